Context: an optimization exercise on an open-source flow, tuned for small area. The choices shown serve that exercise and are no tape-out recipe. RTL that was checked went through simulation tests only; none was proved equivalent to the original. Runs are listed by start time; runs that overlapped did not see each other's results, and the first one shown may already differ from the original design. Not every run is shown, and edits may drop behaviour that the tests do not exercise. For runs 4, 8, 11, 14, 15 and 22 to 24, only the layout was checked, not whether the RTL still works. Power and IR drop assume default switching activity.

File: design.v
module  multiply_cell#(
    parameter WIDTH_multiplicand = 16,
    parameter WIDTH_multiplier = 16
)
(
    input   clk,
    input   rst,
    input   valid,
    input   [WIDTH_multiplicand + WIDTH_multiplier-1:0]       multiplicand,
    input   [WIDTH_multiplier-1:0]                          multiplier,
    input   [WIDTH_multiplicand + WIDTH_multiplier-1:0]       product_in,
    output  reg ready,
    output  reg [WIDTH_multiplicand + WIDTH_multiplier-1:0]   multiplicand_shift,
    output  reg [WIDTH_multiplier-1:0]                      multiplier_shift,
    output  reg [WIDTH_multiplicand + WIDTH_multiplier-1:0]   product_out   
);
always @(posedge clk)begin
    if(!rst)begin
        ready <= 0;
        multiplicand_shift  <= {(WIDTH_multiplicand + WIDTH_multiplier){1'd0}};
        multiplier_shift <= {WIDTH_multiplier{1'd0}};
        product_out <=  {(WIDTH_multiplicand + WIDTH_multiplier){1'd0}};
    end
    else if(valid)begin
        ready <= 1;
        multiplicand_shift <= (multiplicand<<1);
        multiplier_shift <= (multiplier>>1);
        if(multiplier[0])begin
            product_out <= product_in  + multiplicand;
        end
        else begin
            product_out <= product_in;
        end
    end
    else begin
        ready <= 0;
        multiplicand_shift  <= {(WIDTH_multiplicand + WIDTH_multiplier){1'd0}};
        multiplier_shift <= {WIDTH_multiplier{1'd0}};
        product_out <=  {(WIDTH_multiplicand + WIDTH_multiplier){1'd0}};
    end
end
endmodule
module FIX_unsigned_pipline_MUL #(
    parameter WIDTH_multiplicand = 16,
    parameter WIDTH_multiplier = 16
)
(
    input   clk,
    input   rst,
    input   valid,
    input   [WIDTH_multiplicand-1:0]       multiplicand,
    input   [WIDTH_multiplier-1:0]         multiplier,
    output  wire ready,
    output  wire [WIDTH_multiplicand + WIDTH_multiplier-1:0] product                      
);
wire     [WIDTH_multiplicand + WIDTH_multiplier-1:0]     multiplicand_shift [WIDTH_multiplier-1:0];
wire     [WIDTH_multiplier-1:0]                          multiplier_shift   [WIDTH_multiplier-1:0];
wire     [WIDTH_multiplier-1:0]                          valid_array;
wire     [WIDTH_multiplicand + WIDTH_multiplier-1:0]     product_array[WIDTH_multiplier-1:0];
assign  ready = valid_array[WIDTH_multiplier-1];
assign  product = product_array[WIDTH_multiplier-1];
    multiply_cell # (
        .WIDTH_multiplicand         (WIDTH_multiplicand),
        .WIDTH_multiplier           (WIDTH_multiplier)
    ) multiply_cell0(
        .clk                        (clk),
        .rst                        (rst),
        .valid                      (valid),
        .multiplicand               ({{WIDTH_multiplier{1'd0}},multiplicand}),
        .multiplier                 (multiplier),
        .product_in                 ({(WIDTH_multiplicand + WIDTH_multiplier){1'd0}}),
        .ready                      (valid_array[0]),
        .multiplicand_shift         (multiplicand_shift[0]),
        .multiplier_shift           (multiplier_shift[0]),
        .product_out                (product_array[0])
    );
generate
    genvar i;
    for(i=1;i<WIDTH_multiplier;i=i+1)begin:multiply_cellx
        multiply_cell # (
            .WIDTH_multiplicand             (WIDTH_multiplicand),
            .WIDTH_multiplier               (WIDTH_multiplier)
        ) multiply_cellx(
            .clk                            (clk),
            .rst                            (rst),
            .valid                          (valid_array[i-1]),
            .multiplicand                   (multiplicand_shift[i-1]),
            .multiplier                     (multiplier_shift[i-1]),
            .product_in                     (product_array[i-1]),
            .ready                          (valid_array[i]),
            .multiplicand_shift             (multiplicand_shift[i]),
            .multiplier_shift               (multiplier_shift[i]),
            .product_out                    (product_array[i])
        );
    end
    endgenerate
endmodule
module shift_register  #(
    parameter   WIDTH_in  = 16,
    parameter   WIDTH_out  = 16,
    parameter   DEEP      =   128 ,
    parameter   PTR_SIZE  =   10
)(
    input   wire   clk,
    input   wire   rst,
    input   wire   shift_en,
    input   wire   [WIDTH_in-1:0]    shift_in,
    output  wire   [WIDTH_out-1:0]    shift_out
);
reg     [WIDTH_in-1:0] SHIFT_BUFF   [0:DEEP-1];  
reg     [PTR_SIZE-1:0]  cnt;       
integer  i;
assign shift_out = (cnt==DEEP)?{{(WIDTH_out-WIDTH_in){1'd0}},SHIFT_BUFF[DEEP-1]}:0;
always@(posedge  clk)begin
    if(!rst)begin
        cnt <= 0; 
    end
    else  begin
        for(i=0;i<DEEP-1;i=i+1)begin
            SHIFT_BUFF[i+1] <= SHIFT_BUFF[i];
        end
        if(cnt==DEEP)begin
            cnt <= cnt;
        end
        else begin
            cnt <= cnt + 1;
        end
        if(shift_en)
            SHIFT_BUFF[0] <= shift_in;
        else
            SHIFT_BUFF[0] <= 0;
    end
end
endmodule
module pulse_arrays_pe  #(
    parameter   WIDTH_left     =   8,
    parameter   WIDTH_up       =   8,
    parameter   WIDTH_out      =   8
)(
    input   wire    clk,
    input   wire    rst,
    input   wire    [1:0]mode,            
    input   wire    [WIDTH_out-1:0]  left,
    input   wire    [WIDTH_up-1:0]  up,
    output  reg     [WIDTH_out-1:0]  right,
    output  reg     [WIDTH_up-1:0]  down,
    output  reg     [WIDTH_out-1:0]  out_data
);
wire    [WIDTH_out-1:0]  temp_data;
always@(posedge  clk)begin
    if(!rst)begin
        right   <=  0;
        down   <=  0;
        out_data <=  0;
    end
    else begin
        if(mode==0)begin
            right<= left; 
            down     <=  up;
            out_data <=  temp_data+out_data;
        end
        else if(mode==2)begin                  
            right    <=  out_data;
            out_data <=  0;
        end
        else
            right    <=  left;
    end
end
    FIX_unsigned_pipline_MUL  #(.WIDTH_multiplicand(WIDTH_left), .WIDTH_multiplier(WIDTH_up))
    uut
    (
        .clk               (clk),
        .rst               (rst),
        .valid             (1'd1),
        .multiplicand      (left[WIDTH_left-1:0]),
        .multiplier        (up),
        .ready             (),
        .product           (temp_data)
    );
endmodule
module pulse_arrays  #(
    parameter   WIDTH_left     =   8,
    parameter   WIDTH_up       =   8,
    parameter   WIDTH_out      =   16,
    parameter   Mritx_M   =   4, 
    parameter   Mritx_N   =   4,
    parameter   Mritx_L   =   4, 
    parameter   Mritx_LOG2_size  =   10  
)(
    input   clk,
    input   rst,
    input   wire    valid_left,
    input   wire    valid_up,
    input   wire  [Mritx_M*WIDTH_left-1:0]   left,
    input   wire  [Mritx_L*WIDTH_up-1:0]     up,
    output  reg     ready,                           
    output  wire  [WIDTH_out*Mritx_M-1:0]    product 
);
    localparam  idl      = 4'd0;
    localparam  state_in = 4'd1;
    localparam  state_out= 4'd2;
    reg [3:0] state;
    wire    [WIDTH_out-1:0]          left_temp [Mritx_M*Mritx_L-1:0];    
    wire    [WIDTH_up-1:0]           up_temp   [Mritx_M*Mritx_L-1:0];    
    reg     star,export_f,finish; 
    reg     [Mritx_LOG2_size-1:0]      cnt_flow1;
    reg     [Mritx_LOG2_size-1:0]      cnt_flow2;
    reg     [2*Mritx_L-1:0]      mode_control;
    wire    [WIDTH_out-1:0] out_data[Mritx_M*Mritx_L-1:0];  
assign left_temp[0] = valid_left?{{(WIDTH_out-WIDTH_left){1'd0}},left[WIDTH_left-1:0]}:0;
assign up_temp[0]   = valid_up?up[WIDTH_up-1:0]:0;
always @(posedge clk ) begin
    if(!rst)begin
        state <= idl;
        star  <= 0;
        export_f<= 0;
        ready <= 0;
        finish<= 0;
        cnt_flow1 <= 0;
        cnt_flow2 <= 0;
        mode_control   <= 0;
    end
    else begin
        case (state)
        idl :begin
            ready     <= 1;
            star      <= 0;
            export_f  <= 0;
            finish    <= 0;
            cnt_flow1 <= 0;
            cnt_flow2 <= 0;
            mode_control <= 0;
            if(valid_left&valid_up)
                state <= state_in;
            else
                state <= idl;
        end 
        state_in :begin
            ready     <= 0;
            star      <= 1;
            export_f  <= 0;
            finish    <= 0;
            cnt_flow1 <= cnt_flow1 + 1;
            cnt_flow2 <= 0;
            if(cnt_flow1==Mritx_M+Mritx_N+Mritx_L-2+WIDTH_up-1)begin
                state <= state_out;
                mode_control <= {Mritx_L{2'd2}};
            end
            else
                state <= state_in;
        end 
        state_out:begin
            ready     <= 0;
            star      <= 0;
            cnt_flow1 <= 0;
            cnt_flow2 <= cnt_flow2 + 1;
            if(cnt_flow2==0)
                mode_control <= {Mritx_L{2'd1}}<<2;
            else
                mode_control <= mode_control<<2;
            if(cnt_flow2==Mritx_L) begin
                state <= idl;
                finish<= 1;
                export_f<= 0;
            end
            else begin
                state <= state_out;
                finish<= 0;
                export_f<= 1;
            end
        end 
        default: begin
            ready     <= 0;
            star      <= 0;
            export_f  <= 0;
            finish    <= 0;
            cnt_flow1 <= 0;
            cnt_flow2 <= 0;
            mode_control <= 0;
            state <= idl;
        end
        endcase
    end
end
generate 
    genvar  i,j;
    for(i=0;i<=Mritx_M-1;i=i+1)begin
        for(j=0;j<=Mritx_L-1;j=j+1)begin:pulse_arrays_pex
            if(i==0&&j==0)begin
                pulse_arrays_pe #(
                    .WIDTH_left (WIDTH_left),
                    .WIDTH_up   (WIDTH_up),
                    .WIDTH_out  (WIDTH_out)
                )pulse_arrays_pex(
                    .clk        (clk),
                    .rst        (rst),
                    .mode       (mode_control[(j+1)*2-1:j*2]),
                    .left       (left_temp[0]),
                    .up         (up_temp[0]),
                    .right      (left_temp[i*Mritx_L+j+1]),
                    .down       (up_temp[(i+1)*Mritx_L+j]),
                    .out_data   (out_data[i*Mritx_L+j])
                );
            end
            else if(i==Mritx_M-1&&j==Mritx_L-1)begin
                pulse_arrays_pe #(
                    .WIDTH_left (WIDTH_left),
                    .WIDTH_up   (WIDTH_up),
                    .WIDTH_out  (WIDTH_out)
                )pulse_arrays_pex(
                    .clk        (clk),
                    .rst        (rst),
                    .mode       (mode_control[(j+1)*2-1:j*2]),
                    .left       (left_temp[i*Mritx_L+j]),
                    .up         (up_temp[i*Mritx_L+j]),
                    .right      (product[WIDTH_out*(i+1)-1:WIDTH_out*i]),
                    .down       (),
                    .out_data   (out_data[i*Mritx_L+j])
                );
            end
            else if(i==Mritx_M-1)begin
                pulse_arrays_pe #(
                    .WIDTH_left (WIDTH_left),
                    .WIDTH_up   (WIDTH_up),
                    .WIDTH_out  (WIDTH_out)
                )pulse_arrays_pex(
                    .clk        (clk),
                    .rst        (rst),
                    .mode       (mode_control[(j+1)*2-1:j*2]),
                    .left       (left_temp[i*Mritx_L+j]),
                    .up         (up_temp[i*Mritx_L+j]),
                    .right      (left_temp[i*Mritx_L+j+1]),
                    .down       (),
                    .out_data   (out_data[i*Mritx_L+j])
                );
            end
            else if(j==Mritx_L-1)begin
                pulse_arrays_pe #(
                    .WIDTH_left (WIDTH_left),
                    .WIDTH_up   (WIDTH_up),
                    .WIDTH_out  (WIDTH_out)
                )pulse_arrays_pex(
                    .clk        (clk),
                    .rst        (rst),
                    .mode       (mode_control[(j+1)*2-1:j*2]),
                    .left       (left_temp[i*Mritx_L+j]),
                    .up         (up_temp[i*Mritx_L+j]),
                    .right      (product[WIDTH_out*(i+1)-1:WIDTH_out*i]),
                    .down       (up_temp[(i+1)*Mritx_L+j]),
                    .out_data   (out_data[i*Mritx_L+j])
                );
            end
            else begin
                pulse_arrays_pe #(
                    .WIDTH_left (WIDTH_left),
                    .WIDTH_up   (WIDTH_up),
                    .WIDTH_out  (WIDTH_out)
                )pulse_arrays_pex(
                    .clk        (clk),
                    .rst        (rst),
                    .mode       (mode_control[(j+1)*2-1:j*2]),
                    .left       (left_temp[i*Mritx_L+j]),
                    .up         (up_temp[i*Mritx_L+j]),
                    .right      (left_temp[i*Mritx_L+j+1]),
                    .down       (up_temp[(i+1)*Mritx_L+j]),
                    .out_data   (out_data[i*Mritx_L+j])
                );
            end
        end
    end
endgenerate
generate
    genvar m,n;
        for(m=1;m<Mritx_M;m=m+1)begin:shift_register_left
            shift_register #(
                .WIDTH_in(WIDTH_left),
                .WIDTH_out(WIDTH_out),
                .DEEP(m),
                .PTR_SIZE(Mritx_LOG2_size)
            )shift_register_left(
                .clk(clk),
                .rst(rst),
                .shift_en(valid_left),
                .shift_in(left[(m+1)*WIDTH_left-1:(m)*WIDTH_left]),
                .shift_out(left_temp[m*Mritx_L])
            );
        end
        for(n=1;n<Mritx_L;n=n+1)begin:shift_register_up
            shift_register #(
                .WIDTH_in(WIDTH_up),
                .WIDTH_out(WIDTH_up),
                .DEEP(n),
                .PTR_SIZE(Mritx_LOG2_size)
            )shift_register_up(
                .clk(clk),
                .rst(rst),
                .shift_en(valid_up),
                .shift_in(up[(n+1)*WIDTH_up-1:n*WIDTH_up]),
                .shift_out(up_temp[n])
            );
        end
endgenerate
endmodule
File: run.sh
#!/bin/bash
# synth_recipe.tcl (not shown) runs the flow's synth.tcl, then flattens the netlist and writes it again
# the make line also repeats each setting of config.mk as NAME=value (left out here)
make -C /OpenROAD-flow-scripts/flow DESIGN_CONFIG=/design/flow/config.mk WORK_HOME=/design/flow/orfs CLKGATE_MAP_FILE= SYNTH_SCRIPT=/design/flow/synth_recipe.tcl finish
File: config.mk
export PLATFORM = sky130hd
export DESIGN_NAME = pulse_arrays
export DESIGN_NICKNAME = pulse_arrays
export VERILOG_FILES = /design/flow/design.v
export SDC_FILE = /design/flow/constraint.sdc
export NUM_CORES = 4
export LEC_CHECK = 0
export CAP_MARGIN = 20
export CORE_MARGIN = 2
export CORE_UTILIZATION = 40
export PLACE_DENSITY = 0.6
export SLEW_MARGIN = 20
File: constraint.sdc
create_clock -name core_clock -period 5.0 [get_ports {clk}]
set_input_delay 1.0000 -clock core_clock [delete_from_list [all_inputs] [get_ports {clk}]]
set_output_delay 1.0000 -clock core_clock [all_outputs]
set_load 0.01 [all_outputs]
==> results of run 1 <==
-- cell families (layout without fill, tap and decap cells) --
group	Yosys count	after routing	synth area share
AO/OA/AOI/OAI	2512	2512	0.1064
flip-flops	3729	3729	0.4943
other	0	21	0
multiplexers	807	807	0.05297
AND/OR/NAND/NOR	4666	4666	0.1555
adder cells (fa/ha/maj)	1267	1267	0.1099
buffers and inverters	1217	1356	0.02987
XOR/XNOR	893	893	0.05112
-- power by group through the flow --
stage	combinational, W	sequential [W]	clock [W]
3_3_place_gp	0.00145	0.0312	0
5_1_grt	0.00160	0.0306	0.0314
6_report	0.00146	0.0306	0.0297
4_1_cts	0.00148	0.0306	0.0302
2_1_floorplan	0.000952	0.0309	0
3_5_place_dp	0.00147	0.0312	0
-- area by class of cell --
cell class | count | area, sq um | share of cell area
timing repair buffer | 230 | 2402 | 0.01396
clock buffer | 545 | 11150 | 0.06479
antenna | 21 | 52.55 | 0.0003054
clock inverter | 165 | 2058 | 0.01196
inverter | 416 | 1562 | 0.009073
tap | 5038 | 6304 | 0.03663
sequential | 3729 | 75650 | 0.4396
multi-input combinational | 10150 | 72920 | 0.4237
-- worst register-to-register path, cell delays in order, from the launching register on --
cell	delay (ns)
dfxtp_1	0.33
ha_1	0.36
a2111oi_0	0.52
o211ai_1	0.30
a31oi_1	0.23
o21ai_0	0.15
o21bai_1	0.21
mux2i_1	0.50
a31oi_1	0.15
o21ai_0	0.18
-- placed cells by master (no fill, tap or decap), types with 50 or more instances in the layout --
master           instances
nor3_1                  50
dfxtp_1               3622
buf_4                   71
clkinv_2                79
a21boi_0               250
nand2_1                899
nand3_1                 98
nor2b_1                121
clkdlybuf4s50_1        129
mux2i_1                786
xnor2_1                581
ha_1                  1139
a21o_1                 325
a211oi_1               120
a21oi_1                814
o21ai_0                323
fa_1                   128
clkbuf_1                81
nor2_1                1204
clkbuf_8                68
clkbuf_16              396
and3_1                1787
o21bai_1               356
xor2_1                 312
inv_1                  410
edfxtp_1                96
and2_1                 362
-- cells in the mapped netlist, types with 22 or more instances --
library cell  number
a211oi_1         120
nor2b_1          125
fa_1             128
and2_1           362
xor2_1           312
dfxtp_1         3633
o21bai_1         356
o22a_1            36
o31ai_1           32
edfxtp_1          96
a22o_1            31
xnor2_1          581
nand2b_1          25
nand2_1          906
o21ai_0          323
nand3_1           98
nor3b_1           26
buf_1             86
a22oi_1           42
a21oi_1          814
a21o_1           325
nor2_1          1207
and3_1          1787
a31oi_1           22
a21boi_0         250
inv_1            411
ha_1            1139
clkbuf_1         714
nor3_1            50
o21a_1            31
mux2i_1          786
-- stage by stage --
stage	cell area [sq um]	hold slack [ns]	instances	utilization	worst slack (ns)
4_1_cts	172100	0.4108	20270	0.4511	1.905
5_1_grt	172000	0.4153	20270	0.4510	1.728
3_5_place_dp	158800	0.4045	19560	0.4164	1.653
2_1_floorplan	153000	0.4003	15090	-	2.516
3_3_place_gp	158800	0.4014	19560	0.4164	1.636
6_report	172100	0.4165	20290	0.4512	1.960
-- worst min-delay path by stage --
| stage | to | slack [ns] | depth (start not counted) |
|---|---|---|---|
| 3_5_place_dp | flip-flop | 0.40 | 0 |
| 4_1_cts | flip-flop | 0.41 | 0 |
| 6_report | flip-flop | 0.42 | 0 |
| 2_1_floorplan | flip-flop | 0.40 | 0 |
| 5_1_grt | flip-flop | 0.42 | 0 |
| 3_3_place_gp | flip-flop | 0.40 | 0 |
-- per-layer routing --
metal | vias to the layer above | wire, microns
met3 | 530 | 16790
met1 | 48810 | 185200
met5 | - | 46
met4 | 6 | 10130
met2 | 1777 | 177300
li1 | 51690 | -
==> notes.md, run 1 <==
dpl hpwl=274.8 mm; initial drt markers=6377; asr flop ratio synth=0; layout cells sized above 1=0.05332; CP Data Required Time=4.00 ns; Tmin final=3.040 ns; CP Capture Type=primary output; clock share of power=0.481; Bufs and invs on worst path=1; synth warn=16; Max Slew Vio Count=0; Post-synth EDFFs=96; Setup Buffers After CTS=0; final setup fails=0; Remaining DRCs=0; Hold-fix buffers, CTS=0; Die Height=622.4 microns; Synth Register Bits=3729; crit-path max FO=1; outcome=finished clean; final wirelength=389.4 mm; Layout fillers=35740; Area growth syn-to-layout=12.49%; drt via density=5.067; via count=102800; flop2flop setup slack=1.99 ns; largest net degree at the start of global routing=270; GP Congestion=0.8709; gr usage total=0.1963; initial antenna violation count=43; die width=622.4 microns; sequential power share=0.495; switching power=0.01342 W; met1 Resource Use GR=0.2725; met3 usage=0.02030; worst min path class=reg2reg; RSZ-0062 raised after global routing=false; Tightest Pin Transition=1.107 ns; CP top delay family=buffers and inverters; R2R depth=9; Critical Path Start Type=flip-flop; critical path arrival=2.04 ns; # rows=227; max cap viols=0; Critical-path top delay cell=clkdlybuf4s50_1; Primary FF master, synth=dfxtp_1; Power Total=0.06172 W; Detail Route Antenna Nets=0; final hold violations=0; Initial Utilization=0.4011; CP Cell Sequence=clkdlybuf4s50_1; register area share after synthesis=0.4943; Cell Pwr Density=358.7 nW/um^2; Clock Latency Late Sink=0.94 ns; IO Pins=133; setup TNS=0 ns; CTS sink cnt=3729; kind of critical path=reg2out; first-pass GRT wire length=598.7 mm; grt peak-use layer=met2; CTS H-Tree Depth=5; Mapped Area=153000 sq um; clock slew at reported path FFs=0.06 ns; leakage power=77.03 nW; Final nets=16240; wire per inst=19.19 microns; CP endpoint=product[3]; Worst path max stage delay=0.67 ns; Port Buffer Count=132; Logic pwr share=0.024; CTS buffer count=387; met2 usage=0.3240; post-synth top area share=0.4754; Relative slew margins=0.2621; CTS tree=built; clk buf depth=4; CTS root buf=clkbuf_16; CP Depth=1; Core ar.=381400 sq um; Final period util=0.6080; Synth area leader=dfxtp_1; FMAX=0.3289 GHz; Worst IR Drop VDD=0.3016 mV; Setup Skew=0.04788 ns; First-pass DRT Iterations=6; Yosys cell types=76; Total Die Area=387400 sq um; largest cells by area after synthesis=dfxtp_1 48%, ha_1 9.3%, and3_1 7.3%; Cells after Synth=15090; Internal=0.04830 W; GRT overflow=0; sw frac=0.2174; Syn Area/Cell=10.14 sq um; CTS resizes=0; number of global-route vias before repair=101600
==> inputs of run 2 (changes only) <==
==> design.v (replaced) <==
module pulse_arrays_pe (
    input  wire        clk,
    input  wire        load,
    input  wire [7:0]  a_in,
    input  wire [7:0]  b,
    input  wire        first,
    input  wire        last,
    output wire [15:0] out_data
);
reg  [7:0]  a0, a1, a2, a3;
reg  [15:0] acc;
reg  [15:0] r0, r1, r2;
wire [15:0] sum = (first ? 16'd0 : acc) + a2 * b;
always @(posedge clk) begin
    a0  <= load ? a_in : a3;
    a1  <= a0;
    a2  <= a1;
    a3  <= a2;
    acc <= sum;
    r0  <= last ? sum : r2;
    r1  <= r0;
    r2  <= r1;
end
assign out_data = r0;
endmodule
module pulse_arrays #(
    parameter   WIDTH_left     =   8,
    parameter   WIDTH_up       =   8,
    parameter   WIDTH_out      =   16,
    parameter   Mritx_M   =   4,
    parameter   Mritx_N   =   4,
    parameter   Mritx_L   =   4,
    parameter   Mritx_LOG2_size  =   10
)(
    input   clk,
    input   rst,
    input   wire    valid_left,
    input   wire    valid_up,
    input   wire  [31:0]   left,
    input   wire  [31:0]   up,
    output  reg     ready,
    output  wire  [63:0]   product
);
reg  [4:0] cnt;      
always @(posedge clk) begin
    if (!rst) begin
        cnt   <= 5'd0;
        ready <= 1'b0;
    end else if (cnt == 5'd0) begin
        ready <= 1'b1;
        if (valid_left & valid_up)
            cnt <= 5'd1;
    end else begin
        ready <= (cnt == 5'd24);
        cnt   <= (cnt == 5'd24) ? 5'd0 : cnt + 5'd1;
    end
end
wire first = (cnt[1:0] == 2'd3);    
wire last  = (cnt[1:0] == 2'd2);    
reg  [7:0] b [0:15];
integer n;
always @(posedge clk) begin
    for (n = 1; n < 16; n = n + 1)
        if (n % 4 != 0) b[n] <= b[n-1];
    b[0]  <= valid_up ? up[7:0]   : b[15];
    b[4]  <= valid_up ? up[15:8]  : b[3];
    b[8]  <= valid_up ? up[23:16] : b[7];
    b[12] <= valid_up ? up[31:24] : b[11];
end
wire [7:0] b_tap = b[2];
genvar i;
generate
    for (i = 0; i < 4; i = i + 1) begin : row
        pulse_arrays_pe pe (
            .clk     (clk),
            .load    (valid_left),
            .a_in    (left[8*i +: 8]),
            .b       (b_tap),
            .first   (first),
            .last    (last),
            .out_data(product[16*i +: 16])
        );
    end
endgenerate
endmodule
==> notes.md, run 2 <==
number of global-route vias before repair=14560 (was 101600); asr flop ratio synth=0 (unchanged); R2R Path Start=cnt[1]$_SDFFE_PN0P_; Worst Setup SP=cnt[1]$_SDFFE_PN0P_; crit-path most repeated cell=fa_1; Total Die Area=58570 sq um (was 387400 sq um); Largest register FFs=128; Worst path max stage delay=0.54 ns (was 0.67 ns); Port Buffer Count=132 (unchanged); CP endpoint=row[2].pe.r0[15]$_DFF_P_ (was product[3]); Hold-fix buffers, CTS=0 (unchanged); Relative slew margins=0.3256 (was 0.2621); CP Depth=17 (was 1); IO Pins=133 (unchanged); commonest non-fill, non-tap cell in the layout=dfxtp_1 (unchanged); drt via density=4.560 (was 5.067); kind of critical path=reg2reg (was reg2out); most frequent cells in the layout=513 x dfxtp_1, 354 x inv_1, 200 x fa_1, 157 x and2_1, 141 x ha_1 (was 3622 x dfxtp_1, 1787 x and3_1, 1204 x nor2_1, 1139 x ha_1, 899 x nand2_1); flop2flop setup slack=0.23 ns (was 1.99 ns); Tmin final=4.771 ns (was 3.040 ns); Final period util=0.9541 (was 0.6080); synth warn=3 (was 16); Primary FF master, synth=dfxtp_1 (unchanged); Top reg by flops=b; gr usage total=0.1540 (was 0.1963); CP Data Required Time=5.47 ns (was 4.00 ns); Clock Latency Late Sink=0.60 ns (was 0.94 ns); Initial Utilization=0.4035 (was 0.4011); Mapped Area=22660 sq um (was 153000 sq um); CP Capture Type=flip-flop (was primary output); Bufs and invs on worst path=4 (was 1); max cap viols=0 (unchanged); CTS sink cnt=518 (was 3729); CTS buffer count=51 (was 387); # rows=87 (was 227); First-pass DRT Iterations=4 (was 6); GP Congestion=0.8394 (was 0.8709); Setup Skew=0.02687 ns (was 0.04788 ns); capturing point of the worst reg2reg path=row[2].pe.r0[15]$_DFF_P_; CTS root buf=clkbuf_16 (unchanged); final setup fails=0 (unchanged); initial drt markers=474 (was 6377); CTS tree=built (unchanged); FMAX=0.2096 GHz (was 0.3289 GHz); clock slew at reported path FFs=0.06 ns (about the same); hold wc startpoint=b[0][1]$_DFF_P_; Remaining DRCs=0 (unchanged); CTS H-Tree Depth=2 (was 5); setup TNS=0 ns (unchanged); dpl hpwl=31.01 mm (was 274.8 mm); final wirelength=43.42 mm (was 389.4 mm); Tightest Pin Transition=1.012 ns (was 1.107 ns); register area share after synthesis=0.4576 (was 0.4943); GRT overflow=0 (unchanged); largest net degree at the start of global routing=41 (was 270); first-pass GRT wire length=73.74 mm (was 598.7 mm); critical path arrival=5.24 ns (was 2.04 ns); CP Cell Sequence=ha_4 > buf_12 > nand2b_1 > fa_1 > inv_1 > fa_1 > inv_1 > fa_1 > fa_1 > inv_1 > ha_1 > o21a_1 > o31a_1 > o31ai_2 > a41oi_2 > xnor2_1 > mux2_2 (was clkdlybuf4s50_1); R2R depth=17 (was 9); wire per inst=14.77 microns (was 19.19 microns); outcome=finished clean (unchanged); final hold violations=0 (unchanged); Die Height=242.0 microns (was 622.4 microns); crit-path max FO=19 (was 1); Post-synth EDFFs=0 (was 96); via count=13400 (was 102800); top cells by count, synth=518 x dfxtp_1, 354 x inv_1, 200 x fa_1 (was 3633 x dfxtp_1, 1787 x and3_1, 1207 x nor2_1); Core ar.=56170 sq um (was 381400 sq um); Critical-path top delay cell=fa_1 (was clkdlybuf4s50_1); most frequent cell after synthesis=dfxtp_1 (unchanged); clk buf depth=3 (was 4); Yosys cell types=60 (was 76); worst min path class=reg2reg (unchanged); Synth area leader=dfxtp_1 (unchanged); Detail Route Antenna Nets=0 (unchanged); largest cells by area after synthesis=dfxtp_1 46%, fa_1 18%, ha_1 7.9% (was dfxtp_1 48%, ha_1 9.3%, and3_1 7.3%); die width=242.0 microns (was 622.4 microns); initial antenna violation count=5 (was 43); layout cells sized above 1=0.1183 (was 0.05332); Synth Register Bits=518 (was 3729); post-synth top area share=0.4576 (was 0.4754); Final nets=2554 (was 16240); RSZ-0062 raised after global routing=false (unchanged); Critical Path Start Type=flip-flop (unchanged); Max Slew Vio Count=0 (unchanged); Syn Area/Cell=11.39 sq um (was 10.14 sq um); CP top delay family=adder cells (was buffers and inverters); Area growth syn-to-layout=18.86% (was 12.49%); Cells after Synth=1990 (was 15090)
## run 2: changes by cell type in the layout (fill, tap and decap cells not counted), sizes merged, moves of 785 or more
cell   delta
and3   -1785
dfxtp  -3115
ha      -996
mux2i   -785
nand2   -785
nor2   -1176
## run 2: per-stage QoR
step | hold WS (ns) | utilization | instance area [sq um] | setup slack, ns | std cells
after floorplan | 0.3096 | - | 22660 | 0.2563 | 1990
after global placement | 0.3099 | 0.4445 | 24970 | 0.05132 | 2845
after detailed placement | 0.3121 | 0.4445 | 24970 | 0.01013 | 2845
final | 0.3191 | 0.4796 | 26940 | 0.2295 | 2939
after global routing | 0.3241 | 0.4795 | 26930 | 0.01562 | 2938
after CTS | 0.3229 | 0.4778 | 26840 | 0.008865 | 2936
## run 2: worst min-delay path by stage
stage                               to  slack, ns  cells past startpoint
3_5_place_dp   row[0].pe.a2[4]$_DFF_P_       0.31                      0
4_1_cts               b[14][7]$_DFF_P_       0.32                      0
3_3_place_gp           b[1][6]$_DFF_P_       0.31                      0
2_1_floorplan         b[10][0]$_DFF_P_       0.31                      0
6_report               b[1][1]$_DFF_P_       0.32                      0
5_1_grt        row[1].pe.r2[9]$_DFF_P_       0.32                      0
## run 2: cell families after synthesis
group           share of synthesized area
compound gates                    0.03953
xor+xnor                          0.01927
fa+ha+maj                          0.2556
buf+inv                           0.06719
flops                              0.4576
mux                               0.06173
simple gates                      0.09905
## run 2: final cells by class
type                    instances  area, sq um
clock inverters                28        478.0
flip-flops and latches        518        10380
repair buffers                151         1568
multi-input cells            1067        10840
clock buffers                  63         1393
fillers                      5154        29230
diodes                          2        5.005
well taps                     756        945.9
inverters                     354         1329
## run 2: routing by layer
metal | vias to the layer above | GRT usage | wire, microns
li1 | 6449 | - | -
met4 | 6 | 0.04448 | 937
met3 | 65 | 0.04398 | 2634
met1 | 6674 | 0.1968 | 19920
met5 | - | 0 | 36
met2 | 209 | 0.2540 | 19890
## run 2: what timing repair did
action,4_1_cts,5_1_grt
resized for setup,0,18
endpoints found under the hold margin,0,0
endpoints found under the setup margin,0,33
setup buffers,0,0
Power of run 2 is left out: the tool's default activity adds up to more than one toggle a clock period on the data nets, which glitch-free logic cannot reach.
==> inputs of run 3 (changes only) <==
==> design.v (replaced) <==
module pulse_arrays_fa (input wire a, input wire b, input wire c, output wire s, output wire co);
    assign {co, s} = a + b + c;
endmodule
module pulse_arrays_ha (input wire a, input wire b, output wire s, output wire co);
    assign {co, s} = a + b;
endmodule
module pulse_arrays_mac (
    input  wire [7:0]  a,
    input  wire [7:0]  b,
    input  wire [15:0] acc,
    output wire [15:0] y
);
    wire pp_0_0 = a[0] & b[0];
    wire pp_0_1 = a[0] & b[1];
    wire pp_0_2 = a[0] & b[2];
    wire pp_0_3 = a[0] & b[3];
    wire pp_0_4 = a[0] & b[4];
    wire pp_0_5 = a[0] & b[5];
    wire pp_0_6 = a[0] & b[6];
    wire pp_0_7 = a[0] & b[7];
    wire pp_1_0 = a[1] & b[0];
    wire pp_1_1 = a[1] & b[1];
    wire pp_1_2 = a[1] & b[2];
    wire pp_1_3 = a[1] & b[3];
    wire pp_1_4 = a[1] & b[4];
    wire pp_1_5 = a[1] & b[5];
    wire pp_1_6 = a[1] & b[6];
    wire pp_1_7 = a[1] & b[7];
    wire pp_2_0 = a[2] & b[0];
    wire pp_2_1 = a[2] & b[1];
    wire pp_2_2 = a[2] & b[2];
    wire pp_2_3 = a[2] & b[3];
    wire pp_2_4 = a[2] & b[4];
    wire pp_2_5 = a[2] & b[5];
    wire pp_2_6 = a[2] & b[6];
    wire pp_2_7 = a[2] & b[7];
    wire pp_3_0 = a[3] & b[0];
    wire pp_3_1 = a[3] & b[1];
    wire pp_3_2 = a[3] & b[2];
    wire pp_3_3 = a[3] & b[3];
    wire pp_3_4 = a[3] & b[4];
    wire pp_3_5 = a[3] & b[5];
    wire pp_3_6 = a[3] & b[6];
    wire pp_3_7 = a[3] & b[7];
    wire pp_4_0 = a[4] & b[0];
    wire pp_4_1 = a[4] & b[1];
    wire pp_4_2 = a[4] & b[2];
    wire pp_4_3 = a[4] & b[3];
    wire pp_4_4 = a[4] & b[4];
    wire pp_4_5 = a[4] & b[5];
    wire pp_4_6 = a[4] & b[6];
    wire pp_4_7 = a[4] & b[7];
    wire pp_5_0 = a[5] & b[0];
    wire pp_5_1 = a[5] & b[1];
    wire pp_5_2 = a[5] & b[2];
    wire pp_5_3 = a[5] & b[3];
    wire pp_5_4 = a[5] & b[4];
    wire pp_5_5 = a[5] & b[5];
    wire pp_5_6 = a[5] & b[6];
    wire pp_5_7 = a[5] & b[7];
    wire pp_6_0 = a[6] & b[0];
    wire pp_6_1 = a[6] & b[1];
    wire pp_6_2 = a[6] & b[2];
    wire pp_6_3 = a[6] & b[3];
    wire pp_6_4 = a[6] & b[4];
    wire pp_6_5 = a[6] & b[5];
    wire pp_6_6 = a[6] & b[6];
    wire pp_6_7 = a[6] & b[7];
    wire pp_7_0 = a[7] & b[0];
    wire pp_7_1 = a[7] & b[1];
    wire pp_7_2 = a[7] & b[2];
    wire pp_7_3 = a[7] & b[3];
    wire pp_7_4 = a[7] & b[4];
    wire pp_7_5 = a[7] & b[5];
    wire pp_7_6 = a[7] & b[6];
    wire pp_7_7 = a[7] & b[7];
    wire s0, c0;
    pulse_arrays_ha u1 (.a(acc[0]), .b(pp_0_0), .s(s0), .co(c0));
    wire s1, c1;
    pulse_arrays_fa u2 (.a(acc[1]), .b(pp_0_1), .c(pp_1_0), .s(s1), .co(c1));
    wire s2, c2;
    pulse_arrays_ha u3 (.a(c0), .b(s1), .s(s2), .co(c2));
    wire s3, c3;
    pulse_arrays_fa u4 (.a(acc[2]), .b(pp_0_2), .c(pp_1_1), .s(s3), .co(c3));
    wire s4, c4;
    pulse_arrays_fa u5 (.a(pp_2_0), .b(c1), .c(s3), .s(s4), .co(c4));
    wire s5, c5;
    pulse_arrays_ha u6 (.a(c2), .b(s4), .s(s5), .co(c5));
    wire s6, c6;
    pulse_arrays_fa u7 (.a(acc[3]), .b(pp_0_3), .c(pp_1_2), .s(s6), .co(c6));
    wire s7, c7;
    pulse_arrays_fa u8 (.a(pp_2_1), .b(pp_3_0), .c(c3), .s(s7), .co(c7));
    wire s8, c8;
    pulse_arrays_fa u9 (.a(s6), .b(c4), .c(s7), .s(s8), .co(c8));
    wire s9, c9;
    pulse_arrays_ha u10 (.a(c5), .b(s8), .s(s9), .co(c9));
    wire s10, c10;
    pulse_arrays_fa u11 (.a(acc[4]), .b(pp_0_4), .c(pp_1_3), .s(s10), .co(c10));
    wire s11, c11;
    pulse_arrays_fa u12 (.a(pp_2_2), .b(pp_3_1), .c(pp_4_0), .s(s11), .co(c11));
    wire s12, c12;
    pulse_arrays_fa u13 (.a(c6), .b(s10), .c(s11), .s(s12), .co(c12));
    wire s13, c13;
    pulse_arrays_fa u14 (.a(c7), .b(s12), .c(c8), .s(s13), .co(c13));
    wire s14, c14;
    pulse_arrays_ha u15 (.a(c9), .b(s13), .s(s14), .co(c14));
    wire s15, c15;
    pulse_arrays_fa u16 (.a(acc[5]), .b(pp_0_5), .c(pp_1_4), .s(s15), .co(c15));
    wire s16, c16;
    pulse_arrays_fa u17 (.a(pp_2_3), .b(pp_3_2), .c(pp_4_1), .s(s16), .co(c16));
    wire s17, c17;
    pulse_arrays_fa u18 (.a(pp_5_0), .b(c10), .c(c11), .s(s17), .co(c17));
    wire s18, c18;
    pulse_arrays_fa u19 (.a(s15), .b(s16), .c(c12), .s(s18), .co(c18));
    wire s19, c19;
    pulse_arrays_fa u20 (.a(s17), .b(s18), .c(c13), .s(s19), .co(c19));
    wire s20, c20;
    pulse_arrays_ha u21 (.a(c14), .b(s19), .s(s20), .co(c20));
    wire s21, c21;
    pulse_arrays_fa u22 (.a(acc[6]), .b(pp_0_6), .c(pp_1_5), .s(s21), .co(c21));
    wire s22, c22;
    pulse_arrays_fa u23 (.a(pp_2_4), .b(pp_3_3), .c(pp_4_2), .s(s22), .co(c22));
    wire s23, c23;
    pulse_arrays_fa u24 (.a(pp_5_1), .b(pp_6_0), .c(c15), .s(s23), .co(c23));
    wire s24, c24;
    pulse_arrays_fa u25 (.a(c16), .b(s21), .c(s22), .s(s24), .co(c24));
    wire s25, c25;
    pulse_arrays_fa u26 (.a(c17), .b(s23), .c(s24), .s(s25), .co(c25));
    wire s26, c26;
    pulse_arrays_fa u27 (.a(c18), .b(s25), .c(c19), .s(s26), .co(c26));
    wire s27, c27;
    pulse_arrays_ha u28 (.a(c20), .b(s26), .s(s27), .co(c27));
    wire s28, c28;
    pulse_arrays_fa u29 (.a(acc[7]), .b(pp_0_7), .c(pp_1_6), .s(s28), .co(c28));
    wire s29, c29;
    pulse_arrays_fa u30 (.a(pp_2_5), .b(pp_3_4), .c(pp_4_3), .s(s29), .co(c29));
    wire s30, c30;
    pulse_arrays_fa u31 (.a(pp_5_2), .b(pp_6_1), .c(pp_7_0), .s(s30), .co(c30));
    wire s31, c31;
    pulse_arrays_fa u32 (.a(c21), .b(c22), .c(s28), .s(s31), .co(c31));
    wire s32, c32;
    pulse_arrays_fa u33 (.a(s29), .b(s30), .c(c23), .s(s32), .co(c32));
    wire s33, c33;
    pulse_arrays_fa u34 (.a(c24), .b(s31), .c(s32), .s(s33), .co(c33));
    wire s34, c34;
    pulse_arrays_fa u35 (.a(c25), .b(s33), .c(c26), .s(s34), .co(c34));
    wire s35, c35;
    pulse_arrays_ha u36 (.a(c27), .b(s34), .s(s35), .co(c35));
    wire s36, c36;
    pulse_arrays_fa u37 (.a(acc[8]), .b(pp_1_7), .c(pp_2_6), .s(s36), .co(c36));
    wire s37, c37;
    pulse_arrays_fa u38 (.a(pp_3_5), .b(pp_4_4), .c(pp_5_3), .s(s37), .co(c37));
    wire s38, c38;
    pulse_arrays_fa u39 (.a(pp_6_2), .b(pp_7_1), .c(c28), .s(s38), .co(c38));
    wire s39, c39;
    pulse_arrays_fa u40 (.a(c29), .b(c30), .c(s36), .s(s39), .co(c39));
    wire s40, c40;
    pulse_arrays_fa u41 (.a(s37), .b(c31), .c(s38), .s(s40), .co(c40));
    wire s41, c41;
    pulse_arrays_fa u42 (.a(s39), .b(c32), .c(s40), .s(s41), .co(c41));
    wire s42, c42;
    pulse_arrays_fa u43 (.a(c33), .b(s41), .c(c34), .s(s42), .co(c42));
    wire s43, c43;
    pulse_arrays_ha u44 (.a(c35), .b(s42), .s(s43), .co(c43));
    wire s44, c44;
    pulse_arrays_fa u45 (.a(acc[9]), .b(pp_2_7), .c(pp_3_6), .s(s44), .co(c44));
    wire s45, c45;
    pulse_arrays_fa u46 (.a(pp_4_5), .b(pp_5_4), .c(pp_6_3), .s(s45), .co(c45));
    wire s46, c46;
    pulse_arrays_fa u47 (.a(pp_7_2), .b(c36), .c(c37), .s(s46), .co(c46));
    wire s47, c47;
    pulse_arrays_fa u48 (.a(s44), .b(s45), .c(c38), .s(s47), .co(c47));
    wire s48, c48;
    pulse_arrays_fa u49 (.a(c39), .b(s46), .c(c40), .s(s48), .co(c48));
    wire s49, c49;
    pulse_arrays_fa u50 (.a(s47), .b(c41), .c(s48), .s(s49), .co(c49));
    wire s50, c50;
    pulse_arrays_fa u51 (.a(s49), .b(c42), .c(c43), .s(s50), .co(c50));
    wire s51, c51;
    pulse_arrays_fa u52 (.a(acc[10]), .b(pp_3_7), .c(pp_4_6), .s(s51), .co(c51));
    wire s52, c52;
    pulse_arrays_fa u53 (.a(pp_5_5), .b(pp_6_4), .c(pp_7_3), .s(s52), .co(c52));
    wire s53, c53;
    pulse_arrays_fa u54 (.a(c44), .b(c45), .c(s51), .s(s53), .co(c53));
    wire s54, c54;
    pulse_arrays_fa u55 (.a(s52), .b(c46), .c(s53), .s(s54), .co(c54));
    wire s55, c55;
    pulse_arrays_fa u56 (.a(c47), .b(s54), .c(c48), .s(s55), .co(c55));
    wire s56, c56;
    pulse_arrays_fa u57 (.a(c49), .b(s55), .c(c50), .s(s56), .co(c56));
    wire s57, c57;
    pulse_arrays_fa u58 (.a(acc[11]), .b(pp_4_7), .c(pp_5_6), .s(s57), .co(c57));
    wire s58, c58;
    pulse_arrays_fa u59 (.a(pp_6_5), .b(pp_7_4), .c(c51), .s(s58), .co(c58));
    wire s59, c59;
    pulse_arrays_fa u60 (.a(c52), .b(s57), .c(c53), .s(s59), .co(c59));
    wire s60, c60;
    pulse_arrays_fa u61 (.a(s58), .b(c54), .c(s59), .s(s60), .co(c60));
    wire s61, c61;
    pulse_arrays_fa u62 (.a(s60), .b(c55), .c(c56), .s(s61), .co(c61));
    wire s62, c62;
    pulse_arrays_fa u63 (.a(acc[12]), .b(pp_5_7), .c(pp_6_6), .s(s62), .co(c62));
    wire s63, c63;
    pulse_arrays_fa u64 (.a(pp_7_5), .b(c57), .c(s62), .s(s63), .co(c63));
    wire s64, c64;
    pulse_arrays_fa u65 (.a(c58), .b(s63), .c(c59), .s(s64), .co(c64));
    wire s65, c65;
    pulse_arrays_fa u66 (.a(c60), .b(s64), .c(c61), .s(s65), .co(c65));
    wire s66, c66;
    pulse_arrays_fa u67 (.a(acc[13]), .b(pp_6_7), .c(pp_7_6), .s(s66), .co(c66));
    wire s67, c67;
    pulse_arrays_fa u68 (.a(c62), .b(s66), .c(c63), .s(s67), .co(c67));
    wire s68, c68;
    pulse_arrays_fa u69 (.a(s67), .b(c64), .c(c65), .s(s68), .co(c68));
    wire s69, c69;
    pulse_arrays_fa u70 (.a(acc[14]), .b(pp_7_7), .c(c66), .s(s69), .co(c69));
    wire s70, c70;
    pulse_arrays_fa u71 (.a(s69), .b(c67), .c(c68), .s(s70), .co(c70));
    wire s71 = acc[15] ^ c69 ^ c70;
    assign y = {s71, s70, s68, s65, s61, s56, s50, s43, s35, s27, s20, s14, s9, s5, s2, s0};
endmodule
module pulse_arrays #(
    parameter   WIDTH_left     =   8,
    parameter   WIDTH_up       =   8,
    parameter   WIDTH_out      =   16,
    parameter   Mritx_M   =   4,
    parameter   Mritx_N   =   4,
    parameter   Mritx_L   =   4,
    parameter   Mritx_LOG2_size  =   10
)(
    input   clk,
    input   rst,
    input   wire    valid_left,
    input   wire    valid_up,
    input   wire  [31:0]   left,
    input   wire  [31:0]   up,
    output  reg     ready,
    output  wire  [63:0]   product
);
reg  [4:0] cnt;      
always @(posedge clk) begin
    if (!rst) begin
        cnt   <= 5'd0;
        ready <= 1'b0;
    end else if (cnt == 5'd0) begin
        ready <= 1'b1;
        if (valid_left & valid_up)
            cnt <= 5'd1;
    end else begin
        ready <= (cnt == 5'd24);
        cnt   <= (cnt == 5'd24) ? 5'd0 : cnt + 5'd1;
    end
end
wire first = (cnt[1:0] == 2'd3);    
wire last  = (cnt[1:0] == 2'd2);    
reg  [7:0] b [0:15];
integer n;
always @(posedge clk) begin
    for (n = 1; n < 16; n = n + 1)
        if (n % 4 != 0) b[n] <= b[n-1];
    b[0]  <= valid_up ? up[7:0]   : b[15];
    b[4]  <= valid_up ? up[15:8]  : b[3];
    b[8]  <= valid_up ? up[23:16] : b[7];
    b[12] <= valid_up ? up[31:24] : b[11];
end
reg  [7:0]  a0 [0:3], a1 [0:3], a2 [0:3], a3 [0:3];
reg  [15:0] acc [0:3];
reg  [15:0] r0 [0:3], r1 [0:3], r2 [0:3];
wire [15:0] sum [0:3];
genvar i;
generate
    for (i = 0; i < 4; i = i + 1) begin : row
        pulse_arrays_mac mac (
            .a   (a2[i]),
            .b   (b[2]),
            .acc (first ? 16'd0 : acc[i]),
            .y   (sum[i])
        );
        always @(posedge clk) begin
            a0[i]  <= valid_left ? left[8*i +: 8] : a3[i];
            a1[i]  <= a0[i];
            a2[i]  <= a1[i];
            a3[i]  <= a2[i];
            acc[i] <= sum[i];
            r0[i]  <= last ? sum[i] : r2[i];
            r1[i]  <= r0[i];
            r2[i]  <= r1[i];
        end
        assign product[16*i +: 16] = r0[i];
    end
endgenerate
endmodule
--- a/config.mk
+++ b/config.mk
@@ -10,3 +10,4 @@
 export CORE_UTILIZATION = 40
 export PLACE_DENSITY = 0.6
 export SLEW_MARGIN = 20
+export SYNTH_HIERARCHICAL = 1
==> notes.md, run 3 <==
most frequent cell after synthesis=dfxtp_1 (unchanged); Relative slew margins=0.5734 (was 0.3256); wire per inst=16.87 microns (was 14.77 microns); clk buf depth=3 (unchanged); Area growth syn-to-layout=21.84% (was 18.86%); Critical-path top delay cell=fa_1 (unchanged); Post-synth EDFFs=0 (unchanged); Top reg by flops=b (unchanged); Total Die Area=52060 sq um (was 58570 sq um); final hold violations=0 (unchanged); Bufs and invs on worst path=1 (was 4); CP endpoint=r0[2][15]$_DFF_P_ (was row[2].pe.r0[15]$_DFF_P_); Critical Path Start Type=flip-flop (unchanged); initial antenna violation count=1 (was 5); Synth area leader=dfxtp_1 (unchanged); Tmin final=6.671 ns (was 4.771 ns); CP Cell Sequence=ha_4 > buf_12 > nor2b_4 > fa_2 > fa_1 > fa_2 > fa_2 > fa_2 > fa_2 > fa_2 > fa_1 > ha_2 > fa_2 > fa_2 > fa_2 > fa_2 > fa_2 > fa_2 > xor3_1 > mux2_4 (was ha_4 > buf_12 > nand2b_1 > fa_1 > inv_1 > fa_1 > inv_1 > fa_1 > fa_1 > inv_1 > ha_1 > o21a_1 > o31a_1 > o31ai_2 > a41oi_2 > xnor2_1 > mux2_2); post-route insts no fill=2269 (was 2939); CTS tree=built (unchanged); Final period util=1.334 (was 0.9541); RSZ-0062 raised after global routing=true (was false); crit-path most repeated cell=fa_2 (was fa_1); Layout fillers=4375 (was 5154); register area share after synthesis=0.5159 (was 0.4576); via count=9899 (was 13400); Largest register FFs=128 (unchanged); critical path arrival=7.16 ns (was 5.24 ns); most frequent cells in the layout=514 x dfxtp_1, 256 x and2_1, 197 x fa_1, 131 x clkdlybuf4s50_1, 105 x mux2_2 (was 513 x dfxtp_1, 354 x inv_1, 200 x fa_1, 157 x and2_1, 141 x ha_1); Remaining DRCs=0 (unchanged); dpl ws=-1.730 ns (was 0.01013 ns); flop2flop setup slack=-1.67 ns (was 0.23 ns); GP Congestion=0.7897 (was 0.8394); FMAX=0.1499 GHz (was 0.2096 GHz); largest net degree at the start of global routing=34 (was 41); kind of critical path=reg2reg (unchanged); Worst Setup SP=cnt[1]$_SDFFE_PN0P_ (unchanged); CP Depth=20 (was 17); SO Faults=negative setup slack; Core ar.=49860 sq um (was 56170 sq um); Syn Area/Cell=14.68 sq um (was 11.39 sq um); drt via density=4.363 (was 4.560); Synth Register Bits=518 (unchanged); largest cells by area after synthesis=dfxtp_1 52%, fa_1 25%, and2_1 8.0% (was dfxtp_1 46%, fa_1 18%, ha_1 7.9%); number of global-route vias before repair=11400 (was 14560); # rows=82 (was 87); clock slew at reported path FFs=0.06 ns (about the same); R2R Path Start=cnt[1]$_SDFFE_PN0P_ (unchanged); gr usage total=0.1550 (was 0.1540); CTS buffer count=53 (was 51); outcome=failed layout checks (was finished clean); CP Data Required Time=5.48 ns (was 5.47 ns); Port Buffer Count=132 (unchanged); Setup Skew=0.03051 ns (was 0.02687 ns); Primary FF master, synth=dfxtp_1 (unchanged); Yosys cell types=27 (was 60); GRT overflow=0 (unchanged); First-pass DRT Iterations=4 (unchanged); top cells by count, synth=518 x dfxtp_1, 256 x and2_1, 248 x fa_1 (was 518 x dfxtp_1, 354 x inv_1, 200 x fa_1); synth warn=25 (was 3); setup ws final=-1.671 ns (was 0.2295 ns); Mapped Area=20100 sq um (was 22660 sq um); CTS root buf=clkbuf_16 (unchanged); max cap viols=0 (unchanged); post-synth top area share=0.5159 (was 0.4576); CTS sink cnt=518 (unchanged); crit-path max FO=9 (was 19); die width=228.2 microns (was 242.0 microns); Tightest Pin Transition=0.6399 ns (was 1.012 ns); commonest non-fill, non-tap cell in the layout=dfxtp_1 (unchanged); Cells after Synth=1369 (was 1990); placed instance count=2172 (was 2845); Clock Latency Late Sink=0.61 ns (was 0.60 ns); worst min path class=reg2reg (unchanged); Hold-fix buffers, CTS=0 (unchanged); first-pass GRT wire length=63.08 mm (was 73.74 mm); R2R depth=20 (was 17); CP Capture Type=flip-flop (unchanged); dpl hpwl=27.24 mm (was 31.01 mm); Die Height=228.2 microns (was 242.0 microns); final setup fails=45 (was 0); Detail Route Antenna Nets=0 (unchanged); CP top delay family=adder cells (unchanged); IO Pins=133 (unchanged); capturing point of the worst reg2reg path=r0[2][15]$_DFF_P_ (was row[2].pe.r0[15]$_DFF_P_); CTS H-Tree Depth=2 (unchanged); layout cells sized above 1=0.2318 (was 0.1183); Worst path max stage delay=0.48 ns (was 0.54 ns); fin util=0.4911 (was 0.4796); Final nets=1913 (was 2554); initial drt markers=311 (was 474); Max Slew Vio Count=0 (unchanged); final wirelength=38.28 mm (was 43.42 mm); Initial Utilization=0.4031 (was 0.4035); asr flop ratio synth=0 (unchanged)
-- run 3: cell families after synthesis --
| family | Yosys count | share of synthesized area |
|---|---|---|
| AND/OR/NAND/NOR | 332 | 0.1028 |
| flip-flops | 518 | 0.5159 |
| adder cells (fa/ha/maj) | 287 | 0.2713 |
| XOR/XNOR | 6 | 0.005603 |
| AO/OA/AOI/OAI | 7 | 0.002615 |
| buffers and inverters | 90 | 0.02957 |
| multiplexers | 129 | 0.07221 |
-- run 3: Yosys stat by module (local to each module, per instance) --
module            cells  times used  flops+latches
pulse_arrays        761           1            518
pulse_arrays_fa       1         248              0
pulse_arrays_mac     81           4              0
pulse_arrays_ha       1          36              0
-- run 3: repair_timing --
| item | CTS | global route |
|---|---|---|
| resized for setup | 1 | 4 |
| pin swaps | 3 | 0 |
| setup buffers | 2 | 1 |
| gates cloned | 0 | 0 |
| endpoints found under the setup margin | 48 | 51 |
-- run 3: routing by layer --
metal,track usage,vias to the layer above,part of all wire
met1,0.2051,5018,0.46
met5,0,-,0.00029
met4,0.04820,2,0.024
li1,-,4657,-
met3,0.03013,65,0.038
met2,0.2577,157,0.48
-- run 3: area by class of cell --
class	count	area [sq um]	area share
Multi-Input combinational cell	761	9417	0.3845
Clock inverter	22	250.2	0.01022
Sequential cell	518	10380	0.4239
Clock buffer	71	1504	0.06141
Inverter	4	15.01	0.0006131
Tap cell	672	840.8	0.03433
Antenna cell	1	2.502	0.0001022
Timing Repair Buffer	220	2079	0.08492
-- run 3: through the flow --
stage	hold slack (ns)	instance area (sq um)	setup TNS (ns)
floorplan	0.3095	20490	-44.11
global placement	0.3097	22690	-42.29
detailed placement	0.3120	22690	-44.37
CTS	0.3060	24460	-43.90
global route	0.3243	24490	-48.33
finish	0.3138	24490	-42.13
-- run 3: how the worst min path moves through the flow --
stage / cells past startpoint / slack [ns] / end / from
finish: 0 / 0.31 / r2[0][14]$_DFF_P_ / r1[0][14]$_DFF_P_
detailed placement: 0 / 0.31 / b[2][2]$_DFF_P_ / b[1][2]$_DFF_P_
CTS: 0 / 0.31 / r2[0][14]$_DFF_P_ / r1[0][14]$_DFF_P_
floorplan: 0 / 0.31 / b[2][1]$_DFF_P_ / b[1][1]$_DFF_P_
global placement: 0 / 0.31 / r2[1][11]$_DFF_P_ / r1[1][11]$_DFF_P_
global route: 0 / 0.32 / r2[0][14]$_DFF_P_ / r1[0][14]$_DFF_P_
Power of run 3 is not shown: the default activity estimate is doubtful for this run.
==> inputs of run 4 (changes only) <==
==> design.v (replaced) <==
module pulse_arrays_fa (input wire a, input wire b, input wire c, output wire s, output wire co);
    assign {co, s} = a + b + c;
endmodule
module pulse_arrays_ha (input wire a, input wire b, output wire s, output wire co);
    assign {co, s} = a + b;
endmodule
module pulse_arrays_mac (
    input  wire [7:0]  a,
    input  wire [7:0]  b,
    input  wire [15:0] acc,
    output wire [15:0] y
);
    wire pp_0_0 = a[0] & b[0];
    wire pp_0_1 = a[0] & b[1];
    wire pp_0_2 = a[0] & b[2];
    wire pp_0_3 = a[0] & b[3];
    wire pp_0_4 = a[0] & b[4];
    wire pp_0_5 = a[0] & b[5];
    wire pp_0_6 = a[0] & b[6];
    wire pp_0_7 = a[0] & b[7];
    wire pp_1_0 = a[1] & b[0];
    wire pp_1_1 = a[1] & b[1];
    wire pp_1_2 = a[1] & b[2];
    wire pp_1_3 = a[1] & b[3];
    wire pp_1_4 = a[1] & b[4];
    wire pp_1_5 = a[1] & b[5];
    wire pp_1_6 = a[1] & b[6];
    wire pp_1_7 = a[1] & b[7];
    wire pp_2_0 = a[2] & b[0];
    wire pp_2_1 = a[2] & b[1];
    wire pp_2_2 = a[2] & b[2];
    wire pp_2_3 = a[2] & b[3];
    wire pp_2_4 = a[2] & b[4];
    wire pp_2_5 = a[2] & b[5];
    wire pp_2_6 = a[2] & b[6];
    wire pp_2_7 = a[2] & b[7];
    wire pp_3_0 = a[3] & b[0];
    wire pp_3_1 = a[3] & b[1];
    wire pp_3_2 = a[3] & b[2];
    wire pp_3_3 = a[3] & b[3];
    wire pp_3_4 = a[3] & b[4];
    wire pp_3_5 = a[3] & b[5];
    wire pp_3_6 = a[3] & b[6];
    wire pp_3_7 = a[3] & b[7];
    wire pp_4_0 = a[4] & b[0];
    wire pp_4_1 = a[4] & b[1];
    wire pp_4_2 = a[4] & b[2];
    wire pp_4_3 = a[4] & b[3];
    wire pp_4_4 = a[4] & b[4];
    wire pp_4_5 = a[4] & b[5];
    wire pp_4_6 = a[4] & b[6];
    wire pp_4_7 = a[4] & b[7];
    wire pp_5_0 = a[5] & b[0];
    wire pp_5_1 = a[5] & b[1];
    wire pp_5_2 = a[5] & b[2];
    wire pp_5_3 = a[5] & b[3];
    wire pp_5_4 = a[5] & b[4];
    wire pp_5_5 = a[5] & b[5];
    wire pp_5_6 = a[5] & b[6];
    wire pp_5_7 = a[5] & b[7];
    wire pp_6_0 = a[6] & b[0];
    wire pp_6_1 = a[6] & b[1];
    wire pp_6_2 = a[6] & b[2];
    wire pp_6_3 = a[6] & b[3];
    wire pp_6_4 = a[6] & b[4];
    wire pp_6_5 = a[6] & b[5];
    wire pp_6_6 = a[6] & b[6];
    wire pp_6_7 = a[6] & b[7];
    wire pp_7_0 = a[7] & b[0];
    wire pp_7_1 = a[7] & b[1];
    wire pp_7_2 = a[7] & b[2];
    wire pp_7_3 = a[7] & b[3];
    wire pp_7_4 = a[7] & b[4];
    wire pp_7_5 = a[7] & b[5];
    wire pp_7_6 = a[7] & b[6];
    wire pp_7_7 = a[7] & b[7];
    wire s0, c0;
    pulse_arrays_ha u1 (.a(acc[1]), .b(pp_0_1), .s(s0), .co(c0));
    wire s1, c1;
    pulse_arrays_fa u2 (.a(acc[2]), .b(pp_0_2), .c(pp_1_1), .s(s1), .co(c1));
    wire s2, c2;
    pulse_arrays_ha u3 (.a(pp_2_0), .b(c0), .s(s2), .co(c2));
    wire s3, c3;
    pulse_arrays_fa u4 (.a(acc[3]), .b(pp_0_3), .c(pp_1_2), .s(s3), .co(c3));
    wire s4, c4;
    pulse_arrays_fa u5 (.a(pp_2_1), .b(pp_3_0), .c(c1), .s(s4), .co(c4));
    wire s5, c5;
    pulse_arrays_ha u6 (.a(c2), .b(s3), .s(s5), .co(c5));
    wire s6, c6;
    pulse_arrays_fa u7 (.a(acc[4]), .b(pp_0_4), .c(pp_1_3), .s(s6), .co(c6));
    wire s7, c7;
    pulse_arrays_fa u8 (.a(pp_2_2), .b(pp_3_1), .c(pp_4_0), .s(s7), .co(c7));
    wire s8, c8;
    pulse_arrays_fa u9 (.a(c3), .b(s6), .c(s7), .s(s8), .co(c8));
    wire s9, c9;
    pulse_arrays_ha u10 (.a(c5), .b(c4), .s(s9), .co(c9));
    wire s10, c10;
    pulse_arrays_fa u11 (.a(acc[5]), .b(pp_0_5), .c(pp_1_4), .s(s10), .co(c10));
    wire s11, c11;
    pulse_arrays_fa u12 (.a(pp_2_3), .b(pp_3_2), .c(pp_4_1), .s(s11), .co(c11));
    wire s12, c12;
    pulse_arrays_fa u13 (.a(pp_5_0), .b(c6), .c(c7), .s(s12), .co(c12));
    wire s13, c13;
    pulse_arrays_fa u14 (.a(s10), .b(s11), .c(c8), .s(s13), .co(c13));
    wire s14, c14;
    pulse_arrays_ha u15 (.a(s12), .b(c9), .s(s14), .co(c14));
    wire s15, c15;
    pulse_arrays_fa u16 (.a(acc[6]), .b(pp_0_6), .c(pp_1_5), .s(s15), .co(c15));
    wire s16, c16;
    pulse_arrays_fa u17 (.a(pp_2_4), .b(pp_3_3), .c(pp_4_2), .s(s16), .co(c16));
    wire s17, c17;
    pulse_arrays_fa u18 (.a(pp_5_1), .b(pp_6_0), .c(c10), .s(s17), .co(c17));
    wire s18, c18;
    pulse_arrays_fa u19 (.a(c11), .b(s15), .c(s16), .s(s18), .co(c18));
    wire s19, c19;
    pulse_arrays_fa u20 (.a(c12), .b(s17), .c(s18), .s(s19), .co(c19));
    wire s20, c20;
    pulse_arrays_ha u21 (.a(c14), .b(c13), .s(s20), .co(c20));
    wire s21, c21;
    pulse_arrays_fa u22 (.a(acc[7]), .b(pp_0_7), .c(pp_1_6), .s(s21), .co(c21));
    wire s22, c22;
    pulse_arrays_fa u23 (.a(pp_2_5), .b(pp_3_4), .c(pp_4_3), .s(s22), .co(c22));
    wire s23, c23;
    pulse_arrays_fa u24 (.a(pp_5_2), .b(pp_6_1), .c(pp_7_0), .s(s23), .co(c23));
    wire s24, c24;
    pulse_arrays_fa u25 (.a(c15), .b(c16), .c(s21), .s(s24), .co(c24));
    wire s25, c25;
    pulse_arrays_fa u26 (.a(s22), .b(s23), .c(c17), .s(s25), .co(c25));
    wire s26, c26;
    pulse_arrays_fa u27 (.a(c18), .b(s24), .c(s25), .s(s26), .co(c26));
    wire s27, c27;
    pulse_arrays_ha u28 (.a(c19), .b(c20), .s(s27), .co(c27));
    wire s28, c28;
    pulse_arrays_fa u29 (.a(acc[8]), .b(pp_1_7), .c(pp_2_6), .s(s28), .co(c28));
    wire s29, c29;
    pulse_arrays_fa u30 (.a(pp_3_5), .b(pp_4_4), .c(pp_5_3), .s(s29), .co(c29));
    wire s30, c30;
    pulse_arrays_fa u31 (.a(pp_6_2), .b(pp_7_1), .c(c21), .s(s30), .co(c30));
    wire s31, c31;
    pulse_arrays_fa u32 (.a(c22), .b(c23), .c(s28), .s(s31), .co(c31));
    wire s32, c32;
    pulse_arrays_fa u33 (.a(s29), .b(c24), .c(s30), .s(s32), .co(c32));
    wire s33, c33;
    pulse_arrays_fa u34 (.a(s31), .b(c25), .c(s32), .s(s33), .co(c33));
    wire s34, c34;
    pulse_arrays_ha u35 (.a(c26), .b(c27), .s(s34), .co(c34));
    wire s35, c35;
    pulse_arrays_fa u36 (.a(acc[9]), .b(pp_2_7), .c(pp_3_6), .s(s35), .co(c35));
    wire s36, c36;
    pulse_arrays_fa u37 (.a(pp_4_5), .b(pp_5_4), .c(pp_6_3), .s(s36), .co(c36));
    wire s37, c37;
    pulse_arrays_fa u38 (.a(pp_7_2), .b(c28), .c(c29), .s(s37), .co(c37));
    wire s38, c38;
    pulse_arrays_fa u39 (.a(s35), .b(s36), .c(c30), .s(s38), .co(c38));
    wire s39, c39;
    pulse_arrays_fa u40 (.a(c31), .b(s37), .c(s38), .s(s39), .co(c39));
    wire s40, c40;
    pulse_arrays_fa u41 (.a(c32), .b(c33), .c(s39), .s(s40), .co(c40));
    wire s41, c41;
    pulse_arrays_fa u42 (.a(acc[10]), .b(pp_3_7), .c(pp_4_6), .s(s41), .co(c41));
    wire s42, c42;
    pulse_arrays_fa u43 (.a(pp_5_5), .b(pp_6_4), .c(pp_7_3), .s(s42), .co(c42));
    wire s43, c43;
    pulse_arrays_fa u44 (.a(c35), .b(c36), .c(s41), .s(s43), .co(c43));
    wire s44, c44;
    pulse_arrays_fa u45 (.a(s42), .b(c37), .c(s43), .s(s44), .co(c44));
    wire s45, c45;
    pulse_arrays_fa u46 (.a(c38), .b(s44), .c(c39), .s(s45), .co(c45));
    wire s46, c46;
    pulse_arrays_fa u47 (.a(acc[11]), .b(pp_4_7), .c(pp_5_6), .s(s46), .co(c46));
    wire s47, c47;
    pulse_arrays_fa u48 (.a(pp_6_5), .b(pp_7_4), .c(c41), .s(s47), .co(c47));
    wire s48, c48;
    pulse_arrays_fa u49 (.a(c42), .b(s46), .c(c43), .s(s48), .co(c48));
    wire s49, c49;
    pulse_arrays_fa u50 (.a(s47), .b(c44), .c(s48), .s(s49), .co(c49));
    wire s50, c50;
    pulse_arrays_fa u51 (.a(acc[12]), .b(pp_5_7), .c(pp_6_6), .s(s50), .co(c50));
    wire s51, c51;
    pulse_arrays_fa u52 (.a(pp_7_5), .b(c46), .c(s50), .s(s51), .co(c51));
    wire s52, c52;
    pulse_arrays_fa u53 (.a(c47), .b(s51), .c(c48), .s(s52), .co(c52));
    wire s53, c53;
    pulse_arrays_fa u54 (.a(acc[13]), .b(pp_6_7), .c(pp_7_6), .s(s53), .co(c53));
    wire s54, c54;
    pulse_arrays_fa u55 (.a(c50), .b(s53), .c(c51), .s(s54), .co(c54));
    wire s55, c55;
    pulse_arrays_fa u56 (.a(acc[14]), .b(pp_7_7), .c(c53), .s(s55), .co(c55));
    wire [15:0] hi0 = {acc[15], s55, s54, c49, s49, c40, c34, s33, s26, s19, s14, s8, s5, s1, pp_1_0, acc[0]};
    wire [15:0] hi1 = {c55, c54, c52, s52, c45, s45, s40, s34, s27, s20, s13, s9, s4, s2, s0, pp_0_0};
    assign y = hi0 + hi1;
endmodule
module pulse_arrays #(
    parameter   WIDTH_left     =   8,
    parameter   WIDTH_up       =   8,
    parameter   WIDTH_out      =   16,
    parameter   Mritx_M   =   4,
    parameter   Mritx_N   =   4,
    parameter   Mritx_L   =   4,
    parameter   Mritx_LOG2_size  =   10
)(
    input   clk,
    input   rst,
    input   wire    valid_left,
    input   wire    valid_up,
    input   wire  [31:0]   left,
    input   wire  [31:0]   up,
    output  reg     ready,
    output  wire  [63:0]   product
);
reg  [4:0] cnt;      
always @(posedge clk) begin
    if (!rst) begin
        cnt   <= 5'd0;
        ready <= 1'b0;
    end else if (cnt == 5'd0) begin
        ready <= 1'b1;
        if (valid_left & valid_up)
            cnt <= 5'd1;
    end else begin
        ready <= (cnt == 5'd24);
        cnt   <= (cnt == 5'd24) ? 5'd0 : cnt + 5'd1;
    end
end
wire first = (cnt[1:0] == 2'd3);    
wire last  = (cnt[1:0] == 2'd2);    
reg  [7:0] b [0:15];
integer n;
always @(posedge clk) begin
    for (n = 1; n < 16; n = n + 1)
        if (n % 4 != 0) b[n] <= b[n-1];
    b[0]  <= valid_up ? up[7:0]   : b[15];
    b[4]  <= valid_up ? up[15:8]  : b[3];
    b[8]  <= valid_up ? up[23:16] : b[7];
    b[12] <= valid_up ? up[31:24] : b[11];
end
reg  [7:0]  a0 [0:3], a1 [0:3], a2 [0:3], a3 [0:3];
reg  [15:0] acc [0:3];
reg  [15:0] r0 [0:3], r1 [0:3], r2 [0:3];
wire [15:0] sum [0:3];
genvar i;
generate
    for (i = 0; i < 4; i = i + 1) begin : row
        pulse_arrays_mac mac (
            .a   (a2[i]),
            .b   (b[2]),
            .acc (first ? 16'd0 : acc[i]),
            .y   (sum[i])
        );
        always @(posedge clk) begin
            a0[i]  <= valid_left ? left[8*i +: 8] : a3[i];
            a1[i]  <= a0[i];
            a2[i]  <= a1[i];
            a3[i]  <= a2[i];
            acc[i] <= sum[i];
            r0[i]  <= last ? sum[i] : r2[i];
            r1[i]  <= r0[i];
            r2[i]  <= r1[i];
        end
        assign product[16*i +: 16] = r0[i];
    end
endgenerate
endmodule
==> notes.md, run 4 <==
most frequent cells in the layout=517 x dfxtp_1, 256 x and2_1, 196 x fa_1, 131 x clkdlybuf4s50_1, 128 x mux2_2 (was 514 x dfxtp_1, 256 x and2_1, 197 x fa_1, 131 x clkdlybuf4s50_1, 105 x mux2_2); register area share after synthesis=0.4896 (was 0.5159); die width=234.1 microns (was 228.2 microns); initial drt markers=514 (was 311); CTS tree=built (unchanged); wire per inst=17.34 microns (was 16.87 microns); drt via density=4.814 (was 4.363); Max Slew Vio Count=0 (unchanged); final setup fails=0 (was 45); Critical Path Start Type=flip-flop (unchanged); Mapped Area=21180 sq um (was 20100 sq um); Port Buffer Count=132 (unchanged); First-pass DRT Iterations=5 (was 4); final hold slack=0.3136 ns (was 0.3138 ns); Setup Skew=0.01431 ns (was 0.03051 ns); gr usage total=0.1652 (was 0.1550); synth warn=25 (unchanged); Largest register FFs=128 (unchanged); Primary FF master, synth=dfxtp_1 (unchanged); Yosys cell types=39 (was 27); CP endpoint=r0[1][14]$_DFF_P_ (was r0[2][15]$_DFF_P_); crit-path max FO=8 (was 9); commonest non-fill, non-tap cell in the layout=dfxtp_1 (unchanged); CTS buffer count=53 (unchanged); final wirelength=44.05 mm (was 38.28 mm); ANT cells=0 (was 1); post-synth top area share=0.4896 (was 0.5159); Detail Route Antenna Nets=0 (unchanged); Hold-fix buffers, CTS=0 (unchanged); R2R depth=15 (was 20); number of global-route vias before repair=13450 (was 11400); Core ar.=52450 sq um (was 49860 sq um); Post-synth EDFFs=0 (unchanged); first-pass GRT wire length=70.82 mm (was 63.08 mm); clock slew at reported path FFs=0.07 ns (was 0.06 ns); top cells by count, synth=518 x dfxtp_1, 256 x and2_1, 196 x fa_1 (was 518 x dfxtp_1, 256 x and2_1, 248 x fa_1); CTS H-Tree Depth=2 (unchanged); Synth area leader=dfxtp_1 (unchanged); GRT overflow=0 (unchanged); Worst Setup SP=cnt[0]$_SDFFE_PN0P_ (was cnt[1]$_SDFFE_PN0P_); Top reg by flops=b (unchanged); max cap viols=0 (unchanged); Cells after Synth=1617 (was 1369); Clock Latency Late Sink=0.60 ns (was 0.61 ns); final hold violations=0 (unchanged); clk buf depth=3 (unchanged); outcome=finished clean (was failed layout checks); CP Capture Type=flip-flop (unchanged); CTS sink cnt=518 (unchanged); IO Pins=133 (unchanged); Initial Utilization=0.4039 (was 0.4031); Area growth syn-to-layout=20.26% (was 21.84%); largest cells by area after synthesis=dfxtp_1 49%, fa_1 19%, and2_1 7.6% (was dfxtp_1 52%, fa_1 25%, and2_1 8.0%); CP Data Required Time=5.49 ns (was 5.48 ns); Tmin final=4.855 ns (was 6.671 ns); largest net degree at the start of global routing=65 (was 34); initial antenna violation count=0 (was 1); Relative slew margins=0.3076 (was 0.5734); via count=12230 (was 9899); # rows=84 (was 82); Synth Register Bits=518 (unchanged); CTS root buf=clkbuf_16 (unchanged); Final nets=2172 (was 1913); capturing point of the worst reg2reg path=r0[1][14]$_DFF_P_ (was r0[2][15]$_DFF_P_); most frequent cell after synthesis=dfxtp_1 (unchanged); FMAX=0.2060 GHz (was 0.1499 GHz); Total Die Area=54810 sq um (was 52060 sq um); critical path arrival=5.34 ns (was 7.16 ns); R2R Path Start=cnt[0]$_SDFFE_PN0P_ (was cnt[1]$_SDFFE_PN0P_); GP Congestion=0.8421 (was 0.7897); dpl hpwl=30.84 mm (was 27.24 mm); worst min path class=reg2reg (unchanged); Tightest Pin Transition=1.039 ns (was 0.6399 ns); Die Height=234.1 microns (was 228.2 microns); asr flop ratio synth=0 (unchanged); Final period util=0.9709 (was 1.334); kind of critical path=reg2reg (unchanged); flop2flop setup slack=0.15 ns (was -1.67 ns); Remaining DRCs=0 (unchanged); Syn Area/Cell=13.10 sq um (was 14.68 sq um); layout cells sized above 1=0.1447 (was 0.2318)
-- run 4: worst min path at each step --
stage                           from  depth (start not counted)               end  slack [ns]
global placement     b[4][4]$_DFF_P_                          0   b[5][4]$_DFF_P_        0.31
CTS                 a0[1][1]$_DFF_P_                          0  a1[1][1]$_DFF_P_        0.31
detailed placement   b[0][4]$_DFF_P_                          0   b[1][4]$_DFF_P_        0.31
floorplan           a0[0][0]$_DFF_P_                          0  a1[0][0]$_DFF_P_        0.31
finish              a0[1][1]$_DFF_P_                          0  a1[1][1]$_DFF_P_        0.31
global route        a0[1][1]$_DFF_P_                          0  a1[1][1]$_DFF_P_        0.31
-- run 4: Yosys stat by module, one instance, submodules excluded --
module / cells inside / flip-flops and latches / cell area [sq um]
pulse_arrays: 761 / 518 / 12510
pulse_arrays_mac: 158 / 0 / 1107
pulse_arrays_fa: 1 / 0 / 20.02
pulse_arrays_ha: 1 / 0 / 12.51
-- run 4: per-layer routing --
layer,GRT usage,vias to the layer above,part of all wire
li1,-,5800,-
met1,0.2102,6133,0.44
met2,0.2800,212,0.49
met3,0.02833,82,0.037
met4,0.06408,0,0.032
met5,0,-,0
-- run 4: cell type report --
| cell class | count | area [sq um] |
|---|---|---|
| clock buffer | 65 | 1401 |
| clock inverter | 29 | 430.4 |
| fill | 4662 | 26970 |
| inverter | 4 | 15.01 |
| multi-input combinational | 1073 | 10730 |
| sequential | 518 | 10370 |
| tap | 688 | 860.8 |
| timing repair buffer | 163 | 1662 |
-- run 4: worst max-delay path, stage by stage (launching register included) --
cell and delay (ns):
dfxtp_2 0.39, ha_4 0.20, buf_12 0.14, nor2b_1 0.06, fa_1 0.46, fa_1 0.47, fa_1 0.49, fa_1 0.40
fa_1 0.47, ha_1 0.38, and4_2 0.23, o21a_1 0.10, a21oi_1 0.33, o211ai_1 0.17, xor2_1 0.18, mux2_2 0.28
-- run 4: repair_timing --
| item | 4_1_cts | 5_1_grt |
|---|---|---|
| endpoints found under the setup margin | 0 | 16 |
| buffers inserted | 0 | 0 |
| gates resized for setup | 0 | 5 |
-- run 4: kinds of logic after synthesis --
kind of cell | count (synthesis) | synth area share
xor+xnor | 54 | 0.02233
mux | 129 | 0.06853
fa+ha+maj | 291 | 0.2414
buf+inv | 26 | 0.005375
compound gates | 171 | 0.05328
simple gates | 428 | 0.1195
flops | 518 | 0.4896
-- run 4: metrics by stage --
stage | setup WS, ns | instance area (sq um) | TNS [ns] | instances | util
after global routing | -0.0007296 | 25470 | -0.0007296 | 2540 | 0.4857
after global placement | 0.1369 | 23620 | 0 | 2446 | 0.4504
final | 0.1455 | 25470 | 0 | 2540 | 0.4857
after CTS | 0.03527 | 25450 | 0 | 2540 | 0.4853
after floorplan | -0.005110 | 21180 | -0.01533 | 1617 | -
after detailed placement | 0.05214 | 23620 | 0 | 2446 | 0.4504
Power of run 4 is not shown: default switching activity piles up to over one toggle a cycle in this logic, so the estimate is an artifact.
==> inputs of run 5 (changes only) <==
==> design.v (replaced) <==
module pulse_arrays_fa (input wire a, input wire b, input wire c, output wire s, output wire co);
    assign {co, s} = a + b + c;
endmodule
module pulse_arrays_ha (input wire a, input wire b, output wire s, output wire co);
    assign {co, s} = a + b;
endmodule
module pulse_arrays_mac (
    input  wire [7:0]  a,
    input  wire [7:0]  b,
    input  wire [15:0] acc,
    output wire [15:0] y
);
    wire pp_0_0 = a[0] & b[0];
    wire pp_0_1 = a[0] & b[1];
    wire pp_0_2 = a[0] & b[2];
    wire pp_0_3 = a[0] & b[3];
    wire pp_0_4 = a[0] & b[4];
    wire pp_0_5 = a[0] & b[5];
    wire pp_0_6 = a[0] & b[6];
    wire pp_0_7 = a[0] & b[7];
    wire pp_1_0 = a[1] & b[0];
    wire pp_1_1 = a[1] & b[1];
    wire pp_1_2 = a[1] & b[2];
    wire pp_1_3 = a[1] & b[3];
    wire pp_1_4 = a[1] & b[4];
    wire pp_1_5 = a[1] & b[5];
    wire pp_1_6 = a[1] & b[6];
    wire pp_1_7 = a[1] & b[7];
    wire pp_2_0 = a[2] & b[0];
    wire pp_2_1 = a[2] & b[1];
    wire pp_2_2 = a[2] & b[2];
    wire pp_2_3 = a[2] & b[3];
    wire pp_2_4 = a[2] & b[4];
    wire pp_2_5 = a[2] & b[5];
    wire pp_2_6 = a[2] & b[6];
    wire pp_2_7 = a[2] & b[7];
    wire pp_3_0 = a[3] & b[0];
    wire pp_3_1 = a[3] & b[1];
    wire pp_3_2 = a[3] & b[2];
    wire pp_3_3 = a[3] & b[3];
    wire pp_3_4 = a[3] & b[4];
    wire pp_3_5 = a[3] & b[5];
    wire pp_3_6 = a[3] & b[6];
    wire pp_3_7 = a[3] & b[7];
    wire pp_4_0 = a[4] & b[0];
    wire pp_4_1 = a[4] & b[1];
    wire pp_4_2 = a[4] & b[2];
    wire pp_4_3 = a[4] & b[3];
    wire pp_4_4 = a[4] & b[4];
    wire pp_4_5 = a[4] & b[5];
    wire pp_4_6 = a[4] & b[6];
    wire pp_4_7 = a[4] & b[7];
    wire pp_5_0 = a[5] & b[0];
    wire pp_5_1 = a[5] & b[1];
    wire pp_5_2 = a[5] & b[2];
    wire pp_5_3 = a[5] & b[3];
    wire pp_5_4 = a[5] & b[4];
    wire pp_5_5 = a[5] & b[5];
    wire pp_5_6 = a[5] & b[6];
    wire pp_5_7 = a[5] & b[7];
    wire pp_6_0 = a[6] & b[0];
    wire pp_6_1 = a[6] & b[1];
    wire pp_6_2 = a[6] & b[2];
    wire pp_6_3 = a[6] & b[3];
    wire pp_6_4 = a[6] & b[4];
    wire pp_6_5 = a[6] & b[5];
    wire pp_6_6 = a[6] & b[6];
    wire pp_6_7 = a[6] & b[7];
    wire pp_7_0 = a[7] & b[0];
    wire pp_7_1 = a[7] & b[1];
    wire pp_7_2 = a[7] & b[2];
    wire pp_7_3 = a[7] & b[3];
    wire pp_7_4 = a[7] & b[4];
    wire pp_7_5 = a[7] & b[5];
    wire pp_7_6 = a[7] & b[6];
    wire pp_7_7 = a[7] & b[7];
    wire s0, c0;
    pulse_arrays_ha u1 (.a(acc[0]), .b(pp_0_0), .s(s0), .co(c0));
    wire s1, c1;
    pulse_arrays_fa u2 (.a(acc[1]), .b(pp_0_1), .c(pp_1_0), .s(s1), .co(c1));
    wire s2, c2;
    pulse_arrays_ha u3 (.a(c0), .b(s1), .s(s2), .co(c2));
    wire s3, c3;
    pulse_arrays_fa u4 (.a(acc[2]), .b(pp_0_2), .c(pp_1_1), .s(s3), .co(c3));
    wire s4, c4;
    pulse_arrays_fa u5 (.a(pp_2_0), .b(c1), .c(s3), .s(s4), .co(c4));
    wire s5, c5;
    pulse_arrays_ha u6 (.a(c2), .b(s4), .s(s5), .co(c5));
    wire s6, c6;
    pulse_arrays_fa u7 (.a(acc[3]), .b(pp_0_3), .c(pp_1_2), .s(s6), .co(c6));
    wire s7, c7;
    pulse_arrays_fa u8 (.a(pp_2_1), .b(pp_3_0), .c(c3), .s(s7), .co(c7));
    wire s8, c8;
    pulse_arrays_fa u9 (.a(s6), .b(c4), .c(s7), .s(s8), .co(c8));
    wire s9, c9;
    pulse_arrays_ha u10 (.a(c5), .b(s8), .s(s9), .co(c9));
    wire s10, c10;
    pulse_arrays_fa u11 (.a(acc[4]), .b(pp_0_4), .c(pp_1_3), .s(s10), .co(c10));
    wire s11, c11;
    pulse_arrays_fa u12 (.a(pp_2_2), .b(pp_3_1), .c(pp_4_0), .s(s11), .co(c11));
    wire s12, c12;
    pulse_arrays_fa u13 (.a(c6), .b(s10), .c(s11), .s(s12), .co(c12));
    wire s13, c13;
    pulse_arrays_fa u14 (.a(c7), .b(s12), .c(c8), .s(s13), .co(c13));
    wire s14, c14;
    pulse_arrays_fa u15 (.a(acc[5]), .b(pp_0_5), .c(pp_1_4), .s(s14), .co(c14));
    wire s15, c15;
    pulse_arrays_fa u16 (.a(pp_2_3), .b(pp_3_2), .c(pp_4_1), .s(s15), .co(c15));
    wire s16, c16;
    pulse_arrays_fa u17 (.a(pp_5_0), .b(c10), .c(c11), .s(s16), .co(c16));
    wire s17, c17;
    pulse_arrays_fa u18 (.a(s14), .b(s15), .c(c12), .s(s17), .co(c17));
    wire s18, c18;
    pulse_arrays_ha u19 (.a(s16), .b(s17), .s(s18), .co(c18));
    wire s19, c19;
    pulse_arrays_fa u20 (.a(acc[6]), .b(pp_0_6), .c(pp_1_5), .s(s19), .co(c19));
    wire s20, c20;
    pulse_arrays_fa u21 (.a(pp_2_4), .b(pp_3_3), .c(pp_4_2), .s(s20), .co(c20));
    wire s21, c21;
    pulse_arrays_fa u22 (.a(pp_5_1), .b(pp_6_0), .c(c14), .s(s21), .co(c21));
    wire s22, c22;
    pulse_arrays_fa u23 (.a(c15), .b(s19), .c(s20), .s(s22), .co(c22));
    wire s23, c23;
    pulse_arrays_fa u24 (.a(c16), .b(s21), .c(s22), .s(s23), .co(c23));
    wire s24, c24;
    pulse_arrays_ha u25 (.a(c17), .b(s23), .s(s24), .co(c24));
    wire s25, c25;
    pulse_arrays_fa u26 (.a(acc[7]), .b(pp_0_7), .c(pp_1_6), .s(s25), .co(c25));
    wire s26, c26;
    pulse_arrays_fa u27 (.a(pp_2_5), .b(pp_3_4), .c(pp_4_3), .s(s26), .co(c26));
    wire s27, c27;
    pulse_arrays_fa u28 (.a(pp_5_2), .b(pp_6_1), .c(pp_7_0), .s(s27), .co(c27));
    wire s28, c28;
    pulse_arrays_fa u29 (.a(c19), .b(c20), .c(s25), .s(s28), .co(c28));
    wire s29, c29;
    pulse_arrays_fa u30 (.a(s26), .b(s27), .c(c21), .s(s29), .co(c29));
    wire s30, c30;
    pulse_arrays_fa u31 (.a(c22), .b(s28), .c(s29), .s(s30), .co(c30));
    wire s31, c31;
    pulse_arrays_ha u32 (.a(c23), .b(c24), .s(s31), .co(c31));
    wire s32, c32;
    pulse_arrays_fa u33 (.a(acc[8]), .b(pp_1_7), .c(pp_2_6), .s(s32), .co(c32));
    wire s33, c33;
    pulse_arrays_fa u34 (.a(pp_3_5), .b(pp_4_4), .c(pp_5_3), .s(s33), .co(c33));
    wire s34, c34;
    pulse_arrays_fa u35 (.a(pp_6_2), .b(pp_7_1), .c(c25), .s(s34), .co(c34));
    wire s35, c35;
    pulse_arrays_fa u36 (.a(c26), .b(c27), .c(s32), .s(s35), .co(c35));
    wire s36, c36;
    pulse_arrays_fa u37 (.a(s33), .b(c28), .c(s34), .s(s36), .co(c36));
    wire s37, c37;
    pulse_arrays_fa u38 (.a(s35), .b(c29), .c(s36), .s(s37), .co(c37));
    wire s38, c38;
    pulse_arrays_ha u39 (.a(c30), .b(s37), .s(s38), .co(c38));
    wire s39, c39;
    pulse_arrays_fa u40 (.a(acc[9]), .b(pp_2_7), .c(pp_3_6), .s(s39), .co(c39));
    wire s40, c40;
    pulse_arrays_fa u41 (.a(pp_4_5), .b(pp_5_4), .c(pp_6_3), .s(s40), .co(c40));
    wire s41, c41;
    pulse_arrays_fa u42 (.a(pp_7_2), .b(c32), .c(c33), .s(s41), .co(c41));
    wire s42, c42;
    pulse_arrays_fa u43 (.a(s39), .b(s40), .c(c34), .s(s42), .co(c42));
    wire s43, c43;
    pulse_arrays_fa u44 (.a(c35), .b(s41), .c(s42), .s(s43), .co(c43));
    wire s44, c44;
    pulse_arrays_fa u45 (.a(c36), .b(c37), .c(s43), .s(s44), .co(c44));
    wire s45, c45;
    pulse_arrays_fa u46 (.a(acc[10]), .b(pp_3_7), .c(pp_4_6), .s(s45), .co(c45));
    wire s46, c46;
    pulse_arrays_fa u47 (.a(pp_5_5), .b(pp_6_4), .c(pp_7_3), .s(s46), .co(c46));
    wire s47, c47;
    pulse_arrays_fa u48 (.a(c39), .b(c40), .c(s45), .s(s47), .co(c47));
    wire s48, c48;
    pulse_arrays_fa u49 (.a(s46), .b(c41), .c(s47), .s(s48), .co(c48));
    wire s49, c49;
    pulse_arrays_fa u50 (.a(c42), .b(s48), .c(c43), .s(s49), .co(c49));
    wire s50, c50;
    pulse_arrays_fa u51 (.a(acc[11]), .b(pp_4_7), .c(pp_5_6), .s(s50), .co(c50));
    wire s51, c51;
    pulse_arrays_fa u52 (.a(pp_6_5), .b(pp_7_4), .c(c45), .s(s51), .co(c51));
    wire s52, c52;
    pulse_arrays_fa u53 (.a(c46), .b(s50), .c(c47), .s(s52), .co(c52));
    wire s53, c53;
    pulse_arrays_fa u54 (.a(s51), .b(c48), .c(s52), .s(s53), .co(c53));
    wire s54, c54;
    pulse_arrays_fa u55 (.a(acc[12]), .b(pp_5_7), .c(pp_6_6), .s(s54), .co(c54));
    wire s55, c55;
    pulse_arrays_fa u56 (.a(pp_7_5), .b(c50), .c(s54), .s(s55), .co(c55));
    wire s56, c56;
    pulse_arrays_fa u57 (.a(c51), .b(s55), .c(c52), .s(s56), .co(c56));
    wire s57, c57;
    pulse_arrays_fa u58 (.a(acc[13]), .b(pp_6_7), .c(pp_7_6), .s(s57), .co(c57));
    wire s58, c58;
    pulse_arrays_fa u59 (.a(c54), .b(s57), .c(c55), .s(s58), .co(c58));
    wire s59, c59;
    pulse_arrays_fa u60 (.a(acc[14]), .b(pp_7_7), .c(c57), .s(s59), .co(c59));
    wire [11:0] hi0 = {acc[15], s59, s58, c53, s53, c44, c38, c31, s30, c18, s18, c9};
    wire [11:0] hi1 = {c59, c58, c56, s56, c49, s49, s44, s38, s31, s24, c13, s13};
    assign y = {hi0 + hi1, s9, s5, s2, s0};
endmodule
module pulse_arrays #(
    parameter   WIDTH_left     =   8,
    parameter   WIDTH_up       =   8,
    parameter   WIDTH_out      =   16,
    parameter   Mritx_M   =   4,
    parameter   Mritx_N   =   4,
    parameter   Mritx_L   =   4,
    parameter   Mritx_LOG2_size  =   10
)(
    input   clk,
    input   rst,
    input   wire    valid_left,
    input   wire    valid_up,
    input   wire  [31:0]   left,
    input   wire  [31:0]   up,
    output  reg     ready,
    output  wire  [63:0]   product
);
reg  [4:0] cnt;      
always @(posedge clk) begin
    if (!rst) begin
        cnt   <= 5'd0;
        ready <= 1'b0;
    end else if (cnt == 5'd0) begin
        ready <= 1'b1;
        if (valid_left & valid_up)
            cnt <= 5'd1;
    end else begin
        ready <= (cnt == 5'd24);
        cnt   <= (cnt == 5'd24) ? 5'd0 : cnt + 5'd1;
    end
end
wire first = (cnt[1:0] == 2'd3);    
wire last  = (cnt[1:0] == 2'd2);    
reg  [7:0] b [0:15];
integer n;
always @(posedge clk) begin
    for (n = 1; n < 16; n = n + 1)
        if (n % 4 != 0) b[n] <= b[n-1];
    b[0]  <= valid_up ? up[7:0]   : b[15];
    b[4]  <= valid_up ? up[15:8]  : b[3];
    b[8]  <= valid_up ? up[23:16] : b[7];
    b[12] <= valid_up ? up[31:24] : b[11];
end
reg  [7:0]  a0 [0:3], a1 [0:3], a2 [0:3], a3 [0:3];
reg  [15:0] acc [0:3];
reg  [15:0] r0 [0:3], r1 [0:3], r2 [0:3];
wire [15:0] sum [0:3];
genvar i;
generate
    for (i = 0; i < 4; i = i + 1) begin : row
        pulse_arrays_mac mac (
            .a   (a2[i]),
            .b   (b[2]),
            .acc (first ? 16'd0 : acc[i]),
            .y   (sum[i])
        );
        always @(posedge clk) begin
            a0[i]  <= valid_left ? left[8*i +: 8] : a3[i];
            a1[i]  <= a0[i];
            a2[i]  <= a1[i];
            a3[i]  <= a2[i];
            acc[i] <= sum[i];
            r0[i]  <= last ? sum[i] : r2[i];
            r1[i]  <= r0[i];
            r2[i]  <= r1[i];
        end
        assign product[16*i +: 16] = r0[i];
    end
endgenerate
endmodule
==> notes.md, run 5 <==
setup ws final=0.2384 ns (was 0.1455 ns); dpl hpwl=27.73 mm (was 30.84 mm); max cap viols=0 (unchanged); IO Pins=133 (unchanged); layout cells sized above 1=0.1551 (was 0.1447); clk buf depth=3 (unchanged); Post-Synth Adder-Cell Area=0.2515 (was 0.2414); flop2flop setup slack=0.24 ns (was 0.15 ns); Worst path max stage delay=0.54 ns (was 0.49 ns); Detail Route Antenna Nets=0 (unchanged); critical path arrival=5.25 ns (was 5.34 ns); Hold Path Stages=0 (unchanged); Core ar.=51410 sq um (was 52450 sq um); initial antenna violation count=4 (was 0); wire per inst=17.00 microns (was 17.34 microns); clock slew at reported path FFs=0.06 ns (was 0.07 ns); Synth Area in Compound Gates=0.03404 (was 0.05328); Mapped Area=20800 sq um (was 21180 sq um); Hold-fix buffers, CTS=0 (unchanged); # rows=83 (was 84); crit-path max FO=16 (was 8); largest family of logic cells by synthesized area=adder cells (unchanged); Primary FF master, synth=dfxtp_1 (unchanged); number of global-route vias before repair=12330 (was 13450); Clock Latency Late Sink=0.61 ns (was 0.60 ns); R2R depth=15 (unchanged); Cells after Synth=1509 (was 1617); die width=232.1 microns (was 234.1 microns); CP Capture Type=flip-flop (unchanged); CP Depth=15 (unchanged); GP Congestion=0.7900 (was 0.8421); CP top delay family=adder cells (unchanged); Area growth syn-to-layout=19.74% (was 20.26%); Tightest Pin Transition=1.053 ns (was 1.039 ns); Critical Path Start Type=flip-flop (unchanged); post-synth top area share=0.4984 (was 0.4896); Largest register FFs=128 (unchanged); register area share after synthesis=0.4984 (was 0.4896); largest cells by area after synthesis=dfxtp_1 50%, fa_1 20%, and2_1 7.9% (was dfxtp_1 49%, fa_1 19%, and2_1 7.6%); final wirelength=40.83 mm (was 44.05 mm); CTS tree=built (unchanged); multiplexer share of the synthesized area=0.06976 (was 0.06853); Bufs and invs on worst path=1 (unchanged); post-route insts no fill=2401 (was 2540); Yosys cell types=38 (was 39); kind of critical path=reg2reg (unchanged); post-synthesis simple-gate area fraction=0.1149 (was 0.1195); Setup Skew=0.02128 ns (was 0.01431 ns); Critical-path top delay cell=fa_1 (unchanged); Remaining DRCs=0 (unchanged); CP Cell Sequence=ha_4 > buf_12 > nor2b_1 > fa_1 > fa_1 > fa_1 > fa_1 > ha_1 > ha_1 > and3_4 > a2111oi_4 > a21oi_2 > a41oi_2 > xnor2_1 > mux2_2 (was ha_4 > buf_12 > nor2b_1 > fa_1 > fa_1 > fa_1 > fa_1 > fa_1 > ha_1 > and4_2 > o21a_1 > a21oi_1 > o211ai_1 > xor2_1 > mux2_2); final hold violations=0 (unchanged); first-pass GRT wire length=66.86 mm (was 70.82 mm); FMAX=0.2100 GHz (was 0.2060 GHz); GRT overflow=0 (unchanged); Max Slew Vio Count=0 (unchanged); Die Height=232.1 microns (was 234.1 microns); Tmin final=4.762 ns (was 4.855 ns); ANT cells=0 (unchanged); crit-path most repeated cell=fa_1 (unchanged); drt via density=4.631 (was 4.814); CP Data Required Time=5.49 ns (about the same); most frequent cell after synthesis=dfxtp_1 (unchanged); CTS root buf=clkbuf_16 (unchanged); final setup fails=0 (unchanged); Total Die Area=53850 sq um (was 54810 sq um); Relative slew margins=0.2977 (was 0.3076); outcome=finished clean (unchanged); dpl ws=0.003059 ns (was 0.05214 ns); via count=11120 (was 12230); commonest non-fill, non-tap cell in the layout=dfxtp_1 (unchanged); placed instance count=2302 (was 2446); Top reg by flops=b (unchanged); Synth Register Bits=518 (unchanged); Final period util=0.9523 (was 0.9709); asr flop ratio synth=0 (unchanged); synth warn=25 (unchanged); most frequent cells in the layout=516 x dfxtp_1, 264 x and2_1, 212 x fa_1, 130 x clkdlybuf4s50_1, 128 x mux2_2 (was 517 x dfxtp_1, 256 x and2_1, 196 x fa_1, 131 x clkdlybuf4s50_1, 128 x mux2_2); worst min path class=reg2reg (unchanged); Syn Area/Cell=13.79 sq um (was 13.10 sq um); First-pass DRT Iterations=4 (was 5); CTS sink cnt=518 (unchanged); gr usage total=0.1581 (was 0.1652); Synth Area in XOR/XNOR=0.01936 (was 0.02233); largest net degree at the start of global routing=65 (unchanged); CTS H-Tree Depth=2 (unchanged); initial drt markers=335 (was 514); Final nets=2039 (was 2172); Port Buffer Count=132 (unchanged); Synth area leader=dfxtp_1 (unchanged); Post-synth EDFFs=0 (unchanged); top cells by count, synth=518 x dfxtp_1, 264 x and2_1, 212 x fa_1 (was 518 x dfxtp_1, 256 x and2_1, 196 x fa_1); Initial Utilization=0.4047 (was 0.4039); CTS buffer count=52 (was 53)
## run 5: cell count changes after synthesis, sizes merged, moves of 12 or more
cell / delta
nor3: -12
nor2: -16
buf: +16
nand2: -24
o21ai: -32
fa: +16
ha: -16
a21oi: -12
o21a: -12
xor2: -12
nand4: +12
## run 5: cells by family after synthesis
kind of cell	count (synthesis)
fa+ha+maj	291
compound gates	91
xor+xnor	46
flops	518
simple gates	388
buf+inv	46
mux	129
## run 5: worst paths after layout
check / from / endpoint
worst max-delay path: cnt[0]$_SDFFE_PN0P_ / r0[3][15]$_DFF_P_
worst min-delay path: b[14][7]$_DFF_P_ / b[15][7]$_DFF_P_
worst max register to register: cnt[0]$_SDFFE_PN0P_ / r0[3][15]$_DFF_P_
worst min register to register: b[14][7]$_DFF_P_ / b[15][7]$_DFF_P_
## run 5: cell type report
class | count | area [sq um]
inverters | 4 | 15.01
well taps | 680 | 850.8
fillers | 4561 | 26490
repair buffers | 159 | 1632
clock inverters | 22 | 326.6
clock buffers | 73 | 1470
flip-flops and latches | 518 | 10370
multi-input cells | 945 | 10240
## run 5: routing by layer
metal / vias to the layer above / track usage / wire (microns)
li1: 5292 / - / -
met1: 5591 / 0.2089 / 18400
met2: 169 / 0.2646 / 19810
met3: 66 / 0.02701 / 1644
met4: 0 / 0.04948 / 970
met5: - / 0 / 0
## run 5: per-module statistics from Yosys, one instance, submodules excluded
module,cell area (sq um),flip-flops and latches,times used,cells inside
pulse_arrays_ha,12.51,0,32,1
pulse_arrays_mac,933.4,0,4,127
pulse_arrays_fa,20.02,0,208,1
pulse_arrays,12510,518,1,761
## run 5: what timing repair did
action,CTS,global route
cloned,0,1
pin swaps,0,4
endpoints found under the setup margin,3,20
setup buffers,0,3
gates resized for setup,3,9
## run 5: through the flow
step           utilization  hold slack, ns  setup TNS (ns)  area, sq um
3_3_place_gp        0.4478          0.3095               0        23020
6_report            0.4846          0.3112               0        24910
5_1_grt             0.4846          0.3237      -0.0003797        24910
4_1_cts             0.4829          0.3072               0        24830
2_1_floorplan            -          0.3096               0        20810
3_5_place_dp        0.4478          0.3121               0        23020
Power of run 5 is left out for the same reason.
==> inputs of run 6 (changes only) <==
--- a/config.mk
+++ b/config.mk
@@ -8,6 +8,7 @@
 export CAP_MARGIN = 20
 export CORE_MARGIN = 2
 export CORE_UTILIZATION = 40
+export CTS_BUF_LIST = sky130_fd_sc_hd__clkbuf_4
 export PLACE_DENSITY = 0.6
 export SLEW_MARGIN = 20
 export SYNTH_HIERARCHICAL = 1
==> notes.md, run 6 <==
Synth Area in XOR/XNOR=0.01936 (unchanged); FMAX=0.2084 GHz (was 0.2100 GHz); CTS tree=built (unchanged); largest net degree at the start of global routing=65 (unchanged); commonest non-fill, non-tap cell in the layout=dfxtp_1 (unchanged); Mapped Area=20800 sq um (unchanged); asr flop ratio synth=0 (unchanged); Detail Route Antenna Nets=0 (unchanged); met3 routed WL=1.984 mm (was 1.644 mm); most frequent cells in the layout=516 x dfxtp_1, 264 x and2_1, 212 x fa_1, 193 x clkbuf_4, 130 x clkdlybuf4s50_1 (was 516 x dfxtp_1, 264 x and2_1, 212 x fa_1, 130 x clkdlybuf4s50_1, 128 x mux2_2); flop2flop setup slack=0.20 ns (was 0.24 ns); Max Slew Vio Count=0 (unchanged); CP Cell Sequence=ha_4 > buf_12 > nor2b_1 > fa_1 > fa_1 > fa_1 > fa_1 > ha_1 > ha_1 > and3_4 > a2111oi_4 > a21oi_2 > a41oi_2 > xnor2_1 > mux2_2 (unchanged); Worst Setup SP=cnt[0]$_SDFFE_PN0P_ (unchanged); Hold Path Stages=0 (unchanged); clock slew at reported path FFs=0.06 ns (about the same); Relative slew margins=0.2936 (was 0.2977); Multi-input gate area=10250 sq um (was 10240 sq um); First-pass DRT Iterations=4 (unchanged); hold endpoint=r2[2][5]$_DFF_P_ (was b[15][7]$_DFF_P_); Yosys cell types=38 (unchanged); Total Die Area=53850 sq um (unchanged); largest cells by area after synthesis=dfxtp_1 50%, fa_1 20%, and2_1 7.9% (unchanged); top cells by count, synth=518 x dfxtp_1, 264 x and2_1, 212 x fa_1 (unchanged); FF/Latch Area=10370 sq um (unchanged); CTS H-Tree Depth=4 (was 2); CTS root buf=clkbuf_4 (was clkbuf_16); layout cells sized above 1=0.2124 (was 0.1551); Final nets=2122 (was 2039); Hold-fix buffers, CTS=0 (unchanged); first-pass GRT wire length=68.61 mm (was 66.86 mm); final wirelength=41.93 mm (was 40.83 mm); drt via density=4.573 (was 4.631); RSZ-0062 raised after global routing=false; Top reg by flops=b (unchanged); CP Data Required Time=5.82 ns (was 5.49 ns); CTS sink cnt=518 (unchanged); Port Buffer Count=132 (unchanged); Post-Synth Adder-Cell Area=0.2515 (unchanged); initial drt markers=356 (was 335); met2 wire len=20.41 mm (was 19.81 mm); clk buf depth=3 (unchanged); CP Capture Type=flip-flop (unchanged); kind of critical path=reg2reg (unchanged); synth warn=25 (unchanged); Critical-path top delay cell=fa_1 (unchanged); CTS buffer count=135 (was 52); Synth Register Bits=518 (unchanged); Final period util=0.9596 (was 0.9523); Worst path max stage delay=0.53 ns (was 0.54 ns); IO Pins=133 (unchanged); worst min path class=reg2reg (unchanged); Area growth syn-to-layout=19.74% (unchanged); R2R depth=15 (unchanged); Remaining DRCs=0 (unchanged); Synth Area in Compound Gates=0.03404 (unchanged); dpl hpwl=27.73 mm (unchanged); outcome=finished clean (unchanged); initial antenna violation count=5 (was 4); register area share after synthesis=0.4984 (unchanged); wire per inst=16.46 microns (was 17.00 microns); Syn Area/Cell=13.79 sq um (unchanged); setup TNS=0 ns (unchanged); Synth area leader=dfxtp_1 (unchanged); Setup Skew=0.06750 ns (was 0.02128 ns); hold wc startpoint=r1[2][5]$_DFF_P_ (was b[14][7]$_DFF_P_); multiplexer share of the synthesized area=0.06976 (unchanged); die width=232.1 microns (unchanged); Critical Path Start Type=flip-flop (unchanged); max cap viols=0 (unchanged); CP top delay family=adder cells (unchanged); number of global-route vias before repair=13070 (was 12330); Tightest Pin Transition=1.060 ns (was 1.053 ns); Primary FF master, synth=dfxtp_1 (unchanged); crit-path most repeated cell=fa_1 (unchanged); post-synth top area share=0.4984 (unchanged); capturing point of the worst reg2reg path=r0[1][15]$_DFF_P_ (was r0[3][15]$_DFF_P_); # rows=83 (unchanged); Cells after Synth=1509 (unchanged); gr usage total=0.1652 (was 0.1581); final setup fails=0 (unchanged); final hold violations=0 (unchanged); largest family of logic cells by synthesized area=adder cells (unchanged); Clock Latency Late Sink=0.94 ns (was 0.61 ns); via count=11650 (was 11120); R2R Path Start=cnt[0]$_SDFFE_PN0P_ (unchanged); GRT overflow=0 (unchanged); Post-synth EDFFs=0 (unchanged); Core ar.=51410 sq um (unchanged); Top Metal Used=met4 (unchanged); post-synthesis simple-gate area fraction=0.1149 (unchanged); Layout fillers=4677 (was 4561); Largest register FFs=128 (unchanged); crit-path max FO=19 (was 16); wire length on met1=18.60 mm (was 18.40 mm); most frequent cell after synthesis=dfxtp_1 (unchanged); critical path arrival=5.62 ns (was 5.25 ns); Tmin final=4.798 ns (was 4.762 ns); Bufs and invs on worst path=1 (unchanged); Die Height=232.1 microns (unchanged); Initial Utilization=0.4047 (unchanged); GP Congestion=0.7900 (unchanged)
-- run 6: kinds of logic after synthesis --
logic type	Yosys count
mux	129
xor+xnor	46
buf+inv	46
fa+ha+maj	291
simple gates	388
compound gates	91
flops	518
-- run 6: metrics by stage --
step | cell area (sq um) | hold slack [ns] | std cells | util | setup WS [ns]
floorplan | 20810 | 0.3096 | 1509 | - | 0.02816
global placement | 23020 | 0.3095 | 2302 | 0.4478 | 0.1415
detailed placement | 23020 | 0.3121 | 2302 | 0.4478 | 0.003059
CTS | 24800 | 0.2772 | 2536 | 0.4825 | 0.03512
global route | 24910 | 0.2988 | 2546 | 0.4846 | 0.002015
finish | 24910 | 0.2882 | 2547 | 0.4846 | 0.2019
-- run 6: layer usage --
layer	global-route usage	up-vias
met5	0	-
li1	-	5558
met4	0.07051	0
met3	0.04789	71
met2	0.2673	222
met1	0.2059	5796
-- run 6: per-module statistics from Yosys, one instance, submodules excluded --
module / flip-flops and latches / cells
pulse_arrays_ha: 0 / 1
pulse_arrays_fa: 0 / 1
pulse_arrays_mac: 0 / 127
pulse_arrays: 518 / 761
-- run 6: cell type report --
type	instances	share of cell area
Clock buffer	193	0.05816
Antenna cell	7	0.0007032
Inverter	4	0.0006027
Tap cell	680	0.03415
Timing Repair Buffer	159	0.06549
Multi-Input combinational cell	945	0.4114
Clock inverter	41	0.01311
Sequential cell	518	0.4164
-- run 6: worst max-delay path by stage --
stage | end | cells past startpoint
floorplan | r0[1][15]$_DFF_P_ | 16
global placement | r0[2][12]$_DFF_P_ | 15
detailed placement | r0[2][12]$_DFF_P_ | 15
CTS | r0[1][12]$_DFF_P_ | 15
global route | r0[2][15]$_DFF_P_ | 15
finish | r0[1][15]$_DFF_P_ | 15
-- run 6: repair_timing --
action	4_1_cts	5_1_grt
setup buffers	0	3
gates resized for setup	2	11
endpoints found under the setup margin	2	16
gates cloned	0	1
pin swaps	0	3
Power of run 6 is left out for the same reason.
==> inputs of run 7 (changes only) <==
--- a/config.mk
+++ b/config.mk
@@ -8,7 +8,7 @@
 export CAP_MARGIN = 20
 export CORE_MARGIN = 2
 export CORE_UTILIZATION = 40
-export CTS_BUF_LIST = sky130_fd_sc_hd__clkbuf_4
+export CTS_BUF_LIST = sky130_fd_sc_hd__clkbuf_8
 export PLACE_DENSITY = 0.6
 export SLEW_MARGIN = 20
 export SYNTH_HIERARCHICAL = 1
==> notes.md, run 7 <==
outcome=finished clean (unchanged); R2R Path Start=cnt[1]$_SDFFE_PN0P_ (was cnt[0]$_SDFFE_PN0P_); commonest non-fill, non-tap cell in the layout=dfxtp_1 (unchanged); Tmin final=4.775 ns (was 4.798 ns); first-pass GRT wire length=67.54 mm (was 68.61 mm); worst min path class=reg2reg (unchanged); fin util=0.4867 (was 0.4846); Initial Utilization=0.4047 (unchanged); Synth area leader=dfxtp_1 (unchanged); via count=11280 (was 11650); max cap viols=0 (unchanged); wire per inst=16.90 microns (was 16.46 microns); hold endpoint=a2[3][6]$_DFF_P_ (was r2[2][5]$_DFF_P_); synth warn=25 (unchanged); largest net degree at the start of global routing=65 (unchanged); Post-synth EDFFs=0 (unchanged); clk buf depth=3 (unchanged); R2R depth=15 (unchanged); # rows=83 (unchanged); Hold Path Stages=0 (unchanged); initial drt markers=360 (was 356); drt via density=4.586 (was 4.573); critical path arrival=5.31 ns (was 5.62 ns); gr usage total=0.1606 (was 0.1652); FMAX=0.2094 GHz (was 0.2084 GHz); CP Capture Type=flip-flop (unchanged); flop2flop setup slack=0.22 ns (was 0.20 ns); Tightest Pin Transition=1.059 ns (was 1.060 ns); Mapped Area=20800 sq um (unchanged); final hold violations=0 (unchanged); CTS buffer count=86 (was 135); Die Height=232.1 microns (unchanged); dpl ws=0.003059 ns (unchanged); Remaining DRCs=0 (unchanged); asr flop ratio synth=0 (unchanged); hold wc startpoint=a1[3][6]$_DFF_P_ (was r1[2][5]$_DFF_P_); Detail Route Antenna Nets=0 (unchanged); Synth Register Bits=518 (unchanged); most frequent cell after synthesis=dfxtp_1 (unchanged); GRT overflow=0 (unchanged); ANT cells=0 (was 7); number of global-route vias before repair=12670 (was 13070); Max Slew Vio Count=0 (unchanged); Total Die Area=53850 sq um (unchanged); Clock Latency Late Sink=0.66 ns (was 0.94 ns); Cells after Synth=1509 (unchanged); Setup Skew=0.03159 ns (was 0.06750 ns); Critical-path top delay cell=fa_1 (unchanged); kind of critical path=reg2reg (unchanged); Port Buffer Count=132 (unchanged); capturing point of the worst reg2reg path=r0[3][12]$_DFF_P_ (was r0[1][15]$_DFF_P_); Final period util=0.9551 (was 0.9596); setup ws final=0.2247 ns (was 0.2019 ns); Critical Path Start Type=flip-flop (unchanged); Final nets=2073 (was 2122); Largest register FFs=128 (unchanged); CTS root buf=clkbuf_8 (was clkbuf_4); Relative slew margins=0.2942 (was 0.2936); most frequent cells in the layout=515 x dfxtp_1, 264 x and2_1, 212 x fa_1, 130 x clkdlybuf4s50_1, 128 x mux2_2 (was 516 x dfxtp_1, 264 x and2_1, 212 x fa_1, 193 x clkbuf_4, 130 x clkdlybuf4s50_1); Area growth syn-to-layout=20.26% (was 19.74%); Worst path max stage delay=0.49 ns (was 0.53 ns); crit-path most repeated cell=fa_1 (unchanged); post-synth top area share=0.4984 (unchanged); dpl hpwl=27.73 mm (unchanged); layout cells sized above 1=0.1782 (was 0.2124); Core ar.=51410 sq um (unchanged); CTS tree=built (unchanged); register area share after synthesis=0.4984 (unchanged); GP Congestion=0.7900 (unchanged); crit-path max FO=16 (was 19); First-pass DRT Iterations=4 (unchanged); CTS H-Tree Depth=3 (was 4); clock slew at reported path FFs=0.06 ns (about the same); IO Pins=133 (unchanged); Yosys cell types=38 (unchanged); Primary FF master, synth=dfxtp_1 (unchanged); Syn Area/Cell=13.79 sq um (unchanged); Layout fillers=4593 (was 4677); CP Data Required Time=5.53 ns (was 5.82 ns); CP Cell Sequence=ha_4 > buf_12 > nor2b_1 > fa_1 > fa_1 > fa_1 > fa_1 > ha_1 > fa_1 > a211oi_2 > o21bai_1 > a2111oi_1 > nor3_1 > xor2_1 > mux2_2 (was ha_4 > buf_12 > nor2b_1 > fa_1 > fa_1 > fa_1 > fa_1 > ha_1 > ha_1 > and3_4 > a2111oi_4 > a21oi_2 > a41oi_2 > xnor2_1 > mux2_2); initial antenna violation count=2 (was 5); die width=232.1 microns (unchanged); final setup fails=0 (unchanged); top cells by count, synth=518 x dfxtp_1, 264 x and2_1, 212 x fa_1 (unchanged); largest cells by area after synthesis=dfxtp_1 50%, fa_1 20%, and2_1 7.9% (unchanged); Top reg by flops=b (unchanged); CTS sink cnt=518 (unchanged); final wirelength=41.56 mm (was 41.93 mm)
## run 7: cell counts after synthesis
Identical to the previous run, type by type.
## run 7: metal layers
layer	vias up	GRT usage	routed length, microns	share of wire
li1	5378	-	-	-
met1	5651	0.2073	18880	0.45
met2	178	0.2633	20190	0.49
met3	69	0.03942	1557	0.037
met4	0	0.05429	936	0.023
met5	-	0	0	0
## run 7: final cells by class
type | count | area (sq um) | share of cell area
sequential | 518 | 10370 | 0.4146
multi-input combinational | 945 | 10240 | 0.4093
timing repair buffer | 159 | 1649 | 0.06591
clock buffer | 105 | 1445 | 0.05776
tap | 680 | 850.8 | 0.03401
clock inverter | 48 | 446.7 | 0.01785
inverter | 4 | 15.01 | 0.0006001
## run 7: cell families (layout without fill, tap and decap cells)
kind of cell | Yosys count | in the layout | share of synthesized area
AOI/OAI and AO/OA | 91 | 91 | 0.03404
xor gates and xnor gates | 46 | 46 | 0.01936
adders and majority gates | 291 | 291 | 0.2515
buffers and inverters | 46 | 316 | 0.01197
DFF | 518 | 518 | 0.4984
muxes | 129 | 129 | 0.06976
and+or+nand+nor | 388 | 388 | 0.1149
## run 7: worst max-delay path, delay by kind of cell (launching register included)
family,cells,cell delay (ns)
DFF,1,0.38
buffers and inverters,1,0.16
AOI/OAI and AO/OA,3,0.85
xor gates and xnor gates,1,0.17
muxes,1,0.28
and+or+nand+nor,2,0.22
adders and majority gates,7,2.59
## run 7: modules after synthesis, one instance, submodules excluded
module,cell area [sq um],flops+latches,cells inside
pulse_arrays_mac,933.4,0,127
pulse_arrays_fa,20.02,0,1
pulse_arrays,12510,518,761
pulse_arrays_ha,12.51,0,1
## run 7: per-stage QoR
step | hold WS (ns) | TNS, ns | cells | instance area [sq um]
6_report | 0.3066 | 0 | 2459 | 25020
5_1_grt | 0.3136 | -0.06303 | 2459 | 25020
4_1_cts | 0.3061 | 0 | 2455 | 24920
3_5_place_dp | 0.3121 | 0 | 2302 | 23020
3_3_place_gp | 0.3095 | 0 | 2302 | 23020
2_1_floorplan | 0.3096 | 0 | 1509 | 20810
## run 7: how the worst max path moves through the flow
stage / end / start / slack, ns
after floorplan: r0[1][15]$_DFF_P_ / cnt[1]$_SDFFE_PN0P_ / 0.03
after global placement: r0[2][12]$_DFF_P_ / cnt[0]$_SDFFE_PN0P_ / 0.14
after detailed placement: r0[2][12]$_DFF_P_ / cnt[0]$_SDFFE_PN0P_ / 0.003
after CTS: r0[1][12]$_DFF_P_ / cnt[0]$_SDFFE_PN0P_ / 0.006
after global routing: r0[3][12]$_DFF_P_ / cnt[1]$_SDFFE_PN0P_ / -0.06
final: r0[3][12]$_DFF_P_ / cnt[1]$_SDFFE_PN0P_ / 0.22
## run 7: what timing repair did
item                       4_1_cts  5_1_grt
resized for setup                1       11
setup buffers                    0        2
gates cloned                     0        2
setup endpoints to repair        1       18
hold buffers                     0        0
pin swaps                        0        4
Power of run 7 is left out for the same reason.
==> inputs of run 8 (changes only) <==
==> design.v (replaced) <==
module pulse_arrays_fa (input wire a, input wire b, input wire c, output wire s, output wire co);
    assign {co, s} = a + b + c;
endmodule
module pulse_arrays_hai (input wire a, input wire b, output wire s, output wire co);
    assign s  = ~(a ^ b);
    assign co = a | b;
endmodule
module pulse_arrays_mac (
    input  wire [7:0]  a,
    input  wire [7:0]  b,
    input  wire [15:0] acc,
    input  wire        first,
    output wire [15:0] y
);
    wire ppn_0_0 = ~(a[0] & b[0]);
    wire ppn_0_1 = ~(a[0] & b[1]);
    wire ppn_0_2 = ~(a[0] & b[2]);
    wire ppn_0_3 = ~(a[0] & b[3]);
    wire ppn_0_4 = ~(a[0] & b[4]);
    wire ppn_0_5 = ~(a[0] & b[5]);
    wire ppn_0_6 = ~(a[0] & b[6]);
    wire ppn_0_7 = ~(a[0] & b[7]);
    wire ppn_1_0 = ~(a[1] & b[0]);
    wire ppn_1_1 = ~(a[1] & b[1]);
    wire ppn_1_2 = ~(a[1] & b[2]);
    wire ppn_1_3 = ~(a[1] & b[3]);
    wire ppn_1_4 = ~(a[1] & b[4]);
    wire ppn_1_5 = ~(a[1] & b[5]);
    wire ppn_1_6 = ~(a[1] & b[6]);
    wire ppn_1_7 = ~(a[1] & b[7]);
    wire ppn_2_0 = ~(a[2] & b[0]);
    wire ppn_2_1 = ~(a[2] & b[1]);
    wire ppn_2_2 = ~(a[2] & b[2]);
    wire ppn_2_3 = ~(a[2] & b[3]);
    wire ppn_2_4 = ~(a[2] & b[4]);
    wire ppn_2_5 = ~(a[2] & b[5]);
    wire ppn_2_6 = ~(a[2] & b[6]);
    wire ppn_2_7 = ~(a[2] & b[7]);
    wire ppn_3_0 = ~(a[3] & b[0]);
    wire ppn_3_1 = ~(a[3] & b[1]);
    wire ppn_3_2 = ~(a[3] & b[2]);
    wire ppn_3_3 = ~(a[3] & b[3]);
    wire ppn_3_4 = ~(a[3] & b[4]);
    wire ppn_3_5 = ~(a[3] & b[5]);
    wire ppn_3_6 = ~(a[3] & b[6]);
    wire ppn_3_7 = ~(a[3] & b[7]);
    wire ppn_4_0 = ~(a[4] & b[0]);
    wire ppn_4_1 = ~(a[4] & b[1]);
    wire ppn_4_2 = ~(a[4] & b[2]);
    wire ppn_4_3 = ~(a[4] & b[3]);
    wire ppn_4_4 = ~(a[4] & b[4]);
    wire ppn_4_5 = ~(a[4] & b[5]);
    wire ppn_4_6 = ~(a[4] & b[6]);
    wire ppn_4_7 = ~(a[4] & b[7]);
    wire ppn_5_0 = ~(a[5] & b[0]);
    wire ppn_5_1 = ~(a[5] & b[1]);
    wire ppn_5_2 = ~(a[5] & b[2]);
    wire ppn_5_3 = ~(a[5] & b[3]);
    wire ppn_5_4 = ~(a[5] & b[4]);
    wire ppn_5_5 = ~(a[5] & b[5]);
    wire ppn_5_6 = ~(a[5] & b[6]);
    wire ppn_5_7 = ~(a[5] & b[7]);
    wire ppn_6_0 = ~(a[6] & b[0]);
    wire ppn_6_1 = ~(a[6] & b[1]);
    wire ppn_6_2 = ~(a[6] & b[2]);
    wire ppn_6_3 = ~(a[6] & b[3]);
    wire ppn_6_4 = ~(a[6] & b[4]);
    wire ppn_6_5 = ~(a[6] & b[5]);
    wire ppn_6_6 = ~(a[6] & b[6]);
    wire ppn_6_7 = ~(a[6] & b[7]);
    wire ppn_7_0 = ~(a[7] & b[0]);
    wire ppn_7_1 = ~(a[7] & b[1]);
    wire ppn_7_2 = ~(a[7] & b[2]);
    wire ppn_7_3 = ~(a[7] & b[3]);
    wire ppn_7_4 = ~(a[7] & b[4]);
    wire ppn_7_5 = ~(a[7] & b[5]);
    wire ppn_7_6 = ~(a[7] & b[6]);
    wire ppn_7_7 = ~(a[7] & b[7]);
    wire [15:0] accn = ~(acc & {16{~first}});
    wire s0, c0;
    pulse_arrays_hai u1 (.a(accn[0]), .b(ppn_0_0), .s(s0), .co(c0));
    wire s1, c1;
    pulse_arrays_fa u2 (.a(accn[1]), .b(ppn_0_1), .c(ppn_1_0), .s(s1), .co(c1));
    wire s2, c2;
    pulse_arrays_hai u3 (.a(c0), .b(s1), .s(s2), .co(c2));
    wire s3, c3;
    pulse_arrays_fa u4 (.a(accn[2]), .b(ppn_0_2), .c(ppn_1_1), .s(s3), .co(c3));
    wire s4, c4;
    pulse_arrays_fa u5 (.a(ppn_2_0), .b(c1), .c(s3), .s(s4), .co(c4));
    wire s5, c5;
    pulse_arrays_hai u6 (.a(c2), .b(s4), .s(s5), .co(c5));
    wire s6, c6;
    pulse_arrays_fa u7 (.a(accn[3]), .b(ppn_0_3), .c(ppn_1_2), .s(s6), .co(c6));
    wire s7, c7;
    pulse_arrays_fa u8 (.a(ppn_2_1), .b(ppn_3_0), .c(c3), .s(s7), .co(c7));
    wire s8, c8;
    pulse_arrays_fa u9 (.a(s6), .b(c4), .c(s7), .s(s8), .co(c8));
    wire s9, c9;
    pulse_arrays_hai u10 (.a(c5), .b(s8), .s(s9), .co(c9));
    wire s10, c10;
    pulse_arrays_fa u11 (.a(accn[4]), .b(ppn_0_4), .c(ppn_1_3), .s(s10), .co(c10));
    wire s11, c11;
    pulse_arrays_fa u12 (.a(ppn_2_2), .b(ppn_3_1), .c(ppn_4_0), .s(s11), .co(c11));
    wire s12, c12;
    pulse_arrays_fa u13 (.a(c6), .b(s10), .c(s11), .s(s12), .co(c12));
    wire s13, c13;
    pulse_arrays_fa u14 (.a(c7), .b(s12), .c(c8), .s(s13), .co(c13));
    wire s14, c14;
    pulse_arrays_fa u15 (.a(accn[5]), .b(ppn_0_5), .c(ppn_1_4), .s(s14), .co(c14));
    wire s15, c15;
    pulse_arrays_fa u16 (.a(ppn_2_3), .b(ppn_3_2), .c(ppn_4_1), .s(s15), .co(c15));
    wire s16, c16;
    pulse_arrays_fa u17 (.a(ppn_5_0), .b(c10), .c(c11), .s(s16), .co(c16));
    wire s17, c17;
    pulse_arrays_fa u18 (.a(s14), .b(s15), .c(c12), .s(s17), .co(c17));
    wire s18, c18;
    pulse_arrays_hai u19 (.a(s16), .b(s17), .s(s18), .co(c18));
    wire s19, c19;
    pulse_arrays_fa u20 (.a(accn[6]), .b(ppn_0_6), .c(ppn_1_5), .s(s19), .co(c19));
    wire s20, c20;
    pulse_arrays_fa u21 (.a(ppn_2_4), .b(ppn_3_3), .c(ppn_4_2), .s(s20), .co(c20));
    wire s21, c21;
    pulse_arrays_fa u22 (.a(ppn_5_1), .b(ppn_6_0), .c(c14), .s(s21), .co(c21));
    wire s22, c22;
    pulse_arrays_fa u23 (.a(c15), .b(s19), .c(s20), .s(s22), .co(c22));
    wire s23, c23;
    pulse_arrays_fa u24 (.a(c16), .b(s21), .c(s22), .s(s23), .co(c23));
    wire s24, c24;
    pulse_arrays_hai u25 (.a(c17), .b(s23), .s(s24), .co(c24));
    wire s25, c25;
    pulse_arrays_fa u26 (.a(accn[7]), .b(ppn_0_7), .c(ppn_1_6), .s(s25), .co(c25));
    wire s26, c26;
    pulse_arrays_fa u27 (.a(ppn_2_5), .b(ppn_3_4), .c(ppn_4_3), .s(s26), .co(c26));
    wire s27, c27;
    pulse_arrays_fa u28 (.a(ppn_5_2), .b(ppn_6_1), .c(ppn_7_0), .s(s27), .co(c27));
    wire s28, c28;
    pulse_arrays_fa u29 (.a(c19), .b(c20), .c(s25), .s(s28), .co(c28));
    wire s29, c29;
    pulse_arrays_fa u30 (.a(s26), .b(s27), .c(c21), .s(s29), .co(c29));
    wire s30, c30;
    pulse_arrays_fa u31 (.a(c22), .b(s28), .c(s29), .s(s30), .co(c30));
    wire s31, c31;
    pulse_arrays_hai u32 (.a(c23), .b(c24), .s(s31), .co(c31));
    wire s32, c32;
    pulse_arrays_fa u33 (.a(accn[8]), .b(ppn_1_7), .c(ppn_2_6), .s(s32), .co(c32));
    wire s33, c33;
    pulse_arrays_fa u34 (.a(ppn_3_5), .b(ppn_4_4), .c(ppn_5_3), .s(s33), .co(c33));
    wire s34, c34;
    pulse_arrays_fa u35 (.a(ppn_6_2), .b(ppn_7_1), .c(c25), .s(s34), .co(c34));
    wire s35, c35;
    pulse_arrays_fa u36 (.a(c26), .b(c27), .c(s32), .s(s35), .co(c35));
    wire s36, c36;
    pulse_arrays_fa u37 (.a(s33), .b(c28), .c(s34), .s(s36), .co(c36));
    wire s37, c37;
    pulse_arrays_fa u38 (.a(s35), .b(c29), .c(s36), .s(s37), .co(c37));
    wire s38, c38;
    pulse_arrays_hai u39 (.a(c30), .b(s37), .s(s38), .co(c38));
    wire s39, c39;
    pulse_arrays_fa u40 (.a(accn[9]), .b(ppn_2_7), .c(ppn_3_6), .s(s39), .co(c39));
    wire s40, c40;
    pulse_arrays_fa u41 (.a(ppn_4_5), .b(ppn_5_4), .c(ppn_6_3), .s(s40), .co(c40));
    wire s41, c41;
    pulse_arrays_fa u42 (.a(ppn_7_2), .b(c32), .c(c33), .s(s41), .co(c41));
    wire s42, c42;
    pulse_arrays_fa u43 (.a(s39), .b(s40), .c(c34), .s(s42), .co(c42));
    wire s43, c43;
    pulse_arrays_fa u44 (.a(c35), .b(s41), .c(s42), .s(s43), .co(c43));
    wire s44, c44;
    pulse_arrays_fa u45 (.a(c36), .b(c37), .c(s43), .s(s44), .co(c44));
    wire s45, c45;
    pulse_arrays_fa u46 (.a(accn[10]), .b(ppn_3_7), .c(ppn_4_6), .s(s45), .co(c45));
    wire s46, c46;
    pulse_arrays_fa u47 (.a(ppn_5_5), .b(ppn_6_4), .c(ppn_7_3), .s(s46), .co(c46));
    wire s47, c47;
    pulse_arrays_fa u48 (.a(c39), .b(c40), .c(s45), .s(s47), .co(c47));
    wire s48, c48;
    pulse_arrays_fa u49 (.a(s46), .b(c41), .c(s47), .s(s48), .co(c48));
    wire s49, c49;
    pulse_arrays_fa u50 (.a(c42), .b(s48), .c(c43), .s(s49), .co(c49));
    wire s50, c50;
    pulse_arrays_fa u51 (.a(accn[11]), .b(ppn_4_7), .c(ppn_5_6), .s(s50), .co(c50));
    wire s51, c51;
    pulse_arrays_fa u52 (.a(ppn_6_5), .b(ppn_7_4), .c(c45), .s(s51), .co(c51));
    wire s52, c52;
    pulse_arrays_fa u53 (.a(c46), .b(s50), .c(c47), .s(s52), .co(c52));
    wire s53, c53;
    pulse_arrays_fa u54 (.a(s51), .b(c48), .c(s52), .s(s53), .co(c53));
    wire s54, c54;
    pulse_arrays_fa u55 (.a(accn[12]), .b(ppn_5_7), .c(ppn_6_6), .s(s54), .co(c54));
    wire s55, c55;
    pulse_arrays_fa u56 (.a(ppn_7_5), .b(c50), .c(s54), .s(s55), .co(c55));
    wire s56, c56;
    pulse_arrays_fa u57 (.a(c51), .b(s55), .c(c52), .s(s56), .co(c56));
    wire s57, c57;
    pulse_arrays_fa u58 (.a(accn[13]), .b(ppn_6_7), .c(ppn_7_6), .s(s57), .co(c57));
    wire s58, c58;
    pulse_arrays_fa u59 (.a(c54), .b(s57), .c(c55), .s(s58), .co(c58));
    wire s59, c59;
    pulse_arrays_fa u60 (.a(accn[14]), .b(ppn_7_7), .c(c57), .s(s59), .co(c59));
    wire [15:0] r0n = {accn[15], s59, s58, c53, s53, c44, c38, c31, s30, c18, s18, c9, s9, s5, s2, s0};
    wire [15:0] r1n = {c59, c58, c56, s56, c49, s49, s44, s38, s31, s24, c13, s13, 1'b1, 1'b1, 1'b1, 1'b1};
    assign y = ~r0n + ~r1n;
endmodule
module pulse_arrays #(
    parameter   WIDTH_left     =   8,
    parameter   WIDTH_up       =   8,
    parameter   WIDTH_out      =   16,
    parameter   Mritx_M   =   4,
    parameter   Mritx_N   =   4,
    parameter   Mritx_L   =   4,
    parameter   Mritx_LOG2_size  =   10
)(
    input   clk,
    input   rst,
    input   wire    valid_left,
    input   wire    valid_up,
    input   wire  [31:0]   left,
    input   wire  [31:0]   up,
    output  reg     ready,
    output  wire  [63:0]   product
);
reg  [4:0] cnt;      
always @(posedge clk) begin
    if (!rst) begin
        cnt   <= 5'd0;
        ready <= 1'b0;
    end else if (cnt == 5'd0) begin
        ready <= 1'b1;
        if (valid_left & valid_up)
            cnt <= 5'd1;
    end else begin
        ready <= (cnt == 5'd24);
        cnt   <= (cnt == 5'd24) ? 5'd0 : cnt + 5'd1;
    end
end
wire first = (cnt[1:0] == 2'd3);    
wire last  = (cnt[1:0] == 2'd2);    
reg  [7:0] b [0:15];
integer n;
always @(posedge clk) begin
    for (n = 1; n < 16; n = n + 1)
        if (n % 4 != 0) b[n] <= b[n-1];
    b[0]  <= valid_up ? up[7:0]   : b[15];
    b[4]  <= valid_up ? up[15:8]  : b[3];
    b[8]  <= valid_up ? up[23:16] : b[7];
    b[12] <= valid_up ? up[31:24] : b[11];
end
reg  [7:0]  a0 [0:3], a1 [0:3], a2 [0:3], a3 [0:3];
reg  [15:0] acc [0:3];
reg  [15:0] r0 [0:3], r1 [0:3], r2 [0:3];
wire [15:0] sum [0:3];
genvar i;
generate
    for (i = 0; i < 4; i = i + 1) begin : row
        pulse_arrays_mac mac (
            .a   (a2[i]),
            .b   (b[2]),
            .acc (acc[i]),
            .first(first),
            .y   (sum[i])
        );
        always @(posedge clk) begin
            a0[i]  <= valid_left ? left[8*i +: 8] : a3[i];
            a1[i]  <= a0[i];
            a2[i]  <= a1[i];
            a3[i]  <= a2[i];
            acc[i] <= sum[i];
            r0[i]  <= last ? sum[i] : r2[i];
            r1[i]  <= r0[i];
            r2[i]  <= r1[i];
        end
        assign product[16*i +: 16] = r0[i];
    end
endgenerate
endmodule
--- a/config.mk
+++ b/config.mk
@@ -8,7 +8,6 @@
 export CAP_MARGIN = 20
 export CORE_MARGIN = 2
 export CORE_UTILIZATION = 40
-export CTS_BUF_LIST = sky130_fd_sc_hd__clkbuf_8
 export PLACE_DENSITY = 0.6
 export SLEW_MARGIN = 20
 export SYNTH_HIERARCHICAL = 1
==> notes.md, run 8 <==
crit-path max FO=18 (was 16); flop2flop setup slack=0.16 ns (was 0.22 ns); most frequent cell after synthesis=dfxtp_1 (unchanged); R2R depth=16 (was 15); Primary FF master, synth=dfxtp_1 (unchanged); FMAX=0.2064 GHz (was 0.2094 GHz); initial drt markers=452 (was 360); register area share after synthesis=0.4904 (was 0.4984); final hold slack=0.3197 ns (was 0.3066 ns); Hold Path Stages=0 (unchanged); CTS sink cnt=518 (unchanged); Clock Latency Late Sink=0.60 ns (was 0.66 ns); CTS buffer count=53 (was 86); Critical Path Start Type=flip-flop (unchanged); Post-synth EDFFs=0 (unchanged); layout cells sized above 1=0.1548 (was 0.1782); Initial Utilization=0.4032 (was 0.4047); largest net degree at the start of global routing=65 (unchanged); drt via density=4.546 (was 4.586); CP Data Required Time=5.48 ns (was 5.53 ns); setup ws final=0.1550 ns (was 0.2247 ns); number of global-route vias before repair=13260 (was 12670); dpl hpwl=28.69 mm (was 27.73 mm); Port Buffer Count=132 (unchanged); Tightest Pin Transition=0.5467 ns (was 1.059 ns); most frequent cells in the layout=518 x dfxtp_1, 264 x nand2_1, 236 x inv_1, 204 x fa_1, 131 x clkdlybuf4s50_1 (was 515 x dfxtp_1, 264 x and2_1, 212 x fa_1, 130 x clkdlybuf4s50_1, 128 x mux2_2); critical path arrival=5.32 ns (was 5.31 ns); Core ar.=52450 sq um (was 51410 sq um); CTS root buf=clkbuf_16 (was clkbuf_8); via count=12090 (was 11280); Setup Skew=0.01542 ns (was 0.03159 ns); max cap viols=0 (unchanged); capturing point of the worst reg2reg path=r0[2][12]$_DFF_P_ (was r0[3][12]$_DFF_P_); hold endpoint=b[2][0]$_DFF_P_ (was a2[3][6]$_DFF_P_); Yosys cell types=39 (was 38); Cells after Synth=1786 (was 1509); CTS tree=built (unchanged); R2R Path Start=cnt[0]$_SDFFE_PN0P_ (was cnt[1]$_SDFFE_PN0P_); Die Height=233.9 microns (was 232.1 microns); die width=233.9 microns (was 232.1 microns); first-pass GRT wire length=68.62 mm (was 67.54 mm); # rows=84 (was 83); largest cells by area after synthesis=dfxtp_1 49%, fa_1 20%, mux2_2 6.8% (was dfxtp_1 50%, fa_1 20%, and2_1 7.9%); Synth Register Bits=518 (unchanged); post-synth top area share=0.4904 (was 0.4984); clk buf depth=3 (unchanged); gr usage total=0.1607 (was 0.1606); Mapped Area=21140 sq um (was 20800 sq um); IO Pins=133 (unchanged); CP Capture Type=flip-flop (unchanged); synth warn=25 (unchanged); First-pass DRT Iterations=4 (unchanged); CTS H-Tree Depth=2 (was 3); asr flop ratio synth=0 (unchanged); outcome=finished clean (unchanged); commonest non-fill, non-tap cell in the layout=dfxtp_1 (unchanged); final setup fails=0 (unchanged); Relative slew margins=0.6355 (was 0.2942); setup TNS=0 ns (unchanged); Final nets=2285 (was 2073); Detail Route Antenna Nets=0 (unchanged); GP Congestion=0.7938 (was 0.7900); dpl ws=0.01818 ns (was 0.003059 ns); final wirelength=42.20 mm (was 41.56 mm); initial antenna violation count=2 (unchanged); hold wc startpoint=b[1][0]$_DFF_P_ (was a1[3][6]$_DFF_P_); GRT overflow=0 (unchanged); Total Die Area=54720 sq um (was 53850 sq um); final hold violations=0 (unchanged); top cells by count, synth=518 x dfxtp_1, 264 x nand2_1, 236 x inv_1 (was 518 x dfxtp_1, 264 x and2_1, 212 x fa_1); Max Slew Vio Count=0 (unchanged); worst min path class=reg2reg (unchanged); Syn Area/Cell=11.84 sq um (was 13.79 sq um); Largest register FFs=128 (unchanged); Hold-fix buffers, CTS=0 (unchanged); Remaining DRCs=0 (unchanged); Final period util=0.9690 (was 0.9551); clock slew at reported path FFs=0.06 ns (about the same); fin util=0.4836 (was 0.4867); kind of critical path=reg2reg (unchanged); wire per inst=15.86 microns (was 16.90 microns); Top reg by flops=b (unchanged); Area growth syn-to-layout=19.94% (was 20.26%); Tmin final=4.845 ns (was 4.775 ns); Synth area leader=dfxtp_1 (unchanged)
## run 8: cell count changes after synthesis, sizes merged, moves of 12 or more
cell	before	now
clkbuf	13	70
buf	29	17
and2	264	8
nand2b	0	60
inv	4	236
nand2	8	264
nor2b	65	5
## run 8: per-module statistics from Yosys (local to each module, per instance)
module            copies in the design  flops+latches
pulse_arrays                         1            518
pulse_arrays_fa                    208              0
pulse_arrays_hai                    32              0
pulse_arrays_mac                     4              0
## run 8: worst max-delay path, stage by stage (launching register included)
cell	delay [ns]
dfxtp_1	0.33
ha_4	0.21
buf_12	0.17
nand2b_1	0.18
fa_1	0.44
fa_1	0.46
fa_1	0.40
fa_1	0.51
inv_1	0.05
ha_1	0.21
fa_1	0.41
a211oi_2	0.28
o21bai_1	0.14
a2111oi_2	0.38
nor3_1	0.11
xor2_1	0.16
mux2_2	0.27
## run 8: per-stage QoR
stage | cell area [sq um] | cells
finish | 25360 | 2660
global route | 25360 | 2660
CTS | 25100 | 2651
detailed placement | 23330 | 2551
global placement | 23330 | 2551
floorplan | 21150 | 1786
## run 8: how the worst max path moves through the flow
stage | from | to | depth (start not counted)
after floorplan | cnt[1]$_SDFFE_PN0P_ | r0[0][15]$_DFF_P_ | 18
after detailed placement | cnt[0]$_SDFFE_PN0P_ | r0[1][15]$_DFF_P_ | 18
final | cnt[0]$_SDFFE_PN0P_ | r0[2][12]$_DFF_P_ | 16
after global placement | cnt[0]$_SDFFE_PN0P_ | r0[0][15]$_DFF_P_ | 18
after CTS | cnt[0]$_SDFFE_PN0P_ | r0[3][12]$_DFF_P_ | 16
after global routing | cnt[0]$_SDFFE_PN0P_ | r0[3][15]$_DFF_P_ | 18
## run 8: final cells by class
| type | instances | area, sq um |
|---|---|---|
| repair buffers | 172 | 1750 |
| diodes | 2 | 5.005 |
| clock inverters | 24 | 180.2 |
| multi-input cells | 945 | 9727 |
| clock buffers | 75 | 1582 |
| inverters | 236 | 885.9 |
| well taps | 688 | 860.8 |
| flip-flops and latches | 518 | 10370 |
| fillers | 4667 | 27080 |
## run 8: cell families after synthesis
| group | share of synthesized area |
|---|---|
| flip-flops | 0.4904 |
| AND/OR/NAND/NOR | 0.08279 |
| buffers and inverters | 0.05811 |
| adder cells (fa/ha/maj) | 0.2475 |
| multiplexers | 0.06864 |
| AO/OA/AOI/OAI | 0.03349 |
| XOR/XNOR | 0.01905 |
## run 8: metal layers
metal | wire length, microns | track usage | vias to the layer above
met1 | 18900 | 0.2068 | 5962
met4 | 1490 | 0.06388 | 0
met5 | 0 | 0 | -
li1 | - | - | 5784
met3 | 2144 | 0.03696 | 95
met2 | 19660 | 0.2626 | 252
## run 8: repair_timing
item,in CTS,in global routing
cloned,0,1
hold endpoints to repair,0,0
resized for setup,1,35
setup endpoints to repair,2,20
buffers inserted,1,5
pin swaps,1,16
Power of run 8 is left out for the same reason.
==> inputs of run 9 (changes only) <==
==> design.v: back to that of run 5 <==
--- a/config.mk
+++ b/config.mk
@@ -8,6 +8,9 @@
 export CAP_MARGIN = 20
 export CORE_MARGIN = 2
 export CORE_UTILIZATION = 40
+export CTS_BUF_LIST = sky130_fd_sc_hd__clkbuf_8
+export CTS_CLUSTER_DIAMETER = 60
+export CTS_CLUSTER_SIZE = 16
 export PLACE_DENSITY = 0.6
 export SLEW_MARGIN = 20
 export SYNTH_HIERARCHICAL = 1
==> notes.md, run 9 <==
kind of critical path=reg2reg (unchanged); GRT overflow=0 (unchanged); crit-path max FO=16 (was 18); Synth Area in Compound Gates=0.03404 (was 0.03349); CTS buffer count=44 (was 53); Initial Utilization=0.4047 (was 0.4032); gr usage total=0.1560 (was 0.1607); largest family of logic cells by synthesized area=adder cells (unchanged); FMAX=0.2097 GHz (was 0.2064 GHz); placed instance count=2302 (was 2551); post-route insts no fill=2369 (was 2660); CTS H-Tree Depth=2 (unchanged); GP Congestion=0.7900 (was 0.7938); Critical Path Start Type=flip-flop (unchanged); asr flop ratio synth=0 (unchanged); CP top delay family=adder cells (unchanged); Cells after Synth=1509 (was 1786); CP Data Required Time=5.52 ns (was 5.48 ns); Critical-path top delay cell=fa_1 (unchanged); Synth Area in XOR/XNOR=0.01936 (was 0.01905); worst min path class=reg2reg (unchanged); Hold-fix buffers, CTS=0 (unchanged); fin util=0.4664 (was 0.4836); most frequent cells in the layout=516 x dfxtp_1, 264 x and2_1, 212 x fa_1, 130 x clkdlybuf4s50_1, 128 x mux2_2 (was 518 x dfxtp_1, 264 x nand2_1, 236 x inv_1, 204 x fa_1, 131 x clkdlybuf4s50_1); Clock Latency Late Sink=0.63 ns (was 0.60 ns); ANT cells=0 (was 2); Max Slew Vio Count=0 (unchanged); Largest register FFs=128 (unchanged); top cells by count, synth=518 x dfxtp_1, 264 x and2_1, 212 x fa_1 (was 518 x dfxtp_1, 264 x nand2_1, 236 x inv_1); final hold violations=0 (unchanged); Syn Area/Cell=13.79 sq um (was 11.84 sq um); clock slew at reported path FFs=0.10 ns (was 0.06 ns); CP Capture Type=flip-flop (unchanged); Bufs and invs on worst path=1 (was 2); Post-Synth Adder-Cell Area=0.2515 (was 0.2475); First-pass DRT Iterations=4 (unchanged); max cap viols=0 (unchanged); Port Buffer Count=132 (unchanged); Die Height=232.1 microns (was 233.9 microns); largest net degree at the start of global routing=65 (unchanged); Core ar.=51410 sq um (was 52450 sq um); Yosys cell types=38 (was 39); first-pass GRT wire length=66.01 mm (was 68.62 mm); Detail Route Antenna Nets=0 (unchanged); Synth Register Bits=518 (unchanged); Worst path max stage delay=0.49 ns (was 0.51 ns); Setup Skew=0.02301 ns (was 0.01542 ns); via count=10990 (was 12090); outcome=finished clean (unchanged); post-route design area=23980 sq um (was 25360 sq um); die width=232.1 microns (was 233.9 microns); post-synth top area share=0.4984 (was 0.4904); drt via density=4.639 (was 4.546); largest cells by area after synthesis=dfxtp_1 50%, fa_1 20%, and2_1 7.9% (was dfxtp_1 49%, fa_1 20%, mux2_2 6.8%); Post-synth EDFFs=0 (unchanged); CTS sink cnt=518 (unchanged); register area share after synthesis=0.4984 (was 0.4904); Top reg by flops=b (unchanged); Remaining DRCs=0 (unchanged); dpl hpwl=27.73 mm (was 28.69 mm); Primary FF master, synth=dfxtp_1 (unchanged); commonest non-fill, non-tap cell in the layout=dfxtp_1 (unchanged); IO Pins=133 (unchanged); DP Area=23020 sq um (was 23330 sq um); multiplexer share of the synthesized area=0.06976 (was 0.06864); Total Die Area=53850 sq um (was 54720 sq um); synth warn=25 (unchanged); wire per inst=16.99 microns (was 15.86 microns); CTS tree=built (unchanged); most frequent cell after synthesis=dfxtp_1 (unchanged); Final nets=2032 (was 2285); Synth area leader=dfxtp_1 (unchanged); crit-path most repeated cell=fa_1 (unchanged); Area growth syn-to-layout=15.25% (was 19.94%); post-synthesis simple-gate area fraction=0.1149 (was 0.08279); # rows=83 (was 84); CP Cell Sequence=ha_4 > buf_12 > nor2b_1 > fa_1 > fa_1 > fa_1 > fa_1 > ha_1 > fa_1 > a211oi_2 > o21bai_1 > a2111oi_1 > nor3_1 > xor2_1 > mux2_2 (was ha_4 > buf_12 > nand2b_1 > fa_1 > fa_1 > fa_1 > fa_1 > inv_1 > ha_1 > fa_1 > a211oi_2 > o21bai_1 > a2111oi_2 > nor3_1 > xor2_1 > mux2_2); Tmin final=4.769 ns (was 4.845 ns); initial drt markers=347 (was 452); number of global-route vias before repair=12180 (was 13260); Relative slew margins=0.3662 (was 0.6355); critical path arrival=5.29 ns (was 5.32 ns); layout cells sized above 1=0.1445 (was 0.1548); Mapped Area=20800 sq um (was 21140 sq um); final wirelength=40.26 mm (was 42.20 mm); Final period util=0.9538 (was 0.9690); final setup fails=0 (unchanged); CTS root buf=clkbuf_8 (was clkbuf_16); Tightest Pin Transition=0.9507 ns (was 0.5467 ns); initial antenna violation count=3 (was 2); clk buf depth=3 (unchanged)
## run 9: kinds of logic after synthesis
kind of cell,after synthesis
xor+xnor,46
compound gates,91
mux,129
fa+ha+maj,291
simple gates,388
buf+inv,46
flops,518
## run 9: final timing paths
check                            from                 to  slack (ns)  cells after the start
setup / recovery  cnt[1]$_SDFFE_PN0P_  r0[3][12]$_DFF_P_        0.23                     15
hold / removal      r1[2][15]$_DFF_P_  r2[2][15]$_DFF_P_        0.32                      0
setup reg to reg  cnt[1]$_SDFFE_PN0P_  r0[3][12]$_DFF_P_        0.23                     15
hold reg to reg     r1[2][15]$_DFF_P_  r2[2][15]$_DFF_P_        0.32                      0
## run 9: routing by layer
metal | share of wire | vias to the layer above | GRT usage
met4 | 0.021 | 0 | 0.04447
met3 | 0.039 | 57 | 0.02665
met2 | 0.48 | 152 | 0.2604
met1 | 0.46 | 5529 | 0.2082
li1 | - | 5251 | -
met5 | 0 | - | 0
## run 9: cell type report
type	count	area (sq um)
Clock buffer	45	619.3
Multi-Input combinational cell	945	10240
Tap cell	680	850.8
Sequential cell	518	10370
Timing Repair Buffer	160	1659
Clock inverter	17	216.5
Inverter	4	15.01
Fill cell	4637	27430
## run 9: modules after synthesis (local to each module, per instance)
module | cells | cell area [sq um]
pulse_arrays_ha | 1 | 12.51
pulse_arrays_mac | 127 | 933.4
pulse_arrays | 761 | 12510
pulse_arrays_fa | 1 | 20.02
## run 9: what timing repair did
item	in CTS	in global routing
setup endpoints to repair	2	17
cloned	0	1
gates resized for setup	2	10
buffers inserted	0	3
pin swaps	0	4
## run 9: per-stage QoR
stage               setup WS (ns)  TNS (ns)  hold WS [ns]
finish                     0.2308         0        0.3240
CTS                      0.009969         0        0.3179
floorplan                 0.02816         0        0.3096
detailed placement       0.003059         0        0.3121
global placement           0.1415         0        0.3095
global route             -0.09559  -0.09559        0.3244
Power of run 9 is left out for the same reason.
==> inputs of run 10 (changes only) <==
==> flow/run.sh (new file) <==
#!/bin/bash
# The standard layout flow, with one change: the buffers that
# buffer_ports puts on every input and output port are the smallest buffer
# cell (buf_1) instead of the cell buffer_ports picks by default.
set -euo pipefail
export BUFFER_PORTS_ARGS="-buffer_cell sky130_fd_sc_hd__buf_1"
bash standard.sh finish > standard.log 2>&1
==> standard.sh (new file) <==
#!/bin/bash
# synth_recipe.tcl (not shown) runs the flow's synth.tcl, then flattens the netlist and writes it again
# the make line also repeats each setting of config.mk as NAME=value (left out here)
make -C /OpenROAD-flow-scripts/flow DESIGN_CONFIG=/design/flow/config.mk WORK_HOME=/design/flow/orfs CLKGATE_MAP_FILE= SYNTH_SCRIPT=/design/flow/synth_recipe.tcl "${@:-finish}"
removed: run.sh
==> notes.md, run 10 <==
outcome=finished clean (unchanged); gr usage total=0.1567 (was 0.1560); kind of critical path=reg2reg (unchanged); clock slew at reported path FFs=0.10 ns (about the same); Port Buffer Count=132 (unchanged); Layout fillers=4703 (was 4637); First-pass DRT Iterations=4 (unchanged); drt via density=4.664 (was 4.639); top cells by count, synth=518 x dfxtp_1, 264 x and2_1, 212 x fa_1 (unchanged); IO Pins=133 (unchanged); largest net degree at the start of global routing=65 (unchanged); Total Die Area=53850 sq um (unchanged); Die Height=232.1 microns (unchanged); Clock Latency Late Sink=0.64 ns (was 0.63 ns); dpl hpwl=27.98 mm (was 27.73 mm); Top reg by flops=b (unchanged); Largest register FFs=128 (unchanged); final wirelength=40.19 mm (was 40.26 mm); Max Slew Vio Count=0 (unchanged); Synth area leader=dfxtp_1 (unchanged); final hold violations=0 (unchanged); hold wc startpoint=r1[3][10]$_DFF_P_ (was r1[2][15]$_DFF_P_); final hold slack=0.3170 ns (was 0.3240 ns); asr flop ratio synth=0 (unchanged); Primary FF master, synth=dfxtp_1 (unchanged); # rows=83 (unchanged); Hold-fix buffers, CTS=0 (unchanged); worst min path class=reg2reg (unchanged); most frequent cells in the layout=515 x dfxtp_1, 264 x and2_1, 212 x fa_1, 130 x buf_1, 128 x mux2_2 (was 516 x dfxtp_1, 264 x and2_1, 212 x fa_1, 130 x clkdlybuf4s50_1, 128 x mux2_2); Worst Setup SP=cnt[0]$_SDFFE_PN0P_ (was cnt[1]$_SDFFE_PN0P_); largest cells by area after synthesis=dfxtp_1 50%, fa_1 20%, and2_1 7.9% (unchanged); Post-synth EDFFs=0 (unchanged); Mapped Area=20800 sq um (unchanged); critical path arrival=5.30 ns (was 5.29 ns); layout cells sized above 1=0.1420 (was 0.1445); Yosys cell types=38 (unchanged); commonest non-fill, non-tap cell in the layout=dfxtp_1 (unchanged); GRT overflow=0 (unchanged); via count=11020 (was 10990); ANT cells=0 (unchanged); CTS tree=built (unchanged); synth warn=25 (unchanged); initial drt markers=410 (was 347); max cap viols=0 (unchanged); CP Data Required Time=5.53 ns (was 5.52 ns); register area share after synthesis=0.4984 (unchanged); RSZ-0062 raised after global routing=true; die width=232.1 microns (unchanged); CTS sink cnt=518 (unchanged); crit-path max FO=26 (was 16); final setup fails=0 (unchanged); CTS H-Tree Depth=2 (unchanged); Final nets=2024 (was 2032); Remaining DRCs=0 (unchanged); post-synth top area share=0.4984 (unchanged); FMAX=0.2097 GHz (about the same); clk buf depth=3 (unchanged); CP Capture Type=flip-flop (unchanged); Initial Utilization=0.4047 (unchanged); Cells after Synth=1509 (unchanged); CTS buffer count=44 (unchanged); Tightest Pin Transition=1.063 ns (was 0.9507 ns); R2R Path Start=cnt[0]$_SDFFE_PN0P_ (was cnt[1]$_SDFFE_PN0P_); Final period util=0.9539 (was 0.9538); Hold Path Stages=0 (unchanged); post-route insts no fill=2363 (was 2369); Tmin final=4.770 ns (was 4.769 ns); first-pass GRT wire length=66.10 mm (was 66.01 mm); most frequent cell after synthesis=dfxtp_1 (unchanged); placed instance count=2296 (was 2302); wire per inst=17.01 microns (was 16.99 microns); FF/Latch Area=10370 sq um (about the same); Relative slew margins=0.2915 (was 0.3662); Multi-input gate area=10230 sq um (was 10240 sq um); CTS root buf=clkbuf_8 (unchanged); R2R depth=15 (unchanged); Setup Skew=0.01923 ns (was 0.02301 ns); Synth Register Bits=518 (unchanged); initial antenna violation count=3 (unchanged); Syn Area/Cell=13.79 sq um (unchanged); Critical Path Start Type=flip-flop (unchanged); GP Congestion=0.7975 (was 0.7900); Core ar.=51410 sq um (unchanged); Detail Route Antenna Nets=0 (unchanged); Area growth syn-to-layout=11.18% (was 15.25%); number of global-route vias before repair=12200 (was 12180)
==> run 10: cell counts after synthesis <==
No cell type changed its count.
==> run 10: logic make-up after synthesis <==
group	share of synthesized area
adders and majority gates	0.2515
muxes	0.06976
DFF	0.4984
and+or+nand+nor	0.1149
buffers and inverters	0.01197
xor gates and xnor gates	0.01936
AOI/OAI and AO/OA	0.03404
==> run 10: Yosys stat by module, one instance, submodules excluded <==
module / cell area [sq um] / cells / times used
pulse_arrays: 12510 / 761 / 1
pulse_arrays_ha: 12.51 / 1 / 32
pulse_arrays_mac: 933.4 / 127 / 4
pulse_arrays_fa: 20.02 / 1 / 208
==> run 10: area by class of cell <==
cell class,count,share of cell area
Tap cell,680,0.03678
Sequential cell,518,0.4485
Clock buffer,47,0.02797
Timing Repair Buffer,152,0.03359
Clock inverter,17,0.01006
Multi-Input combinational cell,945,0.4425
Inverter,4,0.0006491
==> run 10: through the flow <==
step	worst slack, ns	instance area, sq um	utilization	TNS (ns)
6_report	0.2303	23130	0.4500	0
5_1_grt	-0.01756	23130	0.4500	-0.02181
4_1_cts	0.03305	23070	0.4488	0
3_5_place_dp	0.03744	22190	0.4316	0
3_3_place_gp	0.06751	22190	0.4316	0
2_1_floorplan	0.02816	20810	-	0
==> run 10: timing repair <==
action / in CTS / in global routing
pin swaps: 0 / 3
buffers inserted: 0 / 3
setup endpoints to repair: 1 / 20
resized for setup: 1 / 10
==> run 10: worst max-delay path, cell delays in order, from the launching register on <==
cell and delay [ns]:
dfxtp_2 0.39, ha_4 0.20, buf_12 0.19, nor2b_1 0.09, fa_1 0.45, fa_1 0.45
fa_1 0.53, fa_1 0.41, ha_1 0.28, ha_1 0.34, and3_4 0.18, a2111oi_4 0.40
a21oi_2 0.13, a41oi_2 0.22, xnor2_1 0.10, mux2_2 0.28
==> run 10: per-layer routing <==
metal	part of all wire	track usage	vias to the layer above
met2	0.48	0.2637	177
met5	0	0	-
met3	0.043	0.02615	61
li1	-	-	5230
met4	0.023	0.04647	0
met1	0.45	0.2072	5553
==> run 10: final timing paths <==
kind                       end  slack, ns
max          r0[1][15]$_DFF_P_       0.23
min          r2[3][10]$_DFF_P_       0.32
max reg2reg  r0[1][15]$_DFF_P_       0.23
min reg2reg  r2[3][10]$_DFF_P_       0.32
Power of run 10 is left out for the same reason.
==> inputs of run 11 (changes only) <==
--- a/design.v
+++ b/design.v
@@ -103,100 +103,149 @@
     wire s13, c13;
     pulse_arrays_fa u14 (.a(c7), .b(s12), .c(c8), .s(s13), .co(c13));
     wire s14, c14;
-    pulse_arrays_fa u15 (.a(acc[5]), .b(pp_0_5), .c(pp_1_4), .s(s14), .co(c14));
+    pulse_arrays_ha u15 (.a(c9), .b(s13), .s(s14), .co(c14));
     wire s15, c15;
-    pulse_arrays_fa u16 (.a(pp_2_3), .b(pp_3_2), .c(pp_4_1), .s(s15), .co(c15));
+    pulse_arrays_fa u16 (.a(acc[5]), .b(pp_0_5), .c(pp_1_4), .s(s15), .co(c15));
     wire s16, c16;
-    pulse_arrays_fa u17 (.a(pp_5_0), .b(c10), .c(c11), .s(s16), .co(c16));
+    pulse_arrays_fa u17 (.a(pp_2_3), .b(pp_3_2), .c(pp_4_1), .s(s16), .co(c16));
     wire s17, c17;
-    pulse_arrays_fa u18 (.a(s14), .b(s15), .c(c12), .s(s17), .co(c17));
+    pulse_arrays_fa u18 (.a(pp_5_0), .b(c10), .c(c11), .s(s17), .co(c17));
     wire s18, c18;
-    pulse_arrays_ha u19 (.a(s16), .b(s17), .s(s18), .co(c18));
+    pulse_arrays_fa u19 (.a(s15), .b(s16), .c(c12), .s(s18), .co(c18));
     wire s19, c19;
-    pulse_arrays_fa u20 (.a(acc[6]), .b(pp_0_6), .c(pp_1_5), .s(s19), .co(c19));
+    pulse_arrays_fa u20 (.a(s17), .b(s18), .c(c13), .s(s19), .co(c19));
     wire s20, c20;
-    pulse_arrays_fa u21 (.a(pp_2_4), .b(pp_3_3), .c(pp_4_2), .s(s20), .co(c20));
+    pulse_arrays_ha u21 (.a(c14), .b(s19), .s(s20), .co(c20));
     wire s21, c21;
-    pulse_arrays_fa u22 (.a(pp_5_1), .b(pp_6_0), .c(c14), .s(s21), .co(c21));
+    pulse_arrays_fa u22 (.a(acc[6]), .b(pp_0_6), .c(pp_1_5), .s(s21), .co(c21));
     wire s22, c22;
-    pulse_arrays_fa u23 (.a(c15), .b(s19), .c(s20), .s(s22), .co(c22));
+    pulse_arrays_fa u23 (.a(pp_2_4), .b(pp_3_3), .c(pp_4_2), .s(s22), .co(c22));
     wire s23, c23;
-    pulse_arrays_fa u24 (.a(c16), .b(s21), .c(s22), .s(s23), .co(c23));
+    pulse_arrays_fa u24 (.a(pp_5_1), .b(pp_6_0), .c(c15), .s(s23), .co(c23));
     wire s24, c24;
-    pulse_arrays_ha u25 (.a(c17), .b(s23), .s(s24), .co(c24));
+    pulse_arrays_fa u25 (.a(c16), .b(s21), .c(s22), .s(s24), .co(c24));
     wire s25, c25;
-    pulse_arrays_fa u26 (.a(acc[7]), .b(pp_0_7), .c(pp_1_6), .s(s25), .co(c25));
+    pulse_arrays_fa u26 (.a(c17), .b(s23), .c(s24), .s(s25), .co(c25));
     wire s26, c26;
-    pulse_arrays_fa u27 (.a(pp_2_5), .b(pp_3_4), .c(pp_4_3), .s(s26), .co(c26));
+    pulse_arrays_fa u27 (.a(c18), .b(s25), .c(c19), .s(s26), .co(c26));
     wire s27, c27;
-    pulse_arrays_fa u28 (.a(pp_5_2), .b(pp_6_1), .c(pp_7_0), .s(s27), .co(c27));
+    pulse_arrays_fa u28 (.a(acc[7]), .b(pp_0_7), .c(pp_1_6), .s(s27), .co(c27));
     wire s28, c28;
-    pulse_arrays_fa u29 (.a(c19), .b(c20), .c(s25), .s(s28), .co(c28));
+    pulse_arrays_fa u29 (.a(pp_2_5), .b(pp_3_4), .c(pp_4_3), .s(s28), .co(c28));
     wire s29, c29;
-    pulse_arrays_fa u30 (.a(s26), .b(s27), .c(c21), .s(s29), .co(c29));
+    pulse_arrays_fa u30 (.a(pp_5_2), .b(pp_6_1), .c(pp_7_0), .s(s29), .co(c29));
     wire s30, c30;
-    pulse_arrays_fa u31 (.a(c22), .b(s28), .c(s29), .s(s30), .co(c30));
+    pulse_arrays_fa u31 (.a(c21), .b(c22), .c(s27), .s(s30), .co(c30));
     wire s31, c31;
-    pulse_arrays_ha u32 (.a(c23), .b(c24), .s(s31), .co(c31));
+    pulse_arrays_fa u32 (.a(s28), .b(s29), .c(c23), .s(s31), .co(c31));
     wire s32, c32;
-    pulse_arrays_fa u33 (.a(acc[8]), .b(pp_1_7), .c(pp_2_6), .s(s32), .co(c32));
+    pulse_arrays_fa u33 (.a(c24), .b(s30), .c(s31), .s(s32), .co(c32));
     wire s33, c33;
-    pulse_arrays_fa u34 (.a(pp_3_5), .b(pp_4_4), .c(pp_5_3), .s(s33), .co(c33));
+    pulse_arrays_ha u34 (.a(c25), .b(s32), .s(s33), .co(c33));
     wire s34, c34;
-    pulse_arrays_fa u35 (.a(pp_6_2), .b(pp_7_1), .c(c25), .s(s34), .co(c34));
+    pulse_arrays_fa u35 (.a(acc[8]), .b(pp_1_7), .c(pp_2_6), .s(s34), .co(c34));
     wire s35, c35;
-    pulse_arrays_fa u36 (.a(c26), .b(c27), .c(s32), .s(s35), .co(c35));
+    pulse_arrays_fa u36 (.a(pp_3_5), .b(pp_4_4), .c(pp_5_3), .s(s35), .co(c35));
     wire s36, c36;
-    pulse_arrays_fa u37 (.a(s33), .b(c28), .c(s34), .s(s36), .co(c36));
+    pulse_arrays_fa u37 (.a(pp_6_2), .b(pp_7_1), .c(c27), .s(s36), .co(c36));
     wire s37, c37;
-    pulse_arrays_fa u38 (.a(s35), .b(c29), .c(s36), .s(s37), .co(c37));
+    pulse_arrays_fa u38 (.a(c28), .b(c29), .c(s34), .s(s37), .co(c37));
     wire s38, c38;
-    pulse_arrays_ha u39 (.a(c30), .b(s37), .s(s38), .co(c38));
+    pulse_arrays_fa u39 (.a(s35), .b(c30), .c(s36), .s(s38), .co(c38));
     wire s39, c39;
-    pulse_arrays_fa u40 (.a(acc[9]), .b(pp_2_7), .c(pp_3_6), .s(s39), .co(c39));
+    pulse_arrays_fa u40 (.a(s37), .b(c31), .c(s38), .s(s39), .co(c39));
     wire s40, c40;
-    pulse_arrays_fa u41 (.a(pp_4_5), .b(pp_5_4), .c(pp_6_3), .s(s40), .co(c40));
+    pulse_arrays_ha u41 (.a(c32), .b(s39), .s(s40), .co(c40));
     wire s41, c41;
-    pulse_arrays_fa u42 (.a(pp_7_2), .b(c32), .c(c33), .s(s41), .co(c41));
+    pulse_arrays_fa u42 (.a(acc[9]), .b(pp_2_7), .c(pp_3_6), .s(s41), .co(c41));
     wire s42, c42;
-    pulse_arrays_fa u43 (.a(s39), .b(s40), .c(c34), .s(s42), .co(c42));
+    pulse_arrays_fa u43 (.a(pp_4_5), .b(pp_5_4), .c(pp_6_3), .s(s42), .co(c42));
     wire s43, c43;
-    pulse_arrays_fa u44 (.a(c35), .b(s41), .c(s42), .s(s43), .co(c43));
+    pulse_arrays_fa u44 (.a(pp_7_2), .b(c34), .c(c35), .s(s43), .co(c43));
     wire s44, c44;
-    pulse_arrays_fa u45 (.a(c36), .b(c37), .c(s43), .s(s44), .co(c44));
+    pulse_arrays_fa u45 (.a(s41), .b(s42), .c(c36), .s(s44), .co(c44));
     wire s45, c45;
-    pulse_arrays_fa u46 (.a(acc[10]), .b(pp_3_7), .c(pp_4_6), .s(s45), .co(c45));
+    pulse_arrays_fa u46 (.a(c37), .b(s43), .c(s44), .s(s45), .co(c45));
     wire s46, c46;
-    pulse_arrays_fa u47 (.a(pp_5_5), .b(pp_6_4), .c(pp_7_3), .s(s46), .co(c46));
+    pulse_arrays_fa u47 (.a(c38), .b(c39), .c(s45), .s(s46), .co(c46));
     wire s47, c47;
-    pulse_arrays_fa u48 (.a(c39), .b(c40), .c(s45), .s(s47), .co(c47));
+    pulse_arrays_fa u48 (.a(acc[10]), .b(pp_3_7), .c(pp_4_6), .s(s47), .co(c47));
     wire s48, c48;
-    pulse_arrays_fa u49 (.a(s46), .b(c41), .c(s47), .s(s48), .co(c48));
+    pulse_arrays_fa u49 (.a(pp_5_5), .b(pp_6_4), .c(pp_7_3), .s(s48), .co(c48));
     wire s49, c49;
-    pulse_arrays_fa u50 (.a(c42), .b(s48), .c(c43), .s(s49), .co(c49));
+    pulse_arrays_fa u50 (.a(c41), .b(c42), .c(s47), .s(s49), .co(c49));
     wire s50, c50;
-    pulse_arrays_fa u51 (.a(acc[11]), .b(pp_4_7), .c(pp_5_6), .s(s50), .co(c50));
+    pulse_arrays_fa u51 (.a(s48), .b(c43), .c(s49), .s(s50), .co(c50));
     wire s51, c51;
-    pulse_arrays_fa u52 (.a(pp_6_5), .b(pp_7_4), .c(c45), .s(s51), .co(c51));
+    pulse_arrays_fa u52 (.a(c44), .b(s50), .c(c45), .s(s51), .co(c51));
     wire s52, c52;
-    pulse_arrays_fa u53 (.a(c46), .b(s50), .c(c47), .s(s52), .co(c52));
+    pulse_arrays_fa u53 (.a(acc[11]), .b(pp_4_7), .c(pp_5_6), .s(s52), .co(c52));
     wire s53, c53;
-    pulse_arrays_fa u54 (.a(s51), .b(c48), .c(s52), .s(s53), .co(c53));
+    pulse_arrays_fa u54 (.a(pp_6_5), .b(pp_7_4), .c(c47), .s(s53), .co(c53));
     wire s54, c54;
-    pulse_arrays_fa u55 (.a(acc[12]), .b(pp_5_7), .c(pp_6_6), .s(s54), .co(c54));
+    pulse_arrays_fa u55 (.a(c48), .b(s52), .c(c49), .s(s54), .co(c54));
     wire s55, c55;
-    pulse_arrays_fa u56 (.a(pp_7_5), .b(c50), .c(s54), .s(s55), .co(c55));
+    pulse_arrays_fa u56 (.a(s53), .b(c50), .c(s54), .s(s55), .co(c55));
     wire s56, c56;
-    pulse_arrays_fa u57 (.a(c51), .b(s55), .c(c52), .s(s56), .co(c56));
+    pulse_arrays_fa u57 (.a(acc[12]), .b(pp_5_7), .c(pp_6_6), .s(s56), .co(c56));
     wire s57, c57;
-    pulse_arrays_fa u58 (.a(acc[13]), .b(pp_6_7), .c(pp_7_6), .s(s57), .co(c57));
+    pulse_arrays_fa u58 (.a(pp_7_5), .b(c52), .c(s56), .s(s57), .co(c57));
     wire s58, c58;
-    pulse_arrays_fa u59 (.a(c54), .b(s57), .c(c55), .s(s58), .co(c58));
+    pulse_arrays_fa u59 (.a(c53), .b(s57), .c(c54), .s(s58), .co(c58));
     wire s59, c59;
-    pulse_arrays_fa u60 (.a(acc[14]), .b(pp_7_7), .c(c57), .s(s59), .co(c59));
-    wire [11:0] hi0 = {acc[15], s59, s58, c53, s53, c44, c38, c31, s30, c18, s18, c9};
-    wire [11:0] hi1 = {c59, c58, c56, s56, c49, s49, s44, s38, s31, s24, c13, s13};
-    assign y = {hi0 + hi1, s9, s5, s2, s0};
+    pulse_arrays_fa u60 (.a(acc[13]), .b(pp_6_7), .c(pp_7_6), .s(s59), .co(c59));
+    wire s60, c60;
+    pulse_arrays_fa u61 (.a(c56), .b(s59), .c(c57), .s(s60), .co(c60));
+    wire s61, c61;
+    pulse_arrays_fa u62 (.a(acc[14]), .b(pp_7_7), .c(c59), .s(s61), .co(c61));
+    wire s62, c62;
+    pulse_arrays_ha u63 (.a(c20), .b(s26), .s(s62), .co(c62));
+    wire s63, c63;
+    pulse_arrays_ha u64 (.a(s33), .b(c26), .s(s63), .co(c63));
+    wire s64, c64;
+    pulse_arrays_ha u65 (.a(c33), .b(s40), .s(s64), .co(c64));
+    wire s65, c65;
+    pulse_arrays_ha u66 (.a(c40), .b(s46), .s(s65), .co(c65));
+    wire s66, c66;
+    pulse_arrays_ha u67 (.a(c46), .b(s51), .s(s66), .co(c66));
+    wire s67, c67;
+    pulse_arrays_ha u68 (.a(s55), .b(c51), .s(s67), .co(c67));
+    wire s68, c68;
+    pulse_arrays_ha u69 (.a(c55), .b(s58), .s(s68), .co(c68));
+    wire s69, c69;
+    pulse_arrays_ha u70 (.a(s60), .b(c58), .s(s69), .co(c69));
+    wire s70, c70;
+    pulse_arrays_ha u71 (.a(s61), .b(c60), .s(s70), .co(c70));
+    wire p9 = acc[15] ^ c61;
+    wire gg71 = c63 | (s63 & c62);
+    wire pp71 = s63 & s62;
+    wire gg72 = c65 | (s65 & c64);
+    wire pp72 = s65 & s64;
+    wire gg73 = c67 | (s67 & c66);
+    wire pp73 = s67 & s66;
+    wire gg74 = c69 | (s69 & c68);
+    wire pp74 = s69 & s68;
+    wire gg75 = 1'b0 | (p9 & c70);
+    wire pp75 = p9 & s70;
+    wire gg76 = gg72 | (pp72 & gg71);
+    wire pp76 = pp72 & pp71;
+    wire gg77 = gg74 | (pp74 & gg73);
+    wire pp77 = pp74 & pp73;
+    wire gg78 = gg77 | (pp77 & gg76);
+    wire pp78 = pp77 & pp76;
+    wire gg79 = gg73 | (pp73 & gg76);
+    wire pp79 = pp73 & pp76;
+    wire gg80 = gg75 | (pp75 & gg78);
+    wire pp80 = pp75 & pp78;
+    wire gg81 = c64 | (s64 & gg71);
+    wire pp81 = s64 & pp71;
+    wire gg82 = c66 | (s66 & gg76);
+    wire pp82 = s66 & pp76;
+    wire gg83 = c68 | (s68 & gg79);
+    wire pp83 = s68 & pp79;
+    wire gg84 = c70 | (s70 & gg78);
+    wire pp84 = s70 & pp78;
+    assign y = {(p9 ^ gg84), (s70 ^ gg78), (s69 ^ gg83), (s68 ^ gg79), (s67 ^ gg82), (s66 ^ gg76), (s65 ^ gg81), (s64 ^ gg71), (s63 ^ c62), s62, s20, s14, s9, s5, s2, s0};
 endmodule
 module pulse_arrays #(
     parameter   WIDTH_left     =   8,
@@ -217,21 +266,27 @@
     output  wire  [63:0]   product
 );
 reg  [4:0] cnt;      
+reg        first;    
+reg        last;     
 always @(posedge clk) begin
     if (!rst) begin
         cnt   <= 5'd0;
         ready <= 1'b0;
-    end else if (cnt == 5'd0) begin
-        ready <= 1'b1;
-        if (valid_left & valid_up)
-            cnt <= 5'd1;
+        first <= 1'b0;
+        last  <= 1'b0;
     end else begin
-        ready <= (cnt == 5'd24);
-        cnt   <= (cnt == 5'd24) ? 5'd0 : cnt + 5'd1;
+        first <= (cnt[1:0] == 2'd2);
+        last  <= (cnt[1:0] == 2'd1);
+        if (cnt == 5'd0) begin
+            ready <= 1'b1;
+            if (valid_left & valid_up)
+                cnt <= 5'd1;
+        end else begin
+            ready <= (cnt == 5'd24);
+            cnt   <= (cnt == 5'd24) ? 5'd0 : cnt + 5'd1;
+        end
     end
 end
-wire first = (cnt[1:0] == 2'd3);    
-wire last  = (cnt[1:0] == 2'd2);    
 reg  [7:0] b [0:15];
 integer n;
 always @(posedge clk) begin
==> notes.md, run 11 <==
fin util=0.4562 (was 0.4500); Clock Latency Late Sink=0.63 ns (was 0.64 ns); commonest non-fill, non-tap cell in the layout=dfxtp_1 (unchanged); CTS sink cnt=520 (was 518); placed instance count=2232 (was 2296); Tightest Pin Transition=1.007 ns (was 1.063 ns); post-route design area=22890 sq um (was 23130 sq um); outcome=finished clean (unchanged); GRT overflow=0 (unchanged); Critical Path Start Type=flip-flop (unchanged); setup ws final=0.1552 ns (was 0.2303 ns); Relative slew margins=0.3290 (was 0.2915); dpl ws=-0.2808 ns (was 0.03744 ns); Layout fillers=4587 (was 4703); initial antenna violation count=1 (was 3); Die Height=229.4 microns (was 232.1 microns); drt via density=4.516 (was 4.664); most frequent cell after synthesis=dfxtp_1 (unchanged); # rows=82 (was 83); IO Pins=133 (unchanged); CP Capture Type=flip-flop (unchanged); die width=229.4 microns (was 232.1 microns); Synth area leader=dfxtp_1 (unchanged); largest cells by area after synthesis=dfxtp_1 51%, fa_1 21%, and2_1 7.9% (was dfxtp_1 50%, fa_1 20%, and2_1 7.9%); Top reg by flops=b (unchanged); first-pass GRT wire length=64.56 mm (was 66.10 mm); FMAX=0.2064 GHz (was 0.2097 GHz); Port Buffer Count=132 (unchanged); Setup Skew=0.03889 ns (was 0.01923 ns); synth warn=25 (unchanged); Primary FF master, synth=dfxtp_1 (unchanged); CTS root buf=clkbuf_8 (unchanged); CTS buffer count=43 (was 44); Tmin final=4.845 ns (was 4.770 ns); First-pass DRT Iterations=4 (unchanged); post-synth top area share=0.5121 (was 0.4984); most frequent cells in the layout=516 x dfxtp_1, 257 x and2_1, 191 x fa_1, 130 x buf_1, 128 x mux2_2 (was 515 x dfxtp_1, 264 x and2_1, 212 x fa_1, 130 x buf_1, 128 x mux2_2); CTS H-Tree Depth=2 (unchanged); Detail Route Antenna Nets=0 (unchanged); layout cells sized above 1=0.1841 (was 0.1420); CTS tree=built (unchanged); clk buf depth=3 (unchanged); final setup fails=0 (unchanged); RSZ-0062 raised after global routing=true (unchanged); post-route insts no fill=2297 (was 2363); Max Slew Vio Count=0 (unchanged); max cap viols=0 (unchanged); gr usage total=0.1562 (was 0.1567); Cells after Synth=1434 (was 1509); GP Congestion=0.7827 (was 0.7975); kind of critical path=reg2reg (unchanged); Final nets=1984 (was 2024); final wirelength=39.28 mm (was 40.19 mm); largest net degree at the start of global routing=65 (unchanged); CP Data Required Time=5.53 ns (about the same); final hold violations=0 (unchanged); Hold-fix buffers, CTS=0 (unchanged); Syn Area/Cell=14.18 sq um (was 13.79 sq um); wire per inst=17.10 microns (was 17.01 microns); crit-path max FO=7 (was 26); Total Die Area=52640 sq um (was 53850 sq um); top cells by count, synth=520 x dfxtp_1, 258 x and2_1, 216 x fa_1 (was 518 x dfxtp_1, 264 x and2_1, 212 x fa_1); Post-synth EDFFs=0 (unchanged); Mapped Area=20330 sq um (was 20800 sq um); asr flop ratio synth=0 (unchanged); Remaining DRCs=0 (unchanged); number of global-route vias before repair=11840 (was 12200); register area share after synthesis=0.5121 (was 0.4984); Initial Utilization=0.4052 (was 0.4047); Final period util=0.9690 (was 0.9539); Core ar.=50170 sq um (was 51410 sq um); Yosys cell types=33 (was 38); clock slew at reported path FFs=0.10 ns (about the same); critical path arrival=5.38 ns (was 5.30 ns); Synth Register Bits=520 (was 518); DP Area=21810 sq um (was 22190 sq um); Largest register FFs=128 (unchanged); dpl hpwl=27.16 mm (was 27.98 mm); Area growth syn-to-layout=12.59% (was 11.18%); worst min path class=reg2reg (unchanged); initial drt markers=344 (was 410); via count=10370 (was 11020)
==> run 11: changes by cell type after synthesis, moves of 6 or more <==
| cell | delta |
|---|---|
| a21oi_1 | -24 |
| ha_1 | +13 |
| a21o_1 | -12 |
| buf_4 | +12 |
| nand4_1 | -12 |
| xnor2_1 | -12 |
| xor2_1 | -12 |
| nor2_1 | +8 |
| nor3_1 | -8 |
| o21ai_0 | -8 |
| and2_1 | -6 |
==> run 11: final timing paths <==
check / startpoint / end / slack, ns / cells past startpoint
max: b[2][1]$_DFF_P_ / r0[1][11]$_DFF_P_ / 0.16 / 17
min: a1[1][2]$_DFF_P_ / a2[1][2]$_DFF_P_ / 0.31 / 0
max reg2reg: b[2][1]$_DFF_P_ / r0[1][11]$_DFF_P_ / 0.16 / 17
min reg2reg: a1[1][2]$_DFF_P_ / a2[1][2]$_DFF_P_ / 0.31 / 0
==> run 11: cell families (layout without fill, tap and decap cells) <==
kind of cell	count (synthesis)	in the layout	share of synthesized area
adders and majority gates	308	308	0.2693
muxes	129	129	0.07139
and+or+nand+nor	362	362	0.1084
AOI/OAI and AO/OA	35	35	0.01268
xor gates and xnor gates	22	22	0.009478
buffers and inverters	58	248	0.01668
DFF	520	520	0.5121
other	0	1	0
==> run 11: timing repair <==
item,4_1_cts,5_1_grt
pin swaps,0,21
gates cloned,0,2
endpoints found under the setup margin,28,23
buffers inserted,0,1
resized for setup,9,50
==> run 11: stage by stage <==
step           hold WS, ns  setup TNS, ns
2_1_floorplan       0.3096        -0.7607
3_3_place_gp        0.3096         -1.587
3_5_place_dp        0.3121         -3.209
4_1_cts             0.3178              0
5_1_grt             0.3002       -0.09835
6_report            0.3115              0
==> run 11: worst max-delay path, stage by stage (launching register included) <==
cell and delay, ns:
dfxtp_4 0.39, buf_12 0.15, and2_4 0.16, fa_2 0.35
fa_1 0.49, fa_2 0.39, fa_2 0.38, fa_2 0.37
fa_2 0.48, ha_4 0.18, ha_2 0.17, or2_4 0.25
a31oi_4 0.24, inv_1 0.07, ha_1 0.19, nor2_1 0.12
xnor2_1 0.10, mux2_2 0.27
==> run 11: routing by layer <==
layer  global-route usage  vias to the layer above  wire length (microns)
li1                     -                     4907                      -
met1               0.2114                     5260                  18190
met2               0.2570                      149                  18710
met3              0.02839                       58                   1524
met4              0.04383                        0                    852
met5                    0                        -                      0
==> run 11: area by class of cell <==
| class | count | area, sq um | area share |
|---|---|---|---|
| multi-input cells | 856 | 9798 | 0.4281 |
| flip-flops and latches | 520 | 10420 | 0.4553 |
| clock inverters | 12 | 118.9 | 0.005193 |
| diodes | 1 | 2.502 | 0.0001093 |
| clock buffers | 49 | 674.4 | 0.02946 |
| well taps | 672 | 840.8 | 0.03673 |
| repair buffers | 179 | 1002 | 0.04378 |
| inverters | 8 | 30.03 | 0.001312 |
==> run 11: Yosys stat by module (local to each module, per instance) <==
module,cells,copies in the design
pulse_arrays,766,1
pulse_arrays_mac,96,4
pulse_arrays_fa,1,216
pulse_arrays_ha,1,68
Power of run 11 is left out for the same reason.
==> inputs of run 12 (changes only) <==
--- a/design.v
+++ b/design.v
@@ -103,149 +103,157 @@
     wire s13, c13;
     pulse_arrays_fa u14 (.a(c7), .b(s12), .c(c8), .s(s13), .co(c13));
     wire s14, c14;
-    pulse_arrays_ha u15 (.a(c9), .b(s13), .s(s14), .co(c14));
+    pulse_arrays_fa u15 (.a(acc[5]), .b(pp_0_5), .c(pp_1_4), .s(s14), .co(c14));
     wire s15, c15;
-    pulse_arrays_fa u16 (.a(acc[5]), .b(pp_0_5), .c(pp_1_4), .s(s15), .co(c15));
+    pulse_arrays_fa u16 (.a(pp_2_3), .b(pp_3_2), .c(pp_4_1), .s(s15), .co(c15));
     wire s16, c16;
-    pulse_arrays_fa u17 (.a(pp_2_3), .b(pp_3_2), .c(pp_4_1), .s(s16), .co(c16));
+    pulse_arrays_fa u17 (.a(pp_5_0), .b(c10), .c(c11), .s(s16), .co(c16));
     wire s17, c17;
-    pulse_arrays_fa u18 (.a(pp_5_0), .b(c10), .c(c11), .s(s17), .co(c17));
+    pulse_arrays_fa u18 (.a(s14), .b(s15), .c(c12), .s(s17), .co(c17));
     wire s18, c18;
-    pulse_arrays_fa u19 (.a(s15), .b(s16), .c(c12), .s(s18), .co(c18));
+    pulse_arrays_ha u19 (.a(s16), .b(s17), .s(s18), .co(c18));
     wire s19, c19;
-    pulse_arrays_fa u20 (.a(s17), .b(s18), .c(c13), .s(s19), .co(c19));
+    pulse_arrays_fa u20 (.a(acc[6]), .b(pp_0_6), .c(pp_1_5), .s(s19), .co(c19));
     wire s20, c20;
-    pulse_arrays_ha u21 (.a(c14), .b(s19), .s(s20), .co(c20));
+    pulse_arrays_fa u21 (.a(pp_2_4), .b(pp_3_3), .c(pp_4_2), .s(s20), .co(c20));
     wire s21, c21;
-    pulse_arrays_fa u22 (.a(acc[6]), .b(pp_0_6), .c(pp_1_5), .s(s21), .co(c21));
+    pulse_arrays_fa u22 (.a(pp_5_1), .b(pp_6_0), .c(c14), .s(s21), .co(c21));
     wire s22, c22;
-    pulse_arrays_fa u23 (.a(pp_2_4), .b(pp_3_3), .c(pp_4_2), .s(s22), .co(c22));
+    pulse_arrays_fa u23 (.a(c15), .b(s19), .c(s20), .s(s22), .co(c22));
     wire s23, c23;
-    pulse_arrays_fa u24 (.a(pp_5_1), .b(pp_6_0), .c(c15), .s(s23), .co(c23));
+    pulse_arrays_fa u24 (.a(c16), .b(s21), .c(s22), .s(s23), .co(c23));
     wire s24, c24;
-    pulse_arrays_fa u25 (.a(c16), .b(s21), .c(s22), .s(s24), .co(c24));
+    pulse_arrays_ha u25 (.a(c17), .b(s23), .s(s24), .co(c24));
     wire s25, c25;
-    pulse_arrays_fa u26 (.a(c17), .b(s23), .c(s24), .s(s25), .co(c25));
+    pulse_arrays_fa u26 (.a(acc[7]), .b(pp_0_7), .c(pp_1_6), .s(s25), .co(c25));
     wire s26, c26;
-    pulse_arrays_fa u27 (.a(c18), .b(s25), .c(c19), .s(s26), .co(c26));
+    pulse_arrays_fa u27 (.a(pp_2_5), .b(pp_3_4), .c(pp_4_3), .s(s26), .co(c26));
     wire s27, c27;
-    pulse_arrays_fa u28 (.a(acc[7]), .b(pp_0_7), .c(pp_1_6), .s(s27), .co(c27));
+    pulse_arrays_fa u28 (.a(pp_5_2), .b(pp_6_1), .c(pp_7_0), .s(s27), .co(c27));
     wire s28, c28;
-    pulse_arrays_fa u29 (.a(pp_2_5), .b(pp_3_4), .c(pp_4_3), .s(s28), .co(c28));
+    pulse_arrays_fa u29 (.a(c19), .b(c20), .c(s25), .s(s28), .co(c28));
     wire s29, c29;
-    pulse_arrays_fa u30 (.a(pp_5_2), .b(pp_6_1), .c(pp_7_0), .s(s29), .co(c29));
+    pulse_arrays_fa u30 (.a(s26), .b(s27), .c(c21), .s(s29), .co(c29));
     wire s30, c30;
-    pulse_arrays_fa u31 (.a(c21), .b(c22), .c(s27), .s(s30), .co(c30));
+    pulse_arrays_fa u31 (.a(c22), .b(s28), .c(s29), .s(s30), .co(c30));
     wire s31, c31;
-    pulse_arrays_fa u32 (.a(s28), .b(s29), .c(c23), .s(s31), .co(c31));
+    pulse_arrays_ha u32 (.a(c23), .b(c24), .s(s31), .co(c31));
     wire s32, c32;
-    pulse_arrays_fa u33 (.a(c24), .b(s30), .c(s31), .s(s32), .co(c32));
+    pulse_arrays_fa u33 (.a(acc[8]), .b(pp_1_7), .c(pp_2_6), .s(s32), .co(c32));
     wire s33, c33;
-    pulse_arrays_ha u34 (.a(c25), .b(s32), .s(s33), .co(c33));
+    pulse_arrays_fa u34 (.a(pp_3_5), .b(pp_4_4), .c(pp_5_3), .s(s33), .co(c33));
     wire s34, c34;
-    pulse_arrays_fa u35 (.a(acc[8]), .b(pp_1_7), .c(pp_2_6), .s(s34), .co(c34));
+    pulse_arrays_fa u35 (.a(pp_6_2), .b(pp_7_1), .c(c25), .s(s34), .co(c34));
     wire s35, c35;
-    pulse_arrays_fa u36 (.a(pp_3_5), .b(pp_4_4), .c(pp_5_3), .s(s35), .co(c35));
+    pulse_arrays_fa u36 (.a(c26), .b(c27), .c(s32), .s(s35), .co(c35));
     wire s36, c36;
-    pulse_arrays_fa u37 (.a(pp_6_2), .b(pp_7_1), .c(c27), .s(s36), .co(c36));
+    pulse_arrays_fa u37 (.a(s33), .b(c28), .c(s34), .s(s36), .co(c36));
     wire s37, c37;
-    pulse_arrays_fa u38 (.a(c28), .b(c29), .c(s34), .s(s37), .co(c37));
+    pulse_arrays_fa u38 (.a(s35), .b(c29), .c(s36), .s(s37), .co(c37));
     wire s38, c38;
-    pulse_arrays_fa u39 (.a(s35), .b(c30), .c(s36), .s(s38), .co(c38));
+    pulse_arrays_ha u39 (.a(c30), .b(s37), .s(s38), .co(c38));
     wire s39, c39;
-    pulse_arrays_fa u40 (.a(s37), .b(c31), .c(s38), .s(s39), .co(c39));
+    pulse_arrays_fa u40 (.a(acc[9]), .b(pp_2_7), .c(pp_3_6), .s(s39), .co(c39));
     wire s40, c40;
-    pulse_arrays_ha u41 (.a(c32), .b(s39), .s(s40), .co(c40));
+    pulse_arrays_fa u41 (.a(pp_4_5), .b(pp_5_4), .c(pp_6_3), .s(s40), .co(c40));
     wire s41, c41;
-    pulse_arrays_fa u42 (.a(acc[9]), .b(pp_2_7), .c(pp_3_6), .s(s41), .co(c41));
+    pulse_arrays_fa u42 (.a(pp_7_2), .b(c32), .c(c33), .s(s41), .co(c41));
     wire s42, c42;
-    pulse_arrays_fa u43 (.a(pp_4_5), .b(pp_5_4), .c(pp_6_3), .s(s42), .co(c42));
+    pulse_arrays_fa u43 (.a(s39), .b(s40), .c(c34), .s(s42), .co(c42));
     wire s43, c43;
-    pulse_arrays_fa u44 (.a(pp_7_2), .b(c34), .c(c35), .s(s43), .co(c43));
+    pulse_arrays_fa u44 (.a(c35), .b(s41), .c(s42), .s(s43), .co(c43));
     wire s44, c44;
-    pulse_arrays_fa u45 (.a(s41), .b(s42), .c(c36), .s(s44), .co(c44));
+    pulse_arrays_fa u45 (.a(c36), .b(c37), .c(s43), .s(s44), .co(c44));
     wire s45, c45;
-    pulse_arrays_fa u46 (.a(c37), .b(s43), .c(s44), .s(s45), .co(c45));
+    pulse_arrays_fa u46 (.a(acc[10]), .b(pp_3_7), .c(pp_4_6), .s(s45), .co(c45));
     wire s46, c46;
-    pulse_arrays_fa u47 (.a(c38), .b(c39), .c(s45), .s(s46), .co(c46));
+    pulse_arrays_fa u47 (.a(pp_5_5), .b(pp_6_4), .c(pp_7_3), .s(s46), .co(c46));
     wire s47, c47;
-    pulse_arrays_fa u48 (.a(acc[10]), .b(pp_3_7), .c(pp_4_6), .s(s47), .co(c47));
+    pulse_arrays_fa u48 (.a(c39), .b(c40), .c(s45), .s(s47), .co(c47));
     wire s48, c48;
-    pulse_arrays_fa u49 (.a(pp_5_5), .b(pp_6_4), .c(pp_7_3), .s(s48), .co(c48));
+    pulse_arrays_fa u49 (.a(s46), .b(c41), .c(s47), .s(s48), .co(c48));
     wire s49, c49;
-    pulse_arrays_fa u50 (.a(c41), .b(c42), .c(s47), .s(s49), .co(c49));
+    pulse_arrays_fa u50 (.a(c42), .b(s48), .c(c43), .s(s49), .co(c49));
     wire s50, c50;
-    pulse_arrays_fa u51 (.a(s48), .b(c43), .c(s49), .s(s50), .co(c50));
+    pulse_arrays_fa u51 (.a(acc[11]), .b(pp_4_7), .c(pp_5_6), .s(s50), .co(c50));
     wire s51, c51;
-    pulse_arrays_fa u52 (.a(c44), .b(s50), .c(c45), .s(s51), .co(c51));
+    pulse_arrays_fa u52 (.a(pp_6_5), .b(pp_7_4), .c(c45), .s(s51), .co(c51));
     wire s52, c52;
-    pulse_arrays_fa u53 (.a(acc[11]), .b(pp_4_7), .c(pp_5_6), .s(s52), .co(c52));
+    pulse_arrays_fa u53 (.a(c46), .b(s50), .c(c47), .s(s52), .co(c52));
     wire s53, c53;
-    pulse_arrays_fa u54 (.a(pp_6_5), .b(pp_7_4), .c(c47), .s(s53), .co(c53));
+    pulse_arrays_fa u54 (.a(s51), .b(c48), .c(s52), .s(s53), .co(c53));
     wire s54, c54;
-    pulse_arrays_fa u55 (.a(c48), .b(s52), .c(c49), .s(s54), .co(c54));
+    pulse_arrays_fa u55 (.a(acc[12]), .b(pp_5_7), .c(pp_6_6), .s(s54), .co(c54));
     wire s55, c55;
-    pulse_arrays_fa u56 (.a(s53), .b(c50), .c(s54), .s(s55), .co(c55));
+    pulse_arrays_fa u56 (.a(pp_7_5), .b(c50), .c(s54), .s(s55), .co(c55));
     wire s56, c56;
-    pulse_arrays_fa u57 (.a(acc[12]), .b(pp_5_7), .c(pp_6_6), .s(s56), .co(c56));
+    pulse_arrays_fa u57 (.a(c51), .b(s55), .c(c52), .s(s56), .co(c56));
     wire s57, c57;
-    pulse_arrays_fa u58 (.a(pp_7_5), .b(c52), .c(s56), .s(s57), .co(c57));
+    pulse_arrays_fa u58 (.a(acc[13]), .b(pp_6_7), .c(pp_7_6), .s(s57), .co(c57));
     wire s58, c58;
-    pulse_arrays_fa u59 (.a(c53), .b(s57), .c(c54), .s(s58), .co(c58));
+    pulse_arrays_fa u59 (.a(c54), .b(s57), .c(c55), .s(s58), .co(c58));
     wire s59, c59;
-    pulse_arrays_fa u60 (.a(acc[13]), .b(pp_6_7), .c(pp_7_6), .s(s59), .co(c59));
+    pulse_arrays_fa u60 (.a(acc[14]), .b(pp_7_7), .c(c57), .s(s59), .co(c59));
     wire s60, c60;
-    pulse_arrays_fa u61 (.a(c56), .b(s59), .c(c57), .s(s60), .co(c60));
+    pulse_arrays_ha u61 (.a(c9), .b(s13), .s(s60), .co(c60));
     wire s61, c61;
-    pulse_arrays_fa u62 (.a(acc[14]), .b(pp_7_7), .c(c59), .s(s61), .co(c61));
+    pulse_arrays_ha u62 (.a(s18), .b(c13), .s(s61), .co(c61));
     wire s62, c62;
-    pulse_arrays_ha u63 (.a(c20), .b(s26), .s(s62), .co(c62));
+    pulse_arrays_ha u63 (.a(c18), .b(s24), .s(s62), .co(c62));
     wire s63, c63;
-    pulse_arrays_ha u64 (.a(s33), .b(c26), .s(s63), .co(c63));
+    pulse_arrays_ha u64 (.a(s30), .b(s31), .s(s63), .co(c63));
     wire s64, c64;
-    pulse_arrays_ha u65 (.a(c33), .b(s40), .s(s64), .co(c64));
+    pulse_arrays_ha u65 (.a(c31), .b(s38), .s(s64), .co(c64));
     wire s65, c65;
-    pulse_arrays_ha u66 (.a(c40), .b(s46), .s(s65), .co(c65));
+    pulse_arrays_ha u66 (.a(c38), .b(s44), .s(s65), .co(c65));
     wire s66, c66;
-    pulse_arrays_ha u67 (.a(c46), .b(s51), .s(s66), .co(c66));
+    pulse_arrays_ha u67 (.a(c44), .b(s49), .s(s66), .co(c66));
     wire s67, c67;
-    pulse_arrays_ha u68 (.a(s55), .b(c51), .s(s67), .co(c67));
+    pulse_arrays_ha u68 (.a(s53), .b(c49), .s(s67), .co(c67));
     wire s68, c68;
-    pulse_arrays_ha u69 (.a(c55), .b(s58), .s(s68), .co(c68));
+    pulse_arrays_ha u69 (.a(c53), .b(s56), .s(s68), .co(c68));
     wire s69, c69;
-    pulse_arrays_ha u70 (.a(s60), .b(c58), .s(s69), .co(c69));
+    pulse_arrays_ha u70 (.a(s58), .b(c56), .s(s69), .co(c69));
     wire s70, c70;
-    pulse_arrays_ha u71 (.a(s61), .b(c60), .s(s70), .co(c70));
-    wire p9 = acc[15] ^ c61;
-    wire gg71 = c63 | (s63 & c62);
-    wire pp71 = s63 & s62;
-    wire gg72 = c65 | (s65 & c64);
-    wire pp72 = s65 & s64;
-    wire gg73 = c67 | (s67 & c66);
-    wire pp73 = s67 & s66;
-    wire gg74 = c69 | (s69 & c68);
-    wire pp74 = s69 & s68;
-    wire gg75 = 1'b0 | (p9 & c70);
-    wire pp75 = p9 & s70;
-    wire gg76 = gg72 | (pp72 & gg71);
-    wire pp76 = pp72 & pp71;
-    wire gg77 = gg74 | (pp74 & gg73);
-    wire pp77 = pp74 & pp73;
-    wire gg78 = gg77 | (pp77 & gg76);
-    wire pp78 = pp77 & pp76;
-    wire gg79 = gg73 | (pp73 & gg76);
-    wire pp79 = pp73 & pp76;
-    wire gg80 = gg75 | (pp75 & gg78);
-    wire pp80 = pp75 & pp78;
-    wire gg81 = c64 | (s64 & gg71);
-    wire pp81 = s64 & pp71;
-    wire gg82 = c66 | (s66 & gg76);
-    wire pp82 = s66 & pp76;
-    wire gg83 = c68 | (s68 & gg79);
-    wire pp83 = s68 & pp79;
-    wire gg84 = c70 | (s70 & gg78);
-    wire pp84 = s70 & pp78;
-    assign y = {(p9 ^ gg84), (s70 ^ gg78), (s69 ^ gg83), (s68 ^ gg79), (s67 ^ gg82), (s66 ^ gg76), (s65 ^ gg81), (s64 ^ gg71), (s63 ^ c62), s62, s20, s14, s9, s5, s2, s0};
+    pulse_arrays_ha u71 (.a(s59), .b(c58), .s(s70), .co(c70));
+    wire p11 = acc[15] ^ c59;
+    wire gg71 = c61 | (s61 & c60);
+    wire pp71 = s61 & s60;
+    wire gg72 = c63 | (s63 & c62);
+    wire pp72 = s63 & s62;
+    wire gg73 = c65 | (s65 & c64);
+    wire pp73 = s65 & s64;
+    wire gg74 = c67 | (s67 & c66);
+    wire pp74 = s67 & s66;
+    wire gg75 = c69 | (s69 & c68);
+    wire pp75 = s69 & s68;
+    wire gg76 = 1'b0 | (p11 & c70);
+    wire pp76 = p11 & s70;
+    wire gg77 = gg72 | (pp72 & gg71);
+    wire pp77 = pp72 & pp71;
+    wire gg78 = gg74 | (pp74 & gg73);
+    wire pp78 = pp74 & pp73;
+    wire gg79 = gg76 | (pp76 & gg75);
+    wire pp79 = pp76 & pp75;
+    wire gg80 = gg78 | (pp78 & gg77);
+    wire pp80 = pp78 & pp77;
+    wire gg81 = gg79 | (pp79 & gg80);
+    wire pp81 = pp79 & pp80;
+    wire gg82 = gg73 | (pp73 & gg77);
+    wire pp82 = pp73 & pp77;
+    wire gg83 = gg75 | (pp75 & gg80);
+    wire pp83 = pp75 & pp80;
+    wire gg84 = c62 | (s62 & gg71);
+    wire pp84 = s62 & pp71;
+    wire gg85 = c64 | (s64 & gg77);
+    wire pp85 = s64 & pp77;
+    wire gg86 = c66 | (s66 & gg82);
+    wire pp86 = s66 & pp82;
+    wire gg87 = c68 | (s68 & gg80);
+    wire pp87 = s68 & pp80;
+    wire gg88 = c70 | (s70 & gg83);
+    wire pp88 = s70 & pp83;
+    assign y = {(p11 ^ gg88), (s70 ^ gg83), (s69 ^ gg87), (s68 ^ gg80), (s67 ^ gg86), (s66 ^ gg82), (s65 ^ gg85), (s64 ^ gg77), (s63 ^ gg84), (s62 ^ gg71), (s61 ^ c60), s60, s9, s5, s2, s0};
 endmodule
 module pulse_arrays #(
     parameter   WIDTH_left     =   8,
==> notes.md, run 12 <==
outcome=finished clean (unchanged); Relative slew margins=0.4361 (was 0.3290); critical path arrival=5.28 ns (was 5.38 ns); synth warn=25 (unchanged); Die Height=229.9 microns (was 229.4 microns); max cap viols=0 (unchanged); most frequent cells in the layout=517 x dfxtp_1, 258 x and2_1, 208 x fa_1, 130 x buf_1, 128 x mux2_2 (was 516 x dfxtp_1, 257 x and2_1, 191 x fa_1, 130 x buf_1, 128 x mux2_2); Top reg by flops=b (unchanged); Setup Skew=0.02610 ns (was 0.03889 ns); Mapped Area=20410 sq um (was 20330 sq um); largest net degree at the start of global routing=38 (was 65); Largest register FFs=128 (unchanged); Core ar.=50270 sq um (was 50170 sq um); Cells after Synth=1454 (was 1434); CP Cell Sequence=buf_12 > and2_1 > fa_1 > fa_1 > fa_1 > fa_1 > fa_1 > ha_1 > a21oi_2 > o21ai_1 > a21o_1 > a31o_1 > ha_1 > nor2_1 > xnor2_1 > mux2_2 (was buf_12 > and2_4 > fa_2 > fa_1 > fa_2 > fa_2 > fa_2 > fa_2 > ha_4 > ha_2 > or2_4 > a31oi_4 > inv_1 > ha_1 > nor2_1 > xnor2_1 > mux2_2); worst min path class=reg2reg (unchanged); largest cells by area after synthesis=dfxtp_1 51%, fa_1 20%, and2_1 7.9% (was dfxtp_1 51%, fa_1 21%, and2_1 7.9%); setup TNS=0 ns (unchanged); die width=229.9 microns (was 229.4 microns); post-synth top area share=0.5101 (was 0.5121); Worst path max stage delay=0.49 ns (about the same); dpl hpwl=27.18 mm (was 27.16 mm); Setup Buffers After CTS=0 (unchanged); Remaining DRCs=0 (unchanged); number of global-route vias before repair=11670 (was 11840); Initial Utilization=0.4060 (was 0.4052); CP Capture Type=flip-flop (unchanged); Clock Latency Late Sink=0.64 ns (was 0.63 ns); Area growth syn-to-layout=11.13% (was 12.59%); Tmin final=4.756 ns (was 4.845 ns); RSZ-0062 raised after global routing=false (was true); Layout fillers=4617 (was 4587); clk buf depth=3 (unchanged); Max Slew Vio Count=0 (unchanged); most frequent cell after synthesis=dfxtp_1 (unchanged); Detail Route Antenna Nets=0 (unchanged); initial drt markers=337 (was 344); post-route design area=22680 sq um (was 22890 sq um); CTS H-Tree Depth=2 (unchanged); crit-path max FO=32 (was 7); register area share after synthesis=0.5101 (was 0.5121); ANT cells=0 (was 1); CTS resizes=0 (was 9); GP Congestion=0.7892 (was 0.7827); crit-path most repeated cell=fa_1 (was fa_2); FF/Latch Area=10410 sq um (was 10420 sq um); First-pass DRT Iterations=4 (unchanged); initial antenna violation count=1 (unchanged); FMAX=0.2103 GHz (was 0.2064 GHz); kind of critical path=reg2reg (unchanged); CTS buffer count=43 (unchanged); CTS tree=built (unchanged); Multi-input gate area=9751 sq um (was 9798 sq um); commonest non-fill, non-tap cell in the layout=dfxtp_1 (unchanged); Final period util=0.9512 (was 0.9690); wire per inst=16.61 microns (was 17.10 microns); final hold violations=0 (unchanged); Post-synth EDFFs=0 (unchanged); Final nets=2004 (was 1984); CTS sink cnt=520 (unchanged); Critical Path Start Type=flip-flop (unchanged); top cells by count, synth=520 x dfxtp_1, 258 x and2_1, 208 x fa_1 (was 520 x dfxtp_1, 258 x and2_1, 216 x fa_1); first-pass GRT wire length=63.66 mm (was 64.56 mm); final wirelength=38.40 mm (was 39.28 mm); clock slew at reported path FFs=0.10 ns (about the same); final setup fails=0 (unchanged); GRT overflow=0 (unchanged); IO Pins=133 (unchanged); gr usage total=0.1540 (was 0.1562); # rows=82 (unchanged); Primary FF master, synth=dfxtp_1 (unchanged); asr flop ratio synth=0 (unchanged); drt via density=4.508 (was 4.516); Total Die Area=52850 sq um (was 52640 sq um); Port Buffer Count=132 (unchanged); Synth area leader=dfxtp_1 (unchanged); Hold-fix buffers, CTS=0 (unchanged); via count=10420 (was 10370); Synth Register Bits=520 (unchanged); CTS root buf=clkbuf_8 (unchanged); CP Data Required Time=5.53 ns (about the same); Syn Area/Cell=14.04 sq um (was 14.18 sq um); Yosys cell types=33 (unchanged); layout cells sized above 1=0.1524 (was 0.1841); Tightest Pin Transition=0.8458 ns (was 1.007 ns); Critical-path top delay cell=fa_1 (unchanged); DP Area=21850 sq um (was 21810 sq um)
run 12: final timing paths:
| path | start | to | slack, ns | cells after the start |
|---|---|---|---|---|
| worst min-delay path | a1[3][4]$_DFF_P_ | a2[3][4]$_DFF_P_ | 0.31 | 0 |
| worst min register to register | a1[3][4]$_DFF_P_ | a2[3][4]$_DFF_P_ | 0.31 | 0 |
| worst max-delay path | b[2][4]$_DFF_P_ | r0[0][15]$_DFF_P_ | 0.24 | 16 |
| worst max register to register | b[2][4]$_DFF_P_ | r0[0][15]$_DFF_P_ | 0.24 | 16 |
run 12: layout make-up:
cell class / instances / share of cell area
Sequential cell: 520 / 0.4591
Multi-Input combinational cell: 888 / 0.4299
Timing Repair Buffer: 167 / 0.03757
Tap cell: 672 / 0.03707
Clock buffer: 45 / 0.02731
Clock inverter: 16 / 0.008330
Inverter: 4 / 0.0006620
run 12: critical path: cells and delay by family, from the launching register on:
family	cells	cell delay, ns
adder cells (fa/ha/maj)	7	2.78
AO/OA/AOI/OAI	4	0.68
flip-flops	1	0.35
AND/OR/NAND/NOR	2	0.30
multiplexers	1	0.27
buffers and inverters	1	0.17
XOR/XNOR	1	0.09
run 12: through the flow:
step	std cells	setup slack, ns	utilization	hold slack [ns]
global placement	2251	0.3020	0.4347	0.3096
CTS	2312	0.1883	0.4507	0.3167
floorplan	1454	0.1792	-	0.3096
detailed placement	2251	0.2154	0.4347	0.3121
global route	2312	0.001157	0.4511	0.3120
finish	2312	0.2441	0.4511	0.3147
run 12: logic make-up after synthesis:
kind of cell,count (synthesis),synth area share
multiplexers,129,0.07111
flip-flops,520,0.5101
XOR/XNOR,26,0.01116
AND/OR/NAND/NOR,382,0.1119
buffers and inverters,46,0.01293
adder cells (fa/ha/maj),312,0.2678
AO/OA/AOI/OAI,39,0.01508
run 12: layer usage:
layer  up-vias  part of all wire  track usage
met5         -           0.00026            0
met4         2             0.021      0.04456
met3        57             0.038      0.02790
met2       137              0.47       0.2485
met1      5221              0.47       0.2122
li1       5005                 -            -
run 12: Yosys stat by module (local to each module, per instance):
module,cells inside,flip-flops and latches
pulse_arrays,766,520
pulse_arrays_fa,1,0
pulse_arrays_ha,1,0
pulse_arrays_mac,101,0
Power of run 12 is left out for the same reason.
==> inputs of run 13 (changes only) <==
==> design.v: back to that of run 5 <==
==> flow/run.sh (replaced) <==
#!/bin/bash
# The standard layout flow, with two changes:
# - the buffers that buffer_ports puts on every input and output port are the
#   smallest buffer cell (buf_1) instead of the cell buffer_ports picks;
# - clock tree synthesis inserts no dummy loads (its other arguments are the
#   ones the standard flow derives from config.mk).
set -euo pipefail
export BUFFER_PORTS_ARGS="-buffer_cell sky130_fd_sc_hd__buf_1"
export CTS_ARGS="-sink_clustering_enable -repair_clock_nets -sink_clustering_size 16 -sink_clustering_max_diameter 60 -buf_list sky130_fd_sc_hd__clkbuf_8 -dont_use_dummy_load"
bash standard.sh finish > standard.log 2>&1
==> notes.md, run 13 <==
top cells by count, synth=518 x dfxtp_1, 264 x and2_1, 212 x fa_1 (was 520 x dfxtp_1, 258 x and2_1, 208 x fa_1); Initial Utilization=0.4047 (was 0.4060); Total Die Area=53850 sq um (was 52850 sq um); most frequent cells in the layout=516 x dfxtp_1, 264 x and2_1, 212 x fa_1, 130 x buf_1, 128 x mux2_2 (was 517 x dfxtp_1, 258 x and2_1, 208 x fa_1, 130 x buf_1, 128 x mux2_2); initial drt markers=363 (was 337); register area share after synthesis=0.4984 (was 0.5101); Relative slew margins=0.2864 (was 0.4361); DP Area=22190 sq um (was 21850 sq um); drt via density=4.674 (was 4.508); layout cells sized above 1=0.1312 (was 0.1524); Post-Synth Adder-Cell Area=0.2515 (was 0.2678); met3 routed WL=1.703 mm (was 1.461 mm); Hold Path Stages=0 (unchanged); Core ar.=51410 sq um (was 50270 sq um); post-synthesis simple-gate area fraction=0.1149 (was 0.1119); FMAX=0.2091 GHz (was 0.2103 GHz); CP Capture Type=flip-flop (unchanged); Syn Area/Cell=13.79 sq um (was 14.04 sq um); crit-path max FO=26 (was 32); asr flop ratio synth=0 (unchanged); Layout fillers=4724 (was 4617); initial antenna violation count=3 (was 1); Mapped Area=20800 sq um (was 20410 sq um); Port Buffer Count=132 (unchanged); Worst Setup SP=cnt[1]$_SDFFE_PN0P_ (was b[2][4]$_DFF_P_); wire per inst=17.12 microns (was 16.61 microns); via count=10950 (was 10420); Synth Area in XOR/XNOR=0.01936 (was 0.01116); multiplexer share of the synthesized area=0.06976 (was 0.07111); RSZ-0062 raised after global routing=true (was false); Multi-input gate area=10230 sq um (was 9751 sq um); final setup fails=0 (unchanged); First-pass DRT Iterations=4 (unchanged); Critical Path Start Type=flip-flop (unchanged); dpl hpwl=27.98 mm (was 27.18 mm); Synth Area in Compound Gates=0.03404 (was 0.01508); met2 wire len=19.31 mm (was 17.92 mm); flop2flop setup slack=0.22 ns (was 0.24 ns); Yosys cell types=38 (was 33); largest family of logic cells by synthesized area=adder cells (unchanged); Die Height=232.1 microns (was 229.9 microns); post-synth top area share=0.4984 (was 0.5101); R2R Path Start=cnt[1]$_SDFFE_PN0P_ (was b[2][4]$_DFF_P_); final wirelength=40.10 mm (was 38.40 mm); Setup Skew=0.07513 ns (was 0.02610 ns); Synth area leader=dfxtp_1 (unchanged); Tightest Pin Transition=1.070 ns (was 0.8458 ns); number of global-route vias before repair=12170 (was 11670); Top Metal Used=met4 (was met5); post-route design area=22840 sq um (was 22680 sq um); Post-synth EDFFs=0 (unchanged); GP Congestion=0.7975 (was 0.7892); R2R depth=15 (was 16); CTS tree=built (unchanged); final hold violations=0 (unchanged); capturing point of the worst reg2reg path=r0[0][15]$_DFF_P_ (unchanged); ANT cells=0 (unchanged); Tmin final=4.782 ns (was 4.756 ns); CTS sink cnt=518 (was 520); wire length on met1=18.13 mm (was 18.19 mm); first-pass GRT wire length=65.90 mm (was 63.66 mm); Remaining DRCs=0 (unchanged); gr usage total=0.1563 (was 0.1540); Synth Register Bits=518 (was 520); critical path arrival=5.28 ns (about the same); synth warn=25 (unchanged); largest net degree at the start of global routing=65 (was 38); FF/Latch Area=10370 sq um (was 10410 sq um); clk buf depth=3 (unchanged); outcome=finished clean (unchanged); IO Pins=133 (unchanged); Cells after Synth=1509 (was 1454); Top reg by flops=b (unchanged); CTS buffer count=44 (was 43); kind of critical path=reg2reg (unchanged); CP Data Required Time=5.50 ns (was 5.53 ns); worst min path class=reg2reg (unchanged); # rows=83 (was 82); Detail Route Antenna Nets=0 (unchanged); largest cells by area after synthesis=dfxtp_1 50%, fa_1 20%, and2_1 7.9% (was dfxtp_1 51%, fa_1 20%, and2_1 7.9%); GRT overflow=0 (unchanged); die width=232.1 microns (was 229.9 microns); most frequent cell after synthesis=dfxtp_1 (unchanged); commonest non-fill, non-tap cell in the layout=dfxtp_1 (unchanged); Max Slew Vio Count=0 (unchanged); clock slew at reported path FFs=0.09 ns (was 0.10 ns); CTS root buf=clkbuf_8 (unchanged); Largest register FFs=128 (unchanged); CP endpoint=r0[0][15]$_DFF_P_ (unchanged); Primary FF master, synth=dfxtp_1 (unchanged); Final nets=2023 (was 2004); CTS H-Tree Depth=2 (unchanged); Final period util=0.9565 (was 0.9512); max cap viols=0 (unchanged); Clock Latency Late Sink=0.63 ns (was 0.64 ns); Area growth syn-to-layout=9.791% (was 11.13%)
## run 13: cell count changes after synthesis, sizes merged, moves of 6 or more
cell / before / now
a2111oi: 1 / 9
a21oi: 12 / 36
and2: 258 / 264
and3: 2 / 10
ha: 104 / 79
nand2: 20 / 8
nand4: 1 / 13
nor2: 25 / 9
nor3: 0 / 8
xnor2: 21 / 29
xor2: 5 / 17
## run 13: stage by stage
step           instances  worst slack [ns]    util  setup TNS (ns)  hold slack (ns)
2_1_floorplan       1509           0.02816       -               0           0.3096
3_3_place_gp        2296           0.06751  0.4316               0           0.3096
3_5_place_dp        2296           0.03744  0.4316               0           0.3121
4_1_cts             2340          0.008084  0.4434               0           0.2874
5_1_grt             2342          -0.02115  0.4443        -0.02115           0.2912
6_report            2342            0.2175  0.4443               0           0.2858
## run 13: routing by layer
| layer | global-route usage | vias to the layer above |
|---|---|---|
| met5 | 0 | - |
| met4 | 0.04708 | 0 |
| met3 | 0.02579 | 63 |
| met2 | 0.2629 | 166 |
| met1 | 0.2069 | 5510 |
| li1 | - | 5207 |
## run 13: logic make-up (layout without fill, tap and decap cells)
group,count (synthesis),in the layout
flops,518,518
xor+xnor,46,46
mux,129,129
simple gates,388,388
fa+ha+maj,291,291
compound gates,91,91
buf+inv,46,199
## run 13: what timing repair did
item                                    CTS  global route
setup buffers                             0             2
resized for setup                         0             8
hold endpoints to repair                  0             0
hold buffers                              0             0
endpoints found under the setup margin    0            20
## run 13: how the worst min path moves through the flow
stage / to / from / slack (ns)
global placement: b[15][2]$_DFF_P_ / b[14][2]$_DFF_P_ / 0.31
global route: r2[3][10]$_DFF_P_ / r1[3][10]$_DFF_P_ / 0.29
finish: a1[1][5]$_DFF_P_ / a0[1][5]$_DFF_P_ / 0.29
floorplan: a1[0][0]$_DFF_P_ / a0[0][0]$_DFF_P_ / 0.31
detailed placement: a2[0][3]$_DFF_P_ / a1[0][3]$_DFF_P_ / 0.31
CTS: r2[3][10]$_DFF_P_ / r1[3][10]$_DFF_P_ / 0.29
## run 13: critical path, stage by stage (launching register included)
cell and delay [ns]:
dfxtp_1 0.39, ha_4 0.21, buf_12 0.19, nor2b_1 0.09, fa_1 0.51, fa_1 0.41, fa_1 0.53, fa_1 0.41
ha_1 0.29, ha_1 0.34, and3_4 0.18, a2111oi_4 0.39, a21oi_2 0.14, a41oi_2 0.23, xnor2_1 0.10, mux2_2 0.26
## run 13: modules after synthesis, one instance, submodules excluded
| module | times used | flip-flops and latches |
|---|---|---|
| pulse_arrays | 1 | 518 |
| pulse_arrays_fa | 208 | 0 |
| pulse_arrays_ha | 32 | 0 |
| pulse_arrays_mac | 4 | 0 |
## run 13: area by class of cell
class,instances,area share
multi-input cells,945,0.4480
inverters,4,0.0006573
repair buffers,151,0.03352
well taps,680,0.03725
flip-flops and latches,518,0.4541
clock buffers,44,0.02651
Power of run 13 is left out for the same reason.
==> inputs of run 14 (changes only) <==
==> design.v (replaced) <==
module pulse_arrays_fa (input wire a, input wire b, input wire c, output wire s, output wire co);
    assign {co, s} = a + b + c;
endmodule
module pulse_arrays_ha (input wire a, input wire b, output wire s, output wire co);
    assign {co, s} = a + b;
endmodule
module pulse_arrays_mac (
    input  wire [7:0]  a,
    input  wire [7:0]  b,
    input  wire [15:0] acc,
    output wire [15:0] y
);
    wire pp_0_0 = a[0] & b[0];
    wire pp_0_1 = a[0] & b[1];
    wire pp_0_2 = a[0] & b[2];
    wire pp_0_3 = a[0] & b[3];
    wire pp_0_4 = a[0] & b[4];
    wire pp_0_5 = a[0] & b[5];
    wire pp_0_6 = a[0] & b[6];
    wire pp_0_7 = a[0] & b[7];
    wire pp_1_0 = a[1] & b[0];
    wire pp_1_1 = a[1] & b[1];
    wire pp_1_2 = a[1] & b[2];
    wire pp_1_3 = a[1] & b[3];
    wire pp_1_4 = a[1] & b[4];
    wire pp_1_5 = a[1] & b[5];
    wire pp_1_6 = a[1] & b[6];
    wire pp_1_7 = a[1] & b[7];
    wire pp_2_0 = a[2] & b[0];
    wire pp_2_1 = a[2] & b[1];
    wire pp_2_2 = a[2] & b[2];
    wire pp_2_3 = a[2] & b[3];
    wire pp_2_4 = a[2] & b[4];
    wire pp_2_5 = a[2] & b[5];
    wire pp_2_6 = a[2] & b[6];
    wire pp_2_7 = a[2] & b[7];
    wire pp_3_0 = a[3] & b[0];
    wire pp_3_1 = a[3] & b[1];
    wire pp_3_2 = a[3] & b[2];
    wire pp_3_3 = a[3] & b[3];
    wire pp_3_4 = a[3] & b[4];
    wire pp_3_5 = a[3] & b[5];
    wire pp_3_6 = a[3] & b[6];
    wire pp_3_7 = a[3] & b[7];
    wire pp_4_0 = a[4] & b[0];
    wire pp_4_1 = a[4] & b[1];
    wire pp_4_2 = a[4] & b[2];
    wire pp_4_3 = a[4] & b[3];
    wire pp_4_4 = a[4] & b[4];
    wire pp_4_5 = a[4] & b[5];
    wire pp_4_6 = a[4] & b[6];
    wire pp_4_7 = a[4] & b[7];
    wire pp_5_0 = a[5] & b[0];
    wire pp_5_1 = a[5] & b[1];
    wire pp_5_2 = a[5] & b[2];
    wire pp_5_3 = a[5] & b[3];
    wire pp_5_4 = a[5] & b[4];
    wire pp_5_5 = a[5] & b[5];
    wire pp_5_6 = a[5] & b[6];
    wire pp_5_7 = a[5] & b[7];
    wire pp_6_0 = a[6] & b[0];
    wire pp_6_1 = a[6] & b[1];
    wire pp_6_2 = a[6] & b[2];
    wire pp_6_3 = a[6] & b[3];
    wire pp_6_4 = a[6] & b[4];
    wire pp_6_5 = a[6] & b[5];
    wire pp_6_6 = a[6] & b[6];
    wire pp_6_7 = a[6] & b[7];
    wire pp_7_0 = a[7] & b[0];
    wire pp_7_1 = a[7] & b[1];
    wire pp_7_2 = a[7] & b[2];
    wire pp_7_3 = a[7] & b[3];
    wire pp_7_4 = a[7] & b[4];
    wire pp_7_5 = a[7] & b[5];
    wire pp_7_6 = a[7] & b[6];
    wire pp_7_7 = a[7] & b[7];
    wire s0, c0;
    pulse_arrays_ha u1 (.a(acc[0]), .b(pp_0_0), .s(s0), .co(c0));
    wire s1, c1;
    pulse_arrays_fa u2 (.a(acc[1]), .b(pp_0_1), .c(pp_1_0), .s(s1), .co(c1));
    wire s2, c2;
    pulse_arrays_ha u3 (.a(c0), .b(s1), .s(s2), .co(c2));
    wire s3, c3;
    pulse_arrays_fa u4 (.a(acc[2]), .b(pp_0_2), .c(pp_1_1), .s(s3), .co(c3));
    wire s4, c4;
    pulse_arrays_fa u5 (.a(pp_2_0), .b(c1), .c(s3), .s(s4), .co(c4));
    wire s5, c5;
    pulse_arrays_fa u6 (.a(acc[3]), .b(pp_0_3), .c(pp_1_2), .s(s5), .co(c5));
    wire s6, c6;
    pulse_arrays_fa u7 (.a(pp_2_1), .b(pp_3_0), .c(c3), .s(s6), .co(c6));
    wire s7, c7;
    pulse_arrays_ha u8 (.a(s5), .b(c4), .s(s7), .co(c7));
    wire s8, c8;
    pulse_arrays_fa u9 (.a(acc[4]), .b(pp_0_4), .c(pp_1_3), .s(s8), .co(c8));
    wire s9, c9;
    pulse_arrays_fa u10 (.a(pp_2_2), .b(pp_3_1), .c(pp_4_0), .s(s9), .co(c9));
    wire s10, c10;
    pulse_arrays_fa u11 (.a(c5), .b(s8), .c(s9), .s(s10), .co(c10));
    wire s11, c11;
    pulse_arrays_ha u12 (.a(c6), .b(s10), .s(s11), .co(c11));
    wire s12, c12;
    pulse_arrays_fa u13 (.a(acc[5]), .b(pp_0_5), .c(pp_1_4), .s(s12), .co(c12));
    wire s13, c13;
    pulse_arrays_fa u14 (.a(pp_2_3), .b(pp_3_2), .c(pp_4_1), .s(s13), .co(c13));
    wire s14, c14;
    pulse_arrays_fa u15 (.a(pp_5_0), .b(c8), .c(c9), .s(s14), .co(c14));
    wire s15, c15;
    pulse_arrays_fa u16 (.a(s12), .b(s13), .c(c10), .s(s15), .co(c15));
    wire s16, c16;
    pulse_arrays_ha u17 (.a(s14), .b(c11), .s(s16), .co(c16));
    wire s17, c17;
    pulse_arrays_fa u18 (.a(acc[6]), .b(pp_0_6), .c(pp_1_5), .s(s17), .co(c17));
    wire s18, c18;
    pulse_arrays_fa u19 (.a(pp_2_4), .b(pp_3_3), .c(pp_4_2), .s(s18), .co(c18));
    wire s19, c19;
    pulse_arrays_fa u20 (.a(pp_5_1), .b(pp_6_0), .c(c12), .s(s19), .co(c19));
    wire s20, c20;
    pulse_arrays_fa u21 (.a(c13), .b(s17), .c(s18), .s(s20), .co(c20));
    wire s21, c21;
    pulse_arrays_fa u22 (.a(c14), .b(s19), .c(s20), .s(s21), .co(c21));
    wire s22, c22;
    pulse_arrays_ha u23 (.a(c15), .b(c16), .s(s22), .co(c22));
    wire s23, c23;
    pulse_arrays_fa u24 (.a(acc[7]), .b(pp_0_7), .c(pp_1_6), .s(s23), .co(c23));
    wire s24, c24;
    pulse_arrays_fa u25 (.a(pp_2_5), .b(pp_3_4), .c(pp_4_3), .s(s24), .co(c24));
    wire s25, c25;
    pulse_arrays_fa u26 (.a(pp_5_2), .b(pp_6_1), .c(pp_7_0), .s(s25), .co(c25));
    wire s26, c26;
    pulse_arrays_fa u27 (.a(c17), .b(c18), .c(s23), .s(s26), .co(c26));
    wire s27, c27;
    pulse_arrays_fa u28 (.a(s24), .b(s25), .c(c19), .s(s27), .co(c27));
    wire s28, c28;
    pulse_arrays_fa u29 (.a(c20), .b(s26), .c(s27), .s(s28), .co(c28));
    wire s29, c29;
    pulse_arrays_ha u30 (.a(c21), .b(c22), .s(s29), .co(c29));
    wire s30, c30;
    pulse_arrays_fa u31 (.a(acc[8]), .b(pp_1_7), .c(pp_2_6), .s(s30), .co(c30));
    wire s31, c31;
    pulse_arrays_fa u32 (.a(pp_3_5), .b(pp_4_4), .c(pp_5_3), .s(s31), .co(c31));
    wire s32, c32;
    pulse_arrays_fa u33 (.a(pp_6_2), .b(pp_7_1), .c(c23), .s(s32), .co(c32));
    wire s33, c33;
    pulse_arrays_fa u34 (.a(c24), .b(c25), .c(s30), .s(s33), .co(c33));
    wire s34, c34;
    pulse_arrays_fa u35 (.a(s31), .b(c26), .c(s32), .s(s34), .co(c34));
    wire s35, c35;
    pulse_arrays_fa u36 (.a(s33), .b(c27), .c(s34), .s(s35), .co(c35));
    wire s36, c36;
    pulse_arrays_ha u37 (.a(c28), .b(c29), .s(s36), .co(c36));
    wire s37, c37;
    pulse_arrays_fa u38 (.a(acc[9]), .b(pp_2_7), .c(pp_3_6), .s(s37), .co(c37));
    wire s38, c38;
    pulse_arrays_fa u39 (.a(pp_4_5), .b(pp_5_4), .c(pp_6_3), .s(s38), .co(c38));
    wire s39, c39;
    pulse_arrays_fa u40 (.a(pp_7_2), .b(c30), .c(c31), .s(s39), .co(c39));
    wire s40, c40;
    pulse_arrays_fa u41 (.a(s37), .b(s38), .c(c32), .s(s40), .co(c40));
    wire s41, c41;
    pulse_arrays_fa u42 (.a(c33), .b(s39), .c(s40), .s(s41), .co(c41));
    wire s42, c42;
    pulse_arrays_fa u43 (.a(c34), .b(c35), .c(s41), .s(s42), .co(c42));
    wire s43, c43;
    pulse_arrays_fa u44 (.a(acc[10]), .b(pp_3_7), .c(pp_4_6), .s(s43), .co(c43));
    wire s44, c44;
    pulse_arrays_fa u45 (.a(pp_5_5), .b(pp_6_4), .c(pp_7_3), .s(s44), .co(c44));
    wire s45, c45;
    pulse_arrays_fa u46 (.a(c37), .b(c38), .c(s43), .s(s45), .co(c45));
    wire s46, c46;
    pulse_arrays_fa u47 (.a(s44), .b(c39), .c(s45), .s(s46), .co(c46));
    wire s47, c47;
    pulse_arrays_fa u48 (.a(c40), .b(s46), .c(c41), .s(s47), .co(c47));
    wire s48, c48;
    pulse_arrays_fa u49 (.a(acc[11]), .b(pp_4_7), .c(pp_5_6), .s(s48), .co(c48));
    wire s49, c49;
    pulse_arrays_fa u50 (.a(pp_6_5), .b(pp_7_4), .c(c43), .s(s49), .co(c49));
    wire s50, c50;
    pulse_arrays_fa u51 (.a(c44), .b(s48), .c(c45), .s(s50), .co(c50));
    wire s51, c51;
    pulse_arrays_fa u52 (.a(s49), .b(c46), .c(s50), .s(s51), .co(c51));
    wire s52, c52;
    pulse_arrays_fa u53 (.a(acc[12]), .b(pp_5_7), .c(pp_6_6), .s(s52), .co(c52));
    wire s53, c53;
    pulse_arrays_fa u54 (.a(pp_7_5), .b(c48), .c(s52), .s(s53), .co(c53));
    wire s54, c54;
    pulse_arrays_fa u55 (.a(c49), .b(s53), .c(c50), .s(s54), .co(c54));
    wire s55, c55;
    pulse_arrays_fa u56 (.a(acc[13]), .b(pp_6_7), .c(pp_7_6), .s(s55), .co(c55));
    wire s56, c56;
    pulse_arrays_fa u57 (.a(c52), .b(s55), .c(c53), .s(s56), .co(c56));
    wire s57, c57;
    pulse_arrays_fa u58 (.a(acc[14]), .b(pp_7_7), .c(c55), .s(s57), .co(c57));
    wire s58, c58;
    pulse_arrays_ha u59 (.a(c2), .b(s4), .s(s58), .co(c58));
    wire s59, c59;
    pulse_arrays_ha u60 (.a(s6), .b(s7), .s(s59), .co(c59));
    wire s60, c60;
    pulse_arrays_ha u61 (.a(c7), .b(s11), .s(s60), .co(c60));
    wire s61, c61;
    pulse_arrays_ha u62 (.a(s15), .b(s16), .s(s61), .co(c61));
    wire s62, c62;
    pulse_arrays_ha u63 (.a(s21), .b(s22), .s(s62), .co(c62));
    wire s63, c63;
    pulse_arrays_ha u64 (.a(s28), .b(s29), .s(s63), .co(c63));
    wire s64, c64;
    pulse_arrays_ha u65 (.a(s35), .b(s36), .s(s64), .co(c64));
    wire s65, c65;
    pulse_arrays_ha u66 (.a(c36), .b(s42), .s(s65), .co(c65));
    wire s66, c66;
    pulse_arrays_ha u67 (.a(c42), .b(s47), .s(s66), .co(c66));
    wire s67, c67;
    pulse_arrays_ha u68 (.a(s51), .b(c47), .s(s67), .co(c67));
    wire s68, c68;
    pulse_arrays_ha u69 (.a(c51), .b(s54), .s(s68), .co(c68));
    wire s69, c69;
    pulse_arrays_ha u70 (.a(s56), .b(c54), .s(s69), .co(c69));
    wire s70, c70;
    pulse_arrays_ha u71 (.a(s57), .b(c56), .s(s70), .co(c70));
    wire p13 = acc[15] ^ c57;
    wire gg71 = c59 | (s59 & c58);
    wire pp71 = s59 & s58;
    wire gg72 = c61 | (s61 & c60);
    wire pp72 = s61 & s60;
    wire gg73 = c63 | (s63 & c62);
    wire pp73 = s63 & s62;
    wire gg74 = c65 | (s65 & c64);
    wire pp74 = s65 & s64;
    wire gg75 = c67 | (s67 & c66);
    wire pp75 = s67 & s66;
    wire gg76 = c69 | (s69 & c68);
    wire pp76 = s69 & s68;
    wire gg77 = 1'b0 | (p13 & c70);
    wire pp77 = p13 & s70;
    wire gg78 = gg72 | (pp72 & gg71);
    wire pp78 = pp72 & pp71;
    wire gg79 = gg74 | (pp74 & gg73);
    wire pp79 = pp74 & pp73;
    wire gg80 = gg76 | (pp76 & gg75);
    wire pp80 = pp76 & pp75;
    wire gg81 = gg79 | (pp79 & gg78);
    wire pp81 = pp79 & pp78;
    wire gg82 = gg80 | (pp80 & gg81);
    wire pp82 = pp80 & pp81;
    wire gg83 = gg73 | (pp73 & gg78);
    wire pp83 = pp73 & pp78;
    wire gg84 = gg75 | (pp75 & gg81);
    wire pp84 = pp75 & pp81;
    wire gg85 = gg77 | (pp77 & gg82);
    wire pp85 = pp77 & pp82;
    wire gg86 = c60 | (s60 & gg71);
    wire pp86 = s60 & pp71;
    wire gg87 = c62 | (s62 & gg78);
    wire pp87 = s62 & pp78;
    wire gg88 = c64 | (s64 & gg83);
    wire pp88 = s64 & pp83;
    wire gg89 = c66 | (s66 & gg81);
    wire pp89 = s66 & pp81;
    wire gg90 = c68 | (s68 & gg84);
    wire pp90 = s68 & pp84;
    wire gg91 = c70 | (s70 & gg82);
    wire pp91 = s70 & pp82;
    assign y = {(p13 ^ gg91), (s70 ^ gg82), (s69 ^ gg90), (s68 ^ gg84), (s67 ^ gg89), (s66 ^ gg81), (s65 ^ gg88), (s64 ^ gg83), (s63 ^ gg87), (s62 ^ gg78), (s61 ^ gg86), (s60 ^ gg71), (s59 ^ c58), s58, s2, s0};
endmodule
module pulse_arrays #(
    parameter   WIDTH_left     =   8,
    parameter   WIDTH_up       =   8,
    parameter   WIDTH_out      =   16,
    parameter   Mritx_M   =   4,
    parameter   Mritx_N   =   4,
    parameter   Mritx_L   =   4,
    parameter   Mritx_LOG2_size  =   10
)(
    input   clk,
    input   rst,
    input   wire    valid_left,
    input   wire    valid_up,
    input   wire  [31:0]   left,
    input   wire  [31:0]   up,
    output  reg     ready,
    output  wire  [63:0]   product
);
reg  [4:0] cnt;      
reg        first;    
reg        last;     
always @(posedge clk) begin
    if (!rst) begin
        cnt   <= 5'd0;
        ready <= 1'b0;
        first <= 1'b0;
        last  <= 1'b0;
    end else begin
        first <= (cnt[1:0] == 2'd2);
        last  <= (cnt[1:0] == 2'd1);
        if (cnt == 5'd0) begin
            ready <= 1'b1;
            if (valid_left & valid_up)
                cnt <= 5'd1;
        end else begin
            ready <= (cnt == 5'd24);
            cnt   <= (cnt == 5'd24) ? 5'd0 : cnt + 5'd1;
        end
    end
end
reg  [7:0] b [0:15];
integer n;
always @(posedge clk) begin
    for (n = 1; n < 16; n = n + 1)
        if (n % 4 != 0) b[n] <= b[n-1];
    b[0]  <= valid_up ? up[7:0]   : b[15];
    b[4]  <= valid_up ? up[15:8]  : b[3];
    b[8]  <= valid_up ? up[23:16] : b[7];
    b[12] <= valid_up ? up[31:24] : b[11];
end
reg  [7:0]  a0 [0:3], a1 [0:3], a2 [0:3], a3 [0:3];
reg  [15:0] acc [0:3];
reg  [15:0] r0 [0:3], r1 [0:3], r2 [0:3];
wire [15:0] sum [0:3];
genvar i;
generate
    for (i = 0; i < 4; i = i + 1) begin : row
        pulse_arrays_mac mac (
            .a   (a2[i]),
            .b   (b[2]),
            .acc (first ? 16'd0 : acc[i]),
            .y   (sum[i])
        );
        always @(posedge clk) begin
            a0[i]  <= valid_left ? left[8*i +: 8] : a3[i];
            a1[i]  <= a0[i];
            a2[i]  <= a1[i];
            a3[i]  <= a2[i];
            acc[i] <= sum[i];
            r0[i]  <= last ? sum[i] : r2[i];
            r1[i]  <= r0[i];
            r2[i]  <= r1[i];
        end
        assign product[16*i +: 16] = r0[i];
    end
endgenerate
endmodule
==> flow/run.sh (replaced) <==
#!/bin/bash
# The standard layout flow, with one change: the buffers that
# buffer_ports puts on every input and output port are the smallest buffer
# cell (buf_1) instead of the cell buffer_ports picks by default.
set -euo pipefail
export BUFFER_PORTS_ARGS="-buffer_cell sky130_fd_sc_hd__buf_1"
bash standard.sh finish > standard.log 2>&1
==> notes.md, run 14 <==
outcome=finished clean (unchanged); Hold-fix buffers, CTS=0 (unchanged); Cells after Synth=1482 (was 1509); GRT overflow=0 (unchanged); asr flop ratio synth=0 (unchanged); Mapped Area=20470 sq um (was 20800 sq um); synth warn=25 (unchanged); FF/Latch Area=10420 sq um (was 10370 sq um); First-pass DRT Iterations=6 (was 4); ANT cells=0 (unchanged); dpl hpwl=28.72 mm (was 27.98 mm); Tmin final=4.755 ns (was 4.782 ns); largest cells by area after synthesis=dfxtp_1 51%, fa_1 20%, and2_1 7.9% (was dfxtp_1 50%, fa_1 20%, and2_1 7.9%); Syn Area/Cell=13.82 sq um (was 13.79 sq um); first-pass GRT wire length=65.79 mm (was 65.90 mm); Critical Path Start Type=flip-flop (unchanged); Synth Register Bits=520 (was 518); gr usage total=0.1590 (was 0.1563); via count=10880 (was 10950); commonest non-fill, non-tap cell in the layout=dfxtp_1 (unchanged); Synth Area in Compound Gates=0.01528 (was 0.03404); most frequent cells in the layout=517 x dfxtp_1, 258 x and2_1, 200 x fa_1, 130 x buf_1, 128 x mux2_2 (was 516 x dfxtp_1, 264 x and2_1, 212 x fa_1, 130 x buf_1, 128 x mux2_2); Synth Area in XOR/XNOR=0.01283 (was 0.01936); Clock Latency Late Sink=0.67 ns (was 0.63 ns); GP Congestion=0.8333 (was 0.7975); Tightest Pin Transition=1.011 ns (was 1.070 ns); CTS root buf=clkbuf_8 (unchanged); CTS sink cnt=520 (was 518); # rows=82 (was 83); top cells by count, synth=520 x dfxtp_1, 258 x and2_1, 200 x fa_1 (was 518 x dfxtp_1, 264 x and2_1, 212 x fa_1); Remaining DRCs=0 (unchanged); largest net degree at the start of global routing=35 (was 65); most frequent cell after synthesis=dfxtp_1 (unchanged); Detail Route Antenna Nets=0 (unchanged); largest family of logic cells by synthesized area=adder cells (unchanged); initial antenna violation count=1 (was 3); Setup Skew=0.05345 ns (was 0.07513 ns); clk buf depth=3 (unchanged); IO Pins=133 (unchanged); CTS H-Tree Depth=2 (unchanged); crit-path max FO=13 (was 26); Setup Buffers After CTS=0 (unchanged); Port Buffer Count=132 (unchanged); Primary FF master, synth=dfxtp_1 (unchanged); Synth area leader=dfxtp_1 (unchanged); initial drt markers=339 (was 363); CTS buffer count=44 (unchanged); Yosys cell types=32 (was 38); Multi-input gate area=9882 sq um (was 10230 sq um); register area share after synthesis=0.5084 (was 0.4984); Relative slew margins=0.3260 (was 0.2864); post-synth top area share=0.5084 (was 0.4984); final hold violations=0 (unchanged); Largest register FFs=128 (unchanged); final wirelength=40.52 mm (was 40.10 mm); critical path arrival=5.29 ns (was 5.28 ns); max cap viols=0 (unchanged); Initial Utilization=0.4064 (was 0.4047); Die Height=230.2 microns (was 232.1 microns); post-route design area=22920 sq um (was 22840 sq um); Total Die Area=53010 sq um (was 53850 sq um); layout cells sized above 1=0.1469 (was 0.1312); number of global-route vias before repair=12210 (was 12170); Layout fillers=4572 (was 4724); post-synthesis simple-gate area fraction=0.1147 (was 0.1149); final setup fails=0 (unchanged); Top reg by flops=b (unchanged); clock slew at reported path FFs=0.09 ns (about the same); FMAX=0.2103 GHz (was 0.2091 GHz); multiplexer share of the synthesized area=0.07089 (was 0.06976); Core ar.=50380 sq um (was 51410 sq um); kind of critical path=reg2reg (unchanged); Max Slew Vio Count=0 (unchanged); Post-synth EDFFs=0 (unchanged); drt via density=4.623 (was 4.674); CP Data Required Time=5.53 ns (was 5.50 ns); CP Capture Type=flip-flop (unchanged); Final nets=2048 (was 2023); Final period util=0.9510 (was 0.9565); CTS tree=built (unchanged); Area growth syn-to-layout=11.93% (was 9.791%); Post-Synth Adder-Cell Area=0.2664 (was 0.2515); DP Area=21990 sq um (was 22190 sq um); die width=230.2 microns (was 232.1 microns); wire per inst=17.22 microns (was 17.12 microns); worst min path class=reg2reg (unchanged)
run 14: metal layers:
metal  global-route usage  part of all wire  vias to the layer above
li1                     -                 -                     5155
met1               0.2106              0.46                     5463
met2               0.2610              0.47                      191
met3              0.03646             0.046                       68
met4              0.04435             0.022                        2
met5                    0           0.00047                        -
run 14: timing repair:
item                                    CTS  global route
resized for setup                         1            13
cloned                                    0             1
endpoints found under the setup margin    2            15
run 14: cell families after synthesis:
family                   Yosys count
AO/OA/AOI/OAI                     51
XOR/XNOR                          30
adder cells (fa/ha/maj)          316
buffers and inverters             46
flip-flops                       520
multiplexers                     129
AND/OR/NAND/NOR                  390
run 14: through the flow:
stage | util | setup slack (ns) | hold slack, ns | cells | setup TNS, ns
CTS | 0.4532 | 0.01442 | 0.3144 | 2352 | 0
detailed placement | 0.4366 | 0.06803 | 0.3121 | 2289 | 0
floorplan | - | 0.2737 | 0.3096 | 1482 | 0
finish | 0.4549 | 0.2452 | 0.3133 | 2353 | 0
global route | 0.4549 | -0.002934 | 0.3027 | 2353 | -0.002934
global placement | 0.4366 | 0.1473 | 0.3095 | 2289 | 0
run 14: critical path, cell delays in order, from the launching register on:
cell	delay (ns)
dfxtp_4	0.41
buf_12	0.18
nor2b_1	0.09
fa_1	0.45
fa_1	0.45
fa_1	0.48
fa_1	0.41
fa_1	0.48
ha_1	0.37
a21oi_2	0.17
nand3_1	0.10
a21oi_2	0.19
o21ai_0	0.14
ha_1	0.19
nor2_1	0.13
xnor2_1	0.09
mux2_2	0.27
run 14: modules after synthesis (local to each module, per instance):
module	cells inside	flops+latches	copies in the design	cell area [sq um]
pulse_arrays_ha	1	0	84	12.51
pulse_arrays_mac	108	0	4	711.9
pulse_arrays_fa	1	0	200	20.02
pulse_arrays	766	520	1	12570
run 14: layout make-up:
cell class,instances,share of cell area
flip-flops and latches,520,0.4545
multi-input cells,916,0.4312
repair buffers,170,0.03909
well taps,672,0.03669
clock buffers,47,0.02823
clock inverters,16,0.008299
inverters,12,0.001965
run 14: final timing paths:
check,start,end,slack (ns),cells after the start
worst max-delay path,first$_SDFF_PN0_,r0[2][15]$_DFF_P_,0.25,16
worst min-delay path,r1[2][11]$_DFF_P_,r2[2][11]$_DFF_P_,0.31,0
worst max register to register,first$_SDFF_PN0_,r0[2][15]$_DFF_P_,0.25,16
worst min register to register,r1[2][11]$_DFF_P_,r2[2][11]$_DFF_P_,0.31,0
Power of run 14 is not shown: the default activity estimate is doubtful for this run.
==> inputs of run 15 (changes only) <==
==> design.v (replaced) <==
module pulse_arrays_fa (input wire a, input wire b, input wire c, output wire s, output wire co);
    assign {co, s} = a + b + c;
endmodule
module pulse_arrays_ha (input wire a, input wire b, output wire s, output wire co);
    assign {co, s} = a + b;
endmodule
module pulse_arrays_mac (
    input  wire [7:0]  a,
    input  wire [7:0]  b,
    input  wire [15:0] acc,
    output wire [15:0] y
);
    wire pp_0_0 = a[0] & b[0];
    wire pp_0_1 = a[0] & b[1];
    wire pp_0_2 = a[0] & b[2];
    wire pp_0_3 = a[0] & b[3];
    wire pp_0_4 = a[0] & b[4];
    wire pp_0_5 = a[0] & b[5];
    wire pp_0_6 = a[0] & b[6];
    wire pp_0_7 = a[0] & b[7];
    wire pp_1_0 = a[1] & b[0];
    wire pp_1_1 = a[1] & b[1];
    wire pp_1_2 = a[1] & b[2];
    wire pp_1_3 = a[1] & b[3];
    wire pp_1_4 = a[1] & b[4];
    wire pp_1_5 = a[1] & b[5];
    wire pp_1_6 = a[1] & b[6];
    wire pp_1_7 = a[1] & b[7];
    wire pp_2_0 = a[2] & b[0];
    wire pp_2_1 = a[2] & b[1];
    wire pp_2_2 = a[2] & b[2];
    wire pp_2_3 = a[2] & b[3];
    wire pp_2_4 = a[2] & b[4];
    wire pp_2_5 = a[2] & b[5];
    wire pp_2_6 = a[2] & b[6];
    wire pp_2_7 = a[2] & b[7];
    wire pp_3_0 = a[3] & b[0];
    wire pp_3_1 = a[3] & b[1];
    wire pp_3_2 = a[3] & b[2];
    wire pp_3_3 = a[3] & b[3];
    wire pp_3_4 = a[3] & b[4];
    wire pp_3_5 = a[3] & b[5];
    wire pp_3_6 = a[3] & b[6];
    wire pp_3_7 = a[3] & b[7];
    wire pp_4_0 = a[4] & b[0];
    wire pp_4_1 = a[4] & b[1];
    wire pp_4_2 = a[4] & b[2];
    wire pp_4_3 = a[4] & b[3];
    wire pp_4_4 = a[4] & b[4];
    wire pp_4_5 = a[4] & b[5];
    wire pp_4_6 = a[4] & b[6];
    wire pp_4_7 = a[4] & b[7];
    wire pp_5_0 = a[5] & b[0];
    wire pp_5_1 = a[5] & b[1];
    wire pp_5_2 = a[5] & b[2];
    wire pp_5_3 = a[5] & b[3];
    wire pp_5_4 = a[5] & b[4];
    wire pp_5_5 = a[5] & b[5];
    wire pp_5_6 = a[5] & b[6];
    wire pp_5_7 = a[5] & b[7];
    wire pp_6_0 = a[6] & b[0];
    wire pp_6_1 = a[6] & b[1];
    wire pp_6_2 = a[6] & b[2];
    wire pp_6_3 = a[6] & b[3];
    wire pp_6_4 = a[6] & b[4];
    wire pp_6_5 = a[6] & b[5];
    wire pp_6_6 = a[6] & b[6];
    wire pp_6_7 = a[6] & b[7];
    wire pp_7_0 = a[7] & b[0];
    wire pp_7_1 = a[7] & b[1];
    wire pp_7_2 = a[7] & b[2];
    wire pp_7_3 = a[7] & b[3];
    wire pp_7_4 = a[7] & b[4];
    wire pp_7_5 = a[7] & b[5];
    wire pp_7_6 = a[7] & b[6];
    wire pp_7_7 = a[7] & b[7];
    wire s0, c0;
    pulse_arrays_ha u1 (.a(acc[0]), .b(pp_0_0), .s(s0), .co(c0));
    wire s1, c1;
    pulse_arrays_fa u2 (.a(acc[1]), .b(pp_0_1), .c(pp_1_0), .s(s1), .co(c1));
    wire s2, c2;
    pulse_arrays_ha u3 (.a(c0), .b(s1), .s(s2), .co(c2));
    wire s3, c3;
    pulse_arrays_fa u4 (.a(acc[2]), .b(pp_0_2), .c(pp_1_1), .s(s3), .co(c3));
    wire s4, c4;
    pulse_arrays_fa u5 (.a(pp_2_0), .b(c1), .c(s3), .s(s4), .co(c4));
    wire s5, c5;
    pulse_arrays_ha u6 (.a(c2), .b(s4), .s(s5), .co(c5));
    wire s6, c6;
    pulse_arrays_fa u7 (.a(acc[3]), .b(pp_0_3), .c(pp_1_2), .s(s6), .co(c6));
    wire s7, c7;
    pulse_arrays_fa u8 (.a(pp_2_1), .b(pp_3_0), .c(c3), .s(s7), .co(c7));
    wire s8, c8;
    pulse_arrays_fa u9 (.a(s6), .b(c4), .c(s7), .s(s8), .co(c8));
    wire s9, c9;
    pulse_arrays_ha u10 (.a(c5), .b(s8), .s(s9), .co(c9));
    wire s10, c10;
    pulse_arrays_fa u11 (.a(acc[4]), .b(pp_0_4), .c(pp_1_3), .s(s10), .co(c10));
    wire s11, c11;
    pulse_arrays_fa u12 (.a(pp_2_2), .b(pp_3_1), .c(pp_4_0), .s(s11), .co(c11));
    wire s12, c12;
    pulse_arrays_fa u13 (.a(c6), .b(s10), .c(s11), .s(s12), .co(c12));
    wire s13, c13;
    pulse_arrays_fa u14 (.a(c7), .b(s12), .c(c8), .s(s13), .co(c13));
    wire s14, c14;
    pulse_arrays_fa u15 (.a(acc[5]), .b(pp_0_5), .c(pp_1_4), .s(s14), .co(c14));
    wire s15, c15;
    pulse_arrays_fa u16 (.a(pp_2_3), .b(pp_3_2), .c(pp_4_1), .s(s15), .co(c15));
    wire s16, c16;
    pulse_arrays_fa u17 (.a(pp_5_0), .b(c10), .c(c11), .s(s16), .co(c16));
    wire s17, c17;
    pulse_arrays_fa u18 (.a(s14), .b(s15), .c(c12), .s(s17), .co(c17));
    wire s18, c18;
    pulse_arrays_ha u19 (.a(s16), .b(s17), .s(s18), .co(c18));
    wire s19, c19;
    pulse_arrays_fa u20 (.a(acc[6]), .b(pp_0_6), .c(pp_1_5), .s(s19), .co(c19));
    wire s20, c20;
    pulse_arrays_fa u21 (.a(pp_2_4), .b(pp_3_3), .c(pp_4_2), .s(s20), .co(c20));
    wire s21, c21;
    pulse_arrays_fa u22 (.a(pp_5_1), .b(pp_6_0), .c(c14), .s(s21), .co(c21));
    wire s22, c22;
    pulse_arrays_fa u23 (.a(c15), .b(s19), .c(s20), .s(s22), .co(c22));
    wire s23, c23;
    pulse_arrays_fa u24 (.a(c16), .b(s21), .c(s22), .s(s23), .co(c23));
    wire s24, c24;
    pulse_arrays_ha u25 (.a(c17), .b(s23), .s(s24), .co(c24));
    wire s25, c25;
    pulse_arrays_fa u26 (.a(acc[7]), .b(pp_0_7), .c(pp_1_6), .s(s25), .co(c25));
    wire s26, c26;
    pulse_arrays_fa u27 (.a(pp_2_5), .b(pp_3_4), .c(pp_4_3), .s(s26), .co(c26));
    wire s27, c27;
    pulse_arrays_fa u28 (.a(pp_5_2), .b(pp_6_1), .c(pp_7_0), .s(s27), .co(c27));
    wire s28, c28;
    pulse_arrays_fa u29 (.a(c19), .b(c20), .c(s25), .s(s28), .co(c28));
    wire s29, c29;
    pulse_arrays_fa u30 (.a(s26), .b(s27), .c(c21), .s(s29), .co(c29));
    wire s30, c30;
    pulse_arrays_fa u31 (.a(c22), .b(s28), .c(s29), .s(s30), .co(c30));
    wire s31, c31;
    pulse_arrays_ha u32 (.a(c23), .b(c24), .s(s31), .co(c31));
    wire s32, c32;
    pulse_arrays_fa u33 (.a(acc[8]), .b(pp_1_7), .c(pp_2_6), .s(s32), .co(c32));
    wire s33, c33;
    pulse_arrays_fa u34 (.a(pp_3_5), .b(pp_4_4), .c(pp_5_3), .s(s33), .co(c33));
    wire s34, c34;
    pulse_arrays_fa u35 (.a(pp_6_2), .b(pp_7_1), .c(c25), .s(s34), .co(c34));
    wire s35, c35;
    pulse_arrays_fa u36 (.a(c26), .b(c27), .c(s32), .s(s35), .co(c35));
    wire s36, c36;
    pulse_arrays_fa u37 (.a(s33), .b(c28), .c(s34), .s(s36), .co(c36));
    wire s37, c37;
    pulse_arrays_fa u38 (.a(s35), .b(c29), .c(s36), .s(s37), .co(c37));
    wire s38, c38;
    pulse_arrays_ha u39 (.a(c30), .b(s37), .s(s38), .co(c38));
    wire s39, c39;
    pulse_arrays_fa u40 (.a(acc[9]), .b(pp_2_7), .c(pp_3_6), .s(s39), .co(c39));
    wire s40, c40;
    pulse_arrays_fa u41 (.a(pp_4_5), .b(pp_5_4), .c(pp_6_3), .s(s40), .co(c40));
    wire s41, c41;
    pulse_arrays_fa u42 (.a(pp_7_2), .b(c32), .c(c33), .s(s41), .co(c41));
    wire s42, c42;
    pulse_arrays_fa u43 (.a(s39), .b(s40), .c(c34), .s(s42), .co(c42));
    wire s43, c43;
    pulse_arrays_fa u44 (.a(c35), .b(s41), .c(s42), .s(s43), .co(c43));
    wire s44, c44;
    pulse_arrays_fa u45 (.a(c36), .b(c37), .c(s43), .s(s44), .co(c44));
    wire s45, c45;
    pulse_arrays_fa u46 (.a(acc[10]), .b(pp_3_7), .c(pp_4_6), .s(s45), .co(c45));
    wire s46, c46;
    pulse_arrays_fa u47 (.a(pp_5_5), .b(pp_6_4), .c(pp_7_3), .s(s46), .co(c46));
    wire s47, c47;
    pulse_arrays_fa u48 (.a(c39), .b(c40), .c(s45), .s(s47), .co(c47));
    wire s48, c48;
    pulse_arrays_fa u49 (.a(s46), .b(c41), .c(s47), .s(s48), .co(c48));
    wire s49, c49;
    pulse_arrays_fa u50 (.a(c42), .b(s48), .c(c43), .s(s49), .co(c49));
    wire s50, c50;
    pulse_arrays_fa u51 (.a(acc[11]), .b(pp_4_7), .c(pp_5_6), .s(s50), .co(c50));
    wire s51, c51;
    pulse_arrays_fa u52 (.a(pp_6_5), .b(pp_7_4), .c(c45), .s(s51), .co(c51));
    wire s52, c52;
    pulse_arrays_fa u53 (.a(c46), .b(s50), .c(c47), .s(s52), .co(c52));
    wire s53, c53;
    pulse_arrays_fa u54 (.a(s51), .b(c48), .c(s52), .s(s53), .co(c53));
    wire s54, c54;
    pulse_arrays_fa u55 (.a(acc[12]), .b(pp_5_7), .c(pp_6_6), .s(s54), .co(c54));
    wire s55, c55;
    pulse_arrays_fa u56 (.a(pp_7_5), .b(c50), .c(s54), .s(s55), .co(c55));
    wire s56, c56;
    pulse_arrays_fa u57 (.a(c51), .b(s55), .c(c52), .s(s56), .co(c56));
    wire s57, c57;
    pulse_arrays_fa u58 (.a(acc[13]), .b(pp_6_7), .c(pp_7_6), .s(s57), .co(c57));
    wire s58, c58;
    pulse_arrays_fa u59 (.a(c54), .b(s57), .c(c55), .s(s58), .co(c58));
    wire s59, c59;
    pulse_arrays_fa u60 (.a(acc[14]), .b(pp_7_7), .c(c57), .s(s59), .co(c59));
    wire s60, c60;
    pulse_arrays_ha u61 (.a(c9), .b(s13), .s(s60), .co(c60));
    wire s61, c61;
    pulse_arrays_ha u62 (.a(s18), .b(c13), .s(s61), .co(c61));
    wire s62, c62;
    pulse_arrays_ha u63 (.a(c18), .b(s24), .s(s62), .co(c62));
    wire s63, c63;
    pulse_arrays_ha u64 (.a(s30), .b(s31), .s(s63), .co(c63));
    wire s64, c64;
    pulse_arrays_ha u65 (.a(c31), .b(s38), .s(s64), .co(c64));
    wire s65, c65;
    pulse_arrays_ha u66 (.a(c38), .b(s44), .s(s65), .co(c65));
    wire s66, c66;
    pulse_arrays_ha u67 (.a(c44), .b(s49), .s(s66), .co(c66));
    wire s67, c67;
    pulse_arrays_ha u68 (.a(s53), .b(c49), .s(s67), .co(c67));
    wire s68, c68;
    pulse_arrays_ha u69 (.a(c53), .b(s56), .s(s68), .co(c68));
    wire s69, c69;
    pulse_arrays_ha u70 (.a(s58), .b(c56), .s(s69), .co(c69));
    wire s70, c70;
    pulse_arrays_ha u71 (.a(s59), .b(c58), .s(s70), .co(c70));
    wire p11 = acc[15] ^ c59;
    wire gg71 = c61 | (s61 & c60);
    wire gg72 = c62 | (s62 & gg71);
    wire gg73 = c63 | (s63 & gg72);
    wire gg74 = c64 | (s64 & gg73);
    wire gg75 = c65 | (s65 & gg74);
    wire gg76 = c66 | (s66 & gg75);
    wire gg77 = c67 | (s67 & gg76);
    wire gg78 = c68 | (s68 & gg77);
    wire gg79 = c69 | (s69 & gg78);
    wire gg80 = c70 | (s70 & gg79);
    wire gg81 = 1'b0 | (p11 & gg80);
    assign y = {(p11 ^ gg80), (s70 ^ gg79), (s69 ^ gg78), (s68 ^ gg77), (s67 ^ gg76), (s66 ^ gg75), (s65 ^ gg74), (s64 ^ gg73), (s63 ^ gg72), (s62 ^ gg71), (s61 ^ c60), s60, s9, s5, s2, s0};
endmodule
module pulse_arrays #(
    parameter   WIDTH_left     =   8,
    parameter   WIDTH_up       =   8,
    parameter   WIDTH_out      =   16,
    parameter   Mritx_M   =   4,
    parameter   Mritx_N   =   4,
    parameter   Mritx_L   =   4,
    parameter   Mritx_LOG2_size  =   10
)(
    input   clk,
    input   rst,
    input   wire    valid_left,
    input   wire    valid_up,
    input   wire  [31:0]   left,
    input   wire  [31:0]   up,
    output  reg     ready,
    output  wire  [63:0]   product
);
reg  [4:0] cnt;      
reg        first;    
reg        last;     
always @(posedge clk) begin
    if (!rst) begin
        cnt   <= 5'd0;
        ready <= 1'b0;
        first <= 1'b0;
        last  <= 1'b0;
    end else begin
        first <= (cnt[1:0] == 2'd2);
        last  <= (cnt[1:0] == 2'd1);
        if (cnt == 5'd0) begin
            ready <= 1'b1;
            if (valid_left & valid_up)
                cnt <= 5'd1;
        end else begin
            ready <= (cnt == 5'd24);
            cnt   <= (cnt == 5'd24) ? 5'd0 : cnt + 5'd1;
        end
    end
end
reg  [7:0] b [0:15];
integer n;
always @(posedge clk) begin
    for (n = 1; n < 16; n = n + 1)
        if (n % 4 != 0) b[n] <= b[n-1];
    b[0]  <= valid_up ? up[7:0]   : b[15];
    b[4]  <= valid_up ? up[15:8]  : b[3];
    b[8]  <= valid_up ? up[23:16] : b[7];
    b[12] <= valid_up ? up[31:24] : b[11];
end
reg  [7:0]  a0 [0:3], a1 [0:3], a2 [0:3], a3 [0:3];
reg  [15:0] acc [0:3];
reg  [15:0] r0 [0:3], r1 [0:3], r2 [0:3];
wire [15:0] sum [0:3];
genvar i;
generate
    for (i = 0; i < 4; i = i + 1) begin : row
        pulse_arrays_mac mac (
            .a   (a2[i]),
            .b   (b[2]),
            .acc (first ? 16'd0 : acc[i]),
            .y   (sum[i])
        );
        always @(posedge clk) begin
            a0[i]  <= valid_left ? left[8*i +: 8] : a3[i];
            a1[i]  <= a0[i];
            a2[i]  <= a1[i];
            a3[i]  <= a2[i];
            acc[i] <= sum[i];
            r0[i]  <= last ? sum[i] : r2[i];
            r1[i]  <= r0[i];
            r2[i]  <= r1[i];
        end
        assign product[16*i +: 16] = r0[i];
    end
endgenerate
endmodule
==> notes.md, run 15 <==
crit-path max FO=8 (was 13); layout cells sized above 1=0.2634 (was 0.1469); Synth Register Bits=520 (unchanged); setup ws final=-1.778 ns (was 0.2452 ns); RSZ-0062 raised after global routing=true; Yosys cell types=27 (was 32); final setup fails=44 (was 0); Post-synth EDFFs=0 (unchanged); Largest register FFs=128 (unchanged); Initial Utilization=0.4044 (was 0.4064); CP top delay family=adder cells (unchanged); Mapped Area=20250 sq um (was 20470 sq um); CP Data Required Time=5.54 ns (was 5.53 ns); multiplexer share of the synthesized area=0.07168 (was 0.07089); max cap viols=0 (unchanged); Synth Area in Compound Gates=0.002595 (was 0.01528); Die Height=229.0 microns (was 230.2 microns); Worst path max stage delay=0.46 ns (was 0.48 ns); final hold violations=0 (unchanged); Port Buffer Count=132 (unchanged); largest net degree at the start of global routing=65 (was 35); critical path arrival=7.31 ns (was 5.29 ns); largest family of logic cells by synthesized area=adder cells (unchanged); fin util=0.4803 (was 0.4549); placed instance count=2246 (was 2289); post-route insts no fill=2336 (was 2353); GP Congestion=0.8214 (was 0.8333); synth warn=25 (unchanged); Max Slew Vio Count=0 (unchanged); top cells by count, synth=520 x dfxtp_1, 258 x and2_1, 208 x fa_1 (was 520 x dfxtp_1, 258 x and2_1, 200 x fa_1); Area growth syn-to-layout=18.75% (was 11.93%); FMAX=0.1475 GHz (was 0.2103 GHz); most frequent cell after synthesis=dfxtp_1 (unchanged); CTS H-Tree Depth=2 (unchanged); GRT overflow=0 (unchanged); die width=229.0 microns (was 230.2 microns); CTS root buf=clkbuf_8 (unchanged); outcome=failed layout checks (was finished clean); R2R depth=29 (was 16); Final nets=2042 (was 2048); most frequent cells in the layout=511 x dfxtp_1, 248 x and2_1, 181 x fa_1, 130 x buf_1, 111 x mux2_2 (was 517 x dfxtp_1, 258 x and2_1, 200 x fa_1, 130 x buf_1, 128 x mux2_2); Total Die Area=52440 sq um (was 53010 sq um); first-pass GRT wire length=66.25 mm (was 65.79 mm); CTS tree=built (unchanged); CTS buffer count=45 (was 44); clock slew at reported path FFs=0.09 ns (about the same); Tmin final=6.778 ns (was 4.755 ns); Bufs and invs on worst path=1 (unchanged); initial drt markers=326 (was 339); Critical-path top delay cell=dfxtp_4 (was fa_1); Relative slew margins=0.3860 (was 0.3260); Syn Area/Cell=14.32 sq um (was 13.82 sq um); post-synth top area share=0.5141 (was 0.5084); Tightest Pin Transition=0.9209 ns (was 1.011 ns); First-pass DRT Iterations=4 (was 6); final wirelength=40.85 mm (was 40.52 mm); worst min path class=reg2reg (unchanged); SO Faults=negative setup slack; CTS sink cnt=520 (unchanged); Primary FF master, synth=dfxtp_1 (unchanged); Clock Latency Late Sink=0.65 ns (was 0.67 ns); largest cells by area after synthesis=dfxtp_1 51%, fa_1 21%, and2_1 8.0% (was dfxtp_1 51%, fa_1 20%, and2_1 7.9%); setup TNS=-43.30 ns (was 0 ns); clk buf depth=3 (unchanged); number of global-route vias before repair=11930 (was 12210); wire per inst=17.49 microns (was 17.22 microns); kind of critical path=reg2reg (unchanged); initial antenna violation count=0 (was 1); Hold Path Stages=0 (unchanged); post-synthesis simple-gate area fraction=0.1145 (was 0.1147); Setup Skew=0.04104 ns (was 0.05345 ns); Detail Route Antenna Nets=0 (unchanged); drt via density=4.498 (was 4.623); Remaining DRCs=0 (unchanged); CP Depth=29 (was 16); dpl hpwl=27.97 mm (was 28.72 mm); Top reg by flops=b (unchanged); asr flop ratio synth=0 (unchanged); # rows=82 (unchanged); Critical Path Start Type=flip-flop (unchanged); Synth Area in XOR/XNOR=0.004325 (was 0.01283); via count=10510 (was 10880); Core ar.=50070 sq um (was 50380 sq um); commonest non-fill, non-tap cell in the layout=dfxtp_1 (unchanged); Final period util=1.356 (was 0.9510); register area share after synthesis=0.5141 (was 0.5084); IO Pins=133 (unchanged); Post-Synth Adder-Cell Area=0.2798 (was 0.2664); CP Capture Type=flip-flop (unchanged); Cells after Synth=1414 (was 1482); gr usage total=0.1633 (was 0.1590); Synth area leader=dfxtp_1 (unchanged); dpl ws=-2.743 ns (was 0.06803 ns)
-- run 15: changes by cell type after synthesis, moves of 8 or more --
cell / before / now
a21o_1: 8 / 0
fa_1: 200 / 208
inv_1: 12 / 4
buf_4: 12 / 20
nand4_1: 9 / 1
or2_2: 4 / 36
a21oi_1: 20 / 0
xnor2_1: 25 / 5
nand2_1: 12 / 4
nor2_1: 25 / 5
nand3_1: 10 / 2
o21ai_0: 10 / 2
-- run 15: layout make-up --
type	count	area (sq um)
diodes	1	2.502
fillers	4487	26020
well taps	672	840.8
repair buffers	227	1363
multi-input cells	848	10530
inverters	4	15.01
clock inverters	19	235.2
clock buffers	45	619.3
flip-flops and latches	520	10440
-- run 15: worst register-to-register path, delay by kind of cell (launching register included) --
| kind | cells | cell delay, ns |
|---|---|---|
| and+or+nand+nor | 11 | 2.30 |
| xor gates and xnor gates | 1 | 0.07 |
| buffers and inverters | 1 | 0.17 |
| muxes | 1 | 0.26 |
| DFF | 1 | 0.46 |
| adders and majority gates | 15 | 3.40 |
-- run 15: final timing paths --
path,endpoint,startpoint,slack (ns)
max,r0[3][15]$_DFF_P_,b[2][2]$_DFF_P_,-1.78
min,a1[2][3]$_DFF_P_,a0[2][3]$_DFF_P_,0.32
max reg2reg,r0[3][15]$_DFF_P_,b[2][2]$_DFF_P_,-1.78
min reg2reg,a1[2][3]$_DFF_P_,a0[2][3]$_DFF_P_,0.32
-- run 15: metrics by stage --
step,hold WS [ns],instance area [sq um]
after CTS,0.3126,23950
final,0.3184,24050
after detailed placement,0.3121,22030
after global placement,0.3097,22030
after global routing,0.3114,24040
after floorplan,0.3095,20410
-- run 15: Yosys stat by module (local to each module, per instance) --
module            copies in the design  cell area, sq um
pulse_arrays                         1             12570
pulse_arrays_mac                     4             640.6
pulse_arrays_fa                    208             20.02
pulse_arrays_ha                     76             12.51
-- run 15: logic make-up after synthesis --
group	Yosys count
flip-flops	520
AND/OR/NAND/NOR	374
adder cells (fa/ha/maj)	328
multiplexers	129
buffers and inverters	46
XOR/XNOR	10
AO/OA/AOI/OAI	7
-- run 15: routing by layer --
layer	wire length (microns)	vias to the layer above	track usage
met5	0	-	0
met4	1088	0	0.05296
met3	1562	71	0.02714
met2	19500	185	0.2702
met1	18700	5274	0.2188
li1	-	4977	-
-- run 15: what timing repair did --
| item | CTS | global route |
|---|---|---|
| endpoints found under the setup margin | 56 | 46 |
| pin swaps | 99 | 37 |
| cloned | 1 | 0 |
| gates resized for setup | 180 | 23 |
| hold buffers | 0 | 0 |
| setup buffers | 24 | 2 |
Power of run 15 is left out: the tool's default activity adds up to more than one toggle a clock period on the data nets, which glitch-free logic cannot reach.
==> inputs of run 16 (changes only) <==
--- a/design.v
+++ b/design.v
@@ -218,17 +218,42 @@
     pulse_arrays_ha u71 (.a(s59), .b(c58), .s(s70), .co(c70));
     wire p11 = acc[15] ^ c59;
     wire gg71 = c61 | (s61 & c60);
-    wire gg72 = c62 | (s62 & gg71);
-    wire gg73 = c63 | (s63 & gg72);
-    wire gg74 = c64 | (s64 & gg73);
-    wire gg75 = c65 | (s65 & gg74);
-    wire gg76 = c66 | (s66 & gg75);
-    wire gg77 = c67 | (s67 & gg76);
-    wire gg78 = c68 | (s68 & gg77);
-    wire gg79 = c69 | (s69 & gg78);
-    wire gg80 = c70 | (s70 & gg79);
-    wire gg81 = 1'b0 | (p11 & gg80);
-    assign y = {(p11 ^ gg80), (s70 ^ gg79), (s69 ^ gg78), (s68 ^ gg77), (s67 ^ gg76), (s66 ^ gg75), (s65 ^ gg74), (s64 ^ gg73), (s63 ^ gg72), (s62 ^ gg71), (s61 ^ c60), s60, s9, s5, s2, s0};
+    wire pp71 = s61 & s60;
+    wire gg72 = c63 | (s63 & c62);
+    wire pp72 = s63 & s62;
+    wire gg73 = c65 | (s65 & c64);
+    wire pp73 = s65 & s64;
+    wire gg74 = c67 | (s67 & c66);
+    wire pp74 = s67 & s66;
+    wire gg75 = c69 | (s69 & c68);
+    wire pp75 = s69 & s68;
+    wire gg76 = 1'b0 | (p11 & c70);
+    wire pp76 = p11 & s70;
+    wire gg77 = gg72 | (pp72 & gg71);
+    wire pp77 = pp72 & pp71;
+    wire gg78 = gg74 | (pp74 & gg73);
+    wire pp78 = pp74 & pp73;
+    wire gg79 = gg76 | (pp76 & gg75);
+    wire pp79 = pp76 & pp75;
+    wire gg80 = gg78 | (pp78 & gg77);
+    wire pp80 = pp78 & pp77;
+    wire gg81 = gg79 | (pp79 & gg80);
+    wire pp81 = pp79 & pp80;
+    wire gg82 = gg73 | (pp73 & gg77);
+    wire pp82 = pp73 & pp77;
+    wire gg83 = gg75 | (pp75 & gg80);
+    wire pp83 = pp75 & pp80;
+    wire gg84 = c62 | (s62 & gg71);
+    wire pp84 = s62 & pp71;
+    wire gg85 = c64 | (s64 & gg77);
+    wire pp85 = s64 & pp77;
+    wire gg86 = c66 | (s66 & gg82);
+    wire pp86 = s66 & pp82;
+    wire gg87 = c68 | (s68 & gg80);
+    wire pp87 = s68 & pp80;
+    wire gg88 = c70 | (s70 & gg83);
+    wire pp88 = s70 & pp83;
+    assign y = {(p11 ^ gg88), (s70 ^ gg83), (s69 ^ gg87), (s68 ^ gg80), (s67 ^ gg86), (s66 ^ gg82), (s65 ^ gg85), (s64 ^ gg77), (s63 ^ gg84), (s62 ^ gg71), (s61 ^ c60), s60, s9, s5, s2, s0};
 endmodule
 module pulse_arrays #(
     parameter   WIDTH_left     =   8,
==> flow/run.sh (replaced) <==
#!/bin/bash
# The standard layout flow, with two changes:
# - the buffers that buffer_ports puts on every input and output port are the
#   smallest buffer cell (buf_1) instead of the cell buffer_ports picks;
# - clock tree synthesis inserts no dummy loads (its other arguments are the
#   ones the standard flow derives from config.mk).
set -euo pipefail
export BUFFER_PORTS_ARGS="-buffer_cell sky130_fd_sc_hd__buf_1"
export CTS_ARGS="-sink_clustering_enable -repair_clock_nets -sink_clustering_size 16 -sink_clustering_max_diameter 60 -buf_list sky130_fd_sc_hd__clkbuf_8 -dont_use_dummy_load"
bash standard.sh finish > standard.log 2>&1
==> notes.md, run 16 <==
outcome=finished clean (was failed layout checks); flop2flop setup slack=0.22 ns (was -1.78 ns); post-route insts no fill=2296 (was 2336); Cells after Synth=1454 (was 1414); FMAX=0.2091 GHz (was 0.1475 GHz); met1 Resource Use GR=0.2111 (was 0.2188); final wirelength=38.56 mm (was 40.85 mm); DP Area=21850 sq um (was 22030 sq um); met3 usage=0.02753 (was 0.02714); top cells by count, synth=520 x dfxtp_1, 258 x and2_1, 208 x fa_1 (unchanged); hold wc startpoint=a1[3][4]$_DFF_P_ (was a0[2][3]$_DFF_P_); post-route design area=22510 sq um (was 24050 sq um); met2 usage=0.2486 (was 0.2702); Die Height=229.9 microns (was 229.0 microns); initial antenna violation count=1 (was 0); max cap viols=0 (unchanged); Final period util=0.9566 (was 1.356); Port Buffer Count=132 (unchanged); Clock Latency Late Sink=0.63 ns (was 0.65 ns); Yosys cell types=33 (was 27); Setup Buffers After CTS=0 (was 24); CTS root buf=clkbuf_8 (unchanged); CTS buffer count=43 (was 45); Post-synth EDFFs=0 (unchanged); Core ar.=50270 sq um (was 50070 sq um); initial drt markers=304 (was 326); Detail Route Antenna Nets=0 (unchanged); clk buf depth=3 (unchanged); Final nets=2005 (was 2042); post-synth top area share=0.5101 (was 0.5141); setup TNS=0 ns (was -43.30 ns); drt via density=4.509 (was 4.498); largest net degree at the start of global routing=38 (was 65); dpl hpwl=27.18 mm (was 27.97 mm); worst min path class=reg2reg (unchanged); largest cells by area after synthesis=dfxtp_1 51%, fa_1 20%, and2_1 7.9% (was dfxtp_1 51%, fa_1 21%, and2_1 8.0%); wire per inst=16.79 microns (was 17.49 microns); asr flop ratio synth=0 (unchanged); CP endpoint=r0[3][15]$_DFF_P_ (unchanged); Max Slew Vio Count=0 (unchanged); Synth Register Bits=520 (unchanged); kind of critical path=reg2reg (unchanged); placed instance count=2251 (was 2246); CP Capture Type=flip-flop (unchanged); Syn Area/Cell=14.04 sq um (was 14.32 sq um); Largest register FFs=128 (unchanged); die width=229.9 microns (was 229.0 microns); grt peak-use layer=met2 (unchanged); CTS sink cnt=520 (unchanged); final hold violations=0 (unchanged); RSZ-0062 raised after global routing=false (was true); CTS H-Tree Depth=2 (unchanged); layout cells sized above 1=0.1460 (was 0.2634); Synth area leader=dfxtp_1 (unchanged); critical path arrival=5.28 ns (was 7.31 ns); Layout fillers=4625 (was 4487); CP Data Required Time=5.50 ns (was 5.54 ns); Top reg by flops=b (unchanged); # rows=82 (unchanged); R2R Path Start=b[2][7]$_DFF_P_ (was b[2][2]$_DFF_P_); GRT overflow=0 (unchanged); crit-path max FO=17 (was 8); Worst Setup SP=b[2][7]$_DFF_P_ (was b[2][2]$_DFF_P_); CTS tree=built (unchanged); R2R depth=16 (was 29); commonest non-fill, non-tap cell in the layout=dfxtp_1 (unchanged); final setup fails=0 (was 44); Hold Path Stages=0 (unchanged); register area share after synthesis=0.5101 (was 0.5141); Initial Utilization=0.4060 (was 0.4044); most frequent cells in the layout=517 x dfxtp_1, 258 x and2_1, 207 x fa_1, 130 x buf_1, 128 x mux2_2 (was 511 x dfxtp_1, 248 x and2_1, 181 x fa_1, 130 x buf_1, 111 x mux2_2); first-pass GRT wire length=63.49 mm (was 66.25 mm); Tmin final=4.783 ns (was 6.778 ns); Relative slew margins=0.4382 (was 0.3860); Area growth syn-to-layout=10.29% (was 18.75%); Tightest Pin Transition=0.8427 ns (was 0.9209 ns); clock slew at reported path FFs=0.09 ns (about the same); Remaining DRCs=0 (unchanged); Setup Skew=0.09708 ns (was 0.04104 ns); Total Die Area=52850 sq um (was 52440 sq um); gr usage total=0.1536 (was 0.1633); dpl ws=0.2154 ns (was -2.743 ns); number of global-route vias before repair=11610 (was 11930); Primary FF master, synth=dfxtp_1 (unchanged); setup ws final=0.2169 ns (was -1.778 ns); Critical Path Start Type=flip-flop (unchanged); synth warn=25 (unchanged); First-pass DRT Iterations=4 (unchanged); capturing point of the worst reg2reg path=r0[3][15]$_DFF_P_ (unchanged); IO Pins=133 (unchanged); most frequent cell after synthesis=dfxtp_1 (unchanged); Mapped Area=20410 sq um (was 20250 sq um); via count=10350 (was 10510); GP Congestion=0.7892 (was 0.8214)
-- run 16: timing repair --
action / in CTS / in global routing
hold buffers: 0 / 0
resized for setup: 0 / 7
endpoints found under the setup margin: 0 / 3
-- run 16: critical path, stage by stage (launching register included) --
cell and delay, ns:
dfxtp_4 0.39, buf_12 0.16, and2_1 0.18, fa_1 0.42, fa_1 0.51, fa_1 0.43
fa_1 0.41, fa_1 0.53, ha_2 0.30, a21oi_2 0.16, o21ai_1 0.08, a21o_1 0.18
a31o_1 0.22, ha_1 0.18, nor2_1 0.13, xnor2_1 0.09, mux2_2 0.26
-- run 16: layout make-up --
cell class	count	area (sq um)	share of cell area
well taps	672	840.8	0.03735
clock buffers	43	591.8	0.02629
diodes	1	2.502	0.0001112
repair buffers	168	877.1	0.03897
flip-flops and latches	520	10420	0.4628
multi-input cells	888	9766	0.4339
inverters	4	15.01	0.0006670
-- run 16: per-stage QoR --
step	hold WS, ns	utilization
3_3_place_gp	0.3096	0.4347
4_1_cts	0.2773	0.4464
3_5_place_dp	0.3121	0.4347
5_1_grt	0.2710	0.4477
2_1_floorplan	0.3096	-
6_report	0.2758	0.4477
-- run 16: worst min path at each step --
stage / to / slack (ns)
floorplan: a1[0][0]$_DFF_P_ / 0.31
global placement: r2[1][8]$_DFF_P_ / 0.31
detailed placement: r2[0][6]$_DFF_P_ / 0.31
CTS: a2[3][4]$_DFF_P_ / 0.28
global route: a2[3][4]$_DFF_P_ / 0.27
finish: a2[3][4]$_DFF_P_ / 0.28
-- run 16: cells by family (layout without fill, tap and decap cells) --
logic type | count (synthesis) | after routing | share of synthesized area
fa+ha+maj | 312 | 312 | 0.2678
flops | 520 | 520 | 0.5101
xor+xnor | 26 | 26 | 0.01116
other cells | 0 | 1 | 0
simple gates | 382 | 382 | 0.1119
mux | 129 | 129 | 0.07111
buf+inv | 46 | 215 | 0.01293
compound gates | 39 | 39 | 0.01508
-- run 16: modules after synthesis (local to each module, per instance) --
module,flip-flops and latches,cells
pulse_arrays,520,766
pulse_arrays_ha,0,1
pulse_arrays_fa,0,1
pulse_arrays_mac,0,101
-- run 16: routing by layer --
| layer | share of wire | routed length (microns) |
|---|---|---|
| met5 | 0.00034 | 13 |
| met4 | 0.022 | 829 |
| met3 | 0.039 | 1520 |
| met2 | 0.47 | 18010 |
| met1 | 0.47 | 18180 |
Power of run 16 is left out for the same reason.
==> inputs of run 17 (changes only) <==
--- a/flow/run.sh
+++ b/flow/run.sh
@@ -6,5 +6,5 @@
 #   ones the standard flow derives from config.mk).
 set -euo pipefail
 export BUFFER_PORTS_ARGS="-buffer_cell sky130_fd_sc_hd__buf_1"
-export CTS_ARGS="-sink_clustering_enable -repair_clock_nets -sink_clustering_size 16 -sink_clustering_max_diameter 60 -buf_list sky130_fd_sc_hd__clkbuf_8 -dont_use_dummy_load"
+export CTS_ARGS="-sink_clustering_enable -repair_clock_nets -sink_clustering_size 10 -sink_clustering_max_diameter 50 -buf_list sky130_fd_sc_hd__clkbuf_4 -dont_use_dummy_load"
 bash standard.sh finish > standard.log 2>&1
==> notes.md, run 17 <==
outcome=finished clean (unchanged); wire per inst=16.73 microns (was 16.79 microns); Port Buffer Count=132 (unchanged); post-route insts no fill=2318 (was 2296); Tightest Pin Transition=0.8534 ns (was 0.8427 ns); post-synth top area share=0.5101 (unchanged); setup ws final=0.2191 ns (was 0.2169 ns); Synth Register Bits=520 (unchanged); critical path arrival=5.49 ns (was 5.28 ns); Synth area leader=dfxtp_1 (unchanged); Detail Route Antenna Nets=0 (unchanged); Area growth syn-to-layout=9.766% (was 10.29%); worst min path class=reg2reg (unchanged); # rows=82 (unchanged); Remaining DRCs=0 (unchanged); final setup fails=0 (unchanged); clock slew at reported path FFs=0.10 ns (was 0.09 ns); Critical Path Start Type=flip-flop (unchanged); CTS buffer count=61 (was 43); Syn Area/Cell=14.04 sq um (unchanged); CTS tree=built (unchanged); IO Pins=133 (unchanged); top cells by count, synth=520 x dfxtp_1, 258 x and2_1, 208 x fa_1 (unchanged); Primary FF master, synth=dfxtp_1 (unchanged); number of global-route vias before repair=11870 (was 11610); Multi-input gate area=9778 sq um (was 9766 sq um); via count=10490 (was 10350); largest net degree at the start of global routing=38 (unchanged); dpl hpwl=27.18 mm (unchanged); Layout fillers=4644 (was 4625); FF/Latch Area=10420 sq um (unchanged); Clock Latency Late Sink=0.88 ns (was 0.63 ns); gr usage total=0.1554 (was 0.1536); final hold slack=0.2354 ns (was 0.2758 ns); most frequent cell after synthesis=dfxtp_1 (unchanged); Yosys cell types=33 (unchanged); register area share after synthesis=0.5101 (unchanged); kind of critical path=reg2reg (unchanged); Cells after Synth=1454 (unchanged); Total Die Area=52850 sq um (unchanged); Max Slew Vio Count=0 (unchanged); fin util=0.4456 (was 0.4477); CTS H-Tree Depth=2 (unchanged); Core ar.=50270 sq um (unchanged); Top reg by flops=b (unchanged); Initial Utilization=0.4060 (unchanged); initial antenna violation count=4 (was 1); CP Data Required Time=5.71 ns (was 5.50 ns); Mapped Area=20410 sq um (unchanged); commonest non-fill, non-tap cell in the layout=dfxtp_1 (unchanged); most frequent cells in the layout=517 x dfxtp_1, 258 x and2_1, 207 x fa_1, 130 x buf_1, 128 x mux2_2 (unchanged); CTS root buf=clkbuf_4 (was clkbuf_8); layout cells sized above 1=0.1590 (was 0.1460); placed instance count=2251 (unchanged); crit-path max FO=32 (was 17); GRT overflow=0 (unchanged); Setup Skew=0.1319 ns (was 0.09708 ns); first-pass GRT wire length=64.23 mm (was 63.49 mm); final hold violations=0 (unchanged); RSZ-0062 raised after global routing=true (was false); Post-synth EDFFs=0 (unchanged); GP Congestion=0.7892 (unchanged); Die Height=229.9 microns (unchanged); FMAX=0.2092 GHz (was 0.2091 GHz); Tmin final=4.781 ns (was 4.783 ns); initial drt markers=332 (was 304); final wirelength=38.79 mm (was 38.56 mm); clk buf depth=3 (unchanged); asr flop ratio synth=0 (unchanged); largest cells by area after synthesis=dfxtp_1 51%, fa_1 20%, and2_1 7.9% (unchanged); Final nets=2024 (was 2005); drt via density=4.527 (was 4.509); dpl ws=0.2154 ns (unchanged); Hold-fix buffers, CTS=0 (unchanged); Final period util=0.9562 (was 0.9566); synth warn=25 (unchanged); CP Capture Type=flip-flop (unchanged); max cap viols=0 (unchanged); die width=229.9 microns (unchanged); Relative slew margins=0.4310 (was 0.4382); CTS sink cnt=520 (unchanged); Largest register FFs=128 (unchanged); First-pass DRT Iterations=4 (unchanged)
==> run 17: cell types whose count changed in the layout (fill, tap and decap cells not counted) <==
| cell | change |
|---|---|
| diode_2 | +3 |
| nor2b_1 | -5 |
| clkbuf_8 | -43 |
| buf_4 | +1 |
| nor2b_2 | +5 |
| clkbuf_4 | +61 |
==> run 17: per-layer routing <==
metal,track usage,part of all wire
met1,0.2113,0.47
met2,0.2489,0.47
met3,0.03720,0.043
met4,0.04073,0.018
met5,0,0.00070
==> run 17: modules after synthesis, one instance, submodules excluded <==
module,copies in the design,flops+latches
pulse_arrays,1,520
pulse_arrays_mac,4,0
pulse_arrays_fa,208,0
pulse_arrays_ha,76,0
==> run 17: path summary, 6_finish.rpt <==
check | startpoint | endpoint | slack [ns] | cells past startpoint
worst min register to register | r0[0][13]$_DFF_P_ | r1[0][13]$_DFF_P_ | 0.24 | 0
worst max register to register | b[2][7]$_DFF_P_ | r0[3][15]$_DFF_P_ | 0.22 | 16
worst max-delay path | b[2][7]$_DFF_P_ | r0[3][15]$_DFF_P_ | 0.22 | 16
worst min-delay path | r0[0][13]$_DFF_P_ | r1[0][13]$_DFF_P_ | 0.24 | 0
==> run 17: cell families (layout without fill, tap and decap cells) <==
group | count (synthesis) | after routing | share of synthesized area
flip-flops | 520 | 520 | 0.5101
AND/OR/NAND/NOR | 382 | 382 | 0.1119
adder cells (fa/ha/maj) | 312 | 312 | 0.2678
multiplexers | 129 | 129 | 0.07111
buffers and inverters | 46 | 234 | 0.01293
AO/OA/AOI/OAI | 39 | 39 | 0.01508
XOR/XNOR | 26 | 26 | 0.01116
other | 0 | 4 | 0
==> run 17: stage by stage <==
step | TNS [ns] | instance area (sq um)
floorplan | 0 | 20410
global placement | 0 | 21850
detailed placement | 0 | 21850
CTS | 0 | 22310
global route | -0.01009 | 22400
finish | 0 | 22400
==> run 17: cell type report <==
| class | instances | area share |
|---|---|---|
| timing repair buffer | 169 | 0.03949 |
| antenna | 4 | 0.0004468 |
| sequential | 520 | 0.4650 |
| tap | 672 | 0.03753 |
| inverter | 4 | 0.0006702 |
| clock buffer | 61 | 0.02044 |
| multi-input combinational | 888 | 0.4365 |
==> run 17: what timing repair did <==
| item | 4_1_cts | 5_1_grt |
|---|---|---|
| endpoints found under the setup margin | 0 | 3 |
| setup buffers | 0 | 1 |
| gates resized for setup | 0 | 12 |
==> run 17: worst max-delay path: stages, from the launching register on <==
cell and delay (ns):
dfxtp_2 0.35, buf_12 0.16, and2_1 0.18, fa_1 0.42, fa_1 0.51, fa_1 0.43, fa_1 0.41, fa_1 0.53
ha_2 0.30, a21oi_2 0.16, o21ai_1 0.08, a21o_1 0.18, a31o_1 0.22, ha_1 0.18, nor2_1 0.13, xnor2_1 0.09
mux2_2 0.26
Power of run 17 is left out for the same reason.
==> inputs of run 18 (changes only) <==
--- a/flow/run.sh
+++ b/flow/run.sh
@@ -6,5 +6,5 @@
 #   ones the standard flow derives from config.mk).
 set -euo pipefail
 export BUFFER_PORTS_ARGS="-buffer_cell sky130_fd_sc_hd__buf_1"
-export CTS_ARGS="-sink_clustering_enable -repair_clock_nets -sink_clustering_size 10 -sink_clustering_max_diameter 50 -buf_list sky130_fd_sc_hd__clkbuf_4 -dont_use_dummy_load"
+export CTS_ARGS="-sink_clustering_enable -repair_clock_nets -sink_clustering_size 16 -sink_clustering_max_diameter 60 -buf_list sky130_fd_sc_hd__clkbuf_8 -dont_use_dummy_load"
 bash standard.sh finish > standard.log 2>&1
--- a/config.mk
+++ b/config.mk
@@ -7,10 +7,10 @@
 export LEC_CHECK = 0
 export CAP_MARGIN = 20
 export CORE_MARGIN = 2
-export CORE_UTILIZATION = 40
+export CORE_UTILIZATION = 60
 export CTS_BUF_LIST = sky130_fd_sc_hd__clkbuf_8
 export CTS_CLUSTER_DIAMETER = 60
 export CTS_CLUSTER_SIZE = 16
-export PLACE_DENSITY = 0.6
+export PLACE_DENSITY = 0.75
 export SLEW_MARGIN = 20
 export SYNTH_HIERARCHICAL = 1
==> notes.md, run 18 <==
Tmin final=4.775 ns (was 4.781 ns); final setup fails=0 (unchanged); wire per inst=17.78 microns (was 16.73 microns); layout cells sized above 1=0.1406 (was 0.1590); first-pass GRT wire length=60.13 mm (was 64.23 mm); CTS root buf=clkbuf_8 (was clkbuf_4); Total Die Area=35510 sq um (was 52850 sq um); synth warn=25 (unchanged); flop2flop setup slack=0.23 ns (was 0.22 ns); CP Capture Type=flip-flop (unchanged); Synth Register Bits=520 (unchanged); setup TNS=0 ns (unchanged); Yosys cell types=33 (unchanged); Synth Area in Compound Gates=0.01508 (unchanged); CTS buffer count=40 (was 61); Core ar.=33530 sq um (was 50270 sq um); Final nets=1996 (was 2024); Max Slew Vio Count=0 (unchanged); Setup Skew=0.08706 ns (was 0.1319 ns); Syn Area/Cell=14.04 sq um (unchanged); drt via density=5.084 (was 4.527); Mapped Area=20410 sq um (unchanged); Tightest Pin Transition=0.9277 ns (was 0.8534 ns); Critical Path Start Type=flip-flop (unchanged); commonest non-fill, non-tap cell in the layout=dfxtp_1 (unchanged); final wirelength=36.67 mm (was 38.79 mm); clock slew at reported path FFs=0.10 ns (about the same); Detail Route Antenna Nets=0 (unchanged); CTS H-Tree Depth=2 (unchanged); ANT cells=0 (was 4); Relative slew margins=0.3815 (was 0.4310); Synth Area in XOR/XNOR=0.01116 (unchanged); Remaining DRCs=0 (unchanged); critical path arrival=5.29 ns (was 5.49 ns); Initial Utilization=0.6087 (was 0.4060); Cells after Synth=1454 (unchanged); Top reg by flops=b (unchanged); CTS tree=built (unchanged); most frequent cell after synthesis=dfxtp_1 (unchanged); Die Height=188.4 microns (was 229.9 microns); post-synthesis simple-gate area fraction=0.1119 (unchanged); Post-Synth Adder-Cell Area=0.2678 (unchanged); CP Data Required Time=5.51 ns (was 5.71 ns); die width=188.4 microns (was 229.9 microns); FMAX=0.2094 GHz (was 0.2092 GHz); Area growth syn-to-layout=8.632% (was 9.766%); asr flop ratio synth=0 (unchanged); Synth area leader=dfxtp_1 (unchanged); outcome=finished clean (unchanged); multiplexer share of the synthesized area=0.07111 (unchanged); # rows=67 (was 82); GP Congestion=0.7978 (was 0.7892); final hold violations=0 (unchanged); gr usage total=0.2165 (was 0.1554); most frequent cells in the layout=516 x dfxtp_1, 258 x and2_1, 208 x fa_1, 130 x buf_1, 128 x mux2_2 (was 517 x dfxtp_1, 258 x and2_1, 207 x fa_1, 130 x buf_1, 128 x mux2_2); largest net degree at the start of global routing=35 (was 38); GRT overflow=0 (unchanged); kind of critical path=reg2reg (unchanged); number of global-route vias before repair=11670 (was 11870); First-pass DRT Iterations=4 (unchanged); largest cells by area after synthesis=dfxtp_1 51%, fa_1 20%, and2_1 7.9% (unchanged); Final period util=0.9550 (was 0.9562); crit-path max FO=30 (was 32); worst min path class=reg2reg (unchanged); clk buf depth=3 (unchanged); largest family of logic cells by synthesized area=adder cells (unchanged); Hold-fix buffers, CTS=0 (unchanged); Port Buffer Count=132 (unchanged); CTS sink cnt=520 (unchanged); Layout fillers=2542 (was 4644); top cells by count, synth=520 x dfxtp_1, 258 x and2_1, 208 x fa_1 (unchanged); initial antenna violation count=0 (was 4); RSZ-0062 raised after global routing=false (was true); post-synth top area share=0.5101 (unchanged); Largest register FFs=128 (unchanged); IO Pins=133 (unchanged); initial drt markers=317 (was 332); max cap viols=0 (unchanged); Clock Latency Late Sink=0.63 ns (was 0.88 ns); register area share after synthesis=0.5101 (unchanged); Post-synth EDFFs=0 (unchanged); dpl hpwl=25.14 mm (was 27.18 mm); via count=10480 (was 10490); Primary FF master, synth=dfxtp_1 (unchanged)
## run 18: changes by cell type in the layout (fill, tap and decap cells not counted), moves of 2 or more
| cell | previous run | this run |
|---|---|---|
| nor2b_2 | 5 | 0 |
| clkbuf_8 | 0 | 40 |
| diode_2 | 4 | 0 |
| buf_4 | 28 | 19 |
| clkbuf_4 | 61 | 0 |
| nor2b_1 | 60 | 65 |
| clkbuf_16 | 1 | 3 |
## run 18: path summary, 6_finish.rpt
| check | from | endpoint | depth (start not counted) |
|---|---|---|---|
| hold reg to reg | a1[1][4]$_DFF_P_ | a2[1][4]$_DFF_P_ | 0 |
| setup reg to reg | first$_SDFF_PN0_ | r0[2][15]$_DFF_P_ | 16 |
| hold / removal | a1[1][4]$_DFF_P_ | a2[1][4]$_DFF_P_ | 0 |
| setup / recovery | first$_SDFF_PN0_ | r0[2][15]$_DFF_P_ | 16 |
## run 18: through the flow
| stage | util | instance area (sq um) | cells | setup slack [ns] | hold WS, ns |
|---|---|---|---|---|---|
| 6_report | 0.6612 | 22170 | 2062 | 0.2252 | 0.2500 |
| 3_5_place_dp | 0.6415 | 21510 | 2019 | 0.2135 | 0.3121 |
| 4_1_cts | 0.6579 | 22060 | 2059 | 0.1454 | 0.2543 |
| 3_3_place_gp | 0.6415 | 21510 | 2019 | 0.3180 | 0.3096 |
| 5_1_grt | 0.6612 | 22170 | 2062 | 0.01911 | 0.2452 |
| 2_1_floorplan | - | 20410 | 1454 | 0.1792 | 0.3096 |
## run 18: cells by family (layout without fill, tap and decap cells)
kind of cell    count (synthesis)  count (layout)
flops                         520             520
simple gates                  382             382
fa+ha+maj                     312             312
mux                           129             129
buf+inv                        46             206
compound gates                 39              39
xor+xnor                       26              26
## run 18: modules after synthesis, one instance, submodules excluded
module	flip-flops and latches	area, sq um	times used	cells inside
pulse_arrays_ha	0	12.51	76	1
pulse_arrays_mac	0	680.7	4	101
pulse_arrays	520	12570	1	766
pulse_arrays_fa	0	20.02	208	1
## run 18: timing repair
action                                 4_1_cts  5_1_grt
setup endpoints to repair                    0        2
gates resized for setup                      0        6
endpoints found under the hold margin        0        0
buffers inserted                             0        0
## run 18: layout make-up
cell class,count,area [sq um],area share
clock buffer,40,550.5,0.02483
sequential,520,10420,0.4699
timing repair buffer,162,867.1,0.03911
tap,448,560.5,0.02528
inverter,4,15.01,0.0006772
multi-input combinational,888,9761,0.4402
## run 18: worst max-delay path: stages (launching register included)
cell and delay, ns:
dfxtp_4 0.42, buf_12 0.20, nor2b_1 0.09, fa_1 0.45
fa_1 0.47, fa_1 0.49, fa_1 0.41, fa_1 0.47
ha_1 0.35, a21oi_2 0.18, o21ai_1 0.08, a21o_1 0.19
a31o_1 0.22, ha_1 0.17, nor2_1 0.12, xnor2_1 0.09
mux2_2 0.26
## run 18: metal layers
metal	GRT usage	share of wire	vias to the layer above
li1	-	-	4964
met1	0.2821	0.43	5264
met2	0.3655	0.50	193
met3	0.03744	0.045	63
met4	0.08023	0.026	0
met5	0	0	-
Power of run 18 is left out for the same reason.
==> inputs of run 19 (changes only) <==
--- a/flow/run.sh
+++ b/flow/run.sh
@@ -6,5 +6,5 @@
 #   ones the standard flow derives from config.mk).
 set -euo pipefail
 export BUFFER_PORTS_ARGS="-buffer_cell sky130_fd_sc_hd__buf_1"
-export CTS_ARGS="-sink_clustering_enable -repair_clock_nets -sink_clustering_size 16 -sink_clustering_max_diameter 60 -buf_list sky130_fd_sc_hd__clkbuf_8 -dont_use_dummy_load"
+export CTS_ARGS="-sink_clustering_enable -repair_clock_nets -sink_clustering_size 10 -sink_clustering_max_diameter 50 -buf_list sky130_fd_sc_hd__clkbuf_4 -dont_use_dummy_load"
 bash standard.sh finish > standard.log 2>&1
--- a/config.mk
+++ b/config.mk
@@ -8,9 +8,6 @@
 export CAP_MARGIN = 20
 export CORE_MARGIN = 2
 export CORE_UTILIZATION = 60
-export CTS_BUF_LIST = sky130_fd_sc_hd__clkbuf_8
-export CTS_CLUSTER_DIAMETER = 60
-export CTS_CLUSTER_SIZE = 16
 export PLACE_DENSITY = 0.75
 export SLEW_MARGIN = 20
 export SYNTH_HIERARCHICAL = 1
==> notes.md, run 19 <==
synth warn=25 (unchanged); Remaining DRCs=0 (unchanged); GP Congestion=0.7978 (unchanged); IO Pins=133 (unchanged); post-synth top area share=0.5101 (unchanged); via count=10590 (was 10480); gr usage total=0.2172 (was 0.2165); CTS sink cnt=520 (unchanged); Layout fillers=2599 (was 2542); die width=188.4 microns (unchanged); wire per inst=17.32 microns (was 17.78 microns); placed instance count=2019 (unchanged); Top reg by flops=b (unchanged); Mapped Area=20410 sq um (unchanged); CP Cell Sequence=buf_4 > and2_1 > fa_1 > fa_1 > fa_1 > fa_1 > fa_1 > ha_4 > a21oi_2 > o21ai_1 > a21o_1 > a31o_1 > ha_1 > nor2_1 > xnor2_1 > mux2_2 (was buf_12 > nor2b_1 > fa_1 > fa_1 > fa_1 > fa_1 > fa_1 > ha_1 > a21oi_2 > o21ai_1 > a21o_1 > a31o_1 > ha_1 > nor2_1 > xnor2_1 > mux2_2); commonest non-fill, non-tap cell in the layout=dfxtp_1 (unchanged); initial antenna violation count=1 (was 0); Setup Skew=0.07195 ns (was 0.08706 ns); Max Slew Vio Count=0 (unchanged); CTS tree=built (unchanged); most frequent cells in the layout=518 x dfxtp_1, 258 x and2_1, 208 x fa_1, 130 x buf_1, 128 x mux2_2 (was 516 x dfxtp_1, 258 x and2_1, 208 x fa_1, 130 x buf_1, 128 x mux2_2); most frequent cell after synthesis=dfxtp_1 (unchanged); critical path arrival=5.42 ns (was 5.29 ns); largest net degree at the start of global routing=35 (unchanged); Largest register FFs=128 (unchanged); Core ar.=33530 sq um (unchanged); kind of critical path=reg2reg (unchanged); Synth Register Bits=520 (unchanged); max cap viols=0 (unchanged); DP Area=21510 sq um (unchanged); layout cells sized above 1=0.1483 (was 0.1406); Final period util=0.9574 (was 0.9550); Synth area leader=dfxtp_1 (unchanged); Tmin final=4.787 ns (was 4.775 ns); crit-path max FO=27 (was 30); Total Die Area=35510 sq um (unchanged); Relative slew margins=0.3886 (was 0.3815); GRT overflow=0 (unchanged); Port Buffer Count=132 (unchanged); post-route insts no fill=2081 (was 2062); Cells after Synth=1454 (unchanged); Primary FF master, synth=dfxtp_1 (unchanged); register area share after synthesis=0.5101 (unchanged); post-route design area=21980 sq um (was 22170 sq um); CP Capture Type=flip-flop (unchanged); worst min path class=reg2reg (unchanged); Critical-path top delay cell=fa_1 (unchanged); First-pass DRT Iterations=4 (unchanged); final hold violations=0 (unchanged); final setup fails=0 (unchanged); final wirelength=36.05 mm (was 36.67 mm); initial drt markers=312 (was 317); Syn Area/Cell=14.04 sq um (unchanged); largest cells by area after synthesis=dfxtp_1 51%, fa_1 20%, and2_1 7.9% (unchanged); number of global-route vias before repair=11880 (was 11670); CTS buffer count=61 (was 40); Yosys cell types=33 (unchanged); outcome=finished clean (unchanged); first-pass GRT wire length=60.49 mm (was 60.13 mm); CTS H-Tree Depth=2 (unchanged); Hold-fix buffers, CTS=0 (unchanged); Area growth syn-to-layout=7.718% (was 8.632%); Clock Latency Late Sink=0.81 ns (was 0.63 ns); Tightest Pin Transition=0.9171 ns (was 0.9277 ns); Post-synth EDFFs=0 (unchanged); CP Data Required Time=5.63 ns (was 5.51 ns); Final nets=2014 (was 1996); crit-path most repeated cell=fa_1 (unchanged); clk buf depth=3 (unchanged); setup TNS=0 ns (unchanged); Initial Utilization=0.6087 (unchanged); Detail Route Antenna Nets=0 (unchanged); drt via density=5.087 (was 5.084); Critical Path Start Type=flip-flop (unchanged); final hold slack=0.2608 ns (was 0.2500 ns); # rows=67 (unchanged); FMAX=0.2089 GHz (was 0.2094 GHz); CTS root buf=clkbuf_4 (was clkbuf_8); clock slew at reported path FFs=0.10 ns (about the same); Worst path max stage delay=0.57 ns (was 0.49 ns); top cells by count, synth=520 x dfxtp_1, 258 x and2_1, 208 x fa_1 (unchanged); Die Height=188.4 microns (unchanged); asr flop ratio synth=0 (unchanged); dpl hpwl=25.14 mm (unchanged)
-- run 19: cell counts after synthesis --
No cell type changed its count.
-- run 19: modules after synthesis, one instance, submodules excluded --
module | copies in the design | cell area [sq um]
pulse_arrays_mac | 4 | 680.7
pulse_arrays | 1 | 12570
pulse_arrays_ha | 76 | 12.51
pulse_arrays_fa | 208 | 20.02
-- run 19: per-layer routing --
metal	vias up	part of all wire	GRT usage
li1	5021	-	-
met1	5307	0.44	0.2810
met2	190	0.49	0.3659
met3	68	0.044	0.04098
met4	0	0.025	0.08113
met5	-	0	0
-- run 19: critical path, delay by kind of cell (launching register included) --
kind                       cells  cell delay (ns)
AOI/OAI and AO/OA              4             0.64
xor gates and xnor gates       1             0.09
adders and majority gates      7             2.73
buffers and inverters          1             0.23
DFF                            1             0.32
muxes                          1             0.26
and+or+nand+nor                2             0.32
-- run 19: cell families after synthesis --
family | share of synthesized area
DFF | 0.5101
and+or+nand+nor | 0.1119
adders and majority gates | 0.2678
muxes | 0.07111
buffers and inverters | 0.01293
AOI/OAI and AO/OA | 0.01508
xor gates and xnor gates | 0.01116
-- run 19: metrics by stage --
stage,setup slack [ns],utilization
after global placement,0.3180,0.6415
final,0.2132,0.6556
after detailed placement,0.2135,0.6415
after global routing,-0.002741,0.6556
after CTS,0.1217,0.6552
after floorplan,0.1792,-
-- run 19: path summary, 6_finish.rpt --
kind	endpoint	slack (ns)	cells after the start	startpoint
worst min register to register	a2[1][4]$_DFF_P_	0.26	0	a1[1][4]$_DFF_P_
worst max register to register	r0[3][15]$_DFF_P_	0.21	16	b[2][5]$_DFF_P_
worst min-delay path	a2[1][4]$_DFF_P_	0.26	0	a1[1][4]$_DFF_P_
worst max-delay path	r0[3][15]$_DFF_P_	0.21	16	b[2][5]$_DFF_P_
-- run 19: area by class of cell --
class | instances | area [sq um] | share of cell area
Inverter | 4 | 15.01 | 0.0006829
Timing Repair Buffer | 159 | 788.3 | 0.03585
Multi-Input combinational cell | 888 | 9748 | 0.4434
Clock buffer | 61 | 457.9 | 0.02083
Tap cell | 448 | 560.5 | 0.02550
Sequential cell | 520 | 10410 | 0.4736
Antenna cell | 1 | 2.502 | 0.0001138
-- run 19: repair_timing --
action | CTS | global route
endpoints found under the setup margin | 0 | 1
setup buffers | 0 | 0
resized for setup | 0 | 1
Power of run 19 is left out for the same reason.
==> inputs of run 20 (changes only) <==
==> design.v (replaced) <==
module pulse_arrays_fa (input wire a, input wire b, input wire c, output wire s, output wire co);
    assign {co, s} = a + b + c;
endmodule
module pulse_arrays_ha (input wire a, input wire b, output wire s, output wire co);
    assign {co, s} = a + b;
endmodule
module pulse_arrays_sel (input wire s1, input wire b1, input wire s2, input wire b2,
                         input wire s3, input wire b3, output wire yn);
    assign yn = ~((s1 & b1) | (s2 & b2) | (s3 & b3));
endmodule
module pulse_arrays_mac (
    input  wire [7:0]  a,
    input  wire [7:0]  b,
    input  wire [9:1]  t,
    input  wire [15:0] acc,
    input  wire        nfirst,
    output wire [15:0] y
);
    wire s1_0 = a[0] & ~a[1];
    wire s2_0 = ~a[0] & a[1];
    wire s3_0 = a[0] & a[1];
    wire s1_1 = a[2] & ~a[3];
    wire s2_1 = ~a[2] & a[3];
    wire s3_1 = a[2] & a[3];
    wire s1_2 = a[4] & ~a[5];
    wire s2_2 = ~a[4] & a[5];
    wire s3_2 = a[4] & a[5];
    wire s1_3 = a[6] & ~a[7];
    wire s2_3 = ~a[6] & a[7];
    wire s3_3 = a[6] & a[7];
    wire ppn_0_0 = ~((s1_0 & b[0]) | (s3_0 & b[0]));
    wire ppn_0_1;
    pulse_arrays_sel u_pp_0_1 (.s1(s1_0), .b1(b[1]), .s2(s2_0), .b2(b[0]), .s3(s3_0), .b3(t[1]), .yn(ppn_0_1));
    wire ppn_0_2;
    pulse_arrays_sel u_pp_0_2 (.s1(s1_0), .b1(b[2]), .s2(s2_0), .b2(b[1]), .s3(s3_0), .b3(t[2]), .yn(ppn_0_2));
    wire ppn_0_3;
    pulse_arrays_sel u_pp_0_3 (.s1(s1_0), .b1(b[3]), .s2(s2_0), .b2(b[2]), .s3(s3_0), .b3(t[3]), .yn(ppn_0_3));
    wire ppn_0_4;
    pulse_arrays_sel u_pp_0_4 (.s1(s1_0), .b1(b[4]), .s2(s2_0), .b2(b[3]), .s3(s3_0), .b3(t[4]), .yn(ppn_0_4));
    wire ppn_0_5;
    pulse_arrays_sel u_pp_0_5 (.s1(s1_0), .b1(b[5]), .s2(s2_0), .b2(b[4]), .s3(s3_0), .b3(t[5]), .yn(ppn_0_5));
    wire ppn_0_6;
    pulse_arrays_sel u_pp_0_6 (.s1(s1_0), .b1(b[6]), .s2(s2_0), .b2(b[5]), .s3(s3_0), .b3(t[6]), .yn(ppn_0_6));
    wire ppn_0_7;
    pulse_arrays_sel u_pp_0_7 (.s1(s1_0), .b1(b[7]), .s2(s2_0), .b2(b[6]), .s3(s3_0), .b3(t[7]), .yn(ppn_0_7));
    wire ppn_0_8 = ~((s2_0 & b[7]) | (s3_0 & t[8]));
    wire ppn_0_9 = ~((s3_0 & t[9]));
    wire ppn_1_0 = ~((s1_1 & b[0]) | (s3_1 & b[0]));
    wire ppn_1_1;
    pulse_arrays_sel u_pp_1_1 (.s1(s1_1), .b1(b[1]), .s2(s2_1), .b2(b[0]), .s3(s3_1), .b3(t[1]), .yn(ppn_1_1));
    wire ppn_1_2;
    pulse_arrays_sel u_pp_1_2 (.s1(s1_1), .b1(b[2]), .s2(s2_1), .b2(b[1]), .s3(s3_1), .b3(t[2]), .yn(ppn_1_2));
    wire ppn_1_3;
    pulse_arrays_sel u_pp_1_3 (.s1(s1_1), .b1(b[3]), .s2(s2_1), .b2(b[2]), .s3(s3_1), .b3(t[3]), .yn(ppn_1_3));
    wire ppn_1_4;
    pulse_arrays_sel u_pp_1_4 (.s1(s1_1), .b1(b[4]), .s2(s2_1), .b2(b[3]), .s3(s3_1), .b3(t[4]), .yn(ppn_1_4));
    wire ppn_1_5;
    pulse_arrays_sel u_pp_1_5 (.s1(s1_1), .b1(b[5]), .s2(s2_1), .b2(b[4]), .s3(s3_1), .b3(t[5]), .yn(ppn_1_5));
    wire ppn_1_6;
    pulse_arrays_sel u_pp_1_6 (.s1(s1_1), .b1(b[6]), .s2(s2_1), .b2(b[5]), .s3(s3_1), .b3(t[6]), .yn(ppn_1_6));
    wire ppn_1_7;
    pulse_arrays_sel u_pp_1_7 (.s1(s1_1), .b1(b[7]), .s2(s2_1), .b2(b[6]), .s3(s3_1), .b3(t[7]), .yn(ppn_1_7));
    wire ppn_1_8 = ~((s2_1 & b[7]) | (s3_1 & t[8]));
    wire ppn_1_9 = ~((s3_1 & t[9]));
    wire ppn_2_0 = ~((s1_2 & b[0]) | (s3_2 & b[0]));
    wire ppn_2_1;
    pulse_arrays_sel u_pp_2_1 (.s1(s1_2), .b1(b[1]), .s2(s2_2), .b2(b[0]), .s3(s3_2), .b3(t[1]), .yn(ppn_2_1));
    wire ppn_2_2;
    pulse_arrays_sel u_pp_2_2 (.s1(s1_2), .b1(b[2]), .s2(s2_2), .b2(b[1]), .s3(s3_2), .b3(t[2]), .yn(ppn_2_2));
    wire ppn_2_3;
    pulse_arrays_sel u_pp_2_3 (.s1(s1_2), .b1(b[3]), .s2(s2_2), .b2(b[2]), .s3(s3_2), .b3(t[3]), .yn(ppn_2_3));
    wire ppn_2_4;
    pulse_arrays_sel u_pp_2_4 (.s1(s1_2), .b1(b[4]), .s2(s2_2), .b2(b[3]), .s3(s3_2), .b3(t[4]), .yn(ppn_2_4));
    wire ppn_2_5;
    pulse_arrays_sel u_pp_2_5 (.s1(s1_2), .b1(b[5]), .s2(s2_2), .b2(b[4]), .s3(s3_2), .b3(t[5]), .yn(ppn_2_5));
    wire ppn_2_6;
    pulse_arrays_sel u_pp_2_6 (.s1(s1_2), .b1(b[6]), .s2(s2_2), .b2(b[5]), .s3(s3_2), .b3(t[6]), .yn(ppn_2_6));
    wire ppn_2_7;
    pulse_arrays_sel u_pp_2_7 (.s1(s1_2), .b1(b[7]), .s2(s2_2), .b2(b[6]), .s3(s3_2), .b3(t[7]), .yn(ppn_2_7));
    wire ppn_2_8 = ~((s2_2 & b[7]) | (s3_2 & t[8]));
    wire ppn_2_9 = ~((s3_2 & t[9]));
    wire ppn_3_0 = ~((s1_3 & b[0]) | (s3_3 & b[0]));
    wire ppn_3_1;
    pulse_arrays_sel u_pp_3_1 (.s1(s1_3), .b1(b[1]), .s2(s2_3), .b2(b[0]), .s3(s3_3), .b3(t[1]), .yn(ppn_3_1));
    wire ppn_3_2;
    pulse_arrays_sel u_pp_3_2 (.s1(s1_3), .b1(b[2]), .s2(s2_3), .b2(b[1]), .s3(s3_3), .b3(t[2]), .yn(ppn_3_2));
    wire ppn_3_3;
    pulse_arrays_sel u_pp_3_3 (.s1(s1_3), .b1(b[3]), .s2(s2_3), .b2(b[2]), .s3(s3_3), .b3(t[3]), .yn(ppn_3_3));
    wire ppn_3_4;
    pulse_arrays_sel u_pp_3_4 (.s1(s1_3), .b1(b[4]), .s2(s2_3), .b2(b[3]), .s3(s3_3), .b3(t[4]), .yn(ppn_3_4));
    wire ppn_3_5;
    pulse_arrays_sel u_pp_3_5 (.s1(s1_3), .b1(b[5]), .s2(s2_3), .b2(b[4]), .s3(s3_3), .b3(t[5]), .yn(ppn_3_5));
    wire ppn_3_6;
    pulse_arrays_sel u_pp_3_6 (.s1(s1_3), .b1(b[6]), .s2(s2_3), .b2(b[5]), .s3(s3_3), .b3(t[6]), .yn(ppn_3_6));
    wire ppn_3_7;
    pulse_arrays_sel u_pp_3_7 (.s1(s1_3), .b1(b[7]), .s2(s2_3), .b2(b[6]), .s3(s3_3), .b3(t[7]), .yn(ppn_3_7));
    wire ppn_3_8 = ~((s2_3 & b[7]) | (s3_3 & t[8]));
    wire ppn_3_9 = ~((s3_3 & t[9]));
    wire [15:0] accn = ~(acc & {16{nfirst}});
    wire s0, c0;
    pulse_arrays_fa u1 (.a(accn[0]), .b(ppn_0_0), .c(1'b1), .s(s0), .co(c0));
    wire s1, c1;
    pulse_arrays_fa u2 (.a(accn[1]), .b(ppn_0_1), .c(c0), .s(s1), .co(c1));
    wire s2, c2;
    pulse_arrays_fa u3 (.a(accn[2]), .b(ppn_0_2), .c(ppn_1_0), .s(s2), .co(c2));
    wire s3, c3;
    pulse_arrays_fa u4 (.a(s2), .b(c1), .c(1'b1), .s(s3), .co(c3));
    wire s4, c4;
    pulse_arrays_fa u5 (.a(accn[3]), .b(ppn_0_3), .c(ppn_1_1), .s(s4), .co(c4));
    wire s5, c5;
    pulse_arrays_fa u6 (.a(c2), .b(s4), .c(c3), .s(s5), .co(c5));
    wire s6, c6;
    pulse_arrays_fa u7 (.a(accn[4]), .b(ppn_0_4), .c(ppn_1_2), .s(s6), .co(c6));
    wire s7, c7;
    pulse_arrays_fa u8 (.a(ppn_2_0), .b(c4), .c(s6), .s(s7), .co(c7));
    wire s8, c8;
    pulse_arrays_fa u9 (.a(accn[5]), .b(ppn_0_5), .c(ppn_1_3), .s(s8), .co(c8));
    wire s9, c9;
    pulse_arrays_fa u10 (.a(ppn_2_1), .b(c6), .c(s8), .s(s9), .co(c9));
    wire s10, c10;
    pulse_arrays_fa u11 (.a(accn[6]), .b(ppn_0_6), .c(ppn_1_4), .s(s10), .co(c10));
    wire s11, c11;
    pulse_arrays_fa u12 (.a(ppn_2_2), .b(ppn_3_0), .c(c8), .s(s11), .co(c11));
    wire s12, c12;
    pulse_arrays_fa u13 (.a(s10), .b(c9), .c(1'b1), .s(s12), .co(c12));
    wire s13, c13;
    pulse_arrays_fa u14 (.a(accn[7]), .b(ppn_0_7), .c(ppn_1_5), .s(s13), .co(c13));
    wire s14, c14;
    pulse_arrays_fa u15 (.a(ppn_2_3), .b(ppn_3_1), .c(c10), .s(s14), .co(c14));
    wire s15, c15;
    pulse_arrays_fa u16 (.a(s13), .b(c11), .c(s14), .s(s15), .co(c15));
    wire s16, c16;
    pulse_arrays_fa u17 (.a(accn[8]), .b(ppn_0_8), .c(ppn_1_6), .s(s16), .co(c16));
    wire s17, c17;
    pulse_arrays_fa u18 (.a(ppn_2_4), .b(ppn_3_2), .c(c13), .s(s17), .co(c17));
    wire s18, c18;
    pulse_arrays_fa u19 (.a(s16), .b(c14), .c(s17), .s(s18), .co(c18));
    wire s19, c19;
    pulse_arrays_fa u20 (.a(accn[9]), .b(ppn_0_9), .c(ppn_1_7), .s(s19), .co(c19));
    wire s20, c20;
    pulse_arrays_fa u21 (.a(ppn_2_5), .b(ppn_3_3), .c(c16), .s(s20), .co(c20));
    wire s21, c21;
    pulse_arrays_fa u22 (.a(s19), .b(c17), .c(s20), .s(s21), .co(c21));
    wire s22, c22;
    pulse_arrays_fa u23 (.a(accn[10]), .b(ppn_1_8), .c(ppn_2_6), .s(s22), .co(c22));
    wire s23, c23;
    pulse_arrays_fa u24 (.a(ppn_3_4), .b(c19), .c(s22), .s(s23), .co(c23));
    wire s24, c24;
    pulse_arrays_fa u25 (.a(c20), .b(s23), .c(1'b1), .s(s24), .co(c24));
    wire s25, c25;
    pulse_arrays_fa u26 (.a(accn[11]), .b(ppn_1_9), .c(ppn_2_7), .s(s25), .co(c25));
    wire s26, c26;
    pulse_arrays_fa u27 (.a(ppn_3_5), .b(c22), .c(s25), .s(s26), .co(c26));
    wire s27, c27;
    pulse_arrays_fa u28 (.a(c23), .b(s26), .c(1'b1), .s(s27), .co(c27));
    wire s28, c28;
    pulse_arrays_fa u29 (.a(accn[12]), .b(ppn_2_8), .c(ppn_3_6), .s(s28), .co(c28));
    wire s29, c29;
    pulse_arrays_fa u30 (.a(c25), .b(s28), .c(c26), .s(s29), .co(c29));
    wire s30, c30;
    pulse_arrays_fa u31 (.a(accn[13]), .b(ppn_2_9), .c(ppn_3_7), .s(s30), .co(c30));
    wire s31, c31;
    pulse_arrays_fa u32 (.a(c28), .b(s30), .c(1'b1), .s(s31), .co(c31));
    wire s32, c32;
    pulse_arrays_fa u33 (.a(accn[14]), .b(ppn_3_8), .c(c30), .s(s32), .co(c32));
    wire s33 = accn[15] ^ ppn_3_9 ^ c32;
    wire s34, c34;
    pulse_arrays_ha u35 (.a(s7), .b(c5), .s(s34), .co(c34));
    wire s35, c35;
    pulse_arrays_ha u36 (.a(c7), .b(s9), .s(s35), .co(c35));
    wire s36, c36;
    pulse_arrays_ha u37 (.a(s11), .b(s12), .s(s36), .co(c36));
    wire s37, c37;
    pulse_arrays_ha u38 (.a(c12), .b(s15), .s(s37), .co(c37));
    wire s38, c38;
    pulse_arrays_ha u39 (.a(c15), .b(s18), .s(s38), .co(c38));
    wire s39, c39;
    pulse_arrays_ha u40 (.a(c18), .b(s21), .s(s39), .co(c39));
    wire s40, c40;
    pulse_arrays_ha u41 (.a(c21), .b(s24), .s(s40), .co(c40));
    wire s41, c41;
    pulse_arrays_ha u42 (.a(c24), .b(s27), .s(s41), .co(c41));
    wire s42, c42;
    pulse_arrays_ha u43 (.a(s29), .b(c27), .s(s42), .co(c42));
    wire s43, c43;
    pulse_arrays_ha u44 (.a(s31), .b(c29), .s(s43), .co(c43));
    wire s44, c44;
    pulse_arrays_ha u45 (.a(c31), .b(s32), .s(s44), .co(c44));
    wire p45 = ~s33;
    wire gg46 = c34 | s34;
    wire gg47 = c35 | (s35 & gg46);
    wire pq47 = s35 & 1'b0;
    wire gg48 = c37 | (s37 & c36);
    wire pq48 = s37 & s36;
    wire gg49 = c39 | (s39 & c38);
    wire pq49 = s39 & s38;
    wire gg50 = c41 | (s41 & c40);
    wire pq50 = s41 & s40;
    wire gg51 = c43 | (s43 & c42);
    wire pq51 = s43 & s42;
    wire gg52 = s33 | (p45 & c44);
    wire pq52 = p45 & s44;
    wire gg53 = gg48 | (pq48 & gg47);
    wire pq53 = pq48 & pq47;
    wire gg54 = gg50 | (pq50 & gg49);
    wire pq54 = pq50 & pq49;
    wire gg55 = gg52 | (pq52 & gg51);
    wire pq55 = pq52 & pq51;
    wire gg56 = gg54 | (pq54 & gg53);
    wire pq56 = pq54 & pq53;
    wire gg57 = gg55 | (pq55 & gg56);
    wire pq57 = pq55 & pq56;
    wire gg58 = gg49 | (pq49 & gg53);
    wire pq58 = pq49 & pq53;
    wire gg59 = gg51 | (pq51 & gg56);
    wire pq59 = pq51 & pq56;
    wire gg60 = c36 | (s36 & gg47);
    wire pq60 = s36 & pq47;
    wire gg61 = c38 | (s38 & gg53);
    wire pq61 = s38 & pq53;
    wire gg62 = c40 | (s40 & gg58);
    wire pq62 = s40 & pq58;
    wire gg63 = c42 | (s42 & gg56);
    wire pq63 = s42 & pq56;
    wire gg64 = c44 | (s44 & gg59);
    wire pq64 = s44 & pq59;
    assign y = {~(p45 ^ gg64), ~(s44 ^ gg59), ~(s43 ^ gg63), ~(s42 ^ gg56), ~(s41 ^ gg62), ~(s40 ^ gg58), ~(s39 ^ gg61), ~(s38 ^ gg53), ~(s37 ^ gg60), ~(s36 ^ gg47), ~(s35 ^ gg46), ~(s34 ^ 1'b1), ~s5, ~s3, ~s1, ~s0};
endmodule
module pulse_arrays #(
    parameter   WIDTH_left     =   8,
    parameter   WIDTH_up       =   8,
    parameter   WIDTH_out      =   16,
    parameter   Mritx_M   =   4,
    parameter   Mritx_N   =   4,
    parameter   Mritx_L   =   4,
    parameter   Mritx_LOG2_size  =   10
)(
    input   clk,
    input   rst,
    input   wire    valid_left,
    input   wire    valid_up,
    input   wire  [31:0]   left,
    input   wire  [31:0]   up,
    output  reg     ready,
    output  wire  [63:0]   product
);
reg  [4:0] cnt;      
reg        nfirst;   
reg        last;     
always @(posedge clk) begin
    if (!rst) begin
        cnt   <= 5'd0;
        ready <= 1'b0;
        nfirst <= 1'b1;
        last   <= 1'b0;
    end else begin
        nfirst <= (cnt[1:0] != 2'd2);
        last   <= (cnt[1:0] == 2'd1);
        if (cnt == 5'd0) begin
            ready <= 1'b1;
            if (valid_left & valid_up)
                cnt <= 5'd1;
        end else begin
            ready <= (cnt == 5'd24);
            cnt   <= (cnt == 5'd24) ? 5'd0 : cnt + 5'd1;
        end
    end
end
reg  [7:0] b [0:15];
integer n;
always @(posedge clk) begin
    for (n = 1; n < 16; n = n + 1)
        if (n % 4 != 0) b[n] <= b[n-1];
    b[0]  <= valid_up ? up[7:0]   : b[15];
    b[4]  <= valid_up ? up[15:8]  : b[3];
    b[8]  <= valid_up ? up[23:16] : b[7];
    b[12] <= valid_up ? up[31:24] : b[11];
end
reg  [9:1] t;
wire [9:1] t_next;
wire [8:1] tc;
pulse_arrays_ha t1 (.a(b[1][1]), .b(b[1][0]), .s(t_next[1]), .co(tc[1]));
genvar x;
generate
    for (x = 2; x < 8; x = x + 1) begin : t3
        pulse_arrays_fa f (.a(b[1][x]), .b(b[1][x-1]), .c(tc[x-1]), .s(t_next[x]), .co(tc[x]));
    end
endgenerate
pulse_arrays_ha t8 (.a(b[1][7]), .b(tc[7]), .s(t_next[8]), .co(t_next[9]));
always @(posedge clk)
    t <= t_next;
reg  [7:0]  a0 [0:3], a1 [0:3], a2 [0:3], a3 [0:3];
reg  [15:0] acc [0:3];
reg  [15:0] r0 [0:3], r1 [0:3], r2 [0:3];
wire [15:0] sum [0:3];
genvar i;
generate
    for (i = 0; i < 4; i = i + 1) begin : row
        pulse_arrays_mac mac (
            .a   (a2[i]),
            .b   (b[2]),
            .t   (t),
            .acc (acc[i]),
            .nfirst(nfirst),
            .y   (sum[i])
        );
        always @(posedge clk) begin
            a0[i]  <= valid_left ? left[8*i +: 8] : a3[i];
            a1[i]  <= a0[i];
            a2[i]  <= a1[i];
            a3[i]  <= a2[i];
            acc[i] <= sum[i];
            r0[i]  <= last ? sum[i] : r2[i];
            r1[i]  <= r0[i];
            r2[i]  <= r1[i];
        end
        assign product[16*i +: 16] = r0[i];
    end
endgenerate
endmodule
--- a/config.mk
+++ b/config.mk
@@ -7,7 +7,7 @@
 export LEC_CHECK = 0
 export CAP_MARGIN = 20
 export CORE_MARGIN = 2
-export CORE_UTILIZATION = 60
-export PLACE_DENSITY = 0.75
+export CORE_UTILIZATION = 45
+export PLACE_DENSITY = 0.65
 export SLEW_MARGIN = 20
 export SYNTH_HIERARCHICAL = 1
==> notes.md, run 20 <==
worst min path class=reg2reg (unchanged); Area growth syn-to-layout=10.34% (was 7.718%); CP Cell Sequence=nor2b_2 > a222oi_1 > fa_1 > fa_1 > fa_1 > ha_1 > or2_1 > ha_1 > o211ai_1 > nand2_1 > a21o_1 > a31o_1 > ha_1 > nor2_1 > xnor2_1 > xnor2_1 > mux2_2 (was buf_4 > and2_1 > fa_1 > fa_1 > fa_1 > fa_1 > fa_1 > ha_4 > a21oi_2 > o21ai_1 > a21o_1 > a31o_1 > ha_1 > nor2_1 > xnor2_1 > mux2_2); Mapped Area=18930 sq um (was 20410 sq um); gr usage total=0.1851 (was 0.2172); Post-Synth Adder-Cell Area=0.1949 (was 0.2678); DP Area=20370 sq um (was 21510 sq um); Primary FF master, synth=dfxtp_1 (unchanged); critical path arrival=5.43 ns (was 5.42 ns); synth warn=25 (unchanged); layout cells sized above 1=0.1696 (was 0.1483); First-pass DRT Iterations=14 (was 4); Setup Skew=0.09505 ns (was 0.07195 ns); Yosys cell types=35 (was 33); die width=209.1 microns (was 188.4 microns); Port Buffer Count=132 (unchanged); Layout fillers=3634 (was 2599); Top reg by flops=b (unchanged); GP Congestion=0.9057 (was 0.7978); dpl hpwl=27.87 mm (was 25.14 mm); fin util=0.5002 (was 0.6556); met2 wire len=17.33 mm (was 17.74 mm); CP Capture Type=flip-flop (unchanged); first-pass GRT wire length=63.25 mm (was 60.49 mm); Clock Latency Late Sink=0.84 ns (was 0.81 ns); GRT overflow=0 (unchanged); crit-path max FO=7 (was 27); Final period util=0.9501 (was 0.9574); Post-synth EDFFs=0 (unchanged); max cap viols=0 (unchanged); Remaining DRCs=0 (unchanged); final hold violations=0 (unchanged); final wirelength=39.36 mm (was 36.05 mm); Final nets=1880 (was 2014); IO Pins=133 (unchanged); Synth area leader=dfxtp_1 (unchanged); # rows=75 (was 67); wire per inst=18.39 microns (was 17.32 microns); post-route design area=20890 sq um (was 21980 sq um); register area share after synthesis=0.5595 (was 0.5101); largest cells by area after synthesis=dfxtp_1 56%, fa_1 15%, mux2_2 8.6% (was dfxtp_1 51%, fa_1 20%, and2_1 7.9%); clock slew at reported path FFs=0.10 ns (about the same); CTS sink cnt=529 (was 520); setup TNS=0 ns (unchanged); Initial Utilization=0.4533 (was 0.6087); number of global-route vias before repair=11920 (was 11880); multiplexer share of the synthesized area=0.08619 (was 0.07111); Synth Area in XOR/XNOR=0.01547 (was 0.01116); Detail Route Antenna Nets=0 (unchanged); Worst path max stage delay=0.51 ns (was 0.57 ns); Relative slew margins=0.3522 (was 0.3886); asr flop ratio synth=0 (unchanged); Max Slew Vio Count=0 (unchanged); Syn Area/Cell=13.84 sq um (was 14.04 sq um); initial antenna violation count=3 (was 1); largest family of logic cells by synthesized area=adder cells (unchanged); Synth Register Bits=529 (was 520); CTS H-Tree Depth=2 (unchanged); wire length on met1=17.48 mm (was 15.83 mm); Tightest Pin Transition=0.9716 ns (was 0.9171 ns); met3 routed WL=3.377 mm (was 1.570 mm); CTS tree=built (unchanged); drt via density=5.255 (was 5.087); post-synthesis simple-gate area fraction=0.05361 (was 0.1119); CP Data Required Time=5.68 ns (was 5.63 ns); final hold slack=0.2947 ns (was 0.2608 ns); Die Height=209.1 microns (was 188.4 microns); kind of critical path=reg2reg (unchanged); top cells by count, synth=529 x dfxtp_1, 144 x mux2_2, 138 x fa_1 (was 520 x dfxtp_1, 258 x and2_1, 208 x fa_1); outcome=finished clean (unchanged); Largest register FFs=128 (unchanged); most frequent cell after synthesis=dfxtp_1 (unchanged); Critical-path top delay cell=fa_1 (unchanged); Synth Area in Compound Gates=0.07363 (was 0.01508); post-synth top area share=0.5595 (was 0.5101); CTS buffer count=61 (unchanged); most frequent cells in the layout=524 x dfxtp_1, 144 x mux2_2, 137 x fa_1, 133 x nand2_1, 130 x buf_1 (was 518 x dfxtp_1, 258 x and2_1, 208 x fa_1, 130 x buf_1, 128 x mux2_2); Top Metal Used=met5 (was met4); Core ar.=41760 sq um (was 33530 sq um); initial drt markers=1534 (was 312); Critical Path Start Type=flip-flop (unchanged); Cells after Synth=1368 (was 1454); Total Die Area=43720 sq um (was 35510 sq um); clk buf depth=3 (unchanged); FMAX=0.2105 GHz (was 0.2089 GHz); largest net degree at the start of global routing=35 (unchanged); commonest non-fill, non-tap cell in the layout=dfxtp_1 (unchanged); CTS root buf=clkbuf_4 (unchanged); Tmin final=4.750 ns (was 4.787 ns); final setup fails=0 (unchanged); via count=11250 (was 10590)
==> run 20: changes by cell type in the layout (fill, tap and decap cells not counted), sizes merged, moves of 24 or more <==
cell    previous run  this run
nor2b             65        33
nand2             20       133
inv                4        44
and2             258        17
a222oi             0       112
fa               208       138
conb               0        24
ha               104        74
==> run 20: cell type report <==
type / instances / area (sq um) / area share
flip-flops and latches: 529 / 10600 / 0.5074
well taps: 539 / 674.4 / 0.03229
repair buffers: 176 / 858.3 / 0.04109
clock buffers: 61 / 457.9 / 0.02192
diodes: 3 / 7.507 / 0.0003594
inverters: 44 / 165.2 / 0.007907
multi-input cells: 788 / 8125 / 0.3890
==> run 20: per-stage QoR <==
| step | std cells | setup WS (ns) |
|---|---|---|
| global placement | 2074 | 0.3063 |
| CTS | 2135 | 0.1220 |
| floorplan | 1388 | 0.2731 |
| finish | 2140 | 0.2495 |
| detailed placement | 2074 | 0.1465 |
| global route | 2138 | -0.0008429 |
==> run 20: Yosys stat by module (local to each module, per instance) <==
module / copies in the design / cells
pulse_arrays_mac: 4 / 92
pulse_arrays_fa: 138 / 1
pulse_arrays_ha: 46 / 1
pulse_arrays: 1 / 704
pulse_arrays_sel: 112 / 1
==> run 20: cells by family (layout without fill, tap and decap cells) <==
kind of cell | Yosys count | count (layout)
xor gates and xnor gates | 30 | 30
buffers and inverters | 71 | 281
other | 4 | 27
AOI/OAI and AO/OA | 151 | 151
and+or+nand+nor | 226 | 226
muxes | 145 | 145
adders and majority gates | 212 | 212
DFF | 529 | 529
==> run 20: critical path, delay by kind of cell, from the launching register on <==
family,cells,cell delay [ns]
adders and majority gates,6,2.03
and+or+nand+nor,4,0.71
xor gates and xnor gates,2,0.24
DFF,1,0.37
muxes,1,0.26
AOI/OAI and AO/OA,4,1.03
==> run 20: worst paths after layout <==
path | from | to | slack (ns) | cells past startpoint
worst min-delay path | a1[1][3]$_DFF_P_ | a2[1][3]$_DFF_P_ | 0.29 | 0
worst min register to register | a1[1][3]$_DFF_P_ | a2[1][3]$_DFF_P_ | 0.29 | 0
worst max register to register | a2[2][0]$_DFF_P_ | r0[2][15]$_DFF_P_ | 0.25 | 17
worst max-delay path | a2[2][0]$_DFF_P_ | r0[2][15]$_DFF_P_ | 0.25 | 17
==> run 20: what timing repair did <==
item / CTS / global route
hold buffers: 0 / 0
endpoints found under the setup margin: 0 / 4
setup buffers: 0 / 1
gates resized for setup: 0 / 10
hold endpoints to repair: 0 / 0
==> run 20: routing by layer <==
layer	GRT usage	vias up
met5	0	-
met4	0.07808	2
met3	0.04989	88
met2	0.2818	472
met1	0.2501	5431
li1	-	5253
Power of run 20 is not shown: the default activity estimate is doubtful for this run.
==> inputs of run 21 (changes only) <==
--- a/config.mk
+++ b/config.mk
@@ -7,7 +7,7 @@
 export LEC_CHECK = 0
 export CAP_MARGIN = 20
 export CORE_MARGIN = 2
-export CORE_UTILIZATION = 45
-export PLACE_DENSITY = 0.65
+export CORE_UTILIZATION = 60
+export PLACE_DENSITY = 0.75
 export SLEW_MARGIN = 20
 export SYNTH_HIERARCHICAL = 1
==> notes.md, run 21 <==
outcome=finished clean (unchanged); worst min path class=reg2reg (unchanged); crit-path max FO=8 (was 7); initial drt markers=1432 (was 1534); Multi-input gate area=8129 sq um (was 8125 sq um); Worst path max stage delay=0.51 ns (about the same); Final period util=0.9543 (was 0.9501); Hold-fix buffers, CTS=0 (unchanged); Post-synth EDFFs=0 (unchanged); GRT overflow=0 (unchanged); number of global-route vias before repair=11660 (was 11920); hold endpoint=r2[1][5]$_DFF_P_ (was a2[1][3]$_DFF_P_); Relative slew margins=0.4194 (was 0.3522); CTS sink cnt=529 (unchanged); Largest register FFs=128 (unchanged); flop2flop setup slack=0.23 ns (was 0.25 ns); CP Capture Type=flip-flop (unchanged); R2R depth=17 (unchanged); Critical Path Start Type=flip-flop (unchanged); final hold violations=0 (unchanged); Max Slew Vio Count=0 (unchanged); Initial Utilization=0.6046 (was 0.4533); initial antenna violation count=3 (unchanged); hold wc startpoint=r1[1][5]$_DFF_P_ (was a1[1][3]$_DFF_P_); drt via density=5.653 (was 5.255); Core ar.=31310 sq um (was 41760 sq um); R2R Path Start=a2[2][1]$_DFF_P_ (was a2[2][0]$_DFF_P_); final setup fails=0 (unchanged); FMAX=0.2096 GHz (was 0.2105 GHz); Hold Path Stages=0 (unchanged); post-synth top area share=0.5595 (unchanged); final wirelength=37.62 mm (was 39.36 mm); wire per inst=18.89 microns (was 18.39 microns); asr flop ratio synth=0 (unchanged); Primary FF master, synth=dfxtp_1 (unchanged); top cells by count, synth=529 x dfxtp_1, 144 x mux2_2, 138 x fa_1 (unchanged); kind of critical path=reg2reg (unchanged); CTS tree=built (unchanged); Top reg by flops=b (unchanged); commonest non-fill, non-tap cell in the layout=dfxtp_1 (unchanged); max cap viols=0 (unchanged); Mapped Area=18930 sq um (unchanged); FF/Latch Area=10600 sq um (about the same); register area share after synthesis=0.5595 (unchanged); Critical-path top delay cell=fa_1 (unchanged); gr usage total=0.2348 (was 0.1851); most frequent cells in the layout=525 x dfxtp_1, 144 x mux2_2, 138 x fa_1, 133 x nand2_1, 130 x buf_1 (was 524 x dfxtp_1, 144 x mux2_2, 137 x fa_1, 133 x nand2_1, 130 x buf_1); clk buf depth=3 (unchanged); critical path arrival=5.35 ns (was 5.43 ns); most frequent cell after synthesis=dfxtp_1 (unchanged); dpl hpwl=26.12 mm (was 27.87 mm); Syn Area/Cell=13.84 sq um (unchanged); Tmin final=4.772 ns (was 4.750 ns); Yosys cell types=35 (unchanged); Synth Register Bits=529 (unchanged); CTS H-Tree Depth=2 (unchanged); Detail Route Antenna Nets=0 (unchanged); RSZ-0062 raised after global routing=true; Die Height=181.6 microns (was 209.1 microns); layout cells sized above 1=0.1655 (was 0.1696); synth warn=25 (unchanged); Layout fillers=2312 (was 3634); GP Congestion=0.8886 (was 0.9057); clock slew at reported path FFs=0.11 ns (was 0.10 ns); largest net degree at the start of global routing=37 (was 35); first-pass GRT wire length=61.23 mm (was 63.25 mm); Area growth syn-to-layout=9.280% (was 10.34%); Cells after Synth=1368 (unchanged); CTS buffer count=61 (unchanged); final hold slack=0.2391 ns (was 0.2947 ns); Final nets=1871 (was 1880); setup TNS=0 ns (unchanged); IO Pins=133 (unchanged); CTS root buf=clkbuf_4 (unchanged); capturing point of the worst reg2reg path=r0[2][15]$_DFF_P_ (unchanged); Total Die Area=32990 sq um (was 43720 sq um); CP Data Required Time=5.58 ns (was 5.68 ns); Clock Latency Late Sink=0.77 ns (was 0.84 ns); Tightest Pin Transition=0.8710 ns (was 0.9716 ns); # rows=65 (was 75); via count=11260 (was 11250); Port Buffer Count=132 (unchanged); Remaining DRCs=0 (unchanged); Synth area leader=dfxtp_1 (unchanged); First-pass DRT Iterations=13 (was 14); die width=181.6 microns (was 209.1 microns); largest cells by area after synthesis=dfxtp_1 56%, fa_1 15%, mux2_2 8.6% (unchanged); CP Cell Sequence=and2_2 > a222oi_1 > fa_1 > fa_1 > fa_1 > ha_1 > or2_1 > ha_1 > o211ai_1 > nand2_1 > a21o_1 > a31o_1 > ha_1 > nor2_1 > xnor2_1 > xnor2_1 > mux2_2 (was nor2b_2 > a222oi_1 > fa_1 > fa_1 > fa_1 > ha_1 > or2_1 > ha_1 > o211ai_1 > nand2_1 > a21o_1 > a31o_1 > ha_1 > nor2_1 > xnor2_1 > xnor2_1 > mux2_2); Setup Skew=0.1213 ns (was 0.09505 ns)
[run 21: layout make-up]
cell class | instances | area share
Clock buffer | 61 | 0.02214
Inverter | 44 | 0.007984
Multi-Input combinational cell | 788 | 0.3930
Sequential cell | 529 | 0.5123
Tap cell | 402 | 0.02431
Timing Repair Buffer | 167 | 0.04016
Antenna cell | 1 | 0.0001210
[run 21: metal layers]
metal | vias to the layer above | routed length [microns] | GRT usage
li1 | 5239 | - | -
met1 | 5360 | 16020 | 0.3150
met2 | 552 | 17360 | 0.3767
met3 | 108 | 3082 | 0.05616
met4 | 2 | 1149 | 0.08000
met5 | - | 13 | 0
[run 21: worst max-delay path by stage]
| stage | cells past startpoint | end | from |
|---|---|---|---|
| finish | 17 | r0[2][15]$_DFF_P_ | a2[2][1]$_DFF_P_ |
| global placement | 17 | r0[2][15]$_DFF_P_ | a2[2][0]$_DFF_P_ |
| detailed placement | 17 | r0[3][15]$_DFF_P_ | a2[3][0]$_DFF_P_ |
| global route | 17 | r0[2][15]$_DFF_P_ | a2[2][1]$_DFF_P_ |
| CTS | 17 | r0[2][15]$_DFF_P_ | a2[2][0]$_DFF_P_ |
| floorplan | 17 | r0[0][15]$_DFF_P_ | b[2][0]$_DFF_P_ |
[run 21: logic make-up (layout without fill, tap and decap cells)]
family          count (synthesis)  count (layout)  share of synthesized area
flops                         529             529                     0.5595
compound gates                151             151                    0.07363
simple gates                  226             226                    0.05361
xor+xnor                       30              30                    0.01547
other cells                     4              25                  0.0007929
buf+inv                        71             272                    0.01600
fa+ha+maj                     212             212                     0.1949
mux                           145             145                    0.08619
[run 21: Yosys stat by module, one instance, submodules excluded]
module / flip-flops and latches / cells / times used / cell area, sq um
pulse_arrays: 529 / 704 / 1 / 12320
pulse_arrays_ha: 0 / 1 / 46 / 12.51
pulse_arrays_mac: 0 / 92 / 4 / 536.8
pulse_arrays_sel: 0 / 1 / 112 / 10.01
pulse_arrays_fa: 0 / 1 / 138 / 20.02
[run 21: worst max-delay path: cells and delay by family (launching register included)]
kind	cells	cell delay, ns
flip-flops	1	0.36
adder cells (fa/ha/maj)	6	2.04
AO/OA/AOI/OAI	4	0.95
multiplexers	1	0.26
XOR/XNOR	2	0.25
AND/OR/NAND/NOR	4	0.76
[run 21: what timing repair did]
action                     CTS  global route
setup endpoints to repair    0             4
setup buffers                0             1
resized for setup            0            13
[run 21: metrics by stage]
step | util | setup slack (ns) | std cells | cell area (sq um)
finish | 0.6607 | 0.2283 | 1992 | 20690
floorplan | - | 0.2731 | 1388 | 19000
global route | 0.6607 | -0.02416 | 1992 | 20690
detailed placement | 0.6448 | 0.1686 | 1929 | 20190
CTS | 0.6594 | 0.08458 | 1990 | 20650
global placement | 0.6448 | 0.3201 | 1929 | 20190
Power of run 21 is left out: the tool's default activity adds up to more than one toggle a clock period on the data nets, which glitch-free logic cannot reach.
==> inputs of run 22 (changes only) <==
--- a/design.v
+++ b/design.v
@@ -114,117 +114,109 @@
     wire s7, c7;
     pulse_arrays_fa u8 (.a(ppn_2_0), .b(c4), .c(s6), .s(s7), .co(c7));
     wire s8, c8;
-    pulse_arrays_fa u9 (.a(accn[5]), .b(ppn_0_5), .c(ppn_1_3), .s(s8), .co(c8));
+    pulse_arrays_fa u9 (.a(s7), .b(c5), .c(1'b1), .s(s8), .co(c8));
     wire s9, c9;
-    pulse_arrays_fa u10 (.a(ppn_2_1), .b(c6), .c(s8), .s(s9), .co(c9));
+    pulse_arrays_fa u10 (.a(accn[5]), .b(ppn_0_5), .c(ppn_1_3), .s(s9), .co(c9));
     wire s10, c10;
-    pulse_arrays_fa u11 (.a(accn[6]), .b(ppn_0_6), .c(ppn_1_4), .s(s10), .co(c10));
+    pulse_arrays_fa u11 (.a(ppn_2_1), .b(c6), .c(s9), .s(s10), .co(c10));
     wire s11, c11;
-    pulse_arrays_fa u12 (.a(ppn_2_2), .b(ppn_3_0), .c(c8), .s(s11), .co(c11));
+    pulse_arrays_fa u12 (.a(c7), .b(s10), .c(c8), .s(s11), .co(c11));
     wire s12, c12;
-    pulse_arrays_fa u13 (.a(s10), .b(c9), .c(1'b1), .s(s12), .co(c12));
+    pulse_arrays_fa u13 (.a(accn[6]), .b(ppn_0_6), .c(ppn_1_4), .s(s12), .co(c12));
     wire s13, c13;
-    pulse_arrays_fa u14 (.a(accn[7]), .b(ppn_0_7), .c(ppn_1_5), .s(s13), .co(c13));
+    pulse_arrays_fa u14 (.a(ppn_2_2), .b(ppn_3_0), .c(c9), .s(s13), .co(c13));
     wire s14, c14;
-    pulse_arrays_fa u15 (.a(ppn_2_3), .b(ppn_3_1), .c(c10), .s(s14), .co(c14));
+    pulse_arrays_fa u15 (.a(s12), .b(c10), .c(s13), .s(s14), .co(c14));
     wire s15, c15;
-    pulse_arrays_fa u16 (.a(s13), .b(c11), .c(s14), .s(s15), .co(c15));
+    pulse_arrays_fa u16 (.a(accn[7]), .b(ppn_0_7), .c(ppn_1_5), .s(s15), .co(c15));
     wire s16, c16;
-    pulse_arrays_fa u17 (.a(accn[8]), .b(ppn_0_8), .c(ppn_1_6), .s(s16), .co(c16));
+    pulse_arrays_fa u17 (.a(ppn_2_3), .b(ppn_3_1), .c(c12), .s(s16), .co(c16));
     wire s17, c17;
-    pulse_arrays_fa u18 (.a(ppn_2_4), .b(ppn_3_2), .c(c13), .s(s17), .co(c17));
+    pulse_arrays_fa u18 (.a(s15), .b(c13), .c(s16), .s(s17), .co(c17));
     wire s18, c18;
-    pulse_arrays_fa u19 (.a(s16), .b(c14), .c(s17), .s(s18), .co(c18));
+    pulse_arrays_fa u19 (.a(accn[8]), .b(ppn_0_8), .c(ppn_1_6), .s(s18), .co(c18));
     wire s19, c19;
-    pulse_arrays_fa u20 (.a(accn[9]), .b(ppn_0_9), .c(ppn_1_7), .s(s19), .co(c19));
+    pulse_arrays_fa u20 (.a(ppn_2_4), .b(ppn_3_2), .c(c15), .s(s19), .co(c19));
     wire s20, c20;
-    pulse_arrays_fa u21 (.a(ppn_2_5), .b(ppn_3_3), .c(c16), .s(s20), .co(c20));
+    pulse_arrays_fa u21 (.a(s18), .b(c16), .c(s19), .s(s20), .co(c20));
     wire s21, c21;
-    pulse_arrays_fa u22 (.a(s19), .b(c17), .c(s20), .s(s21), .co(c21));
+    pulse_arrays_fa u22 (.a(accn[9]), .b(ppn_0_9), .c(ppn_1_7), .s(s21), .co(c21));
     wire s22, c22;
-    pulse_arrays_fa u23 (.a(accn[10]), .b(ppn_1_8), .c(ppn_2_6), .s(s22), .co(c22));
+    pulse_arrays_fa u23 (.a(ppn_2_5), .b(ppn_3_3), .c(c18), .s(s22), .co(c22));
     wire s23, c23;
-    pulse_arrays_fa u24 (.a(ppn_3_4), .b(c19), .c(s22), .s(s23), .co(c23));
+    pulse_arrays_fa u24 (.a(s21), .b(c19), .c(s22), .s(s23), .co(c23));
     wire s24, c24;
-    pulse_arrays_fa u25 (.a(c20), .b(s23), .c(1'b1), .s(s24), .co(c24));
+    pulse_arrays_fa u25 (.a(accn[10]), .b(ppn_1_8), .c(ppn_2_6), .s(s24), .co(c24));
     wire s25, c25;
-    pulse_arrays_fa u26 (.a(accn[11]), .b(ppn_1_9), .c(ppn_2_7), .s(s25), .co(c25));
+    pulse_arrays_fa u26 (.a(ppn_3_4), .b(c21), .c(s24), .s(s25), .co(c25));
     wire s26, c26;
-    pulse_arrays_fa u27 (.a(ppn_3_5), .b(c22), .c(s25), .s(s26), .co(c26));
+    pulse_arrays_fa u27 (.a(c22), .b(s25), .c(c23), .s(s26), .co(c26));
     wire s27, c27;
-    pulse_arrays_fa u28 (.a(c23), .b(s26), .c(1'b1), .s(s27), .co(c27));
+    pulse_arrays_fa u28 (.a(accn[11]), .b(ppn_1_9), .c(ppn_2_7), .s(s27), .co(c27));
     wire s28, c28;
-    pulse_arrays_fa u29 (.a(accn[12]), .b(ppn_2_8), .c(ppn_3_6), .s(s28), .co(c28));
+    pulse_arrays_fa u29 (.a(ppn_3_5), .b(c24), .c(s27), .s(s28), .co(c28));
     wire s29, c29;
     pulse_arrays_fa u30 (.a(c25), .b(s28), .c(c26), .s(s29), .co(c29));
     wire s30, c30;
-    pulse_arrays_fa u31 (.a(accn[13]), .b(ppn_2_9), .c(ppn_3_7), .s(s30), .co(c30));
+    pulse_arrays_fa u31 (.a(accn[12]), .b(ppn_2_8), .c(ppn_3_6), .s(s30), .co(c30));
     wire s31, c31;
-    pulse_arrays_fa u32 (.a(c28), .b(s30), .c(1'b1), .s(s31), .co(c31));
+    pulse_arrays_fa u32 (.a(c27), .b(s30), .c(c28), .s(s31), .co(c31));
     wire s32, c32;
-    pulse_arrays_fa u33 (.a(accn[14]), .b(ppn_3_8), .c(c30), .s(s32), .co(c32));
-    wire s33 = accn[15] ^ ppn_3_9 ^ c32;
+    pulse_arrays_fa u33 (.a(accn[13]), .b(ppn_2_9), .c(ppn_3_7), .s(s32), .co(c32));
+    wire s33, c33;
+    pulse_arrays_fa u34 (.a(c30), .b(s32), .c(c31), .s(s33), .co(c33));
     wire s34, c34;
-    pulse_arrays_ha u35 (.a(s7), .b(c5), .s(s34), .co(c34));
-    wire s35, c35;
-    pulse_arrays_ha u36 (.a(c7), .b(s9), .s(s35), .co(c35));
-    wire s36, c36;
-    pulse_arrays_ha u37 (.a(s11), .b(s12), .s(s36), .co(c36));
+    pulse_arrays_fa u35 (.a(accn[14]), .b(ppn_3_8), .c(c32), .s(s34), .co(c34));
+    wire s35 = accn[15] ^ ppn_3_9 ^ c34;
+    wire p36 = ~s11;
     wire s37, c37;
-    pulse_arrays_ha u38 (.a(c12), .b(s15), .s(s37), .co(c37));
+    pulse_arrays_ha u38 (.a(s14), .b(c11), .s(s37), .co(c37));
     wire s38, c38;
-    pulse_arrays_ha u39 (.a(c15), .b(s18), .s(s38), .co(c38));
+    pulse_arrays_ha u39 (.a(c14), .b(s17), .s(s38), .co(c38));
     wire s39, c39;
-    pulse_arrays_ha u40 (.a(c18), .b(s21), .s(s39), .co(c39));
+    pulse_arrays_ha u40 (.a(c17), .b(s20), .s(s39), .co(c39));
     wire s40, c40;
-    pulse_arrays_ha u41 (.a(c21), .b(s24), .s(s40), .co(c40));
-    wire s41, c41;
-    pulse_arrays_ha u42 (.a(c24), .b(s27), .s(s41), .co(c41));
-    wire s42, c42;
-    pulse_arrays_ha u43 (.a(s29), .b(c27), .s(s42), .co(c42));
+    pulse_arrays_ha u41 (.a(c20), .b(s23), .s(s40), .co(c40));
+    wire p41 = ~s26;
+    wire p42 = ~s29;
     wire s43, c43;
     pulse_arrays_ha u44 (.a(s31), .b(c29), .s(s43), .co(c43));
-    wire s44, c44;
-    pulse_arrays_ha u45 (.a(c31), .b(s32), .s(s44), .co(c44));
-    wire p45 = ~s33;
-    wire gg46 = c34 | s34;
-    wire gg47 = c35 | (s35 & gg46);
-    wire pq47 = s35 & 1'b0;
-    wire gg48 = c37 | (s37 & c36);
-    wire pq48 = s37 & s36;
+    wire p44 = ~s33;
+    wire s45, c45;
+    pulse_arrays_ha u46 (.a(s34), .b(c33), .s(s45), .co(c45));
+    wire p46 = ~s35;
+    wire gg47 = s11 | p36;
+    wire gg48 = c37 | (s37 & gg47);
+    wire pq48 = s37 & 1'b0;
     wire gg49 = c39 | (s39 & c38);
     wire pq49 = s39 & s38;
-    wire gg50 = c41 | (s41 & c40);
-    wire pq50 = s41 & s40;
-    wire gg51 = c43 | (s43 & c42);
-    wire pq51 = s43 & s42;
-    wire gg52 = s33 | (p45 & c44);
-    wire pq52 = p45 & s44;
-    wire gg53 = gg48 | (pq48 & gg47);
-    wire pq53 = pq48 & pq47;
-    wire gg54 = gg50 | (pq50 & gg49);
-    wire pq54 = pq50 & pq49;
-    wire gg55 = gg52 | (pq52 & gg51);
-    wire pq55 = pq52 & pq51;
-    wire gg56 = gg54 | (pq54 & gg53);
-    wire pq56 = pq54 & pq53;
-    wire gg57 = gg55 | (pq55 & gg56);
-    wire pq57 = pq55 & pq56;
-    wire gg58 = gg49 | (pq49 & gg53);
-    wire pq58 = pq49 & pq53;
-    wire gg59 = gg51 | (pq51 & gg56);
-    wire pq59 = pq51 & pq56;
-    wire gg60 = c36 | (s36 & gg47);
-    wire pq60 = s36 & pq47;
-    wire gg61 = c38 | (s38 & gg53);
-    wire pq61 = s38 & pq53;
-    wire gg62 = c40 | (s40 & gg58);
-    wire pq62 = s40 & pq58;
-    wire gg63 = c42 | (s42 & gg56);
-    wire pq63 = s42 & pq56;
-    wire gg64 = c44 | (s44 & gg59);
-    wire pq64 = s44 & pq59;
-    assign y = {~(p45 ^ gg64), ~(s44 ^ gg59), ~(s43 ^ gg63), ~(s42 ^ gg56), ~(s41 ^ gg62), ~(s40 ^ gg58), ~(s39 ^ gg61), ~(s38 ^ gg53), ~(s37 ^ gg60), ~(s36 ^ gg47), ~(s35 ^ gg46), ~(s34 ^ 1'b1), ~s5, ~s3, ~s1, ~s0};
+    wire gg50 = s26 | (p41 & c40);
+    wire pq50 = p41 & s40;
+    wire gg51 = c43 | (s43 & s29);
+    wire pq51 = s43 & p42;
+    wire gg52 = c45 | (s45 & s33);
+    wire pq52 = s45 & p44;
+    wire gg53 = gg49 | (pq49 & gg48);
+    wire pq53 = pq49 & pq48;
+    wire gg54 = gg51 | (pq51 & gg50);
+    wire pq54 = pq51 & pq50;
+    wire gg55 = gg54 | (pq54 & gg53);
+    wire pq55 = pq54 & pq53;
+    wire gg56 = gg50 | (pq50 & gg53);
+    wire pq56 = pq50 & pq53;
+    wire gg57 = gg52 | (pq52 & gg55);
+    wire pq57 = pq52 & pq55;
+    wire gg58 = c38 | (s38 & gg48);
+    wire pq58 = s38 & pq48;
+    wire gg59 = c40 | (s40 & gg53);
+    wire pq59 = s40 & pq53;
+    wire gg60 = s29 | (p42 & gg56);
+    wire pq60 = p42 & pq56;
+    wire gg61 = s33 | (p44 & gg55);
+    wire pq61 = p44 & pq55;
+    wire gg62 = s35 | (p46 & gg57);
+    wire pq62 = p46 & pq57;
+    assign y = {~(p46 ^ gg57), ~(s45 ^ gg61), ~(p44 ^ gg55), ~(s43 ^ gg60), ~(p42 ^ gg56), ~(p41 ^ gg59), ~(s40 ^ gg53), ~(s39 ^ gg58), ~(s38 ^ gg48), ~(s37 ^ gg47), ~(p36 ^ 1'b1), ~s8, ~s5, ~s3, ~s1, ~s0};
 endmodule
 module pulse_arrays #(
     parameter   WIDTH_left     =   8,
==> notes.md, run 22 <==
dpl hpwl=26.46 mm (was 26.12 mm); GRT overflow=0 (unchanged); via count=11180 (was 11260); fin util=0.6692 (was 0.6607); First-pass DRT Iterations=15 (was 13); worst min path class=reg2reg (unchanged); Synth Register Bits=529 (unchanged); capturing point of the worst reg2reg path=r0[2][13]$_DFF_P_ (was r0[2][15]$_DFF_P_); Final nets=1810 (was 1871); Critical-path top delay cell=fa_1 (unchanged); kind of critical path=reg2reg (unchanged); Syn Area/Cell=14.15 sq um (was 13.84 sq um); placed instance count=1882 (was 1929); initial antenna violation count=2 (was 3); Worst path max stage delay=0.54 ns (was 0.51 ns); largest cells by area after synthesis=dfxtp_1 57%, fa_1 16%, mux2_2 8.7% (was dfxtp_1 56%, fa_1 15%, mux2_2 8.6%); post-route insts no fill=1945 (was 1992); gr usage total=0.2339 (was 0.2348); Relative slew margins=0.4312 (was 0.4194); setup TNS=0 ns (unchanged); final hold violations=0 (unchanged); crit-path most repeated cell=fa_1; IO Pins=133 (unchanged); most frequent cells in the layout=523 x dfxtp_1, 144 x mux2_2, 142 x fa_1, 130 x buf_1, 121 x nand2_1 (was 525 x dfxtp_1, 144 x mux2_2, 138 x fa_1, 133 x nand2_1, 130 x buf_1); Die Height=180.7 microns (was 181.6 microns); Synth area leader=dfxtp_1 (unchanged); initial drt markers=1641 (was 1432); RSZ-0062 raised after global routing=false (was true); top cells by count, synth=529 x dfxtp_1, 146 x fa_1, 144 x mux2_2 (was 529 x dfxtp_1, 144 x mux2_2, 138 x fa_1); final wirelength=37.67 mm (was 37.62 mm); Port Buffer Count=132 (unchanged); Post-synth EDFFs=0 (unchanged); most frequent cell after synthesis=dfxtp_1 (unchanged); Tmin final=4.838 ns (was 4.772 ns); largest net degree at the start of global routing=35 (was 37); flop2flop setup slack=0.16 ns (was 0.23 ns); clk buf depth=3 (unchanged); CP Capture Type=flip-flop (unchanged); post-synth top area share=0.5651 (was 0.5595); clock slew at reported path FFs=0.10 ns (was 0.11 ns); critical path arrival=5.46 ns (was 5.35 ns); Core ar.=30670 sq um (was 31310 sq um); drt via density=5.747 (was 5.653); R2R Path Start=a2[2][0]$_DFF_P_ (was a2[2][1]$_DFF_P_); Mapped Area=18740 sq um (was 18930 sq um); CP Data Required Time=5.62 ns (was 5.58 ns); Hold-fix buffers, CTS=0 (unchanged); outcome=finished clean (unchanged); max cap viols=0 (unchanged); CTS H-Tree Depth=2 (unchanged); Cells after Synth=1324 (was 1368); wire per inst=19.37 microns (was 18.89 microns); register area share after synthesis=0.5651 (was 0.5595); first-pass GRT wire length=60.77 mm (was 61.23 mm); Total Die Area=32660 sq um (was 32990 sq um); Yosys cell types=41 (was 35); Final period util=0.9676 (was 0.9543); Initial Utilization=0.6110 (was 0.6046); Detail Route Antenna Nets=0 (unchanged); Max Slew Vio Count=0 (unchanged); Tightest Pin Transition=0.8531 ns (was 0.8710 ns); Setup Skew=0.06937 ns (was 0.1213 ns); CTS tree=built (unchanged); CTS root buf=clkbuf_4 (unchanged); # rows=64 (was 65); Top reg by flops=b (unchanged); GP Congestion=0.9273 (was 0.8886); crit-path max FO=7 (was 8); hold wc startpoint=b[6][5]$_DFF_P_ (was r1[1][5]$_DFF_P_); Critical Path Start Type=flip-flop (unchanged); R2R depth=14 (was 17); layout cells sized above 1=0.1970 (was 0.1655); Largest register FFs=128 (unchanged); CP Cell Sequence=nor2b_2 > a222oi_1 > fa_1 > fa_2 > fa_2 > fa_1 > fa_1 > ha_4 > o211ai_1 > a21boi_2 > nor3_2 > o2bb2ai_2 > ha_2 > mux2_2 (was and2_2 > a222oi_1 > fa_1 > fa_1 > fa_1 > ha_1 > or2_1 > ha_1 > o211ai_1 > nand2_1 > a21o_1 > a31o_1 > ha_1 > nor2_1 > xnor2_1 > xnor2_1 > mux2_2); Remaining DRCs=0 (unchanged); die width=180.7 microns (was 181.6 microns); Clock Latency Late Sink=0.75 ns (was 0.77 ns); CTS sink cnt=529 (unchanged); Area growth syn-to-layout=9.521% (was 9.280%); FMAX=0.2067 GHz (was 0.2096 GHz); Hold Path Stages=0 (unchanged); Primary FF master, synth=dfxtp_1 (unchanged); final setup fails=0 (unchanged); synth warn=25 (unchanged); commonest non-fill, non-tap cell in the layout=dfxtp_1 (unchanged); Worst Setup SP=a2[2][0]$_DFF_P_ (was a2[2][1]$_DFF_P_); number of global-route vias before repair=11510 (was 11660); CTS buffer count=61 (unchanged); asr flop ratio synth=0 (unchanged); hold endpoint=b[7][5]$_DFF_P_ (was r2[1][5]$_DFF_P_)
run 22: kinds of logic (layout without fill, tap and decap cells):
logic type,after synthesis,in the layout,synth area share
other cells,4,13,0.0008010
buf+inv,71,287,0.01749
xor+xnor,30,30,0.01562
compound gates,143,143,0.07278
simple gates,210,210,0.05442
mux,145,145,0.08707
flops,529,529,0.5651
fa+ha+maj,192,192,0.1867
run 22: worst max path at each step:
stage / endpoint / slack [ns] / cells after the start
after floorplan: r0[0][13]$_DFF_P_ / 0.18 / 14
after global placement: r0[1][13]$_DFF_P_ / 0.23 / 14
after detailed placement: r0[2][14]$_DFF_P_ / 0.01 / 15
after CTS: r0[2][14]$_DFF_P_ / 0.0004 / 15
after global routing: r0[0][14]$_DFF_P_ / 0.002 / 15
final: r0[2][13]$_DFF_P_ / 0.16 / 14
run 22: critical path: cells and delay by family (launching register included):
kind	cells	cell delay, ns
flops	1	0.36
mux	1	0.26
compound gates	4	0.97
fa+ha+maj	7	2.70
simple gates	2	0.45
run 22: layer usage:
layer | global-route usage | vias to the layer above | wire [microns]
li1 | - | 5109 | -
met1 | 0.3356 | 5354 | 16190
met2 | 0.3497 | 607 | 16560
met3 | 0.05805 | 106 | 3901
met4 | 0.07903 | 2 | 1009
met5 | 0 | - | 12
run 22: repair_timing:
item	in CTS	in global routing
buffers inserted	0	1
hold endpoints to repair	0	0
resized for setup	0	19
setup endpoints to repair	0	17
run 22: per-stage QoR:
step                instance area (sq um)  hold WS, ns  setup slack (ns)
floorplan                           18770       0.3096            0.1839
global placement                    20000       0.3097            0.2271
detailed placement                  20000       0.3121           0.01329
CTS                                 20450       0.2710         0.0003562
global route                        20520       0.2675          0.001751
finish                              20520       0.2757            0.1618
run 22: final cells by class:
type	count	area, sq um
diodes	1	2.502
repair buffers	182	898.4
clock buffers	61	457.9
well taps	396	495.5
flip-flops and latches	529	10600
fillers	2278	10150
inverters	44	165.2
multi-input cells	732	7906
run 22: modules after synthesis, one instance, submodules excluded:
module            flip-flops and latches  copies in the design  cells  cell area [sq um]
pulse_arrays                         529                     1    704              12320
pulse_arrays_fa                        0                   146      1              20.02
pulse_arrays_ha                        0                    26      1              12.51
pulse_arrays_mac                       0                     4     84              511.7
pulse_arrays_sel                       0                   112      1              10.01
Power of run 22 is left out for the same reason.
==> inputs of run 23 (changes only) <==
--- a/config.mk
+++ b/config.mk
@@ -5,6 +5,7 @@
 export SDC_FILE = /design/flow/constraint.sdc
 export NUM_CORES = 4
 export LEC_CHECK = 0
+export ABC_AREA = 1
 export CAP_MARGIN = 20
 export CORE_MARGIN = 2
 export CORE_UTILIZATION = 60
==> notes.md, run 23 <==
outcome=finished clean (unchanged); worst min path class=reg2reg (unchanged); Die Height=191.5 microns (was 180.7 microns); First-pass DRT Iterations=5 (was 15); die width=191.5 microns (was 180.7 microns); Post-synth EDFFs=0 (unchanged); IO Pins=133 (unchanged); FMAX=0.2131 GHz (was 0.2067 GHz); asr flop ratio synth=0 (unchanged); Detail Route Antenna Nets=0 (unchanged); via count=13290 (was 11180); final setup fails=0 (unchanged); Multi-input gate area=9214 sq um (was 7906 sq um); Largest register FFs=128 (unchanged); Hold-fix buffers, CTS=0 (unchanged); largest cells by area after synthesis=dfxtp_1 50%, fa_1 14%, nand2_1 11% (was dfxtp_1 57%, fa_1 16%, mux2_2 8.7%); Initial Utilization=0.6103 (was 0.6110); Synth area leader=dfxtp_1 (unchanged); final hold violations=0 (unchanged); clk buf depth=3 (unchanged); drt via density=4.864 (was 5.747); crit-path most repeated cell=fa_1 (unchanged); gr usage total=0.2450 (was 0.2339); Layout fillers=2792 (was 2278); RSZ-0062 raised after global routing=false (unchanged); initial drt markers=612 (was 1641); synth warn=25 (unchanged); GRT overflow=0 (unchanged); Remaining DRCs=0 (unchanged); largest family of logic cells by synthesized area=simple AND/OR/NAND/NOR gates (was adder cells); CP Cell Sequence=buf_12 > nand2_1 > fa_1 > fa_1 > fa_1 > fa_1 > fa_1 > fa_1 > ha_1 > inv_1 > nand2_2 > nand2_1 > nand2_2 > nand2_2 > and2_1 > ha_1 > xor2_1 > mux2_4 (was nor2b_2 > a222oi_1 > fa_1 > fa_2 > fa_2 > fa_1 > fa_1 > ha_4 > o211ai_1 > a21boi_2 > nor3_2 > o2bb2ai_2 > ha_2 > mux2_2); layout cells sized above 1=0.1771 (was 0.1970); final wirelength=42.10 mm (was 37.67 mm); max cap viols=0 (unchanged); most frequent cells in the layout=627 x nand2_1, 527 x dfxtp_1, 259 x inv_1, 146 x fa_1, 130 x buf_1 (was 523 x dfxtp_1, 144 x mux2_2, 142 x fa_1, 130 x buf_1, 121 x nand2_1); commonest non-fill, non-tap cell in the layout=nand2_1 (was dfxtp_1); Synth Area in XOR/XNOR=0.007062 (was 0.01562); Core ar.=34540 sq um (was 30670 sq um); setup ws final=0.3072 ns (was 0.1618 ns); Worst Setup SP=nfirst$_SDFF_PN1_ (was a2[2][0]$_DFF_P_); Max Slew Vio Count=0 (unchanged); dpl hpwl=30.13 mm (was 26.46 mm); FF/Latch Area=10600 sq um (about the same); largest net degree at the start of global routing=43 (was 35); CTS tree=built (unchanged); Mapped Area=21080 sq um (was 18740 sq um); register area share after synthesis=0.5023 (was 0.5651); Port Buffer Count=132 (unchanged); CP Data Required Time=5.61 ns (was 5.62 ns); Clock Latency Late Sink=0.76 ns (was 0.75 ns); crit-path max FO=42 (was 7); hold wc startpoint=r1[1][14]$_DFF_P_ (was b[6][5]$_DFF_P_); clock slew at reported path FFs=0.11 ns (was 0.10 ns); R2R Path Start=nfirst$_SDFF_PN1_ (was a2[2][0]$_DFF_P_); CTS root buf=clkbuf_4 (unchanged); Post-Synth Adder-Cell Area=0.1659 (was 0.1867); top cells by count, synth=627 x nand2_1, 529 x dfxtp_1, 259 x inv_1 (was 529 x dfxtp_1, 146 x fa_1, 144 x mux2_2); Tightest Pin Transition=0.8455 ns (was 0.8531 ns); Critical Path Start Type=flip-flop (unchanged); CTS H-Tree Depth=3 (was 2); CTS sink cnt=529 (unchanged); Worst path max stage delay=0.45 ns (was 0.54 ns); critical path arrival=5.30 ns (was 5.46 ns); Top reg by flops=b (unchanged); Cells after Synth=2055 (was 1324); wire per inst=15.40 microns (was 19.37 microns); Relative slew margins=0.4363 (was 0.4312); kind of critical path=reg2reg (unchanged); multiplexer share of the synthesized area=0.07976 (was 0.08707); most frequent cell after synthesis=nand2_1 (was dfxtp_1); Tmin final=4.693 ns (was 4.838 ns); CTS buffer count=66 (was 61); Primary FF master, synth=dfxtp_1 (unchanged); CP Capture Type=flip-flop (unchanged); Yosys cell types=29 (was 41); Syn Area/Cell=10.26 sq um (was 14.15 sq um); Final period util=0.9386 (was 0.9676); Setup Skew=0.1106 ns (was 0.06937 ns); GP Congestion=0.8931 (was 0.9273); first-pass GRT wire length=69.61 mm (was 60.77 mm); Area growth syn-to-layout=8.154% (was 9.521%); Critical-path top delay cell=fa_1 (unchanged); number of global-route vias before repair=13790 (was 11510); initial antenna violation count=2 (unchanged); setup TNS=0 ns (unchanged); Final nets=2538 (was 1810); Synth Register Bits=529 (unchanged); post-synth top area share=0.5023 (was 0.5651); post-synthesis simple-gate area fraction=0.1736 (was 0.05442); Total Die Area=36650 sq um (was 32660 sq um); dpl ws=0.2972 ns (was 0.01329 ns); # rows=68 (was 64); Synth Area in Compound Gates=0.008427 (was 0.07278)
## run 23: cell types whose count changed in the layout (fill, tap and decap cells not counted), moves of 13 or more
cell / previous run / this run
nand2_1: 121 / 627
inv_1: 44 / 259
nor2_2: 0 / 118
a222oi_1: 112 / 0
mux2_2: 144 / 64
mux2_4: 0 / 64
nor2_1: 17 / 55
nor2b_1: 31 / 0
nand2_2: 4 / 24
o21ai_0: 2 / 16
buf_4: 48 / 35
## run 23: worst max-delay path, delay by kind of cell, from the launching register on
kind	cells	cell delay (ns)
and+or+nand+nor	6	0.53
DFF	1	0.35
adders and majority gates	8	2.95
buffers and inverters	2	0.27
muxes	1	0.25
xor gates and xnor gates	1	0.17
## run 23: logic make-up after synthesis
kind of cell,Yosys count
XOR/XNOR,17
other,4
AND/OR/NAND/NOR,858
buffers and inverters,295
adder cells (fa/ha/maj),192
AO/OA/AOI/OAI,32
flip-flops,529
multiplexers,128
## run 23: metrics by stage
step / std cells / hold WS, ns / util / instance area [sq um]
3_5_place_dp: 2665 / 0.3121 / 0.6455 / 22300
5_1_grt: 2732 / 0.2823 / 0.6600 / 22800
4_1_cts: 2731 / 0.2764 / 0.6599 / 22790
3_3_place_gp: 2665 / 0.3096 / 0.6455 / 22300
2_1_floorplan: 2063 / 0.3096 / - / 21110
6_report: 2733 / 0.2823 / 0.6601 / 22800
## run 23: final timing paths
kind	to	slack (ns)	depth (start not counted)
setup reg to reg	r0[2][14]$_DFF_P_	0.31	18
hold reg to reg	r2[1][14]$_DFF_P_	0.28	0
hold / removal	r2[1][14]$_DFF_P_	0.28	0
setup / recovery	r0[2][14]$_DFF_P_	0.31	18
## run 23: per-layer routing
metal,vias up,wire length [microns],part of all wire,GRT usage
met1,6259,18530,0.44,0.3214
met3,86,2589,0.062,0.05489
met5,-,0,0,0
li1,6592,-,-,-
met2,357,19650,0.47,0.3989
met4,0,1327,0.032,0.08964
## run 23: layout make-up
cell class                 count  area share
inverter                     267     0.04395
sequential                   529      0.4647
tap                          455     0.02497
timing repair buffer         175     0.04039
clock buffer                  66     0.02173
multi-input combinational   1239      0.4041
antenna                        2   0.0002195
## run 23: Yosys stat by module, one instance, submodules excluded
module            cells  flip-flops and latches  times used
pulse_arrays_mac    124                       0           4
pulse_arrays_sel      6                       0         112
pulse_arrays_fa       1                       0         146
pulse_arrays        715                     529           1
pulse_arrays_ha       1                       0          26
## run 23: what timing repair did
item	CTS	global route
buffers inserted	0	0
resized for setup	0	1
endpoints found under the hold margin	0	0
setup endpoints to repair	0	1
Power of run 23 is not shown: the default activity estimate is doubtful for this run.
==> inputs of run 24 (changes only) <==
--- a/config.mk
+++ b/config.mk
@@ -5,10 +5,9 @@
 export SDC_FILE = /design/flow/constraint.sdc
 export NUM_CORES = 4
 export LEC_CHECK = 0
-export ABC_AREA = 1
-export CAP_MARGIN = 20
+export CAP_MARGIN = 5
 export CORE_MARGIN = 2
 export CORE_UTILIZATION = 60
 export PLACE_DENSITY = 0.75
-export SLEW_MARGIN = 20
+export SLEW_MARGIN = 5
 export SYNTH_HIERARCHICAL = 1
==> notes.md, run 24 <==
outcome=finished clean (unchanged); gr usage total=0.2339 (was 0.2450); Post-synth EDFFs=0 (unchanged); CTS H-Tree Depth=2 (was 3); hold wc startpoint=b[6][5]$_DFF_P_ (was r1[1][14]$_DFF_P_); setup TNS=0 ns (unchanged); Critical-path top delay cell=fa_1 (unchanged); CTS tree=built (unchanged); max cap viols=0 (unchanged); Syn Area/Cell=14.15 sq um (was 10.26 sq um); RSZ-0062 raised after global routing=false (unchanged); Final period util=0.9676 (was 0.9386); most frequent cell after synthesis=dfxtp_1 (was nand2_1); setup ws final=0.1618 ns (was 0.3072 ns); kind of critical path=reg2reg (unchanged); Tightest Pin Transition=0.8531 ns (was 0.8455 ns); Yosys cell types=41 (was 29); largest net degree at the start of global routing=35 (was 43); CP Data Required Time=5.62 ns (was 5.61 ns); Bufs and invs on worst path=0 (was 2); placed instance count=1882 (was 2665); Port Buffer Count=132 (unchanged); top cells by count, synth=529 x dfxtp_1, 146 x fa_1, 144 x mux2_2 (was 627 x nand2_1, 529 x dfxtp_1, 259 x inv_1); Synth Register Bits=529 (unchanged); Total Die Area=32660 sq um (was 36650 sq um); Max Slew Vio Count=0 (unchanged); most frequent cells in the layout=523 x dfxtp_1, 144 x mux2_2, 142 x fa_1, 130 x buf_1, 121 x nand2_1 (was 627 x nand2_1, 527 x dfxtp_1, 259 x inv_1, 146 x fa_1, 130 x buf_1); clock slew at reported path FFs=0.10 ns (was 0.11 ns); Remaining DRCs=0 (unchanged); crit-path max FO=7 (was 42); drt via density=5.747 (was 4.864); die width=180.7 microns (was 191.5 microns); initial drt markers=1641 (was 612); CP top delay family=adder cells (unchanged); wire per inst=19.37 microns (was 15.40 microns); post-synth top area share=0.5651 (was 0.5023); Synth area leader=dfxtp_1 (unchanged); register area share after synthesis=0.5651 (was 0.5023); final hold violations=0 (unchanged); final setup fails=0 (unchanged); Cells after Synth=1324 (was 2055); first-pass GRT wire length=60.77 mm (was 69.61 mm); Clock Latency Late Sink=0.75 ns (was 0.76 ns); CTS root buf=clkbuf_4 (unchanged); asr flop ratio synth=0 (unchanged); CP Capture Type=flip-flop (unchanged); Setup Skew=0.06937 ns (was 0.1106 ns); commonest non-fill, non-tap cell in the layout=dfxtp_1 (was nand2_1); Worst Setup SP=a2[2][0]$_DFF_P_ (was nfirst$_SDFF_PN1_); Tmin final=4.838 ns (was 4.693 ns); post-route insts no fill=1945 (was 2733); Area growth syn-to-layout=9.521% (was 8.154%); Worst path max stage delay=0.54 ns (was 0.45 ns); synth warn=25 (unchanged); IO Pins=133 (unchanged); Largest register FFs=128 (unchanged); Relative slew margins=0.4312 (was 0.4363); # rows=64 (was 68); GRT overflow=0 (unchanged); Critical Path Start Type=flip-flop (unchanged); dpl ws=0.01329 ns (was 0.2972 ns); final hold slack=0.2757 ns (was 0.2823 ns); R2R Path Start=a2[2][0]$_DFF_P_ (was nfirst$_SDFF_PN1_); CTS sink cnt=529 (unchanged); CTS buffer count=61 (was 66); Initial Utilization=0.6110 (was 0.6103); Primary FF master, synth=dfxtp_1 (unchanged); number of global-route vias before repair=11510 (was 13790); FMAX=0.2067 GHz (was 0.2131 GHz); Die Height=180.7 microns (was 191.5 microns); flop2flop setup slack=0.16 ns (was 0.31 ns); Top reg by flops=b (unchanged); critical path arrival=5.46 ns (was 5.30 ns); CP Cell Sequence=nor2b_2 > a222oi_1 > fa_1 > fa_2 > fa_2 > fa_1 > fa_1 > ha_4 > o211ai_1 > a21boi_2 > nor3_2 > o2bb2ai_2 > ha_2 > mux2_2 (was buf_12 > nand2_1 > fa_1 > fa_1 > fa_1 > fa_1 > fa_1 > fa_1 > ha_1 > inv_1 > nand2_2 > nand2_1 > nand2_2 > nand2_2 > and2_1 > ha_1 > xor2_1 > mux2_4); Detail Route Antenna Nets=0 (unchanged); First-pass DRT Iterations=15 (was 5); Mapped Area=18740 sq um (was 21080 sq um); final wirelength=37.67 mm (was 42.10 mm); clk buf depth=3 (unchanged); initial antenna violation count=2 (unchanged); largest cells by area after synthesis=dfxtp_1 57%, fa_1 16%, mux2_2 8.7% (was dfxtp_1 50%, fa_1 14%, nand2_1 11%); via count=11180 (was 13290); Core ar.=30670 sq um (was 34540 sq um); layout cells sized above 1=0.1970 (was 0.1771); dpl hpwl=26.46 mm (was 30.13 mm); crit-path most repeated cell=fa_1 (unchanged); worst min path class=reg2reg (unchanged); GP Congestion=0.9273 (was 0.8931); Final nets=1810 (was 2538)
[run 24: cell types whose count changed in the layout (fill, tap and decap cells not counted), sizes merged, moves of 7 or more]
cell / before / now
a21oi: 15 / 4
a222oi: 0 / 112
and2: 4 / 17
buf: 173 / 180
inv: 267 / 44
mux2: 128 / 144
nand2: 651 / 125
nand3: 18 / 2
nor2: 173 / 17
nor2b: 0 / 33
o21ai: 16 / 2
xnor2: 1 / 17
[run 24: worst paths after layout]
kind         cells after the start                 to
min reg2reg                      0    b[7][5]$_DFF_P_
max reg2reg                     14  r0[2][13]$_DFF_P_
min                              0    b[7][5]$_DFF_P_
max                             14  r0[2][13]$_DFF_P_
[run 24: what timing repair did]
| item | in CTS | in global routing |
|---|---|---|
| setup endpoints to repair | 0 | 17 |
| hold buffers | 0 | 0 |
| setup buffers | 0 | 1 |
| resized for setup | 0 | 19 |
[run 24: layout make-up]
class	instances	area (sq um)
clock buffer	61	457.9
fill	2278	10150
inverter	44	165.2
multi-input combinational	732	7906
tap	396	495.5
sequential	529	10600
timing repair buffer	182	898.4
antenna	1	2.502
[run 24: cells by family (layout without fill, tap and decap cells)]
group	after synthesis	in the layout	share of synthesized area
buffers and inverters	71	287	0.01749
AOI/OAI and AO/OA	143	143	0.07278
DFF	529	529	0.5651
muxes	145	145	0.08707
other	4	13	0.0008010
adders and majority gates	192	192	0.1867
xor gates and xnor gates	30	30	0.01562
and+or+nand+nor	210	210	0.05442
[run 24: per-layer routing]
metal  global-route usage  routed length (microns)
met1               0.3356                    16190
met2               0.3497                    16560
met3              0.05805                     3901
met4              0.07903                     1009
met5                    0                       12
[run 24: Yosys stat by module (local to each module, per instance)]
module | cell area (sq um) | cells inside
pulse_arrays | 12320 | 704
pulse_arrays_mac | 511.7 | 84
pulse_arrays_fa | 20.02 | 1
pulse_arrays_ha | 12.51 | 1
pulse_arrays_sel | 10.01 | 1
[run 24: metrics by stage]
stage	instance area, sq um	util
after global routing	20520	0.6692
after CTS	20450	0.6669
final	20520	0.6692
after global placement	20000	0.6520
after detailed placement	20000	0.6520
after floorplan	18770	-
Power of run 24 is left out: the tool's default activity adds up to more than one toggle a clock period on the data nets, which glitch-free logic cannot reach.
==> inputs of run 25 (changes only) <==
--- a/design.v
+++ b/design.v
@@ -114,109 +114,113 @@
     wire s7, c7;
     pulse_arrays_fa u8 (.a(ppn_2_0), .b(c4), .c(s6), .s(s7), .co(c7));
     wire s8, c8;
-    pulse_arrays_fa u9 (.a(s7), .b(c5), .c(1'b1), .s(s8), .co(c8));
+    pulse_arrays_fa u9 (.a(accn[5]), .b(ppn_0_5), .c(ppn_1_3), .s(s8), .co(c8));
     wire s9, c9;
-    pulse_arrays_fa u10 (.a(accn[5]), .b(ppn_0_5), .c(ppn_1_3), .s(s9), .co(c9));
+    pulse_arrays_fa u10 (.a(ppn_2_1), .b(c6), .c(s8), .s(s9), .co(c9));
     wire s10, c10;
-    pulse_arrays_fa u11 (.a(ppn_2_1), .b(c6), .c(s9), .s(s10), .co(c10));
+    pulse_arrays_fa u11 (.a(accn[6]), .b(ppn_0_6), .c(ppn_1_4), .s(s10), .co(c10));
     wire s11, c11;
-    pulse_arrays_fa u12 (.a(c7), .b(s10), .c(c8), .s(s11), .co(c11));
+    pulse_arrays_fa u12 (.a(ppn_2_2), .b(ppn_3_0), .c(c8), .s(s11), .co(c11));
     wire s12, c12;
-    pulse_arrays_fa u13 (.a(accn[6]), .b(ppn_0_6), .c(ppn_1_4), .s(s12), .co(c12));
+    pulse_arrays_fa u13 (.a(s10), .b(c9), .c(s11), .s(s12), .co(c12));
     wire s13, c13;
-    pulse_arrays_fa u14 (.a(ppn_2_2), .b(ppn_3_0), .c(c9), .s(s13), .co(c13));
+    pulse_arrays_fa u14 (.a(accn[7]), .b(ppn_0_7), .c(ppn_1_5), .s(s13), .co(c13));
     wire s14, c14;
-    pulse_arrays_fa u15 (.a(s12), .b(c10), .c(s13), .s(s14), .co(c14));
+    pulse_arrays_fa u15 (.a(ppn_2_3), .b(ppn_3_1), .c(c10), .s(s14), .co(c14));
     wire s15, c15;
-    pulse_arrays_fa u16 (.a(accn[7]), .b(ppn_0_7), .c(ppn_1_5), .s(s15), .co(c15));
+    pulse_arrays_fa u16 (.a(s13), .b(c11), .c(s14), .s(s15), .co(c15));
     wire s16, c16;
-    pulse_arrays_fa u17 (.a(ppn_2_3), .b(ppn_3_1), .c(c12), .s(s16), .co(c16));
+    pulse_arrays_fa u17 (.a(accn[8]), .b(ppn_0_8), .c(ppn_1_6), .s(s16), .co(c16));
     wire s17, c17;
-    pulse_arrays_fa u18 (.a(s15), .b(c13), .c(s16), .s(s17), .co(c17));
+    pulse_arrays_fa u18 (.a(ppn_2_4), .b(ppn_3_2), .c(c13), .s(s17), .co(c17));
     wire s18, c18;
-    pulse_arrays_fa u19 (.a(accn[8]), .b(ppn_0_8), .c(ppn_1_6), .s(s18), .co(c18));
+    pulse_arrays_fa u19 (.a(s16), .b(c14), .c(s17), .s(s18), .co(c18));
     wire s19, c19;
-    pulse_arrays_fa u20 (.a(ppn_2_4), .b(ppn_3_2), .c(c15), .s(s19), .co(c19));
+    pulse_arrays_fa u20 (.a(accn[9]), .b(ppn_0_9), .c(ppn_1_7), .s(s19), .co(c19));
     wire s20, c20;
-    pulse_arrays_fa u21 (.a(s18), .b(c16), .c(s19), .s(s20), .co(c20));
+    pulse_arrays_fa u21 (.a(ppn_2_5), .b(ppn_3_3), .c(c16), .s(s20), .co(c20));
     wire s21, c21;
-    pulse_arrays_fa u22 (.a(accn[9]), .b(ppn_0_9), .c(ppn_1_7), .s(s21), .co(c21));
+    pulse_arrays_fa u22 (.a(s19), .b(c17), .c(s20), .s(s21), .co(c21));
     wire s22, c22;
-    pulse_arrays_fa u23 (.a(ppn_2_5), .b(ppn_3_3), .c(c18), .s(s22), .co(c22));
+    pulse_arrays_fa u23 (.a(accn[10]), .b(ppn_1_8), .c(ppn_2_6), .s(s22), .co(c22));
     wire s23, c23;
-    pulse_arrays_fa u24 (.a(s21), .b(c19), .c(s22), .s(s23), .co(c23));
+    pulse_arrays_fa u24 (.a(ppn_3_4), .b(c19), .c(s22), .s(s23), .co(c23));
     wire s24, c24;
-    pulse_arrays_fa u25 (.a(accn[10]), .b(ppn_1_8), .c(ppn_2_6), .s(s24), .co(c24));
+    pulse_arrays_fa u25 (.a(c20), .b(s23), .c(c21), .s(s24), .co(c24));
     wire s25, c25;
-    pulse_arrays_fa u26 (.a(ppn_3_4), .b(c21), .c(s24), .s(s25), .co(c25));
+    pulse_arrays_fa u26 (.a(accn[11]), .b(ppn_1_9), .c(ppn_2_7), .s(s25), .co(c25));
     wire s26, c26;
-    pulse_arrays_fa u27 (.a(c22), .b(s25), .c(c23), .s(s26), .co(c26));
+    pulse_arrays_fa u27 (.a(ppn_3_5), .b(c22), .c(s25), .s(s26), .co(c26));
     wire s27, c27;
-    pulse_arrays_fa u28 (.a(accn[11]), .b(ppn_1_9), .c(ppn_2_7), .s(s27), .co(c27));
+    pulse_arrays_fa u28 (.a(c23), .b(s26), .c(c24), .s(s27), .co(c27));
     wire s28, c28;
-    pulse_arrays_fa u29 (.a(ppn_3_5), .b(c24), .c(s27), .s(s28), .co(c28));
+    pulse_arrays_fa u29 (.a(accn[12]), .b(ppn_2_8), .c(ppn_3_6), .s(s28), .co(c28));
     wire s29, c29;
     pulse_arrays_fa u30 (.a(c25), .b(s28), .c(c26), .s(s29), .co(c29));
     wire s30, c30;
-    pulse_arrays_fa u31 (.a(accn[12]), .b(ppn_2_8), .c(ppn_3_6), .s(s30), .co(c30));
+    pulse_arrays_fa u31 (.a(accn[13]), .b(ppn_2_9), .c(ppn_3_7), .s(s30), .co(c30));
     wire s31, c31;
-    pulse_arrays_fa u32 (.a(c27), .b(s30), .c(c28), .s(s31), .co(c31));
+    pulse_arrays_fa u32 (.a(c28), .b(s30), .c(c29), .s(s31), .co(c31));
     wire s32, c32;
-    pulse_arrays_fa u33 (.a(accn[13]), .b(ppn_2_9), .c(ppn_3_7), .s(s32), .co(c32));
-    wire s33, c33;
-    pulse_arrays_fa u34 (.a(c30), .b(s32), .c(c31), .s(s33), .co(c33));
+    pulse_arrays_fa u33 (.a(accn[14]), .b(ppn_3_8), .c(c30), .s(s32), .co(c32));
+    wire s33 = accn[15] ^ ppn_3_9 ^ c32;
     wire s34, c34;
-    pulse_arrays_fa u35 (.a(accn[14]), .b(ppn_3_8), .c(c32), .s(s34), .co(c34));
-    wire s35 = accn[15] ^ ppn_3_9 ^ c34;
-    wire p36 = ~s11;
+    pulse_arrays_ha u35 (.a(s7), .b(c5), .s(s34), .co(c34));
+    wire s35, c35;
+    pulse_arrays_ha u36 (.a(c7), .b(s9), .s(s35), .co(c35));
+    wire p36 = ~s12;
     wire s37, c37;
-    pulse_arrays_ha u38 (.a(s14), .b(c11), .s(s37), .co(c37));
+    pulse_arrays_ha u38 (.a(c12), .b(s15), .s(s37), .co(c37));
     wire s38, c38;
-    pulse_arrays_ha u39 (.a(c14), .b(s17), .s(s38), .co(c38));
+    pulse_arrays_ha u39 (.a(c15), .b(s18), .s(s38), .co(c38));
     wire s39, c39;
-    pulse_arrays_ha u40 (.a(c17), .b(s20), .s(s39), .co(c39));
-    wire s40, c40;
-    pulse_arrays_ha u41 (.a(c20), .b(s23), .s(s40), .co(c40));
-    wire p41 = ~s26;
-    wire p42 = ~s29;
-    wire s43, c43;
-    pulse_arrays_ha u44 (.a(s31), .b(c29), .s(s43), .co(c43));
-    wire p44 = ~s33;
-    wire s45, c45;
-    pulse_arrays_ha u46 (.a(s34), .b(c33), .s(s45), .co(c45));
-    wire p46 = ~s35;
-    wire gg47 = s11 | p36;
-    wire gg48 = c37 | (s37 & gg47);
-    wire pq48 = s37 & 1'b0;
+    pulse_arrays_ha u40 (.a(c18), .b(s21), .s(s39), .co(c39));
+    wire p40 = ~s24;
+    wire p41 = ~s27;
+    wire s42, c42;
+    pulse_arrays_ha u43 (.a(s29), .b(c27), .s(s42), .co(c42));
+    wire p43 = ~s31;
+    wire s44, c44;
+    pulse_arrays_ha u45 (.a(s32), .b(c31), .s(s44), .co(c44));
+    wire p45 = ~s33;
+    wire gg46 = c34 | s34;
+    wire gg47 = c35 | (s35 & gg46);
+    wire pq47 = s35 & 1'b0;
+    wire gg48 = c37 | (s37 & s12);
+    wire pq48 = s37 & p36;
     wire gg49 = c39 | (s39 & c38);
     wire pq49 = s39 & s38;
-    wire gg50 = s26 | (p41 & c40);
-    wire pq50 = p41 & s40;
-    wire gg51 = c43 | (s43 & s29);
-    wire pq51 = s43 & p42;
-    wire gg52 = c45 | (s45 & s33);
-    wire pq52 = s45 & p44;
-    wire gg53 = gg49 | (pq49 & gg48);
-    wire pq53 = pq49 & pq48;
-    wire gg54 = gg51 | (pq51 & gg50);
-    wire pq54 = pq51 & pq50;
-    wire gg55 = gg54 | (pq54 & gg53);
-    wire pq55 = pq54 & pq53;
-    wire gg56 = gg50 | (pq50 & gg53);
-    wire pq56 = pq50 & pq53;
-    wire gg57 = gg52 | (pq52 & gg55);
-    wire pq57 = pq52 & pq55;
-    wire gg58 = c38 | (s38 & gg48);
-    wire pq58 = s38 & pq48;
-    wire gg59 = c40 | (s40 & gg53);
-    wire pq59 = s40 & pq53;
-    wire gg60 = s29 | (p42 & gg56);
-    wire pq60 = p42 & pq56;
-    wire gg61 = s33 | (p44 & gg55);
-    wire pq61 = p44 & pq55;
-    wire gg62 = s35 | (p46 & gg57);
-    wire pq62 = p46 & pq57;
-    assign y = {~(p46 ^ gg57), ~(s45 ^ gg61), ~(p44 ^ gg55), ~(s43 ^ gg60), ~(p42 ^ gg56), ~(p41 ^ gg59), ~(s40 ^ gg53), ~(s39 ^ gg58), ~(s38 ^ gg48), ~(s37 ^ gg47), ~(p36 ^ 1'b1), ~s8, ~s5, ~s3, ~s1, ~s0};
+    wire gg50 = s27 | (p41 & s24);
+    wire pq50 = p41 & p40;
+    wire gg51 = s31 | (p43 & c42);
+    wire pq51 = p43 & s42;
+    wire gg52 = s33 | (p45 & c44);
+    wire pq52 = p45 & s44;
+    wire gg53 = gg48 | (pq48 & gg47);
+    wire pq53 = pq48 & pq47;
+    wire gg54 = gg50 | (pq50 & gg49);
+    wire pq54 = pq50 & pq49;
+    wire gg55 = gg52 | (pq52 & gg51);
+    wire pq55 = pq52 & pq51;
+    wire gg56 = gg54 | (pq54 & gg53);
+    wire pq56 = pq54 & pq53;
+    wire gg57 = gg55 | (pq55 & gg56);
+    wire pq57 = pq55 & pq56;
+    wire gg58 = gg49 | (pq49 & gg53);
+    wire pq58 = pq49 & pq53;
+    wire gg59 = gg51 | (pq51 & gg56);
+    wire pq59 = pq51 & pq56;
+    wire gg60 = s12 | (p36 & gg47);
+    wire pq60 = p36 & pq47;
+    wire gg61 = c38 | (s38 & gg53);
+    wire pq61 = s38 & pq53;
+    wire gg62 = s24 | (p40 & gg58);
+    wire pq62 = p40 & pq58;
+    wire gg63 = c42 | (s42 & gg56);
+    wire pq63 = s42 & pq56;
+    wire gg64 = c44 | (s44 & gg59);
+    wire pq64 = s44 & pq59;
+    assign y = {~(p45 ^ gg64), ~(s44 ^ gg59), ~(p43 ^ gg63), ~(s42 ^ gg56), ~(p41 ^ gg62), ~(p40 ^ gg58), ~(s39 ^ gg61), ~(s38 ^ gg53), ~(s37 ^ gg60), ~(p36 ^ gg47), ~(s35 ^ gg46), ~(s34 ^ 1'b1), ~s5, ~s3, ~s1, ~s0};
 endmodule
 module pulse_arrays #(
     parameter   WIDTH_left     =   8,
--- a/config.mk
+++ b/config.mk
@@ -5,9 +5,9 @@
 export SDC_FILE = /design/flow/constraint.sdc
 export NUM_CORES = 4
 export LEC_CHECK = 0
-export CAP_MARGIN = 5
+export CAP_MARGIN = 20
 export CORE_MARGIN = 2
 export CORE_UTILIZATION = 60
 export PLACE_DENSITY = 0.75
-export SLEW_MARGIN = 5
+export SLEW_MARGIN = 20
 export SYNTH_HIERARCHICAL = 1
==> notes.md, run 25 <==
outcome=finished clean (unchanged); FF/Latch Area=10600 sq um (about the same); commonest non-fill, non-tap cell in the layout=dfxtp_1 (unchanged); Synth area leader=dfxtp_1 (unchanged); Cells after Synth=1332 (was 1324); wire per inst=19.41 microns (was 19.37 microns); Critical Path Start Type=flip-flop (unchanged); largest net degree at the start of global routing=51 (was 35); critical path arrival=5.36 ns (was 5.46 ns); clock slew at reported path FFs=0.11 ns (was 0.10 ns); Hold Path Stages=0 (unchanged); GRT overflow=0 (unchanged); initial antenna violation count=1 (was 2); Top reg by flops=b (unchanged); via count=11030 (was 11180); RSZ-0062 raised after global routing=false (unchanged); clk buf depth=3 (unchanged); CP Capture Type=flip-flop (unchanged); Final nets=1807 (was 1810); CP Data Required Time=5.61 ns (was 5.62 ns); Clock Latency Late Sink=0.79 ns (was 0.75 ns); largest cells by area after synthesis=dfxtp_1 57%, fa_1 15%, mux2_2 8.7% (was dfxtp_1 57%, fa_1 16%, mux2_2 8.7%); Remaining DRCs=0 (unchanged); Largest register FFs=128 (unchanged); most frequent cells in the layout=525 x dfxtp_1, 144 x mux2_2, 138 x fa_1, 130 x buf_1, 113 x nand2_1 (was 523 x dfxtp_1, 144 x mux2_2, 142 x fa_1, 130 x buf_1, 121 x nand2_1); Tightest Pin Transition=0.8480 ns (was 0.8531 ns); synth warn=25 (unchanged); kind of critical path=reg2reg (unchanged); Mapped Area=18660 sq um (was 18740 sq um); max cap viols=0 (unchanged); Final period util=0.9507 (was 0.9676); drt via density=5.692 (was 5.747); final hold violations=0 (unchanged); die width=180.3 microns (was 180.7 microns); Total Die Area=32520 sq um (was 32660 sq um); Initial Utilization=0.6100 (was 0.6110); Die Height=180.3 microns (was 180.7 microns); Layout fillers=2290 (was 2278); setup TNS=0 ns (unchanged); CTS buffer count=61 (unchanged); initial drt markers=1485 (was 1641); Area growth syn-to-layout=9.421% (was 9.521%); fin util=0.6675 (was 0.6692); Setup Skew=0.1453 ns (was 0.06937 ns); final wirelength=37.62 mm (was 37.67 mm); top cells by count, synth=529 x dfxtp_1, 144 x mux2_2, 138 x fa_1 (was 529 x dfxtp_1, 146 x fa_1, 144 x mux2_2); asr flop ratio synth=0 (unchanged); register area share after synthesis=0.5676 (was 0.5651); worst min path class=reg2reg (unchanged); Multi-input gate area=7787 sq um (was 7906 sq um); Primary FF master, synth=dfxtp_1 (unchanged); gr usage total=0.2327 (was 0.2339); CTS root buf=clkbuf_4 (unchanged); First-pass DRT Iterations=12 (was 15); Worst path max stage delay=0.53 ns (was 0.54 ns); CP Cell Sequence=buf_4 > a222oi_1 > fa_1 > fa_1 > fa_1 > ha_1 > or2_2 > ha_1 > or3_4 > nand4_2 > a31oi_1 > ha_1 > nor2_2 > xnor2_1 > xnor2_1 > mux2_2 (was nor2b_2 > a222oi_1 > fa_1 > fa_2 > fa_2 > fa_1 > fa_1 > ha_4 > o211ai_1 > a21boi_2 > nor3_2 > o2bb2ai_2 > ha_2 > mux2_2); # rows=64 (unchanged); Syn Area/Cell=14.01 sq um (was 14.15 sq um); R2R depth=16 (was 14); CTS H-Tree Depth=2 (unchanged); layout cells sized above 1=0.1739 (was 0.1970); Critical-path top delay cell=fa_1 (unchanged); IO Pins=133 (unchanged); Core ar.=30590 sq um (was 30670 sq um); Relative slew margins=0.4347 (was 0.4312); Max Slew Vio Count=0 (unchanged); CTS sink cnt=529 (unchanged); Yosys cell types=35 (was 41); number of global-route vias before repair=11590 (was 11510); final setup fails=0 (unchanged); Detail Route Antenna Nets=0 (unchanged); post-synth top area share=0.5676 (was 0.5651); crit-path max FO=12 (was 7); Tmin final=4.754 ns (was 4.838 ns); FMAX=0.2104 GHz (was 0.2067 GHz); Port Buffer Count=132 (unchanged); CTS tree=built (unchanged); dpl hpwl=25.62 mm (was 26.46 mm); Synth Register Bits=529 (unchanged); GP Congestion=0.8688 (was 0.9273); most frequent cell after synthesis=dfxtp_1 (unchanged); Post-synth EDFFs=0 (unchanged); first-pass GRT wire length=60.82 mm (was 60.77 mm)
## run 25: cell families (layout without fill, tap and decap cells)
kind of cell / count (synthesis) / count (layout) / share of synthesized area
AOI/OAI and AO/OA: 135 / 135 / 0.06853
xor gates and xnor gates: 30 / 30 / 0.01408
DFF: 529 / 529 / 0.5676
other: 4 / 9 / 0.0008044
muxes: 145 / 145 / 0.08744
buffers and inverters: 71 / 276 / 0.01650
adders and majority gates: 196 / 196 / 0.1870
and+or+nand+nor: 222 / 222 / 0.05814
## run 25: path summary, 6_finish.rpt
kind,startpoint,to,slack [ns]
max reg2reg,t[2]$_DFF_P_,r0[0][15]$_DFF_P_,0.25
min reg2reg,r1[1][13]$_DFF_P_,r2[1][13]$_DFF_P_,0.18
min,r1[1][13]$_DFF_P_,r2[1][13]$_DFF_P_,0.18
max,t[2]$_DFF_P_,r0[0][15]$_DFF_P_,0.25
## run 25: critical path: cells and delay by family, from the launching register on
family	cells	cell delay, ns
compound gates	2	0.52
xor+xnor	2	0.24
fa+ha+maj	6	2.08
buf+inv	1	0.19
flops	1	0.34
mux	1	0.27
simple gates	4	0.93
## run 25: what timing repair did
| item | in CTS | in global routing |
|---|---|---|
| hold buffers | 0 | 0 |
| resized for setup | 0 | 9 |
| setup endpoints to repair | 0 | 2 |
| buffers inserted | 0 | 0 |
## run 25: layout make-up
type                            count  share of cell area
Tap cell                          396             0.02427
Antenna cell                        1           0.0001226
Timing Repair Buffer              171             0.04449
Sequential cell                   529              0.5192
Inverter                           44            0.008089
Clock buffer                       61             0.02243
Multi-Input combinational cell    736              0.3814
## run 25: per-stage QoR
step / instances / hold slack (ns) / cell area (sq um) / setup slack, ns
after detailed placement: 1875 / 0.3121 / 19910 / 0.1828
after global placement: 1875 / 0.3099 / 19910 / 0.2913
after floorplan: 1336 / 0.3096 / 18670 / 0.2671
after global routing: 1938 / 0.1896 / 20420 / 0.002037
final: 1938 / 0.1838 / 20420 / 0.2465
after CTS: 1936 / 0.1719 / 20370 / 0.1012
## run 25: Yosys stat by module, one instance, submodules excluded
| module | times used | flops+latches | area, sq um | cells |
|---|---|---|---|---|
| pulse_arrays_ha | 30 | 0 | 12.51 | 1 |
| pulse_arrays_fa | 138 | 0 | 20.02 | 1 |
| pulse_arrays_mac | 4 | 0 | 519.2 | 87 |
| pulse_arrays_sel | 112 | 0 | 10.01 | 1 |
| pulse_arrays | 1 | 529 | 12320 | 704 |
## run 25: routing by layer
layer	track usage	routed length, microns
met5	0	0
met4	0.09226	1255
met3	0.03840	2780
met2	0.3716	17480
met1	0.3201	16110
Power of run 25 is left out for the same reason.
==> inputs of run 26 (changes only) <==
--- a/config.mk
+++ b/config.mk
@@ -7,7 +7,7 @@
 export LEC_CHECK = 0
 export CAP_MARGIN = 20
 export CORE_MARGIN = 2
-export CORE_UTILIZATION = 60
-export PLACE_DENSITY = 0.75
+export CORE_UTILIZATION = 50
+export PLACE_DENSITY = 0.65
 export SLEW_MARGIN = 20
 export SYNTH_HIERARCHICAL = 1
==> notes.md, run 26 <==
final wirelength=38.34 mm (was 37.62 mm); GRT overflow=0 (unchanged); setup TNS=0 ns (unchanged); Area growth syn-to-layout=9.877% (was 9.421%); most frequent cell after synthesis=dfxtp_1 (unchanged); CTS buffer count=66 (was 61); Worst path max stage delay=0.52 ns (was 0.53 ns); wire per inst=18.95 microns (was 19.41 microns); largest net degree at the start of global routing=35 (was 51); flop2flop setup slack=0.23 ns (was 0.25 ns); die width=197.2 microns (was 180.3 microns); asr flop ratio synth=0 (unchanged); Max Slew Vio Count=0 (unchanged); Syn Area/Cell=14.01 sq um (unchanged); most frequent cells in the layout=527 x dfxtp_1, 144 x mux2_2, 138 x fa_1, 130 x buf_1, 113 x nand2_1 (was 525 x dfxtp_1, 144 x mux2_2, 138 x fa_1, 130 x buf_1, 113 x nand2_1); Port Buffer Count=132 (unchanged); Synth area leader=dfxtp_1 (unchanged); Relative slew margins=0.4340 (was 0.4347); gr usage total=0.2041 (was 0.2327); dpl hpwl=27.10 mm (was 25.62 mm); via count=10930 (was 11030); largest cells by area after synthesis=dfxtp_1 57%, fa_1 15%, mux2_2 8.7% (unchanged); Detail Route Antenna Nets=0 (unchanged); initial drt markers=1571 (was 1485); number of global-route vias before repair=11330 (was 11590); crit-path max FO=8 (was 12); Final period util=0.9541 (was 0.9507); Initial Utilization=0.5085 (was 0.6100); Tmin final=4.771 ns (was 4.754 ns); synth warn=25 (unchanged); outcome=finished clean (unchanged); CTS sink cnt=529 (unchanged); setup ws final=0.2293 ns (was 0.2465 ns); Bufs and invs on worst path=0 (was 1); Top reg by flops=b (unchanged); critical path arrival=5.42 ns (was 5.36 ns); IO Pins=133 (unchanged); CTS root buf=clkbuf_4 (unchanged); CP Data Required Time=5.64 ns (was 5.61 ns); Yosys cell types=35 (unchanged); first-pass GRT wire length=61.17 mm (was 60.82 mm); Mapped Area=18660 sq um (unchanged); final hold violations=0 (unchanged); CTS tree=built (unchanged); CTS H-Tree Depth=3 (was 2); layout cells sized above 1=0.1772 (was 0.1739); Primary FF master, synth=dfxtp_1 (unchanged); clk buf depth=3 (unchanged); Remaining DRCs=0 (unchanged); top cells by count, synth=529 x dfxtp_1, 144 x mux2_2, 138 x fa_1 (unchanged); drt via density=5.403 (was 5.692); GP Congestion=0.9455 (was 0.8688); Cells after Synth=1332 (unchanged); final setup fails=0 (unchanged); CP Capture Type=flip-flop (unchanged); Setup Skew=0.07306 ns (was 0.1453 ns); Largest register FFs=128 (unchanged); Final nets=1818 (was 1807); register area share after synthesis=0.5676 (unchanged); Clock Latency Late Sink=0.76 ns (was 0.79 ns); Synth Register Bits=529 (unchanged); Total Die Area=38880 sq um (was 32520 sq um); kind of critical path=reg2reg (unchanged); Post-synth EDFFs=0 (unchanged); CP top delay family=adder cells (unchanged); FMAX=0.2096 GHz (was 0.2104 GHz); Critical-path top delay cell=fa_1 (unchanged); CP Cell Sequence=and2_1 > a222oi_1 > fa_1 > fa_1 > fa_1 > ha_1 > or2_2 > ha_1 > or3_4 > nand4_2 > a31oi_1 > ha_1 > nor2_1 > xnor2_1 > xnor2_1 > mux2_2 (was buf_4 > a222oi_1 > fa_1 > fa_1 > fa_1 > ha_1 > or2_2 > ha_1 > or3_4 > nand4_2 > a31oi_1 > ha_1 > nor2_2 > xnor2_1 > xnor2_1 > mux2_2); initial antenna violation count=2 (was 1); First-pass DRT Iterations=13 (was 12); # rows=70 (was 64); max cap viols=0 (unchanged); worst min path class=reg2reg (unchanged); Critical Path Start Type=flip-flop (unchanged); Core ar.=36700 sq um (was 30590 sq um); commonest non-fill, non-tap cell in the layout=dfxtp_1 (unchanged); dpl ws=0.2001 ns (was 0.1828 ns); post-synth top area share=0.5676 (unchanged); RSZ-0062 raised after global routing=false (unchanged); clock slew at reported path FFs=0.10 ns (was 0.11 ns); Tightest Pin Transition=0.8491 ns (was 0.8480 ns); Die Height=197.2 microns (was 180.3 microns)
==> run 26: cell counts after synthesis <==
No cell type changed its count.
==> run 26: layout make-up <==
cell class / count / area [sq um]
tap: 468 / 585.6
multi-input combinational: 736 / 7782
inverter: 44 / 165.2
clock buffer: 66 / 495.5
timing repair buffer: 177 / 873.3
sequential: 529 / 10590
antenna: 3 / 7.507
fill: 3083 / 16200
==> run 26: logic make-up after synthesis <==
family                   after synthesis  share of synthesized area
AO/OA/AOI/OAI                        135                    0.06853
XOR/XNOR                              30                    0.01408
adder cells (fa/ha/maj)              196                     0.1870
buffers and inverters                 71                    0.01650
flip-flops                           529                     0.5676
multiplexers                         145                    0.08744
other                                  4                  0.0008044
AND/OR/NAND/NOR                      222                    0.05814
==> run 26: path summary, 6_finish.rpt <==
check	depth (start not counted)	start	end
worst max-delay path	16	a2[1][1]$_DFF_P_	r0[1][15]$_DFF_P_
worst min-delay path	0	b[12][4]$_DFF_P_	b[13][4]$_DFF_P_
worst max register to register	16	a2[1][1]$_DFF_P_	r0[1][15]$_DFF_P_
worst min register to register	0	b[12][4]$_DFF_P_	b[13][4]$_DFF_P_
==> run 26: worst reg2reg max path: stages, from the launching register on <==
cell	delay, ns
dfxtp_1	0.36
and2_1	0.26
a222oi_1	0.41
fa_1	0.52
fa_1	0.46
fa_1	0.38
ha_1	0.31
or2_2	0.30
ha_1	0.21
or3_4	0.39
nand4_2	0.12
a31oi_1	0.11
ha_1	0.20
nor2_1	0.14
xnor2_1	0.15
xnor2_1	0.09
mux2_2	0.26
==> run 26: through the flow <==
step                      hold slack [ns]  utilization  instance area, sq um  instances
after detailed placement           0.3121       0.5448                 19990       1954
after global routing               0.2678       0.5587                 20500       2023
after CTS                          0.2670       0.5583                 20490       2020
after floorplan                    0.3096            -                 18670       1336
after global placement             0.3096       0.5448                 19990       1954
final                              0.2670       0.5587                 20500       2023
==> run 26: metal layers <==
layer	vias to the layer above	share of wire	GRT usage
met2	500	0.44	0.3096
li1	5132	-	-
met3	96	0.088	0.06044
met5	-	0	0
met1	5202	0.45	0.2776
met4	0	0.028	0.07547
==> run 26: modules after synthesis (local to each module, per instance) <==
module	times used	cells	flops+latches	cell area, sq um
pulse_arrays	1	704	529	12320
pulse_arrays_fa	138	1	0	20.02
pulse_arrays_ha	30	1	0	12.51
pulse_arrays_mac	4	87	0	519.2
pulse_arrays_sel	112	1	0	10.01
==> run 26: timing repair <==
item / CTS / global route
hold buffers: 0 / 0
buffers inserted: 0 / 0
resized for setup: 0 / 3
endpoints found under the setup margin: 0 / 5
Power of run 26 is left out for the same reason.
==> inputs of run 27 (changes only) <==
--- a/flow/run.sh
+++ b/flow/run.sh
@@ -6,5 +6,5 @@
 #   ones the standard flow derives from config.mk).
 set -euo pipefail
 export BUFFER_PORTS_ARGS="-buffer_cell sky130_fd_sc_hd__buf_1"
-export CTS_ARGS="-sink_clustering_enable -repair_clock_nets -sink_clustering_size 10 -sink_clustering_max_diameter 50 -buf_list sky130_fd_sc_hd__clkbuf_4 -dont_use_dummy_load"
+export CTS_ARGS="-sink_clustering_enable -repair_clock_nets -sink_clustering_size 12 -sink_clustering_max_diameter 60 -buf_list sky130_fd_sc_hd__clkbuf_4 -dont_use_dummy_load"
 bash standard.sh finish > standard.log 2>&1
--- a/config.mk
+++ b/config.mk
@@ -7,7 +7,7 @@
 export LEC_CHECK = 0
 export CAP_MARGIN = 20
 export CORE_MARGIN = 2
-export CORE_UTILIZATION = 50
-export PLACE_DENSITY = 0.65
+export CORE_UTILIZATION = 60
+export PLACE_DENSITY = 0.75
 export SLEW_MARGIN = 20
 export SYNTH_HIERARCHICAL = 1
==> notes.md, run 27 <==
kind of critical path=reg2reg (unchanged); Final period util=0.9473 (was 0.9541); Multi-input gate area=7785 sq um (was 7782 sq um); outcome=finished clean (unchanged); Critical Path Start Type=flip-flop (unchanged); Setup Skew=0.1184 ns (was 0.07306 ns); Mapped Area=18660 sq um (unchanged); CTS sink cnt=529 (unchanged); FMAX=0.2111 GHz (was 0.2096 GHz); top cells by count, synth=529 x dfxtp_1, 144 x mux2_2, 138 x fa_1 (unchanged); worst min path class=reg2reg (unchanged); max cap viols=0 (unchanged); CTS buffer count=51 (was 66); drt via density=5.711 (was 5.403); Layout fillers=2306 (was 3083); Area growth syn-to-layout=8.865% (was 9.877%); Total Die Area=32520 sq um (was 38880 sq um); GP Congestion=0.8688 (was 0.9455); Tightest Pin Transition=0.8409 ns (was 0.8491 ns); Die Height=180.3 microns (was 197.2 microns); clock slew at reported path FFs=0.12 ns (was 0.10 ns); Tmin final=4.736 ns (was 4.771 ns); final hold violations=0 (unchanged); largest net degree at the start of global routing=51 (was 35); FF/Latch Area=10600 sq um (was 10590 sq um); commonest non-fill, non-tap cell in the layout=dfxtp_1 (unchanged); Synth area leader=dfxtp_1 (unchanged); asr flop ratio synth=0 (unchanged); gr usage total=0.2306 (was 0.2041); fin util=0.6641 (was 0.5587); initial drt markers=1648 (was 1571); # rows=64 (was 70); Detail Route Antenna Nets=0 (unchanged); Relative slew margins=0.4394 (was 0.4340); clk buf depth=3 (unchanged); Cells after Synth=1332 (unchanged); initial antenna violation count=1 (was 2); Syn Area/Cell=14.01 sq um (unchanged); Remaining DRCs=0 (unchanged); via count=11010 (was 10930); CTS tree=built (unchanged); flop2flop setup slack=0.26 ns (was 0.23 ns); Initial Utilization=0.6100 (was 0.5085); CP Cell Sequence=buf_4 > a222oi_1 > fa_1 > fa_1 > fa_1 > ha_1 > or2_2 > ha_1 > or3_4 > nand4_2 > a31oi_1 > ha_1 > nor2_2 > xnor2_1 > xnor2_1 > mux2_2 (was and2_1 > a222oi_1 > fa_1 > fa_1 > fa_1 > ha_1 > or2_2 > ha_1 > or3_4 > nand4_2 > a31oi_1 > ha_1 > nor2_1 > xnor2_1 > xnor2_1 > mux2_2); final setup fails=0 (unchanged); Critical-path top delay cell=fa_1 (unchanged); Max Slew Vio Count=0 (unchanged); IO Pins=133 (unchanged); RSZ-0062 raised after global routing=false (unchanged); Final nets=1796 (was 1818); Clock Latency Late Sink=0.76 ns (about the same); setup TNS=0 ns (unchanged); number of global-route vias before repair=11450 (was 11330); GRT overflow=0 (unchanged); final hold slack=0.2200 ns (was 0.2670 ns); synth warn=25 (unchanged); layout cells sized above 1=0.1680 (was 0.1772); wire per inst=19.41 microns (was 18.95 microns); post-synth top area share=0.5676 (unchanged); CP Capture Type=flip-flop (unchanged); critical path arrival=5.34 ns (was 5.42 ns); dpl hpwl=25.62 mm (was 27.10 mm); Largest register FFs=128 (unchanged); die width=180.3 microns (was 197.2 microns); final wirelength=37.41 mm (was 38.34 mm); CTS root buf=clkbuf_4 (unchanged); crit-path max FO=12 (was 8); Yosys cell types=35 (unchanged); largest cells by area after synthesis=dfxtp_1 57%, fa_1 15%, mux2_2 8.7% (unchanged); Worst path max stage delay=0.53 ns (was 0.52 ns); Top reg by flops=b (unchanged); Synth Register Bits=529 (unchanged); Port Buffer Count=132 (unchanged); most frequent cells in the layout=524 x dfxtp_1, 144 x mux2_2, 137 x fa_1, 130 x buf_1, 113 x nand2_1 (was 527 x dfxtp_1, 144 x mux2_2, 138 x fa_1, 130 x buf_1, 113 x nand2_1); CP Data Required Time=5.61 ns (was 5.64 ns); most frequent cell after synthesis=dfxtp_1 (unchanged); Primary FF master, synth=dfxtp_1 (unchanged); first-pass GRT wire length=60.17 mm (was 61.17 mm); Post-synth EDFFs=0 (unchanged); Core ar.=30590 sq um (was 36700 sq um); First-pass DRT Iterations=12 (was 13); CTS H-Tree Depth=2 (was 3); register area share after synthesis=0.5676 (unchanged)
-- run 27: cell counts after synthesis --
Identical to the previous run, type by type.
-- run 27: kinds of logic (layout without fill, tap and decap cells) --
kind of cell,count (synthesis),count (layout),share of synthesized area
AOI/OAI and AO/OA,135,135,0.06853
buffers and inverters,71,265,0.01650
other,4,9,0.0008044
and+or+nand+nor,222,222,0.05814
DFF,529,529,0.5676
adders and majority gates,196,196,0.1870
muxes,145,145,0.08744
xor gates and xnor gates,30,30,0.01408
-- run 27: per-stage QoR --
step | instance area (sq um) | worst slack (ns) | std cells
floorplan | 18670 | 0.2671 | 1336
global placement | 19910 | 0.2913 | 1875
detailed placement | 19910 | 0.1828 | 1875
CTS | 20300 | 0.1165 | 1926
global route | 20310 | 0.001187 | 1927
finish | 20310 | 0.2637 | 1927
-- run 27: repair_timing --
action,in CTS,in global routing
resized for setup,0,8
endpoints found under the setup margin,0,2
buffers inserted,0,0
hold buffers,0,0
-- run 27: path summary, 6_finish.rpt --
check | start | end | cells after the start
min | a0[3][7]$_DFF_P_ | a1[3][7]$_DFF_P_ | 0
max reg2reg | t[2]$_DFF_P_ | r0[0][15]$_DFF_P_ | 16
min reg2reg | a0[3][7]$_DFF_P_ | a1[3][7]$_DFF_P_ | 0
max | t[2]$_DFF_P_ | r0[0][15]$_DFF_P_ | 16
-- run 27: routing by layer --
metal / track usage / part of all wire / up-vias
li1: - / - / 5084
met1: 0.3203 / 0.43 / 5308
met2: 0.3670 / 0.47 / 519
met3: 0.03901 / 0.074 / 94
met4: 0.08516 / 0.027 / 0
met5: 0 / 0 / -
-- run 27: critical path, delay by kind of cell (launching register included) --
| family | cells | cell delay, ns |
|---|---|---|
| AOI/OAI and AO/OA | 2 | 0.55 |
| and+or+nand+nor | 4 | 0.94 |
| muxes | 1 | 0.27 |
| buffers and inverters | 1 | 0.19 |
| xor gates and xnor gates | 2 | 0.23 |
| adders and majority gates | 6 | 2.08 |
| DFF | 1 | 0.34 |
-- run 27: area by class of cell --
type / count / share of cell area
tap: 396 / 0.02439
sequential: 529 / 0.5218
timing repair buffer: 170 / 0.04349
multi-input combinational: 736 / 0.3832
clock buffer: 51 / 0.01885
antenna: 1 / 0.0001232
inverter: 44 / 0.008131
-- run 27: per-module statistics from Yosys (local to each module, per instance) --
module	cell area, sq um	flops+latches	times used	cells
pulse_arrays	12320	529	1	704
pulse_arrays_sel	10.01	0	112	1
pulse_arrays_mac	519.2	0	4	87
pulse_arrays_fa	20.02	0	138	1
pulse_arrays_ha	12.51	0	30	1
Power of run 27 is left out for the same reason.
==> inputs of run 28 (changes only) <==
--- a/flow/run.sh
+++ b/flow/run.sh
@@ -6,5 +6,5 @@
 #   ones the standard flow derives from config.mk).
 set -euo pipefail
 export BUFFER_PORTS_ARGS="-buffer_cell sky130_fd_sc_hd__buf_1"
-export CTS_ARGS="-sink_clustering_enable -repair_clock_nets -sink_clustering_size 12 -sink_clustering_max_diameter 60 -buf_list sky130_fd_sc_hd__clkbuf_4 -dont_use_dummy_load"
+export CTS_ARGS="-sink_clustering_enable -repair_clock_nets -sink_clustering_size 12 -sink_clustering_max_diameter 45 -buf_list sky130_fd_sc_hd__clkbuf_4 -dont_use_dummy_load"
 bash standard.sh finish > standard.log 2>&1
==> notes.md, run 28 <==
outcome=finished clean (unchanged); hold wc startpoint=r0[3][13]$_DFF_P_ (was a0[3][7]$_DFF_P_); dpl hpwl=25.62 mm (unchanged); Core ar.=30590 sq um (unchanged); drt via density=5.710 (was 5.711); Clock Latency Late Sink=0.78 ns (was 0.76 ns); flop2flop setup slack=0.22 ns (was 0.26 ns); commonest non-fill, non-tap cell in the layout=dfxtp_1 (unchanged); Multi-input gate area=7781 sq um (was 7785 sq um); crit-path max FO=11 (was 12); IO Pins=133 (unchanged); Port Buffer Count=132 (unchanged); Top reg by flops=b (unchanged); number of global-route vias before repair=11510 (was 11450); gr usage total=0.2311 (was 0.2306); Hold Path Stages=0 (unchanged); Critical Path Start Type=flip-flop (unchanged); crit-path most repeated cell=fa_1; final hold violations=0 (unchanged); final wirelength=37.27 mm (was 37.41 mm); kind of critical path=reg2reg (unchanged); Post-synth EDFFs=0 (unchanged); Detail Route Antenna Nets=0 (unchanged); Synth Register Bits=529 (unchanged); Layout fillers=2301 (was 2306); FF/Latch Area=10600 sq um (about the same); post-synth top area share=0.5676 (unchanged); asr flop ratio synth=0 (unchanged); clock slew at reported path FFs=0.11 ns (was 0.12 ns); Area growth syn-to-layout=8.958% (was 8.865%); synth warn=25 (unchanged); hold endpoint=r1[3][13]$_DFF_P_ (was a1[3][7]$_DFF_P_); Syn Area/Cell=14.01 sq um (unchanged); die width=180.3 microns (unchanged); CTS tree=built (unchanged); largest net degree at the start of global routing=51 (unchanged); CP Capture Type=flip-flop (unchanged); Setup Skew=0.1512 ns (was 0.1184 ns); CTS H-Tree Depth=2 (unchanged); Yosys cell types=35 (unchanged); FMAX=0.2092 GHz (was 0.2111 GHz); Critical-path top delay cell=dfxtp_1 (was fa_1); capturing point of the worst reg2reg path=r0[0][15]$_DFF_P_ (unchanged); Die Height=180.3 microns (unchanged); Cells after Synth=1332 (unchanged); critical path arrival=5.34 ns (about the same); CTS root buf=clkbuf_4 (unchanged); RSZ-0062 raised after global routing=false (unchanged); CP top delay family=adder cells (unchanged); register area share after synthesis=0.5676 (unchanged); Worst path max stage delay=0.76 ns (was 0.53 ns); top cells by count, synth=529 x dfxtp_1, 144 x mux2_2, 138 x fa_1 (unchanged); Total Die Area=32520 sq um (unchanged); most frequent cells in the layout=525 x dfxtp_1, 144 x mux2_2, 137 x fa_1, 130 x buf_1, 113 x nand2_1 (was 524 x dfxtp_1, 144 x mux2_2, 137 x fa_1, 130 x buf_1, 113 x nand2_1); Mapped Area=18660 sq um (unchanged); Bufs and invs on worst path=0 (was 1); Tightest Pin Transition=0.8458 ns (was 0.8409 ns); Initial Utilization=0.6100 (unchanged); GP Congestion=0.8688 (unchanged); largest cells by area after synthesis=dfxtp_1 57%, fa_1 15%, mux2_2 8.7% (unchanged); First-pass DRT Iterations=14 (was 12); post-route design area=20330 sq um (was 20310 sq um); first-pass GRT wire length=60.33 mm (was 60.17 mm); Largest register FFs=128 (unchanged); max cap viols=0 (unchanged); R2R depth=14 (was 16); wire per inst=19.31 microns (was 19.41 microns); GRT overflow=0 (unchanged); CTS buffer count=54 (was 51); Synth area leader=dfxtp_1 (unchanged); CP Cell Sequence=a222oi_1 > fa_1 > fa_1 > fa_1 > fa_1 > fa_1 > ha_1 > nor4_1 > a31oi_1 > ha_1 > nor2_2 > xnor2_1 > xnor2_1 > mux2_2 (was buf_4 > a222oi_1 > fa_1 > fa_1 > fa_1 > ha_1 > or2_2 > ha_1 > or3_4 > nand4_2 > a31oi_1 > ha_1 > nor2_2 > xnor2_1 > xnor2_1 > mux2_2); setup TNS=0 ns (unchanged); initial antenna violation count=1 (unchanged); # rows=64 (unchanged); Final period util=0.9561 (was 0.9473); final setup fails=0 (unchanged); Remaining DRCs=0 (unchanged); CP Depth=14 (was 16); worst min path class=reg2reg (unchanged); via count=11020 (was 11010); Max Slew Vio Count=0 (unchanged); Primary FF master, synth=dfxtp_1 (unchanged); initial drt markers=1498 (was 1648); Final nets=1799 (was 1796); CTS sink cnt=529 (unchanged); Tmin final=4.780 ns (was 4.736 ns); Relative slew margins=0.4361 (was 0.4394); CP Data Required Time=5.56 ns (was 5.61 ns); R2R Path Start=t[5]$_DFF_P_ (was t[2]$_DFF_P_); DP Area=19910 sq um (unchanged); clk buf depth=3 (unchanged); most frequent cell after synthesis=dfxtp_1 (unchanged); layout cells sized above 1=0.1676 (was 0.1680)
## run 28: worst reg2reg max path: stages, from the launching register on
cell and delay (ns):
dfxtp_1 0.76, a222oi_1 0.26, fa_1 0.44, fa_1 0.44
fa_1 0.45, fa_1 0.40, fa_1 0.38, ha_1 0.22
nor4_1 0.23, a31oi_1 0.12, ha_1 0.22, nor2_2 0.14
xnor2_1 0.14, xnor2_1 0.10, mux2_2 0.27
## run 28: layout make-up
class                   instances  area share
clock buffers                  54     0.01994
multi-input cells             736      0.3827
flip-flops and latches        529      0.5213
repair buffers                170     0.04345
inverters                      44    0.008124
well taps                     396     0.02437
diodes                          1   0.0001231
## run 28: kinds of logic after synthesis
group / share of synthesized area
AOI/OAI and AO/OA: 0.06853
xor gates and xnor gates: 0.01408
adders and majority gates: 0.1870
buffers and inverters: 0.01650
DFF: 0.5676
muxes: 0.08744
other: 0.0008044
and+or+nand+nor: 0.05814
## run 28: metrics by stage
stage	utilization	setup slack (ns)	hold WS [ns]	std cells
6_report	0.6646	0.2197	0.2705	1930
4_1_cts	0.6642	0.02685	0.2535	1929
2_1_floorplan	-	0.2671	0.3096	1336
3_5_place_dp	0.6510	0.1828	0.3121	1875
5_1_grt	0.6646	0.004961	0.2447	1930
3_3_place_gp	0.6510	0.2913	0.3099	1875
## run 28: worst max-delay path by stage
stage	start	to	slack (ns)
global placement	b[2][2]$_DFF_P_	r0[2][15]$_DFF_P_	0.29
CTS	b[2][2]$_DFF_P_	r0[0][15]$_DFF_P_	0.03
detailed placement	a2[0][0]$_DFF_P_	r0[0][15]$_DFF_P_	0.18
finish	t[5]$_DFF_P_	r0[0][15]$_DFF_P_	0.22
floorplan	b[2][0]$_DFF_P_	r0[0][15]$_DFF_P_	0.27
global route	a2[0][1]$_DFF_P_	r0[0][15]$_DFF_P_	0.005
## run 28: per-module statistics from Yosys (local to each module, per instance)
module            cells  cell area (sq um)  flip-flops and latches
pulse_arrays_sel      1              10.01                       0
pulse_arrays_fa       1              20.02                       0
pulse_arrays        704              12320                     529
pulse_arrays_ha       1              12.51                       0
pulse_arrays_mac     87              519.2                       0
## run 28: timing repair
item / in CTS / in global routing
resized for setup: 0 / 5
buffers inserted: 0 / 0
hold buffers: 0 / 0
setup endpoints to repair: 0 / 2
## run 28: layer usage
layer,vias to the layer above,global-route usage,part of all wire,routed length [microns]
met5,-,0,0,0
met4,0,0.09355,0.033,1230
met3,99,0.03719,0.074,2763
met2,547,0.3676,0.46,17280
met1,5286,0.3190,0.43,16000
li1,5089,-,-,-
Power of run 28 is left out for the same reason.
==> inputs of run 29 (changes only) <==
--- a/flow/run.sh
+++ b/flow/run.sh
@@ -6,5 +6,5 @@
 #   ones the standard flow derives from config.mk).
 set -euo pipefail
 export BUFFER_PORTS_ARGS="-buffer_cell sky130_fd_sc_hd__buf_1"
-export CTS_ARGS="-sink_clustering_enable -repair_clock_nets -sink_clustering_size 12 -sink_clustering_max_diameter 45 -buf_list sky130_fd_sc_hd__clkbuf_4 -dont_use_dummy_load"
+export CTS_ARGS="-sink_clustering_enable -repair_clock_nets -sink_clustering_size 10 -sink_clustering_max_diameter 50 -buf_list sky130_fd_sc_hd__clkbuf_4 -dont_use_dummy_load"
 bash standard.sh finish > standard.log 2>&1
--- a/config.mk
+++ b/config.mk
@@ -8,6 +8,7 @@
 export CAP_MARGIN = 20
 export CORE_MARGIN = 2
 export CORE_UTILIZATION = 60
+export GPL_TIMING_DRIVEN = 0
 export PLACE_DENSITY = 0.75
 export SLEW_MARGIN = 20
 export SYNTH_HIERARCHICAL = 1
==> notes.md, run 29 <==
outcome=finished clean (unchanged); GRT overflow=0 (unchanged); post-synth top area share=0.5676 (unchanged); Bufs and invs on worst path=1 (was 0); max cap viols=0 (unchanged); # rows=64 (unchanged); Post-synth EDFFs=0 (unchanged); Detail Route Antenna Nets=0 (unchanged); Layout fillers=2354 (was 2301); post-route design area=20240 sq um (was 20330 sq um); Final nets=1796 (was 1799); number of global-route vias before repair=11280 (was 11510); setup TNS=0 ns (unchanged); Syn Area/Cell=14.01 sq um (unchanged); final setup fails=0 (unchanged); Setup Skew=0.1234 ns (was 0.1512 ns); clk buf depth=3 (unchanged); CP Depth=17 (was 14); synth warn=25 (unchanged); die width=180.3 microns (unchanged); CTS buffer count=61 (was 54); crit-path max FO=7 (was 11); Critical Path Start Type=flip-flop (unchanged); Initial Utilization=0.6100 (unchanged); initial drt markers=1690 (was 1498); final wirelength=37.67 mm (was 37.27 mm); multiplexer share of the synthesized area=0.08744 (unchanged); post-synthesis simple-gate area fraction=0.05814 (unchanged); RSZ-0062 raised after global routing=false (unchanged); final hold violations=0 (unchanged); dpl hpwl=25.19 mm (was 25.62 mm); largest family of logic cells by synthesized area=adder cells (unchanged); Hold-fix buffers, CTS=0 (unchanged); Port Buffer Count=130 (was 132); wire per inst=19.55 microns (was 19.31 microns); Post-Synth Adder-Cell Area=0.1870 (unchanged); Relative slew margins=0.3462 (was 0.4361); Max Slew Vio Count=0 (unchanged); commonest non-fill, non-tap cell in the layout=dfxtp_1 (unchanged); CP Cell Sequence=clkbuf_4 > nand2_1 > fa_1 > fa_1 > fa_1 > fa_1 > ha_1 > or2_2 > ha_1 > or3_4 > nand4_2 > a31oi_1 > ha_1 > nor2_1 > xnor2_1 > xnor2_1 > mux2_2 (was a222oi_1 > fa_1 > fa_1 > fa_1 > fa_1 > fa_1 > ha_1 > nor4_1 > a31oi_1 > ha_1 > nor2_2 > xnor2_1 > xnor2_1 > mux2_2); CP top delay family=adder cells (unchanged); asr flop ratio synth=0 (unchanged); CTS H-Tree Depth=2 (unchanged); Tmin final=4.783 ns (was 4.780 ns); CTS root buf=clkbuf_4 (unchanged); Core ar.=30590 sq um (unchanged); Final period util=0.9567 (was 0.9561); Mapped Area=18660 sq um (unchanged); FMAX=0.2091 GHz (was 0.2092 GHz); R2R depth=17 (was 14); largest net degree at the start of global routing=34 (was 51); worst min path class=reg2reg (unchanged); Synth area leader=dfxtp_1 (unchanged); Tightest Pin Transition=0.9794 ns (was 0.8458 ns); Synth Register Bits=529 (unchanged); Yosys cell types=35 (unchanged); Remaining DRCs=0 (unchanged); top cells by count, synth=529 x dfxtp_1, 144 x mux2_2, 138 x fa_1 (unchanged); crit-path most repeated cell=fa_1 (unchanged); CTS sink cnt=529 (unchanged); GP Congestion=0.8980 (was 0.8688); DP Area=19690 sq um (was 19910 sq um); Hold Path Stages=0 (unchanged); First-pass DRT Iterations=11 (was 14); most frequent cell after synthesis=dfxtp_1 (unchanged); layout cells sized above 1=0.1752 (was 0.1676); CP Capture Type=flip-flop (unchanged); Worst path max stage delay=0.44 ns (was 0.76 ns); drt via density=5.740 (was 5.710); CP Data Required Time=5.61 ns (was 5.56 ns); via count=11060 (was 11020); clock slew at reported path FFs=0.11 ns (about the same); Synth Area in XOR/XNOR=0.01408 (unchanged); Largest register FFs=128 (unchanged); final hold slack=0.2551 ns (was 0.2705 ns); initial antenna violation count=1 (unchanged); most frequent cells in the layout=513 x dfxtp_1, 144 x mux2_2, 138 x fa_1, 130 x buf_1, 113 x nand2_1 (was 525 x dfxtp_1, 144 x mux2_2, 137 x fa_1, 130 x buf_1, 113 x nand2_1); Area growth syn-to-layout=8.469% (was 8.958%); CTS tree=built (unchanged); Top reg by flops=b (unchanged); Die Height=180.3 microns (unchanged); largest cells by area after synthesis=dfxtp_1 57%, fa_1 15%, mux2_2 8.7% (unchanged); Primary FF master, synth=dfxtp_1 (unchanged); Cells after Synth=1332 (unchanged); kind of critical path=reg2reg (unchanged); register area share after synthesis=0.5676 (unchanged); IO Pins=133 (unchanged); first-pass GRT wire length=59.57 mm (was 60.33 mm); Total Die Area=32520 sq um (unchanged); critical path arrival=5.39 ns (was 5.34 ns); Critical-path top delay cell=fa_1 (was dfxtp_1); Clock Latency Late Sink=0.78 ns (about the same); gr usage total=0.2296 (was 0.2311); Synth Area in Compound Gates=0.06853 (unchanged)
run 29: stage by stage:
stage / worst slack (ns) / utilization / instances
3_3_place_gp: -0.6401 / 0.6426 / 1862
6_report: 0.2167 / 0.6616 / 1927
5_1_grt: 0.003136 / 0.6616 / 1927
3_5_place_dp: 0.003409 / 0.6436 / 1863
2_1_floorplan: 0.2671 / - / 1336
4_1_cts: 0.01038 / 0.6586 / 1924
run 29: final cells by class:
type,count,area (sq um),share of cell area
sequential,529,10630,0.5252
multi-input combinational,736,7790,0.3849
timing repair buffer,133,548.0,0.02708
tap,396,495.5,0.02448
clock buffer,61,457.9,0.02263
inverter,44,165.2,0.008160
buffer,27,150.1,0.007418
antenna,1,2.502,0.0001236
run 29: repair_timing:
action	in CTS	in global routing
buffers inserted	0	1
gates cloned	0	1
pin swaps	0	4
gates resized for setup	1	26
endpoints found under the setup margin	2	7
hold endpoints to repair	0	0
run 29: cells by family after synthesis:
logic type      count (synthesis)
buf+inv                        71
mux                           145
simple gates                  222
other cells                     4
flops                         529
xor+xnor                       30
compound gates                135
fa+ha+maj                     196
run 29: per-module statistics from Yosys (local to each module, per instance):
module            times used  cells inside  cell area (sq um)  flops+latches
pulse_arrays               1           704              12320            529
pulse_arrays_mac           4            87              519.2              0
pulse_arrays_fa          138             1              20.02              0
pulse_arrays_ha           30             1              12.51              0
pulse_arrays_sel         112             1              10.01              0
run 29: metal layers:
layer	global-route usage	routed length (microns)	vias up
met1	0.3161	15940	5327
met4	0.09065	1314	0
met3	0.04588	3281	111
li1	-	-	5086
met2	0.3606	17130	537
met5	0	0	-
run 29: final timing paths:
kind / from / end / slack (ns)
setup / recovery: nfirst$_SDFF_PN1_ / r0[0][15]$_DFF_P_ / 0.22
hold / removal: a1[3][6]$_DFF_P_ / a2[3][6]$_DFF_P_ / 0.26
setup reg to reg: nfirst$_SDFF_PN1_ / r0[0][15]$_DFF_P_ / 0.22
hold reg to reg: a1[3][6]$_DFF_P_ / a2[3][6]$_DFF_P_ / 0.26
Power of run 29 is left out for the same reason.
==> inputs of run 30 (changes only) <==
==> flow/run.sh (replaced) <==
#!/bin/bash
# The standard layout flow (bash standard.sh), with two changes:
# - the buffers that buffer_ports puts on every input and output port are the
#   smallest buffer cell (buf_1) instead of the cell buffer_ports picks;
# - clock tree synthesis builds the tree from clkbuf_4 with sink clusters of
#   at most 10 sinks and 50 um, and inserts no dummy loads.
set -euo pipefail
export BUFFER_PORTS_ARGS="-buffer_cell sky130_fd_sc_hd__buf_1"
export CTS_ARGS="-sink_clustering_enable -repair_clock_nets -sink_clustering_size 10 -sink_clustering_max_diameter 50 -buf_list sky130_fd_sc_hd__clkbuf_4 -dont_use_dummy_load"
bash standard.sh finish > standard.log 2>&1
==> notes.md, run 30 <==
most frequent cell after synthesis=dfxtp_1 (unchanged); Synth Register Bits=529 (unchanged); Clock Latency Late Sink=0.78 ns (about the same); wire per inst=19.55 microns (unchanged); First-pass DRT Iterations=11 (unchanged); worst min path class=reg2reg (unchanged); crit-path most repeated cell=fa_1 (unchanged); synth warn=25 (unchanged); CTS root buf=clkbuf_4 (unchanged); die width=180.3 microns (unchanged); critical path arrival=5.39 ns (about the same); crit-path max FO=7 (unchanged); drt via density=5.740 (unchanged); CP top delay family=adder cells (unchanged); Critical-path top delay cell=fa_1 (unchanged); Port Buffer Count=130 (unchanged); CTS H-Tree Depth=2 (unchanged); dpl hpwl=25.19 mm (unchanged); Final nets=1796 (unchanged); Tightest Pin Transition=0.9794 ns (unchanged); GRT overflow=0 (unchanged); RSZ-0062 raised after global routing=false (unchanged); GP Congestion=0.8980 (unchanged); Post-synth EDFFs=0 (unchanged); CP Cell Sequence=clkbuf_4 > nand2_1 > fa_1 > fa_1 > fa_1 > fa_1 > ha_1 > or2_2 > ha_1 > or3_4 > nand4_2 > a31oi_1 > ha_1 > nor2_1 > xnor2_1 > xnor2_1 > mux2_2 (unchanged); Layout fillers=2354 (unchanged); Multi-input gate area=7790 sq um (unchanged); Final period util=0.9567 (unchanged); commonest non-fill, non-tap cell in the layout=dfxtp_1 (unchanged); Detail Route Antenna Nets=0 (unchanged); Total Die Area=32520 sq um (unchanged); Tmin final=4.783 ns (unchanged); Synth area leader=dfxtp_1 (unchanged); Hold-fix buffers, CTS=0 (unchanged); final setup fails=0 (unchanged); Max Slew Vio Count=0 (unchanged); most frequent cells in the layout=513 x dfxtp_1, 144 x mux2_2, 138 x fa_1, 130 x buf_1, 113 x nand2_1 (unchanged); post-synth top area share=0.5676 (unchanged); FF/Latch Area=10630 sq um (unchanged); layout cells sized above 1=0.1752 (unchanged); clk buf depth=3 (unchanged); CP Depth=17 (unchanged); Die Height=180.3 microns (unchanged); max cap viols=0 (unchanged); fin util=0.6616 (unchanged); Area growth syn-to-layout=8.469% (unchanged); Initial Utilization=0.6100 (unchanged); Core ar.=30590 sq um (unchanged); Hold Path Stages=0 (unchanged); CP Data Required Time=5.61 ns (about the same); Syn Area/Cell=14.01 sq um (unchanged); CTS buffer count=61 (unchanged); Critical Path Start Type=flip-flop (unchanged); Cells after Synth=1332 (unchanged); Yosys cell types=35 (unchanged); initial drt markers=1690 (unchanged); FMAX=0.2091 GHz (unchanged); Remaining DRCs=0 (unchanged); setup TNS=0 ns (unchanged); R2R depth=17 (unchanged); top cells by count, synth=529 x dfxtp_1, 144 x mux2_2, 138 x fa_1 (unchanged); IO Pins=133 (unchanged); Primary FF master, synth=dfxtp_1 (unchanged); CTS sink cnt=529 (unchanged); largest net degree at the start of global routing=34 (unchanged); Largest register FFs=128 (unchanged); Setup Skew=0.1234 ns (unchanged); CP Capture Type=flip-flop (unchanged); register area share after synthesis=0.5676 (unchanged); Mapped Area=18660 sq um (unchanged); final wirelength=37.67 mm (unchanged); kind of critical path=reg2reg (unchanged); final hold violations=0 (unchanged); clock slew at reported path FFs=0.11 ns (about the same); setup ws final=0.2167 ns (unchanged); CTS tree=built (unchanged); Bufs and invs on worst path=1 (unchanged); dpl ws=0.003409 ns (unchanged); initial antenna violation count=1 (unchanged); gr usage total=0.2296 (unchanged); via count=11060 (unchanged); outcome=finished clean (unchanged); Top reg by flops=b (unchanged); Relative slew margins=0.3462 (unchanged); Worst path max stage delay=0.44 ns (about the same); number of global-route vias before repair=11280 (unchanged); largest cells by area after synthesis=dfxtp_1 57%, fa_1 15%, mux2_2 8.7% (unchanged); # rows=64 (unchanged); first-pass GRT wire length=59.57 mm (unchanged); asr flop ratio synth=0 (unchanged)
-- run 30: cell counts in the layout (fill, tap and decap cells not counted) --
No cell type changed its count.
-- run 30: cell type report --
| type | count | area share |
|---|---|---|
| sequential | 529 | 0.5252 |
| multi-input combinational | 736 | 0.3849 |
| timing repair buffer | 133 | 0.02708 |
| tap | 396 | 0.02448 |
| clock buffer | 61 | 0.02263 |
| inverter | 44 | 0.008160 |
| buffer | 27 | 0.007418 |
| antenna | 1 | 0.0001236 |
-- run 30: metal layers --
metal	share of wire	up-vias	track usage
met5	0	-	0
met4	0.035	0	0.09065
met3	0.087	111	0.04588
met2	0.45	537	0.3606
met1	0.42	5327	0.3161
li1	-	5086	-
-- run 30: stage by stage --
step	std cells	hold WS [ns]	cell area [sq um]
CTS	1924	0.2222	20150
global placement	1862	0.3096	19660
global route	1927	0.2630	20240
floorplan	1336	0.3096	18670
detailed placement	1863	0.3121	19690
finish	1927	0.2551	20240
-- run 30: worst paths after layout --
check | start | end | slack [ns]
max reg2reg | nfirst$_SDFF_PN1_ | r0[0][15]$_DFF_P_ | 0.22
min reg2reg | a1[3][6]$_DFF_P_ | a2[3][6]$_DFF_P_ | 0.26
min | a1[3][6]$_DFF_P_ | a2[3][6]$_DFF_P_ | 0.26
max | nfirst$_SDFF_PN1_ | r0[0][15]$_DFF_P_ | 0.22
-- run 30: modules after synthesis, one instance, submodules excluded --
module | cells inside | area, sq um | flip-flops and latches
pulse_arrays | 704 | 12320 | 529
pulse_arrays_fa | 1 | 20.02 | 0
pulse_arrays_ha | 1 | 12.51 | 0
pulse_arrays_mac | 87 | 519.2 | 0
pulse_arrays_sel | 1 | 10.01 | 0
-- run 30: cells by family (layout without fill, tap and decap cells) --
group,after synthesis,count (layout),share of synthesized area
adders and majority gates,196,196,0.1870
other,4,9,0.0008044
DFF,529,529,0.5676
and+or+nand+nor,222,222,0.05814
xor gates and xnor gates,30,30,0.01408
AOI/OAI and AO/OA,135,135,0.06853
muxes,145,145,0.08744
buffers and inverters,71,265,0.01650
-- run 30: worst reg2reg max path, stage by stage (launching register included) --
cell and delay, ns:
dfxtp_4 0.40, clkbuf_4 0.20, nand2_1 0.09, fa_1 0.44
fa_1 0.41, fa_1 0.42, fa_1 0.40, ha_1 0.30
or2_2 0.30, ha_1 0.19, or3_4 0.37, nand4_2 0.12
a31oi_1 0.11, ha_1 0.20, nor2_1 0.13, xnor2_1 0.16
xnor2_1 0.10, mux2_2 0.26
-- run 30: repair_timing --
action / 4_1_cts / 5_1_grt
endpoints found under the setup margin: 2 / 7
resized for setup: 1 / 26
pin swaps: 0 / 4
setup buffers: 0 / 1
cloned: 0 / 1
endpoints found under the hold margin: 0 / 0
Power of run 30 is left out for the same reason.

==> afterwards: timing with drivers on the ports <==
No port has a modelled driver above. Below, the same layouts with a new extraction and two added sets of constraints. Step 1 assumes that a clkbuf_16 drives the clock port and a buf_2 every other input. Step 2 times the ports against the registers' clock, not the clock port: input delays grow and output delays shrink by t, the midpoint of the rising clock arrivals with the driver on. Three values: ideal, step 1, step 2; two values: the first two.
run	t (ns)	slack for setup (ns)	slew at the worst register clock pin (ns)	pins driven straight from the clock port
run 1	1.029	1.960 / 1.847 / 1.597	0.07 / 0.07	1
run 2	0.642	0.229 / 0.229 / 0.229	0.07 / 0.07	1
run 3	0.645	-1.671 / -1.671 / -1.671	0.06 / 0.06	1
run 4	0.647	0.145 / 0.145 / 0.145	0.07 / 0.07	1
run 5	0.653	0.238 / 0.238 / 0.238	0.07 / 0.07	1
run 6	0.960	0.202 / 0.202 / 0.202	0.08 / 0.08	1
run 7	0.703	0.225 / 0.225 / 0.225	0.07 / 0.07	1
run 8	0.648	0.155 / 0.155 / 0.155	0.06 / 0.06	1
run 9	0.676	0.231 / 0.231 / 0.231	0.10 / 0.10	1
run 10	0.678	0.230 / 0.230 / 0.230	0.10 / 0.10	1
run 11	0.662	0.155 / 0.155 / 0.155	0.10 / 0.10	1
run 12	0.678	0.244 / 0.244 / 0.244	0.10 / 0.10	1
run 13	0.641	0.218 / 0.218 / 0.218	0.10 / 0.10	1
run 14	0.694	0.245 / 0.245 / 0.245	0.10 / 0.10	1
run 15	0.682	-1.778 / -1.778 / -1.778	0.10 / 0.10	1
run 16	0.635	0.217 / 0.217 / 0.217	0.10 / 0.10	1
run 17	0.868	0.219 / 0.219 / 0.219	0.11 / 0.11	1
run 18	0.639	0.225 / 0.225 / 0.225	0.10 / 0.10	1
run 19	0.813	0.213 / 0.213 / 0.213	0.11 / 0.11	1
run 20	0.841	0.250 / 0.250 / 0.250	0.11 / 0.11	1
run 21	0.756	0.228 / 0.228 / 0.228	0.11 / 0.11	1
run 22	0.762	0.162 / 0.162 / 0.162	0.11 / 0.11	1
run 23	0.763	0.307 / 0.307 / 0.307	0.11 / 0.11	1
run 24	0.762	0.162 / 0.162 / 0.162	0.11 / 0.11	1
run 25	0.764	0.246 / 0.246 / 0.246	0.11 / 0.11	1
run 26	0.776	0.229 / 0.229 / 0.229	0.11 / 0.11	1
run 27	0.743	0.264 / 0.264 / 0.264	0.12 / 0.12	1
run 28	0.746	0.220 / 0.220 / 0.220	0.12 / 0.12	1
run 29	0.760	0.217 / 0.217 / 0.217	0.11 / 0.11	1
run 30	0.760	0.217 / 0.217 / 0.217	0.11 / 0.11	1
For run 1, which loses most, drivers alone change the setup slack by -0.113 ns; drivers and shift together by -0.363 ns.
